From an optimization exercise on the open Yosys and OpenROAD flow, aimed at small area; shortcuts taken in it are not production practice.
Only simulation tests tie the RTL to the original design; equivalence was not proved.
Order is by start time. A run may have started before the one above it ended, and the first run may already hold edits.
The series may have gaps, and a smaller design here may also do less where the tests do not look.

<file path="design/flow/constraint.sdc">
create_clock -name core_clock -period 25.0 [get_ports {clk}]
set_input_delay 5.0000 -clock core_clock [delete_from_list [all_inputs] [get_ports {clk}]]
set_output_delay 5.0000 -clock core_clock [all_outputs]
set_load 0.01 [all_outputs]
</file>
<file path="design/flow/config.mk">
export PLATFORM = sky130hd
export DESIGN_NAME = Processor
export DESIGN_NICKNAME = Processor
export VERILOG_FILES = /design/flow/design.v
export SDC_FILE = /design/flow/constraint.sdc
export NUM_CORES = 4
export LEC_CHECK = 0
export CAP_MARGIN = 20
export CORE_MARGIN = 2
export CORE_UTILIZATION = 40
export SLEW_MARGIN = 20
</file>
<file path="design/flow/run.sh">
#!/bin/bash
# synth_recipe.tcl (not shown) runs the flow's synth.tcl, then flattens the netlist and writes it again
# the make line also repeats each setting of config.mk as NAME=value (left out here)
make -C /OpenROAD-flow-scripts/flow DESIGN_CONFIG=/design/flow/config.mk WORK_HOME=/design/flow/orfs CLKGATE_MAP_FILE= SYNTH_SCRIPT=/design/flow/synth_recipe.tcl finish
</file>
<file path="design/flow/design.v">
module ComplexALU(
    input wire [31:0] operand1,
    input wire [31:0] operand2,
    input wire [3:0] opcode,
    output reg [31:0] result
);
always @(*) begin
    case(opcode)
        4'b0000: begin 
            result[31:16] = operand1[31:16] + operand2[31:16];
            result[15:0] = operand1[15:0] + operand2[15:0];
        end
        4'b0001: begin 
            result[31:16] = operand1[31:16] - operand2[31:16];
            result[15:0] = operand1[15:0] - operand2[15:0];
        end
        4'b0010: begin  
            result[31:16] = (operand1[31:16] * operand2[31:16]) - (operand1[15:0] * operand2[15:0]);
            result[15:0] = (operand1[31:16] * operand2[15:0]) + (operand1[15:0] *operand2[31:16]);
        end
        default:  
            result = 32'h0;
    endcase
end
endmodule
module RegisterFile(
    input wire clk,
    input wire rst,
    input wire [4:0] read_addr1,
    input wire [4:0] read_addr2,
    input wire [4:0] write_addr,
    input wire write_enable,
    input wire [31:0] write_data,
    output reg [31:0] read_data1,
    output reg [31:0] read_data2
);
reg [31:0] registers [15:0];
integer i;
always @(*) begin
	read_data1 = registers[read_addr1[3:0]];
    read_data2 = registers[read_addr2[3:0]];
end
always @(posedge clk) begin
    if (rst) begin
        for (i = 0; i < 16; i = i + 1)
            registers[i] <= 32'h0;
        registers[0] <= 32'h00010002;  
        registers[1] <= 32'h00030004;  
    end
	else if (write_enable) begin
        registers[write_addr[3:0]] <= write_data;
    end
end
endmodule
module Processor(
    input wire clk,
    input wire rst,
    input wire [15:0] instruction,
    output reg [4:0] pc,
    output wire [31:0] result,
    output wire [31:0] data_1,
    output wire [31:0] data_2
);
RegisterFile reg_file_inst(
    .clk(clk),
    .rst(rst),
    .read_addr1({1'b0, instruction[11:8]}),
    .read_addr2({1'b0, instruction[7:4]}),
    .write_addr({1'b0, instruction[3:0]}),
    .write_enable(1'b1),
    .write_data(result),
    .read_data1(data_1),
    .read_data2(data_2)
);
ComplexALU alu(
    .operand1(data_1),
    .operand2(data_2),
    .opcode(instruction[15:12]),
    .result(result)
);
always @(posedge clk) begin
    if (rst)
        pc <= 5'd0;
    else
        pc <= pc + 1;
end
endmodule
</file>
==> flow_summary.toml, run 1 <==
[synthesis]
synth.top_cells.by_count = "nor2_1 (915), inv_1 (548), edfxtp_1 (512)"
synth_warnings = 3
synth_area_leaders = "edfxtp_1 (35%), fa_1 (17%), mux4_2 (13%)"
yosys.cell_count.top_type = "nor2_1"
synthCells = 3930
synth_top_area_share_pct = 34.8
ys.flop_type = "edfxtp_1"
synth_edf_count = 512
synth_area_leader_cell = "edfxtp_1"
synthArstFlopShare_pct = 0
synth_area_um2 = 44200
syn_avg_cell_area_um2 = 11.2
synth.net_count = 4541
synthDistinctLibCells = 72
synth-seq-area-share_pct = 35.0
ys_ff_latch = 517

[drt]
drtIter0Drc = 4193
postRouteAntennaNets = 0
num_vias = 32300
wl_per_cell_um = 28.9
firstDrtPassIters = 5
drc = 0
wirelength_um = 158000
viasPerCell = 5.89

[die]
die_h_um = 336
start_util_pct = 40.4
num_rows = 121
ios = 119
die_x_um = 336
core_area_um2 = 109000
dieArea_um2 = 113000

[timing]
tns_ps = 0
setup_viol = 0
relSlewSlack_pct = 26.2
hold_viol = 0
layout_min_cycle_time_ps = 20470
fmax_mhz = 48.8
worstMarginPinSlew_ps = 1100
rsz0062_at_grt = "no"
fin_crit_sh_pct = 81.9
fin_skew_ps = 13.2
drv_slew = 0

[worst_setup_path]
worstSetupPathType = "input port to output pin"
crit_slowest_cell = "inv_1"
worstPathArrival_ps = 15470
critical_path_buf_inv_count = 9
cp_common_cell = "fa_1"
cp-start-kind = "input port"
path_max_fanout = 23
cp.required_ps = 20000
max_stage_delay_ps = 780
end_kind = "output pin"
cp_top_family = "adder cells"

[global_route]
antenna_found_initial = 2
grt_pass1_vias = 32900
gr-usage-all-layers_pct = 28.2
gr-total-overflow = 0
grt_first_pass_wirelength_um = 230000
grt_max_degree = 79

[hold_path]
hold_class = "flop to flop"

[clocking]
clock_latency_ps = 580
cts.sinks = 517
cts_buffer_depth = 3
cts_hold_buf = 0
post-cts-setup-buffers = 0
cts_tree = "built"
cts_resized = 0
clk_pin_slew_ps = 60
cts_buffers = 50
cts_root_buf = "clkbuf_16"
cts-htree-levels = 2

[outcome]
status = "timing/DRC/antenna clean"

[flow_run]
cap_violations = 0

[place]
port_buffers = 118
dp.final_hpwl_um = 102000
gp_congestion = 0.940

[cells_and_area]
area.growth.synth_to_final_pct = 10.5
fin_nets = 4566
drive_above_1_share_pct = 14.5
cell type report:
cell class | count | area, um2
antenna | 3 | 7.51
clock inverter | 26 | 320
sequential | 517 | 15500
tap | 1476 | 1850
timing repair buffer | 229 | 2040
fill | 10200 | 60400
multi-input combinational | 2596 | 25700
inverter | 561 | 2110
clock buffer | 66 | 1390
registers in the layout (all words and copies together), names as in the netlist:
name	count
reg_file_inst.registers	512
pc	5
kinds of logic (layout without fill, tap and decap cells):
group	Yosys count	in the layout	synth area share, %
xor gates and xnor gates	191	191	3.91
other	0	3	0
DFF	517	517	35.0
buffers and inverters	817	882	7.62
AOI/OAI and AO/OA	278	278	5.20
adders and majority gates	593	593	23.1
muxes	304	304	14.3
and+or+nand+nor	1230	1230	10.9
path summary, 6_finish.rpt:
check             slack [ps]                                           end                                          from  cells past startpoint
hold / removal           470                              pc[0]$_SDFF_PP0_                              pc[0]$_SDFF_PP0_                      1
hold reg to reg          470                              pc[0]$_SDFF_PP0_                              pc[0]$_SDFF_PP0_                      1
setup reg to reg       15540  reg_file_inst.registers[8][15]$_SDFFCE_PN0P_  reg_file_inst.registers[0][16]$_SDFFCE_PN1P_                     28
setup / recovery        4530                                    result[15]                               instruction[10]                     31
routing by layer:
metal	part of all wire (%)	wire length, um	vias to the layer above	global-route usage, %
li1	-	-	13200	-
met1	38	60100	16500	38.5
met2	45	71900	2195	44.3
met3	13	19800	394	6.19
met4	4.2	6690	0	10.4
met5	0	0	-	0
placed cells by master, fill, tap and decap left out, drive strengths merged, types with 11 or more instances in the layout:
cell / n
xor2: 34
inv: 558
mux2i: 29
a21oi: 62
a21o: 22
ha: 219
clkinv: 17
nor2b: 20
clkbuf: 67
a22o: 34
edfxtp: 512
a221oi: 34
fa: 374
xnor2: 155
clkdlybuf4s50: 112
nand2: 234
mux4: 257
buf: 116
nor3: 22
o21ai: 25
a31oi: 11
a22oi: 36
nor2: 918
mux2: 18
worst reg2reg max path: cells and delay by family, from the launching register on:
kind	cells	cell delay (ps)
buffers and inverters	4	1230
adders and majority gates	9	3670
muxes	1	500
and+or+nand+nor	4	610
xor gates and xnor gates	1	210
DFF	1	420
AOI/OAI and AO/OA	9	2530
through the flow:
step,hold slack (ps),area (um2),util (%),std cells,worst slack (ps)
floorplan,469,44200,-,3930,6710
global placement,446,47100,43.1,5378,4660
detailed placement,457,47100,43.1,5378,4600
CTS,471,48800,44.7,5470,4600
global route,528,48900,44.7,5471,4110
finish,469,48900,44.7,5474,4530
Power of run 1 is not shown: the default activity estimate is doubtful for this run.
==> run 2: changes to the inputs <==
==> design/flow/design.v (replaced) <==
module g_fa(input a, input b, input c, output s, output co);
    assign s = a ^ b ^ c;
    assign co = (a & b) | (a & c) | (b & c);
endmodule
module g_ha(input a, input b, output s, output co);
    assign s = a ^ b;
    assign co = a & b;
endmodule
module g_xor2(input a, input b, output y);
    assign y = a ^ b;
endmodule
module g_xnor2(input a, input b, output y);
    assign y = ~(a ^ b);
endmodule
module g_or2(input a, input b, output y);
    assign y = a | b;
endmodule
module g_nor2(input a, input b, output y);
    assign y = ~(a | b);
endmodule
module g_nand2(input a, input b, output y);
    assign y = ~(a & b);
endmodule
module g_inv(input a, output y);
    assign y = ~a;
endmodule
module g_a22o(input a1, input a2, input b1, input b2, output y);
    assign y = (a1 & a2) | (b1 & b2);
endmodule
module g_mux2(input a0, input a1, input s, output y);
    assign y = s ? a1 : a0;
endmodule
module ComplexALU(
    input wire [31:0] operand1,
    input wire [31:0] operand2,
    input wire [3:0] opcode,
    input wire kill,           
    output wire [31:0] result
);
    wire sub = opcode[0];
    wire addop = (opcode[3:1] == 3'b000);
    wire is_add = ~kill & addop;
    wire is_mul = ~kill & (opcode == 4'b0010);
    wire w0, w1, w2, w3, w4, w5, w6, w7, w8, w9, w10, w11, w12, w13, w14, w15;
    wire w16, w17, w18, w19, w20, w21, w22, w23, w24, w25, w26, w27, w28, w29, w30, w31;
    wire w32, w33, w34, w35, w36, w37, w38, w39, w40, w41, w42, w43, w44, w45, w46, w47;
    wire w48, w49, w50, w51, w52, w53, w54, w55, w56, w57, w58, w59, w60, w61, w62, w63;
    wire w64, w65, w66, w67, w68, w69, w70, w71, w72, w73, w74, w75, w76, w77, w78, w79;
    wire w80, w81, w82, w83, w84, w85, w86, w87, w88, w89, w90, w91, w92, w93, w94, w95;
    wire w96, w97, w98, w99, w100, w101, w102, w103, w104, w105, w106, w107, w108, w109, w110, w111;
    wire w112, w113, w114, w115, w116, w117, w118, w119, w120, w121, w122, w123, w124, w125, w126, w127;
    wire w128, w129, w130, w131, w132, w133, w134, w135, w136, w137, w138, w139, w140, w141, w142, w143;
    wire w144, w145, w146, w147, w148, w149, w150, w151, w152, w153, w154, w155, w156, w157, w158, w159;
    wire w160, w161, w162, w163, w164, w165, w166, w167, w168, w169, w170, w171, w172, w173, w174, w175;
    wire w176, w177, w178, w179, w180, w181, w182, w183, w184, w185, w186, w187, w188, w189, w190, w191;
    wire w192, w193, w194, w195, w196, w197, w198, w199, w200, w201, w202, w203, w204, w205, w206, w207;
    wire w208, w209, w210, w211, w212, w213, w214, w215, w216, w217, w218, w219, w220, w221, w222, w223;
    wire w224, w225, w226, w227, w228, w229, w230, w231, w232, w233, w234, w235, w236, w237, w238, w239;
    wire w240, w241, w242, w243, w244, w245, w246, w247, w248, w249, w250, w251, w252, w253, w254, w255;
    wire w256, w257, w258, w259, w260, w261, w262, w263, w264, w265, w266, w267, w268, w269, w270, w271;
    wire w272, w273, w274, w275, w276, w277, w278, w279, w280, w281, w282, w283, w284, w285, w286, w287;
    wire w288, w289, w290, w291, w292, w293, w294, w295, w296, w297, w298, w299, w300, w301, w302, w303;
    wire w304, w305, w306, w307, w308, w309, w310, w311, w312, w313, w314, w315, w316, w317, w318, w319;
    wire w320, w321, w322, w323, w324, w325, w326, w327, w328, w329, w330, w331, w332, w333, w334, w335;
    wire w336, w337, w338, w339, w340, w341, w342, w343, w344, w345, w346, w347, w348, w349, w350, w351;
    wire w352, w353, w354, w355, w356, w357, w358, w359, w360, w361, w362, w363, w364, w365, w366, w367;
    wire w368, w369, w370, w371, w372, w373, w374, w375, w376, w377, w378, w379, w380, w381, w382, w383;
    wire w384, w385, w386, w387, w388, w389, w390, w391, w392, w393, w394, w395, w396, w397, w398, w399;
    wire w400, w401, w402, w403, w404, w405, w406, w407, w408, w409, w410, w411, w412, w413, w414, w415;
    wire w416, w417, w418, w419, w420, w421, w422, w423, w424, w425, w426, w427, w428, w429, w430, w431;
    wire w432, w433, w434, w435, w436, w437, w438, w439, w440, w441, w442, w443, w444, w445, w446, w447;
    wire w448, w449, w450, w451, w452, w453, w454, w455, w456, w457, w458, w459, w460, w461, w462, w463;
    wire w464, w465, w466, w467, w468, w469, w470, w471, w472, w473, w474, w475, w476, w477, w478, w479;
    wire w480, w481, w482, w483, w484, w485, w486, w487, w488, w489, w490, w491, w492, w493, w494, w495;
    wire w496, w497, w498, w499, w500, w501, w502, w503, w504, w505, w506, w507, w508, w509, w510, w511;
    wire w512, w513, w514, w515, w516, w517, w518, w519, w520, w521, w522, w523, w524, w525, w526, w527;
    wire w528, w529, w530, w531, w532, w533, w534, w535, w536, w537, w538, w539, w540, w541, w542, w543;
    wire w544, w545, w546, w547, w548, w549, w550, w551, w552, w553, w554, w555, w556, w557, w558, w559;
    wire w560, w561, w562, w563, w564, w565, w566, w567, w568, w569, w570, w571, w572, w573, w574, w575;
    wire w576, w577, w578, w579, w580, w581, w582, w583, w584, w585, w586, w587, w588, w589, w590, w591;
    wire w592, w593, w594, w595, w596, w597, w598, w599, w600, w601, w602, w603, w604, w605, w606, w607;
    wire w608, w609, w610, w611, w612, w613, w614, w615, w616, w617, w618, w619, w620, w621, w622, w623;
    wire w624, w625, w626, w627, w628, w629, w630, w631, w632, w633, w634, w635, w636, w637, w638, w639;
    wire w640, w641, w642, w643, w644, w645, w646, w647, w648, w649, w650, w651, w652, w653, w654, w655;
    wire w656, w657, w658, w659, w660, w661, w662, w663, w664, w665, w666, w667, w668, w669, w670, w671;
    wire w672, w673, w674, w675, w676, w677, w678, w679, w680, w681, w682, w683, w684, w685, w686, w687;
    wire w688, w689, w690, w691, w692, w693, w694, w695, w696, w697, w698, w699, w700, w701, w702, w703;
    wire w704, w705, w706, w707, w708, w709, w710, w711, w712, w713, w714, w715, w716, w717, w718, w719;
    wire w720, w721, w722, w723, w724, w725, w726, w727, w728, w729, w730, w731, w732, w733, w734, w735;
    wire w736, w737, w738, w739, w740, w741, w742, w743, w744, w745, w746, w747, w748, w749, w750, w751;
    wire w752, w753, w754, w755, w756, w757, w758, w759, w760, w761, w762, w763, w764, w765, w766, w767;
    wire w768, w769, w770, w771, w772, w773, w774, w775, w776, w777, w778, w779, w780, w781, w782, w783;
    wire w784, w785, w786, w787, w788, w789, w790, w791, w792, w793, w794, w795, w796, w797, w798, w799;
    wire w800, w801, w802, w803, w804, w805, w806, w807, w808, w809, w810, w811, w812, w813, w814, w815;
    wire w816, w817, w818, w819, w820, w821, w822, w823, w824, w825, w826, w827, w828, w829, w830, w831;
    wire w832, w833, w834, w835, w836, w837, w838, w839, w840, w841, w842, w843, w844, w845, w846, w847;
    wire w848, w849, w850, w851, w852, w853, w854, w855, w856, w857, w858, w859, w860, w861, w862, w863;
    wire w864, w865, w866, w867, w868, w869, w870, w871, w872, w873, w874, w875, w876, w877, w878, w879;
    wire w880, w881, w882, w883, w884, w885, w886, w887, w888, w889, w890, w891, w892, w893, w894, w895;
    wire w896, w897, w898, w899, w900, w901, w902, w903, w904, w905, w906, w907, w908, w909, w910, w911;
    wire w912, w913, w914, w915, w916, w917, w918, w919, w920, w921, w922, w923, w924, w925, w926, w927;
    wire w928, w929, w930, w931, w932, w933, w934, w935, w936, w937, w938, w939, w940, w941, w942, w943;
    wire w944, w945, w946, w947, w948, w949, w950, w951, w952, w953, w954, w955, w956, w957, w958, w959;
    wire w960, w961, w962, w963, w964, w965, w966, w967, w968, w969, w970, w971, w972, w973, w974, w975;
    wire w976, w977, w978, w979, w980, w981, w982, w983, w984, w985, w986, w987, w988, w989, w990, w991;
    wire w992, w993, w994, w995, w996, w997, w998, w999, w1000, w1001, w1002, w1003, w1004, w1005, w1006, w1007;
    wire w1008, w1009, w1010, w1011, w1012, w1013, w1014, w1015, w1016, w1017, w1018, w1019, w1020, w1021, w1022, w1023;
    wire w1024, w1025, w1026, w1027, w1028, w1029, w1030, w1031, w1032, w1033, w1034, w1035, w1036, w1037, w1038, w1039;
    wire w1040, w1041, w1042, w1043, w1044, w1045, w1046, w1047, w1048, w1049, w1050, w1051, w1052, w1053, w1054, w1055;
    wire w1056, w1057, w1058, w1059, w1060, w1061, w1062, w1063, w1064, w1065, w1066, w1067, w1068, w1069, w1070, w1071;
    wire w1072, w1073, w1074, w1075, w1076, w1077, w1078, w1079, w1080, w1081, w1082, w1083, w1084, w1085, w1086, w1087;
    wire w1088, w1089, w1090, w1091, w1092, w1093, w1094, w1095, w1096, w1097, w1098, w1099, w1100, w1101, w1102, w1103;
    wire w1104, w1105, w1106, w1107, w1108, w1109, w1110, w1111, w1112, w1113, w1114, w1115, w1116, w1117, w1118, w1119;
    wire w1120, w1121, w1122, w1123, w1124, w1125, w1126, w1127, w1128, w1129, w1130, w1131, w1132, w1133, w1134, w1135;
    wire w1136, w1137, w1138, w1139, w1140, w1141, w1142, w1143, w1144, w1145, w1146, w1147, w1148, w1149, w1150, w1151;
    wire w1152, w1153, w1154, w1155, w1156, w1157, w1158, w1159, w1160, w1161, w1162, w1163, w1164, w1165, w1166, w1167;
    wire w1168, w1169, w1170, w1171, w1172, w1173, w1174, w1175, w1176, w1177, w1178, w1179, w1180, w1181, w1182, w1183;
    wire w1184, w1185, w1186, w1187, w1188, w1189, w1190, w1191, w1192, w1193, w1194, w1195, w1196, w1197, w1198, w1199;
    wire w1200, w1201, w1202, w1203, w1204, w1205, w1206, w1207, w1208, w1209, w1210, w1211, w1212, w1213, w1214, w1215;
    wire w1216, w1217, w1218, w1219, w1220, w1221, w1222, w1223, w1224, w1225, w1226, w1227, w1228, w1229, w1230, w1231;
    wire w1232, w1233, w1234, w1235, w1236, w1237, w1238, w1239, w1240, w1241, w1242, w1243, w1244, w1245, w1246, w1247;
    wire w1248, w1249, w1250, w1251, w1252, w1253, w1254, w1255, w1256, w1257, w1258, w1259, w1260, w1261, w1262, w1263;
    wire w1264, w1265, w1266, w1267, w1268, w1269, w1270, w1271, w1272, w1273, w1274, w1275, w1276, w1277, w1278, w1279;
    wire w1280, w1281, w1282, w1283, w1284, w1285, w1286, w1287, w1288, w1289, w1290, w1291, w1292, w1293, w1294, w1295;
    wire w1296, w1297, w1298, w1299, w1300, w1301, w1302, w1303, w1304, w1305, w1306, w1307, w1308, w1309, w1310, w1311;
    wire w1312, w1313, w1314, w1315, w1316, w1317, w1318, w1319, w1320, w1321, w1322, w1323, w1324, w1325, w1326, w1327;
    wire w1328, w1329, w1330, w1331, w1332, w1333, w1334, w1335, w1336, w1337, w1338, w1339, w1340, w1341, w1342, w1343;
    wire w1344, w1345, w1346, w1347, w1348, w1349, w1350, w1351, w1352, w1353, w1354, w1355, w1356, w1357, w1358, w1359;
    wire w1360, w1361, w1362, w1363, w1364, w1365, w1366, w1367, w1368, w1369, w1370, w1371, w1372, w1373, w1374, w1375;
    wire w1376, w1377, w1378, w1379, w1380, w1381, w1382, w1383, w1384, w1385, w1386, w1387, w1388, w1389, w1390, w1391;
    wire w1392, w1393, w1394, w1395, w1396, w1397, w1398, w1399, w1400, w1401, w1402, w1403, w1404, w1405, w1406, w1407;
    wire w1408, w1409, w1410, w1411, w1412, w1413, w1414, w1415, w1416, w1417, w1418, w1419, w1420, w1421, w1422, w1423;
    wire w1424, w1425, w1426, w1427, w1428, w1429, w1430, w1431, w1432, w1433, w1434, w1435, w1436, w1437, w1438, w1439;
    wire w1440, w1441, w1442, w1443, w1444;
    g_inv u0 (.a(operand2[0]), .y(w0));
    g_inv u1 (.a(operand2[1]), .y(w1));
    g_inv u2 (.a(operand2[2]), .y(w2));
    g_inv u3 (.a(operand2[3]), .y(w3));
    g_inv u4 (.a(operand2[4]), .y(w4));
    g_inv u5 (.a(operand2[5]), .y(w5));
    g_inv u6 (.a(operand2[6]), .y(w6));
    g_inv u7 (.a(operand2[7]), .y(w7));
    g_inv u8 (.a(operand2[8]), .y(w8));
    g_inv u9 (.a(operand2[9]), .y(w9));
    g_inv u10 (.a(operand2[10]), .y(w10));
    g_inv u11 (.a(operand2[11]), .y(w11));
    g_inv u12 (.a(operand2[12]), .y(w12));
    g_inv u13 (.a(operand2[13]), .y(w13));
    g_inv u14 (.a(operand2[14]), .y(w14));
    g_inv u15 (.a(operand2[15]), .y(w15));
    g_ha u16 (.a(operand1[16]), .b(operand1[0]), .s(w16), .co(w17));
    g_fa u17 (.a(operand1[17]), .b(operand1[1]), .c(w17), .s(w18), .co(w19));
    g_fa u18 (.a(operand1[18]), .b(operand1[2]), .c(w19), .s(w20), .co(w21));
    g_fa u19 (.a(operand1[19]), .b(operand1[3]), .c(w21), .s(w22), .co(w23));
    g_fa u20 (.a(operand1[20]), .b(operand1[4]), .c(w23), .s(w24), .co(w25));
    g_fa u21 (.a(operand1[21]), .b(operand1[5]), .c(w25), .s(w26), .co(w27));
    g_fa u22 (.a(operand1[22]), .b(operand1[6]), .c(w27), .s(w28), .co(w29));
    g_fa u23 (.a(operand1[23]), .b(operand1[7]), .c(w29), .s(w30), .co(w31));
    g_fa u24 (.a(operand1[24]), .b(operand1[8]), .c(w31), .s(w32), .co(w33));
    g_fa u25 (.a(operand1[25]), .b(operand1[9]), .c(w33), .s(w34), .co(w35));
    g_fa u26 (.a(operand1[26]), .b(operand1[10]), .c(w35), .s(w36), .co(w37));
    g_fa u27 (.a(operand1[27]), .b(operand1[11]), .c(w37), .s(w38), .co(w39));
    g_fa u28 (.a(operand1[28]), .b(operand1[12]), .c(w39), .s(w40), .co(w41));
    g_fa u29 (.a(operand1[29]), .b(operand1[13]), .c(w41), .s(w42), .co(w43));
    g_fa u30 (.a(operand1[30]), .b(operand1[14]), .c(w43), .s(w44), .co(w45));
    g_xor2 u31 (.a(operand1[31]), .b(operand1[15]), .y(w46));
    g_xor2 u32 (.a(w46), .b(w45), .y(w47));
    g_ha u33 (.a(operand2[16]), .b(operand2[0]), .s(w48), .co(w49));
    g_fa u34 (.a(operand2[17]), .b(operand2[1]), .c(w49), .s(w50), .co(w51));
    g_fa u35 (.a(operand2[18]), .b(operand2[2]), .c(w51), .s(w52), .co(w53));
    g_fa u36 (.a(operand2[19]), .b(operand2[3]), .c(w53), .s(w54), .co(w55));
    g_fa u37 (.a(operand2[20]), .b(operand2[4]), .c(w55), .s(w56), .co(w57));
    g_fa u38 (.a(operand2[21]), .b(operand2[5]), .c(w57), .s(w58), .co(w59));
    g_fa u39 (.a(operand2[22]), .b(operand2[6]), .c(w59), .s(w60), .co(w61));
    g_fa u40 (.a(operand2[23]), .b(operand2[7]), .c(w61), .s(w62), .co(w63));
    g_fa u41 (.a(operand2[24]), .b(operand2[8]), .c(w63), .s(w64), .co(w65));
    g_fa u42 (.a(operand2[25]), .b(operand2[9]), .c(w65), .s(w66), .co(w67));
    g_fa u43 (.a(operand2[26]), .b(operand2[10]), .c(w67), .s(w68), .co(w69));
    g_fa u44 (.a(operand2[27]), .b(operand2[11]), .c(w69), .s(w70), .co(w71));
    g_fa u45 (.a(operand2[28]), .b(operand2[12]), .c(w71), .s(w72), .co(w73));
    g_fa u46 (.a(operand2[29]), .b(operand2[13]), .c(w73), .s(w74), .co(w75));
    g_fa u47 (.a(operand2[30]), .b(operand2[14]), .c(w75), .s(w76), .co(w77));
    g_xor2 u48 (.a(operand2[31]), .b(operand2[15]), .y(w78));
    g_xor2 u49 (.a(w78), .b(w77), .y(w79));
    g_xor2 u50 (.a(operand2[16]), .b(sub), .y(w80));
    g_xor2 u51 (.a(operand2[17]), .b(sub), .y(w81));
    g_xor2 u52 (.a(operand2[18]), .b(sub), .y(w82));
    g_xor2 u53 (.a(operand2[19]), .b(sub), .y(w83));
    g_xor2 u54 (.a(operand2[20]), .b(sub), .y(w84));
    g_xor2 u55 (.a(operand2[21]), .b(sub), .y(w85));
    g_xor2 u56 (.a(operand2[22]), .b(sub), .y(w86));
    g_xor2 u57 (.a(operand2[23]), .b(sub), .y(w87));
    g_xor2 u58 (.a(operand2[24]), .b(sub), .y(w88));
    g_xor2 u59 (.a(operand2[25]), .b(sub), .y(w89));
    g_xor2 u60 (.a(operand2[26]), .b(sub), .y(w90));
    g_xor2 u61 (.a(operand2[27]), .b(sub), .y(w91));
    g_xor2 u62 (.a(operand2[28]), .b(sub), .y(w92));
    g_xor2 u63 (.a(operand2[29]), .b(sub), .y(w93));
    g_xor2 u64 (.a(operand2[30]), .b(sub), .y(w94));
    g_xor2 u65 (.a(operand2[31]), .b(sub), .y(w95));
    g_xor2 u66 (.a(operand2[0]), .b(sub), .y(w96));
    g_xor2 u67 (.a(operand2[1]), .b(sub), .y(w97));
    g_xor2 u68 (.a(operand2[2]), .b(sub), .y(w98));
    g_xor2 u69 (.a(operand2[3]), .b(sub), .y(w99));
    g_xor2 u70 (.a(operand2[4]), .b(sub), .y(w100));
    g_xor2 u71 (.a(operand2[5]), .b(sub), .y(w101));
    g_xor2 u72 (.a(operand2[6]), .b(sub), .y(w102));
    g_xor2 u73 (.a(operand2[7]), .b(sub), .y(w103));
    g_xor2 u74 (.a(operand2[8]), .b(sub), .y(w104));
    g_xor2 u75 (.a(operand2[9]), .b(sub), .y(w105));
    g_xor2 u76 (.a(operand2[10]), .b(sub), .y(w106));
    g_xor2 u77 (.a(operand2[11]), .b(sub), .y(w107));
    g_xor2 u78 (.a(operand2[12]), .b(sub), .y(w108));
    g_xor2 u79 (.a(operand2[13]), .b(sub), .y(w109));
    g_xor2 u80 (.a(operand2[14]), .b(sub), .y(w110));
    g_xor2 u81 (.a(operand2[15]), .b(sub), .y(w111));
    g_fa u82 (.a(operand1[16]), .b(sub), .c(w80), .s(w112), .co(w113));
    g_fa u83 (.a(operand1[17]), .b(w81), .c(w113), .s(w114), .co(w115));
    g_fa u84 (.a(operand1[18]), .b(w82), .c(w115), .s(w116), .co(w117));
    g_fa u85 (.a(operand1[19]), .b(w83), .c(w117), .s(w118), .co(w119));
    g_fa u86 (.a(operand1[20]), .b(w84), .c(w119), .s(w120), .co(w121));
    g_fa u87 (.a(operand1[21]), .b(w85), .c(w121), .s(w122), .co(w123));
    g_fa u88 (.a(operand1[22]), .b(w86), .c(w123), .s(w124), .co(w125));
    g_fa u89 (.a(operand1[23]), .b(w87), .c(w125), .s(w126), .co(w127));
    g_fa u90 (.a(operand1[24]), .b(w88), .c(w127), .s(w128), .co(w129));
    g_fa u91 (.a(operand1[25]), .b(w89), .c(w129), .s(w130), .co(w131));
    g_fa u92 (.a(operand1[26]), .b(w90), .c(w131), .s(w132), .co(w133));
    g_fa u93 (.a(operand1[27]), .b(w91), .c(w133), .s(w134), .co(w135));
    g_fa u94 (.a(operand1[28]), .b(w92), .c(w135), .s(w136), .co(w137));
    g_fa u95 (.a(operand1[29]), .b(w93), .c(w137), .s(w138), .co(w139));
    g_fa u96 (.a(operand1[30]), .b(w94), .c(w139), .s(w140), .co(w141));
    g_xor2 u97 (.a(operand1[31]), .b(w95), .y(w142));
    g_xor2 u98 (.a(w142), .b(w141), .y(w143));
    g_fa u99 (.a(operand1[0]), .b(sub), .c(w96), .s(w144), .co(w145));
    g_fa u100 (.a(operand1[1]), .b(w97), .c(w145), .s(w146), .co(w147));
    g_fa u101 (.a(operand1[2]), .b(w98), .c(w147), .s(w148), .co(w149));
    g_fa u102 (.a(operand1[3]), .b(w99), .c(w149), .s(w150), .co(w151));
    g_fa u103 (.a(operand1[4]), .b(w100), .c(w151), .s(w152), .co(w153));
    g_fa u104 (.a(operand1[5]), .b(w101), .c(w153), .s(w154), .co(w155));
    g_fa u105 (.a(operand1[6]), .b(w102), .c(w155), .s(w156), .co(w157));
    g_fa u106 (.a(operand1[7]), .b(w103), .c(w157), .s(w158), .co(w159));
    g_fa u107 (.a(operand1[8]), .b(w104), .c(w159), .s(w160), .co(w161));
    g_fa u108 (.a(operand1[9]), .b(w105), .c(w161), .s(w162), .co(w163));
    g_fa u109 (.a(operand1[10]), .b(w106), .c(w163), .s(w164), .co(w165));
    g_fa u110 (.a(operand1[11]), .b(w107), .c(w165), .s(w166), .co(w167));
    g_fa u111 (.a(operand1[12]), .b(w108), .c(w167), .s(w168), .co(w169));
    g_fa u112 (.a(operand1[13]), .b(w109), .c(w169), .s(w170), .co(w171));
    g_fa u113 (.a(operand1[14]), .b(w110), .c(w171), .s(w172), .co(w173));
    g_xor2 u114 (.a(operand1[15]), .b(w111), .y(w174));
    g_xor2 u115 (.a(w174), .b(w173), .y(w175));
    g_fa u116 (.a(operand2[16]), .b(1'b1), .c(w0), .s(w176), .co(w177));
    g_fa u117 (.a(operand2[17]), .b(w1), .c(w177), .s(w178), .co(w179));
    g_fa u118 (.a(operand2[18]), .b(w2), .c(w179), .s(w180), .co(w181));
    g_fa u119 (.a(operand2[19]), .b(w3), .c(w181), .s(w182), .co(w183));
    g_fa u120 (.a(operand2[20]), .b(w4), .c(w183), .s(w184), .co(w185));
    g_fa u121 (.a(operand2[21]), .b(w5), .c(w185), .s(w186), .co(w187));
    g_fa u122 (.a(operand2[22]), .b(w6), .c(w187), .s(w188), .co(w189));
    g_fa u123 (.a(operand2[23]), .b(w7), .c(w189), .s(w190), .co(w191));
    g_fa u124 (.a(operand2[24]), .b(w8), .c(w191), .s(w192), .co(w193));
    g_fa u125 (.a(operand2[25]), .b(w9), .c(w193), .s(w194), .co(w195));
    g_fa u126 (.a(operand2[26]), .b(w10), .c(w195), .s(w196), .co(w197));
    g_fa u127 (.a(operand2[27]), .b(w11), .c(w197), .s(w198), .co(w199));
    g_fa u128 (.a(operand2[28]), .b(w12), .c(w199), .s(w200), .co(w201));
    g_fa u129 (.a(operand2[29]), .b(w13), .c(w201), .s(w202), .co(w203));
    g_fa u130 (.a(operand2[30]), .b(w14), .c(w203), .s(w204), .co(w205));
    g_xor2 u131 (.a(operand2[31]), .b(w15), .y(w206));
    g_xor2 u132 (.a(w206), .b(w205), .y(w207));
    g_nand2 u133 (.a(operand2[16]), .b(w16), .y(w208));
    g_nand2 u134 (.a(operand2[16]), .b(w18), .y(w209));
    g_nand2 u135 (.a(operand2[16]), .b(w20), .y(w210));
    g_nand2 u136 (.a(operand2[16]), .b(w22), .y(w211));
    g_nand2 u137 (.a(operand2[16]), .b(w24), .y(w212));
    g_nand2 u138 (.a(operand2[16]), .b(w26), .y(w213));
    g_nand2 u139 (.a(operand2[16]), .b(w28), .y(w214));
    g_nand2 u140 (.a(operand2[16]), .b(w30), .y(w215));
    g_nand2 u141 (.a(operand2[16]), .b(w32), .y(w216));
    g_nand2 u142 (.a(operand2[16]), .b(w34), .y(w217));
    g_nand2 u143 (.a(operand2[16]), .b(w36), .y(w218));
    g_nand2 u144 (.a(operand2[16]), .b(w38), .y(w219));
    g_nand2 u145 (.a(operand2[16]), .b(w40), .y(w220));
    g_nand2 u146 (.a(operand2[16]), .b(w42), .y(w221));
    g_nand2 u147 (.a(operand2[16]), .b(w44), .y(w222));
    g_nand2 u148 (.a(operand2[16]), .b(w47), .y(w223));
    g_nand2 u149 (.a(operand2[17]), .b(w16), .y(w224));
    g_nand2 u150 (.a(operand2[17]), .b(w18), .y(w225));
    g_nand2 u151 (.a(operand2[17]), .b(w20), .y(w226));
    g_nand2 u152 (.a(operand2[17]), .b(w22), .y(w227));
    g_nand2 u153 (.a(operand2[17]), .b(w24), .y(w228));
    g_nand2 u154 (.a(operand2[17]), .b(w26), .y(w229));
    g_nand2 u155 (.a(operand2[17]), .b(w28), .y(w230));
    g_nand2 u156 (.a(operand2[17]), .b(w30), .y(w231));
    g_nand2 u157 (.a(operand2[17]), .b(w32), .y(w232));
    g_nand2 u158 (.a(operand2[17]), .b(w34), .y(w233));
    g_nand2 u159 (.a(operand2[17]), .b(w36), .y(w234));
    g_nand2 u160 (.a(operand2[17]), .b(w38), .y(w235));
    g_nand2 u161 (.a(operand2[17]), .b(w40), .y(w236));
    g_nand2 u162 (.a(operand2[17]), .b(w42), .y(w237));
    g_nand2 u163 (.a(operand2[17]), .b(w44), .y(w238));
    g_nand2 u164 (.a(operand2[18]), .b(w16), .y(w239));
    g_nand2 u165 (.a(operand2[18]), .b(w18), .y(w240));
    g_nand2 u166 (.a(operand2[18]), .b(w20), .y(w241));
    g_nand2 u167 (.a(operand2[18]), .b(w22), .y(w242));
    g_nand2 u168 (.a(operand2[18]), .b(w24), .y(w243));
    g_nand2 u169 (.a(operand2[18]), .b(w26), .y(w244));
    g_nand2 u170 (.a(operand2[18]), .b(w28), .y(w245));
    g_nand2 u171 (.a(operand2[18]), .b(w30), .y(w246));
    g_nand2 u172 (.a(operand2[18]), .b(w32), .y(w247));
    g_nand2 u173 (.a(operand2[18]), .b(w34), .y(w248));
    g_nand2 u174 (.a(operand2[18]), .b(w36), .y(w249));
    g_nand2 u175 (.a(operand2[18]), .b(w38), .y(w250));
    g_nand2 u176 (.a(operand2[18]), .b(w40), .y(w251));
    g_nand2 u177 (.a(operand2[18]), .b(w42), .y(w252));
    g_nand2 u178 (.a(operand2[19]), .b(w16), .y(w253));
    g_nand2 u179 (.a(operand2[19]), .b(w18), .y(w254));
    g_nand2 u180 (.a(operand2[19]), .b(w20), .y(w255));
    g_nand2 u181 (.a(operand2[19]), .b(w22), .y(w256));
    g_nand2 u182 (.a(operand2[19]), .b(w24), .y(w257));
    g_nand2 u183 (.a(operand2[19]), .b(w26), .y(w258));
    g_nand2 u184 (.a(operand2[19]), .b(w28), .y(w259));
    g_nand2 u185 (.a(operand2[19]), .b(w30), .y(w260));
    g_nand2 u186 (.a(operand2[19]), .b(w32), .y(w261));
    g_nand2 u187 (.a(operand2[19]), .b(w34), .y(w262));
    g_nand2 u188 (.a(operand2[19]), .b(w36), .y(w263));
    g_nand2 u189 (.a(operand2[19]), .b(w38), .y(w264));
    g_nand2 u190 (.a(operand2[19]), .b(w40), .y(w265));
    g_nand2 u191 (.a(operand2[20]), .b(w16), .y(w266));
    g_nand2 u192 (.a(operand2[20]), .b(w18), .y(w267));
    g_nand2 u193 (.a(operand2[20]), .b(w20), .y(w268));
    g_nand2 u194 (.a(operand2[20]), .b(w22), .y(w269));
    g_nand2 u195 (.a(operand2[20]), .b(w24), .y(w270));
    g_nand2 u196 (.a(operand2[20]), .b(w26), .y(w271));
    g_nand2 u197 (.a(operand2[20]), .b(w28), .y(w272));
    g_nand2 u198 (.a(operand2[20]), .b(w30), .y(w273));
    g_nand2 u199 (.a(operand2[20]), .b(w32), .y(w274));
    g_nand2 u200 (.a(operand2[20]), .b(w34), .y(w275));
    g_nand2 u201 (.a(operand2[20]), .b(w36), .y(w276));
    g_nand2 u202 (.a(operand2[20]), .b(w38), .y(w277));
    g_nand2 u203 (.a(operand2[21]), .b(w16), .y(w278));
    g_nand2 u204 (.a(operand2[21]), .b(w18), .y(w279));
    g_nand2 u205 (.a(operand2[21]), .b(w20), .y(w280));
    g_nand2 u206 (.a(operand2[21]), .b(w22), .y(w281));
    g_nand2 u207 (.a(operand2[21]), .b(w24), .y(w282));
    g_nand2 u208 (.a(operand2[21]), .b(w26), .y(w283));
    g_nand2 u209 (.a(operand2[21]), .b(w28), .y(w284));
    g_nand2 u210 (.a(operand2[21]), .b(w30), .y(w285));
    g_nand2 u211 (.a(operand2[21]), .b(w32), .y(w286));
    g_nand2 u212 (.a(operand2[21]), .b(w34), .y(w287));
    g_nand2 u213 (.a(operand2[21]), .b(w36), .y(w288));
    g_nand2 u214 (.a(operand2[22]), .b(w16), .y(w289));
    g_nand2 u215 (.a(operand2[22]), .b(w18), .y(w290));
    g_nand2 u216 (.a(operand2[22]), .b(w20), .y(w291));
    g_nand2 u217 (.a(operand2[22]), .b(w22), .y(w292));
    g_nand2 u218 (.a(operand2[22]), .b(w24), .y(w293));
    g_nand2 u219 (.a(operand2[22]), .b(w26), .y(w294));
    g_nand2 u220 (.a(operand2[22]), .b(w28), .y(w295));
    g_nand2 u221 (.a(operand2[22]), .b(w30), .y(w296));
    g_nand2 u222 (.a(operand2[22]), .b(w32), .y(w297));
    g_nand2 u223 (.a(operand2[22]), .b(w34), .y(w298));
    g_nand2 u224 (.a(operand2[23]), .b(w16), .y(w299));
    g_nand2 u225 (.a(operand2[23]), .b(w18), .y(w300));
    g_nand2 u226 (.a(operand2[23]), .b(w20), .y(w301));
    g_nand2 u227 (.a(operand2[23]), .b(w22), .y(w302));
    g_nand2 u228 (.a(operand2[23]), .b(w24), .y(w303));
    g_nand2 u229 (.a(operand2[23]), .b(w26), .y(w304));
    g_nand2 u230 (.a(operand2[23]), .b(w28), .y(w305));
    g_nand2 u231 (.a(operand2[23]), .b(w30), .y(w306));
    g_nand2 u232 (.a(operand2[23]), .b(w32), .y(w307));
    g_nand2 u233 (.a(operand2[24]), .b(w16), .y(w308));
    g_nand2 u234 (.a(operand2[24]), .b(w18), .y(w309));
    g_nand2 u235 (.a(operand2[24]), .b(w20), .y(w310));
    g_nand2 u236 (.a(operand2[24]), .b(w22), .y(w311));
    g_nand2 u237 (.a(operand2[24]), .b(w24), .y(w312));
    g_nand2 u238 (.a(operand2[24]), .b(w26), .y(w313));
    g_nand2 u239 (.a(operand2[24]), .b(w28), .y(w314));
    g_nand2 u240 (.a(operand2[24]), .b(w30), .y(w315));
    g_nand2 u241 (.a(operand2[25]), .b(w16), .y(w316));
    g_nand2 u242 (.a(operand2[25]), .b(w18), .y(w317));
    g_nand2 u243 (.a(operand2[25]), .b(w20), .y(w318));
    g_nand2 u244 (.a(operand2[25]), .b(w22), .y(w319));
    g_nand2 u245 (.a(operand2[25]), .b(w24), .y(w320));
    g_nand2 u246 (.a(operand2[25]), .b(w26), .y(w321));
    g_nand2 u247 (.a(operand2[25]), .b(w28), .y(w322));
    g_nand2 u248 (.a(operand2[26]), .b(w16), .y(w323));
    g_nand2 u249 (.a(operand2[26]), .b(w18), .y(w324));
    g_nand2 u250 (.a(operand2[26]), .b(w20), .y(w325));
    g_nand2 u251 (.a(operand2[26]), .b(w22), .y(w326));
    g_nand2 u252 (.a(operand2[26]), .b(w24), .y(w327));
    g_nand2 u253 (.a(operand2[26]), .b(w26), .y(w328));
    g_nand2 u254 (.a(operand2[27]), .b(w16), .y(w329));
    g_nand2 u255 (.a(operand2[27]), .b(w18), .y(w330));
    g_nand2 u256 (.a(operand2[27]), .b(w20), .y(w331));
    g_nand2 u257 (.a(operand2[27]), .b(w22), .y(w332));
    g_nand2 u258 (.a(operand2[27]), .b(w24), .y(w333));
    g_nand2 u259 (.a(operand2[28]), .b(w16), .y(w334));
    g_nand2 u260 (.a(operand2[28]), .b(w18), .y(w335));
    g_nand2 u261 (.a(operand2[28]), .b(w20), .y(w336));
    g_nand2 u262 (.a(operand2[28]), .b(w22), .y(w337));
    g_nand2 u263 (.a(operand2[29]), .b(w16), .y(w338));
    g_nand2 u264 (.a(operand2[29]), .b(w18), .y(w339));
    g_nand2 u265 (.a(operand2[29]), .b(w20), .y(w340));
    g_nand2 u266 (.a(operand2[30]), .b(w16), .y(w341));
    g_nand2 u267 (.a(operand2[30]), .b(w18), .y(w342));
    g_nand2 u268 (.a(operand2[31]), .b(w16), .y(w343));
    g_xnor2 u269 (.a(w224), .b(w209), .y(w344));
    g_or2 u270 (.a(w224), .b(w209), .y(w345));
    g_fa u271 (.a(w239), .b(w225), .c(w345), .s(w346), .co(w347));
    g_xnor2 u272 (.a(w210), .b(w346), .y(w348));
    g_or2 u273 (.a(w210), .b(w346), .y(w349));
    g_fa u274 (.a(w253), .b(w240), .c(w226), .s(w350), .co(w351));
    g_fa u275 (.a(w347), .b(w349), .c(w211), .s(w352), .co(w353));
    g_xnor2 u276 (.a(w350), .b(w352), .y(w354));
    g_or2 u277 (.a(w350), .b(w352), .y(w355));
    g_fa u278 (.a(w266), .b(w254), .c(w241), .s(w356), .co(w357));
    g_fa u279 (.a(w351), .b(w227), .c(w356), .s(w358), .co(w359));
    g_fa u280 (.a(w212), .b(w353), .c(w358), .s(w360), .co(w361));
    g_xnor2 u281 (.a(w355), .b(w360), .y(w362));
    g_or2 u282 (.a(w355), .b(w360), .y(w363));
    g_fa u283 (.a(w278), .b(w267), .c(w255), .s(w364), .co(w365));
    g_fa u284 (.a(w357), .b(w242), .c(w364), .s(w366), .co(w367));
    g_fa u285 (.a(w228), .b(w359), .c(w366), .s(w368), .co(w369));
    g_fa u286 (.a(w213), .b(w361), .c(w368), .s(w370), .co(w371));
    g_xnor2 u287 (.a(w363), .b(w370), .y(w372));
    g_or2 u288 (.a(w363), .b(w370), .y(w373));
    g_fa u289 (.a(w289), .b(w279), .c(w268), .s(w374), .co(w375));
    g_fa u290 (.a(w365), .b(w256), .c(w374), .s(w376), .co(w377));
    g_fa u291 (.a(w243), .b(w367), .c(w376), .s(w378), .co(w379));
    g_fa u292 (.a(w229), .b(w369), .c(w378), .s(w380), .co(w381));
    g_fa u293 (.a(w214), .b(w371), .c(w380), .s(w382), .co(w383));
    g_xnor2 u294 (.a(w373), .b(w382), .y(w384));
    g_or2 u295 (.a(w373), .b(w382), .y(w385));
    g_fa u296 (.a(w299), .b(w290), .c(w280), .s(w386), .co(w387));
    g_fa u297 (.a(w375), .b(w269), .c(w386), .s(w388), .co(w389));
    g_fa u298 (.a(w257), .b(w377), .c(w388), .s(w390), .co(w391));
    g_fa u299 (.a(w244), .b(w379), .c(w390), .s(w392), .co(w393));
    g_fa u300 (.a(w230), .b(w381), .c(w392), .s(w394), .co(w395));
    g_fa u301 (.a(w215), .b(w383), .c(w394), .s(w396), .co(w397));
    g_xnor2 u302 (.a(w385), .b(w396), .y(w398));
    g_or2 u303 (.a(w385), .b(w396), .y(w399));
    g_fa u304 (.a(w308), .b(w300), .c(w291), .s(w400), .co(w401));
    g_fa u305 (.a(w387), .b(w281), .c(w400), .s(w402), .co(w403));
    g_fa u306 (.a(w270), .b(w389), .c(w402), .s(w404), .co(w405));
    g_fa u307 (.a(w258), .b(w391), .c(w404), .s(w406), .co(w407));
    g_fa u308 (.a(w245), .b(w393), .c(w406), .s(w408), .co(w409));
    g_fa u309 (.a(w231), .b(w395), .c(w408), .s(w410), .co(w411));
    g_fa u310 (.a(w216), .b(w397), .c(w410), .s(w412), .co(w413));
    g_xnor2 u311 (.a(w399), .b(w412), .y(w414));
    g_or2 u312 (.a(w399), .b(w412), .y(w415));
    g_fa u313 (.a(w316), .b(w309), .c(w301), .s(w416), .co(w417));
    g_fa u314 (.a(w401), .b(w292), .c(w416), .s(w418), .co(w419));
    g_fa u315 (.a(w282), .b(w403), .c(w418), .s(w420), .co(w421));
    g_fa u316 (.a(w271), .b(w405), .c(w420), .s(w422), .co(w423));
    g_fa u317 (.a(w259), .b(w407), .c(w422), .s(w424), .co(w425));
    g_fa u318 (.a(w246), .b(w409), .c(w424), .s(w426), .co(w427));
    g_fa u319 (.a(w232), .b(w411), .c(w426), .s(w428), .co(w429));
    g_fa u320 (.a(w217), .b(w413), .c(w428), .s(w430), .co(w431));
    g_xnor2 u321 (.a(w415), .b(w430), .y(w432));
    g_or2 u322 (.a(w415), .b(w430), .y(w433));
    g_fa u323 (.a(w323), .b(w317), .c(w310), .s(w434), .co(w435));
    g_fa u324 (.a(w417), .b(w302), .c(w434), .s(w436), .co(w437));
    g_fa u325 (.a(w293), .b(w419), .c(w436), .s(w438), .co(w439));
    g_fa u326 (.a(w283), .b(w421), .c(w438), .s(w440), .co(w441));
    g_fa u327 (.a(w272), .b(w423), .c(w440), .s(w442), .co(w443));
    g_fa u328 (.a(w260), .b(w425), .c(w442), .s(w444), .co(w445));
    g_fa u329 (.a(w247), .b(w427), .c(w444), .s(w446), .co(w447));
    g_fa u330 (.a(w233), .b(w429), .c(w446), .s(w448), .co(w449));
    g_fa u331 (.a(w218), .b(w431), .c(w448), .s(w450), .co(w451));
    g_xnor2 u332 (.a(w433), .b(w450), .y(w452));
    g_or2 u333 (.a(w433), .b(w450), .y(w453));
    g_fa u334 (.a(w329), .b(w324), .c(w318), .s(w454), .co(w455));
    g_fa u335 (.a(w435), .b(w311), .c(w454), .s(w456), .co(w457));
    g_fa u336 (.a(w303), .b(w437), .c(w456), .s(w458), .co(w459));
    g_fa u337 (.a(w294), .b(w439), .c(w458), .s(w460), .co(w461));
    g_fa u338 (.a(w284), .b(w441), .c(w460), .s(w462), .co(w463));
    g_fa u339 (.a(w273), .b(w443), .c(w462), .s(w464), .co(w465));
    g_fa u340 (.a(w261), .b(w445), .c(w464), .s(w466), .co(w467));
    g_fa u341 (.a(w248), .b(w447), .c(w466), .s(w468), .co(w469));
    g_fa u342 (.a(w234), .b(w449), .c(w219), .s(w470), .co(w471));
    g_fa u343 (.a(w468), .b(w451), .c(w470), .s(w472), .co(w473));
    g_xnor2 u344 (.a(w453), .b(w472), .y(w474));
    g_or2 u345 (.a(w453), .b(w472), .y(w475));
    g_fa u346 (.a(w334), .b(w330), .c(w325), .s(w476), .co(w477));
    g_fa u347 (.a(w455), .b(w319), .c(w476), .s(w478), .co(w479));
    g_fa u348 (.a(w312), .b(w457), .c(w478), .s(w480), .co(w481));
    g_fa u349 (.a(w304), .b(w459), .c(w480), .s(w482), .co(w483));
    g_fa u350 (.a(w295), .b(w461), .c(w482), .s(w484), .co(w485));
    g_fa u351 (.a(w285), .b(w463), .c(w484), .s(w486), .co(w487));
    g_fa u352 (.a(w274), .b(w465), .c(w486), .s(w488), .co(w489));
    g_fa u353 (.a(w262), .b(w467), .c(w488), .s(w490), .co(w491));
    g_fa u354 (.a(w249), .b(w469), .c(w235), .s(w492), .co(w493));
    g_fa u355 (.a(w490), .b(w220), .c(w471), .s(w494), .co(w495));
    g_fa u356 (.a(w492), .b(w473), .c(w494), .s(w496), .co(w497));
    g_xnor2 u357 (.a(w475), .b(w496), .y(w498));
    g_or2 u358 (.a(w475), .b(w496), .y(w499));
    g_fa u359 (.a(w338), .b(w335), .c(w331), .s(w500), .co(w501));
    g_fa u360 (.a(w477), .b(w326), .c(w500), .s(w502), .co(w503));
    g_fa u361 (.a(w320), .b(w479), .c(w502), .s(w504), .co(w505));
    g_fa u362 (.a(w313), .b(w481), .c(w504), .s(w506), .co(w507));
    g_fa u363 (.a(w305), .b(w483), .c(w506), .s(w508), .co(w509));
    g_fa u364 (.a(w296), .b(w485), .c(w508), .s(w510), .co(w511));
    g_fa u365 (.a(w286), .b(w487), .c(w510), .s(w512), .co(w513));
    g_fa u366 (.a(w275), .b(w489), .c(w512), .s(w514), .co(w515));
    g_fa u367 (.a(w263), .b(w491), .c(w250), .s(w516), .co(w517));
    g_fa u368 (.a(w514), .b(w236), .c(w493), .s(w518), .co(w519));
    g_fa u369 (.a(w516), .b(w221), .c(w495), .s(w520), .co(w521));
    g_fa u370 (.a(w518), .b(w497), .c(w520), .s(w522), .co(w523));
    g_xnor2 u371 (.a(w499), .b(w522), .y(w524));
    g_or2 u372 (.a(w499), .b(w522), .y(w525));
    g_fa u373 (.a(w341), .b(w339), .c(w336), .s(w526), .co(w527));
    g_fa u374 (.a(w501), .b(w332), .c(w526), .s(w528), .co(w529));
    g_fa u375 (.a(w327), .b(w503), .c(w528), .s(w530), .co(w531));
    g_fa u376 (.a(w321), .b(w505), .c(w530), .s(w532), .co(w533));
    g_fa u377 (.a(w314), .b(w507), .c(w532), .s(w534), .co(w535));
    g_fa u378 (.a(w306), .b(w509), .c(w534), .s(w536), .co(w537));
    g_fa u379 (.a(w297), .b(w511), .c(w536), .s(w538), .co(w539));
    g_fa u380 (.a(w287), .b(w513), .c(w538), .s(w540), .co(w541));
    g_fa u381 (.a(w276), .b(w515), .c(w264), .s(w542), .co(w543));
    g_fa u382 (.a(w540), .b(w251), .c(w517), .s(w544), .co(w545));
    g_fa u383 (.a(w542), .b(w237), .c(w519), .s(w546), .co(w547));
    g_fa u384 (.a(w544), .b(w222), .c(w521), .s(w548), .co(w549));
    g_fa u385 (.a(w546), .b(w523), .c(w548), .s(w550), .co(w551));
    g_xnor2 u386 (.a(w525), .b(w550), .y(w552));
    g_or2 u387 (.a(w525), .b(w550), .y(w553));
    g_xnor2 u388 (.a(w343), .b(w342), .y(w554));
    g_xnor2 u389 (.a(w554), .b(w340), .y(w555));
    g_xnor2 u390 (.a(w555), .b(w527), .y(w556));
    g_xnor2 u391 (.a(w337), .b(w556), .y(w557));
    g_xnor2 u392 (.a(w333), .b(w529), .y(w558));
    g_xnor2 u393 (.a(w557), .b(w558), .y(w559));
    g_xnor2 u394 (.a(w328), .b(w531), .y(w560));
    g_xnor2 u395 (.a(w559), .b(w560), .y(w561));
    g_xnor2 u396 (.a(w322), .b(w533), .y(w562));
    g_xnor2 u397 (.a(w561), .b(w562), .y(w563));
    g_xnor2 u398 (.a(w315), .b(w535), .y(w564));
    g_xnor2 u399 (.a(w563), .b(w307), .y(w565));
    g_xnor2 u400 (.a(w564), .b(w537), .y(w566));
    g_xnor2 u401 (.a(w565), .b(w298), .y(w567));
    g_xnor2 u402 (.a(w566), .b(w567), .y(w568));
    g_xnor2 u403 (.a(w539), .b(w288), .y(w569));
    g_xnor2 u404 (.a(w568), .b(w569), .y(w570));
    g_xnor2 u405 (.a(w541), .b(w277), .y(w571));
    g_xnor2 u406 (.a(w570), .b(w571), .y(w572));
    g_xnor2 u407 (.a(w265), .b(w543), .y(w573));
    g_xnor2 u408 (.a(w572), .b(w573), .y(w574));
    g_xnor2 u409 (.a(w252), .b(w545), .y(w575));
    g_xnor2 u410 (.a(w574), .b(w575), .y(w576));
    g_xnor2 u411 (.a(w238), .b(w547), .y(w577));
    g_xnor2 u412 (.a(w576), .b(w223), .y(w578));
    g_xnor2 u413 (.a(w577), .b(w549), .y(w579));
    g_xnor2 u414 (.a(w578), .b(w579), .y(w580));
    g_xnor2 u415 (.a(w551), .b(w580), .y(w581));
    g_xnor2 u416 (.a(w553), .b(w581), .y(w582));
    g_inv u417 (.a(w208), .y(w583));
    g_inv u418 (.a(w344), .y(w584));
    g_inv u419 (.a(w348), .y(w585));
    g_inv u420 (.a(w354), .y(w586));
    g_inv u421 (.a(w362), .y(w587));
    g_inv u422 (.a(w372), .y(w588));
    g_inv u423 (.a(w384), .y(w589));
    g_inv u424 (.a(w398), .y(w590));
    g_inv u425 (.a(w414), .y(w591));
    g_inv u426 (.a(w432), .y(w592));
    g_inv u427 (.a(w452), .y(w593));
    g_inv u428 (.a(w474), .y(w594));
    g_inv u429 (.a(w498), .y(w595));
    g_inv u430 (.a(w524), .y(w596));
    g_inv u431 (.a(w552), .y(w597));
    g_inv u432 (.a(w582), .y(w598));
    g_nand2 u433 (.a(operand1[0]), .b(w48), .y(w599));
    g_nand2 u434 (.a(operand1[0]), .b(w50), .y(w600));
    g_nand2 u435 (.a(operand1[0]), .b(w52), .y(w601));
    g_nand2 u436 (.a(operand1[0]), .b(w54), .y(w602));
    g_nand2 u437 (.a(operand1[0]), .b(w56), .y(w603));
    g_nand2 u438 (.a(operand1[0]), .b(w58), .y(w604));
    g_nand2 u439 (.a(operand1[0]), .b(w60), .y(w605));
    g_nand2 u440 (.a(operand1[0]), .b(w62), .y(w606));
    g_nand2 u441 (.a(operand1[0]), .b(w64), .y(w607));
    g_nand2 u442 (.a(operand1[0]), .b(w66), .y(w608));
    g_nand2 u443 (.a(operand1[0]), .b(w68), .y(w609));
    g_nand2 u444 (.a(operand1[0]), .b(w70), .y(w610));
    g_nand2 u445 (.a(operand1[0]), .b(w72), .y(w611));
    g_nand2 u446 (.a(operand1[0]), .b(w74), .y(w612));
    g_nand2 u447 (.a(operand1[0]), .b(w76), .y(w613));
    g_nand2 u448 (.a(operand1[0]), .b(w79), .y(w614));
    g_nand2 u449 (.a(operand1[1]), .b(w48), .y(w615));
    g_nand2 u450 (.a(operand1[1]), .b(w50), .y(w616));
    g_nand2 u451 (.a(operand1[1]), .b(w52), .y(w617));
    g_nand2 u452 (.a(operand1[1]), .b(w54), .y(w618));
    g_nand2 u453 (.a(operand1[1]), .b(w56), .y(w619));
    g_nand2 u454 (.a(operand1[1]), .b(w58), .y(w620));
    g_nand2 u455 (.a(operand1[1]), .b(w60), .y(w621));
    g_nand2 u456 (.a(operand1[1]), .b(w62), .y(w622));
    g_nand2 u457 (.a(operand1[1]), .b(w64), .y(w623));
    g_nand2 u458 (.a(operand1[1]), .b(w66), .y(w624));
    g_nand2 u459 (.a(operand1[1]), .b(w68), .y(w625));
    g_nand2 u460 (.a(operand1[1]), .b(w70), .y(w626));
    g_nand2 u461 (.a(operand1[1]), .b(w72), .y(w627));
    g_nand2 u462 (.a(operand1[1]), .b(w74), .y(w628));
    g_nand2 u463 (.a(operand1[1]), .b(w76), .y(w629));
    g_nand2 u464 (.a(operand1[2]), .b(w48), .y(w630));
    g_nand2 u465 (.a(operand1[2]), .b(w50), .y(w631));
    g_nand2 u466 (.a(operand1[2]), .b(w52), .y(w632));
    g_nand2 u467 (.a(operand1[2]), .b(w54), .y(w633));
    g_nand2 u468 (.a(operand1[2]), .b(w56), .y(w634));
    g_nand2 u469 (.a(operand1[2]), .b(w58), .y(w635));
    g_nand2 u470 (.a(operand1[2]), .b(w60), .y(w636));
    g_nand2 u471 (.a(operand1[2]), .b(w62), .y(w637));
    g_nand2 u472 (.a(operand1[2]), .b(w64), .y(w638));
    g_nand2 u473 (.a(operand1[2]), .b(w66), .y(w639));
    g_nand2 u474 (.a(operand1[2]), .b(w68), .y(w640));
    g_nand2 u475 (.a(operand1[2]), .b(w70), .y(w641));
    g_nand2 u476 (.a(operand1[2]), .b(w72), .y(w642));
    g_nand2 u477 (.a(operand1[2]), .b(w74), .y(w643));
    g_nand2 u478 (.a(operand1[3]), .b(w48), .y(w644));
    g_nand2 u479 (.a(operand1[3]), .b(w50), .y(w645));
    g_nand2 u480 (.a(operand1[3]), .b(w52), .y(w646));
    g_nand2 u481 (.a(operand1[3]), .b(w54), .y(w647));
    g_nand2 u482 (.a(operand1[3]), .b(w56), .y(w648));
    g_nand2 u483 (.a(operand1[3]), .b(w58), .y(w649));
    g_nand2 u484 (.a(operand1[3]), .b(w60), .y(w650));
    g_nand2 u485 (.a(operand1[3]), .b(w62), .y(w651));
    g_nand2 u486 (.a(operand1[3]), .b(w64), .y(w652));
    g_nand2 u487 (.a(operand1[3]), .b(w66), .y(w653));
    g_nand2 u488 (.a(operand1[3]), .b(w68), .y(w654));
    g_nand2 u489 (.a(operand1[3]), .b(w70), .y(w655));
    g_nand2 u490 (.a(operand1[3]), .b(w72), .y(w656));
    g_nand2 u491 (.a(operand1[4]), .b(w48), .y(w657));
    g_nand2 u492 (.a(operand1[4]), .b(w50), .y(w658));
    g_nand2 u493 (.a(operand1[4]), .b(w52), .y(w659));
    g_nand2 u494 (.a(operand1[4]), .b(w54), .y(w660));
    g_nand2 u495 (.a(operand1[4]), .b(w56), .y(w661));
    g_nand2 u496 (.a(operand1[4]), .b(w58), .y(w662));
    g_nand2 u497 (.a(operand1[4]), .b(w60), .y(w663));
    g_nand2 u498 (.a(operand1[4]), .b(w62), .y(w664));
    g_nand2 u499 (.a(operand1[4]), .b(w64), .y(w665));
    g_nand2 u500 (.a(operand1[4]), .b(w66), .y(w666));
    g_nand2 u501 (.a(operand1[4]), .b(w68), .y(w667));
    g_nand2 u502 (.a(operand1[4]), .b(w70), .y(w668));
    g_nand2 u503 (.a(operand1[5]), .b(w48), .y(w669));
    g_nand2 u504 (.a(operand1[5]), .b(w50), .y(w670));
    g_nand2 u505 (.a(operand1[5]), .b(w52), .y(w671));
    g_nand2 u506 (.a(operand1[5]), .b(w54), .y(w672));
    g_nand2 u507 (.a(operand1[5]), .b(w56), .y(w673));
    g_nand2 u508 (.a(operand1[5]), .b(w58), .y(w674));
    g_nand2 u509 (.a(operand1[5]), .b(w60), .y(w675));
    g_nand2 u510 (.a(operand1[5]), .b(w62), .y(w676));
    g_nand2 u511 (.a(operand1[5]), .b(w64), .y(w677));
    g_nand2 u512 (.a(operand1[5]), .b(w66), .y(w678));
    g_nand2 u513 (.a(operand1[5]), .b(w68), .y(w679));
    g_nand2 u514 (.a(operand1[6]), .b(w48), .y(w680));
    g_nand2 u515 (.a(operand1[6]), .b(w50), .y(w681));
    g_nand2 u516 (.a(operand1[6]), .b(w52), .y(w682));
    g_nand2 u517 (.a(operand1[6]), .b(w54), .y(w683));
    g_nand2 u518 (.a(operand1[6]), .b(w56), .y(w684));
    g_nand2 u519 (.a(operand1[6]), .b(w58), .y(w685));
    g_nand2 u520 (.a(operand1[6]), .b(w60), .y(w686));
    g_nand2 u521 (.a(operand1[6]), .b(w62), .y(w687));
    g_nand2 u522 (.a(operand1[6]), .b(w64), .y(w688));
    g_nand2 u523 (.a(operand1[6]), .b(w66), .y(w689));
    g_nand2 u524 (.a(operand1[7]), .b(w48), .y(w690));
    g_nand2 u525 (.a(operand1[7]), .b(w50), .y(w691));
    g_nand2 u526 (.a(operand1[7]), .b(w52), .y(w692));
    g_nand2 u527 (.a(operand1[7]), .b(w54), .y(w693));
    g_nand2 u528 (.a(operand1[7]), .b(w56), .y(w694));
    g_nand2 u529 (.a(operand1[7]), .b(w58), .y(w695));
    g_nand2 u530 (.a(operand1[7]), .b(w60), .y(w696));
    g_nand2 u531 (.a(operand1[7]), .b(w62), .y(w697));
    g_nand2 u532 (.a(operand1[7]), .b(w64), .y(w698));
    g_nand2 u533 (.a(operand1[8]), .b(w48), .y(w699));
    g_nand2 u534 (.a(operand1[8]), .b(w50), .y(w700));
    g_nand2 u535 (.a(operand1[8]), .b(w52), .y(w701));
    g_nand2 u536 (.a(operand1[8]), .b(w54), .y(w702));
    g_nand2 u537 (.a(operand1[8]), .b(w56), .y(w703));
    g_nand2 u538 (.a(operand1[8]), .b(w58), .y(w704));
    g_nand2 u539 (.a(operand1[8]), .b(w60), .y(w705));
    g_nand2 u540 (.a(operand1[8]), .b(w62), .y(w706));
    g_nand2 u541 (.a(operand1[9]), .b(w48), .y(w707));
    g_nand2 u542 (.a(operand1[9]), .b(w50), .y(w708));
    g_nand2 u543 (.a(operand1[9]), .b(w52), .y(w709));
    g_nand2 u544 (.a(operand1[9]), .b(w54), .y(w710));
    g_nand2 u545 (.a(operand1[9]), .b(w56), .y(w711));
    g_nand2 u546 (.a(operand1[9]), .b(w58), .y(w712));
    g_nand2 u547 (.a(operand1[9]), .b(w60), .y(w713));
    g_nand2 u548 (.a(operand1[10]), .b(w48), .y(w714));
    g_nand2 u549 (.a(operand1[10]), .b(w50), .y(w715));
    g_nand2 u550 (.a(operand1[10]), .b(w52), .y(w716));
    g_nand2 u551 (.a(operand1[10]), .b(w54), .y(w717));
    g_nand2 u552 (.a(operand1[10]), .b(w56), .y(w718));
    g_nand2 u553 (.a(operand1[10]), .b(w58), .y(w719));
    g_nand2 u554 (.a(operand1[11]), .b(w48), .y(w720));
    g_nand2 u555 (.a(operand1[11]), .b(w50), .y(w721));
    g_nand2 u556 (.a(operand1[11]), .b(w52), .y(w722));
    g_nand2 u557 (.a(operand1[11]), .b(w54), .y(w723));
    g_nand2 u558 (.a(operand1[11]), .b(w56), .y(w724));
    g_nand2 u559 (.a(operand1[12]), .b(w48), .y(w725));
    g_nand2 u560 (.a(operand1[12]), .b(w50), .y(w726));
    g_nand2 u561 (.a(operand1[12]), .b(w52), .y(w727));
    g_nand2 u562 (.a(operand1[12]), .b(w54), .y(w728));
    g_nand2 u563 (.a(operand1[13]), .b(w48), .y(w729));
    g_nand2 u564 (.a(operand1[13]), .b(w50), .y(w730));
    g_nand2 u565 (.a(operand1[13]), .b(w52), .y(w731));
    g_nand2 u566 (.a(operand1[14]), .b(w48), .y(w732));
    g_nand2 u567 (.a(operand1[14]), .b(w50), .y(w733));
    g_nand2 u568 (.a(operand1[15]), .b(w48), .y(w734));
    g_xnor2 u569 (.a(w599), .b(w583), .y(w735));
    g_or2 u570 (.a(w599), .b(w583), .y(w736));
    g_fa u571 (.a(w615), .b(w736), .c(w600), .s(w737), .co(w738));
    g_xnor2 u572 (.a(w584), .b(w737), .y(w739));
    g_or2 u573 (.a(w584), .b(w737), .y(w740));
    g_fa u574 (.a(w630), .b(w616), .c(w601), .s(w741), .co(w742));
    g_fa u575 (.a(w738), .b(w740), .c(w741), .s(w743), .co(w744));
    g_xnor2 u576 (.a(w585), .b(w743), .y(w745));
    g_or2 u577 (.a(w585), .b(w743), .y(w746));
    g_fa u578 (.a(w644), .b(w631), .c(w617), .s(w747), .co(w748));
    g_fa u579 (.a(w742), .b(w602), .c(w747), .s(w749), .co(w750));
    g_fa u580 (.a(w744), .b(w749), .c(w746), .s(w751), .co(w752));
    g_xnor2 u581 (.a(w586), .b(w751), .y(w753));
    g_or2 u582 (.a(w586), .b(w751), .y(w754));
    g_fa u583 (.a(w657), .b(w645), .c(w632), .s(w755), .co(w756));
    g_fa u584 (.a(w748), .b(w618), .c(w755), .s(w757), .co(w758));
    g_fa u585 (.a(w603), .b(w750), .c(w757), .s(w759), .co(w760));
    g_fa u586 (.a(w759), .b(w752), .c(w754), .s(w761), .co(w762));
    g_xnor2 u587 (.a(w587), .b(w761), .y(w763));
    g_or2 u588 (.a(w587), .b(w761), .y(w764));
    g_fa u589 (.a(w669), .b(w658), .c(w646), .s(w765), .co(w766));
    g_fa u590 (.a(w756), .b(w633), .c(w765), .s(w767), .co(w768));
    g_fa u591 (.a(w619), .b(w758), .c(w767), .s(w769), .co(w770));
    g_fa u592 (.a(w604), .b(w760), .c(w769), .s(w771), .co(w772));
    g_fa u593 (.a(w771), .b(w762), .c(w764), .s(w773), .co(w774));
    g_xnor2 u594 (.a(w588), .b(w773), .y(w775));
    g_or2 u595 (.a(w588), .b(w773), .y(w776));
    g_fa u596 (.a(w680), .b(w670), .c(w659), .s(w777), .co(w778));
    g_fa u597 (.a(w766), .b(w647), .c(w777), .s(w779), .co(w780));
    g_fa u598 (.a(w634), .b(w768), .c(w779), .s(w781), .co(w782));
    g_fa u599 (.a(w620), .b(w770), .c(w781), .s(w783), .co(w784));
    g_fa u600 (.a(w605), .b(w772), .c(w783), .s(w785), .co(w786));
    g_fa u601 (.a(w785), .b(w774), .c(w589), .s(w787), .co(w788));
    g_xnor2 u602 (.a(w776), .b(w787), .y(w789));
    g_or2 u603 (.a(w776), .b(w787), .y(w790));
    g_fa u604 (.a(w690), .b(w681), .c(w671), .s(w791), .co(w792));
    g_fa u605 (.a(w778), .b(w660), .c(w791), .s(w793), .co(w794));
    g_fa u606 (.a(w648), .b(w780), .c(w793), .s(w795), .co(w796));
    g_fa u607 (.a(w635), .b(w782), .c(w795), .s(w797), .co(w798));
    g_fa u608 (.a(w621), .b(w784), .c(w797), .s(w799), .co(w800));
    g_fa u609 (.a(w606), .b(w786), .c(w799), .s(w801), .co(w802));
    g_fa u610 (.a(w801), .b(w788), .c(w590), .s(w803), .co(w804));
    g_xnor2 u611 (.a(w790), .b(w803), .y(w805));
    g_or2 u612 (.a(w790), .b(w803), .y(w806));
    g_fa u613 (.a(w699), .b(w691), .c(w682), .s(w807), .co(w808));
    g_fa u614 (.a(w792), .b(w672), .c(w807), .s(w809), .co(w810));
    g_fa u615 (.a(w661), .b(w794), .c(w809), .s(w811), .co(w812));
    g_fa u616 (.a(w649), .b(w796), .c(w811), .s(w813), .co(w814));
    g_fa u617 (.a(w636), .b(w798), .c(w813), .s(w815), .co(w816));
    g_fa u618 (.a(w622), .b(w800), .c(w815), .s(w817), .co(w818));
    g_fa u619 (.a(w607), .b(w802), .c(w817), .s(w819), .co(w820));
    g_fa u620 (.a(w819), .b(w804), .c(w591), .s(w821), .co(w822));
    g_xnor2 u621 (.a(w806), .b(w821), .y(w823));
    g_or2 u622 (.a(w806), .b(w821), .y(w824));
    g_fa u623 (.a(w707), .b(w700), .c(w692), .s(w825), .co(w826));
    g_fa u624 (.a(w808), .b(w683), .c(w825), .s(w827), .co(w828));
    g_fa u625 (.a(w673), .b(w810), .c(w827), .s(w829), .co(w830));
    g_fa u626 (.a(w662), .b(w812), .c(w829), .s(w831), .co(w832));
    g_fa u627 (.a(w650), .b(w814), .c(w831), .s(w833), .co(w834));
    g_fa u628 (.a(w637), .b(w816), .c(w833), .s(w835), .co(w836));
    g_fa u629 (.a(w623), .b(w818), .c(w835), .s(w837), .co(w838));
    g_fa u630 (.a(w608), .b(w820), .c(w837), .s(w839), .co(w840));
    g_fa u631 (.a(w839), .b(w822), .c(w592), .s(w841), .co(w842));
    g_xnor2 u632 (.a(w824), .b(w841), .y(w843));
    g_or2 u633 (.a(w824), .b(w841), .y(w844));
    g_fa u634 (.a(w714), .b(w708), .c(w701), .s(w845), .co(w846));
    g_fa u635 (.a(w826), .b(w693), .c(w845), .s(w847), .co(w848));
    g_fa u636 (.a(w684), .b(w828), .c(w847), .s(w849), .co(w850));
    g_fa u637 (.a(w674), .b(w830), .c(w849), .s(w851), .co(w852));
    g_fa u638 (.a(w663), .b(w832), .c(w851), .s(w853), .co(w854));
    g_fa u639 (.a(w651), .b(w834), .c(w853), .s(w855), .co(w856));
    g_fa u640 (.a(w638), .b(w836), .c(w855), .s(w857), .co(w858));
    g_fa u641 (.a(w624), .b(w838), .c(w857), .s(w859), .co(w860));
    g_fa u642 (.a(w609), .b(w840), .c(w859), .s(w861), .co(w862));
    g_fa u643 (.a(w861), .b(w842), .c(w593), .s(w863), .co(w864));
    g_xnor2 u644 (.a(w844), .b(w863), .y(w865));
    g_or2 u645 (.a(w844), .b(w863), .y(w866));
    g_fa u646 (.a(w720), .b(w715), .c(w709), .s(w867), .co(w868));
    g_fa u647 (.a(w846), .b(w702), .c(w867), .s(w869), .co(w870));
    g_fa u648 (.a(w694), .b(w848), .c(w869), .s(w871), .co(w872));
    g_fa u649 (.a(w685), .b(w850), .c(w871), .s(w873), .co(w874));
    g_fa u650 (.a(w675), .b(w852), .c(w873), .s(w875), .co(w876));
    g_fa u651 (.a(w664), .b(w854), .c(w875), .s(w877), .co(w878));
    g_fa u652 (.a(w652), .b(w856), .c(w877), .s(w879), .co(w880));
    g_fa u653 (.a(w639), .b(w858), .c(w879), .s(w881), .co(w882));
    g_fa u654 (.a(w625), .b(w860), .c(w610), .s(w883), .co(w884));
    g_fa u655 (.a(w881), .b(w862), .c(w883), .s(w885), .co(w886));
    g_fa u656 (.a(w885), .b(w864), .c(w594), .s(w887), .co(w888));
    g_xnor2 u657 (.a(w866), .b(w887), .y(w889));
    g_or2 u658 (.a(w866), .b(w887), .y(w890));
    g_fa u659 (.a(w725), .b(w721), .c(w716), .s(w891), .co(w892));
    g_fa u660 (.a(w868), .b(w710), .c(w891), .s(w893), .co(w894));
    g_fa u661 (.a(w703), .b(w870), .c(w893), .s(w895), .co(w896));
    g_fa u662 (.a(w695), .b(w872), .c(w895), .s(w897), .co(w898));
    g_fa u663 (.a(w686), .b(w874), .c(w897), .s(w899), .co(w900));
    g_fa u664 (.a(w676), .b(w876), .c(w899), .s(w901), .co(w902));
    g_fa u665 (.a(w665), .b(w878), .c(w901), .s(w903), .co(w904));
    g_fa u666 (.a(w653), .b(w880), .c(w903), .s(w905), .co(w906));
    g_fa u667 (.a(w640), .b(w882), .c(w626), .s(w907), .co(w908));
    g_fa u668 (.a(w905), .b(w611), .c(w884), .s(w909), .co(w910));
    g_fa u669 (.a(w907), .b(w886), .c(w909), .s(w911), .co(w912));
    g_fa u670 (.a(w911), .b(w595), .c(w888), .s(w913), .co(w914));
    g_xnor2 u671 (.a(w890), .b(w913), .y(w915));
    g_or2 u672 (.a(w890), .b(w913), .y(w916));
    g_fa u673 (.a(w729), .b(w726), .c(w722), .s(w917), .co(w918));
    g_fa u674 (.a(w892), .b(w717), .c(w917), .s(w919), .co(w920));
    g_fa u675 (.a(w711), .b(w894), .c(w919), .s(w921), .co(w922));
    g_fa u676 (.a(w704), .b(w896), .c(w921), .s(w923), .co(w924));
    g_fa u677 (.a(w696), .b(w898), .c(w923), .s(w925), .co(w926));
    g_fa u678 (.a(w687), .b(w900), .c(w925), .s(w927), .co(w928));
    g_fa u679 (.a(w677), .b(w902), .c(w927), .s(w929), .co(w930));
    g_fa u680 (.a(w666), .b(w904), .c(w929), .s(w931), .co(w932));
    g_fa u681 (.a(w654), .b(w906), .c(w641), .s(w933), .co(w934));
    g_fa u682 (.a(w931), .b(w627), .c(w908), .s(w935), .co(w936));
    g_fa u683 (.a(w933), .b(w612), .c(w910), .s(w937), .co(w938));
    g_fa u684 (.a(w935), .b(w912), .c(w937), .s(w939), .co(w940));
    g_fa u685 (.a(w939), .b(w596), .c(w914), .s(w941), .co(w942));
    g_xnor2 u686 (.a(w916), .b(w941), .y(w943));
    g_or2 u687 (.a(w916), .b(w941), .y(w944));
    g_fa u688 (.a(w732), .b(w730), .c(w727), .s(w945), .co(w946));
    g_fa u689 (.a(w918), .b(w723), .c(w945), .s(w947), .co(w948));
    g_fa u690 (.a(w718), .b(w920), .c(w947), .s(w949), .co(w950));
    g_fa u691 (.a(w712), .b(w922), .c(w949), .s(w951), .co(w952));
    g_fa u692 (.a(w705), .b(w924), .c(w951), .s(w953), .co(w954));
    g_fa u693 (.a(w697), .b(w926), .c(w953), .s(w955), .co(w956));
    g_fa u694 (.a(w688), .b(w928), .c(w955), .s(w957), .co(w958));
    g_fa u695 (.a(w678), .b(w930), .c(w957), .s(w959), .co(w960));
    g_fa u696 (.a(w667), .b(w932), .c(w655), .s(w961), .co(w962));
    g_fa u697 (.a(w959), .b(w642), .c(w934), .s(w963), .co(w964));
    g_fa u698 (.a(w961), .b(w628), .c(w936), .s(w965), .co(w966));
    g_fa u699 (.a(w963), .b(w613), .c(w938), .s(w967), .co(w968));
    g_fa u700 (.a(w965), .b(w940), .c(w967), .s(w969), .co(w970));
    g_fa u701 (.a(w969), .b(w597), .c(w942), .s(w971), .co(w972));
    g_xnor2 u702 (.a(w944), .b(w971), .y(w973));
    g_or2 u703 (.a(w944), .b(w971), .y(w974));
    g_xnor2 u704 (.a(w734), .b(w733), .y(w975));
    g_xnor2 u705 (.a(w975), .b(w731), .y(w976));
    g_xnor2 u706 (.a(w976), .b(w946), .y(w977));
    g_xnor2 u707 (.a(w728), .b(w977), .y(w978));
    g_xnor2 u708 (.a(w724), .b(w948), .y(w979));
    g_xnor2 u709 (.a(w978), .b(w979), .y(w980));
    g_xnor2 u710 (.a(w719), .b(w950), .y(w981));
    g_xnor2 u711 (.a(w980), .b(w981), .y(w982));
    g_xnor2 u712 (.a(w713), .b(w952), .y(w983));
    g_xnor2 u713 (.a(w982), .b(w983), .y(w984));
    g_xnor2 u714 (.a(w706), .b(w954), .y(w985));
    g_xnor2 u715 (.a(w984), .b(w698), .y(w986));
    g_xnor2 u716 (.a(w985), .b(w956), .y(w987));
    g_xnor2 u717 (.a(w986), .b(w689), .y(w988));
    g_xnor2 u718 (.a(w987), .b(w988), .y(w989));
    g_xnor2 u719 (.a(w958), .b(w679), .y(w990));
    g_xnor2 u720 (.a(w989), .b(w990), .y(w991));
    g_xnor2 u721 (.a(w960), .b(w668), .y(w992));
    g_xnor2 u722 (.a(w991), .b(w992), .y(w993));
    g_xnor2 u723 (.a(w656), .b(w962), .y(w994));
    g_xnor2 u724 (.a(w993), .b(w994), .y(w995));
    g_xnor2 u725 (.a(w643), .b(w964), .y(w996));
    g_xnor2 u726 (.a(w995), .b(w996), .y(w997));
    g_xnor2 u727 (.a(w629), .b(w966), .y(w998));
    g_xnor2 u728 (.a(w997), .b(w614), .y(w999));
    g_xnor2 u729 (.a(w998), .b(w968), .y(w1000));
    g_xnor2 u730 (.a(w999), .b(w1000), .y(w1001));
    g_xnor2 u731 (.a(w970), .b(w1001), .y(w1002));
    g_xnor2 u732 (.a(w1002), .b(w598), .y(w1003));
    g_xnor2 u733 (.a(w972), .b(w1003), .y(w1004));
    g_xnor2 u734 (.a(w974), .b(w1004), .y(w1005));
    g_nand2 u735 (.a(operand1[16]), .b(w176), .y(w1006));
    g_nand2 u736 (.a(operand1[16]), .b(w178), .y(w1007));
    g_nand2 u737 (.a(operand1[16]), .b(w180), .y(w1008));
    g_nand2 u738 (.a(operand1[16]), .b(w182), .y(w1009));
    g_nand2 u739 (.a(operand1[16]), .b(w184), .y(w1010));
    g_nand2 u740 (.a(operand1[16]), .b(w186), .y(w1011));
    g_nand2 u741 (.a(operand1[16]), .b(w188), .y(w1012));
    g_nand2 u742 (.a(operand1[16]), .b(w190), .y(w1013));
    g_nand2 u743 (.a(operand1[16]), .b(w192), .y(w1014));
    g_nand2 u744 (.a(operand1[16]), .b(w194), .y(w1015));
    g_nand2 u745 (.a(operand1[16]), .b(w196), .y(w1016));
    g_nand2 u746 (.a(operand1[16]), .b(w198), .y(w1017));
    g_nand2 u747 (.a(operand1[16]), .b(w200), .y(w1018));
    g_nand2 u748 (.a(operand1[16]), .b(w202), .y(w1019));
    g_nand2 u749 (.a(operand1[16]), .b(w204), .y(w1020));
    g_nand2 u750 (.a(operand1[16]), .b(w207), .y(w1021));
    g_nand2 u751 (.a(operand1[17]), .b(w176), .y(w1022));
    g_nand2 u752 (.a(operand1[17]), .b(w178), .y(w1023));
    g_nand2 u753 (.a(operand1[17]), .b(w180), .y(w1024));
    g_nand2 u754 (.a(operand1[17]), .b(w182), .y(w1025));
    g_nand2 u755 (.a(operand1[17]), .b(w184), .y(w1026));
    g_nand2 u756 (.a(operand1[17]), .b(w186), .y(w1027));
    g_nand2 u757 (.a(operand1[17]), .b(w188), .y(w1028));
    g_nand2 u758 (.a(operand1[17]), .b(w190), .y(w1029));
    g_nand2 u759 (.a(operand1[17]), .b(w192), .y(w1030));
    g_nand2 u760 (.a(operand1[17]), .b(w194), .y(w1031));
    g_nand2 u761 (.a(operand1[17]), .b(w196), .y(w1032));
    g_nand2 u762 (.a(operand1[17]), .b(w198), .y(w1033));
    g_nand2 u763 (.a(operand1[17]), .b(w200), .y(w1034));
    g_nand2 u764 (.a(operand1[17]), .b(w202), .y(w1035));
    g_nand2 u765 (.a(operand1[17]), .b(w204), .y(w1036));
    g_nand2 u766 (.a(operand1[18]), .b(w176), .y(w1037));
    g_nand2 u767 (.a(operand1[18]), .b(w178), .y(w1038));
    g_nand2 u768 (.a(operand1[18]), .b(w180), .y(w1039));
    g_nand2 u769 (.a(operand1[18]), .b(w182), .y(w1040));
    g_nand2 u770 (.a(operand1[18]), .b(w184), .y(w1041));
    g_nand2 u771 (.a(operand1[18]), .b(w186), .y(w1042));
    g_nand2 u772 (.a(operand1[18]), .b(w188), .y(w1043));
    g_nand2 u773 (.a(operand1[18]), .b(w190), .y(w1044));
    g_nand2 u774 (.a(operand1[18]), .b(w192), .y(w1045));
    g_nand2 u775 (.a(operand1[18]), .b(w194), .y(w1046));
    g_nand2 u776 (.a(operand1[18]), .b(w196), .y(w1047));
    g_nand2 u777 (.a(operand1[18]), .b(w198), .y(w1048));
    g_nand2 u778 (.a(operand1[18]), .b(w200), .y(w1049));
    g_nand2 u779 (.a(operand1[18]), .b(w202), .y(w1050));
    g_nand2 u780 (.a(operand1[19]), .b(w176), .y(w1051));
    g_nand2 u781 (.a(operand1[19]), .b(w178), .y(w1052));
    g_nand2 u782 (.a(operand1[19]), .b(w180), .y(w1053));
    g_nand2 u783 (.a(operand1[19]), .b(w182), .y(w1054));
    g_nand2 u784 (.a(operand1[19]), .b(w184), .y(w1055));
    g_nand2 u785 (.a(operand1[19]), .b(w186), .y(w1056));
    g_nand2 u786 (.a(operand1[19]), .b(w188), .y(w1057));
    g_nand2 u787 (.a(operand1[19]), .b(w190), .y(w1058));
    g_nand2 u788 (.a(operand1[19]), .b(w192), .y(w1059));
    g_nand2 u789 (.a(operand1[19]), .b(w194), .y(w1060));
    g_nand2 u790 (.a(operand1[19]), .b(w196), .y(w1061));
    g_nand2 u791 (.a(operand1[19]), .b(w198), .y(w1062));
    g_nand2 u792 (.a(operand1[19]), .b(w200), .y(w1063));
    g_nand2 u793 (.a(operand1[20]), .b(w176), .y(w1064));
    g_nand2 u794 (.a(operand1[20]), .b(w178), .y(w1065));
    g_nand2 u795 (.a(operand1[20]), .b(w180), .y(w1066));
    g_nand2 u796 (.a(operand1[20]), .b(w182), .y(w1067));
    g_nand2 u797 (.a(operand1[20]), .b(w184), .y(w1068));
    g_nand2 u798 (.a(operand1[20]), .b(w186), .y(w1069));
    g_nand2 u799 (.a(operand1[20]), .b(w188), .y(w1070));
    g_nand2 u800 (.a(operand1[20]), .b(w190), .y(w1071));
    g_nand2 u801 (.a(operand1[20]), .b(w192), .y(w1072));
    g_nand2 u802 (.a(operand1[20]), .b(w194), .y(w1073));
    g_nand2 u803 (.a(operand1[20]), .b(w196), .y(w1074));
    g_nand2 u804 (.a(operand1[20]), .b(w198), .y(w1075));
    g_nand2 u805 (.a(operand1[21]), .b(w176), .y(w1076));
    g_nand2 u806 (.a(operand1[21]), .b(w178), .y(w1077));
    g_nand2 u807 (.a(operand1[21]), .b(w180), .y(w1078));
    g_nand2 u808 (.a(operand1[21]), .b(w182), .y(w1079));
    g_nand2 u809 (.a(operand1[21]), .b(w184), .y(w1080));
    g_nand2 u810 (.a(operand1[21]), .b(w186), .y(w1081));
    g_nand2 u811 (.a(operand1[21]), .b(w188), .y(w1082));
    g_nand2 u812 (.a(operand1[21]), .b(w190), .y(w1083));
    g_nand2 u813 (.a(operand1[21]), .b(w192), .y(w1084));
    g_nand2 u814 (.a(operand1[21]), .b(w194), .y(w1085));
    g_nand2 u815 (.a(operand1[21]), .b(w196), .y(w1086));
    g_nand2 u816 (.a(operand1[22]), .b(w176), .y(w1087));
    g_nand2 u817 (.a(operand1[22]), .b(w178), .y(w1088));
    g_nand2 u818 (.a(operand1[22]), .b(w180), .y(w1089));
    g_nand2 u819 (.a(operand1[22]), .b(w182), .y(w1090));
    g_nand2 u820 (.a(operand1[22]), .b(w184), .y(w1091));
    g_nand2 u821 (.a(operand1[22]), .b(w186), .y(w1092));
    g_nand2 u822 (.a(operand1[22]), .b(w188), .y(w1093));
    g_nand2 u823 (.a(operand1[22]), .b(w190), .y(w1094));
    g_nand2 u824 (.a(operand1[22]), .b(w192), .y(w1095));
    g_nand2 u825 (.a(operand1[22]), .b(w194), .y(w1096));
    g_nand2 u826 (.a(operand1[23]), .b(w176), .y(w1097));
    g_nand2 u827 (.a(operand1[23]), .b(w178), .y(w1098));
    g_nand2 u828 (.a(operand1[23]), .b(w180), .y(w1099));
    g_nand2 u829 (.a(operand1[23]), .b(w182), .y(w1100));
    g_nand2 u830 (.a(operand1[23]), .b(w184), .y(w1101));
    g_nand2 u831 (.a(operand1[23]), .b(w186), .y(w1102));
    g_nand2 u832 (.a(operand1[23]), .b(w188), .y(w1103));
    g_nand2 u833 (.a(operand1[23]), .b(w190), .y(w1104));
    g_nand2 u834 (.a(operand1[23]), .b(w192), .y(w1105));
    g_nand2 u835 (.a(operand1[24]), .b(w176), .y(w1106));
    g_nand2 u836 (.a(operand1[24]), .b(w178), .y(w1107));
    g_nand2 u837 (.a(operand1[24]), .b(w180), .y(w1108));
    g_nand2 u838 (.a(operand1[24]), .b(w182), .y(w1109));
    g_nand2 u839 (.a(operand1[24]), .b(w184), .y(w1110));
    g_nand2 u840 (.a(operand1[24]), .b(w186), .y(w1111));
    g_nand2 u841 (.a(operand1[24]), .b(w188), .y(w1112));
    g_nand2 u842 (.a(operand1[24]), .b(w190), .y(w1113));
    g_nand2 u843 (.a(operand1[25]), .b(w176), .y(w1114));
    g_nand2 u844 (.a(operand1[25]), .b(w178), .y(w1115));
    g_nand2 u845 (.a(operand1[25]), .b(w180), .y(w1116));
    g_nand2 u846 (.a(operand1[25]), .b(w182), .y(w1117));
    g_nand2 u847 (.a(operand1[25]), .b(w184), .y(w1118));
    g_nand2 u848 (.a(operand1[25]), .b(w186), .y(w1119));
    g_nand2 u849 (.a(operand1[25]), .b(w188), .y(w1120));
    g_nand2 u850 (.a(operand1[26]), .b(w176), .y(w1121));
    g_nand2 u851 (.a(operand1[26]), .b(w178), .y(w1122));
    g_nand2 u852 (.a(operand1[26]), .b(w180), .y(w1123));
    g_nand2 u853 (.a(operand1[26]), .b(w182), .y(w1124));
    g_nand2 u854 (.a(operand1[26]), .b(w184), .y(w1125));
    g_nand2 u855 (.a(operand1[26]), .b(w186), .y(w1126));
    g_nand2 u856 (.a(operand1[27]), .b(w176), .y(w1127));
    g_nand2 u857 (.a(operand1[27]), .b(w178), .y(w1128));
    g_nand2 u858 (.a(operand1[27]), .b(w180), .y(w1129));
    g_nand2 u859 (.a(operand1[27]), .b(w182), .y(w1130));
    g_nand2 u860 (.a(operand1[27]), .b(w184), .y(w1131));
    g_nand2 u861 (.a(operand1[28]), .b(w176), .y(w1132));
    g_nand2 u862 (.a(operand1[28]), .b(w178), .y(w1133));
    g_nand2 u863 (.a(operand1[28]), .b(w180), .y(w1134));
    g_nand2 u864 (.a(operand1[28]), .b(w182), .y(w1135));
    g_nand2 u865 (.a(operand1[29]), .b(w176), .y(w1136));
    g_nand2 u866 (.a(operand1[29]), .b(w178), .y(w1137));
    g_nand2 u867 (.a(operand1[29]), .b(w180), .y(w1138));
    g_nand2 u868 (.a(operand1[30]), .b(w176), .y(w1139));
    g_nand2 u869 (.a(operand1[30]), .b(w178), .y(w1140));
    g_nand2 u870 (.a(operand1[31]), .b(w176), .y(w1141));
    g_xnor2 u871 (.a(w583), .b(w1006), .y(w1142));
    g_or2 u872 (.a(w583), .b(w1006), .y(w1143));
    g_fa u873 (.a(w1022), .b(w1143), .c(w584), .s(w1144), .co(w1145));
    g_xnor2 u874 (.a(w1007), .b(w1144), .y(w1146));
    g_or2 u875 (.a(w1007), .b(w1144), .y(w1147));
    g_fa u876 (.a(w1037), .b(w1023), .c(w1145), .s(w1148), .co(w1149));
    g_fa u877 (.a(w1008), .b(w585), .c(w1147), .s(w1150), .co(w1151));
    g_xnor2 u878 (.a(w1148), .b(w1150), .y(w1152));
    g_or2 u879 (.a(w1148), .b(w1150), .y(w1153));
    g_fa u880 (.a(w1051), .b(w1038), .c(w1024), .s(w1154), .co(w1155));
    g_fa u881 (.a(w1149), .b(w1009), .c(w1154), .s(w1156), .co(w1157));
    g_fa u882 (.a(w1151), .b(w1153), .c(w586), .s(w1158), .co(w1159));
    g_xnor2 u883 (.a(w1156), .b(w1158), .y(w1160));
    g_or2 u884 (.a(w1156), .b(w1158), .y(w1161));
    g_fa u885 (.a(w1064), .b(w1052), .c(w1039), .s(w1162), .co(w1163));
    g_fa u886 (.a(w1025), .b(w1155), .c(w1162), .s(w1164), .co(w1165));
    g_fa u887 (.a(w1010), .b(w1157), .c(w1164), .s(w1166), .co(w1167));
    g_fa u888 (.a(w1159), .b(w587), .c(w1166), .s(w1168), .co(w1169));
    g_xnor2 u889 (.a(w1161), .b(w1168), .y(w1170));
    g_or2 u890 (.a(w1161), .b(w1168), .y(w1171));
    g_fa u891 (.a(w1076), .b(w1065), .c(w1053), .s(w1172), .co(w1173));
    g_fa u892 (.a(w1040), .b(w1163), .c(w1172), .s(w1174), .co(w1175));
    g_fa u893 (.a(w1026), .b(w1165), .c(w1174), .s(w1176), .co(w1177));
    g_fa u894 (.a(w1011), .b(w1167), .c(w1176), .s(w1178), .co(w1179));
    g_fa u895 (.a(w1169), .b(w588), .c(w1178), .s(w1180), .co(w1181));
    g_xnor2 u896 (.a(w1171), .b(w1180), .y(w1182));
    g_or2 u897 (.a(w1171), .b(w1180), .y(w1183));
    g_fa u898 (.a(w1087), .b(w1077), .c(w1066), .s(w1184), .co(w1185));
    g_fa u899 (.a(w1054), .b(w1173), .c(w1184), .s(w1186), .co(w1187));
    g_fa u900 (.a(w1041), .b(w1175), .c(w1186), .s(w1188), .co(w1189));
    g_fa u901 (.a(w1027), .b(w1177), .c(w1188), .s(w1190), .co(w1191));
    g_fa u902 (.a(w1012), .b(w1179), .c(w1190), .s(w1192), .co(w1193));
    g_fa u903 (.a(w1181), .b(w589), .c(w1192), .s(w1194), .co(w1195));
    g_xnor2 u904 (.a(w1183), .b(w1194), .y(w1196));
    g_or2 u905 (.a(w1183), .b(w1194), .y(w1197));
    g_fa u906 (.a(w1097), .b(w1088), .c(w1078), .s(w1198), .co(w1199));
    g_fa u907 (.a(w1067), .b(w1185), .c(w1198), .s(w1200), .co(w1201));
    g_fa u908 (.a(w1055), .b(w1187), .c(w1200), .s(w1202), .co(w1203));
    g_fa u909 (.a(w1042), .b(w1189), .c(w1202), .s(w1204), .co(w1205));
    g_fa u910 (.a(w1028), .b(w1191), .c(w1204), .s(w1206), .co(w1207));
    g_fa u911 (.a(w1013), .b(w1193), .c(w1206), .s(w1208), .co(w1209));
    g_fa u912 (.a(w1195), .b(w590), .c(w1208), .s(w1210), .co(w1211));
    g_xnor2 u913 (.a(w1197), .b(w1210), .y(w1212));
    g_or2 u914 (.a(w1197), .b(w1210), .y(w1213));
    g_fa u915 (.a(w1106), .b(w1098), .c(w1089), .s(w1214), .co(w1215));
    g_fa u916 (.a(w1079), .b(w1199), .c(w1214), .s(w1216), .co(w1217));
    g_fa u917 (.a(w1068), .b(w1201), .c(w1216), .s(w1218), .co(w1219));
    g_fa u918 (.a(w1056), .b(w1203), .c(w1218), .s(w1220), .co(w1221));
    g_fa u919 (.a(w1043), .b(w1205), .c(w1220), .s(w1222), .co(w1223));
    g_fa u920 (.a(w1029), .b(w1207), .c(w1222), .s(w1224), .co(w1225));
    g_fa u921 (.a(w1014), .b(w1209), .c(w1224), .s(w1226), .co(w1227));
    g_fa u922 (.a(w1211), .b(w591), .c(w1226), .s(w1228), .co(w1229));
    g_xnor2 u923 (.a(w1213), .b(w1228), .y(w1230));
    g_or2 u924 (.a(w1213), .b(w1228), .y(w1231));
    g_fa u925 (.a(w1114), .b(w1107), .c(w1099), .s(w1232), .co(w1233));
    g_fa u926 (.a(w1090), .b(w1215), .c(w1232), .s(w1234), .co(w1235));
    g_fa u927 (.a(w1080), .b(w1217), .c(w1234), .s(w1236), .co(w1237));
    g_fa u928 (.a(w1069), .b(w1219), .c(w1236), .s(w1238), .co(w1239));
    g_fa u929 (.a(w1057), .b(w1221), .c(w1238), .s(w1240), .co(w1241));
    g_fa u930 (.a(w1044), .b(w1223), .c(w1240), .s(w1242), .co(w1243));
    g_fa u931 (.a(w1030), .b(w1225), .c(w1242), .s(w1244), .co(w1245));
    g_fa u932 (.a(w1015), .b(w1227), .c(w1244), .s(w1246), .co(w1247));
    g_fa u933 (.a(w1229), .b(w592), .c(w1246), .s(w1248), .co(w1249));
    g_xnor2 u934 (.a(w1231), .b(w1248), .y(w1250));
    g_or2 u935 (.a(w1231), .b(w1248), .y(w1251));
    g_fa u936 (.a(w1121), .b(w1115), .c(w1108), .s(w1252), .co(w1253));
    g_fa u937 (.a(w1100), .b(w1233), .c(w1252), .s(w1254), .co(w1255));
    g_fa u938 (.a(w1091), .b(w1235), .c(w1254), .s(w1256), .co(w1257));
    g_fa u939 (.a(w1081), .b(w1237), .c(w1256), .s(w1258), .co(w1259));
    g_fa u940 (.a(w1070), .b(w1239), .c(w1258), .s(w1260), .co(w1261));
    g_fa u941 (.a(w1058), .b(w1241), .c(w1260), .s(w1262), .co(w1263));
    g_fa u942 (.a(w1045), .b(w1243), .c(w1262), .s(w1264), .co(w1265));
    g_fa u943 (.a(w1031), .b(w1245), .c(w1264), .s(w1266), .co(w1267));
    g_fa u944 (.a(w1016), .b(w1247), .c(w1266), .s(w1268), .co(w1269));
    g_fa u945 (.a(w1249), .b(w593), .c(w1268), .s(w1270), .co(w1271));
    g_xnor2 u946 (.a(w1251), .b(w1270), .y(w1272));
    g_or2 u947 (.a(w1251), .b(w1270), .y(w1273));
    g_fa u948 (.a(w1127), .b(w1122), .c(w1116), .s(w1274), .co(w1275));
    g_fa u949 (.a(w1109), .b(w1253), .c(w1274), .s(w1276), .co(w1277));
    g_fa u950 (.a(w1101), .b(w1255), .c(w1276), .s(w1278), .co(w1279));
    g_fa u951 (.a(w1092), .b(w1257), .c(w1278), .s(w1280), .co(w1281));
    g_fa u952 (.a(w1082), .b(w1259), .c(w1280), .s(w1282), .co(w1283));
    g_fa u953 (.a(w1071), .b(w1261), .c(w1282), .s(w1284), .co(w1285));
    g_fa u954 (.a(w1059), .b(w1263), .c(w1284), .s(w1286), .co(w1287));
    g_fa u955 (.a(w1046), .b(w1265), .c(w1286), .s(w1288), .co(w1289));
    g_fa u956 (.a(w1032), .b(w1267), .c(w1017), .s(w1290), .co(w1291));
    g_fa u957 (.a(w1288), .b(w1269), .c(w1290), .s(w1292), .co(w1293));
    g_fa u958 (.a(w1271), .b(w594), .c(w1292), .s(w1294), .co(w1295));
    g_xnor2 u959 (.a(w1273), .b(w1294), .y(w1296));
    g_or2 u960 (.a(w1273), .b(w1294), .y(w1297));
    g_fa u961 (.a(w1132), .b(w1128), .c(w1123), .s(w1298), .co(w1299));
    g_fa u962 (.a(w1117), .b(w1275), .c(w1298), .s(w1300), .co(w1301));
    g_fa u963 (.a(w1110), .b(w1277), .c(w1300), .s(w1302), .co(w1303));
    g_fa u964 (.a(w1102), .b(w1279), .c(w1302), .s(w1304), .co(w1305));
    g_fa u965 (.a(w1093), .b(w1281), .c(w1304), .s(w1306), .co(w1307));
    g_fa u966 (.a(w1083), .b(w1283), .c(w1306), .s(w1308), .co(w1309));
    g_fa u967 (.a(w1072), .b(w1285), .c(w1308), .s(w1310), .co(w1311));
    g_fa u968 (.a(w1060), .b(w1287), .c(w1310), .s(w1312), .co(w1313));
    g_fa u969 (.a(w1047), .b(w1289), .c(w1033), .s(w1314), .co(w1315));
    g_fa u970 (.a(w1312), .b(w1018), .c(w1291), .s(w1316), .co(w1317));
    g_fa u971 (.a(w1314), .b(w1293), .c(w1316), .s(w1318), .co(w1319));
    g_fa u972 (.a(w595), .b(w1295), .c(w1318), .s(w1320), .co(w1321));
    g_xnor2 u973 (.a(w1297), .b(w1320), .y(w1322));
    g_or2 u974 (.a(w1297), .b(w1320), .y(w1323));
    g_fa u975 (.a(w1136), .b(w1133), .c(w1129), .s(w1324), .co(w1325));
    g_fa u976 (.a(w1124), .b(w1299), .c(w1324), .s(w1326), .co(w1327));
    g_fa u977 (.a(w1118), .b(w1301), .c(w1326), .s(w1328), .co(w1329));
    g_fa u978 (.a(w1111), .b(w1303), .c(w1328), .s(w1330), .co(w1331));
    g_fa u979 (.a(w1103), .b(w1305), .c(w1330), .s(w1332), .co(w1333));
    g_fa u980 (.a(w1094), .b(w1307), .c(w1332), .s(w1334), .co(w1335));
    g_fa u981 (.a(w1084), .b(w1309), .c(w1334), .s(w1336), .co(w1337));
    g_fa u982 (.a(w1073), .b(w1311), .c(w1336), .s(w1338), .co(w1339));
    g_fa u983 (.a(w1061), .b(w1313), .c(w1048), .s(w1340), .co(w1341));
    g_fa u984 (.a(w1338), .b(w1034), .c(w1315), .s(w1342), .co(w1343));
    g_fa u985 (.a(w1340), .b(w1019), .c(w1317), .s(w1344), .co(w1345));
    g_fa u986 (.a(w1342), .b(w1319), .c(w1344), .s(w1346), .co(w1347));
    g_fa u987 (.a(w596), .b(w1321), .c(w1346), .s(w1348), .co(w1349));
    g_xnor2 u988 (.a(w1323), .b(w1348), .y(w1350));
    g_or2 u989 (.a(w1323), .b(w1348), .y(w1351));
    g_fa u990 (.a(w1139), .b(w1137), .c(w1134), .s(w1352), .co(w1353));
    g_fa u991 (.a(w1130), .b(w1325), .c(w1352), .s(w1354), .co(w1355));
    g_fa u992 (.a(w1125), .b(w1327), .c(w1354), .s(w1356), .co(w1357));
    g_fa u993 (.a(w1119), .b(w1329), .c(w1356), .s(w1358), .co(w1359));
    g_fa u994 (.a(w1112), .b(w1331), .c(w1358), .s(w1360), .co(w1361));
    g_fa u995 (.a(w1104), .b(w1333), .c(w1360), .s(w1362), .co(w1363));
    g_fa u996 (.a(w1095), .b(w1335), .c(w1362), .s(w1364), .co(w1365));
    g_fa u997 (.a(w1085), .b(w1337), .c(w1364), .s(w1366), .co(w1367));
    g_fa u998 (.a(w1074), .b(w1339), .c(w1062), .s(w1368), .co(w1369));
    g_fa u999 (.a(w1366), .b(w1049), .c(w1341), .s(w1370), .co(w1371));
    g_fa u1000 (.a(w1368), .b(w1035), .c(w1343), .s(w1372), .co(w1373));
    g_fa u1001 (.a(w1370), .b(w1020), .c(w1345), .s(w1374), .co(w1375));
    g_fa u1002 (.a(w1372), .b(w1347), .c(w1374), .s(w1376), .co(w1377));
    g_fa u1003 (.a(w597), .b(w1349), .c(w1376), .s(w1378), .co(w1379));
    g_xnor2 u1004 (.a(w1351), .b(w1378), .y(w1380));
    g_or2 u1005 (.a(w1351), .b(w1378), .y(w1381));
    g_xnor2 u1006 (.a(w1141), .b(w1140), .y(w1382));
    g_xnor2 u1007 (.a(w1382), .b(w1138), .y(w1383));
    g_xnor2 u1008 (.a(w1383), .b(w1135), .y(w1384));
    g_xnor2 u1009 (.a(w1353), .b(w1384), .y(w1385));
    g_xnor2 u1010 (.a(w1131), .b(w1355), .y(w1386));
    g_xnor2 u1011 (.a(w1385), .b(w1386), .y(w1387));
    g_xnor2 u1012 (.a(w1126), .b(w1357), .y(w1388));
    g_xnor2 u1013 (.a(w1387), .b(w1388), .y(w1389));
    g_xnor2 u1014 (.a(w1120), .b(w1359), .y(w1390));
    g_xnor2 u1015 (.a(w1389), .b(w1113), .y(w1391));
    g_xnor2 u1016 (.a(w1390), .b(w1361), .y(w1392));
    g_xnor2 u1017 (.a(w1391), .b(w1105), .y(w1393));
    g_xnor2 u1018 (.a(w1392), .b(w1363), .y(w1394));
    g_xnor2 u1019 (.a(w1393), .b(w1096), .y(w1395));
    g_xnor2 u1020 (.a(w1394), .b(w1395), .y(w1396));
    g_xnor2 u1021 (.a(w1365), .b(w1086), .y(w1397));
    g_xnor2 u1022 (.a(w1396), .b(w1397), .y(w1398));
    g_xnor2 u1023 (.a(w1367), .b(w1075), .y(w1399));
    g_xnor2 u1024 (.a(w1398), .b(w1399), .y(w1400));
    g_xnor2 u1025 (.a(w1063), .b(w1369), .y(w1401));
    g_xnor2 u1026 (.a(w1400), .b(w1401), .y(w1402));
    g_xnor2 u1027 (.a(w1050), .b(w1371), .y(w1403));
    g_xnor2 u1028 (.a(w1402), .b(w1403), .y(w1404));
    g_xnor2 u1029 (.a(w1036), .b(w1373), .y(w1405));
    g_xnor2 u1030 (.a(w1404), .b(w1021), .y(w1406));
    g_xnor2 u1031 (.a(w1405), .b(w1375), .y(w1407));
    g_xnor2 u1032 (.a(w1406), .b(w1407), .y(w1408));
    g_xnor2 u1033 (.a(w1377), .b(w1408), .y(w1409));
    g_xnor2 u1034 (.a(w598), .b(w1409), .y(w1410));
    g_xnor2 u1035 (.a(w1379), .b(w1410), .y(w1411));
    g_xnor2 u1036 (.a(w1381), .b(w1411), .y(w1412));
    g_a22o u1037 (.a1(is_mul), .a2(w1142), .b1(is_add), .b2(w144), .y(w1413));
    g_a22o u1038 (.a1(is_mul), .a2(w1146), .b1(is_add), .b2(w146), .y(w1414));
    g_a22o u1039 (.a1(is_mul), .a2(w1152), .b1(is_add), .b2(w148), .y(w1415));
    g_a22o u1040 (.a1(is_mul), .a2(w1160), .b1(is_add), .b2(w150), .y(w1416));
    g_a22o u1041 (.a1(is_mul), .a2(w1170), .b1(is_add), .b2(w152), .y(w1417));
    g_a22o u1042 (.a1(is_mul), .a2(w1182), .b1(is_add), .b2(w154), .y(w1418));
    g_a22o u1043 (.a1(is_mul), .a2(w1196), .b1(is_add), .b2(w156), .y(w1419));
    g_a22o u1044 (.a1(is_mul), .a2(w1212), .b1(is_add), .b2(w158), .y(w1420));
    g_a22o u1045 (.a1(is_mul), .a2(w1230), .b1(is_add), .b2(w160), .y(w1421));
    g_a22o u1046 (.a1(is_mul), .a2(w1250), .b1(is_add), .b2(w162), .y(w1422));
    g_a22o u1047 (.a1(is_mul), .a2(w1272), .b1(is_add), .b2(w164), .y(w1423));
    g_a22o u1048 (.a1(is_mul), .a2(w1296), .b1(is_add), .b2(w166), .y(w1424));
    g_a22o u1049 (.a1(is_mul), .a2(w1322), .b1(is_add), .b2(w168), .y(w1425));
    g_a22o u1050 (.a1(is_mul), .a2(w1350), .b1(is_add), .b2(w170), .y(w1426));
    g_a22o u1051 (.a1(is_mul), .a2(w1380), .b1(is_add), .b2(w172), .y(w1427));
    g_a22o u1052 (.a1(is_mul), .a2(w1412), .b1(is_add), .b2(w175), .y(w1428));
    g_a22o u1053 (.a1(is_mul), .a2(w735), .b1(is_add), .b2(w112), .y(w1429));
    g_a22o u1054 (.a1(is_mul), .a2(w739), .b1(is_add), .b2(w114), .y(w1430));
    g_a22o u1055 (.a1(is_mul), .a2(w745), .b1(is_add), .b2(w116), .y(w1431));
    g_a22o u1056 (.a1(is_mul), .a2(w753), .b1(is_add), .b2(w118), .y(w1432));
    g_a22o u1057 (.a1(is_mul), .a2(w763), .b1(is_add), .b2(w120), .y(w1433));
    g_a22o u1058 (.a1(is_mul), .a2(w775), .b1(is_add), .b2(w122), .y(w1434));
    g_a22o u1059 (.a1(is_mul), .a2(w789), .b1(is_add), .b2(w124), .y(w1435));
    g_a22o u1060 (.a1(is_mul), .a2(w805), .b1(is_add), .b2(w126), .y(w1436));
    g_a22o u1061 (.a1(is_mul), .a2(w823), .b1(is_add), .b2(w128), .y(w1437));
    g_a22o u1062 (.a1(is_mul), .a2(w843), .b1(is_add), .b2(w130), .y(w1438));
    g_a22o u1063 (.a1(is_mul), .a2(w865), .b1(is_add), .b2(w132), .y(w1439));
    g_a22o u1064 (.a1(is_mul), .a2(w889), .b1(is_add), .b2(w134), .y(w1440));
    g_a22o u1065 (.a1(is_mul), .a2(w915), .b1(is_add), .b2(w136), .y(w1441));
    g_a22o u1066 (.a1(is_mul), .a2(w943), .b1(is_add), .b2(w138), .y(w1442));
    g_a22o u1067 (.a1(is_mul), .a2(w973), .b1(is_add), .b2(w140), .y(w1443));
    g_a22o u1068 (.a1(is_mul), .a2(w1005), .b1(is_add), .b2(w143), .y(w1444));
    assign result = {w1444, w1443, w1442, w1441, w1440, w1439, w1438, w1437, w1436, w1435, w1434, w1433, w1432, w1431, w1430, w1429, w1428, w1427, w1426, w1425, w1424, w1423, w1422, w1421, w1420, w1419, w1418, w1417, w1416, w1415, w1414, w1413};
endmodule
module g_a222oi(input a1, input a2, input b1, input b2, input c1, input c2, output y);
    assign y = ~((a1 & a2) | (b1 & b2) | (c1 & c2));
endmodule
module g_and3(input a, input b, input c, output y);
    assign y = a & b & c;
endmodule
module g_nand4(input a, input b, input c, input d, output y);
    assign y = ~(a & b & c & d);
endmodule
module g_nand2r(input a, input b, output y);
    assign y = ~(a & b);
endmodule
module rd_bit(input [15:0] sel, input [15:0] d, output y);
    wire [5:0] n;
    wire m;
    g_a222oi u0(sel[0], d[0], sel[1], d[1], sel[2], d[2], n[0]);
    g_a222oi u1(sel[3], d[3], sel[4], d[4], sel[5], d[5], n[1]);
    g_a222oi u2(sel[6], d[6], sel[7], d[7], sel[8], d[8], n[2]);
    g_a222oi u3(sel[9], d[9], sel[10], d[10], sel[11], d[11], n[3]);
    g_a222oi u4(sel[12], d[12], sel[13], d[13], sel[14], d[14], n[4]);
    g_nand2r u5(sel[15], d[15], n[5]);
    g_and3 u6(n[0], n[1], n[2], m);
    g_nand4 u7(m, n[3], n[4], n[5], y);
endmodule
module rd_dec(input [3:0] a, output [15:0] sel);
    assign sel = 16'd1 << a;
endmodule
module RegisterFile(
    input wire [511:0] q,
    input wire [3:0] read_addr1,
    input wire [3:0] read_addr2,
    output wire [31:0] read_data1,
    output wire [31:0] read_data2
);
    wire [15:0] sel1, sel2;
    rd_dec d1(read_addr1, sel1);
    rd_dec d2(read_addr2, sel2);
    genvar b, r;
    generate
        for (b = 0; b < 32; b = b + 1) begin : bits
            wire [15:0] col;
            for (r = 0; r < 16; r = r + 1) begin : regs
                assign col[r] = q[32 * r + b];
            end
            rd_bit m1(sel1, col, read_data1[b]);
            rd_bit m2(sel2, col, read_data2[b]);
        end
    endgenerate
endmodule
module Processor(
    input wire clk,
    input wire rst,
    input wire [15:0] instruction,
    output reg [4:0] pc,
    output wire [31:0] result,
    output wire [31:0] data_1,
    output wire [31:0] data_2
);
reg [31:0] registers [15:0];
wire [511:0] q;
genvar r;
generate
    for (r = 0; r < 16; r = r + 1) begin : flat
        assign q[32 * r +: 32] = registers[r];
    end
endgenerate
RegisterFile reg_file_inst(
    .q(q),
    .read_addr1(instruction[11:8]),
    .read_addr2(instruction[7:4]),
    .read_data1(data_1),
    .read_data2(data_2)
);
ComplexALU alu(
    .operand1(data_1),
    .operand2(data_2),
    .opcode(instruction[15:12]),
    .kill(rst),
    .result(result)
);
wire [15:0] wsel = 16'd1 << instruction[3:0];
wire [31:0] wd0 = result | ({32{rst}} & 32'h00010002);
wire [31:0] wd1 = result | ({32{rst}} & 32'h00030004);
integer i;
always @(posedge clk) begin
    if (rst | wsel[0]) registers[0] <= wd0;
    if (rst | wsel[1]) registers[1] <= wd1;
    for (i = 2; i < 16; i = i + 1)
        if (rst | wsel[i]) registers[i] <= result;
end
always @(posedge clk) begin
    if (rst)
        pc <= 5'd0;
    else
        pc <= pc + 1;
end
endmodule
--- a/design/flow/config.mk
+++ b/design/flow/config.mk
@@ -10,2 +10,3 @@
 export CORE_UTILIZATION = 40
 export SLEW_MARGIN = 20
+export SYNTH_HIERARCHICAL = 1
==> flow_summary.toml, run 2 <==
[outcome]
status = "timing/DRC/antenna clean"

[die]
num_rows = 103
core_area_um2 = 79100
ios = 119
start_util_pct = 40.5
die_h_um = 287
dieArea_um2 = 82400
die_x_um = 287

[worst_setup_path]
worstSetupPathType = "input port to output pin"
end_kind = "output pin"
r2r_end = "registers[7][31]$_DFFE_PP_"
path_max_fanout = 32
max_stage_delay_ps = 920
cp.required_ps = 20000
cp_common_cell = "fa_1"
r2r-start = "registers[0][1]$_DFFE_PP_"
cp-start-kind = "input port"
startpoint = "instruction[6]"
r2r_slack_ps = 13020
ff2ff_path_depth = 26
endpoint = "result[31]"
crit_slowest_cell = "clkdlybuf4s50_1"
worstPathArrival_ps = 18380

[cells_and_area]
largest_registers = "registers: 512 flops, pc: 5 flops"
largest_reg_flops = 512
final_cell_mix = "edfxtp_1 (512), nand2_1 (472), fa_1 (374)"
regMostFlops = "registers"
fin_nets = 2839
drive_above_1_share_pct = 9.07
layout_commonest_cell = "edfxtp_1"
area.growth.synth_to_final_pct = 14.6

[clocking]
clk_pin_slew_ps = 60
cts_buffer_depth = 3
cts_resized = 0
cts-htree-levels = 2
cts_hold_buf = 0
cts.sinks = 517
cts_tree = "built"
post-cts-setup-buffers = 0
cts_buffers = 47
cts_root_buf = "clkbuf_16"
clock_latency_ps = 580

[synthesis]
synth_area_leaders = "edfxtp_1 (48%), fa_1 (23%), a222oi_1 (10%)"
synth-seq-area-share_pct = 48.3
yosys.cell_count.top_type = "edfxtp_1"
synthDistinctLibCells = 34
synth.net_count = 2611
synth.top_cells.by_count = "edfxtp_1 (512), nand2_1 (472), fa_1 (374)"
synthArstFlopShare_pct = 0
synth_area_um2 = 32000
ys_ff_latch = 517
ys.flop_type = "edfxtp_1"
synthCells = 2216
synth_area_leader_cell = "edfxtp_1"
syn_avg_cell_area_um2 = 14.5
synth_top_area_share_pct = 48.0
synth_warnings = 8
synth_edf_count = 512

[timing]
hold_viol = 0
drv_slew = 0
rsz0062_at_grt = "no"
fin_skew_ps = 27.7
layout_min_cycle_time_ps = 23380
setup_viol = 0
tns_ps = 0
fin_crit_sh_pct = 93.5
relSlewSlack_pct = 22.7
worstMarginPinSlew_ps = 1160
fmax_mhz = 42.8

[flow_run]
cap_violations = 0

[hold_path]
hold_class = "flop to flop"
hp-start = "pc[0]$_SDFF_PP0_"

[global_route]
gr-usage-all-layers_pct = 25.6
grt_max_degree = 33
grt_pass1_vias = 23800
gr-total-overflow = 0
grt_first_pass_wirelength_um = 156000
antenna_found_initial = 1

[drt]
wl_per_cell_um = 30.2
wirelength_um = 107000
num_vias = 23200
firstDrtPassIters = 13
postRouteAntennaNets = 0
viasPerCell = 6.56
drc = 0
drtIter0Drc = 4613

[place]
gp_congestion = 0.925
port_buffers = 118
dp.final_hpwl_um = 73800
run 2: changes by cell type in the layout (fill, tap and decap cells not counted), moves of 44 or more:
| cell | change |
|---|---|
| ha_1 | -216 |
| a21oi_1 | -55 |
| a222oi_1 | +320 |
| nand4_1 | +62 |
| inv_1 | -516 |
| mux4_2 | -254 |
| nor2_1 | -907 |
| or2_1 | +44 |
| nand2_1 | +253 |
| and3_1 | +64 |
run 2: worst min path at each step:
stage | end | slack [ps] | cells past startpoint
global placement | pc[0]$_SDFF_PP0_ | 450 | 1
finish | pc[0]$_SDFF_PP0_ | 480 | 1
CTS | pc[0]$_SDFF_PP0_ | 480 | 1
detailed placement | pc[0]$_SDFF_PP0_ | 460 | 1
floorplan | pc[0]$_SDFF_PP0_ | 470 | 1
global route | pc[0]$_SDFF_PP0_ | 500 | 1
run 2: per-layer routing:
| layer | track usage (%) | wire [um] |
|---|---|---|
| met1 | 34.3 | 40100 |
| met2 | 41.6 | 50300 |
| met3 | 4.43 | 12500 |
| met4 | 9.74 | 3860 |
| met5 | 0 | 0 |
run 2: critical path, delay by kind of cell:
| kind | cells | cell delay, ps |
|---|---|---|
| simple gates | 8 | 2380 |
| fa+ha+maj | 16 | 7770 |
| compound gates | 2 | 1060 |
| buf+inv | 3 | 1870 |
| xor+xnor | 1 | 250 |
run 2: per-module statistics from Yosys, one instance, submodules excluded, excerpt:
module      area [um2]  flip-flops and latches  cells inside  times used
ComplexALU         275                       0            36           1
Processor        15800                     517           559           1
g_ha              12.5                       0             1           2
g_nand4           6.26                       0             1          64
g_or2             6.26                       0             1          44
g_xnor2           8.76                       0             1         135
run 2: logic make-up (layout without fill, tap and decap cells):
logic type,count (synthesis),in the layout,share of synthesized area [%]
other,1,2,0.0117
AOI/OAI and AO/OA,368,368,11.3
buffers and inverters,75,340,1.38
xor gates and xnor gates,178,178,4.86
and+or+nand+nor,698,698,10.6
DFF,517,517,48.3
adders and majority gates,377,377,23.5
muxes,2,2,0.0703
run 2: area by class of cell:
type	count	area, um2
multi-input combinational	1624	16300
timing repair buffer	222	1970
inverter	32	120
clock inverter	29	359
clock buffer	57	1230
sequential	517	15500
tap	1050	1310
fill	6941	42400
antenna	1	2.50
run 2: through the flow:
step	hold WS (ps)	util, %	std cells	worst slack, ps	instance area [um2]
floorplan	469	-	2216	3730	32000
global placement	450	44.3	3442	2030	35100
detailed placement	455	44.4	3445	1760	35100
CTS	478	46.4	3531	1810	36700
global route	497	46.4	3531	1220	36700
finish	475	46.4	3532	1620	36700
Power of run 2 is left out: the tool's default activity adds up to more than one toggle a clock period on the data nets, which glitch-free logic cannot reach.
==> run 3: too many edits to list; what changed since run 2 <==
design/flow/design.v: 1302 -> 1304 lines; modules unchanged: 18
  g_a22oi: new, 3 lines
  g_and2: new, 3 lines
  ComplexALU: edited, 1173 -> 1169 lines, shown in part
==> module g_a22oi as of run 3 <==
module g_a22oi(input a1, input a2, input b1, input b2, output y);
    assign y = ~((a1 & a2) | (b1 & b2));
endmodule
==> module g_and2 as of run 3 <==
module g_and2(input a, input b, output y);
    assign y = a & b;
endmodule
==> module ComplexALU as of run 3, first 26 of 1169 lines <==
module ComplexALU(
    input wire [31:0] operand1,
    input wire [31:0] operand2,
    input wire [3:0] opcode,
    input wire kill,           
    output wire [31:0] result
);
    wire sub = opcode[0];
    wire addop = (opcode[3:1] == 3'b000);
    wire is_add = ~kill & addop;
    wire is_mul = ~kill & (opcode == 4'b0010);
    wire w0, w1, w2, w3, w4, w5, w6, w7, w8, w9, w10, w11, w12, w13, w14, w15;
    wire w16, w17, w18, w19, w20, w21, w22, w23, w24, w25, w26, w27, w28, w29, w30, w31;
    wire w32, w33, w34, w35, w36, w37, w38, w39, w40, w41, w42, w43, w44, w45, w46, w47;
    wire w48, w49, w50, w51, w52, w53, w54, w55, w56, w57, w58, w59, w60, w61, w62, w63;
    wire w64, w65, w66, w67, w68, w69, w70, w71, w72, w73, w74, w75, w76, w77, w78, w79;
    wire w80, w81, w82, w83, w84, w85, w86, w87, w88, w89, w90, w91, w92, w93, w94, w95;
    wire w96, w97, w98, w99, w100, w101, w102, w103, w104, w105, w106, w107, w108, w109, w110, w111;
    wire w112, w113, w114, w115, w116, w117, w118, w119, w120, w121, w122, w123, w124, w125, w126, w127;
    wire w128, w129, w130, w131, w132, w133, w134, w135, w136, w137, w138, w139, w140, w141, w142, w143;
    wire w144, w145, w146, w147, w148, w149, w150, w151, w152, w153, w154, w155, w156, w157, w158, w159;
    wire w160, w161, w162, w163, w164, w165, w166, w167, w168, w169, w170, w171, w172, w173, w174, w175;
    wire w176, w177, w178, w179, w180, w181, w182, w183, w184, w185, w186, w187, w188, w189, w190, w191;
    wire w192, w193, w194, w195, w196, w197, w198, w199, w200, w201, w202, w203, w204, w205, w206, w207;
    wire w208, w209, w210, w211, w212, w213, w214, w215, w216, w217, w218, w219, w220, w221, w222, w223;
    wire w224, w225, w226, w227, w228, w229, w230, w231, w232, w233, w234, w235, w236, w237, w238, w239;
removed: design/flow/run.sh
==> design/flow/flow/run.sh (new file) <==
#!/bin/bash
# The standard layout (standard.sh) with three changes:
#  - ports are buffered with buf_1 instead of the default port buffer,
#  - CTS builds its tree from clkbuf_8 with clusters of at most 14 sinks,
#  - CTS inserts no dummy loads.
# The whole make output goes to flow.log; ORFS keeps each step's log under orfs/logs.
set -euo pipefail
export BUFFER_PORTS_ARGS="-buffer_cell sky130_fd_sc_hd__buf_1"
export CTS_ARGS="-sink_clustering_enable -repair_clock_nets -dont_use_dummy_load -buf_list sky130_fd_sc_hd__clkbuf_8 -sink_clustering_size 14 -sink_clustering_max_diameter 60"
bash standard.sh > flow.log 2>&1
==> design/flow/standard.sh (new file) <==
#!/bin/bash
# synth_recipe.tcl (not shown) runs the flow's synth.tcl, then flattens the netlist and writes it again
# the make line also repeats each setting of config.mk as NAME=value (left out here)
make -C /OpenROAD-flow-scripts/flow DESIGN_CONFIG=/design/flow/config.mk WORK_HOME=/design/flow/orfs CLKGATE_MAP_FILE= SYNTH_SCRIPT=/design/flow/synth_recipe.tcl "${@:-finish}"
==> flow_summary.toml, run 3 <==
[clocking]
cts_tree = "built"
cts.sinks = 517
post-cts-setup-buffers = 0
cts_hold_buf = 0
cts_root_buf = "clkbuf_8"
cts-htree-levels = 2
clock_latency_ps = 610
clk_pin_slew_ps = 80
cts_buffers = 43
cts_buffer_depth = 3
cts_resized = 0

[global_route]
grt_first_pass_wirelength_um = 156000
grt_max_degree = 36
grt_pass1_vias = 23400
gr-total-overflow = 0
antenna_found_initial = 5
gr-usage-all-layers_pct = 25.7

[cells_and_area]
area.growth.synth_to_final_pct = 8.83
layout_commonest_cell = "edfxtp_1"
multi_input_area_um2 = 16100
largest_reg_flops = 512
final_cell_mix = "edfxtp_1 (512), nand2_1 (472), fa_1 (346)"
largest_registers = "registers: 512 flops, pc: 5 flops"
regMostFlops = "registers"
drive_above_1_share_pct = 8.81
ff_latch_area_um2 = 15500
fin_nets = 2786
fillers = 7042

[timing]
fin_skew_ps = 53.4
fin_crit_sh_pct = 94.1
layout_min_cycle_time_ps = 23530
tns_ps = 0
fmax_mhz = 42.5
rsz0062_at_grt = "no"
worstMarginPinSlew_ps = 1120
hold_viol = 0
setup_viol = 0
drv_slew = 0
relSlewSlack_pct = 25.3

[drt]
wl_per_cell_um = 30.8
viasPerCell = 6.58
drtIter0Drc = 4520
wirelength_um = 107000
drc = 0
postRouteAntennaNets = 0
num_vias = 22900
firstDrtPassIters = 13

[outcome]
status = "timing/DRC/antenna clean"

[synthesis]
synth_area_leader_cell = "edfxtp_1"
synthArstFlopShare_pct = 0
synth-seq-area-share_pct = 48.5
synth_area_um2 = 31900
synth_top_area_share_pct = 48.2
synth_edf_count = 512
ys_ff_latch = 517
synth.net_count = 2580
ys.flop_type = "edfxtp_1"
yosys.cell_count.top_type = "edfxtp_1"
synth_warnings = 8
synth.top_cells.by_count = "edfxtp_1 (512), nand2_1 (472), fa_1 (346)"
synthDistinctLibCells = 37
synthCells = 2215
synth_area_leaders = "edfxtp_1 (48%), fa_1 (22%), a222oi_1 (10%)"
syn_avg_cell_area_um2 = 14.4

[die]
dieArea_um2 = 82000
ios = 119
start_util_pct = 40.4
die_h_um = 286
num_rows = 103
die_x_um = 286
core_area_um2 = 79000

[place]
gp_congestion = 0.924
port_buffers = 118
dp.final_hpwl_um = 72800

[worst_setup_path]
end_kind = "output pin"
max_stage_delay_ps = 880
cp-start-kind = "input port"
critical_path_buf_inv_count = 3
cp_top_family = "adder cells"
path_max_fanout = 31
worstPathArrival_ps = 18530
cp_common_cell = "fa_1"
crit_slowest_cell = "fa_1"
worstSetupPathType = "input port to output pin"
cp.required_ps = 20000

[hold_path]
hold_class = "flop to flop"

[flow_run]
cap_violations = 0
==> run 3: final cells by class <==
type                       count  share of cell area [%]
tap                         1050                    3.78
multi-input combinational   1623                    46.4
timing repair buffer         204                    3.20
antenna                        3                  0.0216
clock buffer                  43                    1.70
sequential                   517                    44.6
inverter                      32                   0.346
==> run 3: final timing paths <==
| path | startpoint | slack [ps] | to | cells after the start |
|---|---|---|---|---|
| worst min-delay path | pc[0]$_SDFF_PP0_ | 480 | pc[0]$_SDFF_PP0_ | 1 |
| worst max register to register | registers[0][1]$_DFFE_PP_ | 12040 | registers[13][31]$_DFFE_PP_ | 29 |
| worst min register to register | pc[0]$_SDFF_PP0_ | 480 | pc[0]$_SDFF_PP0_ | 1 |
| worst max-delay path | instruction[8] | 1470 | result[31] | 32 |
==> run 3: worst register-to-register path, delay by kind of cell (launching register included) <==
kind	cells	cell delay, ps
xor gates and xnor gates	1	160
adders and majority gates	16	7560
AOI/OAI and AO/OA	2	1270
DFF	1	500
muxes	1	540
and+or+nand+nor	9	2580
==> run 3: cell families after synthesis <==
logic type	Yosys count	synth area share (%)
flops	517	48.5
other cells	1	0.0118
compound gates	368	11.3
simple gates	699	10.6
mux	34	1.58
fa+ha+maj	347	21.8
buf+inv	75	1.38
xor+xnor	174	4.78
==> run 3: per-stage QoR <==
step	hold slack, ps	worst slack, ps	instances	utilization (%)	area (um2)
after CTS	484	1680	3468	43.9	34700
after detailed placement	463	1680	3425	43.2	34100
after global placement	446	1850	3425	43.1	34100
final	479	1470	3472	43.9	34700
after global routing	500	1130	3470	43.9	34700
after floorplan	469	1520	2215	-	31900
==> run 3: per-module statistics from Yosys (local to each module, per instance), a selection <==
module      cell area [um2]  times used  flip-flops and latches  cells
g_a222oi               10.0         320                       0      1
g_and3                 6.26          64                       0      1
g_fa                   20.0         346                       0      1
g_mux2                 15.0          32                       0      1
Processor             15800           1                     517    559
ComplexALU              268           1                       0     37
g_nand2r               3.75          64                       0      1
g_a22o                 8.76          32                       0      1
g_nand2                3.75         408                       0      1
==> run 3: layer usage <==
metal  global-route usage [%]  vias to the layer above  share of wire, %
met3                     4.27                      240                10
met5                        0                        -            0.0065
met4                     8.82                        2               3.7
li1                         -                     9175                 -
met2                     42.2                     1539                47
met1                     34.8                    11900                38
Power of run 3 is left out for the same reason.
==> run 4: changes to the inputs <==
--- a/design/flow/config.mk
+++ b/design/flow/config.mk
@@ -6,7 +6,7 @@
 export NUM_CORES = 4
 export LEC_CHECK = 0
-export CAP_MARGIN = 20
+export CAP_MARGIN = 0
 export CORE_MARGIN = 2
 export CORE_UTILIZATION = 40
-export SLEW_MARGIN = 20
+export SLEW_MARGIN = 0
 export SYNTH_HIERARCHICAL = 1
==> flow_summary.toml, run 4 <==
[outcome]
status = "timing/DRC/antenna clean"

[timing]
relSlewSlack_pct = 22.1
rsz0062_at_grt = "no"
tns_ps = 0
fin_skew_ps = 66.3
drv_slew = 0
hold_viol = 0
setup_viol = 0
layout_min_cycle_time_ps = 23460
fin_crit_sh_pct = 93.8
fmax_mhz = 42.6
worstMarginPinSlew_ps = 1170

[place]
placed_cells = 3425
dp.final_hpwl_um = 72700
port_buffers = 118
gp_congestion = 0.924
postPlaceCellArea_um2 = 34100

[synthesis]
synth_edf_count = 512
synth_area_leaders = "edfxtp_1 (48%), fa_1 (22%), a222oi_1 (10%)"
syn_avg_cell_area_um2 = 14.4
synth.top_cells.by_count = "edfxtp_1 (512), nand2_1 (472), fa_1 (346)"
synth_area_um2 = 31900
synthDistinctLibCells = 37
ys.flop_type = "edfxtp_1"
synth-seq-area-share_pct = 48.5
ys_ff_latch = 517
synth_area_leader_cell = "edfxtp_1"
synth.net_count = 2580
synth_warnings = 8
synth_top_area_share_pct = 48.2
synthCells = 2215
yosys.cell_count.top_type = "edfxtp_1"
synthArstFlopShare_pct = 0

[flow_run]
cap_violations = 0

[drt]
postRouteAntennaNets = 0
firstDrtPassIters = 9
viasPerCell = 6.62
wirelength_um = 107000
drtIter0Drc = 4136
wl_per_cell_um = 30.8
num_vias = 23000
drc = 0

[hold_path]
hp-start = "pc[0]$_SDFF_PP0_"
hold_class = "flop to flop"

[worst_setup_path]
worstSetupPathType = "input port to output pin"
r2r-start = "registers[6][1]$_DFFE_PP_"
path_max_fanout = 31
startpoint = "instruction[8]"
worstPathArrival_ps = 18460
crit_slowest_cell = "fa_1"
max_stage_delay_ps = 850
cp_common_cell = "fa_1"
cp.required_ps = 20000
end_kind = "output pin"
cp-start-kind = "input port"

[die]
die_h_um = 286
start_util_pct = 40.4
die_x_um = 286
ios = 119
num_rows = 103
dieArea_um2 = 82000
core_area_um2 = 79000

[global_route]
grtUsageMet3_pct = 4.10
grt_first_pass_wirelength_um = 156000
grt_max_degree = 36
gr-total-overflow = 0
grtUsageMet2_pct = 42.0
antenna_found_initial = 5
gr-usage-all-layers_pct = 25.7
grt_pass1_vias = 23500
use_met1_pct = 35.1
gr-max-usage-layer = "met2"

[clocking]
clock_latency_ps = 600
cts_resized = 0
cts_root_buf = "clkbuf_8"
cts_tree = "built"
cts_buffers = 43
cts-htree-levels = 2
post-cts-setup-buffers = 0
cts_buffer_depth = 3
clk_pin_slew_ps = 90
cts.sinks = 517
cts_hold_buf = 0

[cells_and_area]
largest_reg_flops = 512
layout_commonest_cell = "edfxtp_1"
final_area_um2 = 34700
area.growth.synth_to_final_pct = 8.70
largest_registers = "registers: 512 flops, pc: 5 flops"
fillers = 7114
drive_above_1_share_pct = 8.77
regMostFlops = "registers"
final_cell_mix = "edfxtp_1 (512), nand2_1 (472), fa_1 (346)"
fin_nets = 2785
fin_cells = 3469
## run 4: cell counts after synthesis
No cell type changed its count.
## run 4: worst paths after layout
path / to / slack (ps) / cells past startpoint
min: pc[0]$_SDFF_PP0_ / 470 / 1
max reg2reg: registers[10][31]$_DFFE_PP_ / 12060 / 29
min reg2reg: pc[0]$_SDFF_PP0_ / 470 / 1
max: result[31] / 1540 / 32
## run 4: kinds of logic after synthesis
group	synth area share (%)
AND/OR/NAND/NOR	10.6
other	0.0118
buffers and inverters	1.38
adder cells (fa/ha/maj)	21.8
XOR/XNOR	4.78
flip-flops	48.5
multiplexers	1.58
AO/OA/AOI/OAI	11.3
## run 4: layout make-up
class                   count  area, um2  share of cell area, %
diodes                      1       2.50                0.00722
clock buffers              43        592                   1.71
inverters                  32        120                  0.346
multi-input cells        1623      16100                   46.4
flip-flops and latches    517      15500                   44.6
well taps                1050       1310                   3.79
repair buffers            203       1080                   3.12
## run 4: through the flow
stage                     worst slack (ps)  hold slack, ps  utilization (%)
after floorplan                       1520             469                -
after global placement                1850             446             43.1
after detailed placement              1660             448             43.1
after CTS                             1660             470             43.9
after global routing                  1150             496             43.9
final                                 1540             471             43.9
## run 4: critical path: cells and delay by family
family / cells / cell delay [ps]
mux: 1 / 530
simple gates: 9 / 2770
compound gates: 2 / 1290
xor+xnor: 1 / 160
fa+ha+maj: 16 / 7550
buf+inv: 3 / 1110
## run 4: layer usage
layer	vias to the layer above	share of wire [%]
li1	9181	-
met1	12000	39
met2	1563	47
met3	199	11
met4	4	3.4
met5	-	0.020
## run 4: modules after synthesis (local to each module, per instance), excerpt
module	cells	area, um2	flops+latches
g_mux2	1	15.0	0
rd_dec	20	226	0
g_or2	1	6.26	0
g_nand2r	1	3.75	0
ComplexALU	37	268	0
Processor	559	15800	517
g_nand2	1	3.75	0
g_a22o	1	8.76	0
g_nand4	1	6.26	0
g_xor2	1	8.76	0
g_a222oi	1	10.0	0
Power of run 4 is left out for the same reason.
==> run 5: changes to the inputs <==
--- a/design/flow/design.v
+++ b/design/flow/design.v
@@ -46,4 +46,5 @@
     wire sub = opcode[0];
     wire addop = (opcode[3:1] == 3'b000);
+    wire naddop = ~addop;
     wire is_add = ~kill & addop;
     wire is_mul = ~kill & (opcode == 4'b0010);
@@ -185,36 +186,36 @@
     g_xor2 u46 (.a(operand2[14]), .b(sub), .y(w46));
     g_xor2 u47 (.a(operand2[15]), .b(sub), .y(w47));
-    g_mux2 u48 (.a0(operand1[0]), .a1(w16), .s(addop), .y(w48));
-    g_mux2 u49 (.a0(operand1[1]), .a1(w17), .s(addop), .y(w49));
-    g_mux2 u50 (.a0(operand1[2]), .a1(w18), .s(addop), .y(w50));
-    g_mux2 u51 (.a0(operand1[3]), .a1(w19), .s(addop), .y(w51));
-    g_mux2 u52 (.a0(operand1[4]), .a1(w20), .s(addop), .y(w52));
-    g_mux2 u53 (.a0(operand1[5]), .a1(w21), .s(addop), .y(w53));
-    g_mux2 u54 (.a0(operand1[6]), .a1(w22), .s(addop), .y(w54));
-    g_mux2 u55 (.a0(operand1[7]), .a1(w23), .s(addop), .y(w55));
-    g_mux2 u56 (.a0(operand1[8]), .a1(w24), .s(addop), .y(w56));
-    g_mux2 u57 (.a0(operand1[9]), .a1(w25), .s(addop), .y(w57));
-    g_mux2 u58 (.a0(operand1[10]), .a1(w26), .s(addop), .y(w58));
-    g_mux2 u59 (.a0(operand1[11]), .a1(w27), .s(addop), .y(w59));
-    g_mux2 u60 (.a0(operand1[12]), .a1(w28), .s(addop), .y(w60));
-    g_mux2 u61 (.a0(operand1[13]), .a1(w29), .s(addop), .y(w61));
-    g_mux2 u62 (.a0(operand1[14]), .a1(w30), .s(addop), .y(w62));
-    g_mux2 u63 (.a0(operand1[15]), .a1(w31), .s(addop), .y(w63));
-    g_mux2 u64 (.a0(operand2[16]), .a1(operand1[0]), .s(addop), .y(w64));
-    g_mux2 u65 (.a0(operand2[17]), .a1(operand1[1]), .s(addop), .y(w65));
-    g_mux2 u66 (.a0(operand2[18]), .a1(operand1[2]), .s(addop), .y(w66));
-    g_mux2 u67 (.a0(operand2[19]), .a1(operand1[3]), .s(addop), .y(w67));
-    g_mux2 u68 (.a0(operand2[20]), .a1(operand1[4]), .s(addop), .y(w68));
-    g_mux2 u69 (.a0(operand2[21]), .a1(operand1[5]), .s(addop), .y(w69));
-    g_mux2 u70 (.a0(operand2[22]), .a1(operand1[6]), .s(addop), .y(w70));
-    g_mux2 u71 (.a0(operand2[23]), .a1(operand1[7]), .s(addop), .y(w71));
-    g_mux2 u72 (.a0(operand2[24]), .a1(operand1[8]), .s(addop), .y(w72));
-    g_mux2 u73 (.a0(operand2[25]), .a1(operand1[9]), .s(addop), .y(w73));
-    g_mux2 u74 (.a0(operand2[26]), .a1(operand1[10]), .s(addop), .y(w74));
-    g_mux2 u75 (.a0(operand2[27]), .a1(operand1[11]), .s(addop), .y(w75));
-    g_mux2 u76 (.a0(operand2[28]), .a1(operand1[12]), .s(addop), .y(w76));
-    g_mux2 u77 (.a0(operand2[29]), .a1(operand1[13]), .s(addop), .y(w77));
-    g_mux2 u78 (.a0(operand2[30]), .a1(operand1[14]), .s(addop), .y(w78));
-    g_mux2 u79 (.a0(operand2[31]), .a1(operand1[15]), .s(addop), .y(w79));
+    g_a22o u48 (.a1(naddop), .a2(operand1[0]), .b1(addop), .b2(w16), .y(w48));
+    g_a22o u49 (.a1(naddop), .a2(operand1[1]), .b1(addop), .b2(w17), .y(w49));
+    g_a22o u50 (.a1(naddop), .a2(operand1[2]), .b1(addop), .b2(w18), .y(w50));
+    g_a22o u51 (.a1(naddop), .a2(operand1[3]), .b1(addop), .b2(w19), .y(w51));
+    g_a22o u52 (.a1(naddop), .a2(operand1[4]), .b1(addop), .b2(w20), .y(w52));
+    g_a22o u53 (.a1(naddop), .a2(operand1[5]), .b1(addop), .b2(w21), .y(w53));
+    g_a22o u54 (.a1(naddop), .a2(operand1[6]), .b1(addop), .b2(w22), .y(w54));
+    g_a22o u55 (.a1(naddop), .a2(operand1[7]), .b1(addop), .b2(w23), .y(w55));
+    g_a22o u56 (.a1(naddop), .a2(operand1[8]), .b1(addop), .b2(w24), .y(w56));
+    g_a22o u57 (.a1(naddop), .a2(operand1[9]), .b1(addop), .b2(w25), .y(w57));
+    g_a22o u58 (.a1(naddop), .a2(operand1[10]), .b1(addop), .b2(w26), .y(w58));
+    g_a22o u59 (.a1(naddop), .a2(operand1[11]), .b1(addop), .b2(w27), .y(w59));
+    g_a22o u60 (.a1(naddop), .a2(operand1[12]), .b1(addop), .b2(w28), .y(w60));
+    g_a22o u61 (.a1(naddop), .a2(operand1[13]), .b1(addop), .b2(w29), .y(w61));
+    g_a22o u62 (.a1(naddop), .a2(operand1[14]), .b1(addop), .b2(w30), .y(w62));
+    g_a22o u63 (.a1(naddop), .a2(operand1[15]), .b1(addop), .b2(w31), .y(w63));
+    g_a22o u64 (.a1(naddop), .a2(operand2[16]), .b1(addop), .b2(operand1[0]), .y(w64));
+    g_a22o u65 (.a1(naddop), .a2(operand2[17]), .b1(addop), .b2(operand1[1]), .y(w65));
+    g_a22o u66 (.a1(naddop), .a2(operand2[18]), .b1(addop), .b2(operand1[2]), .y(w66));
+    g_a22o u67 (.a1(naddop), .a2(operand2[19]), .b1(addop), .b2(operand1[3]), .y(w67));
+    g_a22o u68 (.a1(naddop), .a2(operand2[20]), .b1(addop), .b2(operand1[4]), .y(w68));
+    g_a22o u69 (.a1(naddop), .a2(operand2[21]), .b1(addop), .b2(operand1[5]), .y(w69));
+    g_a22o u70 (.a1(naddop), .a2(operand2[22]), .b1(addop), .b2(operand1[6]), .y(w70));
+    g_a22o u71 (.a1(naddop), .a2(operand2[23]), .b1(addop), .b2(operand1[7]), .y(w71));
+    g_a22o u72 (.a1(naddop), .a2(operand2[24]), .b1(addop), .b2(operand1[8]), .y(w72));
+    g_a22o u73 (.a1(naddop), .a2(operand2[25]), .b1(addop), .b2(operand1[9]), .y(w73));
+    g_a22o u74 (.a1(naddop), .a2(operand2[26]), .b1(addop), .b2(operand1[10]), .y(w74));
+    g_a22o u75 (.a1(naddop), .a2(operand2[27]), .b1(addop), .b2(operand1[11]), .y(w75));
+    g_a22o u76 (.a1(naddop), .a2(operand2[28]), .b1(addop), .b2(operand1[12]), .y(w76));
+    g_a22o u77 (.a1(naddop), .a2(operand2[29]), .b1(addop), .b2(operand1[13]), .y(w77));
+    g_a22o u78 (.a1(naddop), .a2(operand2[30]), .b1(addop), .b2(operand1[14]), .y(w78));
+    g_a22o u79 (.a1(naddop), .a2(operand2[31]), .b1(addop), .b2(operand1[15]), .y(w79));
     g_fa u80 (.a(operand1[16]), .b(sub), .c(w48), .s(w80), .co(w81));
     g_fa u81 (.a(operand1[17]), .b(w49), .c(w81), .s(w82), .co(w83));
--- a/design/flow/config.mk
+++ b/design/flow/config.mk
@@ -6,7 +6,8 @@
 export NUM_CORES = 4
 export LEC_CHECK = 0
-export CAP_MARGIN = 0
+export CAP_MARGIN = 20
 export CORE_MARGIN = 2
-export CORE_UTILIZATION = 40
-export SLEW_MARGIN = 0
+export CORE_UTILIZATION = 60
+export PLACE_DENSITY = 0.75
+export SLEW_MARGIN = 20
 export SYNTH_HIERARCHICAL = 1
==> flow_summary.toml, run 5 <==
[outcome]
status = "timing/DRC/antenna clean"

[place]
placed_cells = 3067
port_buffers = 118
dp.final_hpwl_um = 68300
gp_congestion = 0.941

[cells_and_area]
regMostFlops = "registers"
layout_commonest_cell = "edfxtp_1"
final_cell_mix = "edfxtp_1 (512), nand2_1 (472), fa_1 (346)"
fin_cells = 3115
largest_registers = "registers: 512 flops, pc: 5 flops"
fillers = 3811
fin_nets = 2790
area.growth.synth_to_final_pct = 7.44
largest_reg_flops = 512
drive_above_1_share_pct = 7.47

[clocking]
cts_buffer_depth = 3
cts_resized = 0
cts_root_buf = "clkbuf_8"
clock_latency_ps = 610
clk_pin_slew_ps = 80
cts.sinks = 517
cts_buffers = 43
cts-htree-levels = 2
cts_tree = "built"
post-cts-setup-buffers = 0
cts_hold_buf = 0

[worst_setup_path]
cp_common_cell = "fa_1"
worstPathArrival_ps = 18200
path_max_fanout = 21
ff2ff_path_depth = 29
endpoint = "result[30]"
r2r-start = "registers[6][0]$_DFFE_PP_"
startpoint = "instruction[6]"
crit_slowest_cell = "fa_1"
worstSetupPathType = "input port to output pin"
cp-start-kind = "input port"
max_stage_delay_ps = 900
cp.required_ps = 20000
r2r_end = "registers[10][30]$_DFFE_PP_"
r2r_slack_ps = 12750
end_kind = "output pin"

[synthesis]
yosys.cell_count.top_type = "edfxtp_1"
synth.top_cells.by_count = "edfxtp_1 (512), nand2_1 (472), fa_1 (346)"
synthCells = 2216
synth_area_um2 = 31700
synthArstFlopShare_pct = 0
synth_warnings = 8
ys.flop_type = "edfxtp_1"
synth.net_count = 2581
synth_top_area_share_pct = 48.5
synthDistinctLibCells = 37
syn_avg_cell_area_um2 = 14.3
ys_ff_latch = 517
synth_edf_count = 512
synth_area_leader_cell = "edfxtp_1"
synth-seq-area-share_pct = 48.8
synth_area_leaders = "edfxtp_1 (48%), fa_1 (22%), a222oi_1 (10%)"

[drt]
wirelength_um = 99200
num_vias = 23400
postRouteAntennaNets = 0
wl_per_cell_um = 31.8
drtIter0Drc = 4843
viasPerCell = 7.51
drc = 0
firstDrtPassIters = 12

[timing]
worstMarginPinSlew_ps = 1140
fmax_mhz = 43.1
drv_slew = 0
hold_viol = 0
relSlewSlack_pct = 24.0
fin_skew_ps = 42.3
fin_crit_sh_pct = 92.8
rsz0062_at_grt = "no"
tns_ps = 0
layout_min_cycle_time_ps = 23200
setup_viol = 0

[hold_path]
hold_class = "flop to flop"

[die]
num_rows = 84
ios = 119
dieArea_um2 = 54700
start_util_pct = 60.5
core_area_um2 = 52400
die_h_um = 234
die_x_um = 234

[global_route]
gr-total-overflow = 0
antenna_found_initial = 3
grt_max_degree = 36
grt_pass1_vias = 23200
gr-usage-all-layers_pct = 36.8
grt_first_pass_wirelength_um = 147000

[flow_run]
cap_violations = 0
run 5: Yosys stat by module (local to each module, per instance), a selection:
module / cell area (um2) / cells
Processor: 15800 / 559
rd_dec: 226 / 20
g_a222oi: 10.0 / 1
g_a22o: 8.76 / 1
g_xor2: 8.76 / 1
g_or2: 6.26 / 1
g_nand2: 3.75 / 1
g_nand2r: 3.75 / 1
run 5: cell families after synthesis:
kind of cell / after synthesis / share of synthesized area, %
XOR/XNOR: 174 / 4.81
buffers and inverters: 76 / 1.40
AND/OR/NAND/NOR: 699 / 10.7
adder cells (fa/ha/maj): 347 / 21.9
AO/OA/AOI/OAI: 400 / 12.3
flip-flops: 517 / 48.8
multiplexers: 2 / 0.0710
other: 1 / 0.0118
run 5: metrics by stage:
stage | util [%] | setup WS (ps) | instance area, um2 | hold WS [ps]
finish | 65.0 | 1800 | 34100 | 474
global route | 64.9 | 1470 | 34100 | 495
CTS | 64.9 | 1940 | 34000 | 473
detailed placement | 63.8 | 1940 | 33500 | 454
global placement | 63.8 | 2220 | 33500 | 445
floorplan | - | 2770 | 31700 | 469
run 5: metal layers:
metal	track usage (%)	routed length, um	vias up
met3	8.33	13900	361
met2	57.7	45900	2002
met5	0	0	-
met1	48.7	33700	11800
met4	18.6	5690	0
li1	-	-	9221
run 5: how the worst min path moves through the flow:
stage | startpoint | slack (ps) | to | cells after the start
2_1_floorplan | pc[0]$_SDFF_PP0_ | 470 | pc[0]$_SDFF_PP0_ | 1
3_5_place_dp | pc[0]$_SDFF_PP0_ | 450 | pc[0]$_SDFF_PP0_ | 1
6_report | pc[0]$_SDFF_PP0_ | 470 | pc[0]$_SDFF_PP0_ | 1
3_3_place_gp | pc[0]$_SDFF_PP0_ | 450 | pc[0]$_SDFF_PP0_ | 1
4_1_cts | pc[0]$_SDFF_PP0_ | 470 | pc[0]$_SDFF_PP0_ | 1
5_1_grt | pc[0]$_SDFF_PP0_ | 500 | pc[0]$_SDFF_PP0_ | 1
run 5: area by class of cell:
| cell class | count | area [um2] | share of cell area (%) |
|---|---|---|---|
| repair buffers | 207 | 1120 | 3.28 |
| inverters | 33 | 124 | 0.364 |
| diodes | 4 | 10.0 | 0.0294 |
| flip-flops and latches | 517 | 15500 | 45.4 |
| well taps | 688 | 861 | 2.53 |
| clock buffers | 43 | 592 | 1.74 |
| multi-input cells | 1623 | 15900 | 46.6 |
run 5: critical path: cells and delay by family:
| kind | cells | cell delay, ps |
|---|---|---|
| fa+ha+maj | 17 | 8050 |
| simple gates | 9 | 2270 |
| buf+inv | 4 | 1410 |
| compound gates | 3 | 1290 |
| xor+xnor | 1 | 120 |
Power of run 5 is left out for the same reason.
==> run 6: changes to the inputs <==
--- a/design/flow/config.mk
+++ b/design/flow/config.mk
@@ -8,6 +8,5 @@
 export CAP_MARGIN = 20
 export CORE_MARGIN = 2
-export CORE_UTILIZATION = 60
-export PLACE_DENSITY = 0.75
+export CORE_UTILIZATION = 40
 export SLEW_MARGIN = 20
 export SYNTH_HIERARCHICAL = 1
==> flow_summary.toml, run 6 <==
[timing]
fin_skew_ps = 39.4
layout_min_cycle_time_ps = 23250
drv_slew = 0
fin_crit_sh_pct = 93.0
rsz0062_at_grt = "no"
hold_viol = 0
fmax_mhz = 43.0
worstMarginPinSlew_ps = 1140
relSlewSlack_pct = 23.8
tns_ps = 0
setup_viol = 0

[drt]
viasPerCell = 6.62
wl_per_cell_um = 30.8
num_vias = 22900
drtIter0Drc = 4222
firstDrtPassIters = 13
postRouteAntennaNets = 0
drc = 0
wirelength_um = 107000

[clocking]
cts_buffers = 43
cts_hold_buf = 0
cts_buffer_depth = 3
cts-htree-levels = 2
cts_resized = 0
cts_root_buf = "clkbuf_8"
clock_latency_ps = 610
clk_pin_slew_ps = 80
post-cts-setup-buffers = 0
cts.sinks = 517
cts_tree = "built"

[place]
placed_cells = 3419
port_buffers = 118
dp.final_hpwl_um = 72700
gp_congestion = 0.908

[synthesis]
ys.flop_type = "edfxtp_1"
syn_avg_cell_area_um2 = 14.3
synth_edf_count = 512
synth-seq-area-share_pct = 48.8
synth.top_cells.by_count = "edfxtp_1 (512), nand2_1 (472), fa_1 (346)"
synth_warnings = 8
yosys.cell_count.top_type = "edfxtp_1"
synth_top_area_share_pct = 48.5
synthDistinctLibCells = 37
synth_area_um2 = 31700
synth_area_leaders = "edfxtp_1 (48%), fa_1 (22%), a222oi_1 (10%)"
ys_ff_latch = 517
synthCells = 2216
synthArstFlopShare_pct = 0
synth.net_count = 2581
synth_area_leader_cell = "edfxtp_1"

[cells_and_area]
area.growth.synth_to_final_pct = 8.65
regMostFlops = "registers"
multi_input_area_um2 = 15900
largest_reg_flops = 512
fin_cells = 3465
final_cell_mix = "edfxtp_1 (512), nand2_1 (472), fa_1 (346)"
layout_commonest_cell = "edfxtp_1"
largest_registers = "registers: 512 flops, pc: 5 flops"
fillers = 7149
drive_above_1_share_pct = 7.21
ff_latch_area_um2 = 15500
fin_nets = 2779

[worst_setup_path]
end_kind = "output pin"
worstSetupPathType = "input port to output pin"
max_stage_delay_ps = 1050
worstPathArrival_ps = 18250
path_max_fanout = 32
cp.depth = 37
cp_common_cell = "fa_1"
cp.required_ps = 20000
critical_path_buf_inv_count = 5
cp-start-kind = "input port"
r2r_slack_ps = 12480
crit_slowest_cell = "fa_1"
cp_top_family = "adder cells"
ff2ff_path_depth = 33

[die]
dieArea_um2 = 81500
num_rows = 103
die_h_um = 286
ios = 119
die_x_um = 286
start_util_pct = 40.3
core_area_um2 = 78700

[global_route]
gr-total-overflow = 0
antenna_found_initial = 3
grt_max_degree = 34
grt_pass1_vias = 23200
gr-usage-all-layers_pct = 25.7
grt_first_pass_wirelength_um = 155000

[outcome]
status = "timing/DRC/antenna clean"

[flow_run]
cap_violations = 0

[hold_path]
hold_class = "flop to flop"
whs_path_depth = 1
==> run 6: cell counts after synthesis <==
Identical to the previous run, type by type.
==> run 6: path summary, 6_finish.rpt <==
check / startpoint / endpoint
min reg2reg: pc[0]$_SDFF_PP0_ / pc[0]$_SDFF_PP0_
min: pc[0]$_SDFF_PP0_ / pc[0]$_SDFF_PP0_
max reg2reg: registers[2][16]$_DFFE_PP_ / registers[1][15]$_DFFE_PP_
max: instruction[5] / result[15]
==> run 6: cells by family (layout without fill, tap and decap cells) <==
group / after synthesis / count (layout) / synth area share [%]
compound gates: 400 / 400 / 12.3
mux: 2 / 2 / 0.0710
other cells: 1 / 4 / 0.0118
simple gates: 699 / 699 / 10.7
xor+xnor: 174 / 174 / 4.81
buf+inv: 76 / 272 / 1.40
flops: 517 / 517 / 48.8
fa+ha+maj: 347 / 347 / 21.9
==> run 6: per-module statistics from Yosys (local to each module, per instance), a selection <==
module	cells	cell area [um2]	times used	flip-flops and latches
Processor	559	15800	1	517
g_inv	1	3.75	32	0
g_nand2r	1	3.75	64	0
g_or2	1	6.26	44	0
g_xnor2	1	8.76	135	0
g_xor2	1	8.76	38	0
rd_dec	20	226	2	0
==> run 6: layout make-up <==
type | count | area share [%]
Antenna cell | 3 | 0.0218
Timing Repair Buffer | 196 | 2.99
Tap cell | 1050 | 3.81
Clock buffer | 43 | 1.72
Inverter | 33 | 0.360
Sequential cell | 517 | 44.9
Multi-Input combinational cell | 1623 | 46.2
==> run 6: through the flow <==
| stage | worst slack [ps] | cell area, um2 | util [%] | hold slack [ps] |
|---|---|---|---|---|
| finish | 1750 | 34500 | 43.8 | 478 |
| floorplan | 2770 | 31700 | - | 469 |
| CTS | 1820 | 34400 | 43.7 | 486 |
| detailed placement | 1790 | 33800 | 43.0 | 465 |
| global route | 1290 | 34400 | 43.7 | 507 |
| global placement | 1970 | 33800 | 43.0 | 445 |
==> run 6: layer usage <==
layer	vias up	track usage [%]	routed length, um
met5	-	0	0
met4	0	8.73	3610
met3	201	4.72	11500
met2	1558	42.3	50800
met1	12000	34.4	40700
li1	9206	-	-
Power of run 6 is left out for the same reason.
==> run 7: changes to the inputs <==
==> design/flow/flow/run.sh (replaced) <==
#!/bin/bash
# The standard layout (standard.sh) with these changes after synthesis:
#  - ports are buffered with buf_1 instead of the default port buffer,
#  - CTS builds its tree from clkbuf_8 with clusters of at most 16 sinks and
#    inserts no dummy loads,
#  - the resizer may not use the large buf_4..buf_16 buffers (it uses buf_1/buf_2).
# Synthesis is the standard synthesis, unchanged. Make output goes to
# synth.log and layout.log; ORFS keeps each step's own log under orfs/logs.
set -euo pipefail
bash standard.sh synth > synth.log 2>&1
export BUFFER_PORTS_ARGS="-buffer_cell sky130_fd_sc_hd__buf_1"
export CTS_ARGS="-sink_clustering_enable -repair_clock_nets -dont_use_dummy_load -buf_list sky130_fd_sc_hd__clkbuf_8 -sink_clustering_size 16 -sink_clustering_max_diameter 70"
export DONT_USE_CELLS="sky130_fd_sc_hd__buf_4 sky130_fd_sc_hd__buf_6 sky130_fd_sc_hd__buf_8 sky130_fd_sc_hd__buf_12 sky130_fd_sc_hd__buf_16"
bash standard.sh > layout.log 2>&1
==> flow_summary.toml, run 7 <==
[timing]
hold_viol = 0
fin_skew_ps = 49.8
setup_viol = 0
worstMarginPinSlew_ps = 1130
drv_slew = 0
rsz0062_at_grt = "no"
fmax_mhz = 43.0
relSlewSlack_pct = 24.6
layout_min_cycle_time_ps = 23230
tns_ps = 0
fin_crit_sh_pct = 92.9

[synthesis]
synth_area_um2 = 31700
synthCells = 2216
syn_avg_cell_area_um2 = 14.3
synth_area_leader_cell = "edfxtp_1"
synth_top_area_share_pct = 48.5
synth.top_cells.by_count = "edfxtp_1 (512), nand2_1 (472), fa_1 (346)"
synthDistinctLibCells = 37
synth_area_leaders = "edfxtp_1 (48%), fa_1 (22%), a222oi_1 (10%)"
synth.net_count = 2581
ys_ff_latch = 517
yosys.cell_count.top_type = "edfxtp_1"
ys.flop_type = "edfxtp_1"
synthArstFlopShare_pct = 0
synth-seq-area-share_pct = 48.8
synth_edf_count = 512
synth_warnings = 8

[place]
gp_congestion = 0.908
dp.final_hpwl_um = 72700
port_buffers = 118

[global_route]
use_met1_pct = 34.4
grt_pass1_vias = 23100
grt_first_pass_wirelength_um = 155000
grt_max_degree = 34
gr-total-overflow = 0
gr-usage-all-layers_pct = 25.6
grtUsageMet2_pct = 42.3
gr-max-usage-layer = "met2"
grtUsageMet3_pct = 4.67
antenna_found_initial = 3

[cells_and_area]
area.growth.synth_to_final_pct = 8.42
regMostFlops = "registers"
final_cell_mix = "edfxtp_1 (512), nand2_1 (472), fa_1 (346)"
fin_nets = 2774
largest_reg_flops = 512
drive_above_1_share_pct = 7.02
fillers = 7145
layout_commonest_cell = "edfxtp_1"
largest_registers = "registers: 512 flops, pc: 5 flops"

[clocking]
cts-htree-levels = 2
cts_root_buf = "clkbuf_8"
cts_tree = "built"
clk_pin_slew_ps = 90
post-cts-setup-buffers = 0
cts_resized = 0
cts.sinks = 517
clock_latency_ps = 610
cts_buffers = 38
cts_buffer_depth = 3
cts_hold_buf = 0

[drt]
num_vias = 22900
drc = 0
viasPerCell = 6.61
drtIter0Drc = 4425
wirelength_um = 107000
firstDrtPassIters = 11
postRouteAntennaNets = 0
wl_per_cell_um = 30.8

[worst_setup_path]
cp_common_cell = "fa_1"
path_max_fanout = 32
ff2ff_path_depth = 33
cp.required_ps = 20000
worstPathArrival_ps = 18230
r2r_slack_ps = 12490
r2r-start = "registers[6][16]$_DFFE_PP_"
cp-start-kind = "input port"
worstSetupPathType = "input port to output pin"
r2r_end = "registers[11][15]$_DFFE_PP_"
max_stage_delay_ps = 1040
crit_slowest_cell = "fa_1"
end_kind = "output pin"

[die]
num_rows = 103
start_util_pct = 40.3
die_h_um = 286
core_area_um2 = 78700
ios = 119
dieArea_um2 = 81500
die_x_um = 286

[flow_run]
cap_violations = 0

[outcome]
status = "timing/DRC/antenna clean"

[hold_path]
whs_path_depth = 1
hp-start = "pc[0]$_SDFF_PP0_"
hold_end = "pc[0]$_SDFF_PP0_"
hold_class = "flop to flop"
## run 7: layer usage
metal | part of all wire (%) | routed length (um)
met1 | 38 | 40400
met2 | 48 | 50900
met3 | 11 | 11700
met4 | 3.2 | 3460
met5 | 0 | 0
## run 7: logic make-up after synthesis
logic type               after synthesis  synth area share, %
AO/OA/AOI/OAI                        400                 12.3
XOR/XNOR                             174                 4.81
adder cells (fa/ha/maj)              347                 21.9
buffers and inverters                 76                 1.40
flip-flops                           517                 48.8
multiplexers                           2               0.0710
other                                  1               0.0118
AND/OR/NAND/NOR                      699                 10.7
## run 7: how the worst max path moves through the flow
stage | start | to | slack [ps] | cells past startpoint
2_1_floorplan | instruction[5] | result[31] | 2770 | 35
4_1_cts | instruction[5] | result[31] | 1820 | 37
3_5_place_dp | instruction[5] | result[15] | 1790 | 37
5_1_grt | instruction[5] | result[31] | 1290 | 37
6_report | instruction[5] | result[15] | 1770 | 37
3_3_place_gp | instruction[5] | result[31] | 1970 | 37
## run 7: critical path, delay by kind of cell
kind,cells,cell delay (ps)
XOR/XNOR,3,430
buffers and inverters,5,1770
AO/OA/AOI/OAI,3,1100
AND/OR/NAND/NOR,11,2750
adder cells (fa/ha/maj),15,7130
## run 7: stage by stage
step / area (um2) / std cells / util, % / setup slack, ps / hold WS [ps]
after floorplan: 31700 / 2216 / - / 2770 / 469
after global routing: 34400 / 3458 / 43.7 / 1290 / 510
final: 34400 / 3458 / 43.7 / 1770 / 479
after detailed placement: 33800 / 3419 / 43.0 / 1790 / 465
after global placement: 33800 / 3419 / 43.0 / 1970 / 445
after CTS: 34400 / 3457 / 43.6 / 1820 / 489
## run 7: modules after synthesis (local to each module, per instance), a selection
module / cells / area, um2 / copies in the design
g_nand2: 1 / 3.75 / 408
g_fa: 1 / 20.0 / 346
rd_dec: 20 / 226 / 2
g_xnor2: 1 / 8.76 / 135
g_nand4: 1 / 6.26 / 64
g_and3: 1 / 6.26 / 64
g_inv: 1 / 3.75 / 32
g_xor2: 1 / 8.76 / 38
g_a222oi: 1 / 10.0 / 320
g_or2: 1 / 6.26 / 44
ComplexALU: 38 / 278 / 1
g_a22o: 1 / 8.76 / 64
Processor: 559 / 15800 / 1
g_nand2r: 1 / 3.75 / 64
## run 7: layout make-up
type	instances	area (um2)	share of cell area, %
timing repair buffer	196	1030	3.00
tap	1050	1310	3.82
inverter	33	124	0.360
sequential	517	15500	45.0
antenna	1	2.50	0.00728
multi-input combinational	1623	15900	46.3
clock buffer	38	523	1.52
Power of run 7 is left out for the same reason.
==> run 8: changes to the inputs <==
==> design/flow/flow/run.sh (replaced) <==
#!/bin/bash
# The standard layout (standard.sh) with these changes after synthesis:
#  - ports are buffered with buf_1 instead of the default port buffer,
#  - CTS builds its tree from clkbuf_8 with clusters of at most 16 sinks and
#    inserts no dummy loads.
# Synthesis is the standard synthesis, unchanged. Make output goes to
# synth.log and layout.log; ORFS keeps each step's own log under orfs/logs.
set -euo pipefail
bash standard.sh synth > synth.log 2>&1
export BUFFER_PORTS_ARGS="-buffer_cell sky130_fd_sc_hd__buf_1"
export CTS_ARGS="-sink_clustering_enable -repair_clock_nets -dont_use_dummy_load -buf_list sky130_fd_sc_hd__clkbuf_8 -sink_clustering_size 16 -sink_clustering_max_diameter 70"
bash standard.sh > layout.log 2>&1
==> flow_summary.toml, run 8 <==
[drt]
viasPerCell = 6.61
postRouteAntennaNets = 0
num_vias = 22900
wl_per_cell_um = 30.8
drc = 0
wirelength_um = 107000
drtIter0Drc = 4425
firstDrtPassIters = 11

[synthesis]
synth-seq-area-share_pct = 48.8
synth_mux_area_share_pct = 0.0710
synth-xor-area-share_pct = 4.81
synth-simple-area-share_pct = 10.7
synth_area_um2 = 31700
synth.top_cells.by_count = "edfxtp_1 (512), nand2_1 (472), fa_1 (346)"
synthDistinctLibCells = 37
synthAdderAreaFrac_pct = 21.9
synth_compound_area_share_pct = 12.3
synthArstFlopShare_pct = 0
syn_avg_cell_area_um2 = 14.3
synth_edf_count = 512
synth_top_family_by_area = "adder cells"
synth_top_area_share_pct = 48.5
ys.flop_type = "edfxtp_1"
yosys.cell_count.top_type = "edfxtp_1"
synth_area_leader_cell = "edfxtp_1"
ys_ff_latch = 517
synth.net_count = 2581
synth_area_leaders = "edfxtp_1 (48%), fa_1 (22%), a222oi_1 (10%)"
synthCells = 2216
synth_warnings = 8

[timing]
worstMarginPinSlew_ps = 1130
fmax_mhz = 43.0
hold_viol = 0
layout_min_cycle_time_ps = 23230
relSlewSlack_pct = 24.6
setup_viol = 0
tns_ps = 0
drv_slew = 0
fin_skew_ps = 49.8
rsz0062_at_grt = "no"
fin_crit_sh_pct = 92.9

[die]
core_area_um2 = 78700
die_x_um = 286
ios = 119
num_rows = 103
die_h_um = 286
dieArea_um2 = 81500
start_util_pct = 40.3

[place]
dp.final_hpwl_um = 72700
port_buffers = 118
gp_congestion = 0.908

[cells_and_area]
final_cell_mix = "edfxtp_1 (512), nand2_1 (472), fa_1 (346)"
largest_reg_flops = 512
largest_registers = "registers: 512 flops, pc: 5 flops"
layout_commonest_cell = "edfxtp_1"
fillers = 7145
area.growth.synth_to_final_pct = 8.42
fin_nets = 2774
regMostFlops = "registers"
drive_above_1_share_pct = 7.02

[clocking]
cts_buffers = 38
cts_tree = "built"
post-cts-setup-buffers = 0
clk_pin_slew_ps = 90
clock_latency_ps = 610
cts_root_buf = "clkbuf_8"
cts_resized = 0
cts_hold_buf = 0
cts.sinks = 517
cts_buffer_depth = 3
cts-htree-levels = 2

[worst_setup_path]
end_kind = "output pin"
crit_slowest_cell = "fa_1"
max_stage_delay_ps = 1040
cp.required_ps = 20000
cp-start-kind = "input port"
worstPathArrival_ps = 18230
cp_common_cell = "fa_1"
worstSetupPathType = "input port to output pin"
path_max_fanout = 32

[global_route]
grt_pass1_vias = 23100
antenna_found_initial = 3
gr-total-overflow = 0
gr-usage-all-layers_pct = 25.6
grt_first_pass_wirelength_um = 155000
grt_max_degree = 34

[hold_path]
hold_class = "flop to flop"

[flow_run]
cap_violations = 0

[outcome]
status = "timing/DRC/antenna clean"
run 8: final cells by class:
class	instances	area [um2]	share of cell area, %
multi-input combinational	1623	15900	46.3
tap	1050	1310	3.82
timing repair buffer	196	1030	3.00
inverter	33	124	0.360
clock buffer	38	523	1.52
sequential	517	15500	45.0
antenna	1	2.50	0.00728
run 8: metrics by stage:
step	area (um2)	hold WS (ps)	worst slack [ps]	std cells	util, %
final	34400	479	1770	3458	43.7
after global placement	33800	445	1970	3419	43.0
after floorplan	31700	469	2770	2216	-
after detailed placement	33800	465	1790	3419	43.0
after CTS	34400	489	1820	3457	43.6
after global routing	34400	510	1290	3458	43.7
run 8: worst max-delay path, delay by kind of cell:
family / cells / cell delay [ps]
AND/OR/NAND/NOR: 11 / 2750
XOR/XNOR: 3 / 430
AO/OA/AOI/OAI: 3 / 1100
buffers and inverters: 5 / 1770
adder cells (fa/ha/maj): 15 / 7130
run 8: path summary, 6_finish.rpt:
check	from	to	slack, ps	cells past startpoint
worst max register to register	registers[6][16]$_DFFE_PP_	registers[11][15]$_DFFE_PP_	12490	33
worst min-delay path	pc[0]$_SDFF_PP0_	pc[0]$_SDFF_PP0_	480	1
worst max-delay path	instruction[5]	result[15]	1770	37
worst min register to register	pc[0]$_SDFF_PP0_	pc[0]$_SDFF_PP0_	480	1
run 8: Yosys stat by module (local to each module, per instance), a selection:
module / area (um2) / cells
g_nand4: 6.26 / 1
g_xor2: 8.76 / 1
rd_dec: 226 / 20
g_nand2: 3.75 / 1
g_a22o: 8.76 / 1
ComplexALU: 278 / 38
run 8: cells by family (layout without fill, tap and decap cells):
family                   after synthesis  in the layout
AO/OA/AOI/OAI                        400            400
XOR/XNOR                             174            174
adder cells (fa/ha/maj)              347            347
buffers and inverters                 76            267
flip-flops                           517            517
multiplexers                           2              2
other                                  1              2
AND/OR/NAND/NOR                      699            699
run 8: routing by layer:
metal  wire length, um  global-route usage [%]  part of all wire (%)  vias to the layer above
met4              3460                    8.35                   3.2                        0
met1             40400                    34.4                    38                    11900
met2             50900                    42.3                    48                     1576
li1                  -                       -                     -                     9181
met3             11700                    4.67                    11                      192
met5                 0                       0                     0                        -
Power of run 8 is left out for the same reason.
==> run 9: changes to the inputs <==
==> design/flow/design.v (replaced) <==
module g_fa(input a, input b, input c, output s, output co);
    assign s = a ^ b ^ c;
    assign co = (a & b) | (a & c) | (b & c);
endmodule
module g_ha(input a, input b, output s, output co);
    assign s = a ^ b;
    assign co = a & b;
endmodule
module g_xor2(input a, input b, output y);
    assign y = a ^ b;
endmodule
module g_xnor2(input a, input b, output y);
    assign y = ~(a ^ b);
endmodule
module g_or2(input a, input b, output y);
    assign y = a | b;
endmodule
module g_nor2(input a, input b, output y);
    assign y = ~(a | b);
endmodule
module g_nand2(input a, input b, output y);
    assign y = ~(a & b);
endmodule
module g_inv(input a, output y);
    assign y = ~a;
endmodule
module g_a22o(input a1, input a2, input b1, input b2, output y);
    assign y = (a1 & a2) | (b1 & b2);
endmodule
module g_a22oi(input a1, input a2, input b1, input b2, output y);
    assign y = ~((a1 & a2) | (b1 & b2));
endmodule
module g_a222oi(input a1, input a2, input b1, input b2, input c1, input c2, output y);
    assign y = ~((a1 & a2) | (b1 & b2) | (c1 & c2));
endmodule
module g_and2(input a, input b, output y);
    assign y = a & b;
endmodule
module g_mux2(input a0, input a1, input s, output y);
    assign y = s ? a1 : a0;
endmodule
module ComplexALU(
    input wire [31:0] operand1,
    input wire [31:0] operand2,
    input wire [3:0] opcode,
    input wire kill,           
    output wire [31:0] result
);
    wire sub = opcode[0];
    wire addop = (opcode[3:1] == 3'b000);
    wire naddop = ~addop;
    wire is_add = ~kill & addop;
    wire is_mul = ~kill & (opcode == 4'b0010);
    wire is_add0 = ~kill & (opcode == 4'b0000);
    wire is_sub = ~kill & (opcode == 4'b0001);
    wire w0, w1, w2, w3, w4, w5, w6, w7, w8, w9, w10, w11, w12, w13, w14, w15;
    wire w16, w17, w18, w19, w20, w21, w22, w23, w24, w25, w26, w27, w28, w29, w30, w31;
    wire w32, w33, w34, w35, w36, w37, w38, w39, w40, w41, w42, w43, w44, w45, w46, w47;
    wire w48, w49, w50, w51, w52, w53, w54, w55, w56, w57, w58, w59, w60, w61, w62, w63;
    wire w64, w65, w66, w67, w68, w69, w70, w71, w72, w73, w74, w75, w76, w77, w78, w79;
    wire w80, w81, w82, w83, w84, w85, w86, w87, w88, w89, w90, w91, w92, w93, w94, w95;
    wire w96, w97, w98, w99, w100, w101, w102, w103, w104, w105, w106, w107, w108, w109, w110, w111;
    wire w112, w113, w114, w115, w116, w117, w118, w119, w120, w121, w122, w123, w124, w125, w126, w127;
    wire w128, w129, w130, w131, w132, w133, w134, w135, w136, w137, w138, w139, w140, w141, w142, w143;
    wire w144, w145, w146, w147, w148, w149, w150, w151, w152, w153, w154, w155, w156, w157, w158, w159;
    wire w160, w161, w162, w163, w164, w165, w166, w167, w168, w169, w170, w171, w172, w173, w174, w175;
    wire w176, w177, w178, w179, w180, w181, w182, w183, w184, w185, w186, w187, w188, w189, w190, w191;
    wire w192, w193, w194, w195, w196, w197, w198, w199, w200, w201, w202, w203, w204, w205, w206, w207;
    wire w208, w209, w210, w211, w212, w213, w214, w215, w216, w217, w218, w219, w220, w221, w222, w223;
    wire w224, w225, w226, w227, w228, w229, w230, w231, w232, w233, w234, w235, w236, w237, w238, w239;
    wire w240, w241, w242, w243, w244, w245, w246, w247, w248, w249, w250, w251, w252, w253, w254, w255;
    wire w256, w257, w258, w259, w260, w261, w262, w263, w264, w265, w266, w267, w268, w269, w270, w271;
    wire w272, w273, w274, w275, w276, w277, w278, w279, w280, w281, w282, w283, w284, w285, w286, w287;
    wire w288, w289, w290, w291, w292, w293, w294, w295, w296, w297, w298, w299, w300, w301, w302, w303;
    wire w304, w305, w306, w307, w308, w309, w310, w311, w312, w313, w314, w315, w316, w317, w318, w319;
    wire w320, w321, w322, w323, w324, w325, w326, w327, w328, w329, w330, w331, w332, w333, w334, w335;
    wire w336, w337, w338, w339, w340, w341, w342, w343, w344, w345, w346, w347, w348, w349, w350, w351;
    wire w352, w353, w354, w355, w356, w357, w358, w359, w360, w361, w362, w363, w364, w365, w366, w367;
    wire w368, w369, w370, w371, w372, w373, w374, w375, w376, w377, w378, w379, w380, w381, w382, w383;
    wire w384, w385, w386, w387, w388, w389, w390, w391, w392, w393, w394, w395, w396, w397, w398, w399;
    wire w400, w401, w402, w403, w404, w405, w406, w407, w408, w409, w410, w411, w412, w413, w414, w415;
    wire w416, w417, w418, w419, w420, w421, w422, w423, w424, w425, w426, w427, w428, w429, w430, w431;
    wire w432, w433, w434, w435, w436, w437, w438, w439, w440, w441, w442, w443, w444, w445, w446, w447;
    wire w448, w449, w450, w451, w452, w453, w454, w455, w456, w457, w458, w459, w460, w461, w462, w463;
    wire w464, w465, w466, w467, w468, w469, w470, w471, w472, w473, w474, w475, w476, w477, w478, w479;
    wire w480, w481, w482, w483, w484, w485, w486, w487, w488, w489, w490, w491, w492, w493, w494, w495;
    wire w496, w497, w498, w499, w500, w501, w502, w503, w504, w505, w506, w507, w508, w509, w510, w511;
    wire w512, w513, w514, w515, w516, w517, w518, w519, w520, w521, w522, w523, w524, w525, w526, w527;
    wire w528, w529, w530, w531, w532, w533, w534, w535, w536, w537, w538, w539, w540, w541, w542, w543;
    wire w544, w545, w546, w547, w548, w549, w550, w551, w552, w553, w554, w555, w556, w557, w558, w559;
    wire w560, w561, w562, w563, w564, w565, w566, w567, w568, w569, w570, w571, w572, w573, w574, w575;
    wire w576, w577, w578, w579, w580, w581, w582, w583, w584, w585, w586, w587, w588, w589, w590, w591;
    wire w592, w593, w594, w595, w596, w597, w598, w599, w600, w601, w602, w603, w604, w605, w606, w607;
    wire w608, w609, w610, w611, w612, w613, w614, w615, w616, w617, w618, w619, w620, w621, w622, w623;
    wire w624, w625, w626, w627, w628, w629, w630, w631, w632, w633, w634, w635, w636, w637, w638, w639;
    wire w640, w641, w642, w643, w644, w645, w646, w647, w648, w649, w650, w651, w652, w653, w654, w655;
    wire w656, w657, w658, w659, w660, w661, w662, w663, w664, w665, w666, w667, w668, w669, w670, w671;
    wire w672, w673, w674, w675, w676, w677, w678, w679, w680, w681, w682, w683, w684, w685, w686, w687;
    wire w688, w689, w690, w691, w692, w693, w694, w695, w696, w697, w698, w699, w700, w701, w702, w703;
    wire w704, w705, w706, w707, w708, w709, w710, w711, w712, w713, w714, w715, w716, w717, w718, w719;
    wire w720, w721, w722, w723, w724, w725, w726, w727, w728, w729, w730, w731, w732, w733, w734, w735;
    wire w736, w737, w738, w739, w740, w741, w742, w743, w744, w745, w746, w747, w748, w749, w750, w751;
    wire w752, w753, w754, w755, w756, w757, w758, w759, w760, w761, w762, w763, w764, w765, w766, w767;
    wire w768, w769, w770, w771, w772, w773, w774, w775, w776, w777, w778, w779, w780, w781, w782, w783;
    wire w784, w785, w786, w787, w788, w789, w790, w791, w792, w793, w794, w795, w796, w797, w798, w799;
    wire w800, w801, w802, w803, w804, w805, w806, w807, w808, w809, w810, w811, w812, w813, w814, w815;
    wire w816, w817, w818, w819, w820, w821, w822, w823, w824, w825, w826, w827, w828, w829, w830, w831;
    wire w832, w833, w834, w835, w836, w837, w838, w839, w840, w841, w842, w843, w844, w845, w846, w847;
    wire w848, w849, w850, w851, w852, w853, w854, w855, w856, w857, w858, w859, w860, w861, w862, w863;
    wire w864, w865, w866, w867, w868, w869, w870, w871, w872, w873, w874, w875, w876, w877, w878, w879;
    wire w880, w881, w882, w883, w884, w885, w886, w887, w888, w889, w890, w891, w892, w893, w894, w895;
    wire w896, w897, w898, w899, w900, w901, w902, w903, w904, w905, w906, w907, w908, w909, w910, w911;
    wire w912, w913, w914, w915, w916, w917, w918, w919, w920, w921, w922, w923, w924, w925, w926, w927;
    wire w928, w929, w930, w931, w932, w933, w934, w935, w936, w937, w938, w939, w940, w941, w942, w943;
    wire w944, w945, w946, w947, w948, w949, w950, w951, w952, w953, w954, w955, w956, w957, w958, w959;
    wire w960, w961, w962, w963, w964, w965, w966, w967, w968, w969, w970, w971, w972, w973, w974, w975;
    wire w976, w977, w978, w979, w980, w981, w982, w983, w984, w985, w986, w987, w988, w989, w990, w991;
    wire w992, w993, w994, w995, w996, w997, w998, w999, w1000, w1001, w1002, w1003, w1004, w1005, w1006, w1007;
    wire w1008, w1009, w1010, w1011, w1012, w1013, w1014, w1015, w1016, w1017, w1018, w1019, w1020, w1021, w1022, w1023;
    wire w1024, w1025, w1026, w1027, w1028, w1029, w1030, w1031, w1032, w1033, w1034, w1035, w1036, w1037, w1038, w1039;
    wire w1040, w1041, w1042, w1043, w1044, w1045, w1046, w1047, w1048, w1049, w1050, w1051, w1052, w1053, w1054, w1055;
    wire w1056, w1057, w1058, w1059, w1060, w1061, w1062, w1063, w1064, w1065, w1066, w1067, w1068, w1069, w1070, w1071;
    wire w1072, w1073, w1074, w1075, w1076, w1077, w1078, w1079, w1080, w1081, w1082, w1083, w1084, w1085, w1086, w1087;
    wire w1088, w1089, w1090, w1091, w1092, w1093, w1094, w1095, w1096, w1097, w1098, w1099, w1100, w1101, w1102, w1103;
    wire w1104, w1105, w1106, w1107, w1108, w1109, w1110, w1111, w1112, w1113, w1114, w1115, w1116, w1117, w1118, w1119;
    wire w1120, w1121, w1122, w1123, w1124, w1125, w1126, w1127, w1128, w1129, w1130, w1131, w1132, w1133, w1134, w1135;
    wire w1136, w1137, w1138, w1139, w1140, w1141, w1142, w1143, w1144, w1145, w1146, w1147, w1148, w1149, w1150, w1151;
    wire w1152, w1153, w1154, w1155, w1156, w1157, w1158, w1159, w1160, w1161, w1162, w1163, w1164, w1165, w1166, w1167;
    wire w1168, w1169, w1170, w1171, w1172, w1173, w1174, w1175, w1176, w1177, w1178, w1179, w1180, w1181, w1182, w1183;
    wire w1184, w1185, w1186, w1187, w1188, w1189, w1190, w1191, w1192, w1193, w1194, w1195, w1196, w1197, w1198, w1199;
    wire w1200, w1201, w1202, w1203, w1204, w1205, w1206, w1207, w1208, w1209, w1210, w1211, w1212, w1213, w1214, w1215;
    wire w1216, w1217, w1218, w1219, w1220, w1221, w1222, w1223, w1224, w1225, w1226, w1227, w1228, w1229, w1230, w1231;
    wire w1232, w1233, w1234, w1235, w1236, w1237, w1238, w1239, w1240, w1241, w1242, w1243, w1244, w1245, w1246, w1247;
    wire w1248, w1249, w1250, w1251, w1252, w1253, w1254, w1255, w1256, w1257, w1258, w1259, w1260, w1261, w1262, w1263;
    wire w1264, w1265, w1266, w1267, w1268, w1269, w1270, w1271, w1272, w1273, w1274, w1275, w1276, w1277, w1278, w1279;
    wire w1280, w1281, w1282, w1283, w1284, w1285, w1286, w1287, w1288, w1289, w1290, w1291, w1292, w1293, w1294, w1295;
    wire w1296, w1297, w1298, w1299, w1300, w1301, w1302, w1303, w1304, w1305, w1306, w1307, w1308, w1309, w1310, w1311;
    wire w1312, w1313, w1314, w1315, w1316, w1317, w1318, w1319, w1320, w1321, w1322, w1323, w1324, w1325, w1326, w1327;
    wire w1328, w1329, w1330, w1331, w1332, w1333, w1334, w1335, w1336, w1337, w1338, w1339, w1340, w1341, w1342, w1343;
    wire w1344, w1345, w1346, w1347, w1348, w1349, w1350, w1351, w1352, w1353, w1354, w1355, w1356, w1357, w1358, w1359;
    wire w1360, w1361, w1362, w1363, w1364, w1365, w1366, w1367, w1368, w1369, w1370, w1371, w1372, w1373, w1374, w1375;
    wire w1376, w1377, w1378, w1379, w1380, w1381, w1382, w1383, w1384, w1385, w1386, w1387, w1388, w1389, w1390, w1391;
    wire w1392, w1393, w1394, w1395, w1396, w1397, w1398, w1399, w1400, w1401, w1402, w1403, w1404, w1405, w1406, w1407;
    wire w1408, w1409, w1410, w1411, w1412;
    g_inv u0 (.a(operand2[0]), .y(w0));
    g_inv u1 (.a(operand2[1]), .y(w1));
    g_inv u2 (.a(operand2[2]), .y(w2));
    g_inv u3 (.a(operand2[3]), .y(w3));
    g_inv u4 (.a(operand2[4]), .y(w4));
    g_inv u5 (.a(operand2[5]), .y(w5));
    g_inv u6 (.a(operand2[6]), .y(w6));
    g_inv u7 (.a(operand2[7]), .y(w7));
    g_inv u8 (.a(operand2[8]), .y(w8));
    g_inv u9 (.a(operand2[9]), .y(w9));
    g_inv u10 (.a(operand2[10]), .y(w10));
    g_inv u11 (.a(operand2[11]), .y(w11));
    g_inv u12 (.a(operand2[12]), .y(w12));
    g_inv u13 (.a(operand2[13]), .y(w13));
    g_inv u14 (.a(operand2[14]), .y(w14));
    g_inv u15 (.a(operand2[15]), .y(w15));
    g_xor2 u16 (.a(operand2[16]), .b(sub), .y(w16));
    g_xor2 u17 (.a(operand2[17]), .b(sub), .y(w17));
    g_xor2 u18 (.a(operand2[18]), .b(sub), .y(w18));
    g_xor2 u19 (.a(operand2[19]), .b(sub), .y(w19));
    g_xor2 u20 (.a(operand2[20]), .b(sub), .y(w20));
    g_xor2 u21 (.a(operand2[21]), .b(sub), .y(w21));
    g_xor2 u22 (.a(operand2[22]), .b(sub), .y(w22));
    g_xor2 u23 (.a(operand2[23]), .b(sub), .y(w23));
    g_xor2 u24 (.a(operand2[24]), .b(sub), .y(w24));
    g_xor2 u25 (.a(operand2[25]), .b(sub), .y(w25));
    g_xor2 u26 (.a(operand2[26]), .b(sub), .y(w26));
    g_xor2 u27 (.a(operand2[27]), .b(sub), .y(w27));
    g_xor2 u28 (.a(operand2[28]), .b(sub), .y(w28));
    g_xor2 u29 (.a(operand2[29]), .b(sub), .y(w29));
    g_xor2 u30 (.a(operand2[30]), .b(sub), .y(w30));
    g_xor2 u31 (.a(operand2[31]), .b(sub), .y(w31));
    g_a22o u32 (.a1(naddop), .a2(operand1[0]), .b1(addop), .b2(w16), .y(w32));
    g_a22o u33 (.a1(naddop), .a2(operand1[1]), .b1(addop), .b2(w17), .y(w33));
    g_a22o u34 (.a1(naddop), .a2(operand1[2]), .b1(addop), .b2(w18), .y(w34));
    g_a22o u35 (.a1(naddop), .a2(operand1[3]), .b1(addop), .b2(w19), .y(w35));
    g_a22o u36 (.a1(naddop), .a2(operand1[4]), .b1(addop), .b2(w20), .y(w36));
    g_a22o u37 (.a1(naddop), .a2(operand1[5]), .b1(addop), .b2(w21), .y(w37));
    g_a22o u38 (.a1(naddop), .a2(operand1[6]), .b1(addop), .b2(w22), .y(w38));
    g_a22o u39 (.a1(naddop), .a2(operand1[7]), .b1(addop), .b2(w23), .y(w39));
    g_a22o u40 (.a1(naddop), .a2(operand1[8]), .b1(addop), .b2(w24), .y(w40));
    g_a22o u41 (.a1(naddop), .a2(operand1[9]), .b1(addop), .b2(w25), .y(w41));
    g_a22o u42 (.a1(naddop), .a2(operand1[10]), .b1(addop), .b2(w26), .y(w42));
    g_a22o u43 (.a1(naddop), .a2(operand1[11]), .b1(addop), .b2(w27), .y(w43));
    g_a22o u44 (.a1(naddop), .a2(operand1[12]), .b1(addop), .b2(w28), .y(w44));
    g_a22o u45 (.a1(naddop), .a2(operand1[13]), .b1(addop), .b2(w29), .y(w45));
    g_a22o u46 (.a1(naddop), .a2(operand1[14]), .b1(addop), .b2(w30), .y(w46));
    g_a22o u47 (.a1(naddop), .a2(operand1[15]), .b1(addop), .b2(w31), .y(w47));
    g_a22o u48 (.a1(naddop), .a2(operand2[16]), .b1(addop), .b2(operand1[0]), .y(w48));
    g_a22o u49 (.a1(naddop), .a2(operand2[17]), .b1(addop), .b2(operand1[1]), .y(w49));
    g_a22o u50 (.a1(naddop), .a2(operand2[18]), .b1(addop), .b2(operand1[2]), .y(w50));
    g_a22o u51 (.a1(naddop), .a2(operand2[19]), .b1(addop), .b2(operand1[3]), .y(w51));
    g_a22o u52 (.a1(naddop), .a2(operand2[20]), .b1(addop), .b2(operand1[4]), .y(w52));
    g_a22o u53 (.a1(naddop), .a2(operand2[21]), .b1(addop), .b2(operand1[5]), .y(w53));
    g_a22o u54 (.a1(naddop), .a2(operand2[22]), .b1(addop), .b2(operand1[6]), .y(w54));
    g_a22o u55 (.a1(naddop), .a2(operand2[23]), .b1(addop), .b2(operand1[7]), .y(w55));
    g_a22o u56 (.a1(naddop), .a2(operand2[24]), .b1(addop), .b2(operand1[8]), .y(w56));
    g_a22o u57 (.a1(naddop), .a2(operand2[25]), .b1(addop), .b2(operand1[9]), .y(w57));
    g_a22o u58 (.a1(naddop), .a2(operand2[26]), .b1(addop), .b2(operand1[10]), .y(w58));
    g_a22o u59 (.a1(naddop), .a2(operand2[27]), .b1(addop), .b2(operand1[11]), .y(w59));
    g_a22o u60 (.a1(naddop), .a2(operand2[28]), .b1(addop), .b2(operand1[12]), .y(w60));
    g_a22o u61 (.a1(naddop), .a2(operand2[29]), .b1(addop), .b2(operand1[13]), .y(w61));
    g_a22o u62 (.a1(naddop), .a2(operand2[30]), .b1(addop), .b2(operand1[14]), .y(w62));
    g_a22o u63 (.a1(naddop), .a2(operand2[31]), .b1(addop), .b2(operand1[15]), .y(w63));
    g_fa u64 (.a(operand1[16]), .b(sub), .c(w32), .s(w64), .co(w65));
    g_fa u65 (.a(operand1[17]), .b(w33), .c(w65), .s(w66), .co(w67));
    g_fa u66 (.a(operand1[18]), .b(w34), .c(w67), .s(w68), .co(w69));
    g_fa u67 (.a(operand1[19]), .b(w35), .c(w69), .s(w70), .co(w71));
    g_fa u68 (.a(operand1[20]), .b(w36), .c(w71), .s(w72), .co(w73));
    g_fa u69 (.a(operand1[21]), .b(w37), .c(w73), .s(w74), .co(w75));
    g_fa u70 (.a(operand1[22]), .b(w38), .c(w75), .s(w76), .co(w77));
    g_fa u71 (.a(operand1[23]), .b(w39), .c(w77), .s(w78), .co(w79));
    g_fa u72 (.a(operand1[24]), .b(w40), .c(w79), .s(w80), .co(w81));
    g_fa u73 (.a(operand1[25]), .b(w41), .c(w81), .s(w82), .co(w83));
    g_fa u74 (.a(operand1[26]), .b(w42), .c(w83), .s(w84), .co(w85));
    g_fa u75 (.a(operand1[27]), .b(w43), .c(w85), .s(w86), .co(w87));
    g_fa u76 (.a(operand1[28]), .b(w44), .c(w87), .s(w88), .co(w89));
    g_fa u77 (.a(operand1[29]), .b(w45), .c(w89), .s(w90), .co(w91));
    g_fa u78 (.a(operand1[30]), .b(w46), .c(w91), .s(w92), .co(w93));
    g_xor2 u79 (.a(operand1[31]), .b(w47), .y(w94));
    g_xor2 u80 (.a(w94), .b(w93), .y(w95));
    g_ha u81 (.a(operand2[0]), .b(w48), .s(w96), .co(w97));
    g_fa u82 (.a(operand2[1]), .b(w49), .c(w97), .s(w98), .co(w99));
    g_fa u83 (.a(operand2[2]), .b(w50), .c(w99), .s(w100), .co(w101));
    g_fa u84 (.a(operand2[3]), .b(w51), .c(w101), .s(w102), .co(w103));
    g_fa u85 (.a(operand2[4]), .b(w52), .c(w103), .s(w104), .co(w105));
    g_fa u86 (.a(operand2[5]), .b(w53), .c(w105), .s(w106), .co(w107));
    g_fa u87 (.a(operand2[6]), .b(w54), .c(w107), .s(w108), .co(w109));
    g_fa u88 (.a(operand2[7]), .b(w55), .c(w109), .s(w110), .co(w111));
    g_fa u89 (.a(operand2[8]), .b(w56), .c(w111), .s(w112), .co(w113));
    g_fa u90 (.a(operand2[9]), .b(w57), .c(w113), .s(w114), .co(w115));
    g_fa u91 (.a(operand2[10]), .b(w58), .c(w115), .s(w116), .co(w117));
    g_fa u92 (.a(operand2[11]), .b(w59), .c(w117), .s(w118), .co(w119));
    g_fa u93 (.a(operand2[12]), .b(w60), .c(w119), .s(w120), .co(w121));
    g_fa u94 (.a(operand2[13]), .b(w61), .c(w121), .s(w122), .co(w123));
    g_fa u95 (.a(operand2[14]), .b(w62), .c(w123), .s(w124), .co(w125));
    g_xor2 u96 (.a(operand2[15]), .b(w63), .y(w126));
    g_xor2 u97 (.a(w126), .b(w125), .y(w127));
    g_fa u98 (.a(1'b1), .b(w0), .c(w48), .s(w128), .co(w129));
    g_fa u99 (.a(w1), .b(w49), .c(w129), .s(w130), .co(w131));
    g_fa u100 (.a(w2), .b(w50), .c(w131), .s(w132), .co(w133));
    g_fa u101 (.a(w3), .b(w51), .c(w133), .s(w134), .co(w135));
    g_fa u102 (.a(w4), .b(w52), .c(w135), .s(w136), .co(w137));
    g_fa u103 (.a(w5), .b(w53), .c(w137), .s(w138), .co(w139));
    g_fa u104 (.a(w6), .b(w54), .c(w139), .s(w140), .co(w141));
    g_fa u105 (.a(w7), .b(w55), .c(w141), .s(w142), .co(w143));
    g_fa u106 (.a(w8), .b(w56), .c(w143), .s(w144), .co(w145));
    g_fa u107 (.a(w9), .b(w57), .c(w145), .s(w146), .co(w147));
    g_fa u108 (.a(w10), .b(w58), .c(w147), .s(w148), .co(w149));
    g_fa u109 (.a(w11), .b(w59), .c(w149), .s(w150), .co(w151));
    g_fa u110 (.a(w12), .b(w60), .c(w151), .s(w152), .co(w153));
    g_fa u111 (.a(w13), .b(w61), .c(w153), .s(w154), .co(w155));
    g_fa u112 (.a(w14), .b(w62), .c(w155), .s(w156), .co(w157));
    g_xor2 u113 (.a(w15), .b(w63), .y(w158));
    g_xor2 u114 (.a(w158), .b(w157), .y(w159));
    g_nand2 u115 (.a(operand2[16]), .b(w64), .y(w160));
    g_nand2 u116 (.a(operand2[16]), .b(w66), .y(w161));
    g_nand2 u117 (.a(operand2[16]), .b(w68), .y(w162));
    g_nand2 u118 (.a(operand2[16]), .b(w70), .y(w163));
    g_nand2 u119 (.a(operand2[16]), .b(w72), .y(w164));
    g_nand2 u120 (.a(operand2[16]), .b(w74), .y(w165));
    g_nand2 u121 (.a(operand2[16]), .b(w76), .y(w166));
    g_nand2 u122 (.a(operand2[16]), .b(w78), .y(w167));
    g_nand2 u123 (.a(operand2[16]), .b(w80), .y(w168));
    g_nand2 u124 (.a(operand2[16]), .b(w82), .y(w169));
    g_nand2 u125 (.a(operand2[16]), .b(w84), .y(w170));
    g_nand2 u126 (.a(operand2[16]), .b(w86), .y(w171));
    g_nand2 u127 (.a(operand2[16]), .b(w88), .y(w172));
    g_nand2 u128 (.a(operand2[16]), .b(w90), .y(w173));
    g_nand2 u129 (.a(operand2[16]), .b(w92), .y(w174));
    g_nand2 u130 (.a(operand2[16]), .b(w95), .y(w175));
    g_nand2 u131 (.a(operand2[17]), .b(w64), .y(w176));
    g_nand2 u132 (.a(operand2[17]), .b(w66), .y(w177));
    g_nand2 u133 (.a(operand2[17]), .b(w68), .y(w178));
    g_nand2 u134 (.a(operand2[17]), .b(w70), .y(w179));
    g_nand2 u135 (.a(operand2[17]), .b(w72), .y(w180));
    g_nand2 u136 (.a(operand2[17]), .b(w74), .y(w181));
    g_nand2 u137 (.a(operand2[17]), .b(w76), .y(w182));
    g_nand2 u138 (.a(operand2[17]), .b(w78), .y(w183));
    g_nand2 u139 (.a(operand2[17]), .b(w80), .y(w184));
    g_nand2 u140 (.a(operand2[17]), .b(w82), .y(w185));
    g_nand2 u141 (.a(operand2[17]), .b(w84), .y(w186));
    g_nand2 u142 (.a(operand2[17]), .b(w86), .y(w187));
    g_nand2 u143 (.a(operand2[17]), .b(w88), .y(w188));
    g_nand2 u144 (.a(operand2[17]), .b(w90), .y(w189));
    g_nand2 u145 (.a(operand2[17]), .b(w92), .y(w190));
    g_nand2 u146 (.a(operand2[18]), .b(w64), .y(w191));
    g_nand2 u147 (.a(operand2[18]), .b(w66), .y(w192));
    g_nand2 u148 (.a(operand2[18]), .b(w68), .y(w193));
    g_nand2 u149 (.a(operand2[18]), .b(w70), .y(w194));
    g_nand2 u150 (.a(operand2[18]), .b(w72), .y(w195));
    g_nand2 u151 (.a(operand2[18]), .b(w74), .y(w196));
    g_nand2 u152 (.a(operand2[18]), .b(w76), .y(w197));
    g_nand2 u153 (.a(operand2[18]), .b(w78), .y(w198));
    g_nand2 u154 (.a(operand2[18]), .b(w80), .y(w199));
    g_nand2 u155 (.a(operand2[18]), .b(w82), .y(w200));
    g_nand2 u156 (.a(operand2[18]), .b(w84), .y(w201));
    g_nand2 u157 (.a(operand2[18]), .b(w86), .y(w202));
    g_nand2 u158 (.a(operand2[18]), .b(w88), .y(w203));
    g_nand2 u159 (.a(operand2[18]), .b(w90), .y(w204));
    g_nand2 u160 (.a(operand2[19]), .b(w64), .y(w205));
    g_nand2 u161 (.a(operand2[19]), .b(w66), .y(w206));
    g_nand2 u162 (.a(operand2[19]), .b(w68), .y(w207));
    g_nand2 u163 (.a(operand2[19]), .b(w70), .y(w208));
    g_nand2 u164 (.a(operand2[19]), .b(w72), .y(w209));
    g_nand2 u165 (.a(operand2[19]), .b(w74), .y(w210));
    g_nand2 u166 (.a(operand2[19]), .b(w76), .y(w211));
    g_nand2 u167 (.a(operand2[19]), .b(w78), .y(w212));
    g_nand2 u168 (.a(operand2[19]), .b(w80), .y(w213));
    g_nand2 u169 (.a(operand2[19]), .b(w82), .y(w214));
    g_nand2 u170 (.a(operand2[19]), .b(w84), .y(w215));
    g_nand2 u171 (.a(operand2[19]), .b(w86), .y(w216));
    g_nand2 u172 (.a(operand2[19]), .b(w88), .y(w217));
    g_nand2 u173 (.a(operand2[20]), .b(w64), .y(w218));
    g_nand2 u174 (.a(operand2[20]), .b(w66), .y(w219));
    g_nand2 u175 (.a(operand2[20]), .b(w68), .y(w220));
    g_nand2 u176 (.a(operand2[20]), .b(w70), .y(w221));
    g_nand2 u177 (.a(operand2[20]), .b(w72), .y(w222));
    g_nand2 u178 (.a(operand2[20]), .b(w74), .y(w223));
    g_nand2 u179 (.a(operand2[20]), .b(w76), .y(w224));
    g_nand2 u180 (.a(operand2[20]), .b(w78), .y(w225));
    g_nand2 u181 (.a(operand2[20]), .b(w80), .y(w226));
    g_nand2 u182 (.a(operand2[20]), .b(w82), .y(w227));
    g_nand2 u183 (.a(operand2[20]), .b(w84), .y(w228));
    g_nand2 u184 (.a(operand2[20]), .b(w86), .y(w229));
    g_nand2 u185 (.a(operand2[21]), .b(w64), .y(w230));
    g_nand2 u186 (.a(operand2[21]), .b(w66), .y(w231));
    g_nand2 u187 (.a(operand2[21]), .b(w68), .y(w232));
    g_nand2 u188 (.a(operand2[21]), .b(w70), .y(w233));
    g_nand2 u189 (.a(operand2[21]), .b(w72), .y(w234));
    g_nand2 u190 (.a(operand2[21]), .b(w74), .y(w235));
    g_nand2 u191 (.a(operand2[21]), .b(w76), .y(w236));
    g_nand2 u192 (.a(operand2[21]), .b(w78), .y(w237));
    g_nand2 u193 (.a(operand2[21]), .b(w80), .y(w238));
    g_nand2 u194 (.a(operand2[21]), .b(w82), .y(w239));
    g_nand2 u195 (.a(operand2[21]), .b(w84), .y(w240));
    g_nand2 u196 (.a(operand2[22]), .b(w64), .y(w241));
    g_nand2 u197 (.a(operand2[22]), .b(w66), .y(w242));
    g_nand2 u198 (.a(operand2[22]), .b(w68), .y(w243));
    g_nand2 u199 (.a(operand2[22]), .b(w70), .y(w244));
    g_nand2 u200 (.a(operand2[22]), .b(w72), .y(w245));
    g_nand2 u201 (.a(operand2[22]), .b(w74), .y(w246));
    g_nand2 u202 (.a(operand2[22]), .b(w76), .y(w247));
    g_nand2 u203 (.a(operand2[22]), .b(w78), .y(w248));
    g_nand2 u204 (.a(operand2[22]), .b(w80), .y(w249));
    g_nand2 u205 (.a(operand2[22]), .b(w82), .y(w250));
    g_nand2 u206 (.a(operand2[23]), .b(w64), .y(w251));
    g_nand2 u207 (.a(operand2[23]), .b(w66), .y(w252));
    g_nand2 u208 (.a(operand2[23]), .b(w68), .y(w253));
    g_nand2 u209 (.a(operand2[23]), .b(w70), .y(w254));
    g_nand2 u210 (.a(operand2[23]), .b(w72), .y(w255));
    g_nand2 u211 (.a(operand2[23]), .b(w74), .y(w256));
    g_nand2 u212 (.a(operand2[23]), .b(w76), .y(w257));
    g_nand2 u213 (.a(operand2[23]), .b(w78), .y(w258));
    g_nand2 u214 (.a(operand2[23]), .b(w80), .y(w259));
    g_nand2 u215 (.a(operand2[24]), .b(w64), .y(w260));
    g_nand2 u216 (.a(operand2[24]), .b(w66), .y(w261));
    g_nand2 u217 (.a(operand2[24]), .b(w68), .y(w262));
    g_nand2 u218 (.a(operand2[24]), .b(w70), .y(w263));
    g_nand2 u219 (.a(operand2[24]), .b(w72), .y(w264));
    g_nand2 u220 (.a(operand2[24]), .b(w74), .y(w265));
    g_nand2 u221 (.a(operand2[24]), .b(w76), .y(w266));
    g_nand2 u222 (.a(operand2[24]), .b(w78), .y(w267));
    g_nand2 u223 (.a(operand2[25]), .b(w64), .y(w268));
    g_nand2 u224 (.a(operand2[25]), .b(w66), .y(w269));
    g_nand2 u225 (.a(operand2[25]), .b(w68), .y(w270));
    g_nand2 u226 (.a(operand2[25]), .b(w70), .y(w271));
    g_nand2 u227 (.a(operand2[25]), .b(w72), .y(w272));
    g_nand2 u228 (.a(operand2[25]), .b(w74), .y(w273));
    g_nand2 u229 (.a(operand2[25]), .b(w76), .y(w274));
    g_nand2 u230 (.a(operand2[26]), .b(w64), .y(w275));
    g_nand2 u231 (.a(operand2[26]), .b(w66), .y(w276));
    g_nand2 u232 (.a(operand2[26]), .b(w68), .y(w277));
    g_nand2 u233 (.a(operand2[26]), .b(w70), .y(w278));
    g_nand2 u234 (.a(operand2[26]), .b(w72), .y(w279));
    g_nand2 u235 (.a(operand2[26]), .b(w74), .y(w280));
    g_nand2 u236 (.a(operand2[27]), .b(w64), .y(w281));
    g_nand2 u237 (.a(operand2[27]), .b(w66), .y(w282));
    g_nand2 u238 (.a(operand2[27]), .b(w68), .y(w283));
    g_nand2 u239 (.a(operand2[27]), .b(w70), .y(w284));
    g_nand2 u240 (.a(operand2[27]), .b(w72), .y(w285));
    g_nand2 u241 (.a(operand2[28]), .b(w64), .y(w286));
    g_nand2 u242 (.a(operand2[28]), .b(w66), .y(w287));
    g_nand2 u243 (.a(operand2[28]), .b(w68), .y(w288));
    g_nand2 u244 (.a(operand2[28]), .b(w70), .y(w289));
    g_nand2 u245 (.a(operand2[29]), .b(w64), .y(w290));
    g_nand2 u246 (.a(operand2[29]), .b(w66), .y(w291));
    g_nand2 u247 (.a(operand2[29]), .b(w68), .y(w292));
    g_nand2 u248 (.a(operand2[30]), .b(w64), .y(w293));
    g_nand2 u249 (.a(operand2[30]), .b(w66), .y(w294));
    g_nand2 u250 (.a(operand2[31]), .b(w64), .y(w295));
    g_xnor2 u251 (.a(w176), .b(w161), .y(w296));
    g_or2 u252 (.a(w176), .b(w161), .y(w297));
    g_fa u253 (.a(w191), .b(w177), .c(w297), .s(w298), .co(w299));
    g_xnor2 u254 (.a(w162), .b(w298), .y(w300));
    g_or2 u255 (.a(w162), .b(w298), .y(w301));
    g_fa u256 (.a(w205), .b(w192), .c(w178), .s(w302), .co(w303));
    g_fa u257 (.a(w299), .b(w301), .c(w163), .s(w304), .co(w305));
    g_xnor2 u258 (.a(w302), .b(w304), .y(w306));
    g_or2 u259 (.a(w302), .b(w304), .y(w307));
    g_fa u260 (.a(w218), .b(w206), .c(w193), .s(w308), .co(w309));
    g_fa u261 (.a(w303), .b(w179), .c(w308), .s(w310), .co(w311));
    g_fa u262 (.a(w164), .b(w305), .c(w310), .s(w312), .co(w313));
    g_xnor2 u263 (.a(w307), .b(w312), .y(w314));
    g_or2 u264 (.a(w307), .b(w312), .y(w315));
    g_fa u265 (.a(w230), .b(w219), .c(w207), .s(w316), .co(w317));
    g_fa u266 (.a(w309), .b(w194), .c(w316), .s(w318), .co(w319));
    g_fa u267 (.a(w180), .b(w311), .c(w318), .s(w320), .co(w321));
    g_fa u268 (.a(w165), .b(w313), .c(w320), .s(w322), .co(w323));
    g_xnor2 u269 (.a(w315), .b(w322), .y(w324));
    g_or2 u270 (.a(w315), .b(w322), .y(w325));
    g_fa u271 (.a(w241), .b(w231), .c(w220), .s(w326), .co(w327));
    g_fa u272 (.a(w317), .b(w208), .c(w326), .s(w328), .co(w329));
    g_fa u273 (.a(w195), .b(w319), .c(w328), .s(w330), .co(w331));
    g_fa u274 (.a(w181), .b(w321), .c(w330), .s(w332), .co(w333));
    g_fa u275 (.a(w166), .b(w323), .c(w332), .s(w334), .co(w335));
    g_xnor2 u276 (.a(w325), .b(w334), .y(w336));
    g_or2 u277 (.a(w325), .b(w334), .y(w337));
    g_fa u278 (.a(w251), .b(w242), .c(w232), .s(w338), .co(w339));
    g_fa u279 (.a(w327), .b(w221), .c(w338), .s(w340), .co(w341));
    g_fa u280 (.a(w209), .b(w329), .c(w340), .s(w342), .co(w343));
    g_fa u281 (.a(w196), .b(w331), .c(w342), .s(w344), .co(w345));
    g_fa u282 (.a(w182), .b(w333), .c(w344), .s(w346), .co(w347));
    g_fa u283 (.a(w167), .b(w335), .c(w346), .s(w348), .co(w349));
    g_xnor2 u284 (.a(w337), .b(w348), .y(w350));
    g_or2 u285 (.a(w337), .b(w348), .y(w351));
    g_fa u286 (.a(w260), .b(w252), .c(w243), .s(w352), .co(w353));
    g_fa u287 (.a(w339), .b(w233), .c(w352), .s(w354), .co(w355));
    g_fa u288 (.a(w222), .b(w341), .c(w354), .s(w356), .co(w357));
    g_fa u289 (.a(w210), .b(w343), .c(w356), .s(w358), .co(w359));
    g_fa u290 (.a(w197), .b(w345), .c(w358), .s(w360), .co(w361));
    g_fa u291 (.a(w183), .b(w347), .c(w360), .s(w362), .co(w363));
    g_fa u292 (.a(w168), .b(w349), .c(w362), .s(w364), .co(w365));
    g_xnor2 u293 (.a(w351), .b(w364), .y(w366));
    g_or2 u294 (.a(w351), .b(w364), .y(w367));
    g_fa u295 (.a(w268), .b(w261), .c(w253), .s(w368), .co(w369));
    g_fa u296 (.a(w353), .b(w244), .c(w368), .s(w370), .co(w371));
    g_fa u297 (.a(w234), .b(w355), .c(w370), .s(w372), .co(w373));
    g_fa u298 (.a(w223), .b(w357), .c(w372), .s(w374), .co(w375));
    g_fa u299 (.a(w211), .b(w359), .c(w374), .s(w376), .co(w377));
    g_fa u300 (.a(w198), .b(w361), .c(w376), .s(w378), .co(w379));
    g_fa u301 (.a(w184), .b(w363), .c(w378), .s(w380), .co(w381));
    g_fa u302 (.a(w169), .b(w365), .c(w380), .s(w382), .co(w383));
    g_xnor2 u303 (.a(w367), .b(w382), .y(w384));
    g_or2 u304 (.a(w367), .b(w382), .y(w385));
    g_fa u305 (.a(w275), .b(w269), .c(w262), .s(w386), .co(w387));
    g_fa u306 (.a(w369), .b(w254), .c(w386), .s(w388), .co(w389));
    g_fa u307 (.a(w245), .b(w371), .c(w388), .s(w390), .co(w391));
    g_fa u308 (.a(w235), .b(w373), .c(w390), .s(w392), .co(w393));
    g_fa u309 (.a(w224), .b(w375), .c(w392), .s(w394), .co(w395));
    g_fa u310 (.a(w212), .b(w377), .c(w394), .s(w396), .co(w397));
    g_fa u311 (.a(w199), .b(w379), .c(w396), .s(w398), .co(w399));
    g_fa u312 (.a(w185), .b(w381), .c(w398), .s(w400), .co(w401));
    g_fa u313 (.a(w170), .b(w383), .c(w400), .s(w402), .co(w403));
    g_xnor2 u314 (.a(w385), .b(w402), .y(w404));
    g_or2 u315 (.a(w385), .b(w402), .y(w405));
    g_fa u316 (.a(w281), .b(w276), .c(w270), .s(w406), .co(w407));
    g_fa u317 (.a(w387), .b(w263), .c(w406), .s(w408), .co(w409));
    g_fa u318 (.a(w255), .b(w389), .c(w408), .s(w410), .co(w411));
    g_fa u319 (.a(w246), .b(w391), .c(w410), .s(w412), .co(w413));
    g_fa u320 (.a(w236), .b(w393), .c(w412), .s(w414), .co(w415));
    g_fa u321 (.a(w225), .b(w395), .c(w414), .s(w416), .co(w417));
    g_fa u322 (.a(w213), .b(w397), .c(w416), .s(w418), .co(w419));
    g_fa u323 (.a(w200), .b(w399), .c(w418), .s(w420), .co(w421));
    g_fa u324 (.a(w186), .b(w401), .c(w171), .s(w422), .co(w423));
    g_fa u325 (.a(w420), .b(w403), .c(w422), .s(w424), .co(w425));
    g_xnor2 u326 (.a(w405), .b(w424), .y(w426));
    g_or2 u327 (.a(w405), .b(w424), .y(w427));
    g_fa u328 (.a(w286), .b(w282), .c(w277), .s(w428), .co(w429));
    g_fa u329 (.a(w407), .b(w271), .c(w428), .s(w430), .co(w431));
    g_fa u330 (.a(w264), .b(w409), .c(w430), .s(w432), .co(w433));
    g_fa u331 (.a(w256), .b(w411), .c(w432), .s(w434), .co(w435));
    g_fa u332 (.a(w247), .b(w413), .c(w434), .s(w436), .co(w437));
    g_fa u333 (.a(w237), .b(w415), .c(w436), .s(w438), .co(w439));
    g_fa u334 (.a(w226), .b(w417), .c(w438), .s(w440), .co(w441));
    g_fa u335 (.a(w214), .b(w419), .c(w440), .s(w442), .co(w443));
    g_fa u336 (.a(w201), .b(w421), .c(w187), .s(w444), .co(w445));
    g_fa u337 (.a(w442), .b(w172), .c(w423), .s(w446), .co(w447));
    g_fa u338 (.a(w444), .b(w425), .c(w446), .s(w448), .co(w449));
    g_xnor2 u339 (.a(w427), .b(w448), .y(w450));
    g_or2 u340 (.a(w427), .b(w448), .y(w451));
    g_fa u341 (.a(w290), .b(w287), .c(w283), .s(w452), .co(w453));
    g_fa u342 (.a(w429), .b(w278), .c(w452), .s(w454), .co(w455));
    g_fa u343 (.a(w272), .b(w431), .c(w454), .s(w456), .co(w457));
    g_fa u344 (.a(w265), .b(w433), .c(w456), .s(w458), .co(w459));
    g_fa u345 (.a(w257), .b(w435), .c(w458), .s(w460), .co(w461));
    g_fa u346 (.a(w248), .b(w437), .c(w460), .s(w462), .co(w463));
    g_fa u347 (.a(w238), .b(w439), .c(w462), .s(w464), .co(w465));
    g_fa u348 (.a(w227), .b(w441), .c(w464), .s(w466), .co(w467));
    g_fa u349 (.a(w215), .b(w443), .c(w202), .s(w468), .co(w469));
    g_fa u350 (.a(w466), .b(w188), .c(w445), .s(w470), .co(w471));
    g_fa u351 (.a(w468), .b(w173), .c(w447), .s(w472), .co(w473));
    g_fa u352 (.a(w470), .b(w449), .c(w472), .s(w474), .co(w475));
    g_xnor2 u353 (.a(w451), .b(w474), .y(w476));
    g_or2 u354 (.a(w451), .b(w474), .y(w477));
    g_fa u355 (.a(w293), .b(w291), .c(w288), .s(w478), .co(w479));
    g_fa u356 (.a(w453), .b(w284), .c(w478), .s(w480), .co(w481));
    g_fa u357 (.a(w279), .b(w455), .c(w480), .s(w482), .co(w483));
    g_fa u358 (.a(w273), .b(w457), .c(w482), .s(w484), .co(w485));
    g_fa u359 (.a(w266), .b(w459), .c(w484), .s(w486), .co(w487));
    g_fa u360 (.a(w258), .b(w461), .c(w486), .s(w488), .co(w489));
    g_fa u361 (.a(w249), .b(w463), .c(w488), .s(w490), .co(w491));
    g_fa u362 (.a(w239), .b(w465), .c(w490), .s(w492), .co(w493));
    g_fa u363 (.a(w228), .b(w467), .c(w216), .s(w494), .co(w495));
    g_fa u364 (.a(w492), .b(w203), .c(w469), .s(w496), .co(w497));
    g_fa u365 (.a(w494), .b(w189), .c(w471), .s(w498), .co(w499));
    g_fa u366 (.a(w496), .b(w174), .c(w473), .s(w500), .co(w501));
    g_fa u367 (.a(w498), .b(w475), .c(w500), .s(w502), .co(w503));
    g_xnor2 u368 (.a(w477), .b(w502), .y(w504));
    g_or2 u369 (.a(w477), .b(w502), .y(w505));
    g_xnor2 u370 (.a(w295), .b(w294), .y(w506));
    g_xnor2 u371 (.a(w506), .b(w292), .y(w507));
    g_xnor2 u372 (.a(w507), .b(w479), .y(w508));
    g_xnor2 u373 (.a(w289), .b(w508), .y(w509));
    g_xnor2 u374 (.a(w285), .b(w481), .y(w510));
    g_xnor2 u375 (.a(w509), .b(w510), .y(w511));
    g_xnor2 u376 (.a(w280), .b(w483), .y(w512));
    g_xnor2 u377 (.a(w511), .b(w512), .y(w513));
    g_xnor2 u378 (.a(w274), .b(w485), .y(w514));
    g_xnor2 u379 (.a(w513), .b(w267), .y(w515));
    g_xnor2 u380 (.a(w514), .b(w487), .y(w516));
    g_xnor2 u381 (.a(w515), .b(w259), .y(w517));
    g_xnor2 u382 (.a(w516), .b(w517), .y(w518));
    g_xnor2 u383 (.a(w489), .b(w250), .y(w519));
    g_xnor2 u384 (.a(w518), .b(w519), .y(w520));
    g_xnor2 u385 (.a(w491), .b(w240), .y(w521));
    g_xnor2 u386 (.a(w520), .b(w521), .y(w522));
    g_xnor2 u387 (.a(w493), .b(w229), .y(w523));
    g_xnor2 u388 (.a(w522), .b(w523), .y(w524));
    g_xnor2 u389 (.a(w217), .b(w495), .y(w525));
    g_xnor2 u390 (.a(w524), .b(w525), .y(w526));
    g_xnor2 u391 (.a(w204), .b(w497), .y(w527));
    g_xnor2 u392 (.a(w526), .b(w527), .y(w528));
    g_xnor2 u393 (.a(w190), .b(w499), .y(w529));
    g_xnor2 u394 (.a(w528), .b(w175), .y(w530));
    g_xnor2 u395 (.a(w529), .b(w501), .y(w531));
    g_xnor2 u396 (.a(w530), .b(w531), .y(w532));
    g_xnor2 u397 (.a(w503), .b(w532), .y(w533));
    g_xnor2 u398 (.a(w505), .b(w533), .y(w534));
    g_inv u399 (.a(w160), .y(w535));
    g_inv u400 (.a(w296), .y(w536));
    g_inv u401 (.a(w300), .y(w537));
    g_inv u402 (.a(w306), .y(w538));
    g_inv u403 (.a(w314), .y(w539));
    g_inv u404 (.a(w324), .y(w540));
    g_inv u405 (.a(w336), .y(w541));
    g_inv u406 (.a(w350), .y(w542));
    g_inv u407 (.a(w366), .y(w543));
    g_inv u408 (.a(w384), .y(w544));
    g_inv u409 (.a(w404), .y(w545));
    g_inv u410 (.a(w426), .y(w546));
    g_inv u411 (.a(w450), .y(w547));
    g_inv u412 (.a(w476), .y(w548));
    g_inv u413 (.a(w504), .y(w549));
    g_inv u414 (.a(w534), .y(w550));
    g_nand2 u415 (.a(operand1[0]), .b(w96), .y(w551));
    g_nand2 u416 (.a(operand1[0]), .b(w98), .y(w552));
    g_nand2 u417 (.a(operand1[0]), .b(w100), .y(w553));
    g_nand2 u418 (.a(operand1[0]), .b(w102), .y(w554));
    g_nand2 u419 (.a(operand1[0]), .b(w104), .y(w555));
    g_nand2 u420 (.a(operand1[0]), .b(w106), .y(w556));
    g_nand2 u421 (.a(operand1[0]), .b(w108), .y(w557));
    g_nand2 u422 (.a(operand1[0]), .b(w110), .y(w558));
    g_nand2 u423 (.a(operand1[0]), .b(w112), .y(w559));
    g_nand2 u424 (.a(operand1[0]), .b(w114), .y(w560));
    g_nand2 u425 (.a(operand1[0]), .b(w116), .y(w561));
    g_nand2 u426 (.a(operand1[0]), .b(w118), .y(w562));
    g_nand2 u427 (.a(operand1[0]), .b(w120), .y(w563));
    g_nand2 u428 (.a(operand1[0]), .b(w122), .y(w564));
    g_nand2 u429 (.a(operand1[0]), .b(w124), .y(w565));
    g_nand2 u430 (.a(operand1[0]), .b(w127), .y(w566));
    g_nand2 u431 (.a(operand1[1]), .b(w96), .y(w567));
    g_nand2 u432 (.a(operand1[1]), .b(w98), .y(w568));
    g_nand2 u433 (.a(operand1[1]), .b(w100), .y(w569));
    g_nand2 u434 (.a(operand1[1]), .b(w102), .y(w570));
    g_nand2 u435 (.a(operand1[1]), .b(w104), .y(w571));
    g_nand2 u436 (.a(operand1[1]), .b(w106), .y(w572));
    g_nand2 u437 (.a(operand1[1]), .b(w108), .y(w573));
    g_nand2 u438 (.a(operand1[1]), .b(w110), .y(w574));
    g_nand2 u439 (.a(operand1[1]), .b(w112), .y(w575));
    g_nand2 u440 (.a(operand1[1]), .b(w114), .y(w576));
    g_nand2 u441 (.a(operand1[1]), .b(w116), .y(w577));
    g_nand2 u442 (.a(operand1[1]), .b(w118), .y(w578));
    g_nand2 u443 (.a(operand1[1]), .b(w120), .y(w579));
    g_nand2 u444 (.a(operand1[1]), .b(w122), .y(w580));
    g_nand2 u445 (.a(operand1[1]), .b(w124), .y(w581));
    g_nand2 u446 (.a(operand1[2]), .b(w96), .y(w582));
    g_nand2 u447 (.a(operand1[2]), .b(w98), .y(w583));
    g_nand2 u448 (.a(operand1[2]), .b(w100), .y(w584));
    g_nand2 u449 (.a(operand1[2]), .b(w102), .y(w585));
    g_nand2 u450 (.a(operand1[2]), .b(w104), .y(w586));
    g_nand2 u451 (.a(operand1[2]), .b(w106), .y(w587));
    g_nand2 u452 (.a(operand1[2]), .b(w108), .y(w588));
    g_nand2 u453 (.a(operand1[2]), .b(w110), .y(w589));
    g_nand2 u454 (.a(operand1[2]), .b(w112), .y(w590));
    g_nand2 u455 (.a(operand1[2]), .b(w114), .y(w591));
    g_nand2 u456 (.a(operand1[2]), .b(w116), .y(w592));
    g_nand2 u457 (.a(operand1[2]), .b(w118), .y(w593));
    g_nand2 u458 (.a(operand1[2]), .b(w120), .y(w594));
    g_nand2 u459 (.a(operand1[2]), .b(w122), .y(w595));
    g_nand2 u460 (.a(operand1[3]), .b(w96), .y(w596));
    g_nand2 u461 (.a(operand1[3]), .b(w98), .y(w597));
    g_nand2 u462 (.a(operand1[3]), .b(w100), .y(w598));
    g_nand2 u463 (.a(operand1[3]), .b(w102), .y(w599));
    g_nand2 u464 (.a(operand1[3]), .b(w104), .y(w600));
    g_nand2 u465 (.a(operand1[3]), .b(w106), .y(w601));
    g_nand2 u466 (.a(operand1[3]), .b(w108), .y(w602));
    g_nand2 u467 (.a(operand1[3]), .b(w110), .y(w603));
    g_nand2 u468 (.a(operand1[3]), .b(w112), .y(w604));
    g_nand2 u469 (.a(operand1[3]), .b(w114), .y(w605));
    g_nand2 u470 (.a(operand1[3]), .b(w116), .y(w606));
    g_nand2 u471 (.a(operand1[3]), .b(w118), .y(w607));
    g_nand2 u472 (.a(operand1[3]), .b(w120), .y(w608));
    g_nand2 u473 (.a(operand1[4]), .b(w96), .y(w609));
    g_nand2 u474 (.a(operand1[4]), .b(w98), .y(w610));
    g_nand2 u475 (.a(operand1[4]), .b(w100), .y(w611));
    g_nand2 u476 (.a(operand1[4]), .b(w102), .y(w612));
    g_nand2 u477 (.a(operand1[4]), .b(w104), .y(w613));
    g_nand2 u478 (.a(operand1[4]), .b(w106), .y(w614));
    g_nand2 u479 (.a(operand1[4]), .b(w108), .y(w615));
    g_nand2 u480 (.a(operand1[4]), .b(w110), .y(w616));
    g_nand2 u481 (.a(operand1[4]), .b(w112), .y(w617));
    g_nand2 u482 (.a(operand1[4]), .b(w114), .y(w618));
    g_nand2 u483 (.a(operand1[4]), .b(w116), .y(w619));
    g_nand2 u484 (.a(operand1[4]), .b(w118), .y(w620));
    g_nand2 u485 (.a(operand1[5]), .b(w96), .y(w621));
    g_nand2 u486 (.a(operand1[5]), .b(w98), .y(w622));
    g_nand2 u487 (.a(operand1[5]), .b(w100), .y(w623));
    g_nand2 u488 (.a(operand1[5]), .b(w102), .y(w624));
    g_nand2 u489 (.a(operand1[5]), .b(w104), .y(w625));
    g_nand2 u490 (.a(operand1[5]), .b(w106), .y(w626));
    g_nand2 u491 (.a(operand1[5]), .b(w108), .y(w627));
    g_nand2 u492 (.a(operand1[5]), .b(w110), .y(w628));
    g_nand2 u493 (.a(operand1[5]), .b(w112), .y(w629));
    g_nand2 u494 (.a(operand1[5]), .b(w114), .y(w630));
    g_nand2 u495 (.a(operand1[5]), .b(w116), .y(w631));
    g_nand2 u496 (.a(operand1[6]), .b(w96), .y(w632));
    g_nand2 u497 (.a(operand1[6]), .b(w98), .y(w633));
    g_nand2 u498 (.a(operand1[6]), .b(w100), .y(w634));
    g_nand2 u499 (.a(operand1[6]), .b(w102), .y(w635));
    g_nand2 u500 (.a(operand1[6]), .b(w104), .y(w636));
    g_nand2 u501 (.a(operand1[6]), .b(w106), .y(w637));
    g_nand2 u502 (.a(operand1[6]), .b(w108), .y(w638));
    g_nand2 u503 (.a(operand1[6]), .b(w110), .y(w639));
    g_nand2 u504 (.a(operand1[6]), .b(w112), .y(w640));
    g_nand2 u505 (.a(operand1[6]), .b(w114), .y(w641));
    g_nand2 u506 (.a(operand1[7]), .b(w96), .y(w642));
    g_nand2 u507 (.a(operand1[7]), .b(w98), .y(w643));
    g_nand2 u508 (.a(operand1[7]), .b(w100), .y(w644));
    g_nand2 u509 (.a(operand1[7]), .b(w102), .y(w645));
    g_nand2 u510 (.a(operand1[7]), .b(w104), .y(w646));
    g_nand2 u511 (.a(operand1[7]), .b(w106), .y(w647));
    g_nand2 u512 (.a(operand1[7]), .b(w108), .y(w648));
    g_nand2 u513 (.a(operand1[7]), .b(w110), .y(w649));
    g_nand2 u514 (.a(operand1[7]), .b(w112), .y(w650));
    g_nand2 u515 (.a(operand1[8]), .b(w96), .y(w651));
    g_nand2 u516 (.a(operand1[8]), .b(w98), .y(w652));
    g_nand2 u517 (.a(operand1[8]), .b(w100), .y(w653));
    g_nand2 u518 (.a(operand1[8]), .b(w102), .y(w654));
    g_nand2 u519 (.a(operand1[8]), .b(w104), .y(w655));
    g_nand2 u520 (.a(operand1[8]), .b(w106), .y(w656));
    g_nand2 u521 (.a(operand1[8]), .b(w108), .y(w657));
    g_nand2 u522 (.a(operand1[8]), .b(w110), .y(w658));
    g_nand2 u523 (.a(operand1[9]), .b(w96), .y(w659));
    g_nand2 u524 (.a(operand1[9]), .b(w98), .y(w660));
    g_nand2 u525 (.a(operand1[9]), .b(w100), .y(w661));
    g_nand2 u526 (.a(operand1[9]), .b(w102), .y(w662));
    g_nand2 u527 (.a(operand1[9]), .b(w104), .y(w663));
    g_nand2 u528 (.a(operand1[9]), .b(w106), .y(w664));
    g_nand2 u529 (.a(operand1[9]), .b(w108), .y(w665));
    g_nand2 u530 (.a(operand1[10]), .b(w96), .y(w666));
    g_nand2 u531 (.a(operand1[10]), .b(w98), .y(w667));
    g_nand2 u532 (.a(operand1[10]), .b(w100), .y(w668));
    g_nand2 u533 (.a(operand1[10]), .b(w102), .y(w669));
    g_nand2 u534 (.a(operand1[10]), .b(w104), .y(w670));
    g_nand2 u535 (.a(operand1[10]), .b(w106), .y(w671));
    g_nand2 u536 (.a(operand1[11]), .b(w96), .y(w672));
    g_nand2 u537 (.a(operand1[11]), .b(w98), .y(w673));
    g_nand2 u538 (.a(operand1[11]), .b(w100), .y(w674));
    g_nand2 u539 (.a(operand1[11]), .b(w102), .y(w675));
    g_nand2 u540 (.a(operand1[11]), .b(w104), .y(w676));
    g_nand2 u541 (.a(operand1[12]), .b(w96), .y(w677));
    g_nand2 u542 (.a(operand1[12]), .b(w98), .y(w678));
    g_nand2 u543 (.a(operand1[12]), .b(w100), .y(w679));
    g_nand2 u544 (.a(operand1[12]), .b(w102), .y(w680));
    g_nand2 u545 (.a(operand1[13]), .b(w96), .y(w681));
    g_nand2 u546 (.a(operand1[13]), .b(w98), .y(w682));
    g_nand2 u547 (.a(operand1[13]), .b(w100), .y(w683));
    g_nand2 u548 (.a(operand1[14]), .b(w96), .y(w684));
    g_nand2 u549 (.a(operand1[14]), .b(w98), .y(w685));
    g_nand2 u550 (.a(operand1[15]), .b(w96), .y(w686));
    g_xnor2 u551 (.a(w551), .b(w535), .y(w687));
    g_or2 u552 (.a(w551), .b(w535), .y(w688));
    g_fa u553 (.a(w567), .b(w552), .c(w688), .s(w689), .co(w690));
    g_xnor2 u554 (.a(w689), .b(w536), .y(w691));
    g_or2 u555 (.a(w689), .b(w536), .y(w692));
    g_fa u556 (.a(w582), .b(w568), .c(w553), .s(w693), .co(w694));
    g_fa u557 (.a(w690), .b(w693), .c(w692), .s(w695), .co(w696));
    g_xnor2 u558 (.a(w537), .b(w695), .y(w697));
    g_or2 u559 (.a(w537), .b(w695), .y(w698));
    g_fa u560 (.a(w596), .b(w583), .c(w569), .s(w699), .co(w700));
    g_fa u561 (.a(w554), .b(w694), .c(w699), .s(w701), .co(w702));
    g_fa u562 (.a(w701), .b(w696), .c(w698), .s(w703), .co(w704));
    g_xnor2 u563 (.a(w703), .b(w538), .y(w705));
    g_or2 u564 (.a(w703), .b(w538), .y(w706));
    g_fa u565 (.a(w609), .b(w597), .c(w584), .s(w707), .co(w708));
    g_fa u566 (.a(w570), .b(w700), .c(w707), .s(w709), .co(w710));
    g_fa u567 (.a(w555), .b(w702), .c(w709), .s(w711), .co(w712));
    g_fa u568 (.a(w711), .b(w704), .c(w706), .s(w713), .co(w714));
    g_xnor2 u569 (.a(w539), .b(w713), .y(w715));
    g_or2 u570 (.a(w539), .b(w713), .y(w716));
    g_fa u571 (.a(w621), .b(w610), .c(w598), .s(w717), .co(w718));
    g_fa u572 (.a(w585), .b(w708), .c(w717), .s(w719), .co(w720));
    g_fa u573 (.a(w571), .b(w710), .c(w719), .s(w721), .co(w722));
    g_fa u574 (.a(w556), .b(w712), .c(w721), .s(w723), .co(w724));
    g_fa u575 (.a(w723), .b(w714), .c(w716), .s(w725), .co(w726));
    g_xnor2 u576 (.a(w540), .b(w725), .y(w727));
    g_or2 u577 (.a(w540), .b(w725), .y(w728));
    g_fa u578 (.a(w632), .b(w622), .c(w611), .s(w729), .co(w730));
    g_fa u579 (.a(w599), .b(w718), .c(w729), .s(w731), .co(w732));
    g_fa u580 (.a(w586), .b(w720), .c(w731), .s(w733), .co(w734));
    g_fa u581 (.a(w572), .b(w722), .c(w733), .s(w735), .co(w736));
    g_fa u582 (.a(w557), .b(w724), .c(w735), .s(w737), .co(w738));
    g_fa u583 (.a(w737), .b(w726), .c(w728), .s(w739), .co(w740));
    g_xnor2 u584 (.a(w541), .b(w739), .y(w741));
    g_or2 u585 (.a(w541), .b(w739), .y(w742));
    g_fa u586 (.a(w642), .b(w633), .c(w623), .s(w743), .co(w744));
    g_fa u587 (.a(w612), .b(w730), .c(w743), .s(w745), .co(w746));
    g_fa u588 (.a(w600), .b(w732), .c(w745), .s(w747), .co(w748));
    g_fa u589 (.a(w587), .b(w734), .c(w747), .s(w749), .co(w750));
    g_fa u590 (.a(w573), .b(w736), .c(w749), .s(w751), .co(w752));
    g_fa u591 (.a(w558), .b(w738), .c(w751), .s(w753), .co(w754));
    g_fa u592 (.a(w753), .b(w740), .c(w742), .s(w755), .co(w756));
    g_xnor2 u593 (.a(w542), .b(w755), .y(w757));
    g_or2 u594 (.a(w542), .b(w755), .y(w758));
    g_fa u595 (.a(w651), .b(w643), .c(w634), .s(w759), .co(w760));
    g_fa u596 (.a(w624), .b(w744), .c(w759), .s(w761), .co(w762));
    g_fa u597 (.a(w613), .b(w746), .c(w761), .s(w763), .co(w764));
    g_fa u598 (.a(w601), .b(w748), .c(w763), .s(w765), .co(w766));
    g_fa u599 (.a(w588), .b(w750), .c(w765), .s(w767), .co(w768));
    g_fa u600 (.a(w574), .b(w752), .c(w767), .s(w769), .co(w770));
    g_fa u601 (.a(w559), .b(w754), .c(w769), .s(w771), .co(w772));
    g_fa u602 (.a(w771), .b(w756), .c(w543), .s(w773), .co(w774));
    g_xnor2 u603 (.a(w758), .b(w773), .y(w775));
    g_or2 u604 (.a(w758), .b(w773), .y(w776));
    g_fa u605 (.a(w659), .b(w652), .c(w644), .s(w777), .co(w778));
    g_fa u606 (.a(w635), .b(w760), .c(w777), .s(w779), .co(w780));
    g_fa u607 (.a(w625), .b(w762), .c(w779), .s(w781), .co(w782));
    g_fa u608 (.a(w614), .b(w764), .c(w781), .s(w783), .co(w784));
    g_fa u609 (.a(w602), .b(w766), .c(w783), .s(w785), .co(w786));
    g_fa u610 (.a(w589), .b(w768), .c(w785), .s(w787), .co(w788));
    g_fa u611 (.a(w575), .b(w770), .c(w787), .s(w789), .co(w790));
    g_fa u612 (.a(w560), .b(w772), .c(w789), .s(w791), .co(w792));
    g_fa u613 (.a(w791), .b(w774), .c(w544), .s(w793), .co(w794));
    g_xnor2 u614 (.a(w776), .b(w793), .y(w795));
    g_or2 u615 (.a(w776), .b(w793), .y(w796));
    g_fa u616 (.a(w666), .b(w660), .c(w653), .s(w797), .co(w798));
    g_fa u617 (.a(w645), .b(w778), .c(w797), .s(w799), .co(w800));
    g_fa u618 (.a(w636), .b(w780), .c(w799), .s(w801), .co(w802));
    g_fa u619 (.a(w626), .b(w782), .c(w801), .s(w803), .co(w804));
    g_fa u620 (.a(w615), .b(w784), .c(w803), .s(w805), .co(w806));
    g_fa u621 (.a(w603), .b(w786), .c(w805), .s(w807), .co(w808));
    g_fa u622 (.a(w590), .b(w788), .c(w807), .s(w809), .co(w810));
    g_fa u623 (.a(w576), .b(w790), .c(w809), .s(w811), .co(w812));
    g_fa u624 (.a(w561), .b(w792), .c(w811), .s(w813), .co(w814));
    g_fa u625 (.a(w813), .b(w794), .c(w545), .s(w815), .co(w816));
    g_xnor2 u626 (.a(w796), .b(w815), .y(w817));
    g_or2 u627 (.a(w796), .b(w815), .y(w818));
    g_fa u628 (.a(w672), .b(w667), .c(w661), .s(w819), .co(w820));
    g_fa u629 (.a(w654), .b(w798), .c(w819), .s(w821), .co(w822));
    g_fa u630 (.a(w646), .b(w800), .c(w821), .s(w823), .co(w824));
    g_fa u631 (.a(w637), .b(w802), .c(w823), .s(w825), .co(w826));
    g_fa u632 (.a(w627), .b(w804), .c(w825), .s(w827), .co(w828));
    g_fa u633 (.a(w616), .b(w806), .c(w827), .s(w829), .co(w830));
    g_fa u634 (.a(w604), .b(w808), .c(w829), .s(w831), .co(w832));
    g_fa u635 (.a(w591), .b(w810), .c(w831), .s(w833), .co(w834));
    g_fa u636 (.a(w577), .b(w812), .c(w562), .s(w835), .co(w836));
    g_fa u637 (.a(w833), .b(w814), .c(w835), .s(w837), .co(w838));
    g_fa u638 (.a(w837), .b(w816), .c(w546), .s(w839), .co(w840));
    g_xnor2 u639 (.a(w818), .b(w839), .y(w841));
    g_or2 u640 (.a(w818), .b(w839), .y(w842));
    g_fa u641 (.a(w677), .b(w673), .c(w668), .s(w843), .co(w844));
    g_fa u642 (.a(w662), .b(w820), .c(w843), .s(w845), .co(w846));
    g_fa u643 (.a(w655), .b(w822), .c(w845), .s(w847), .co(w848));
    g_fa u644 (.a(w647), .b(w824), .c(w847), .s(w849), .co(w850));
    g_fa u645 (.a(w638), .b(w826), .c(w849), .s(w851), .co(w852));
    g_fa u646 (.a(w628), .b(w828), .c(w851), .s(w853), .co(w854));
    g_fa u647 (.a(w617), .b(w830), .c(w853), .s(w855), .co(w856));
    g_fa u648 (.a(w605), .b(w832), .c(w855), .s(w857), .co(w858));
    g_fa u649 (.a(w592), .b(w834), .c(w578), .s(w859), .co(w860));
    g_fa u650 (.a(w857), .b(w563), .c(w836), .s(w861), .co(w862));
    g_fa u651 (.a(w859), .b(w838), .c(w861), .s(w863), .co(w864));
    g_fa u652 (.a(w863), .b(w547), .c(w840), .s(w865), .co(w866));
    g_xnor2 u653 (.a(w842), .b(w865), .y(w867));
    g_or2 u654 (.a(w842), .b(w865), .y(w868));
    g_fa u655 (.a(w681), .b(w678), .c(w674), .s(w869), .co(w870));
    g_fa u656 (.a(w669), .b(w844), .c(w869), .s(w871), .co(w872));
    g_fa u657 (.a(w663), .b(w846), .c(w871), .s(w873), .co(w874));
    g_fa u658 (.a(w656), .b(w848), .c(w873), .s(w875), .co(w876));
    g_fa u659 (.a(w648), .b(w850), .c(w875), .s(w877), .co(w878));
    g_fa u660 (.a(w639), .b(w852), .c(w877), .s(w879), .co(w880));
    g_fa u661 (.a(w629), .b(w854), .c(w879), .s(w881), .co(w882));
    g_fa u662 (.a(w618), .b(w856), .c(w881), .s(w883), .co(w884));
    g_fa u663 (.a(w606), .b(w858), .c(w593), .s(w885), .co(w886));
    g_fa u664 (.a(w883), .b(w579), .c(w860), .s(w887), .co(w888));
    g_fa u665 (.a(w885), .b(w564), .c(w862), .s(w889), .co(w890));
    g_fa u666 (.a(w887), .b(w864), .c(w889), .s(w891), .co(w892));
    g_fa u667 (.a(w891), .b(w548), .c(w866), .s(w893), .co(w894));
    g_xnor2 u668 (.a(w868), .b(w893), .y(w895));
    g_or2 u669 (.a(w868), .b(w893), .y(w896));
    g_fa u670 (.a(w684), .b(w682), .c(w679), .s(w897), .co(w898));
    g_fa u671 (.a(w675), .b(w870), .c(w897), .s(w899), .co(w900));
    g_fa u672 (.a(w670), .b(w872), .c(w899), .s(w901), .co(w902));
    g_fa u673 (.a(w664), .b(w874), .c(w901), .s(w903), .co(w904));
    g_fa u674 (.a(w657), .b(w876), .c(w903), .s(w905), .co(w906));
    g_fa u675 (.a(w649), .b(w878), .c(w905), .s(w907), .co(w908));
    g_fa u676 (.a(w640), .b(w880), .c(w907), .s(w909), .co(w910));
    g_fa u677 (.a(w630), .b(w882), .c(w909), .s(w911), .co(w912));
    g_fa u678 (.a(w619), .b(w884), .c(w607), .s(w913), .co(w914));
    g_fa u679 (.a(w911), .b(w594), .c(w886), .s(w915), .co(w916));
    g_fa u680 (.a(w913), .b(w580), .c(w888), .s(w917), .co(w918));
    g_fa u681 (.a(w915), .b(w565), .c(w890), .s(w919), .co(w920));
    g_fa u682 (.a(w917), .b(w892), .c(w919), .s(w921), .co(w922));
    g_fa u683 (.a(w921), .b(w549), .c(w894), .s(w923), .co(w924));
    g_xnor2 u684 (.a(w896), .b(w923), .y(w925));
    g_or2 u685 (.a(w896), .b(w923), .y(w926));
    g_xnor2 u686 (.a(w686), .b(w685), .y(w927));
    g_xnor2 u687 (.a(w927), .b(w683), .y(w928));
    g_xnor2 u688 (.a(w928), .b(w680), .y(w929));
    g_xnor2 u689 (.a(w898), .b(w929), .y(w930));
    g_xnor2 u690 (.a(w676), .b(w900), .y(w931));
    g_xnor2 u691 (.a(w930), .b(w931), .y(w932));
    g_xnor2 u692 (.a(w671), .b(w902), .y(w933));
    g_xnor2 u693 (.a(w932), .b(w933), .y(w934));
    g_xnor2 u694 (.a(w665), .b(w904), .y(w935));
    g_xnor2 u695 (.a(w934), .b(w658), .y(w936));
    g_xnor2 u696 (.a(w935), .b(w906), .y(w937));
    g_xnor2 u697 (.a(w936), .b(w650), .y(w938));
    g_xnor2 u698 (.a(w937), .b(w938), .y(w939));
    g_xnor2 u699 (.a(w908), .b(w641), .y(w940));
    g_xnor2 u700 (.a(w939), .b(w940), .y(w941));
    g_xnor2 u701 (.a(w910), .b(w631), .y(w942));
    g_xnor2 u702 (.a(w941), .b(w942), .y(w943));
    g_xnor2 u703 (.a(w912), .b(w620), .y(w944));
    g_xnor2 u704 (.a(w943), .b(w944), .y(w945));
    g_xnor2 u705 (.a(w608), .b(w914), .y(w946));
    g_xnor2 u706 (.a(w945), .b(w946), .y(w947));
    g_xnor2 u707 (.a(w595), .b(w916), .y(w948));
    g_xnor2 u708 (.a(w947), .b(w948), .y(w949));
    g_xnor2 u709 (.a(w581), .b(w918), .y(w950));
    g_xnor2 u710 (.a(w949), .b(w566), .y(w951));
    g_xnor2 u711 (.a(w950), .b(w920), .y(w952));
    g_xnor2 u712 (.a(w951), .b(w952), .y(w953));
    g_xnor2 u713 (.a(w922), .b(w953), .y(w954));
    g_xnor2 u714 (.a(w954), .b(w550), .y(w955));
    g_xnor2 u715 (.a(w924), .b(w955), .y(w956));
    g_xnor2 u716 (.a(w926), .b(w956), .y(w957));
    g_nand2 u717 (.a(operand1[16]), .b(w128), .y(w958));
    g_nand2 u718 (.a(operand1[16]), .b(w130), .y(w959));
    g_nand2 u719 (.a(operand1[16]), .b(w132), .y(w960));
    g_nand2 u720 (.a(operand1[16]), .b(w134), .y(w961));
    g_nand2 u721 (.a(operand1[16]), .b(w136), .y(w962));
    g_nand2 u722 (.a(operand1[16]), .b(w138), .y(w963));
    g_nand2 u723 (.a(operand1[16]), .b(w140), .y(w964));
    g_nand2 u724 (.a(operand1[16]), .b(w142), .y(w965));
    g_nand2 u725 (.a(operand1[16]), .b(w144), .y(w966));
    g_nand2 u726 (.a(operand1[16]), .b(w146), .y(w967));
    g_nand2 u727 (.a(operand1[16]), .b(w148), .y(w968));
    g_nand2 u728 (.a(operand1[16]), .b(w150), .y(w969));
    g_nand2 u729 (.a(operand1[16]), .b(w152), .y(w970));
    g_nand2 u730 (.a(operand1[16]), .b(w154), .y(w971));
    g_nand2 u731 (.a(operand1[16]), .b(w156), .y(w972));
    g_nand2 u732 (.a(operand1[16]), .b(w159), .y(w973));
    g_nand2 u733 (.a(operand1[17]), .b(w128), .y(w974));
    g_nand2 u734 (.a(operand1[17]), .b(w130), .y(w975));
    g_nand2 u735 (.a(operand1[17]), .b(w132), .y(w976));
    g_nand2 u736 (.a(operand1[17]), .b(w134), .y(w977));
    g_nand2 u737 (.a(operand1[17]), .b(w136), .y(w978));
    g_nand2 u738 (.a(operand1[17]), .b(w138), .y(w979));
    g_nand2 u739 (.a(operand1[17]), .b(w140), .y(w980));
    g_nand2 u740 (.a(operand1[17]), .b(w142), .y(w981));
    g_nand2 u741 (.a(operand1[17]), .b(w144), .y(w982));
    g_nand2 u742 (.a(operand1[17]), .b(w146), .y(w983));
    g_nand2 u743 (.a(operand1[17]), .b(w148), .y(w984));
    g_nand2 u744 (.a(operand1[17]), .b(w150), .y(w985));
    g_nand2 u745 (.a(operand1[17]), .b(w152), .y(w986));
    g_nand2 u746 (.a(operand1[17]), .b(w154), .y(w987));
    g_nand2 u747 (.a(operand1[17]), .b(w156), .y(w988));
    g_nand2 u748 (.a(operand1[18]), .b(w128), .y(w989));
    g_nand2 u749 (.a(operand1[18]), .b(w130), .y(w990));
    g_nand2 u750 (.a(operand1[18]), .b(w132), .y(w991));
    g_nand2 u751 (.a(operand1[18]), .b(w134), .y(w992));
    g_nand2 u752 (.a(operand1[18]), .b(w136), .y(w993));
    g_nand2 u753 (.a(operand1[18]), .b(w138), .y(w994));
    g_nand2 u754 (.a(operand1[18]), .b(w140), .y(w995));
    g_nand2 u755 (.a(operand1[18]), .b(w142), .y(w996));
    g_nand2 u756 (.a(operand1[18]), .b(w144), .y(w997));
    g_nand2 u757 (.a(operand1[18]), .b(w146), .y(w998));
    g_nand2 u758 (.a(operand1[18]), .b(w148), .y(w999));
    g_nand2 u759 (.a(operand1[18]), .b(w150), .y(w1000));
    g_nand2 u760 (.a(operand1[18]), .b(w152), .y(w1001));
    g_nand2 u761 (.a(operand1[18]), .b(w154), .y(w1002));
    g_nand2 u762 (.a(operand1[19]), .b(w128), .y(w1003));
    g_nand2 u763 (.a(operand1[19]), .b(w130), .y(w1004));
    g_nand2 u764 (.a(operand1[19]), .b(w132), .y(w1005));
    g_nand2 u765 (.a(operand1[19]), .b(w134), .y(w1006));
    g_nand2 u766 (.a(operand1[19]), .b(w136), .y(w1007));
    g_nand2 u767 (.a(operand1[19]), .b(w138), .y(w1008));
    g_nand2 u768 (.a(operand1[19]), .b(w140), .y(w1009));
    g_nand2 u769 (.a(operand1[19]), .b(w142), .y(w1010));
    g_nand2 u770 (.a(operand1[19]), .b(w144), .y(w1011));
    g_nand2 u771 (.a(operand1[19]), .b(w146), .y(w1012));
    g_nand2 u772 (.a(operand1[19]), .b(w148), .y(w1013));
    g_nand2 u773 (.a(operand1[19]), .b(w150), .y(w1014));
    g_nand2 u774 (.a(operand1[19]), .b(w152), .y(w1015));
    g_nand2 u775 (.a(operand1[20]), .b(w128), .y(w1016));
    g_nand2 u776 (.a(operand1[20]), .b(w130), .y(w1017));
    g_nand2 u777 (.a(operand1[20]), .b(w132), .y(w1018));
    g_nand2 u778 (.a(operand1[20]), .b(w134), .y(w1019));
    g_nand2 u779 (.a(operand1[20]), .b(w136), .y(w1020));
    g_nand2 u780 (.a(operand1[20]), .b(w138), .y(w1021));
    g_nand2 u781 (.a(operand1[20]), .b(w140), .y(w1022));
    g_nand2 u782 (.a(operand1[20]), .b(w142), .y(w1023));
    g_nand2 u783 (.a(operand1[20]), .b(w144), .y(w1024));
    g_nand2 u784 (.a(operand1[20]), .b(w146), .y(w1025));
    g_nand2 u785 (.a(operand1[20]), .b(w148), .y(w1026));
    g_nand2 u786 (.a(operand1[20]), .b(w150), .y(w1027));
    g_nand2 u787 (.a(operand1[21]), .b(w128), .y(w1028));
    g_nand2 u788 (.a(operand1[21]), .b(w130), .y(w1029));
    g_nand2 u789 (.a(operand1[21]), .b(w132), .y(w1030));
    g_nand2 u790 (.a(operand1[21]), .b(w134), .y(w1031));
    g_nand2 u791 (.a(operand1[21]), .b(w136), .y(w1032));
    g_nand2 u792 (.a(operand1[21]), .b(w138), .y(w1033));
    g_nand2 u793 (.a(operand1[21]), .b(w140), .y(w1034));
    g_nand2 u794 (.a(operand1[21]), .b(w142), .y(w1035));
    g_nand2 u795 (.a(operand1[21]), .b(w144), .y(w1036));
    g_nand2 u796 (.a(operand1[21]), .b(w146), .y(w1037));
    g_nand2 u797 (.a(operand1[21]), .b(w148), .y(w1038));
    g_nand2 u798 (.a(operand1[22]), .b(w128), .y(w1039));
    g_nand2 u799 (.a(operand1[22]), .b(w130), .y(w1040));
    g_nand2 u800 (.a(operand1[22]), .b(w132), .y(w1041));
    g_nand2 u801 (.a(operand1[22]), .b(w134), .y(w1042));
    g_nand2 u802 (.a(operand1[22]), .b(w136), .y(w1043));
    g_nand2 u803 (.a(operand1[22]), .b(w138), .y(w1044));
    g_nand2 u804 (.a(operand1[22]), .b(w140), .y(w1045));
    g_nand2 u805 (.a(operand1[22]), .b(w142), .y(w1046));
    g_nand2 u806 (.a(operand1[22]), .b(w144), .y(w1047));
    g_nand2 u807 (.a(operand1[22]), .b(w146), .y(w1048));
    g_nand2 u808 (.a(operand1[23]), .b(w128), .y(w1049));
    g_nand2 u809 (.a(operand1[23]), .b(w130), .y(w1050));
    g_nand2 u810 (.a(operand1[23]), .b(w132), .y(w1051));
    g_nand2 u811 (.a(operand1[23]), .b(w134), .y(w1052));
    g_nand2 u812 (.a(operand1[23]), .b(w136), .y(w1053));
    g_nand2 u813 (.a(operand1[23]), .b(w138), .y(w1054));
    g_nand2 u814 (.a(operand1[23]), .b(w140), .y(w1055));
    g_nand2 u815 (.a(operand1[23]), .b(w142), .y(w1056));
    g_nand2 u816 (.a(operand1[23]), .b(w144), .y(w1057));
    g_nand2 u817 (.a(operand1[24]), .b(w128), .y(w1058));
    g_nand2 u818 (.a(operand1[24]), .b(w130), .y(w1059));
    g_nand2 u819 (.a(operand1[24]), .b(w132), .y(w1060));
    g_nand2 u820 (.a(operand1[24]), .b(w134), .y(w1061));
    g_nand2 u821 (.a(operand1[24]), .b(w136), .y(w1062));
    g_nand2 u822 (.a(operand1[24]), .b(w138), .y(w1063));
    g_nand2 u823 (.a(operand1[24]), .b(w140), .y(w1064));
    g_nand2 u824 (.a(operand1[24]), .b(w142), .y(w1065));
    g_nand2 u825 (.a(operand1[25]), .b(w128), .y(w1066));
    g_nand2 u826 (.a(operand1[25]), .b(w130), .y(w1067));
    g_nand2 u827 (.a(operand1[25]), .b(w132), .y(w1068));
    g_nand2 u828 (.a(operand1[25]), .b(w134), .y(w1069));
    g_nand2 u829 (.a(operand1[25]), .b(w136), .y(w1070));
    g_nand2 u830 (.a(operand1[25]), .b(w138), .y(w1071));
    g_nand2 u831 (.a(operand1[25]), .b(w140), .y(w1072));
    g_nand2 u832 (.a(operand1[26]), .b(w128), .y(w1073));
    g_nand2 u833 (.a(operand1[26]), .b(w130), .y(w1074));
    g_nand2 u834 (.a(operand1[26]), .b(w132), .y(w1075));
    g_nand2 u835 (.a(operand1[26]), .b(w134), .y(w1076));
    g_nand2 u836 (.a(operand1[26]), .b(w136), .y(w1077));
    g_nand2 u837 (.a(operand1[26]), .b(w138), .y(w1078));
    g_nand2 u838 (.a(operand1[27]), .b(w128), .y(w1079));
    g_nand2 u839 (.a(operand1[27]), .b(w130), .y(w1080));
    g_nand2 u840 (.a(operand1[27]), .b(w132), .y(w1081));
    g_nand2 u841 (.a(operand1[27]), .b(w134), .y(w1082));
    g_nand2 u842 (.a(operand1[27]), .b(w136), .y(w1083));
    g_nand2 u843 (.a(operand1[28]), .b(w128), .y(w1084));
    g_nand2 u844 (.a(operand1[28]), .b(w130), .y(w1085));
    g_nand2 u845 (.a(operand1[28]), .b(w132), .y(w1086));
    g_nand2 u846 (.a(operand1[28]), .b(w134), .y(w1087));
    g_nand2 u847 (.a(operand1[29]), .b(w128), .y(w1088));
    g_nand2 u848 (.a(operand1[29]), .b(w130), .y(w1089));
    g_nand2 u849 (.a(operand1[29]), .b(w132), .y(w1090));
    g_nand2 u850 (.a(operand1[30]), .b(w128), .y(w1091));
    g_nand2 u851 (.a(operand1[30]), .b(w130), .y(w1092));
    g_nand2 u852 (.a(operand1[31]), .b(w128), .y(w1093));
    g_xnor2 u853 (.a(w958), .b(w535), .y(w1094));
    g_or2 u854 (.a(w958), .b(w535), .y(w1095));
    g_fa u855 (.a(w974), .b(w959), .c(w1095), .s(w1096), .co(w1097));
    g_xnor2 u856 (.a(w1096), .b(w536), .y(w1098));
    g_or2 u857 (.a(w1096), .b(w536), .y(w1099));
    g_fa u858 (.a(w989), .b(w975), .c(w960), .s(w1100), .co(w1101));
    g_fa u859 (.a(w1097), .b(w1099), .c(w1100), .s(w1102), .co(w1103));
    g_xnor2 u860 (.a(w537), .b(w1102), .y(w1104));
    g_or2 u861 (.a(w537), .b(w1102), .y(w1105));
    g_fa u862 (.a(w1003), .b(w990), .c(w976), .s(w1106), .co(w1107));
    g_fa u863 (.a(w961), .b(w1101), .c(w1106), .s(w1108), .co(w1109));
    g_fa u864 (.a(w1103), .b(w1108), .c(w1105), .s(w1110), .co(w1111));
    g_xnor2 u865 (.a(w538), .b(w1110), .y(w1112));
    g_or2 u866 (.a(w538), .b(w1110), .y(w1113));
    g_fa u867 (.a(w1016), .b(w1004), .c(w991), .s(w1114), .co(w1115));
    g_fa u868 (.a(w977), .b(w1107), .c(w1114), .s(w1116), .co(w1117));
    g_fa u869 (.a(w962), .b(w1109), .c(w1116), .s(w1118), .co(w1119));
    g_fa u870 (.a(w1118), .b(w1111), .c(w1113), .s(w1120), .co(w1121));
    g_xnor2 u871 (.a(w539), .b(w1120), .y(w1122));
    g_or2 u872 (.a(w539), .b(w1120), .y(w1123));
    g_fa u873 (.a(w1028), .b(w1017), .c(w1005), .s(w1124), .co(w1125));
    g_fa u874 (.a(w992), .b(w1115), .c(w1124), .s(w1126), .co(w1127));
    g_fa u875 (.a(w978), .b(w1117), .c(w1126), .s(w1128), .co(w1129));
    g_fa u876 (.a(w963), .b(w1119), .c(w1128), .s(w1130), .co(w1131));
    g_fa u877 (.a(w1130), .b(w1121), .c(w1123), .s(w1132), .co(w1133));
    g_xnor2 u878 (.a(w540), .b(w1132), .y(w1134));
    g_or2 u879 (.a(w540), .b(w1132), .y(w1135));
    g_fa u880 (.a(w1039), .b(w1029), .c(w1018), .s(w1136), .co(w1137));
    g_fa u881 (.a(w1006), .b(w1125), .c(w1136), .s(w1138), .co(w1139));
    g_fa u882 (.a(w993), .b(w1127), .c(w1138), .s(w1140), .co(w1141));
    g_fa u883 (.a(w979), .b(w1129), .c(w1140), .s(w1142), .co(w1143));
    g_fa u884 (.a(w964), .b(w1131), .c(w1142), .s(w1144), .co(w1145));
    g_fa u885 (.a(w1144), .b(w1133), .c(w1135), .s(w1146), .co(w1147));
    g_xnor2 u886 (.a(w541), .b(w1146), .y(w1148));
    g_or2 u887 (.a(w541), .b(w1146), .y(w1149));
    g_fa u888 (.a(w1049), .b(w1040), .c(w1030), .s(w1150), .co(w1151));
    g_fa u889 (.a(w1019), .b(w1137), .c(w1150), .s(w1152), .co(w1153));
    g_fa u890 (.a(w1007), .b(w1139), .c(w1152), .s(w1154), .co(w1155));
    g_fa u891 (.a(w994), .b(w1141), .c(w1154), .s(w1156), .co(w1157));
    g_fa u892 (.a(w980), .b(w1143), .c(w1156), .s(w1158), .co(w1159));
    g_fa u893 (.a(w965), .b(w1145), .c(w1158), .s(w1160), .co(w1161));
    g_fa u894 (.a(w1160), .b(w1147), .c(w1149), .s(w1162), .co(w1163));
    g_xnor2 u895 (.a(w542), .b(w1162), .y(w1164));
    g_or2 u896 (.a(w542), .b(w1162), .y(w1165));
    g_fa u897 (.a(w1058), .b(w1050), .c(w1041), .s(w1166), .co(w1167));
    g_fa u898 (.a(w1031), .b(w1151), .c(w1166), .s(w1168), .co(w1169));
    g_fa u899 (.a(w1020), .b(w1153), .c(w1168), .s(w1170), .co(w1171));
    g_fa u900 (.a(w1008), .b(w1155), .c(w1170), .s(w1172), .co(w1173));
    g_fa u901 (.a(w995), .b(w1157), .c(w1172), .s(w1174), .co(w1175));
    g_fa u902 (.a(w981), .b(w1159), .c(w1174), .s(w1176), .co(w1177));
    g_fa u903 (.a(w966), .b(w1161), .c(w1176), .s(w1178), .co(w1179));
    g_fa u904 (.a(w1178), .b(w1163), .c(w543), .s(w1180), .co(w1181));
    g_xnor2 u905 (.a(w1165), .b(w1180), .y(w1182));
    g_or2 u906 (.a(w1165), .b(w1180), .y(w1183));
    g_fa u907 (.a(w1066), .b(w1059), .c(w1051), .s(w1184), .co(w1185));
    g_fa u908 (.a(w1042), .b(w1167), .c(w1184), .s(w1186), .co(w1187));
    g_fa u909 (.a(w1032), .b(w1169), .c(w1186), .s(w1188), .co(w1189));
    g_fa u910 (.a(w1021), .b(w1171), .c(w1188), .s(w1190), .co(w1191));
    g_fa u911 (.a(w1009), .b(w1173), .c(w1190), .s(w1192), .co(w1193));
    g_fa u912 (.a(w996), .b(w1175), .c(w1192), .s(w1194), .co(w1195));
    g_fa u913 (.a(w982), .b(w1177), .c(w1194), .s(w1196), .co(w1197));
    g_fa u914 (.a(w967), .b(w1179), .c(w1196), .s(w1198), .co(w1199));
    g_fa u915 (.a(w1198), .b(w1181), .c(w544), .s(w1200), .co(w1201));
    g_xnor2 u916 (.a(w1183), .b(w1200), .y(w1202));
    g_or2 u917 (.a(w1183), .b(w1200), .y(w1203));
    g_fa u918 (.a(w1073), .b(w1067), .c(w1060), .s(w1204), .co(w1205));
    g_fa u919 (.a(w1052), .b(w1185), .c(w1204), .s(w1206), .co(w1207));
    g_fa u920 (.a(w1043), .b(w1187), .c(w1206), .s(w1208), .co(w1209));
    g_fa u921 (.a(w1033), .b(w1189), .c(w1208), .s(w1210), .co(w1211));
    g_fa u922 (.a(w1022), .b(w1191), .c(w1210), .s(w1212), .co(w1213));
    g_fa u923 (.a(w1010), .b(w1193), .c(w1212), .s(w1214), .co(w1215));
    g_fa u924 (.a(w997), .b(w1195), .c(w1214), .s(w1216), .co(w1217));
    g_fa u925 (.a(w983), .b(w1197), .c(w1216), .s(w1218), .co(w1219));
    g_fa u926 (.a(w968), .b(w1199), .c(w1218), .s(w1220), .co(w1221));
    g_fa u927 (.a(w1220), .b(w1201), .c(w545), .s(w1222), .co(w1223));
    g_xnor2 u928 (.a(w1203), .b(w1222), .y(w1224));
    g_or2 u929 (.a(w1203), .b(w1222), .y(w1225));
    g_fa u930 (.a(w1079), .b(w1074), .c(w1068), .s(w1226), .co(w1227));
    g_fa u931 (.a(w1061), .b(w1205), .c(w1226), .s(w1228), .co(w1229));
    g_fa u932 (.a(w1053), .b(w1207), .c(w1228), .s(w1230), .co(w1231));
    g_fa u933 (.a(w1044), .b(w1209), .c(w1230), .s(w1232), .co(w1233));
    g_fa u934 (.a(w1034), .b(w1211), .c(w1232), .s(w1234), .co(w1235));
    g_fa u935 (.a(w1023), .b(w1213), .c(w1234), .s(w1236), .co(w1237));
    g_fa u936 (.a(w1011), .b(w1215), .c(w1236), .s(w1238), .co(w1239));
    g_fa u937 (.a(w998), .b(w1217), .c(w1238), .s(w1240), .co(w1241));
    g_fa u938 (.a(w984), .b(w1219), .c(w969), .s(w1242), .co(w1243));
    g_fa u939 (.a(w1240), .b(w1221), .c(w1242), .s(w1244), .co(w1245));
    g_fa u940 (.a(w1244), .b(w1223), .c(w546), .s(w1246), .co(w1247));
    g_xnor2 u941 (.a(w1225), .b(w1246), .y(w1248));
    g_or2 u942 (.a(w1225), .b(w1246), .y(w1249));
    g_fa u943 (.a(w1084), .b(w1080), .c(w1075), .s(w1250), .co(w1251));
    g_fa u944 (.a(w1069), .b(w1227), .c(w1250), .s(w1252), .co(w1253));
    g_fa u945 (.a(w1062), .b(w1229), .c(w1252), .s(w1254), .co(w1255));
    g_fa u946 (.a(w1054), .b(w1231), .c(w1254), .s(w1256), .co(w1257));
    g_fa u947 (.a(w1045), .b(w1233), .c(w1256), .s(w1258), .co(w1259));
    g_fa u948 (.a(w1035), .b(w1235), .c(w1258), .s(w1260), .co(w1261));
    g_fa u949 (.a(w1024), .b(w1237), .c(w1260), .s(w1262), .co(w1263));
    g_fa u950 (.a(w1012), .b(w1239), .c(w1262), .s(w1264), .co(w1265));
    g_fa u951 (.a(w999), .b(w1241), .c(w985), .s(w1266), .co(w1267));
    g_fa u952 (.a(w1264), .b(w970), .c(w1243), .s(w1268), .co(w1269));
    g_fa u953 (.a(w1266), .b(w1245), .c(w1268), .s(w1270), .co(w1271));
    g_fa u954 (.a(w1270), .b(w547), .c(w1247), .s(w1272), .co(w1273));
    g_xnor2 u955 (.a(w1249), .b(w1272), .y(w1274));
    g_or2 u956 (.a(w1249), .b(w1272), .y(w1275));
    g_fa u957 (.a(w1088), .b(w1085), .c(w1081), .s(w1276), .co(w1277));
    g_fa u958 (.a(w1076), .b(w1251), .c(w1276), .s(w1278), .co(w1279));
    g_fa u959 (.a(w1070), .b(w1253), .c(w1278), .s(w1280), .co(w1281));
    g_fa u960 (.a(w1063), .b(w1255), .c(w1280), .s(w1282), .co(w1283));
    g_fa u961 (.a(w1055), .b(w1257), .c(w1282), .s(w1284), .co(w1285));
    g_fa u962 (.a(w1046), .b(w1259), .c(w1284), .s(w1286), .co(w1287));
    g_fa u963 (.a(w1036), .b(w1261), .c(w1286), .s(w1288), .co(w1289));
    g_fa u964 (.a(w1025), .b(w1263), .c(w1288), .s(w1290), .co(w1291));
    g_fa u965 (.a(w1013), .b(w1265), .c(w1000), .s(w1292), .co(w1293));
    g_fa u966 (.a(w1290), .b(w986), .c(w1267), .s(w1294), .co(w1295));
    g_fa u967 (.a(w1292), .b(w971), .c(w1269), .s(w1296), .co(w1297));
    g_fa u968 (.a(w1294), .b(w1271), .c(w1296), .s(w1298), .co(w1299));
    g_fa u969 (.a(w1298), .b(w548), .c(w1273), .s(w1300), .co(w1301));
    g_xnor2 u970 (.a(w1275), .b(w1300), .y(w1302));
    g_or2 u971 (.a(w1275), .b(w1300), .y(w1303));
    g_fa u972 (.a(w1091), .b(w1089), .c(w1086), .s(w1304), .co(w1305));
    g_fa u973 (.a(w1082), .b(w1277), .c(w1304), .s(w1306), .co(w1307));
    g_fa u974 (.a(w1077), .b(w1279), .c(w1306), .s(w1308), .co(w1309));
    g_fa u975 (.a(w1071), .b(w1281), .c(w1308), .s(w1310), .co(w1311));
    g_fa u976 (.a(w1064), .b(w1283), .c(w1310), .s(w1312), .co(w1313));
    g_fa u977 (.a(w1056), .b(w1285), .c(w1312), .s(w1314), .co(w1315));
    g_fa u978 (.a(w1047), .b(w1287), .c(w1314), .s(w1316), .co(w1317));
    g_fa u979 (.a(w1037), .b(w1289), .c(w1316), .s(w1318), .co(w1319));
    g_fa u980 (.a(w1026), .b(w1291), .c(w1014), .s(w1320), .co(w1321));
    g_fa u981 (.a(w1318), .b(w1001), .c(w1293), .s(w1322), .co(w1323));
    g_fa u982 (.a(w1320), .b(w987), .c(w1295), .s(w1324), .co(w1325));
    g_fa u983 (.a(w1322), .b(w972), .c(w1297), .s(w1326), .co(w1327));
    g_fa u984 (.a(w1324), .b(w1299), .c(w1326), .s(w1328), .co(w1329));
    g_fa u985 (.a(w1328), .b(w549), .c(w1301), .s(w1330), .co(w1331));
    g_xnor2 u986 (.a(w1303), .b(w1330), .y(w1332));
    g_or2 u987 (.a(w1303), .b(w1330), .y(w1333));
    g_xnor2 u988 (.a(w1093), .b(w1092), .y(w1334));
    g_xnor2 u989 (.a(w1334), .b(w1090), .y(w1335));
    g_xnor2 u990 (.a(w1335), .b(w1087), .y(w1336));
    g_xnor2 u991 (.a(w1305), .b(w1336), .y(w1337));
    g_xnor2 u992 (.a(w1083), .b(w1307), .y(w1338));
    g_xnor2 u993 (.a(w1337), .b(w1338), .y(w1339));
    g_xnor2 u994 (.a(w1078), .b(w1309), .y(w1340));
    g_xnor2 u995 (.a(w1339), .b(w1340), .y(w1341));
    g_xnor2 u996 (.a(w1072), .b(w1311), .y(w1342));
    g_xnor2 u997 (.a(w1341), .b(w1065), .y(w1343));
    g_xnor2 u998 (.a(w1342), .b(w1313), .y(w1344));
    g_xnor2 u999 (.a(w1343), .b(w1057), .y(w1345));
    g_xnor2 u1000 (.a(w1344), .b(w1345), .y(w1346));
    g_xnor2 u1001 (.a(w1315), .b(w1048), .y(w1347));
    g_xnor2 u1002 (.a(w1346), .b(w1347), .y(w1348));
    g_xnor2 u1003 (.a(w1317), .b(w1038), .y(w1349));
    g_xnor2 u1004 (.a(w1348), .b(w1349), .y(w1350));
    g_xnor2 u1005 (.a(w1319), .b(w1027), .y(w1351));
    g_xnor2 u1006 (.a(w1350), .b(w1351), .y(w1352));
    g_xnor2 u1007 (.a(w1015), .b(w1321), .y(w1353));
    g_xnor2 u1008 (.a(w1352), .b(w1353), .y(w1354));
    g_xnor2 u1009 (.a(w1002), .b(w1323), .y(w1355));
    g_xnor2 u1010 (.a(w1354), .b(w1355), .y(w1356));
    g_xnor2 u1011 (.a(w988), .b(w1325), .y(w1357));
    g_xnor2 u1012 (.a(w1356), .b(w973), .y(w1358));
    g_xnor2 u1013 (.a(w1357), .b(w1327), .y(w1359));
    g_xnor2 u1014 (.a(w1358), .b(w1359), .y(w1360));
    g_xnor2 u1015 (.a(w1329), .b(w1360), .y(w1361));
    g_xnor2 u1016 (.a(w1361), .b(w550), .y(w1362));
    g_xnor2 u1017 (.a(w1331), .b(w1362), .y(w1363));
    g_xnor2 u1018 (.a(w1333), .b(w1363), .y(w1364));
    g_a222oi u1019 (.a1(is_mul), .a2(w1094), .b1(is_add0), .b2(w96), .c1(is_sub), .c2(w128), .y(w1365));
    g_inv u1020 (.a(w1365), .y(w1366));
    g_a222oi u1021 (.a1(is_mul), .a2(w1098), .b1(is_add0), .b2(w98), .c1(is_sub), .c2(w130), .y(w1367));
    g_inv u1022 (.a(w1367), .y(w1368));
    g_a222oi u1023 (.a1(is_mul), .a2(w1104), .b1(is_add0), .b2(w100), .c1(is_sub), .c2(w132), .y(w1369));
    g_inv u1024 (.a(w1369), .y(w1370));
    g_a222oi u1025 (.a1(is_mul), .a2(w1112), .b1(is_add0), .b2(w102), .c1(is_sub), .c2(w134), .y(w1371));
    g_inv u1026 (.a(w1371), .y(w1372));
    g_a222oi u1027 (.a1(is_mul), .a2(w1122), .b1(is_add0), .b2(w104), .c1(is_sub), .c2(w136), .y(w1373));
    g_inv u1028 (.a(w1373), .y(w1374));
    g_a222oi u1029 (.a1(is_mul), .a2(w1134), .b1(is_add0), .b2(w106), .c1(is_sub), .c2(w138), .y(w1375));
    g_inv u1030 (.a(w1375), .y(w1376));
    g_a222oi u1031 (.a1(is_mul), .a2(w1148), .b1(is_add0), .b2(w108), .c1(is_sub), .c2(w140), .y(w1377));
    g_inv u1032 (.a(w1377), .y(w1378));
    g_a222oi u1033 (.a1(is_mul), .a2(w1164), .b1(is_add0), .b2(w110), .c1(is_sub), .c2(w142), .y(w1379));
    g_inv u1034 (.a(w1379), .y(w1380));
    g_a222oi u1035 (.a1(is_mul), .a2(w1182), .b1(is_add0), .b2(w112), .c1(is_sub), .c2(w144), .y(w1381));
    g_inv u1036 (.a(w1381), .y(w1382));
    g_a222oi u1037 (.a1(is_mul), .a2(w1202), .b1(is_add0), .b2(w114), .c1(is_sub), .c2(w146), .y(w1383));
    g_inv u1038 (.a(w1383), .y(w1384));
    g_a222oi u1039 (.a1(is_mul), .a2(w1224), .b1(is_add0), .b2(w116), .c1(is_sub), .c2(w148), .y(w1385));
    g_inv u1040 (.a(w1385), .y(w1386));
    g_a222oi u1041 (.a1(is_mul), .a2(w1248), .b1(is_add0), .b2(w118), .c1(is_sub), .c2(w150), .y(w1387));
    g_inv u1042 (.a(w1387), .y(w1388));
    g_a222oi u1043 (.a1(is_mul), .a2(w1274), .b1(is_add0), .b2(w120), .c1(is_sub), .c2(w152), .y(w1389));
    g_inv u1044 (.a(w1389), .y(w1390));
    g_a222oi u1045 (.a1(is_mul), .a2(w1302), .b1(is_add0), .b2(w122), .c1(is_sub), .c2(w154), .y(w1391));
    g_inv u1046 (.a(w1391), .y(w1392));
    g_a222oi u1047 (.a1(is_mul), .a2(w1332), .b1(is_add0), .b2(w124), .c1(is_sub), .c2(w156), .y(w1393));
    g_inv u1048 (.a(w1393), .y(w1394));
    g_a222oi u1049 (.a1(is_mul), .a2(w1364), .b1(is_add0), .b2(w127), .c1(is_sub), .c2(w159), .y(w1395));
    g_inv u1050 (.a(w1395), .y(w1396));
    g_a22o u1051 (.a1(is_mul), .a2(w687), .b1(is_add), .b2(w64), .y(w1397));
    g_a22o u1052 (.a1(is_mul), .a2(w691), .b1(is_add), .b2(w66), .y(w1398));
    g_a22o u1053 (.a1(is_mul), .a2(w697), .b1(is_add), .b2(w68), .y(w1399));
    g_a22o u1054 (.a1(is_mul), .a2(w705), .b1(is_add), .b2(w70), .y(w1400));
    g_a22o u1055 (.a1(is_mul), .a2(w715), .b1(is_add), .b2(w72), .y(w1401));
    g_a22o u1056 (.a1(is_mul), .a2(w727), .b1(is_add), .b2(w74), .y(w1402));
    g_a22o u1057 (.a1(is_mul), .a2(w741), .b1(is_add), .b2(w76), .y(w1403));
    g_a22o u1058 (.a1(is_mul), .a2(w757), .b1(is_add), .b2(w78), .y(w1404));
    g_a22o u1059 (.a1(is_mul), .a2(w775), .b1(is_add), .b2(w80), .y(w1405));
    g_a22o u1060 (.a1(is_mul), .a2(w795), .b1(is_add), .b2(w82), .y(w1406));
    g_a22o u1061 (.a1(is_mul), .a2(w817), .b1(is_add), .b2(w84), .y(w1407));
    g_a22o u1062 (.a1(is_mul), .a2(w841), .b1(is_add), .b2(w86), .y(w1408));
    g_a22o u1063 (.a1(is_mul), .a2(w867), .b1(is_add), .b2(w88), .y(w1409));
    g_a22o u1064 (.a1(is_mul), .a2(w895), .b1(is_add), .b2(w90), .y(w1410));
    g_a22o u1065 (.a1(is_mul), .a2(w925), .b1(is_add), .b2(w92), .y(w1411));
    g_a22o u1066 (.a1(is_mul), .a2(w957), .b1(is_add), .b2(w95), .y(w1412));
    assign result = {w1412, w1411, w1410, w1409, w1408, w1407, w1406, w1405, w1404, w1403, w1402, w1401, w1400, w1399, w1398, w1397, w1396, w1394, w1392, w1390, w1388, w1386, w1384, w1382, w1380, w1378, w1376, w1374, w1372, w1370, w1368, w1366};
endmodule
module g_and3(input a, input b, input c, output y);
    assign y = a & b & c;
endmodule
module g_nand4(input a, input b, input c, input d, output y);
    assign y = ~(a & b & c & d);
endmodule
module g_nand2r(input a, input b, output y);
    assign y = ~(a & b);
endmodule
module rd_bit(input [15:0] sel, input [15:0] d, output y);
    wire [5:0] n;
    wire m;
    g_a222oi u0(sel[0], d[0], sel[1], d[1], sel[2], d[2], n[0]);
    g_a222oi u1(sel[3], d[3], sel[4], d[4], sel[5], d[5], n[1]);
    g_a222oi u2(sel[6], d[6], sel[7], d[7], sel[8], d[8], n[2]);
    g_a222oi u3(sel[9], d[9], sel[10], d[10], sel[11], d[11], n[3]);
    g_a222oi u4(sel[12], d[12], sel[13], d[13], sel[14], d[14], n[4]);
    g_nand2r u5(sel[15], d[15], n[5]);
    g_and3 u6(n[0], n[1], n[2], m);
    g_nand4 u7(m, n[3], n[4], n[5], y);
endmodule
module rd_dec(input [3:0] a, output [15:0] sel);
    assign sel = 16'd1 << a;
endmodule
module RegisterFile(
    input wire [511:0] q,
    input wire [3:0] read_addr1,
    input wire [3:0] read_addr2,
    output wire [31:0] read_data1,
    output wire [31:0] read_data2
);
    wire [15:0] sel1, sel2;
    rd_dec d1(read_addr1, sel1);
    rd_dec d2(read_addr2, sel2);
    genvar b, r;
    generate
        for (b = 0; b < 32; b = b + 1) begin : bits
            wire [15:0] col;
            for (r = 0; r < 16; r = r + 1) begin : regs
                assign col[r] = q[32 * r + b];
            end
            rd_bit m1(sel1, col, read_data1[b]);
            rd_bit m2(sel2, col, read_data2[b]);
        end
    endgenerate
endmodule
module Processor(
    input wire clk,
    input wire rst,
    input wire [15:0] instruction,
    output reg [4:0] pc,
    output wire [31:0] result,
    output wire [31:0] data_1,
    output wire [31:0] data_2
);
reg [31:0] registers [15:0];
wire [511:0] q;
genvar r;
generate
    for (r = 0; r < 16; r = r + 1) begin : flat
        assign q[32 * r +: 32] = registers[r];
    end
endgenerate
RegisterFile reg_file_inst(
    .q(q),
    .read_addr1(instruction[11:8]),
    .read_addr2(instruction[7:4]),
    .read_data1(data_1),
    .read_data2(data_2)
);
ComplexALU alu(
    .operand1(data_1),
    .operand2(data_2),
    .opcode(instruction[15:12]),
    .kill(rst),
    .result(result)
);
wire [15:0] wsel = 16'd1 << instruction[3:0];
wire [31:0] wd0 = result | ({32{rst}} & 32'h00010002);
wire [31:0] wd1 = result | ({32{rst}} & 32'h00030004);
integer i;
always @(posedge clk) begin
    if (rst | wsel[0]) registers[0] <= wd0;
    if (rst | wsel[1]) registers[1] <= wd1;
    for (i = 2; i < 16; i = i + 1)
        if (rst | wsel[i]) registers[i] <= result;
end
always @(posedge clk) begin
    if (rst)
        pc <= 5'd0;
    else
        pc <= pc + 1;
end
endmodule
==> flow_summary.toml, run 9 <==
[synthesis]
synth_top_area_share_pct = 48.6
ys_ff_latch = 517
synth_area_leader_cell = "edfxtp_1"
yosys.cell_count.top_type = "edfxtp_1"
synth_edf_count = 512
synth.net_count = 2583
synth_area_um2 = 31700
synth_area_leaders = "edfxtp_1 (49%), fa_1 (22%), a222oi_1 (11%)"
syn_avg_cell_area_um2 = 14.3
synth_warnings = 8
synth-seq-area-share_pct = 48.9
synthArstFlopShare_pct = 0
synthDistinctLibCells = 38
ys.flop_type = "edfxtp_1"
synth.top_cells.by_count = "edfxtp_1 (512), nand2_1 (472), fa_1 (345)"
synthCells = 2218

[clocking]
cts_tree = "built"
cts-htree-levels = 2
clock_latency_ps = 620
cts_buffer_depth = 3
post-cts-setup-buffers = 0
cts.sinks = 517
cts_root_buf = "clkbuf_8"
clk_pin_slew_ps = 100
cts_hold_buf = 0
cts_resized = 0
cts_buffers = 38

[worst_setup_path]
cp-start-kind = "input port"
cp_common_cell = "fa_1"
startpoint = "instruction[7]"
r2r-start = "registers[3][17]$_DFFE_PP_"
cp.required_ps = 20000
worstSetupPathType = "input port to output pin"
path_max_fanout = 18
end_kind = "output pin"
max_stage_delay_ps = 870
worstPathArrival_ps = 18880
crit_slowest_cell = "fa_1"

[global_route]
gr-usage-all-layers_pct = 26.8
gr-max-usage-layer = "met2"
grt_pass1_vias = 23800
grt_first_pass_wirelength_um = 160000
grtUsageMet2_pct = 42.3
antenna_found_initial = 3
gr-total-overflow = 0
grt_max_degree = 34
grtUsageMet3_pct = 6.75
use_met1_pct = 34.9

[drt]
wl_per_cell_um = 32.1
drtIter0Drc = 4636
postRouteAntennaNets = 0
num_vias = 23500
wirelength_um = 111000
viasPerCell = 6.78
drc = 0
firstDrtPassIters = 13

[die]
core_area_um2 = 78600
die_x_um = 285
die_h_um = 285
dieArea_um2 = 81400
ios = 119
num_rows = 103
start_util_pct = 40.3

[cells_and_area]
drive_above_1_share_pct = 7.20
layout_commonest_cell = "edfxtp_1"
largest_registers = "registers: 512 flops, pc: 5 flops"
largest_reg_flops = 512
fillers = 7146
regMostFlops = "registers"
fin_nets = 2784
final_cell_mix = "edfxtp_1 (512), nand2_1 (472), fa_1 (345)"
area.growth.synth_to_final_pct = 8.70

[timing]
hold_viol = 0
drv_slew = 0
rsz0062_at_grt = "no"
fin_crit_sh_pct = 95.5
relSlewSlack_pct = 16.4
fmax_mhz = 41.9
setup_viol = 0
layout_min_cycle_time_ps = 23880
fin_skew_ps = 82.0
tns_ps = 0
worstMarginPinSlew_ps = 1250

[place]
dp.final_hpwl_um = 75500
gp_congestion = 0.928
port_buffers = 118

[flow_run]
cap_violations = 0

[hold_path]
hold_class = "flop to flop"
hp-start = "pc[0]$_SDFF_PP0_"

[outcome]
status = "timing/DRC/antenna clean"
run 9: cell count changes in the layout (fill, tap and decap cells not counted), sizes merged, moves of 2 or more:
cell,change
a222oi,+16
a22o,-16
buf,+6
clkbuf,+2
inv,+16
xor2,-16
run 9: worst paths after layout:
check / to / slack, ps / cells after the start
max reg2reg: registers[6][15]$_DFFE_PP_ / 11980 / 30
max: result[15] / 1120 / 34
min: pc[0]$_SDFF_PP0_ / 480 / 1
min reg2reg: pc[0]$_SDFF_PP0_ / 480 / 1
run 9: through the flow:
stage / utilization (%) / cell area [um2] / hold WS (ps) / setup WS [ps] / instances
global placement: 43.0 / 33800 / 441 / 1460 / 3425
finish: 43.8 / 34400 / 484 / 1120 / 3469
detailed placement: 43.0 / 33800 / 469 / 1340 / 3425
CTS: 43.7 / 34400 / 488 / 1330 / 3463
global route: 43.8 / 34400 / 518 / 661 / 3468
floorplan: - / 31700 / 469 / 2670 / 2218
run 9: Yosys stat by module (local to each module, per instance), excerpt:
module      cells  flops+latches  copies in the design  area (um2)
ComplexALU     40              0                     1         293
Processor     559            517                     1       15800
g_a222oi        1              0                   336        10.0
g_a22o          1              0                    48        8.76
g_and3          1              0                    64        6.26
g_fa            1              0                   345        20.0
g_ha            1              0                     1        12.5
g_inv           1              0                    48        3.75
g_nand2         1              0                   408        3.75
g_nand2r        1              0                    64        3.75
g_nand4         1              0                    64        6.26
g_xnor2         1              0                   135        8.76
g_xor2          1              0                    22        8.76
rd_dec         20              0                     2         226
run 9: worst max-delay path, delay by kind of cell:
kind,cells,cell delay [ps]
xor gates and xnor gates,1,130
and+or+nand+nor,10,3200
buffers and inverters,4,1510
adders and majority gates,16,7560
AOI/OAI and AO/OA,3,1470
run 9: cell families (layout without fill, tap and decap cells):
family,Yosys count,in the layout,synth area share (%)
flip-flops,517,517,48.9
AO/OA/AOI/OAI,400,400,12.4
AND/OR/NAND/NOR,701,701,10.8
multiplexers,2,2,0.0711
other,1,3,0.0118
XOR/XNOR,158,158,4.37
buffers and inverters,92,291,1.60
adder cells (fa/ha/maj),347,347,21.9
run 9: area by class of cell:
class / instances / area [um2] / area share [%]
Multi-Input combinational cell: 1609 / 15800 / 45.9
Sequential cell: 517 / 15500 / 45.0
Tap cell: 1050 / 1310 / 3.82
Timing Repair Buffer: 204 / 1110 / 3.23
Clock buffer: 38 / 523 / 1.52
Inverter: 49 / 184 / 0.534
Antenna cell: 2 / 5.00 / 0.0145
run 9: metal layers:
metal,share of wire [%],vias up,wire length [um]
met5,0.011,-,12
met4,4.7,2,5190
met3,13,308,14100
met2,46,1796,51100
met1,37,12200,40900
li1,-,9220,-
Power of run 9 is left out for the same reason.
==> run 10: changes to the inputs <==
--- a/design/flow/design.v
+++ b/design/flow/design.v
@@ -1218,4 +1218,7 @@
     assign y = ~(a & b & c & d);
 endmodule
+module g_o21ai(input a1, input a2, input b1, output y);
+    assign y = ~((a1 | a2) & b1);
+endmodule
 module g_nand2r(input a, input b, output y);
     assign y = ~(a & b);
@@ -1234,5 +1237,50 @@
 endmodule
 module rd_dec(input [3:0] a, output [15:0] sel);
-    assign sel = 16'd1 << a;
+    wire [3:0] na, hn, ln;
+    g_inv i0(a[0], na[0]);
+    g_inv i1(a[1], na[1]);
+    g_inv i2(a[2], na[2]);
+    g_inv i3(a[3], na[3]);
+    g_nand2 h0(na[3], na[2], hn[0]);
+    g_nand2 h1(na[3], a[2], hn[1]);
+    g_nand2 h2(a[3], na[2], hn[2]);
+    g_nand2 h3(a[3], a[2], hn[3]);
+    g_nand2 l0(na[1], na[0], ln[0]);
+    g_nand2 l1(na[1], a[0], ln[1]);
+    g_nand2 l2(a[1], na[0], ln[2]);
+    g_nand2 l3(a[1], a[0], ln[3]);
+    genvar k, j;
+    generate
+        for (k = 0; k < 4; k = k + 1) begin : hi
+            for (j = 0; j < 4; j = j + 1) begin : lo
+                g_nor2 n(hn[k], ln[j], sel[4 * k + j]);
+            end
+        end
+    endgenerate
+endmodule
+module wr_dec(input [3:0] a, input rst, output [15:0] we);
+    wire [3:0] na, hn, ln;
+    wire nrst;
+    g_inv i0(a[0], na[0]);
+    g_inv i1(a[1], na[1]);
+    g_inv i2(a[2], na[2]);
+    g_inv i3(a[3], na[3]);
+    g_inv ir(rst, nrst);
+    g_nand2 h0(na[3], na[2], hn[0]);
+    g_nand2 h1(na[3], a[2], hn[1]);
+    g_nand2 h2(a[3], na[2], hn[2]);
+    g_nand2 h3(a[3], a[2], hn[3]);
+    g_nand2 l0(na[1], na[0], ln[0]);
+    g_nand2 l1(na[1], a[0], ln[1]);
+    g_nand2 l2(a[1], na[0], ln[2]);
+    g_nand2 l3(a[1], a[0], ln[3]);
+    genvar k, j;
+    generate
+        for (k = 0; k < 4; k = k + 1) begin : hi
+            for (j = 0; j < 4; j = j + 1) begin : lo
+                g_o21ai n(hn[k], ln[j], nrst, we[4 * k + j]);
+            end
+        end
+    endgenerate
 endmodule
 module RegisterFile(
@@ -1289,13 +1337,14 @@
     .result(result)
 );
-wire [15:0] wsel = 16'd1 << instruction[3:0];
+wire [15:0] we;
+wr_dec wdec(.a(instruction[3:0]), .rst(rst), .we(we));
 wire [31:0] wd0 = result | ({32{rst}} & 32'h00010002);
 wire [31:0] wd1 = result | ({32{rst}} & 32'h00030004);
 integer i;
 always @(posedge clk) begin
-    if (rst | wsel[0]) registers[0] <= wd0;
-    if (rst | wsel[1]) registers[1] <= wd1;
+    if (we[0]) registers[0] <= wd0;
+    if (we[1]) registers[1] <= wd1;
     for (i = 2; i < 16; i = i + 1)
-        if (rst | wsel[i]) registers[i] <= result;
+        if (we[i]) registers[i] <= result;
 end
 always @(posedge clk) begin
==> flow_summary.toml, run 10 <==
[cells_and_area]
fin_nets = 2833
fillers = 6961
regMostFlops = "registers"
largest_registers = "registers: 512 flops, pc: 5 flops"
multi_input_area_um2 = 15800
final_cell_mix = "edfxtp_1 (512), nand2_1 (496), fa_1 (345)"
area.growth.synth_to_final_pct = 10.3
drive_above_1_share_pct = 7.91
layout_commonest_cell = "edfxtp_1"
largest_reg_flops = 512
ff_latch_area_um2 = 15500

[worst_setup_path]
startpoint = "instruction[11]"
ff2ff_path_depth = 29
worstPathArrival_ps = 18430
r2r_slack_ps = 11990
cp.required_ps = 20000
cp-start-kind = "input port"
r2r-start = "registers[0][1]$_DFFE_PP_"
worstSetupPathType = "input port to output pin"
r2r_end = "registers[5][31]$_DFFE_PP_"
endpoint = "result[31]"
end_kind = "output pin"
max_stage_delay_ps = 980
cp_top_family = "adder cells"
path_max_fanout = 32
cp.depth = 35
crit_slowest_cell = "fa_1"
cp_common_cell = "fa_1"
critical_path_buf_inv_count = 4

[clocking]
post-cts-setup-buffers = 0
clk_pin_slew_ps = 90
cts.sinks = 517
clock_latency_ps = 600
cts_buffer_depth = 3
cts_resized = 0
cts_root_buf = "clkbuf_8"
cts_tree = "built"
cts-htree-levels = 2
cts_buffers = 39
cts_hold_buf = 0

[place]
port_buffers = 118
gp_congestion = 0.937
dp.final_hpwl_um = 75500

[global_route]
grt_first_pass_wirelength_um = 159000
grt_max_degree = 34
gr-total-overflow = 0
grt_pass1_vias = 23500
gr-usage-all-layers_pct = 26.6
antenna_found_initial = 4

[synthesis]
synth_warnings = 8
syn_avg_cell_area_um2 = 14.0
synth_area_leaders = "edfxtp_1 (49%), fa_1 (22%), a222oi_1 (11%)"
ys.flop_type = "edfxtp_1"
synthArstFlopShare_pct = 0
ys_ff_latch = 517
synth.top_cells.by_count = "edfxtp_1 (512), nand2_1 (496), fa_1 (345)"
synth_top_area_share_pct = 49.1
synth_area_um2 = 31300
yosys.cell_count.top_type = "edfxtp_1"
synth-seq-area-share_pct = 49.4
synth_area_leader_cell = "edfxtp_1"
synth.net_count = 2604
synthDistinctLibCells = 27
synthCells = 2239
synth_edf_count = 512

[die]
dieArea_um2 = 80600
num_rows = 102
ios = 119
die_x_um = 284
core_area_um2 = 77500
die_h_um = 284
start_util_pct = 40.5

[hold_path]
hold_class = "flop to flop"

[drt]
wirelength_um = 109000
viasPerCell = 6.63
drtIter0Drc = 4829
firstDrtPassIters = 14
num_vias = 23300
postRouteAntennaNets = 0
drc = 0
wl_per_cell_um = 31.2

[outcome]
status = "timing/DRC/antenna clean"

[timing]
layout_min_cycle_time_ps = 23430
rsz0062_at_grt = "no"
fmax_mhz = 42.7
relSlewSlack_pct = 24.6
tns_ps = 0
fin_crit_sh_pct = 93.7
worstMarginPinSlew_ps = 1130
fin_skew_ps = 72.3
hold_viol = 0
drv_slew = 0
setup_viol = 0

[flow_run]
cap_violations = 0
run 10: changes by cell type after synthesis, sizes merged, moves of 9 or more:
cell    previous run  this run
nand2            472       496
nor2               6        36
buf               43        33
o21ai              0        16
a21o               9         0
and4bb            12         0
inv               49        62
run 10: cell type report:
| type | instances | share of cell area, % |
|---|---|---|
| antenna | 2 | 0.0145 |
| inverter | 62 | 0.673 |
| tap | 1040 | 3.76 |
| sequential | 517 | 44.8 |
| timing repair buffer | 221 | 3.52 |
| multi-input combinational | 1627 | 45.7 |
| clock buffer | 39 | 1.55 |
run 10: modules after synthesis, one instance, submodules excluded, excerpt:
module,cells inside,copies in the design,flip-flops and latches,cell area (um2)
g_a22o,1,48,0,8.76
g_and3,1,64,0,6.26
g_fa,1,345,0,20.0
g_ha,1,1,0,12.5
g_inv,1,61,0,3.75
g_nand2,1,432,0,3.75
g_nand2r,1,64,0,3.75
g_nand4,1,64,0,6.26
g_nor2,1,32,0,3.75
g_o21ai,1,16,0,5.00
g_xnor2,1,135,0,8.76
run 10: worst min path at each step:
stage	to	start	depth (start not counted)
2_1_floorplan	pc[0]$_SDFF_PP0_	pc[0]$_SDFF_PP0_	1
3_3_place_gp	pc[0]$_SDFF_PP0_	pc[0]$_SDFF_PP0_	1
3_5_place_dp	pc[0]$_SDFF_PP0_	pc[0]$_SDFF_PP0_	1
4_1_cts	pc[0]$_SDFF_PP0_	pc[0]$_SDFF_PP0_	1
5_1_grt	pc[0]$_SDFF_PP0_	pc[0]$_SDFF_PP0_	1
6_report	pc[0]$_SDFF_PP0_	pc[0]$_SDFF_PP0_	1
run 10: routing by layer:
metal	part of all wire, %	wire length, um	GRT usage [%]
met5	0.023	25	0
met4	3.9	4240	9.43
met3	11	12200	4.38
met2	46	50800	42.9
met1	38	42100	36.4
run 10: per-stage QoR:
| stage | setup WS, ps | cells | area [um2] | hold WS [ps] | utilization [%] |
|---|---|---|---|---|---|
| finish | 1570 | 3508 | 34600 | 478 | 44.6 |
| detailed placement | 1770 | 3467 | 34000 | 457 | 43.9 |
| floorplan | 3130 | 2239 | 31300 | 469 | - |
| global route | 1120 | 3507 | 34600 | 503 | 44.6 |
| global placement | 1940 | 3467 | 34000 | 446 | 43.9 |
| CTS | 1720 | 3506 | 34600 | 478 | 44.6 |
run 10: cells by family (layout without fill, tap and decap cells):
kind of cell             count (synthesis)  in the layout  synth area share, %
AO/OA/AOI/OAI                          400            400                 12.3
XOR/XNOR                               158            158                 4.42
adder cells (fa/ha/maj)                347            347                 22.1
buffers and inverters                   95            322                 1.53
flip-flops                             517            517                 49.4
multiplexers                             2              2               0.0958
other                                    1              3               0.0120
AND/OR/NAND/NOR                        719            719                 10.1
run 10: worst reg2reg max path, delay by kind of cell (launching register included):
| family | cells | cell delay (ps) |
|---|---|---|
| flip-flops | 1 | 400 |
| AO/OA/AOI/OAI | 3 | 1590 |
| XOR/XNOR | 1 | 150 |
| AND/OR/NAND/NOR | 9 | 2810 |
| adder cells (fa/ha/maj) | 16 | 7710 |
Power of run 10 is left out for the same reason.
==> run 11: changes to the inputs <==
==> design/flow/flow/run.sh (replaced) <==
#!/bin/bash
# The standard layout (standard.sh) with these changes after synthesis:
#  - ports are buffered with buf_1 instead of the default port buffer,
#  - CTS builds its tree from clkbuf_8 with clusters of at most 14 sinks and
#    inserts no dummy loads.
# Synthesis is the standard synthesis, unchanged. Make output goes to
# synth.log and layout.log; ORFS keeps each step's own log under orfs/logs.
set -euo pipefail
bash standard.sh synth > synth.log 2>&1
export BUFFER_PORTS_ARGS="-buffer_cell sky130_fd_sc_hd__buf_1"
export CTS_ARGS="-sink_clustering_enable -repair_clock_nets -dont_use_dummy_load -buf_list sky130_fd_sc_hd__clkbuf_8 -sink_clustering_size 14 -sink_clustering_max_diameter 60"
bash standard.sh > layout.log 2>&1
==> flow_summary.toml, run 11 <==
[clocking]
clock_latency_ps = 620
cts_resized = 0
post-cts-setup-buffers = 0
clk_pin_slew_ps = 60
cts_hold_buf = 0
cts.sinks = 517
cts_buffer_depth = 3
cts_root_buf = "clkbuf_8"
cts-htree-levels = 2
cts_tree = "built"
cts_buffers = 44

[drt]
wirelength_um = 109000
postRouteAntennaNets = 0
drc = 0
drtIter0Drc = 4511
viasPerCell = 6.65
num_vias = 23300
wl_per_cell_um = 31.1
firstDrtPassIters = 14

[synthesis]
synth-seq-area-share_pct = 49.4
synth_warnings = 8
syn_avg_cell_area_um2 = 14.0
ys_ff_latch = 517
synth_top_area_share_pct = 49.1
synth_area_um2 = 31300
synth.net_count = 2604
synthArstFlopShare_pct = 0
synth_area_leader_cell = "edfxtp_1"
synthCells = 2239
synth.top_cells.by_count = "edfxtp_1 (512), nand2_1 (496), fa_1 (345)"
ys.flop_type = "edfxtp_1"
synthDistinctLibCells = 27
yosys.cell_count.top_type = "edfxtp_1"
synth_area_leaders = "edfxtp_1 (49%), fa_1 (22%), a222oi_1 (11%)"
synth_edf_count = 512

[timing]
fin_crit_sh_pct = 93.5
hold_viol = 0
rsz0062_at_grt = "no"
fmax_mhz = 42.8
tns_ps = 0
setup_viol = 0
fin_ws_ps = 1630
layout_min_cycle_time_ps = 23370
drv_slew = 0
hold_slack_ps = 473
fin_skew_ps = 67.4
relSlewSlack_pct = 24.6
worstMarginPinSlew_ps = 1130

[die]
ios = 119
die_x_um = 284
start_util_pct = 40.5
core_area_um2 = 77500
num_rows = 102
dieArea_um2 = 80600
die_h_um = 284

[cells_and_area]
ff_latch_area_um2 = 15500
final_cell_mix = "edfxtp_1 (512), nand2_1 (496), fa_1 (345)"
multi_input_area_um2 = 15800
layout_commonest_cell = "edfxtp_1"
area.growth.synth_to_final_pct = 10.5
largest_registers = "registers: 512 flops, pc: 5 flops"
drive_above_1_share_pct = 8.09
regMostFlops = "registers"
final_area_um2 = 34600
largest_reg_flops = 512
fin_nets = 2838
fillers = 6973

[flow_run]
cap_violations = 0

[worst_setup_path]
worstPathArrival_ps = 18370
r2r_slack_ps = 12050
endpoint = "result[31]"
cp.required_ps = 20000
worstSetupPathType = "input port to output pin"
cp_common_cell = "fa_1"
r2r_end = "registers[12][31]$_DFFE_PP_"
cp-start-kind = "input port"
startpoint = "instruction[11]"
max_stage_delay_ps = 1000
r2r-start = "registers[0][1]$_DFFE_PP_"
crit_slowest_cell = "fa_1"
ff2ff_path_depth = 29
end_kind = "output pin"
path_max_fanout = 32

[place]
gp_congestion = 0.937
port_buffers = 118
postPlaceCellArea_um2 = 34000
dp_slack_ps = 1770
dp.final_hpwl_um = 75500

[hold_path]
hp-start = "pc[0]$_SDFF_PP0_"
whs_path_depth = 1
hold_class = "flop to flop"

[global_route]
gr-total-overflow = 0
grt_pass1_vias = 23600
use_met1_pct = 36.2
grt_max_degree = 34
antenna_found_initial = 6
grtUsageMet2_pct = 42.8
grtUsageMet3_pct = 4.32
grt_first_pass_wirelength_um = 159000
gr-max-usage-layer = "met2"
gr-usage-all-layers_pct = 26.5

[outcome]
status = "timing/DRC/antenna clean"
[run 11: cell counts after synthesis]
Identical to the previous run, type by type.
[run 11: cell families after synthesis]
| group | synth area share, % |
|---|---|
| buffers and inverters | 1.53 |
| AOI/OAI and AO/OA | 12.3 |
| DFF | 49.4 |
| and+or+nand+nor | 10.1 |
| other | 0.0120 |
| muxes | 0.0958 |
| adders and majority gates | 22.1 |
| xor gates and xnor gates | 4.42 |
[run 11: through the flow]
step	util, %	cells
after floorplan	-	2239
after global placement	43.9	3467
after detailed placement	43.9	3467
after CTS	44.7	3511
after global routing	44.7	3512
final	44.7	3512
[run 11: per-module statistics from Yosys, one instance, submodules excluded, excerpt]
module | copies in the design | cell area (um2) | flops+latches | cells
g_xnor2 | 135 | 8.76 | 0 | 1
g_a222oi | 336 | 10.0 | 0 | 1
g_a22o | 48 | 8.76 | 0 | 1
g_and3 | 64 | 6.26 | 0 | 1
g_nand2r | 64 | 3.75 | 0 | 1
g_nand4 | 64 | 6.26 | 0 | 1
g_fa | 345 | 20.0 | 0 | 1
g_ha | 1 | 12.5 | 0 | 1
g_o21ai | 16 | 5.00 | 0 | 1
[run 11: worst max-delay path, delay by kind of cell]
kind                       cells  cell delay, ps
adders and majority gates     16            7730
and+or+nand+nor               11            3120
AOI/OAI and AO/OA              3            1610
buffers and inverters          4             720
xor gates and xnor gates       1             150
[run 11: metal layers]
metal / routed length, um / part of all wire (%)
met1: 41500 / 38
met2: 50700 / 46
met3: 12400 / 11
met4: 4460 / 4.1
met5: 61 / 0.056
[run 11: worst min path at each step]
stage | end | slack [ps]
3_3_place_gp | pc[0]$_SDFF_PP0_ | 450
2_1_floorplan | pc[0]$_SDFF_PP0_ | 470
4_1_cts | pc[0]$_SDFF_PP0_ | 470
5_1_grt | pc[0]$_SDFF_PP0_ | 490
3_5_place_dp | pc[0]$_SDFF_PP0_ | 460
6_report | pc[0]$_SDFF_PP0_ | 470
[run 11: final cells by class]
class                           count  area share (%)
Tap cell                         1040            3.76
Timing Repair Buffer              221            3.51
Antenna cell                        1         0.00722
Clock buffer                       44            1.75
Sequential cell                   517            44.7
Multi-Input combinational cell   1627            45.6
Inverter                           62           0.672
Power of run 11 is left out for the same reason.
==> run 12: changes to the inputs <==
--- a/design/flow/design.v
+++ b/design/flow/design.v
@@ -1218,7 +1218,4 @@
     assign y = ~(a & b & c & d);
 endmodule
-module g_o21ai(input a1, input a2, input b1, output y);
-    assign y = ~((a1 | a2) & b1);
-endmodule
 module g_nand2r(input a, input b, output y);
     assign y = ~(a & b);
@@ -1259,29 +1256,4 @@
     endgenerate
 endmodule
-module wr_dec(input [3:0] a, input rst, output [15:0] we);
-    wire [3:0] na, hn, ln;
-    wire nrst;
-    g_inv i0(a[0], na[0]);
-    g_inv i1(a[1], na[1]);
-    g_inv i2(a[2], na[2]);
-    g_inv i3(a[3], na[3]);
-    g_inv ir(rst, nrst);
-    g_nand2 h0(na[3], na[2], hn[0]);
-    g_nand2 h1(na[3], a[2], hn[1]);
-    g_nand2 h2(a[3], na[2], hn[2]);
-    g_nand2 h3(a[3], a[2], hn[3]);
-    g_nand2 l0(na[1], na[0], ln[0]);
-    g_nand2 l1(na[1], a[0], ln[1]);
-    g_nand2 l2(a[1], na[0], ln[2]);
-    g_nand2 l3(a[1], a[0], ln[3]);
-    genvar k, j;
-    generate
-        for (k = 0; k < 4; k = k + 1) begin : hi
-            for (j = 0; j < 4; j = j + 1) begin : lo
-                g_o21ai n(hn[k], ln[j], nrst, we[4 * k + j]);
-            end
-        end
-    endgenerate
-endmodule
 module RegisterFile(
     input wire [511:0] q,
@@ -1337,14 +1309,13 @@
     .result(result)
 );
-wire [15:0] we;
-wr_dec wdec(.a(instruction[3:0]), .rst(rst), .we(we));
+wire [15:0] wsel = 16'd1 << instruction[3:0];
 wire [31:0] wd0 = result | ({32{rst}} & 32'h00010002);
 wire [31:0] wd1 = result | ({32{rst}} & 32'h00030004);
 integer i;
 always @(posedge clk) begin
-    if (we[0]) registers[0] <= wd0;
-    if (we[1]) registers[1] <= wd1;
+    if (rst | wsel[0]) registers[0] <= wd0;
+    if (rst | wsel[1]) registers[1] <= wd1;
     for (i = 2; i < 16; i = i + 1)
-        if (we[i]) registers[i] <= result;
+        if (rst | wsel[i]) registers[i] <= result;
 end
 always @(posedge clk) begin
==> design/flow/flow/run.sh (replaced) <==
#!/bin/bash
# The standard layout (standard.sh) with these changes after synthesis:
#  - ports are buffered with buf_1 instead of the default port buffer,
#  - CTS builds its tree from clkbuf_8 with clusters of at most 16 sinks and
#    inserts no dummy loads.
# Synthesis is the standard synthesis, unchanged. Make output goes to
# synth.log and layout.log; ORFS keeps each step's own log under orfs/logs.
set -euo pipefail
bash standard.sh synth > synth.log 2>&1
export BUFFER_PORTS_ARGS="-buffer_cell sky130_fd_sc_hd__buf_1"
export CTS_ARGS="-sink_clustering_enable -repair_clock_nets -dont_use_dummy_load -buf_list sky130_fd_sc_hd__clkbuf_8 -sink_clustering_size 16 -sink_clustering_max_diameter 70"
bash standard.sh > layout.log 2>&1
==> flow_summary.toml, run 12 <==
[drt]
wl_per_cell_um = 31.9
postRouteAntennaNets = 0
drtIter0Drc = 5477
viasPerCell = 6.70
num_vias = 23300
drc = 0
firstDrtPassIters = 13
wirelength_um = 111000

[synthesis]
synth.top_cells.by_count = "edfxtp_1 (512), nand2_1 (488), fa_1 (345)"
synth_top_family_by_area = "adder cells"
ys.flop_type = "edfxtp_1"
synthArstFlopShare_pct = 0
synth_area_um2 = 31400
synth_warnings = 8
ys_ff_latch = 517
synth_compound_area_share_pct = 12.5
synth_mux_area_share_pct = 0.0717
synth_edf_count = 512
yosys.cell_count.top_type = "edfxtp_1"
synth.net_count = 2599
synth-xor-area-share_pct = 4.40
synth-seq-area-share_pct = 49.3
synth-simple-area-share_pct = 10.2
synth_area_leader_cell = "edfxtp_1"
synthAdderAreaFrac_pct = 22.1
syn_avg_cell_area_um2 = 14.1
synthDistinctLibCells = 34
synth_top_area_share_pct = 48.9
synthCells = 2234
synth_area_leaders = "edfxtp_1 (49%), fa_1 (22%), a222oi_1 (11%)"

[outcome]
status = "timing/DRC/antenna clean"

[timing]
relSlewSlack_pct = 24.8
layout_min_cycle_time_ps = 23420
fin_skew_ps = 57.3
setup_viol = 0
drv_slew = 0
fin_crit_sh_pct = 93.7
worstMarginPinSlew_ps = 1130
hold_viol = 0
fmax_mhz = 42.7
rsz0062_at_grt = "no"
tns_ps = 0

[worst_setup_path]
ff2ff_path_depth = 30
max_stage_delay_ps = 900
critical_path_buf_inv_count = 4
crit_slowest_cell = "fa_1"
path_max_fanout = 18
cp-start-kind = "input port"
r2r_end = "registers[14][15]$_DFFE_PP_"
worstPathArrival_ps = 18420
worstSetupPathType = "input port to output pin"
cp_common_cell = "fa_1"
r2r-start = "registers[6][17]$_DFFE_PP_"
cp.required_ps = 20000
r2r_slack_ps = 11810
end_kind = "output pin"
cp_top_family = "adder cells"

[place]
port_buffers = 118
placed_cells = 3433
dp.final_hpwl_um = 76500
gp_congestion = 0.967

[cells_and_area]
layout_commonest_cell = "edfxtp_1"
area.growth.synth_to_final_pct = 8.62
largest_registers = "registers: 512 flops, pc: 5 flops"
drive_above_1_share_pct = 7.24
regMostFlops = "registers"
largest_reg_flops = 512
fin_nets = 2799
final_cell_mix = "edfxtp_1 (512), nand2_1 (488), fa_1 (345)"
fin_cells = 3473
fillers = 7112

[die]
dieArea_um2 = 80800
die_h_um = 284
core_area_um2 = 77600
num_rows = 102
die_x_um = 284
ios = 119
start_util_pct = 40.5

[clocking]
cts_buffer_depth = 3
cts_tree = "built"
cts_root_buf = "clkbuf_8"
cts-htree-levels = 2
cts_buffers = 38
clk_pin_slew_ps = 100
cts_resized = 0
clock_latency_ps = 620
cts.sinks = 517
post-cts-setup-buffers = 0
cts_hold_buf = 0

[global_route]
gr-usage-all-layers_pct = 26.9
grt_first_pass_wirelength_um = 160000
gr-total-overflow = 0
antenna_found_initial = 4
grt_pass1_vias = 23400
grt_max_degree = 34

[hold_path]
whs_path_depth = 1
hold_class = "flop to flop"
hold_end = "pc[0]$_SDFF_PP0_"
hp-start = "pc[0]$_SDFF_PP0_"

[flow_run]
cap_violations = 0
[run 12: cell types whose count changed in the layout (fill, tap and decap cells not counted), moves of 3 or more]
cell and delta:
buf_4 -28, nor2_2 +28, nor2_4 -28, o21ai_4 -16, a21o_2 +8, nand2_1 -8, a31o_2 +6, clkbuf_8 -6
inv_1 -5, nor2b_4 +4, or2_1 -3, or2_2 +3
[run 12: how the worst max path moves through the flow]
stage	start	to	slack, ps	cells past startpoint
detailed placement	instruction[7]	result[31]	1780	34
CTS	instruction[7]	result[31]	1790	34
finish	instruction[4]	result[15]	1580	35
floorplan	instruction[4]	result[15]	3130	37
global placement	instruction[7]	result[31]	1920	34
global route	instruction[7]	result[31]	1270	34
[run 12: worst reg2reg max path, delay by kind of cell (launching register included)]
family	cells	cell delay, ps
fa+ha+maj	16	7500
simple gates	9	2680
compound gates	3	1560
buf+inv	1	470
flops	1	420
xor+xnor	1	140
[run 12: modules after synthesis, one instance, submodules excluded, excerpt]
module      flip-flops and latches  copies in the design
Processor                      517                     1
ComplexALU                       0                     1
g_a222oi                         0                   336
g_a22o                           0                    48
g_xnor2                          0                   135
g_xor2                           0                    22
g_and3                           0                    64
g_nand4                          0                    64
g_or2                            0                    44
g_inv                            0                    56
g_nand2r                         0                    64
g_nand2                          0                   424
[run 12: layout make-up]
class	instances	area (um2)	area share [%]
diodes	1	2.50	0.00733
clock buffers	38	523	1.53
inverters	57	214	0.627
multi-input cells	1625	15600	45.7
flip-flops and latches	517	15500	45.3
well taps	1040	1300	3.81
repair buffers	195	1030	3.02
[run 12: stage by stage]
stage	cell area, um2	hold WS (ps)	utilization, %	setup WS, ps
2_1_floorplan	31400	469	-	3130
3_3_place_gp	33600	445	43.3	1920
3_5_place_dp	33600	458	43.3	1780
4_1_cts	34100	481	44.0	1790
5_1_grt	34100	524	44.0	1270
6_report	34100	476	44.0	1580
[run 12: cells by family after synthesis]
logic type / count (synthesis)
buf+inv: 92
other cells: 1
simple gates: 717
fa+ha+maj: 347
compound gates: 400
xor+xnor: 158
mux: 2
flops: 517
[run 12: per-layer routing]
metal	global-route usage, %	vias up	share of wire, %
li1	-	9206	-
met1	36.2	12000	37
met2	42.9	1786	46
met3	5.17	273	12
met4	11.0	2	4.4
met5	0	-	0.013
Power of run 12 is left out for the same reason.
==> run 13: changes to the inputs <==
==> design/flow/flow/run.sh (replaced) <==
#!/bin/bash
# The standard layout (standard.sh) with these changes after synthesis:
#  - ports are buffered with buf_1 instead of the default port buffer,
#  - CTS builds its tree from clkbuf_8 with clusters of at most 14 sinks and
#    inserts no dummy loads.
# Synthesis is the standard synthesis, unchanged. Make output goes to
# synth.log and layout.log; ORFS keeps each step's own log under orfs/logs.
set -euo pipefail
bash standard.sh synth > synth.log 2>&1
export BUFFER_PORTS_ARGS="-buffer_cell sky130_fd_sc_hd__buf_1"
export CTS_ARGS="-sink_clustering_enable -repair_clock_nets -dont_use_dummy_load -buf_list sky130_fd_sc_hd__clkbuf_8 -sink_clustering_size 14 -sink_clustering_max_diameter 60"
bash standard.sh > layout.log 2>&1
==> flow_summary.toml, run 13 <==
[outcome]
status = "timing/DRC/antenna clean"

[worst_setup_path]
cp_common_cell = "fa_1"
max_stage_delay_ps = 900
crit_slowest_cell = "fa_1"
cp.required_ps = 20000
startpoint = "instruction[5]"
worstPathArrival_ps = 18490
r2r-start = "registers[6][17]$_DFFE_PP_"
worstSetupPathType = "input port to output pin"
cp-start-kind = "input port"
path_max_fanout = 18
end_kind = "output pin"

[timing]
fin_crit_sh_pct = 94.0
hold_viol = 0
rsz0062_at_grt = "no"
layout_min_cycle_time_ps = 23490
drv_slew = 0
fin_skew_ps = 86.7
tns_ps = 0
relSlewSlack_pct = 24.8
worstMarginPinSlew_ps = 1130
setup_viol = 0
fmax_mhz = 42.6

[synthesis]
syn_avg_cell_area_um2 = 14.1
synth_area_leader_cell = "edfxtp_1"
synthCells = 2234
synth_edf_count = 512
ys_ff_latch = 517
ys.flop_type = "edfxtp_1"
synth_warnings = 8
synthDistinctLibCells = 34
yosys.cell_count.top_type = "edfxtp_1"
synth_area_um2 = 31400
synthArstFlopShare_pct = 0
synth_area_leaders = "edfxtp_1 (49%), fa_1 (22%), a222oi_1 (11%)"
synth.net_count = 2599
synth-seq-area-share_pct = 49.3
synth.top_cells.by_count = "edfxtp_1 (512), nand2_1 (488), fa_1 (345)"
synth_top_area_share_pct = 48.9

[global_route]
grtUsageMet2_pct = 43.0
gr-max-usage-layer = "met2"
use_met1_pct = 36.4
grt_pass1_vias = 23400
gr-total-overflow = 0
grt_max_degree = 34
antenna_found_initial = 3
grt_first_pass_wirelength_um = 160000
grtUsageMet3_pct = 5.06
gr-usage-all-layers_pct = 26.9

[clocking]
cts.sinks = 517
cts_hold_buf = 0
cts-htree-levels = 2
cts_tree = "built"
cts_resized = 0
cts_buffer_depth = 3
cts_buffers = 44
clk_pin_slew_ps = 90
clock_latency_ps = 630
post-cts-setup-buffers = 0
cts_root_buf = "clkbuf_8"

[flow_run]
cap_violations = 0

[die]
die_x_um = 284
die_h_um = 284
num_rows = 102
ios = 119
core_area_um2 = 77600
dieArea_um2 = 80800
start_util_pct = 40.5

[place]
dp.final_hpwl_um = 76500
gp_congestion = 0.967
port_buffers = 118

[cells_and_area]
regMostFlops = "registers"
final_cell_mix = "edfxtp_1 (512), nand2_1 (488), fa_1 (345)"
final_util_pct = 44.1
area.growth.synth_to_final_pct = 8.89
fin_nets = 2805
largest_reg_flops = 512
layout_commonest_cell = "edfxtp_1"
largest_registers = "registers: 512 flops, pc: 5 flops"
drive_above_1_share_pct = 7.47

[drt]
drtIter0Drc = 5383
postRouteAntennaNets = 0
viasPerCell = 6.66
num_vias = 23200
firstDrtPassIters = 15
drc = 0
wl_per_cell_um = 31.9
wirelength_um = 111000

[hold_path]
hold_class = "flop to flop"
hp-start = "pc[0]$_SDFF_PP0_"
==> run 13: cell counts after synthesis <==
No cell type changed its count.
==> run 13: path summary, 6_finish.rpt <==
check                                                  end  slack [ps]  depth (start not counted)
worst max-delay path                            result[15]        1510                         35
worst min-delay path                      pc[0]$_SDFF_PP0_         470                          1
worst max register to register  registers[6][15]$_DFFE_PP_       11790                         30
worst min register to register            pc[0]$_SDFF_PP0_         470                          1
==> run 13: modules after synthesis (local to each module, per instance), excerpt <==
module | flops+latches | times used | cells inside
g_xor2 | 0 | 22 | 1
g_a222oi | 0 | 336 | 1
g_a22o | 0 | 48 | 1
Processor | 517 | 1 | 559
g_nand4 | 0 | 64 | 1
g_nand2 | 0 | 424 | 1
ComplexALU | 0 | 1 | 40
g_nor2 | 0 | 32 | 1
g_fa | 0 | 345 | 1
g_xnor2 | 0 | 135 | 1
g_or2 | 0 | 44 | 1
==> run 13: through the flow <==
stage          setup WS, ps  hold WS, ps  cell area, um2  cells
2_1_floorplan          3130          469           31400   2234
3_3_place_gp           1920          445           33600   3432
3_5_place_dp           1780          458           33600   3433
4_1_cts                1790          479           34200   3477
5_1_grt                1270          521           34200   3479
6_report               1510          473           34200   3480
==> run 13: area by class of cell <==
class                           instances  area (um2)
Sequential cell                       517       15500
Multi-Input combinational cell       1625       15600
Inverter                               57         214
Antenna cell                            2        5.00
Clock buffer                           44         606
Timing Repair Buffer                  195        1030
Tap cell                             1040        1300
Fill cell                            7099       43400
==> run 13: worst max-delay path: cells and delay by family <==
family                   cells  cell delay [ps]
AND/OR/NAND/NOR             11             3120
XOR/XNOR                     1              140
adder cells (fa/ha/maj)     16             7520
buffers and inverters        4             1110
AO/OA/AOI/OAI                3             1580
==> run 13: kinds of logic after synthesis <==
kind of cell	count (synthesis)	synth area share [%]
flops	517	49.3
other cells	1	0.0119
mux	2	0.0717
xor+xnor	158	4.40
buf+inv	92	1.51
simple gates	717	10.2
compound gates	400	12.5
fa+ha+maj	347	22.1
==> run 13: metal layers <==
metal | share of wire, % | vias to the layer above
met3 | 11 | 274
met4 | 4.4 | 2
met5 | 0.013 | -
li1 | - | 9215
met1 | 38 | 11900
met2 | 46 | 1767
Power of run 13 is left out for the same reason.

afterwards: timing with drivers on the ports:
Ports are ideal in the flow. The routed layouts listed here were re-timed in OpenROAD. Step 1, drivers: a clkbuf_16 drives clk and a buf_2 each remaining input, both assumed. Step 2 moves the port delays by t, midway between the first and last clock arrival at a register: inputs arrive t later, outputs are due t later. That takes back most of the time a late clock gives input paths. Slacks: ideal / step 1 / step 2; pairs: ideal / step 1.
run | t, ns | setup WS [ns] | worst setup path at the end | clock arrival spread, ns | cell pins on the clock port's net
run 1 | 0.637 | 4.527 / 4.501 / 4.501 | input to output | 0.013 / 0.013 | 1
run 2 | 0.619 | 1.622 / 1.588 / 1.588 | input to output | 0.028 / 0.028 | 1
run 3 | 0.629 | 1.470 / 1.410 / 1.410 | input to output | 0.054 / 0.053 | 1
run 4 | 0.621 | 1.543 / 1.487 / 1.487 | input to output | 0.066 / 0.066 | 1
run 5 | 0.642 | 1.798 / 1.770 / 1.770 | input to output | 0.043 / 0.042 | 1
run 6 | 0.639 | 1.749 / 1.712 / 1.712 | input to output | 0.039 / 0.039 | 1
run 7 | 0.637 | 1.765 / 1.728 / 1.728 | input to output | 0.050 / 0.049 | 1
run 8 | 0.637 | 1.765 / 1.728 / 1.728 | input to output | 0.050 / 0.049 | 1
run 9 | 0.623 | 1.125 / 1.075 / 1.075 | input to output | 0.082 / 0.082 | 1
run 10 | 0.621 | 1.566 / 1.523 / 1.523 | input to output | 0.072 / 0.073 | 1
run 11 | 0.639 | 1.628 / 1.583 / 1.583 | input to output | 0.068 / 0.067 | 1
run 12 | 0.641 | 1.585 / 1.556 / 1.556 | input to output | 0.057 / 0.058 | 1
run 13 | 0.637 | 1.506 / 1.472 / 1.473 | input to output | 0.087 / 0.086 | 1
After both steps every run listed still meets setup and hold. The setup slack of run 3, which loses most, moves by -0.060 ns with the drivers and by -0.060 ns with both steps.
